This design comes from an exercise in tuning for small area, a short achievable clock period and few clock cycles per item on the open sky130 flow, not from production work. RTL that was checked went through simulation tests only; none was proved equivalent to the original. Order is by start time. A run may have started before the one above it ended, and the first run may already hold edits. Not every run is shown, and edits may drop behaviour that the tests do not exercise. No functional check of the RTL was part of runs 2 and 8 to 11.

$ cat flow/design.v
module MCH (
    input               clk,
    input               reset,
    input               [ 7:0]  X,
    input               [ 7:0]  Y,
    output               Done,
    output reg          [16:0]  area
);
parameter READ = 4'd0, INIT0 = 4'd1, CROSS_JUDGE = 4'd2, CROSS = 4'd3, INIT1 = 4'd4, SCAN_JUDGE = 4'd5, SCAN = 4'd6, INIT2 = 4'd7, CALC_AREA = 4'd8, PREPARE_OUTPUT = 4'd9, DONE = 4'd10, CROSS_COLLINEAR = 4'd11;
reg [3:0] state, next_state;
reg [4:0] input_cnt, sort_boundary_cnt, sort_cnt, stack_cnt, area_cnt;
reg [7:0] X_buffer [0:19];
reg [7:0] Y_buffer [0:19];
reg [7:0] X_stack [0:19];
reg [7:0] Y_stack [0:19];
reg [7:0] x [0:2];
reg [7:0] y [0:2];
reg [8:0] dx1, dy1, dx2, dy2;  
reg signed  [ 8:0]  Vx, Vy, Wx, Wy;
reg signed  [17:0]  VxWy, WxVy;
reg signed  [18:0]  VxWy_WxVy;
reg signed  [21:0]  total_area;
always @(posedge clk or posedge reset) begin
    if (reset) begin
        state <= READ;
    end else begin
        state <= next_state;
    end
end
always @(*) begin
    case (state)
        READ: next_state = (input_cnt == 5'd19) ? INIT0 : READ;
        INIT0: next_state = CROSS_JUDGE;
        CROSS_JUDGE: begin
            if(sort_boundary_cnt == 5'd20) next_state = INIT1;
            else if(VxWy_WxVy == 0) next_state = CROSS_COLLINEAR; 
            else next_state = CROSS;
        end
        CROSS: next_state = CROSS_JUDGE;
        CROSS_COLLINEAR: next_state = (sort_boundary_cnt == 5'd20) ? INIT1 : CROSS;
        INIT1: next_state = SCAN_JUDGE;
        SCAN_JUDGE: next_state = (sort_boundary_cnt == 5'd20) ? INIT2 : SCAN;
        SCAN: next_state = SCAN_JUDGE;
        INIT2: next_state = CALC_AREA;
        CALC_AREA: next_state = (area_cnt == stack_cnt + 5'd1) ? PREPARE_OUTPUT : CALC_AREA;
        PREPARE_OUTPUT: next_state = DONE;
        DONE: next_state = READ;
        default: next_state = READ;
    endcase
end
integer i;
always @(posedge clk or posedge reset) begin
    if (reset) begin
        input_cnt <= 5'd0;
        sort_boundary_cnt <= 5'd2;
        sort_cnt <= 5'd2; 
        stack_cnt <= 5'd0;
        area_cnt <= 5'd1;
        total_area <= 22'd0;
        for (i = 0; i < 20; i = i + 1) begin
            X_buffer[i] <= 8'd0;
            Y_buffer[i] <= 8'd0;
            X_stack[i] <= 8'd0;
            Y_stack[i] <= 8'd0;
        end
    end else begin
        case (state)
            READ: begin                          
                input_cnt <= input_cnt + 5'd1;
                if(input_cnt == 5'd0) begin
                    X_buffer[0] <= X;
                    Y_buffer[0] <= Y;
                end 
                else if(Y < Y_buffer[0] || (Y == Y_buffer[0] && X < X_buffer[0])) begin
                    X_buffer[0] <= X;
                    Y_buffer[0] <= Y;
                    X_buffer[input_cnt] <= X_buffer[0];
                    Y_buffer[input_cnt] <= Y_buffer[0];
                end
                else begin
                    X_buffer[input_cnt] <= X;
                    Y_buffer[input_cnt] <= Y;
                end
            end
            INIT0: begin
                x[0] <= X_buffer[0];
                y[0] <= Y_buffer[0];
                x[1] <= X_buffer[1];
                y[1] <= Y_buffer[1];
                x[2] <= X_buffer[2];
                y[2] <= Y_buffer[2];
            end
            CROSS_JUDGE: begin
                if(sort_boundary_cnt != 5'd20) begin
                    if(VxWy_WxVy < 0) begin              
                        X_buffer[sort_cnt] <= X_buffer[sort_cnt - 1];
                        Y_buffer[sort_cnt] <= Y_buffer[sort_cnt - 1];
                        X_buffer[sort_cnt - 1] <= X_buffer[sort_cnt];
                        Y_buffer[sort_cnt - 1] <= Y_buffer[sort_cnt];
                        if(sort_cnt == 5'd2) begin
                            sort_boundary_cnt <= sort_boundary_cnt + 5'd1;
                            sort_cnt <= sort_boundary_cnt + 5'd1;
                        end
                        else begin
                            sort_cnt <= sort_cnt - 5'd1;
                        end
                    end
                    else if(VxWy_WxVy == 0) begin      
                        dx1 = (X_buffer[sort_cnt-1] > X_buffer[0]) ?  (X_buffer[sort_cnt-1] - X_buffer[0]) : (X_buffer[0] - X_buffer[sort_cnt-1]);
                        dy1 = (Y_buffer[sort_cnt-1] > Y_buffer[0]) ?  (Y_buffer[sort_cnt-1] - Y_buffer[0]) : (Y_buffer[0] - Y_buffer[sort_cnt-1]);
                        dx2 = (X_buffer[sort_cnt] > X_buffer[0]) ?  (X_buffer[sort_cnt] - X_buffer[0]) : (X_buffer[0] - X_buffer[sort_cnt]);
                        dy2 = (Y_buffer[sort_cnt] > Y_buffer[0]) ?  (Y_buffer[sort_cnt] - Y_buffer[0]) : (Y_buffer[0] - Y_buffer[sort_cnt]);
                    end
                    else begin                        
                        sort_boundary_cnt <= sort_boundary_cnt + 5'd1;
                        sort_cnt <= sort_boundary_cnt + 5'd1;
                    end
                end
            end
            CROSS: begin
                x[1] <= X_buffer[sort_cnt - 1];
                y[1] <= Y_buffer[sort_cnt - 1];
                x[2] <= X_buffer[sort_cnt];
                y[2] <= Y_buffer[sort_cnt];
            end
            CROSS_COLLINEAR: begin
                if(dx1 + dy1 > dx2 + dy2) begin              
                    X_buffer[sort_cnt] <= X_buffer[sort_cnt - 1];
                    Y_buffer[sort_cnt] <= Y_buffer[sort_cnt - 1];
                    X_buffer[sort_cnt - 1] <= X_buffer[sort_cnt];
                    Y_buffer[sort_cnt - 1] <= Y_buffer[sort_cnt];
                    if(sort_cnt == 5'd2) begin
                        sort_boundary_cnt <= sort_boundary_cnt + 5'd1;
                        sort_cnt <= sort_boundary_cnt + 5'd1;
                    end
                    else begin
                        sort_cnt <= sort_cnt - 5'd1;
                    end
                end
                else begin
                    sort_boundary_cnt <= sort_boundary_cnt + 5'd1;
                    sort_cnt <= sort_boundary_cnt + 5'd1; 
                end
            end
            INIT1: begin
                x[0] <=  X_buffer[0];
                y[0] <=  Y_buffer[0];
                x[1] <=  X_buffer[1];
                y[1] <=  Y_buffer[1];
                x[2] <=  X_buffer[2];
                y[2] <=  Y_buffer[2];
                X_stack[0] <= X_buffer[0];
                Y_stack[0] <= Y_buffer[0];
                X_stack[1] <= X_buffer[1];
                Y_stack[1] <= Y_buffer[1];
                stack_cnt <= 5'd1;
                sort_boundary_cnt <= 5'd2;
            end
            SCAN_JUDGE: begin
                if(sort_boundary_cnt < 5'd20) begin
                    if(VxWy_WxVy <= 19'sd0) begin             
                        if(stack_cnt == 5'd1) begin          
                            X_stack[1] <= X_buffer[sort_boundary_cnt];
                            Y_stack[1] <= Y_buffer[sort_boundary_cnt];
                            sort_boundary_cnt <= sort_boundary_cnt + 5'd1;
                        end
                        else begin
                            stack_cnt <= stack_cnt - 5'd1;
                        end    
                    end
                    else begin
                        X_stack[stack_cnt + 1] <= X_buffer[sort_boundary_cnt];
                        Y_stack[stack_cnt + 1] <= Y_buffer[sort_boundary_cnt];
                        stack_cnt <= stack_cnt + 5'd1;
                        sort_boundary_cnt <= sort_boundary_cnt + 5'd1;
                    end
                end
            end
            SCAN: begin
                x[0] <= X_stack[stack_cnt - 1];
                y[0] <= Y_stack[stack_cnt - 1];
                x[1] <= X_stack[stack_cnt];
                y[1] <= Y_stack[stack_cnt];
                x[2] <= X_buffer[sort_boundary_cnt];
                y[2] <= Y_buffer[sort_boundary_cnt];
            end
            INIT2: begin
                x[0] <= 8'd0;
                y[0] <= 8'd0;
                x[1] <= X_stack[0];
                y[1] <= Y_stack[0];
                x[2] <= X_stack[1];
                y[2] <= Y_stack[1];
                total_area <= 22'd0;       
            end
            CALC_AREA: begin
                total_area <= total_area + VxWy_WxVy;
                area_cnt <= area_cnt + 5'd1;
                x[1] <= X_stack[area_cnt];
                y[1] <= Y_stack[area_cnt];
                if(area_cnt == stack_cnt) begin
                    x[2] <= X_stack[0];
                    y[2] <= Y_stack[0];
                end
                else begin
                    x[2] <= X_stack[area_cnt + 1];
                    y[2] <= Y_stack[area_cnt + 1];
                end
            end
            DONE: begin
                input_cnt <= 5'd0;
                sort_boundary_cnt <= 5'd2;
                sort_cnt <= 5'd2; 
                stack_cnt <= 5'd0;
                area_cnt <= 5'd1;
                for (i = 0; i < 20; i = i + 1) begin
                    X_buffer[i] <= 8'd0;
                    Y_buffer[i] <= 8'd0;
                    X_stack[i] <= 8'd0;
                    Y_stack[i] <= 8'd0;
                end
            end
        endcase
    end
end
always @(*) begin
    Vx = {1'b0, x[1]} - {1'b0, x[0]};
    Vy = {1'b0, y[1]} - {1'b0, y[0]};
    Wx = {1'b0, x[2]} - {1'b0, x[0]};
    Wy = {1'b0, y[2]} - {1'b0, y[0]};
    VxWy = Vx * Wy;
    WxVy = Wx * Vy;
    VxWy_WxVy = VxWy - WxVy;
end
always @(*) begin
    if(state == DONE || state == PREPARE_OUTPUT) area = total_area[16:0];
    else area = 17'd0;
end
assign Done = (state == DONE) ? 1'b1 : 1'b0;
endmodule
$ cat flow/run.sh
#!/bin/bash
# synth_recipe.tcl (not shown) runs the flow's synth.tcl, then flattens the netlist and writes it again
# the make line also repeats each setting of config.mk as NAME=value (left out here)
make -C /OpenROAD-flow-scripts/flow DESIGN_CONFIG=/design/flow/config.mk WORK_HOME=/design/flow/orfs CLKGATE_MAP_FILE= SYNTH_SCRIPT=/design/flow/synth_recipe.tcl finish
$ cat flow/config.mk
export PLATFORM = sky130hd
export DESIGN_NAME = MCH
export DESIGN_NICKNAME = MCH
export VERILOG_FILES = /design/flow/design.v
export SDC_FILE = /design/flow/constraint.sdc
export NUM_CORES = 8
export LEC_CHECK = 0
export CAP_MARGIN = 20
export CORE_MARGIN = 2
export CORE_UTILIZATION = 25
export PLACE_DENSITY = 0.45
export SLEW_MARGIN = 20
$ cat flow/constraint.sdc
create_clock -name core_clock -period 13.0 [get_ports {clk}]
set_input_delay 2.6000 -clock core_clock [delete_from_list [all_inputs] [get_ports {clk}]]
set_output_delay 2.6000 -clock core_clock [all_outputs]
set_load 0.01 [all_outputs]
==> results.json, run 1 <==
{
  "crit_path_max_fanout": 24,
  "routabilityCongestion": 1.00,
  "tns_ps": 0,
  "hold_depth": 1,
  "r2r_start": "x[1][0]",
  "max_freq_mhz": 92.2,
  "core-area_mm2": 0.253,
  "row_count": 185,
  "grt_pass1_vias": 65800,
  "yosysMostFrequentCell": "nand2_1",
  "setup_viol": 0,
  "synth_edf_count": 84,
  "cts_setup_buffers": 0,
  "ys_top_cells_by_count": "nand2_1 (761), dfrtp_1 (683), nor2_1 (558), a22oi_1 (489), clkbuf_1 (474)",
  "cap_violations": 0,
  "seq_area_mm2": 0.0197,
  "syn_nets": 7686,
  "grt-ovfl-total": 0,
  "hold_buffers": 0,
  "r2r_slack_ps": 2150,
  "min_to": "total_area[16]",
  "wl_per_cell_um": 38.1,
  "worst_path_most_repeated_cell": "fa_1",
  "drc": 0,
  "hpwl_um": 268000,
  "area_growth_pct": 14.7,
  "r2r_end": "X_buffer[15][2]",
  "drt-total-wl_um": 402000,
  "hp-start": "total_area[16]",
  "cts_tree": "built",
  "htreeDepth": 3,
  "drt_iter0_drc": 11600,
  "via_per_inst": 6.49,
  "cp.required_ps": 13730,
  "setup.worst_path.class": "flop to flop",
  "clk_pin_slew_ps": 60,
  "synthFlopType": "dfrtp_1",
  "ys_top_cells_by_area": "dfrtp_1 (27%), fa_1 (6.1%), a22oi_1 (5.8%), ha_1 (5.1%), nand2_1 (4.5%)",
  "critPathSlowestCell": "nand4_1",
  "nFillCells": 26800,
  "finalMaxSlewViolations": 0,
  "synthArstFlopShare_pct": 89.1,
  "die_w_um": 508,
  "num_io_pins": 36,
  "grt_max_degree": 130,
  "drive_gt1_share_pct": 11.7,
  "rsz0062_at_grt": "false",
  "netlist_instances": 7214,
  "cts_sinks": 770,
  "slew-limit-headroom_pct": 14.0,
  "fin_worst_skew_ps": 75.9,
  "insertion_delay_ps": 820,
  "yosysUniqueCellTypes": 107,
  "worst_pin_slew_ps": 1280,
  "cp_data_arrival_time_ps": 11580,
  "ys_seq_area_share_pct": 31.0,
  "port_buffers": 35,
  "dr_total_vias": 68600,
  "cts_root_buffer": "clkbuf_16",
  "status": "no timing/DRC/antenna violations",
  "syn_area_per_cell_um2": 8.81,
  "ys_warn_count": 7,
  "antenna_found_initial": 23,
  "multi_input_area_mm2": 0.0411,
  "crit_path_max_incr_delay_ps": 850,
  "hold_class": "flop to flop",
  "cp-start-kind": "flop",
  "synth_largest_area_cell": "dfrtp_1",
  "globalRouteTotalUtil_pct": 30.1,
  "dr.pass1.iters": 14,
  "synth-seq-cells": 770,
  "cts_resized": 0,
  "end_kind": "flop",
  "reg2reg_depth": 34,
  "start_util_pct": 25.1,
  "post-synth-top-area-fraction_pct": 26.9,
  "dieArea_mm2": 0.258,
  "die_y_um": 508,
  "grt_pass1_wl_um": 549000,
  "clock_path_buffers": 3,
  "finalHoldViolCount": 0,
  "antenna_left": 0,
  "fin_crit_sh_pct": 83.4,
  "cts_made_buffers": 99,
  "synth_area_mm2": 0.0635,
  "period_needed_ps": 10850,
  "final_nets": 7583
}
==> per-layer routing <==
layer	up-vias	routed length, µm	global-route usage [%]
li1	27300	-	-
met2	5243	164000	42.9
met5	-	93	0
met3	1613	50900	11.6
met1	34400	156000	37.8
met4	14	32100	19.3
==> worst max path at each step <==
stage,startpoint,to,cells after the start
6_report,x[1][0],X_buffer[15][2],34
5_1_grt,y[0][1],X_buffer[13][7],30
4_1_cts,x[1][0],Y_buffer[15][4],34
3_5_place_dp,y[0][1],Y_buffer[15][4],31
3_3_place_gp,y[0][1],X_buffer[13][7],30
2_1_floorplan,reset,X_buffer[0][0],1
==> state kept, by name, indices dropped and copies added (netlist names), 9 cells and up <==
| name | cells |
|---|---|
| dx1 | 9 |
| dy1 | 9 |
| y | 24 |
| Y_stack | 160 |
| X_buffer | 160 |
| Y_buffer | 160 |
| total_area | 17 |
| x | 24 |
| dx2 | 9 |
| X_stack | 160 |
| dy2 | 9 |
==> stage by stage <==
step                worst slack [ps]  cells  util, %  area, µm²  hold WS [ps]
finish                          2150  10600     28.8      72900           507
global route                    1720  10600     28.8      72900           542
detailed placement              2290  10400     27.4      69300           498
CTS                             2280  10600     28.7      72800           510
global placement                2340  10400     27.3      69300           487
floorplan                       1020   7214        -      63500           440
==> placed cells by master (no fill, tap or decap), types with 58 or more instances in the layout <==
| cell | count |
|---|---|
| nand2_1 | 760 |
| dfrtp_1 | 680 |
| nor2_1 | 544 |
| a22oi_1 | 489 |
| buf_4 | 366 |
| a21oi_1 | 339 |
| inv_1 | 314 |
| nand3_1 | 264 |
| ha_1 | 255 |
| mux2i_1 | 249 |
| nor3_1 | 218 |
| a22o_1 | 208 |
| fa_1 | 195 |
| a221oi_1 | 184 |
| a222oi_1 | 143 |
| o21ai_0 | 140 |
| nand4_1 | 135 |
| a221o_1 | 102 |
| clkbuf_16 | 101 |
| a21o_1 | 100 |
| xnor2_1 | 91 |
| edfxtp_1 | 84 |
| o2111ai_1 | 59 |
| and3_1 | 58 |
==> kinds of logic (layout without fill, tap and decap cells) <==
logic type               Yosys count  count (layout)  synth area share (%)
AO/OA/AOI/OAI                   2302            2302                  28.1
flip-flops                       770             770                  31.0
XOR/XNOR                         133             133                  1.83
multiplexers                     298             298                  4.81
adder cells (fa/ha/maj)          454             454                  11.2
other                              0              11                     0
buffers and inverters            927             909                  5.78
AND/OR/NAND/NOR                 2330            2330                  17.2
==> critical path: cells and delay by family, from the launching register on <==
kind | cells | cell delay [ps]
adder cells (fa/ha/maj) | 10 | 4300
AO/OA/AOI/OAI | 9 | 2430
AND/OR/NAND/NOR | 7 | 2080
buffers and inverters | 7 | 1400
flip-flops | 1 | 370
XOR/XNOR | 1 | 150
==> area by class of cell <==
cell class                 count  area share [%]
tap                         3366            5.78
clock buffer                 145            4.04
multi-input combinational   5517            56.3
sequential                   770            27.0
clock inverter                41           0.755
inverter                     316            1.64
timing repair buffer         407            4.38
antenna                       11          0.0378
Testbench counts, summed over its fixed seeds: cycles 114,076, hulls 384.
Power of run 1 is not shown: default switching activity piles up to over one toggle a cycle in this logic, so the estimate is an artifact.
==> run 2, diff against run 1 <==
==> flow/design.v (replaced) <==
module MCH (
    input               clk,
    input               reset,
    input       [ 7:0]  X,
    input       [ 7:0]  Y,
    output              Done,
    output      [16:0]  area
);
localparam N = 20;
localparam S_READ = 2'd0, S_WAIT = 2'd1, S_SCAN = 2'd2, S_DONE = 2'd3;
reg  [1:0] state;
reg  [4:0] icnt;
reg  [2:0] init;      
reg        ph;        
reg        done_r;
reg  [7:0] px, py;
reg        pv;
reg  [7:0] ex [0:N-1];
reg  [7:0] ey [0:N-1];
reg  [N-1:0] val, nNE, nNW, nSE, nSW;
reg  [N-1:0] onU, onD;
wire [N-1:0] lt_x, eq_x, lt_y, eq_y;
genvar g;
generate for (g = 0; g < N; g = g + 1) begin : cmp
    assign lt_x[g] = ex[g] < px;
    assign eq_x[g] = ex[g] == px;
    assign lt_y[g] = ey[g] < py;
    assign eq_y[g] = ey[g] == py;
end endgenerate
wire [N-1:0] le_x = lt_x | eq_x;
wire [N-1:0] le_y = lt_y | eq_y;
wire [N-1:0] eq_p = eq_x & eq_y;
wire dNE_p = |(val & ~lt_x & ~lt_y);
wire dNW_p = |(val &  le_x & ~lt_y);
wire dSE_p = |(val & ~lt_x &  le_y);
wire dSW_p = |(val &  le_x &  le_y);
wire dead_p = dNE_p & dNW_p & dSE_p & dSW_p;
wire [N-1:0] kNE = le_x &  le_y & ~eq_p;
wire [N-1:0] kNW = ~lt_x & le_y & ~eq_p;
wire [N-1:0] kSE = le_x & ~lt_y & ~eq_p;
wire [N-1:0] kSW = ~lt_x & ~lt_y & ~eq_p;
wire [N-1:0] upd = {N{pv}};
wire [N-1:0] fNE = nNE & ~(kNE & upd);
wire [N-1:0] fNW = nNW & ~(kNW & upd);
wire [N-1:0] fSE = nSE & ~(kSE & upd);
wire [N-1:0] fSW = nSW & ~(kSW & upd);
wire [N-1:0] kl = val & (lt_x | (eq_x & lt_y));
wire ins = pv & ~dead_p;
wire [N-1:0] lastv = val & ~{1'b0, val[N-1:1]};
wire [N-1:0] ends  = {{(N-1){1'b0}}, 1'b1} | lastv;
wire [N-1:0] relU  = val & (nNE | nNW | ends);
wire [N-1:0] relD  = val & (nSE | nSW | ends);
reg [7:0] tx [0:1], ty [0:1];  reg [4:0] tp [0:1];    
reg [7:0] sx [0:1], sy [0:1];  reg [4:0] sp [0:1];    
reg [7:0] hx [0:1], hy [0:1];  reg [4:0] hp [0:1];    
reg [7:0] qx [0:1], qy [0:1];  reg [4:0] qp [0:1];   reg qok [0:1];   
reg [7:0] nx [0:1], ny [0:1];  reg [4:0] np [0:1];   reg nok [0:1];   
reg [4:0] sz [0:1];
reg       first [0:1];
reg       rdn [0:1];    
reg       rdh [0:1];    
function [N-1:0] lowest;  input [N-1:0] m; integer k; begin
    lowest = 0;
    for (k = N-1; k >= 0; k = k - 1) if (m[k]) begin lowest = 0; lowest[k] = 1'b1; end
end endfunction
function [N-1:0] highest; input [N-1:0] m; integer k; begin
    highest = 0;
    for (k = 0; k < N; k = k + 1) if (m[k]) begin highest = 0; highest[k] = 1'b1; end
end endfunction
function [N-1:0] above; input [4:0] a; integer k; begin
    for (k = 0; k < N; k = k + 1) above[k] = (k > a);
end endfunction
function [N-1:0] below; input [4:0] a; integer k; begin
    for (k = 0; k < N; k = k + 1) below[k] = (k < a);
end endfunction
wire [N-1:0] selU, selD;
reg  [4:0] rposU, rposD;
reg  [7:0] rxU, ryU, rxD, ryD;
wire [4:0] nfromU = (init == 3'd1) ? 5'd0 : (init == 3'd2) ? qp[0] : np[0];
wire [4:0] nfromD = (init == 3'd1) ? 5'd0 : (init == 3'd2) ? qp[1] : np[1];
assign selU = rdh[0] ? highest(onU & below(sp[0])) : lowest(relU & above(nfromU));
assign selD = rdh[1] ? highest(onD & below(sp[1])) : lowest(relD & above(nfromD));
wire okU = |selU, okD = |selD;
integer r;
always @(*) begin
    rxU = 0; ryU = 0; rposU = 0; rxD = 0; ryD = 0; rposD = 0;
    for (r = 0; r < N; r = r + 1) begin
        rxU = rxU | (ex[r] & {8{selU[r]}});
        ryU = ryU | (ey[r] & {8{selU[r]}});
        rposU = rposU | (r[4:0] & {5{selU[r]}});
        rxD = rxD | (ex[r] & {8{selD[r]}});
        ryD = ryD | (ey[r] & {8{selD[r]}});
        rposD = rposD | (r[4:0] & {5{selD[r]}});
    end
end
wire       c1 = ~ph;
wire       scan = (state == S_SCAN) && (init != 3'd1);
wire       iss = scan && qok[c1];
wire [8:0] ax = {1'b0, tx[c1]} - {1'b0, sx[c1]};    
wire [8:0] ay = {1'b0, ty[c1]} - {1'b0, sy[c1]};
wire [8:0] bx = {1'b0, qx[c1]} - {1'b0, sx[c1]};    
wire [8:0] by = {1'b0, qy[c1]} - {1'b0, sy[c1]};
wire signed [17:0] m1 = $signed({1'b0, ax[7:0]}) * $signed(by);
wire signed [17:0] m2 = $signed(ay) * $signed({1'b0, bx[7:0]});
wire [7:0] tw = qx[c1] - tx[c1];
wire [8:0] th = {1'b0, qy[c1]} + {1'b0, ty[c1]};
wire [16:0] trap = tw * th;
reg  signed [17:0] r1, r2;
reg  [16:0] rtrap;
reg         s2v, s2c, s2first, s2force;
wire signed [17:0] tv = r1 - r2;
wire popU = s2v && !s2force && (s2c == 1'b0) && !tv[17];                  
wire popD = s2v && !s2force && (s2c == 1'b1) && (tv[17] || tv == 18'd0);  
wire pop  = popU | popD;
wire push = s2v && !pop;
reg  [16:0] acc;
wire [16:0] add = (s2first ? rtrap : 17'd0) + (pop ? tv[16:0] : 17'd0);
integer i, c;
always @(posedge clk or posedge reset) begin
    if (reset) begin
        state <= S_READ;
        icnt <= 5'd0;
        pv <= 1'b0;
        done_r <= 1'b0;
        init <= 3'd0;
        ph <= 1'b0;
        s2v <= 1'b0;
    end else begin
        done_r <= 1'b0;
        pv <= (state == S_READ);
        case (state)
            S_READ: begin
                icnt <= icnt + 5'd1;
                if (icnt == 5'd19) state <= S_WAIT;
            end
            S_WAIT: begin
                state <= S_SCAN;
                init <= 3'd1;
                ph <= 1'b0;
            end
            S_SCAN: begin
                ph <= ~ph;
                if (init == 3'd1) init <= 3'd2;
                else if (init == 3'd2) init <= 3'd3;
                else init <= 3'd0;
                if (init == 3'd0 && !s2v && !qok[0] && !qok[1]) begin
                    state <= S_DONE;
                    done_r <= 1'b1;
                end
            end
            S_DONE: begin
                state <= S_READ;
                icnt <= 5'd0;
            end
        endcase
        s2v <= iss;
    end
end
always @(posedge clk) begin
    px <= X;
    py <= Y;
    if (state == S_READ && icnt == 5'd0) begin
        val <= {N{1'b0}};
    end else if (ins) begin
        for (i = 0; i < N; i = i + 1) begin
            if (kl[i]) begin
                nNE[i] <= fNE[i]; nNW[i] <= fNW[i]; nSE[i] <= fSE[i]; nSW[i] <= fSW[i];
            end else if (i == 0 || kl[i-1]) begin
                ex[i] <= px; ey[i] <= py; val[i] <= 1'b1;
                nNE[i] <= ~dNE_p; nNW[i] <= ~dNW_p; nSE[i] <= ~dSE_p; nSW[i] <= ~dSW_p;
            end else begin
                ex[i] <= ex[i-1]; ey[i] <= ey[i-1]; val[i] <= val[i-1];
                nNE[i] <= fNE[i-1]; nNW[i] <= fNW[i-1]; nSE[i] <= fSE[i-1]; nSW[i] <= fSW[i-1];
            end
        end
    end else if (pv) begin
        nNE <= fNE; nNW <= fNW; nSE <= fSE; nSW <= fSW;
    end
    r1 <= m1; r2 <= m2; rtrap <= trap;
    s2c <= c1; s2first <= first[c1]; s2force <= (sz[c1] < 5'd2);
    if (state == S_WAIT) begin
        acc <= 17'd0;
    end else if (s2v) begin
        if (s2c == 1'b0) acc <= acc + add;
        else             acc <= acc - add;
    end
    for (c = 0; c < 2; c = c + 1) begin
        rdn[c] <= 1'b0;
        rdh[c] <= 1'b0;
    end
    if (state == S_WAIT) begin
        onU <= 0; onD <= 0;
    end
    if (state == S_SCAN && init == 3'd1) begin
        onU <= {{(N-1){1'b0}}, 1'b1};
        onD <= {{(N-1){1'b0}}, 1'b1};
        for (c = 0; c < 2; c = c + 1) begin
            tx[c] <= ex[0]; ty[c] <= ey[0]; tp[c] <= 5'd0; sz[c] <= 5'd1; first[c] <= 1'b1;
        end
        qx[0] <= rxU; qy[0] <= ryU; qp[0] <= rposU; qok[0] <= okU;
        qx[1] <= rxD; qy[1] <= ryD; qp[1] <= rposD; qok[1] <= okD;
    end
    if (state == S_SCAN && init == 3'd2) begin
        nx[0] <= rxU; ny[0] <= ryU; np[0] <= rposU; nok[0] <= okU;
        nx[1] <= rxD; ny[1] <= ryD; np[1] <= rposD; nok[1] <= okD;
    end
    if (state == S_SCAN && init == 3'd0) begin
        if (rdn[0]) begin nx[0] <= rxU; ny[0] <= ryU; np[0] <= rposU; nok[0] <= okU; end
        if (rdh[0]) begin hx[0] <= rxU; hy[0] <= ryU; hp[0] <= rposU; end
        if (rdn[1]) begin nx[1] <= rxD; ny[1] <= ryD; np[1] <= rposD; nok[1] <= okD; end
        if (rdh[1]) begin hx[1] <= rxD; hy[1] <= ryD; hp[1] <= rposD; end
    end
    if (s2v) begin
        if (push) begin
            if (s2c == 1'b0) onU[qp[0]] <= 1'b1; else onD[qp[1]] <= 1'b1;
            hx[s2c] <= sx[s2c]; hy[s2c] <= sy[s2c]; hp[s2c] <= sp[s2c];
            sx[s2c] <= tx[s2c]; sy[s2c] <= ty[s2c]; sp[s2c] <= tp[s2c];
            tx[s2c] <= qx[s2c]; ty[s2c] <= qy[s2c]; tp[s2c] <= qp[s2c];
            qx[s2c] <= nx[s2c]; qy[s2c] <= ny[s2c]; qp[s2c] <= np[s2c]; qok[s2c] <= nok[s2c];
            sz[s2c] <= sz[s2c] + 5'd1;
            first[s2c] <= 1'b1;
            rdn[s2c] <= 1'b1;
        end else begin
            if (s2c == 1'b0) onU[tp[0]] <= 1'b0; else onD[tp[1]] <= 1'b0;
            tx[s2c] <= sx[s2c]; ty[s2c] <= sy[s2c]; tp[s2c] <= sp[s2c];
            sx[s2c] <= hx[s2c]; sy[s2c] <= hy[s2c]; sp[s2c] <= hp[s2c];
            sz[s2c] <= sz[s2c] - 5'd1;
            first[s2c] <= 1'b0;
            rdh[s2c] <= 1'b1;
        end
    end
end
assign Done = done_r;
assign area = acc;
endmodule
==> run 2 against run 1 <==
Fmax rose by 19%; via count down 20%; clock skew about the same; first-iteration DRC count shrank 44%; design area down 4.7%; hold slack got worse by 58 ps; critical path depth is 1 lower; wire length shrank 27%; largest cell class unchanged.
==> results.json, run 2 <==
{
  "status": "no timing/DRC/antenna violations",
  "num_io_pins": 36,
  "yosysUniqueCellTypes": 109,
  "r2r_slack_ps": 3890,
  "cts_root_buffer": "clkbuf_16",
  "cts_resized": 0,
  "ys_warn_count": 13,
  "worst_path_most_repeated_cell": "a21o_1",
  "setup.worst_path.class": "flop to flop",
  "wl_per_cell_um": 30.2,
  "area_growth_pct": 13.3,
  "fin_worst_skew_ps": 75.5,
  "cts_sinks": 788,
  "drt_iter0_drc": 6517,
  "dp.cells": 9588,
  "cp-start-kind": "flop",
  "insertion_delay_ps": 790,
  "final_common_cell": "nand2_1",
  "hpwl_um": 228000,
  "final_nets": 7227,
  "routabilityCongestion": 1.05,
  "ys_top_cells_by_area": "edfxtp_1 (28%), ha_1 (12%), dfxtp_1 (6.5%), fa_1 (5.1%), nand2_1 (4.4%)",
  "synth_largest_area_cell": "edfxtp_1",
  "synthArstFlopShare_pct": 1.65,
  "drive_gt1_share_pct": 10.5,
  "worst_pin_slew_ps": 1320,
  "reg.largest.list": "ex x160, ey x160",
  "r2r_start": "r2[10]",
  "hold_class": "flop to flop",
  "antenna_left": 0,
  "dr.pass1.iters": 11,
  "cts_made_buffers": 97,
  "critical_path.top_delay_family": "compound AO/OA/AOI/OAI gates",
  "row_count": 181,
  "cp.required_ps": 13620,
  "rsz0062_at_grt": "false",
  "ys_top_cells_by_count": "nand2_1 (721), edfxtp_1 (576), ha_1 (566), o21ai_0 (457), inv_1 (443)",
  "grt_pass1_wl_um": 412000,
  "grt_max_degree": 77,
  "hold_depth": 2,
  "synthFlopType": "edfxtp_1",
  "via_per_inst": 5.61,
  "grt_pass1_vias": 53400,
  "worst_slack_ps": 3890,
  "clock_path_buffers": 3,
  "synth-seq-cells": 788,
  "min_to": "ny[0][7]",
  "cap_violations": 0,
  "ys_seq_area_share_pct": 35.3,
  "netlist_instances": 6480,
  "crit_path_max_incr_delay_ps": 880,
  "start_util_pct": 25.2,
  "fin_crit_sh_pct": 70.1,
  "cp_data_arrival_time_ps": 9730,
  "core-area_mm2": 0.243,
  "crit_path_max_fanout": 36,
  "fin_cells": 9780,
  "globalRouteTotalUtil_pct": 22.9,
  "cts_tree": "built",
  "reg2reg_depth": 33,
  "port_buffers": 35,
  "die_w_um": 499,
  "dieArea_mm2": 0.249,
  "grt-ovfl-total": 0,
  "worst-path-buf-inv": 2,
  "syn_area_per_cell_um2": 9.45,
  "finalHoldViolCount": 0,
  "antenna_found_initial": 13,
  "max_freq_mhz": 110,
  "hold_buffers": 0,
  "dr_total_vias": 54900,
  "die_y_um": 499,
  "yosysMostFrequentCell": "nand2_1",
  "r2r_end": "acc[16]",
  "pre_cts_ws_ps": 3820,
  "tns_ps": 0,
  "hp-start": "ny[0][7]",
  "finalMaxSlewViolations": 0,
  "htreeDepth": 3,
  "syn_nets": 7219,
  "critPathSlowestCell": "o21ai_1",
  "post-synth-top-area-fraction_pct": 28.2,
  "layout_common_cells": "nand2_1 (716), edfxtp_1 (576), ha_1 (564)",
  "slew-limit-headroom_pct": 11.3,
  "period_needed_ps": 9110,
  "whs_ps": 448,
  "cts_setup_buffers": 0,
  "end_kind": "flop",
  "synth_edf_count": 576,
  "drt-total-wl_um": 295000,
  "drc": 0,
  "setup_viol": 0,
  "clk_pin_slew_ps": 60,
  "synth_area_mm2": 0.0613
}
==> run 2: kinds of logic after synthesis <==
family,count (synthesis),share of synthesized area (%)
multiplexers,350,6.15
XOR/XNOR,160,2.33
flip-flops,788,35.3
AO/OA/AOI/OAI,1795,20.0
adder cells (fa/ha/maj),721,16.6
buffers and inverters,756,4.78
AND/OR/NAND/NOR,1910,14.9
==> run 2: how the worst max path moves through the flow <==
stage	startpoint	to	slack [ps]	cells after the start
CTS	r2[10]	acc[16]	3840	33
floorplan	ph	r1[17]	5350	31
global route	r2[10]	acc[16]	3250	33
detailed placement	r2[10]	acc[16]	3820	33
finish	r2[10]	acc[16]	3890	33
global placement	r2[10]	acc[16]	3870	33
==> run 2: layout make-up <==
cell class	instances	area (µm²)
diodes	6	15.0
fillers	25600	174000
well taps	3202	4010
flip-flops and latches	788	21600
multi-input cells	4936	37100
clock inverters	55	577
clock buffers	128	2650
repair buffers	220	1780
inverters	445	1670
==> run 2: routing by layer <==
metal | up-vias | share of wire (%) | track usage [%] | wire length [µm]
met5 | - | 0.026 | 0 | 77
met2 | 2777 | 44 | 36.0 | 130000
met3 | 752 | 7.9 | 4.43 | 23400
li1 | 24100 | - | - | -
met4 | 10 | 7.6 | 15.1 | 22600
met1 | 27200 | 40 | 28.6 | 119000
==> run 2: through the flow <==
step	cell area [µm²]	utilization [%]
2_1_floorplan	61300	-
3_3_place_gp	66100	27.1
3_5_place_dp	66100	27.2
4_1_cts	69300	28.5
5_1_grt	69400	28.5
6_report	69400	28.5
==> run 2: tightest hold or removal path, cell delays in order, from the launching register on <==
cell     delay, ps
dfxtp_1        310
nand2_1         50
o21ai_1         50
Power of run 2 is left out for the same reason.
==> run 3: too many edits to list; what changed since run 2 <==
flow/design.v: 235 -> 847 lines; modules unchanged: 0
  MCH: edited, 235 -> 847 lines, shown in part
==> module MCH, changes in run 3, first 56 of 999 lines <==
@@ -10,22 +10,31 @@
 localparam S_READ = 2'd0, S_WAIT = 2'd1, S_SCAN = 2'd2, S_DONE = 2'd3;
 reg  [1:0] state;
 reg  [4:0] icnt;
-reg  [2:0] init;      
+reg  [2:0] scnt;      
 reg        ph;        
-reg        done_r;
 reg  [7:0] px, py;
 reg        pv;
 reg  [7:0] ex [0:N-1];
 reg  [7:0] ey [0:N-1];
 reg  [N-1:0] val, nNE, nNW, nSE, nSW;
-reg  [N-1:0] onU, onD;
+function [1:0] cmp8;   
+    input [7:0] a, b;
+    integer k;
+    reg l, e;
+    begin
+        l = 1'b0; e = 1'b1;
+        for (k = 7; k >= 0; k = k - 1) begin
+            l = l | (e & ~a[k] & b[k]);
+            e = e & ~(a[k] ^ b[k]);
+        end
+        cmp8 = {l, e};
+    end
+endfunction
 wire [N-1:0] lt_x, eq_x, lt_y, eq_y;
 genvar g;
 generate for (g = 0; g < N; g = g + 1) begin : cmp
-    assign lt_x[g] = ex[g] < px;
-    assign eq_x[g] = ex[g] == px;
-    assign lt_y[g] = ey[g] < py;
-    assign eq_y[g] = ey[g] == py;
+    assign {lt_x[g], eq_x[g]} = cmp8(ex[g], px);
+    assign {lt_y[g], eq_y[g]} = cmp8(ey[g], py);
 end endgenerate
 wire [N-1:0] le_x = lt_x | eq_x;
 wire [N-1:0] le_y = lt_y | eq_y;
@@ -34,100 +43,780 @@
 wire dNW_p = |(val &  le_x & ~lt_y);
 wire dSE_p = |(val & ~lt_x &  le_y);
 wire dSW_p = |(val &  le_x &  le_y);
-wire dead_p = dNE_p & dNW_p & dSE_p & dSW_p;
-wire [N-1:0] kNE = le_x &  le_y & ~eq_p;
-wire [N-1:0] kNW = ~lt_x & le_y & ~eq_p;
-wire [N-1:0] kSE = le_x & ~lt_y & ~eq_p;
-wire [N-1:0] kSW = ~lt_x & ~lt_y & ~eq_p;
-wire [N-1:0] upd = {N{pv}};
-wire [N-1:0] fNE = nNE & ~(kNE & upd);
-wire [N-1:0] fNW = nNW & ~(kNW & upd);
-wire [N-1:0] fSE = nSE & ~(kSE & upd);
-wire [N-1:0] fSW = nSW & ~(kSW & upd);
+wire [N-1:0] upd = {N{pv}} & ~eq_p;
+wire [N-1:0] fNE = nNE & ~(upd &  le_x &  le_y);
+wire [N-1:0] fNW = nNW & ~(upd & ~lt_x &  le_y);
==> run 3 against run 2 <==
Non-clock buffer count increased by 3; via count increased by 4.1%; global-route usage decreased by 0.19 points; sequential share of layout area increased by 1.0 points; sequential cell count increased by 91; utilization decreased by 0.24 points; clock-buffer cell count increased by 26; die area increased by 6.3%; design area increased by 5.6%; clock skew decreased by 8.2 ps; wire length increased by 4.8%; setup slack improved by 2800 ps; highest routed layer unchanged.
==> results.json, run 3 <==
{
  "start_util_pct": 25.1,
  "drc": 0,
  "cp_data_arrival_time_ps": 6910,
  "setup_viol": 0,
  "dieArea_mm2": 0.265,
  "startpoint": "ph",
  "layout_common_cells": "nand2_1 (821), edfxtp_1 (585), inv_1 (553)",
  "yosysUniqueCellTypes": 114,
  "grt-ovfl-total": 0,
  "crit_end": "hx0[5]",
  "fin_crit_sh_pct": 48.8,
  "grt_max_degree": 77,
  "finalHoldViolCount": 0,
  "synth-seq-cells": 879,
  "cp-start-kind": "flop",
  "wl_per_cell_um": 29.3,
  "antenna_found_initial": 32,
  "synthArstFlopShare_pct": 1.71,
  "antenna_left": 0,
  "r2r_start": "ph",
  "syn_area_per_cell_um2": 9.12,
  "die_w_um": 514,
  "ys_seq_area_share_pct": 36.1,
  "via_per_inst": 5.40,
  "cts_sinks": 879,
  "synth_largest_area_cell": "edfxtp_1",
  "multi_input_area_mm2": 0.0378,
  "reg2reg_depth": 11,
  "yosysMostFrequentCell": "nand2_1",
  "final_nets": 7544,
  "ys_top_cells_by_count": "nand2_1 (821), edfxtp_1 (585), inv_1 (555), o21ai_0 (528), nor2_1 (363)",
  "syn_nets": 7633,
  "synthFlopType": "edfxtp_1",
  "nFillCells": 27500,
  "synth_edf_count": 585,
  "slew-limit-headroom_pct": 3.18,
  "netlist_instances": 7142,
  "die_y_um": 514,
  "crit_path_max_fanout": 62,
  "hold_buffers": 0,
  "r2r_end": "hx0[5]",
  "r2r_slack_ps": 6660,
  "tns_ps": 0,
  "grt_pass1_wl_um": 432000,
  "max_freq_mhz": 158,
  "cap_violations": 0,
  "cts_root_buffer": "clkbuf_16",
  "end_kind": "flop",
  "area_growth_pct": 12.6,
  "insertion_delay_ps": 810,
  "cts_tree": "built",
  "drive_gt1_share_pct": 9.02,
  "synth_area_mm2": 0.0651,
  "htreeDepth": 3,
  "num_io_pins": 36,
  "post-synth-top-area-fraction_pct": 27.0,
  "ys_warn_count": 9,
  "cts_setup_buffers": 0,
  "rsz0062_at_grt": "false",
  "port_buffers": 35,
  "reg.largest.list": "ex x160, ey x160",
  "row_count": 187,
  "period_needed_ps": 6340,
  "cts_resized": 0,
  "cts_made_buffers": 109,
  "cp.required_ps": 13570,
  "ys_top_cells_by_area": "edfxtp_1 (27%), dfxtp_1 (8.6%), fa_1 (6.6%), ha_1 (5.0%), nand2_1 (4.7%)",
  "routabilityCongestion": 1.04,
  "core-area_mm2": 0.259,
  "dr_total_vias": 57100,
  "globalRouteTotalUtil_pct": 22.8,
  "hold_class": "flop to flop",
  "clk_pin_slew_ps": 60,
  "hpwl_um": 240000,
  "grt_pass1_vias": 55000,
  "finalMaxSlewViolations": 0,
  "fin_worst_skew_ps": 67.3,
  "drt_iter0_drc": 7550,
  "seq_area_mm2": 0.0236,
  "setup.worst_path.class": "flop to flop",
  "status": "no timing/DRC/antenna violations",
  "worst_pin_slew_ps": 1450,
  "clock_path_buffers": 3,
  "drt-total-wl_um": 310000,
  "dr.pass1.iters": 10,
  "final_common_cell": "nand2_1"
}
==> run 3: cell types whose count changed in the layout (fill, tap and decap cells not counted), moves of 89 or more <==
cell and delta:
a22oi_1 -101, ha_1 -305, inv_1 +110, maj3_1 +106
nand2_1 +105, nand2b_1 +89, nor2b_1 +141, xnor2_1 +104
==> run 3: critical path, cell delays in order, from the launching register on <==
cell      delay (ps)
dfrtp_4          610
buf_4            650
nor4_1           230
a22oi_1          760
nor4_4           280
a222oi_1        1100
nand3_1          570
a211oi_1         340
buf_2            270
nand3_1          100
nor3_1           930
o221ai_1         230
==> run 3: cells by family after synthesis <==
| logic type | count (synthesis) | synth area share (%) |
|---|---|---|
| fa+ha+maj | 579 | 13.2 |
| mux | 245 | 4.01 |
| buf+inv | 988 | 6.18 |
| flops | 879 | 36.1 |
| compound gates | 1771 | 17.6 |
| simple gates | 2339 | 18.3 |
| xor+xnor | 341 | 4.59 |
==> run 3: how the worst min path moves through the flow <==
stage,start,end,slack (ps),cells past startpoint
floorplan,d1force,s2force,310,0
global placement,d1force,s2force,310,0
detailed placement,d1force,s2force,320,0
CTS,d1force,s2force,330,0
global route,d1force,s2force,340,0
finish,d1force,s2force,330,0
==> run 3: cell type report <==
type / count / area share (%)
antenna: 20 / 0.0683
timing repair buffer: 223 / 2.48
tap: 3402 / 5.81
inverter: 565 / 2.89
clock buffer: 154 / 4.23
sequential: 879 / 32.1
clock inverter: 53 / 0.812
multi-input combinational: 5275 / 51.6
==> run 3: metal layers <==
metal	up-vias	wire length, µm	GRT usage, %
met3	599	25600	4.39
li1	25300	-	-
met5	-	66	0
met1	28500	128000	29.7
met4	10	19100	12.1
met2	2694	136000	35.5
==> run 3: stage by stage <==
stage / utilization, % / std cells / worst slack (ps) / area, µm² / hold WS, ps
after floorplan: - / 7142 / 8520 / 65100 / 310
after global placement: 26.8 / 10300 / 6180 / 69400 / 315
after detailed placement: 26.8 / 10300 / 6820 / 69500 / 320
after CTS: 28.2 / 10500 / 6770 / 73200 / 334
after global routing: 28.3 / 10600 / 6640 / 73300 / 340
final: 28.3 / 10600 / 6660 / 73300 / 331
Testbench counts for the RTL of run 3, summed over its fixed seeds: cycles 15,593, hulls 384.
Power of run 3 is left out for the same reason.
## Run 4: large edit since run 3, in outline
flow/design.v: 847 -> 1203 lines; modules unchanged: 0
  MCH: edited, 847 -> 1203 lines, shown in part
==> module MCH, changes in run 4, first 42 of 839 lines <==
@@ -105,8 +105,17 @@
 reg  [N-1:0] rem0, rem1, deep0, deep1;
 reg        rq0, rn0, rq1, rn1;                   
 wire       rdh = ph ? rdh0 : rdh1;
-wire [N-1:0] cmask = rq0 ? (relU & ~{{(N-1){1'b0}}, 1'b1}) : rq1 ? (relD & ~{{(N-1){1'b0}}, 1'b1}) : (ph ? rem0 : rem1);
-wire [N-1:0] sel = rdh ? highest(ph ? deep0 : deep1) : lowest(cmask);
+reg  [N-1:0] nsel0, nsel1, hsel0, hsel1;
+reg          wait2;
+wire [N-1:0] sel = rdh ? (ph ? hsel0 : hsel1) : (ph ? nsel0 : nsel1);
+wire [N-1:0] relU1 = relU & ~{{(N-1){1'b0}}, 1'b1};
+wire [N-1:0] relD1 = relD & ~{{(N-1){1'b0}}, 1'b1};
+always @(posedge clk) begin
+    nsel0 <= wait2 ? lowest(relU1) : lowest(rem0);
+    nsel1 <= wait2 ? lowest(relD1) : lowest(rem1);
+    hsel0 <= highest(deep0);
+    hsel1 <= highest(deep1);
+end
 reg  [7:0] rx, ry;
 reg  [4:0] rp;
 wire       rok = |sel;
@@ -515,186 +524,523 @@
     wire tu384 = (tu352 & tu353) | (tu352 & tu144) | (tu353 & tu144);
 wire [17:0] row0 = {1'b1, tu384, tu382, tu380, tu378, tu376, tu374, tu372, tu370, tu368, tu366, tu364, tu362, tu360, tu358, tu356, tu355, tu1};
 wire [17:0] row1 = {1'b0, tu354, tu383, tu381, tu379, tu377, tu375, tu373, tu371, tu369, tu367, tu365, tu363, tu361, tu359, tu357, tu82, tu73};
-wire [16:0] trap = dW * dH;
+    wire tz1 = dW[0] & dH[0];
+    wire tz2 = dW[0] & dH[1];
+    wire tz3 = dW[0] & dH[2];
+    wire tz4 = dW[0] & dH[3];
+    wire tz5 = dW[0] & dH[4];
+    wire tz6 = dW[0] & dH[5];
+    wire tz7 = dW[0] & dH[6];
+    wire tz8 = dW[0] & dH[7];
+    wire tz9 = dW[0] & dH[8];
+    wire tz10 = dW[1] & dH[0];
+    wire tz11 = dW[1] & dH[1];
+    wire tz12 = dW[1] & dH[2];
+    wire tz13 = dW[1] & dH[3];
+    wire tz14 = dW[1] & dH[4];
+    wire tz15 = dW[1] & dH[5];
+    wire tz16 = dW[1] & dH[6];
+    wire tz17 = dW[1] & dH[7];
==> run 4 against run 3 <==
Critical path depth shrank 1; first-iteration DRC count fell by 31%; still clean; via count down 5.2%; setup slack improved by 920 ps; die area increased by 0.92%; fmax up 17%; area after synthesis rose by 0.93%; wire length shrank 9.3%; non-clock buffer count decreased by 62; hold slack got worse by 2.8 ps; synthesized cell count shrank 0.81%; register-to-register slack better by 920 ps.
==> results.json, run 4 <==
{
  "setup.worst_path.class": "flop to flop",
  "antenna_left": 0,
  "die_y_um": 517,
  "dp.cells": 10300,
  "drive_gt1_share_pct": 7.35,
  "reg.largest.list": "ex x160, ey x160",
  "synthFlopType": "edfxtp_1",
  "area_growth_pct": 12.5,
  "dr_total_vias": 54100,
  "ys_top_cells_by_area": "edfxtp_1 (31%), dfxtp_1 (8.9%), fa_1 (6.9%), nand2_1 (5.9%), ha_1 (4.6%)",
  "drt_iter0_drc": 5224,
  "critical_path.top_delay_family": "simple AND/OR/NAND/NOR gates",
  "cts_resized": 0,
  "die_w_um": 517,
  "dieArea_mm2": 0.267,
  "startpoint": "py[1]",
  "drt-total-wl_um": 281000,
  "cts_root_buffer": "clkbuf_16",
  "crit_chain": "buf_4, xor2_1, nor4_1, nand2_1, o211ai_1, nor2_1, a221oi_1, and4_2, a31oi_1, a21oi_1",
  "grt_max_degree": 85,
  "place_area_mm2": 0.0698,
  "tns_ps": 0,
  "grt_pass1_wl_um": 399000,
  "hold_buffers": 0,
  "layout_common_cells": "nand2_1 (1030), edfxtp_1 (669), inv_1 (634)",
  "nFillCells": 27800,
  "final_nets": 7440,
  "setup_viol": 0,
  "dr.pass1.iters": 6,
  "fin_cells": 10600,
  "fin_worst_skew_ps": 114,
  "netlist_instances": 7084,
  "syn_nets": 7573,
  "cts_sinks": 976,
  "ys_warn_count": 9,
  "max_freq_mhz": 184,
  "cp-start-kind": "flop",
  "globalRouteTotalUtil_pct": 20.7,
  "post-synth-top-area-fraction_pct": 30.6,
  "end_kind": "flop",
  "cp.required_ps": 13610,
  "cp_data_arrival_time_ps": 6030,
  "synth-seq-cells": 976,
  "fin_crit_sh_pct": 41.7,
  "core-area_mm2": 0.262,
  "wl_per_cell_um": 26.6,
  "yosysUniqueCellTypes": 94,
  "seq_area_mm2": 0.0264,
  "finalHoldViolCount": 0,
  "slew-limit-headroom_pct": 14.5,
  "ys_top_cells_by_count": "nand2_1 (1030), edfxtp_1 (669), inv_1 (635), o21ai_0 (489), a21oi_1 (355)",
  "antenna_found_initial": 8,
  "htreeDepth": 3,
  "cap_violations": 0,
  "finalMaxSlewViolations": 0,
  "cts_setup_buffers": 0,
  "num_io_pins": 36,
  "hp-start": "d1force",
  "hpwl_um": 214000,
  "hold_class": "flop to flop",
  "worst-path-buf-inv": 1,
  "crit_path_max_incr_delay_ps": 950,
  "port_buffers": 35,
  "rsz0062_at_grt": "false",
  "yosysMostFrequentCell": "nand2_1",
  "critPathSlowestCell": "and4_2",
  "routabilityCongestion": 0.990,
  "final_common_cell": "nand2_1",
  "clock_path_buffers": 3,
  "insertion_delay_ps": 840,
  "ys_seq_area_share_pct": 40.0,
  "synth_area_mm2": 0.0657,
  "crit_path_max_fanout": 25,
  "drc": 0,
  "design_area_mm2": 0.0739,
  "row_count": 188,
  "clk_pin_slew_ps": 60,
  "cts_tree": "built",
  "via_per_inst": 5.12,
  "cts_made_buffers": 120,
  "status": "no timing/DRC/antenna violations",
  "grt_pass1_vias": 53200,
  "worst_pin_slew_ps": 1270,
  "period_needed_ps": 5420,
  "multi_input_area_mm2": 0.0354,
  "r2r_start": "py[1]",
  "synth_largest_area_cell": "edfxtp_1",
  "syn_area_per_cell_um2": 9.28,
  "start_util_pct": 25.1,
  "synth_edf_count": 669,
  "grt-ovfl-total": 0,
  "synthArstFlopShare_pct": 1.64
}
run 4: changes by cell type after synthesis, moves of 52 or more:
cell | previous run | this run
nand2_1 | 821 | 1030
edfxtp_1 | 585 | 669
mux2_2 | 126 | 44
inv_1 | 555 | 635
nor2_1 | 363 | 286
a222oi_1 | 61 | 0
o21ai_1 | 81 | 21
a211oi_1 | 93 | 38
and3_1 | 101 | 49
run 4: logic make-up after synthesis:
logic type / count (synthesis) / synth area share [%]
flip-flops: 976 / 40.0
AND/OR/NAND/NOR: 2373 / 17.5
multiplexers: 131 / 2.46
buffers and inverters: 1058 / 6.43
adder cells (fa/ha/maj): 551 / 12.8
AO/OA/AOI/OAI: 1621 / 15.8
XOR/XNOR: 374 / 4.98
run 4: worst paths after layout:
check	end	slack, ps	depth (start not counted)
worst max-delay path	nNE[18]	7580	10
worst min-delay path	s2force	330	0
worst max register to register	nNE[18]	7580	10
worst min register to register	s2force	330	0
max in group asynchronous	s2v	9970	2
min in group asynchronous	wait2	2340	2
run 4: final cells by class:
class / instances / area share [%]
tap: 3515 / 5.95
sequential: 976 / 35.6
clock inverter: 66 / 1.02
multi-input combinational: 5050 / 47.9
clock buffer: 163 / 4.51
antenna: 3 / 0.0102
inverter: 642 / 3.26
timing repair buffer: 161 / 1.75
run 4: worst reg2reg max path, delay by kind of cell, from the launching register on:
family | cells | cell delay [ps]
and+or+nand+nor | 4 | 2010
DFF | 1 | 730
xor gates and xnor gates | 1 | 170
AOI/OAI and AO/OA | 4 | 1790
buffers and inverters | 1 | 500
run 4: stage by stage:
stage / setup WS, ps / hold WS (ps) / utilization, %
final: 7580 / 328 / 28.2
after global routing: 7450 / 334 / 28.2
after floorplan: 8680 / 310 / -
after detailed placement: 7820 / 314 / 26.6
after CTS: 7770 / 328 / 28.2
after global placement: 7460 / 318 / 26.6
run 4: routing by layer:
| layer | wire (µm) | track usage [%] | vias to the layer above | part of all wire, % |
|---|---|---|---|---|
| met5 | 71 | 0 | - | 0.025 |
| met1 | 117000 | 26.2 | 26900 | 42 |
| met4 | 18700 | 11.8 | 10 | 6.7 |
| met2 | 127000 | 33.3 | 2165 | 45 |
| li1 | - | - | 24500 | - |
| met3 | 18100 | 3.31 | 565 | 6.5 |
Testbench counts for the RTL of run 4, summed over its fixed seeds: cycles 15,977, hulls 384.
Power of run 4 is left out for the same reason.
==> run 5, diff against run 4 <==
==> flow/flow/run.sh (new file) <==
#!/bin/bash
# Layout flow: the standard flow (standard synthesis, floorplan, placement,
# CTS, routing) unchanged, except that ORFS's timing repair (after CTS and after
# global routing) is asked to leave 9 ns of setup slack instead of 0, so that it
# also speeds up paths that already meet the 13 ns clock. The clock, the I/O
# constraints and everything else are the design's.
set -uo pipefail
cp standard.sh standard_sh.copy.log
export SETUP_SLACK_MARGIN=9
bash standard.sh > standard.log 2>&1
==> flow/standard.sh (new file) <==
#!/bin/bash
# synth_recipe.tcl (not shown) runs the flow's synth.tcl, then flattens the netlist and writes it again
# the make line also repeats each setting of config.mk as NAME=value (left out here)
make -C /OpenROAD-flow-scripts/flow DESIGN_CONFIG=/design/flow/config.mk WORK_HOME=/design/flow/orfs CLKGATE_MAP_FILE= SYNTH_SCRIPT=/design/flow/synth_recipe.tcl "${@:-finish}"
removed: flow/run.sh
==> run 5 against run 4 <==
Via count grew 1.3%; setup slack gained 1200 ps; global-route usage shrank 0.087 points; hold slack gained 26 ps; clock skew shrank 4.5 ps; fmax grew 30%; highest routed layer unchanged.
==> results.json, run 5 <==
{
  "crit_path_max_incr_delay_ps": 550,
  "slew-limit-headroom_pct": 9.57,
  "ys_top_cells_by_area": "edfxtp_1 (31%), dfxtp_1 (8.9%), fa_1 (6.9%), nand2_1 (5.9%), ha_1 (4.6%)",
  "drc": 0,
  "cts_tree": "built",
  "dr_total_vias": 54800,
  "insertion_delay_ps": 830,
  "drt-total-wl_um": 282000,
  "min_to": "rn1",
  "yosysUniqueCellTypes": 94,
  "tns_ps": 0,
  "post-synth-top-area-fraction_pct": 30.6,
  "ys_seq_area_share_pct": 40.0,
  "drive_gt1_share_pct": 11.3,
  "row_count": 188,
  "globalRouteTotalUtil_pct": 20.6,
  "setup.worst_path.class": "flop to flop",
  "synthFlopType": "edfxtp_1",
  "cp.required_ps": 13700,
  "r2r_start": "trr1[2]",
  "r2r_end": "acc[16]",
  "antenna_left": 0,
  "cp-start-kind": "flop",
  "end_kind": "flop",
  "rsz0062_at_grt": "true",
  "antenna_found_initial": 9,
  "routabilityCongestion": 0.959,
  "pre_cts_ws_ps": 7960,
  "max_freq_mhz": 239,
  "ys_warn_count": 9,
  "wl_per_cell_um": 26.4,
  "synth_area_mm2": 0.0657,
  "status": "no timing/DRC/antenna violations",
  "critical_path.top_delay_family": "adder cells",
  "hpwl_um": 198000,
  "synth_largest_area_cell": "edfxtp_1",
  "drt_iter0_drc": 5648,
  "finalHoldViolCount": 0,
  "cp_data_arrival_time_ps": 4880,
  "start_util_pct": 25.1,
  "final_nets": 7558,
  "cts_made_buffers": 117,
  "core-area_mm2": 0.262,
  "port_buffers": 35,
  "reg2reg_depth": 15,
  "worst_slack_ps": 8820,
  "grt-ovfl-total": 0,
  "crit_path_max_fanout": 3,
  "cts_root_buffer": "clkbuf_16",
  "crit_chain": "fa_1, inv_2, fa_1, inv_1, fa_1, ha_4, a211o_1, o211ai_1, a21oi_2, a41oi_2, a21oi_2, a31o_2, a2111oi_4, a311oi_1, a311oi_1",
  "fin_crit_sh_pct": 32.2,
  "netlist_instances": 7084,
  "fin_worst_skew_ps": 109,
  "grt_max_degree": 78,
  "via_per_inst": 5.13,
  "cts_sinks": 976,
  "setup_viol": 0,
  "hold_depth": 0,
  "syn_area_per_cell_um2": 9.28,
  "layout_common_cells": "nand2_1 (1027), edfxtp_1 (669), inv_1 (628)",
  "grt_pass1_wl_um": 398000,
  "synthArstFlopShare_pct": 1.64,
  "synth-seq-cells": 976,
  "final_common_cell": "nand2_1",
  "hold_class": "flop to flop",
  "dr.pass1.iters": 7,
  "finalMaxSlewViolations": 0,
  "num_io_pins": 36,
  "hold_buffers": 0,
  "syn_nets": 7573,
  "synth_edf_count": 669,
  "yosysMostFrequentCell": "nand2_1",
  "grt_pass1_vias": 54000,
  "cap_violations": 0,
  "die_y_um": 517,
  "area_growth_pct": 16.0,
  "htreeDepth": 3,
  "worst-path-buf-inv": 2,
  "clk_pin_slew_ps": 60,
  "ys_top_cells_by_count": "nand2_1 (1030), edfxtp_1 (669), inv_1 (635), o21ai_0 (489), a21oi_1 (355)",
  "worst_path_most_repeated_cell": "fa_1",
  "worst_pin_slew_ps": 1360,
  "hp-start": "rn0",
  "die_w_um": 517,
  "dieArea_mm2": 0.267,
  "reg.largest.list": "ex x160, ey x160",
  "period_needed_ps": 4180,
  "critPathSlowestCell": "fa_1",
  "clock_path_buffers": 3,
  "r2r_slack_ps": 8820
}
==> run 5: cell counts after synthesis <==
Identical to the previous run, type by type.
==> run 5: repair_timing <==
| action | CTS | global route |
|---|---|---|
| gates cloned | 15 | 3 |
| setup endpoints to repair | 700 | 249 |
| setup buffers | 84 | 34 |
| gates resized for setup | 291 | 115 |
| pin swaps | 51 | 54 |
==> run 5: how the worst max path moves through the flow <==
| stage | from | endpoint | cells after the start |
|---|---|---|---|
| 2_1_floorplan | q0r[12] | dH[8] | 19 |
| 3_3_place_gp | ph | qy1[1] | 11 |
| 3_5_place_dp | py[4] | nNE[2] | 11 |
| 4_1_cts | trr0[1] | acc[16] | 15 |
| 5_1_grt | acc[1] | acc[16] | 15 |
| 6_report | trr1[2] | acc[16] | 15 |
==> run 5: cell families (layout without fill, tap and decap cells) <==
kind of cell    after synthesis  count (layout)  synth area share (%)
other cells                   0               7                     0
xor+xnor                    374             374                  4.98
simple gates               2373            2374                  17.5
fa+ha+maj                   551             551                  12.8
compound gates             1621            1621                  15.8
buf+inv                    1058            1133                  6.43
flops                       976             976                  40.0
mux                         131             143                  2.46
==> run 5: per-layer routing <==
metal | GRT usage (%) | part of all wire, % | up-vias | routed length [µm]
met5 | 0 | 0.0081 | - | 23
met3 | 3.05 | 6.3 | 606 | 17900
met1 | 25.7 | 41 | 27300 | 115000
li1 | - | - | 24800 | -
met4 | 11.8 | 6.8 | 4 | 19300
met2 | 33.7 | 46 | 2173 | 131000
==> run 5: cell type report <==
cell class | instances | area [µm²]
sequential | 976 | 26500
timing repair buffer | 269 | 2560
tap | 3515 | 4400
inverter | 642 | 2420
fill | 27600 | 186000
clock inverter | 44 | 465
antenna | 7 | 17.5
clock buffer | 178 | 3460
multi-input combinational | 5063 | 36500
==> run 5: stage by stage <==
stage | hold slack, ps | instance area, µm² | instances | util (%)
2_1_floorplan | 310 | 65800 | 7084 | -
3_3_place_gp | 339 | 69700 | 10300 | 26.6
3_5_place_dp | 345 | 69700 | 10300 | 26.6
4_1_cts | 355 | 75400 | 10700 | 28.8
5_1_grt | 359 | 76200 | 10700 | 29.1
6_report | 354 | 76200 | 10700 | 29.1
==> run 5: worst register-to-register path: cells and delay by family, from the launching register on <==
kind	cells	cell delay (ps)
AO/OA/AOI/OAI	9	1830
buffers and inverters	2	100
adder cells (fa/ha/maj)	4	1840
flip-flops	1	330
Power of run 5 is left out for the same reason.
==> run 6, diff against run 5 <==
--- a/flow/config.mk
+++ b/flow/config.mk
@@ -7,6 +7,6 @@
 export LEC_CHECK = 0
 export CAP_MARGIN = 20
 export CORE_MARGIN = 2
-export CORE_UTILIZATION = 25
-export PLACE_DENSITY = 0.45
+export CORE_UTILIZATION = 45
+export PLACE_DENSITY = 0.65
 export SLEW_MARGIN = 20
==> run 6 against run 5 <==
Global-route usage is 12 points higher; area after synthesis did not move; highest routed layer unchanged; first-iteration DRC count rose by 5.7%; wire length shrank 13%; setup slack improved by 20 ps; clock-buffer cell count is 13 lower.
==> results.json, run 6 <==
{
  "status": "no timing/DRC/antenna violations",
  "cap_violations": 0,
  "routabilityCongestion": 1.05,
  "fin_crit_sh_pct": 32.0,
  "ys_seq_area_share_pct": 40.0,
  "dr_total_vias": 54700,
  "synthArstFlopShare_pct": 1.64,
  "final_common_cell": "nand2_1",
  "ys_warn_count": 9,
  "via_per_inst": 6.06,
  "period_needed_ps": 4160,
  "synth_largest_area_cell": "edfxtp_1",
  "cts_made_buffers": 110,
  "htreeDepth": 3,
  "globalRouteTotalUtil_pct": 32.1,
  "design_area_mm2": 0.0731,
  "wl_per_cell_um": 27.1,
  "antenna_left": 0,
  "die_y_um": 386,
  "hold_class": "flop to flop",
  "setup_viol": 0,
  "grt_pass1_wl_um": 352000,
  "cts_sinks": 976,
  "synth-seq-cells": 976,
  "nFillCells": 13400,
  "netlist_instances": 7084,
  "reg2reg_depth": 15,
  "final_nets": 7491,
  "port_buffers": 35,
  "syn_nets": 7573,
  "grt-ovfl-total": 0,
  "finalMaxSlewViolations": 0,
  "syn_area_per_cell_um2": 9.28,
  "layout_common_cells": "nand2_1 (1029), edfxtp_1 (669), inv_1 (627)",
  "cts_root_buffer": "clkbuf_16",
  "drc": 0,
  "cp_data_arrival_time_ps": 4790,
  "grt_pass1_vias": 52900,
  "crit_end": "acc[16]",
  "yosysUniqueCellTypes": 94,
  "yosysMostFrequentCell": "nand2_1",
  "die_w_um": 386,
  "dieArea_mm2": 0.149,
  "r2r_end": "acc[16]",
  "fin_worst_skew_ps": 56.1,
  "drt_iter0_drc": 5970,
  "drt-total-wl_um": 244000,
  "clk_pin_slew_ps": 60,
  "ys_top_cells_by_area": "edfxtp_1 (31%), dfxtp_1 (8.9%), fa_1 (6.9%), nand2_1 (5.9%), ha_1 (4.6%)",
  "drive_gt1_share_pct": 9.76,
  "hpwl_um": 178000,
  "end_kind": "flop",
  "tns_ps": 0,
  "num_io_pins": 36,
  "crit_path_max_fanout": 2,
  "area_growth_pct": 11.2,
  "clock_path_buffers": 3,
  "worst_pin_slew_ps": 1270,
  "cts_tree": "built",
  "r2r_slack_ps": 8840,
  "rsz0062_at_grt": "true",
  "max_freq_mhz": 240,
  "synthFlopType": "edfxtp_1",
  "synth_area_mm2": 0.0657,
  "startpoint": "acc[1]",
  "antenna_found_initial": 7,
  "slew-limit-headroom_pct": 15.6,
  "dr.pass1.iters": 6,
  "r2r_start": "acc[1]",
  "start_util_pct": 45.2,
  "cp.required_ps": 13630,
  "setup.worst_path.class": "flop to flop",
  "ys_top_cells_by_count": "nand2_1 (1030), edfxtp_1 (669), inv_1 (635), o21ai_0 (489), a21oi_1 (355)",
  "place_area_mm2": 0.0676,
  "row_count": 140,
  "synth_edf_count": 669,
  "post-synth-top-area-fraction_pct": 30.6,
  "reg.largest.list": "ex x160, ey x160",
  "hold_buffers": 0,
  "finalHoldViolCount": 0,
  "cp-start-kind": "flop",
  "core-area_mm2": 0.145,
  "grt_max_degree": 85,
  "insertion_delay_ps": 770
}
==> run 6: cell count changes in the layout (fill, tap and decap cells not counted), moves of 8 or more <==
cell / delta
buf_4: -39
dfxtp_1: +14
buf_12: -12
dfxtp_4: -11
a21oi_2: -9
a21oi_1: +8
clkbuf_8: -8
fa_1: +8
fa_2: -8
==> run 6: logic make-up after synthesis <==
logic type | Yosys count | synth area share, %
compound gates | 1621 | 15.8
fa+ha+maj | 551 | 12.8
xor+xnor | 374 | 4.98
simple gates | 2373 | 17.5
buf+inv | 1058 | 6.43
flops | 976 | 40.0
mux | 131 | 2.46
==> run 6: worst max-delay path, stage by stage, from the launching register on <==
cell,delay (ps)
dfxtp_4,350
fa_1,490
fa_1,500
inv_2,40
fa_1,520
inv_2,50
fa_2,350
a211o_1,260
o211ai_1,150
a21oi_2,120
a41oi_2,200
a21oi_2,120
a31o_4,250
a2111oi_4,280
a311oi_1,90
a311oi_1,260
==> run 6: cell type report <==
cell class	instances	area (µm²)	share of cell area, %
clock buffers	165	3230	4.41
flip-flops and latches	976	26400	36.1
inverters	642	2420	3.32
repair buffers	214	1950	2.67
diodes	3	7.51	0.0103
multi-input cells	5058	36200	49.6
clock inverters	44	447	0.611
well taps	1917	2400	3.28
==> run 6: metrics by stage <==
step	setup WS [ps]	instances	util, %	hold slack (ps)
2_1_floorplan	8980	7084	-	310
3_3_place_gp	7800	8721	46.5	314
3_5_place_dp	7780	8721	46.5	312
4_1_cts	8800	8987	49.8	326
5_1_grt	8700	9018	50.3	343
6_report	8840	9019	50.3	326
==> run 6: worst min-delay path by stage <==
stage | startpoint | end | slack [ps] | cells past startpoint
final | d1force | s2force | 330 | 0
after global routing | d1force | s2force | 340 | 0
after CTS | d1force | s2force | 330 | 0
after detailed placement | d1force | s2force | 310 | 0
after global placement | d1force | s2force | 310 | 0
after floorplan | d1force | s2force | 310 | 0
==> run 6: repair_timing <==
| action | in CTS | in global routing |
|---|---|---|
| buffers inserted | 49 | 26 |
| resized for setup | 199 | 117 |
| pin swaps | 34 | 39 |
| cloned | 8 | 3 |
| setup endpoints to repair | 621 | 287 |
==> run 6: metal layers <==
| metal | share of wire [%] | global-route usage (%) | vias up |
|---|---|---|---|
| li1 | - | - | 24600 |
| met1 | 38 | 39.2 | 26600 |
| met2 | 46 | 51.9 | 2781 |
| met3 | 8.5 | 5.94 | 660 |
| met4 | 8.3 | 21.3 | 2 |
| met5 | 0.0045 | 0 | - |
Power of run 6 is left out for the same reason.
==> run 7, diff against run 6 <==
--- a/flow/config.mk
+++ b/flow/config.mk
@@ -7,6 +7,6 @@
 export LEC_CHECK = 0
 export CAP_MARGIN = 20
 export CORE_MARGIN = 2
-export CORE_UTILIZATION = 45
-export PLACE_DENSITY = 0.65
+export CORE_UTILIZATION = 35
+export PLACE_DENSITY = 0.55
 export SLEW_MARGIN = 20
==> run 7 against run 6 <==
Still clean; wire length increased by 1.4%; critical path depth unchanged; via count is 0.30% lower; highest routed layer unchanged.
==> results.json, run 7 <==
{
  "hold_class": "flop to flop",
  "ys_top_cells_by_count": "nand2_1 (1030), edfxtp_1 (669), inv_1 (635), o21ai_0 (489), a21oi_1 (355)",
  "num_io_pins": 36,
  "crit_chain": "fa_1, fa_1, inv_1, fa_1, inv_2, fa_2, a211o_1, o211ai_1, a21oi_2, a41oi_2, a21oi_2, a31o_4, a2111oi_4, a311oi_1, a311oi_1",
  "synth_top_family_by_area": "simple AND/OR/NAND/NOR gates",
  "synth-seq-cells": 976,
  "setup.worst_path.class": "flop to flop",
  "critPathSlowestCell": "fa_1",
  "yosysUniqueCellTypes": 94,
  "synth_largest_area_cell": "edfxtp_1",
  "final_common_cell": "nand2_1",
  "row_count": 159,
  "fin_crit_sh_pct": 31.7,
  "worst_pin_slew_ps": 1140,
  "multi_input_area_mm2": 0.0361,
  "reg.largest.list": "ex x160, ey x160",
  "antenna_left": 0,
  "wl_per_cell_um": 25.8,
  "drt-total-wl_um": 248000,
  "crit_path_max_incr_delay_ps": 490,
  "synthXorXnorAreaFrac_pct": 4.98,
  "synth_compound_area_share_pct": 15.8,
  "cts_root_buffer": "clkbuf_16",
  "dr.pass1.iters": 7,
  "layout_common_cells": "nand2_1 (1027), edfxtp_1 (669), inv_1 (632)",
  "slew-limit-headroom_pct": 24.3,
  "routabilityCongestion": 0.995,
  "drive_gt1_share_pct": 9.64,
  "dieArea_mm2": 0.191,
  "synth_area_mm2": 0.0657,
  "cp.required_ps": 13660,
  "dr_total_vias": 54500,
  "synth_edf_count": 669,
  "area_growth_pct": 12.4,
  "core-area_mm2": 0.187,
  "yosysMostFrequentCell": "nand2_1",
  "die_y_um": 437,
  "ys_warn_count": 9,
  "grt_pass1_wl_um": 351000,
  "max_freq_mhz": 243,
  "period_needed_ps": 4120,
  "cap_violations": 0,
  "fin_worst_skew_ps": 51.3,
  "grt_max_degree": 95,
  "hpwl_um": 181000,
  "via_per_inst": 5.67,
  "setup_viol": 0,
  "clock_path_buffers": 3,
  "synthFlopType": "edfxtp_1",
  "cp_data_arrival_time_ps": 4780,
  "synthMuxAreaShare_pct": 2.46,
  "drc": 0,
  "port_buffers": 35,
  "ys_top_cells_by_area": "edfxtp_1 (31%), dfxtp_1 (8.9%), fa_1 (6.9%), nand2_1 (5.9%), ha_1 (4.6%)",
  "grt-ovfl-total": 0,
  "end_kind": "flop",
  "ys_seq_area_share_pct": 40.0,
  "start_util_pct": 35.1,
  "finalHoldViolCount": 0,
  "die_w_um": 437,
  "antenna_found_initial": 15,
  "synthAdderAreaFrac_pct": 12.8,
  "insertion_delay_ps": 790,
  "drt_iter0_drc": 6316,
  "clk_pin_slew_ps": 60,
  "post-synth-top-area-fraction_pct": 30.6,
  "syn_nets": 7573,
  "crit_path_max_fanout": 3,
  "r2r_slack_ps": 8880,
  "cts_made_buffers": 113,
  "htreeDepth": 3,
  "globalRouteTotalUtil_pct": 24.7,
  "netlist_instances": 7084,
  "grt_pass1_vias": 51600,
  "syn_area_per_cell_um2": 9.28,
  "synthArstFlopShare_pct": 1.64,
  "finalMaxSlewViolations": 0,
  "cts_sinks": 976,
  "tns_ps": 0,
  "nFillCells": 18500,
  "seq_area_mm2": 0.0264,
  "cts_tree": "built",
  "synth-simple-area-share_pct": 17.5,
  "status": "no timing/DRC/antenna violations",
  "rsz0062_at_grt": "true",
  "worst_path_most_repeated_cell": "fa_1",
  "final_nets": 7493,
  "cp-start-kind": "flop"
}
run 7: worst paths after layout:
kind,start,end,cells past startpoint
min reg2reg,d1force,s2force,0
max in group asynchronous,reset,ph,2
min in group asynchronous,reset,icnt[0],2
max reg2reg,acc[1],acc[16],15
min,d1force,s2force,0
max,acc[1],acc[16],15
run 7: logic make-up (layout without fill, tap and decap cells):
family,count (synthesis),after routing
compound gates,1621,1621
xor+xnor,374,374
other cells,0,20
mux,131,135
buf+inv,1058,1074
fa+ha+maj,551,551
flops,976,976
simple gates,2373,2374
run 7: timing repair:
action / CTS / global route
cloned: 2 / 6
gates resized for setup: 193 / 102
hold buffers: 0 / 0
setup endpoints to repair: 629 / 286
endpoints found under the hold margin: 0 / 0
buffers inserted: 46 / 34
pin swaps: 35 / 30
run 7: area by class of cell:
class | instances | area share, %
multi-input cells | 5055 | 48.9
flip-flops and latches | 976 | 35.8
clock buffers | 158 | 4.31
well taps | 2495 | 4.22
inverters | 642 | 3.29
repair buffers | 216 | 2.71
clock inverters | 58 | 0.745
diodes | 20 | 0.0677
run 7: through the flow:
step           area [µm²]  util, %  hold WS, ps  setup WS (ps)  instances
6_report            73900     39.5          327           8880       9620
5_1_grt             73900     39.5          334           8690       9616
4_1_cts             73000     39.0          328           8820       9560
3_5_place_dp        68300     36.5          316           8130       9296
3_3_place_gp        68300     36.5          316           7760       9294
2_1_floorplan       65800        -          310           8980       7084
run 7: worst max-delay path: cells and delay by family (launching register included):
family	cells	cell delay (ps)
adders and majority gates	4	1830
DFF	1	360
AOI/OAI and AO/OA	9	1730
buffers and inverters	2	100
run 7: per-layer routing:
layer / track usage, % / up-vias / share of wire [%]
li1: - / 24600 / -
met1: 32.3 / 26600 / 40
met2: 39.0 / 2630 / 45
met3: 4.06 / 621 / 8.0
met4: 13.2 / 2 / 6.6
met5: 0 / - / 0.0065
Power of run 7 is left out for the same reason.
==> run 8, diff against run 7 <==
--- a/flow/design.v
+++ b/flow/design.v
@@ -695,352 +695,149 @@
 wire [16:0] trap0 = {1'b0, tz168, tz166, tz164, tz162, tz160, tz158, tz156, tz154, tz152, tz150, tz148, tz146, tz144, tz143, tz2, tz1};
 wire [16:0] trap1 = {1'b0, tz72, tz167, tz165, tz163, tz161, tz159, tz157, tz155, tz153, tz151, tz149, tz147, tz145, tz19, tz10, 1'b0};
 reg  [17:0] q0r, q1r;
-reg  [16:0] trr0, trr1;
-reg         trneg;
+reg  [16:0] trr;
 reg         s2v, s2c, s2force;
 wire [17:0] tv = q0r + q1r;
 wire        pop  = s2v && !s2force && !tv[17];
 wire        push = s2v && !pop;
-    wire ak1 = acc[0];
-    wire ak2 = trr0[0];
-    wire ak3 = trr1[0];
-    wire ak4 = acc[1];
-    wire ak5 = trr0[1];
-    wire ak6 = trr1[1];
-    wire ak7 = acc[2];
-    wire ak8 = trr0[2];
-    wire ak9 = trr1[2];
-    wire ak10 = acc[3];
-    wire ak11 = trr0[3];
-    wire ak12 = trr1[3];
-    wire ak13 = acc[4];
-    wire ak14 = trr0[4];
-    wire ak15 = trr1[4];
-    wire ak16 = acc[5];
-    wire ak17 = trr0[5];
-    wire ak18 = trr1[5];
-    wire ak19 = acc[6];
-    wire ak20 = trr0[6];
-    wire ak21 = trr1[6];
-    wire ak22 = acc[7];
-    wire ak23 = trr0[7];
-    wire ak24 = trr1[7];
-    wire ak25 = acc[8];
-    wire ak26 = trr0[8];
-    wire ak27 = trr1[8];
-    wire ak28 = acc[9];
-    wire ak29 = trr0[9];
-    wire ak30 = trr1[9];
-    wire ak31 = acc[10];
-    wire ak32 = trr0[10];
-    wire ak33 = trr1[10];
-    wire ak34 = acc[11];
-    wire ak35 = trr0[11];
-    wire ak36 = trr1[11];
-    wire ak37 = acc[12];
-    wire ak38 = trr0[12];
-    wire ak39 = trr1[12];
-    wire ak40 = acc[13];
-    wire ak41 = trr0[13];
-    wire ak42 = trr1[13];
-    wire ak43 = acc[14];
-    wire ak44 = trr0[14];
-    wire ak45 = trr1[14];
-    wire ak46 = acc[15];
-    wire ak47 = trr0[15];
-    wire ak48 = trr1[15];
-    wire ak49 = acc[16];
-    wire ak50 = trr0[16];
-    wire ak51 = trr1[16];
-    wire ak52 = trneg;
-    wire ak53 = ak4 ^ ak5;
-    wire ak54 = ak4 & ak5;
-    wire ak55 = ak7 ^ ak8;
-    wire ak56 = ak7 & ak8;
-    wire ak57 = ak10 ^ ak11;
-    wire ak58 = ak10 & ak11;
-    wire ak59 = ak13 ^ ak14;
-    wire ak60 = ak13 & ak14;
-    wire ak61 = ak16 ^ ak17;
-    wire ak62 = ak16 & ak17;
-    wire ak63 = ak19 ^ ak20;
-    wire ak64 = ak19 & ak20;
-    wire ak65 = ak22 ^ ak23;
-    wire ak66 = ak22 & ak23;
-    wire ak67 = ak25 ^ ak26;
-    wire ak68 = ak25 & ak26;
-    wire ak69 = ak28 ^ ak29;
-    wire ak70 = ak28 & ak29;
-    wire ak71 = ak31 ^ ak32;
-    wire ak72 = ak31 & ak32;
-    wire ak73 = ak34 ^ ak35;
-    wire ak74 = ak34 & ak35;
-    wire ak75 = ak37 ^ ak38;
-    wire ak76 = ak37 & ak38;
-    wire ak77 = ak40 ^ ak41;
-    wire ak78 = ak40 & ak41;
-    wire ak79 = ak43 ^ ak44;
-    wire ak80 = ak43 & ak44;
-    wire ak81 = ak46 ^ ak47;
-    wire ak82 = ak46 & ak47;
-    wire ak83 = ak49 ^ ak50;
-    wire ak84 = ak49 & ak50;
-    wire ak85 = ak1 ^ ak2;
-    wire ak86 = ak1 & ak2;
-    wire ak87 = ak53 ^ ak6 ^ ak52;
-    wire ak88 = (ak53 & ak6) | (ak53 & ak52) | (ak6 & ak52);
-    wire ak89 = ak54 ^ ak55 ^ ak9;
-    wire ak90 = (ak54 & ak55) | (ak54 & ak9) | (ak55 & ak9);
-    wire ak91 = ak56 ^ ak57 ^ ak12;
-    wire ak92 = (ak56 & ak57) | (ak56 & ak12) | (ak57 & ak12);
-    wire ak93 = ak58 ^ ak59 ^ ak15;
-    wire ak94 = (ak58 & ak59) | (ak58 & ak15) | (ak59 & ak15);
-    wire ak95 = ak60 ^ ak61 ^ ak18;
-    wire ak96 = (ak60 & ak61) | (ak60 & ak18) | (ak61 & ak18);
-    wire ak97 = ak62 ^ ak63 ^ ak21;
-    wire ak98 = (ak62 & ak63) | (ak62 & ak21) | (ak63 & ak21);
-    wire ak99 = ak64 ^ ak65 ^ ak24;
-    wire ak100 = (ak64 & ak65) | (ak64 & ak24) | (ak65 & ak24);
-    wire ak101 = ak66 ^ ak67 ^ ak27;
-    wire ak102 = (ak66 & ak67) | (ak66 & ak27) | (ak67 & ak27);
-    wire ak103 = ak68 ^ ak69 ^ ak30;
-    wire ak104 = (ak68 & ak69) | (ak68 & ak30) | (ak69 & ak30);
-    wire ak105 = ak70 ^ ak71 ^ ak33;
-    wire ak106 = (ak70 & ak71) | (ak70 & ak33) | (ak71 & ak33);
-    wire ak107 = ak72 ^ ak73 ^ ak36;
-    wire ak108 = (ak72 & ak73) | (ak72 & ak36) | (ak73 & ak36);
-    wire ak109 = ak74 ^ ak75 ^ ak39;
-    wire ak110 = (ak74 & ak75) | (ak74 & ak39) | (ak75 & ak39);
-    wire ak111 = ak76 ^ ak77 ^ ak42;
-    wire ak112 = (ak76 & ak77) | (ak76 & ak42) | (ak77 & ak42);
-    wire ak113 = ak78 ^ ak79 ^ ak45;
-    wire ak114 = (ak78 & ak79) | (ak78 & ak45) | (ak79 & ak45);
-    wire ak115 = ak80 ^ ak81 ^ ak48;
-    wire ak116 = (ak80 & ak81) | (ak80 & ak48) | (ak81 & ak48);
-    wire ak117 = ak82 ^ ak83 ^ ak51;
-    wire ak118 = (ak82 & ak83) | (ak82 & ak51) | (ak83 & ak51);
-wire [16:0] acc_k = {ak116, ak114, ak112, ak110, ak108, ak106, ak104, ak102, ak100, ak98, ak96, ak94, ak92, ak90, ak88, ak86, ak85} + {ak117, ak115, ak113, ak111, ak109, ak107, ak105, ak103, ak101, ak99, ak97, ak95, ak93, ak91, ak89, ak87, ak3};
+wire [16:0] acc_k = acc + trr;
     wire ac1 = acc[0];
-    wire ac2 = trr0[0];
-    wire ac3 = trr1[0];
-    wire ac4 = q0r[0];
-    wire ac5 = q1r[0];
-    wire ac6 = acc[1];
-    wire ac7 = trr0[1];
-    wire ac8 = trr1[1];
-    wire ac9 = q0r[1];
-    wire ac10 = q1r[1];
-    wire ac11 = acc[2];
-    wire ac12 = trr0[2];
-    wire ac13 = trr1[2];
-    wire ac14 = q0r[2];
-    wire ac15 = q1r[2];
-    wire ac16 = acc[3];
-    wire ac17 = trr0[3];
-    wire ac18 = trr1[3];
-    wire ac19 = q0r[3];
-    wire ac20 = q1r[3];
-    wire ac21 = acc[4];
-    wire ac22 = trr0[4];
-    wire ac23 = trr1[4];
-    wire ac24 = q0r[4];
-    wire ac25 = q1r[4];
-    wire ac26 = acc[5];
-    wire ac27 = trr0[5];
-    wire ac28 = trr1[5];
-    wire ac29 = q0r[5];
-    wire ac30 = q1r[5];
-    wire ac31 = acc[6];
-    wire ac32 = trr0[6];
-    wire ac33 = trr1[6];
-    wire ac34 = q0r[6];
-    wire ac35 = q1r[6];
-    wire ac36 = acc[7];
-    wire ac37 = trr0[7];
-    wire ac38 = trr1[7];
-    wire ac39 = q0r[7];
-    wire ac40 = q1r[7];
-    wire ac41 = acc[8];
-    wire ac42 = trr0[8];
-    wire ac43 = trr1[8];
-    wire ac44 = q0r[8];
-    wire ac45 = q1r[8];
-    wire ac46 = acc[9];
-    wire ac47 = trr0[9];
-    wire ac48 = trr1[9];
-    wire ac49 = q0r[9];
-    wire ac50 = q1r[9];
-    wire ac51 = acc[10];
-    wire ac52 = trr0[10];
-    wire ac53 = trr1[10];
-    wire ac54 = q0r[10];
-    wire ac55 = q1r[10];
-    wire ac56 = acc[11];
-    wire ac57 = trr0[11];
-    wire ac58 = trr1[11];
-    wire ac59 = q0r[11];
-    wire ac60 = q1r[11];
-    wire ac61 = acc[12];
-    wire ac62 = trr0[12];
-    wire ac63 = trr1[12];
-    wire ac64 = q0r[12];
-    wire ac65 = q1r[12];
-    wire ac66 = acc[13];
-    wire ac67 = trr0[13];
-    wire ac68 = trr1[13];
-    wire ac69 = q0r[13];
-    wire ac70 = q1r[13];
-    wire ac71 = acc[14];
-    wire ac72 = trr0[14];
-    wire ac73 = trr1[14];
-    wire ac74 = q0r[14];
-    wire ac75 = q1r[14];
-    wire ac76 = acc[15];
-    wire ac77 = trr0[15];
-    wire ac78 = trr1[15];
-    wire ac79 = q0r[15];
-    wire ac80 = q1r[15];
-    wire ac81 = acc[16];
-    wire ac82 = trr0[16];
-    wire ac83 = trr1[16];
-    wire ac84 = q0r[16];
-    wire ac85 = q1r[16];
-    wire ac86 = trneg;
-    wire ac87 = ac1 ^ ac2;
-    wire ac88 = ac1 & ac2;
-    wire ac89 = ac6 ^ ac7 ^ ac8;
-    wire ac90 = (ac6 & ac7) | (ac6 & ac8) | (ac7 & ac8);
-    wire ac91 = ac9 ^ ac10;
-    wire ac92 = ac9 & ac10;
-    wire ac93 = ac11 ^ ac12 ^ ac13;
-    wire ac94 = (ac11 & ac12) | (ac11 & ac13) | (ac12 & ac13);
-    wire ac95 = ac14 ^ ac15;
-    wire ac96 = ac14 & ac15;
-    wire ac97 = ac16 ^ ac17 ^ ac18;
-    wire ac98 = (ac16 & ac17) | (ac16 & ac18) | (ac17 & ac18);
-    wire ac99 = ac19 ^ ac20;
-    wire ac100 = ac19 & ac20;
-    wire ac101 = ac21 ^ ac22 ^ ac23;
-    wire ac102 = (ac21 & ac22) | (ac21 & ac23) | (ac22 & ac23);
-    wire ac103 = ac24 ^ ac25;
-    wire ac104 = ac24 & ac25;
-    wire ac105 = ac26 ^ ac27 ^ ac28;
-    wire ac106 = (ac26 & ac27) | (ac26 & ac28) | (ac27 & ac28);
-    wire ac107 = ac29 ^ ac30;
-    wire ac108 = ac29 & ac30;
-    wire ac109 = ac31 ^ ac32 ^ ac33;
-    wire ac110 = (ac31 & ac32) | (ac31 & ac33) | (ac32 & ac33);
-    wire ac111 = ac34 ^ ac35;
-    wire ac112 = ac34 & ac35;
-    wire ac113 = ac36 ^ ac37 ^ ac38;
-    wire ac114 = (ac36 & ac37) | (ac36 & ac38) | (ac37 & ac38);
-    wire ac115 = ac39 ^ ac40;
-    wire ac116 = ac39 & ac40;
-    wire ac117 = ac41 ^ ac42 ^ ac43;
-    wire ac118 = (ac41 & ac42) | (ac41 & ac43) | (ac42 & ac43);
-    wire ac119 = ac44 ^ ac45;
-    wire ac120 = ac44 & ac45;
-    wire ac121 = ac46 ^ ac47 ^ ac48;
-    wire ac122 = (ac46 & ac47) | (ac46 & ac48) | (ac47 & ac48);
-    wire ac123 = ac49 ^ ac50;
-    wire ac124 = ac49 & ac50;
-    wire ac125 = ac51 ^ ac52 ^ ac53;
-    wire ac126 = (ac51 & ac52) | (ac51 & ac53) | (ac52 & ac53);
-    wire ac127 = ac54 ^ ac55;
-    wire ac128 = ac54 & ac55;
-    wire ac129 = ac56 ^ ac57 ^ ac58;
-    wire ac130 = (ac56 & ac57) | (ac56 & ac58) | (ac57 & ac58);
-    wire ac131 = ac59 ^ ac60;
-    wire ac132 = ac59 & ac60;
-    wire ac133 = ac61 ^ ac62 ^ ac63;
-    wire ac134 = (ac61 & ac62) | (ac61 & ac63) | (ac62 & ac63);
-    wire ac135 = ac64 ^ ac65;
-    wire ac136 = ac64 & ac65;
-    wire ac137 = ac66 ^ ac67 ^ ac68;
-    wire ac138 = (ac66 & ac67) | (ac66 & ac68) | (ac67 & ac68);
-    wire ac139 = ac69 ^ ac70;
-    wire ac140 = ac69 & ac70;
-    wire ac141 = ac71 ^ ac72 ^ ac73;
-    wire ac142 = (ac71 & ac72) | (ac71 & ac73) | (ac72 & ac73);
-    wire ac143 = ac74 ^ ac75;
-    wire ac144 = ac74 & ac75;
-    wire ac145 = ac76 ^ ac77 ^ ac78;
-    wire ac146 = (ac76 & ac77) | (ac76 & ac78) | (ac77 & ac78);
-    wire ac147 = ac79 ^ ac80;
-    wire ac148 = ac79 & ac80;
-    wire ac149 = ac81 ^ ac82 ^ ac83;
-    wire ac150 = (ac81 & ac82) | (ac81 & ac83) | (ac82 & ac83);
-    wire ac151 = ac84 ^ ac85;
-    wire ac152 = ac84 & ac85;
-    wire ac153 = ac87 ^ ac3;
-    wire ac154 = ac87 & ac3;
-    wire ac155 = ac88 ^ ac89 ^ ac91;
-    wire ac156 = (ac88 & ac89) | (ac88 & ac91) | (ac89 & ac91);
-    wire ac157 = ac90 ^ ac92 ^ ac93;
-    wire ac158 = (ac90 & ac92) | (ac90 & ac93) | (ac92 & ac93);
-    wire ac159 = ac94 ^ ac96 ^ ac97;
-    wire ac160 = (ac94 & ac96) | (ac94 & ac97) | (ac96 & ac97);
-    wire ac161 = ac98 ^ ac100 ^ ac101;
-    wire ac162 = (ac98 & ac100) | (ac98 & ac101) | (ac100 & ac101);
-    wire ac163 = ac102 ^ ac104 ^ ac105;
-    wire ac164 = (ac102 & ac104) | (ac102 & ac105) | (ac104 & ac105);
-    wire ac165 = ac106 ^ ac108 ^ ac109;
-    wire ac166 = (ac106 & ac108) | (ac106 & ac109) | (ac108 & ac109);
-    wire ac167 = ac110 ^ ac112 ^ ac113;
-    wire ac168 = (ac110 & ac112) | (ac110 & ac113) | (ac112 & ac113);
-    wire ac169 = ac114 ^ ac116 ^ ac117;
-    wire ac170 = (ac114 & ac116) | (ac114 & ac117) | (ac116 & ac117);
-    wire ac171 = ac118 ^ ac120 ^ ac121;
-    wire ac172 = (ac118 & ac120) | (ac118 & ac121) | (ac120 & ac121);
-    wire ac173 = ac122 ^ ac124 ^ ac125;
-    wire ac174 = (ac122 & ac124) | (ac122 & ac125) | (ac124 & ac125);
-    wire ac175 = ac126 ^ ac128 ^ ac129;
-    wire ac176 = (ac126 & ac128) | (ac126 & ac129) | (ac128 & ac129);
-    wire ac177 = ac130 ^ ac132 ^ ac133;
-    wire ac178 = (ac130 & ac132) | (ac130 & ac133) | (ac132 & ac133);
-    wire ac179 = ac134 ^ ac136 ^ ac137;
-    wire ac180 = (ac134 & ac136) | (ac134 & ac137) | (ac136 & ac137);
-    wire ac181 = ac138 ^ ac140 ^ ac141;
-    wire ac182 = (ac138 & ac140) | (ac138 & ac141) | (ac140 & ac141);
-    wire ac183 = ac142 ^ ac144 ^ ac145;
-    wire ac184 = (ac142 & ac144) | (ac142 & ac145) | (ac144 & ac145);
-    wire ac185 = ac146 ^ ac148 ^ ac149;
-    wire ac186 = (ac146 & ac148) | (ac146 & ac149) | (ac148 & ac149);
-    wire ac187 = ac153 ^ ac4;
-    wire ac188 = ac153 & ac4;
-    wire ac189 = ac154 ^ ac155 ^ ac86;
-    wire ac190 = (ac154 & ac155) | (ac154 & ac86) | (ac155 & ac86);
-    wire ac191 = ac156 ^ ac157 ^ ac95;
-    wire ac192 = (ac156 & ac157) | (ac156 & ac95) | (ac157 & ac95);
-    wire ac193 = ac158 ^ ac159 ^ ac99;
-    wire ac194 = (ac158 & ac159) | (ac158 & ac99) | (ac159 & ac99);
-    wire ac195 = ac160 ^ ac161 ^ ac103;
-    wire ac196 = (ac160 & ac161) | (ac160 & ac103) | (ac161 & ac103);
-    wire ac197 = ac162 ^ ac163 ^ ac107;
-    wire ac198 = (ac162 & ac163) | (ac162 & ac107) | (ac163 & ac107);
-    wire ac199 = ac164 ^ ac165 ^ ac111;
-    wire ac200 = (ac164 & ac165) | (ac164 & ac111) | (ac165 & ac111);
-    wire ac201 = ac166 ^ ac167 ^ ac115;
-    wire ac202 = (ac166 & ac167) | (ac166 & ac115) | (ac167 & ac115);
-    wire ac203 = ac168 ^ ac169 ^ ac119;
-    wire ac204 = (ac168 & ac169) | (ac168 & ac119) | (ac169 & ac119);
-    wire ac205 = ac170 ^ ac171 ^ ac123;
-    wire ac206 = (ac170 & ac171) | (ac170 & ac123) | (ac171 & ac123);
-    wire ac207 = ac172 ^ ac173 ^ ac127;
-    wire ac208 = (ac172 & ac173) | (ac172 & ac127) | (ac173 & ac127);
-    wire ac209 = ac174 ^ ac175 ^ ac131;
-    wire ac210 = (ac174 & ac175) | (ac174 & ac131) | (ac175 & ac131);
-    wire ac211 = ac176 ^ ac177 ^ ac135;
-    wire ac212 = (ac176 & ac177) | (ac176 & ac135) | (ac177 & ac135);
-    wire ac213 = ac178 ^ ac179 ^ ac139;
-    wire ac214 = (ac178 & ac179) | (ac178 & ac139) | (ac179 & ac139);
-    wire ac215 = ac180 ^ ac181 ^ ac143;
-    wire ac216 = (ac180 & ac181) | (ac180 & ac143) | (ac181 & ac143);
-    wire ac217 = ac182 ^ ac183 ^ ac147;
-    wire ac218 = (ac182 & ac183) | (ac182 & ac147) | (ac183 & ac147);
-    wire ac219 = ac184 ^ ac185 ^ ac151;
-    wire ac220 = (ac184 & ac185) | (ac184 & ac151) | (ac185 & ac151);
-wire [16:0] acc_p = {ac218, ac216, ac214, ac212, ac210, ac208, ac206, ac204, ac202, ac200, ac198, ac196, ac194, ac192, ac190, ac188, ac187} + {ac219, ac217, ac215, ac213, ac211, ac209, ac207, ac205, ac203, ac201, ac199, ac197, ac195, ac193, ac191, ac189, ac5};
+    wire ac2 = trr[0];
+    wire ac3 = q0r[0];
+    wire ac4 = q1r[0];
+    wire ac5 = acc[1];
+    wire ac6 = trr[1];
+    wire ac7 = q0r[1];
+    wire ac8 = q1r[1];
+    wire ac9 = acc[2];
+    wire ac10 = trr[2];
+    wire ac11 = q0r[2];
+    wire ac12 = q1r[2];
+    wire ac13 = acc[3];
+    wire ac14 = trr[3];
+    wire ac15 = q0r[3];
+    wire ac16 = q1r[3];
+    wire ac17 = acc[4];
+    wire ac18 = trr[4];
+    wire ac19 = q0r[4];
+    wire ac20 = q1r[4];
+    wire ac21 = acc[5];
+    wire ac22 = trr[5];
+    wire ac23 = q0r[5];
+    wire ac24 = q1r[5];
+    wire ac25 = acc[6];
+    wire ac26 = trr[6];
+    wire ac27 = q0r[6];
+    wire ac28 = q1r[6];
+    wire ac29 = acc[7];
+    wire ac30 = trr[7];
+    wire ac31 = q0r[7];
+    wire ac32 = q1r[7];
+    wire ac33 = acc[8];
+    wire ac34 = trr[8];
+    wire ac35 = q0r[8];
+    wire ac36 = q1r[8];
+    wire ac37 = acc[9];
+    wire ac38 = trr[9];
+    wire ac39 = q0r[9];
+    wire ac40 = q1r[9];
+    wire ac41 = acc[10];
+    wire ac42 = trr[10];
+    wire ac43 = q0r[10];
+    wire ac44 = q1r[10];
+    wire ac45 = acc[11];
+    wire ac46 = trr[11];
+    wire ac47 = q0r[11];
+    wire ac48 = q1r[11];
+    wire ac49 = acc[12];
+    wire ac50 = trr[12];
+    wire ac51 = q0r[12];
+    wire ac52 = q1r[12];
+    wire ac53 = acc[13];
+    wire ac54 = trr[13];
+    wire ac55 = q0r[13];
+    wire ac56 = q1r[13];
+    wire ac57 = acc[14];
+    wire ac58 = trr[14];
+    wire ac59 = q0r[14];
+    wire ac60 = q1r[14];
+    wire ac61 = acc[15];
+    wire ac62 = trr[15];
+    wire ac63 = q0r[15];
+    wire ac64 = q1r[15];
+    wire ac65 = acc[16];
+    wire ac66 = trr[16];
+    wire ac67 = q0r[16];
+    wire ac68 = q1r[16];
+    wire ac69 = ac1 ^ ac2;
+    wire ac70 = ac1 & ac2;
+    wire ac71 = ac5 ^ ac6 ^ ac7;
+    wire ac72 = (ac5 & ac6) | (ac5 & ac7) | (ac6 & ac7);
+    wire ac73 = ac9 ^ ac10 ^ ac11;
+    wire ac74 = (ac9 & ac10) | (ac9 & ac11) | (ac10 & ac11);
+    wire ac75 = ac13 ^ ac14 ^ ac15;
+    wire ac76 = (ac13 & ac14) | (ac13 & ac15) | (ac14 & ac15);
+    wire ac77 = ac17 ^ ac18 ^ ac19;
+    wire ac78 = (ac17 & ac18) | (ac17 & ac19) | (ac18 & ac19);
+    wire ac79 = ac21 ^ ac22 ^ ac23;
+    wire ac80 = (ac21 & ac22) | (ac21 & ac23) | (ac22 & ac23);
+    wire ac81 = ac25 ^ ac26 ^ ac27;
+    wire ac82 = (ac25 & ac26) | (ac25 & ac27) | (ac26 & ac27);
+    wire ac83 = ac29 ^ ac30 ^ ac31;
+    wire ac84 = (ac29 & ac30) | (ac29 & ac31) | (ac30 & ac31);
+    wire ac85 = ac33 ^ ac34 ^ ac35;
+    wire ac86 = (ac33 & ac34) | (ac33 & ac35) | (ac34 & ac35);
+    wire ac87 = ac37 ^ ac38 ^ ac39;
+    wire ac88 = (ac37 & ac38) | (ac37 & ac39) | (ac38 & ac39);
+    wire ac89 = ac41 ^ ac42 ^ ac43;
+    wire ac90 = (ac41 & ac42) | (ac41 & ac43) | (ac42 & ac43);
+    wire ac91 = ac45 ^ ac46 ^ ac47;
+    wire ac92 = (ac45 & ac46) | (ac45 & ac47) | (ac46 & ac47);
+    wire ac93 = ac49 ^ ac50 ^ ac51;
+    wire ac94 = (ac49 & ac50) | (ac49 & ac51) | (ac50 & ac51);
+    wire ac95 = ac53 ^ ac54 ^ ac55;
+    wire ac96 = (ac53 & ac54) | (ac53 & ac55) | (ac54 & ac55);
+    wire ac97 = ac57 ^ ac58 ^ ac59;
+    wire ac98 = (ac57 & ac58) | (ac57 & ac59) | (ac58 & ac59);
+    wire ac99 = ac61 ^ ac62 ^ ac63;
+    wire ac100 = (ac61 & ac62) | (ac61 & ac63) | (ac62 & ac63);
+    wire ac101 = ac65 ^ ac66 ^ ac67;
+    wire ac102 = (ac65 & ac66) | (ac65 & ac67) | (ac66 & ac67);
+    wire ac103 = ac69 ^ ac3;
+    wire ac104 = ac69 & ac3;
+    wire ac105 = ac70 ^ ac71 ^ ac8;
+    wire ac106 = (ac70 & ac71) | (ac70 & ac8) | (ac71 & ac8);
+    wire ac107 = ac72 ^ ac73 ^ ac12;
+    wire ac108 = (ac72 & ac73) | (ac72 & ac12) | (ac73 & ac12);
+    wire ac109 = ac74 ^ ac75 ^ ac16;
+    wire ac110 = (ac74 & ac75) | (ac74 & ac16) | (ac75 & ac16);
+    wire ac111 = ac76 ^ ac77 ^ ac20;
+    wire ac112 = (ac76 & ac77) | (ac76 & ac20) | (ac77 & ac20);
+    wire ac113 = ac78 ^ ac79 ^ ac24;
+    wire ac114 = (ac78 & ac79) | (ac78 & ac24) | (ac79 & ac24);
+    wire ac115 = ac80 ^ ac81 ^ ac28;
+    wire ac116 = (ac80 & ac81) | (ac80 & ac28) | (ac81 & ac28);
+    wire ac117 = ac82 ^ ac83 ^ ac32;
+    wire ac118 = (ac82 & ac83) | (ac82 & ac32) | (ac83 & ac32);
+    wire ac119 = ac84 ^ ac85 ^ ac36;
+    wire ac120 = (ac84 & ac85) | (ac84 & ac36) | (ac85 & ac36);
+    wire ac121 = ac86 ^ ac87 ^ ac40;
+    wire ac122 = (ac86 & ac87) | (ac86 & ac40) | (ac87 & ac40);
+    wire ac123 = ac88 ^ ac89 ^ ac44;
+    wire ac124 = (ac88 & ac89) | (ac88 & ac44) | (ac89 & ac44);
+    wire ac125 = ac90 ^ ac91 ^ ac48;
+    wire ac126 = (ac90 & ac91) | (ac90 & ac48) | (ac91 & ac48);
+    wire ac127 = ac92 ^ ac93 ^ ac52;
+    wire ac128 = (ac92 & ac93) | (ac92 & ac52) | (ac93 & ac52);
+    wire ac129 = ac94 ^ ac95 ^ ac56;
+    wire ac130 = (ac94 & ac95) | (ac94 & ac56) | (ac95 & ac56);
+    wire ac131 = ac96 ^ ac97 ^ ac60;
+    wire ac132 = (ac96 & ac97) | (ac96 & ac60) | (ac97 & ac60);
+    wire ac133 = ac98 ^ ac99 ^ ac64;
+    wire ac134 = (ac98 & ac99) | (ac98 & ac64) | (ac99 & ac64);
+    wire ac135 = ac100 ^ ac101 ^ ac68;
+    wire ac136 = (ac100 & ac101) | (ac100 & ac68) | (ac101 & ac68);
+wire [16:0] acc_p = {ac134, ac132, ac130, ac128, ac126, ac124, ac122, ac120, ac118, ac116, ac114, ac112, ac110, ac108, ac106, ac104, ac103} + {ac135, ac133, ac131, ac129, ac127, ac125, ac123, ac121, ac119, ac117, ac115, ac113, ac111, ac109, ac107, ac105, ac4};
 wire        dec0 = s2v && (s2c == 1'b0);
 wire        dec1 = s2v && (s2c == 1'b1);
 wire        cn = ph;                           
@@ -1074,9 +871,7 @@
 reg         done_r;
 always @(posedge clk) begin
     q0r <= row0; q1r <= row1;
-    trr0 <= d1first ? (trap0 ^ {17{d1c}}) : 17'd0;
-    trr1 <= d1first ? (trap1 ^ {17{d1c}}) : 17'd0;
-    trneg <= d1first & d1c;
+    trr <= !d1first ? 17'd0 : d1c ? ((~trap0) + (~trap1) + 17'd2) : (trap0 + trap1);
     s2c <= d1c; s2force <= d1force;
     if (state == S_WAIT) acc <= 17'd0;
     else if (s2v) acc <= pop ? acc_p : acc_k;
==> run 8 against run 7 <==
Area after synthesis about the same; hold slack better by 19 ps; fmax down 17%; clock skew up 13 ps; utilization up 0.59 points; design area up 1.5%; still clean on timing, DRC and antenna; highest routed layer unchanged; first-iteration DRC count down 7.5%; die area about the same; register-to-register slack worse by 820 ps; critical endpoint is now trr[14]; sequential share of layout area down 0.93 points.
==> results.json, run 8 <==
{
  "status": "no timing/DRC/antenna violations",
  "ys_seq_area_share_pct": 39.5,
  "clock_path_buffers": 3,
  "ys_top_cells_by_count": "nand2_1 (817), edfxtp_1 (669), inv_1 (534), o21ai_0 (393), a21oi_1 (305)",
  "drive_gt1_share_pct": 13.2,
  "whs_ps": 346,
  "worst_path_most_repeated_cell": "fa_1",
  "slew-limit-headroom_pct": 27.4,
  "design_area_mm2": 0.0750,
  "dr.pass1.iters": 7,
  "yosysUniqueCellTypes": 97,
  "place_area_mm2": 0.0688,
  "finalMaxSlewViolations": 0,
  "syn_area_per_cell_um2": 9.64,
  "synth_edf_count": 669,
  "end_kind": "flop",
  "seq_area_mm2": 0.0261,
  "clk_pin_slew_ps": 70,
  "synth_largest_area_cell": "edfxtp_1",
  "hpwl_um": 183000,
  "antenna_left": 0,
  "num_io_pins": 36,
  "drc": 0,
  "critical_path.top_delay_family": "adder cells",
  "antenna_found_initial": 11,
  "ys_top_cells_by_area": "edfxtp_1 (31%), dfxtp_1 (8.4%), fa_1 (6.1%), ha_1 (5.2%), nand2_1 (4.7%)",
  "htreeDepth": 3,
  "synthArstFlopShare_pct": 1.67,
  "dieArea_mm2": 0.191,
  "hold_class": "flop to flop",
  "finalHoldViolCount": 0,
  "cts_sinks": 960,
  "grt_pass1_vias": 52000,
  "min_to": "s2force",
  "r2r_slack_ps": 8060,
  "die_w_um": 437,
  "dr_total_vias": 54600,
  "routabilityCongestion": 0.986,
  "nFillCells": 18400,
  "insertion_delay_ps": 790,
  "final_common_cell": "nand2_1",
  "critPathSlowestCell": "fa_1",
  "layout_common_cells": "nand2_1 (812), edfxtp_1 (669), inv_1 (518)",
  "cp_data_arrival_time_ps": 5560,
  "cp-start-kind": "flop",
  "cap_violations": 0,
  "synth-seq-cells": 960,
  "globalRouteTotalUtil_pct": 25.1,
  "cts_root_buffer": "clkbuf_16",
  "worst_slack_ps": 8060,
  "hp-start": "d1force",
  "post-synth-top-area-fraction_pct": 30.6,
  "setup_viol": 0,
  "yosysMostFrequentCell": "nand2_1",
  "start_util_pct": 35.1,
  "worst_pin_slew_ps": 1090,
  "crit_chain": "and2_4, fa_1, inv_1, fa_1, fa_1, inv_1, fa_1, ha_4, ha_4, or2_4, o31ai_2, inv_1, a41oi_2, nor3_2, mux2_2, or4_1, and3_1",
  "row_count": 159,
  "ys_warn_count": 9,
  "drt-total-wl_um": 250000,
  "hold_depth": 0,
  "setup.worst_path.class": "flop to flop",
  "multi_input_area_mm2": 0.0373,
  "rsz0062_at_grt": "true",
  "cts_made_buffers": 108,
  "fin_worst_skew_ps": 64.4,
  "grt_pass1_wl_um": 357000,
  "wl_per_cell_um": 26.5,
  "via_per_inst": 5.77,
  "crit_path_max_incr_delay_ps": 530,
  "cp.required_ps": 13620,
  "grt_max_degree": 77,
  "reg2reg_depth": 17,
  "drt_iter0_drc": 5843,
  "max_freq_mhz": 202,
  "final_nets": 7347,
  "cts_tree": "built",
  "die_y_um": 437,
  "crit_path_max_fanout": 4,
  "netlist_instances": 6823,
  "port_buffers": 35,
  "synthFlopType": "edfxtp_1",
  "r2r_start": "dH[7]",
  "synth_area_mm2": 0.0658,
  "period_needed_ps": 4940,
  "area_growth_pct": 14.0,
  "r2r_end": "trr[14]",
  "worst-path-buf-inv": 3,
  "core-area_mm2": 0.187,
  "tns_ps": 0,
  "fin_crit_sh_pct": 38.0,
  "syn_nets": 7312,
  "grt-ovfl-total": 0,
  "pre_cts_ws_ps": 6920,
  "reg.largest.list": "ex x160, ey x160"
}
==> run 8: changes by cell type after synthesis, sizes merged, moves of 24 or more <==
cell / change
maj3: +29
mux2: +120
a21oi: -50
o21ai: -115
nor2: -27
inv: -106
a31oi: -24
ha: +28
nand2: -213
fa: -28
o221ai: +25
clkbuf: -24
o31ai: +53
==> run 8: metal layers <==
layer  track usage (%)  wire [µm]  vias to the layer above
li1                  -          -                    24600
met1              32.9     101000                    26900
met2              40.2     115000                     2498
met3              3.80      19600                      520
met4              12.7      14100                        4
met5             0.378        103                        -
==> run 8: worst max path at each step <==
stage / from / end / depth (start not counted)
2_1_floorplan: dH[7] / trr[14] / 17
3_3_place_gp: q0r[2] / dH[8] / 22
3_5_place_dp: q0r[2] / dH[8] / 22
4_1_cts: dH[7] / trr[14] / 17
5_1_grt: dH[7] / trr[14] / 17
6_report: dH[7] / trr[14] / 17
==> run 8: worst register-to-register path: cells and delay by family, from the launching register on <==
kind	cells	cell delay (ps)
compound gates	2	260
flops	1	460
buf+inv	3	200
mux	1	290
fa+ha+maj	6	2480
simple gates	5	1140
==> run 8: stage by stage <==
stage          std cells  util (%)
2_1_floorplan       6823         -
3_3_place_gp        9094      36.7
3_5_place_dp        9094      36.7
4_1_cts             9385      39.5
5_1_grt             9456      40.1
6_report            9457      40.1
==> run 8: logic make-up (layout without fill, tap and decap cells) <==
group	Yosys count	count (layout)	share of synthesized area, %
simple gates	2137	2137	16.2
compound gates	1612	1612	16.5
flops	960	960	39.5
buf+inv	919	1045	5.52
fa+ha+maj	580	580	12.9
xor+xnor	360	360	4.80
mux	255	259	4.57
other cells	0	9	0
==> run 8: layout make-up <==
cell class / instances / area share, %
Antenna cell: 9 / 0.0300
Clock buffer: 152 / 4.05
Clock inverter: 53 / 0.793
Inverter: 542 / 2.79
Multi-Input combinational cell: 4948 / 49.7
Sequential cell: 960 / 34.9
Tap cell: 2495 / 4.16
Timing Repair Buffer: 296 / 3.57
Timing Repair inverter: 2 / 0.0184
==> run 8: what timing repair did <==
item | CTS | global route
pin swaps | 44 | 66
cloned | 6 | 3
gates resized for setup | 255 | 124
endpoints found under the hold margin | 0 | 0
endpoints found under the setup margin | 784 | 304
setup buffers | 80 | 60
hold buffers | 0 | 0
Power of run 8 is left out for the same reason.
==> run 9, diff against run 8 <==
--- a/flow/design.v
+++ b/flow/design.v
@@ -695,149 +695,452 @@
 wire [16:0] trap0 = {1'b0, tz168, tz166, tz164, tz162, tz160, tz158, tz156, tz154, tz152, tz150, tz148, tz146, tz144, tz143, tz2, tz1};
 wire [16:0] trap1 = {1'b0, tz72, tz167, tz165, tz163, tz161, tz159, tz157, tz155, tz153, tz151, tz149, tz147, tz145, tz19, tz10, 1'b0};
 reg  [17:0] q0r, q1r;
-reg  [16:0] trr;
+reg  [16:0] trr0, trr1;
+reg         trneg;
 reg         s2v, s2c, s2force;
 wire [17:0] tv = q0r + q1r;
 wire        pop  = s2v && !s2force && !tv[17];
 wire        push = s2v && !pop;
-wire [16:0] acc_k = acc + trr;
-    wire ac1 = acc[0];
-    wire ac2 = trr[0];
-    wire ac3 = q0r[0];
-    wire ac4 = q1r[0];
-    wire ac5 = acc[1];
-    wire ac6 = trr[1];
-    wire ac7 = q0r[1];
-    wire ac8 = q1r[1];
-    wire ac9 = acc[2];
-    wire ac10 = trr[2];
-    wire ac11 = q0r[2];
-    wire ac12 = q1r[2];
-    wire ac13 = acc[3];
-    wire ac14 = trr[3];
-    wire ac15 = q0r[3];
-    wire ac16 = q1r[3];
-    wire ac17 = acc[4];
-    wire ac18 = trr[4];
-    wire ac19 = q0r[4];
-    wire ac20 = q1r[4];
-    wire ac21 = acc[5];
-    wire ac22 = trr[5];
-    wire ac23 = q0r[5];
-    wire ac24 = q1r[5];
-    wire ac25 = acc[6];
-    wire ac26 = trr[6];
-    wire ac27 = q0r[6];
-    wire ac28 = q1r[6];
-    wire ac29 = acc[7];
-    wire ac30 = trr[7];
-    wire ac31 = q0r[7];
-    wire ac32 = q1r[7];
-    wire ac33 = acc[8];
-    wire ac34 = trr[8];
-    wire ac35 = q0r[8];
-    wire ac36 = q1r[8];
-    wire ac37 = acc[9];
-    wire ac38 = trr[9];
-    wire ac39 = q0r[9];
-    wire ac40 = q1r[9];
-    wire ac41 = acc[10];
-    wire ac42 = trr[10];
-    wire ac43 = q0r[10];
-    wire ac44 = q1r[10];
-    wire ac45 = acc[11];
-    wire ac46 = trr[11];
-    wire ac47 = q0r[11];
-    wire ac48 = q1r[11];
-    wire ac49 = acc[12];
-    wire ac50 = trr[12];
-    wire ac51 = q0r[12];
-    wire ac52 = q1r[12];
-    wire ac53 = acc[13];
-    wire ac54 = trr[13];
-    wire ac55 = q0r[13];
-    wire ac56 = q1r[13];
-    wire ac57 = acc[14];
-    wire ac58 = trr[14];
-    wire ac59 = q0r[14];
-    wire ac60 = q1r[14];
-    wire ac61 = acc[15];
-    wire ac62 = trr[15];
-    wire ac63 = q0r[15];
-    wire ac64 = q1r[15];
-    wire ac65 = acc[16];
-    wire ac66 = trr[16];
-    wire ac67 = q0r[16];
-    wire ac68 = q1r[16];
-    wire ac69 = ac1 ^ ac2;
-    wire ac70 = ac1 & ac2;
-    wire ac71 = ac5 ^ ac6 ^ ac7;
-    wire ac72 = (ac5 & ac6) | (ac5 & ac7) | (ac6 & ac7);
-    wire ac73 = ac9 ^ ac10 ^ ac11;
-    wire ac74 = (ac9 & ac10) | (ac9 & ac11) | (ac10 & ac11);
-    wire ac75 = ac13 ^ ac14 ^ ac15;
-    wire ac76 = (ac13 & ac14) | (ac13 & ac15) | (ac14 & ac15);
-    wire ac77 = ac17 ^ ac18 ^ ac19;
-    wire ac78 = (ac17 & ac18) | (ac17 & ac19) | (ac18 & ac19);
-    wire ac79 = ac21 ^ ac22 ^ ac23;
-    wire ac80 = (ac21 & ac22) | (ac21 & ac23) | (ac22 & ac23);
-    wire ac81 = ac25 ^ ac26 ^ ac27;
-    wire ac82 = (ac25 & ac26) | (ac25 & ac27) | (ac26 & ac27);
-    wire ac83 = ac29 ^ ac30 ^ ac31;
-    wire ac84 = (ac29 & ac30) | (ac29 & ac31) | (ac30 & ac31);
-    wire ac85 = ac33 ^ ac34 ^ ac35;
-    wire ac86 = (ac33 & ac34) | (ac33 & ac35) | (ac34 & ac35);
-    wire ac87 = ac37 ^ ac38 ^ ac39;
-    wire ac88 = (ac37 & ac38) | (ac37 & ac39) | (ac38 & ac39);
-    wire ac89 = ac41 ^ ac42 ^ ac43;
-    wire ac90 = (ac41 & ac42) | (ac41 & ac43) | (ac42 & ac43);
-    wire ac91 = ac45 ^ ac46 ^ ac47;
-    wire ac92 = (ac45 & ac46) | (ac45 & ac47) | (ac46 & ac47);
-    wire ac93 = ac49 ^ ac50 ^ ac51;
-    wire ac94 = (ac49 & ac50) | (ac49 & ac51) | (ac50 & ac51);
-    wire ac95 = ac53 ^ ac54 ^ ac55;
-    wire ac96 = (ac53 & ac54) | (ac53 & ac55) | (ac54 & ac55);
-    wire ac97 = ac57 ^ ac58 ^ ac59;
-    wire ac98 = (ac57 & ac58) | (ac57 & ac59) | (ac58 & ac59);
-    wire ac99 = ac61 ^ ac62 ^ ac63;
-    wire ac100 = (ac61 & ac62) | (ac61 & ac63) | (ac62 & ac63);
-    wire ac101 = ac65 ^ ac66 ^ ac67;
-    wire ac102 = (ac65 & ac66) | (ac65 & ac67) | (ac66 & ac67);
-    wire ac103 = ac69 ^ ac3;
-    wire ac104 = ac69 & ac3;
-    wire ac105 = ac70 ^ ac71 ^ ac8;
-    wire ac106 = (ac70 & ac71) | (ac70 & ac8) | (ac71 & ac8);
-    wire ac107 = ac72 ^ ac73 ^ ac12;
-    wire ac108 = (ac72 & ac73) | (ac72 & ac12) | (ac73 & ac12);
-    wire ac109 = ac74 ^ ac75 ^ ac16;
-    wire ac110 = (ac74 & ac75) | (ac74 & ac16) | (ac75 & ac16);
-    wire ac111 = ac76 ^ ac77 ^ ac20;
-    wire ac112 = (ac76 & ac77) | (ac76 & ac20) | (ac77 & ac20);
-    wire ac113 = ac78 ^ ac79 ^ ac24;
-    wire ac114 = (ac78 & ac79) | (ac78 & ac24) | (ac79 & ac24);
-    wire ac115 = ac80 ^ ac81 ^ ac28;
-    wire ac116 = (ac80 & ac81) | (ac80 & ac28) | (ac81 & ac28);
-    wire ac117 = ac82 ^ ac83 ^ ac32;
-    wire ac118 = (ac82 & ac83) | (ac82 & ac32) | (ac83 & ac32);
-    wire ac119 = ac84 ^ ac85 ^ ac36;
-    wire ac120 = (ac84 & ac85) | (ac84 & ac36) | (ac85 & ac36);
-    wire ac121 = ac86 ^ ac87 ^ ac40;
-    wire ac122 = (ac86 & ac87) | (ac86 & ac40) | (ac87 & ac40);
-    wire ac123 = ac88 ^ ac89 ^ ac44;
-    wire ac124 = (ac88 & ac89) | (ac88 & ac44) | (ac89 & ac44);
-    wire ac125 = ac90 ^ ac91 ^ ac48;
-    wire ac126 = (ac90 & ac91) | (ac90 & ac48) | (ac91 & ac48);
-    wire ac127 = ac92 ^ ac93 ^ ac52;
-    wire ac128 = (ac92 & ac93) | (ac92 & ac52) | (ac93 & ac52);
-    wire ac129 = ac94 ^ ac95 ^ ac56;
-    wire ac130 = (ac94 & ac95) | (ac94 & ac56) | (ac95 & ac56);
-    wire ac131 = ac96 ^ ac97 ^ ac60;
-    wire ac132 = (ac96 & ac97) | (ac96 & ac60) | (ac97 & ac60);
-    wire ac133 = ac98 ^ ac99 ^ ac64;
-    wire ac134 = (ac98 & ac99) | (ac98 & ac64) | (ac99 & ac64);
-    wire ac135 = ac100 ^ ac101 ^ ac68;
-    wire ac136 = (ac100 & ac101) | (ac100 & ac68) | (ac101 & ac68);
-wire [16:0] acc_p = {ac134, ac132, ac130, ac128, ac126, ac124, ac122, ac120, ac118, ac116, ac114, ac112, ac110, ac108, ac106, ac104, ac103} + {ac135, ac133, ac131, ac129, ac127, ac125, ac123, ac121, ac119, ac117, ac115, ac113, ac111, ac109, ac107, ac105, ac4};
+    wire ak1 = accs[0];
+    wire ak2 = accc[0];
+    wire ak3 = trr0[0];
+    wire ak4 = trr1[0];
+    wire ak5 = accs[1];
+    wire ak6 = accc[1];
+    wire ak7 = trr0[1];
+    wire ak8 = trr1[1];
+    wire ak9 = accs[2];
+    wire ak10 = accc[2];
+    wire ak11 = trr0[2];
+    wire ak12 = trr1[2];
+    wire ak13 = accs[3];
+    wire ak14 = accc[3];
+    wire ak15 = trr0[3];
+    wire ak16 = trr1[3];
+    wire ak17 = accs[4];
+    wire ak18 = accc[4];
+    wire ak19 = trr0[4];
+    wire ak20 = trr1[4];
+    wire ak21 = accs[5];
+    wire ak22 = accc[5];
+    wire ak23 = trr0[5];
+    wire ak24 = trr1[5];
+    wire ak25 = accs[6];
+    wire ak26 = accc[6];
+    wire ak27 = trr0[6];
+    wire ak28 = trr1[6];
+    wire ak29 = accs[7];
+    wire ak30 = accc[7];
+    wire ak31 = trr0[7];
+    wire ak32 = trr1[7];
+    wire ak33 = accs[8];
+    wire ak34 = accc[8];
+    wire ak35 = trr0[8];
+    wire ak36 = trr1[8];
+    wire ak37 = accs[9];
+    wire ak38 = accc[9];
+    wire ak39 = trr0[9];
+    wire ak40 = trr1[9];
+    wire ak41 = accs[10];
+    wire ak42 = accc[10];
+    wire ak43 = trr0[10];
+    wire ak44 = trr1[10];
+    wire ak45 = accs[11];
+    wire ak46 = accc[11];
+    wire ak47 = trr0[11];
+    wire ak48 = trr1[11];
+    wire ak49 = accs[12];
+    wire ak50 = accc[12];
+    wire ak51 = trr0[12];
+    wire ak52 = trr1[12];
+    wire ak53 = accs[13];
+    wire ak54 = accc[13];
+    wire ak55 = trr0[13];
+    wire ak56 = trr1[13];
+    wire ak57 = accs[14];
+    wire ak58 = accc[14];
+    wire ak59 = trr0[14];
+    wire ak60 = trr1[14];
+    wire ak61 = accs[15];
+    wire ak62 = accc[15];
+    wire ak63 = trr0[15];
+    wire ak64 = trr1[15];
+    wire ak65 = accs[16];
+    wire ak66 = accc[16];
+    wire ak67 = trr0[16];
+    wire ak68 = trr1[16];
+    wire ak69 = trneg;
+    wire ak70 = ak5 ^ ak6;
+    wire ak71 = ak5 & ak6;
+    wire ak72 = ak9 ^ ak10;
+    wire ak73 = ak9 & ak10;
+    wire ak74 = ak13 ^ ak14;
+    wire ak75 = ak13 & ak14;
+    wire ak76 = ak17 ^ ak18;
+    wire ak77 = ak17 & ak18;
+    wire ak78 = ak21 ^ ak22;
+    wire ak79 = ak21 & ak22;
+    wire ak80 = ak25 ^ ak26;
+    wire ak81 = ak25 & ak26;
+    wire ak82 = ak29 ^ ak30;
+    wire ak83 = ak29 & ak30;
+    wire ak84 = ak33 ^ ak34;
+    wire ak85 = ak33 & ak34;
+    wire ak86 = ak37 ^ ak38;
+    wire ak87 = ak37 & ak38;
+    wire ak88 = ak41 ^ ak42;
+    wire ak89 = ak41 & ak42;
+    wire ak90 = ak45 ^ ak46;
+    wire ak91 = ak45 & ak46;
+    wire ak92 = ak49 ^ ak50;
+    wire ak93 = ak49 & ak50;
+    wire ak94 = ak53 ^ ak54;
+    wire ak95 = ak53 & ak54;
+    wire ak96 = ak57 ^ ak58;
+    wire ak97 = ak57 & ak58;
+    wire ak98 = ak61 ^ ak62;
+    wire ak99 = ak61 & ak62;
+    wire ak100 = ak65 ^ ak66;
+    wire ak101 = ak65 & ak66;
+    wire ak102 = ak1 ^ ak2;
+    wire ak103 = ak1 & ak2;
+    wire ak104 = ak70 ^ ak7 ^ ak8;
+    wire ak105 = (ak70 & ak7) | (ak70 & ak8) | (ak7 & ak8);
+    wire ak106 = ak71 ^ ak72 ^ ak11;
+    wire ak107 = (ak71 & ak72) | (ak71 & ak11) | (ak72 & ak11);
+    wire ak108 = ak73 ^ ak74 ^ ak15;
+    wire ak109 = (ak73 & ak74) | (ak73 & ak15) | (ak74 & ak15);
+    wire ak110 = ak75 ^ ak76 ^ ak19;
+    wire ak111 = (ak75 & ak76) | (ak75 & ak19) | (ak76 & ak19);
+    wire ak112 = ak77 ^ ak78 ^ ak23;
+    wire ak113 = (ak77 & ak78) | (ak77 & ak23) | (ak78 & ak23);
+    wire ak114 = ak79 ^ ak80 ^ ak27;
+    wire ak115 = (ak79 & ak80) | (ak79 & ak27) | (ak80 & ak27);
+    wire ak116 = ak81 ^ ak82 ^ ak31;
+    wire ak117 = (ak81 & ak82) | (ak81 & ak31) | (ak82 & ak31);
+    wire ak118 = ak83 ^ ak84 ^ ak35;
+    wire ak119 = (ak83 & ak84) | (ak83 & ak35) | (ak84 & ak35);
+    wire ak120 = ak85 ^ ak86 ^ ak39;
+    wire ak121 = (ak85 & ak86) | (ak85 & ak39) | (ak86 & ak39);
+    wire ak122 = ak87 ^ ak88 ^ ak43;
+    wire ak123 = (ak87 & ak88) | (ak87 & ak43) | (ak88 & ak43);
+    wire ak124 = ak89 ^ ak90 ^ ak47;
+    wire ak125 = (ak89 & ak90) | (ak89 & ak47) | (ak90 & ak47);
+    wire ak126 = ak91 ^ ak92 ^ ak51;
+    wire ak127 = (ak91 & ak92) | (ak91 & ak51) | (ak92 & ak51);
+    wire ak128 = ak93 ^ ak94 ^ ak55;
+    wire ak129 = (ak93 & ak94) | (ak93 & ak55) | (ak94 & ak55);
+    wire ak130 = ak95 ^ ak96 ^ ak59;
+    wire ak131 = (ak95 & ak96) | (ak95 & ak59) | (ak96 & ak59);
+    wire ak132 = ak97 ^ ak98 ^ ak63;
+    wire ak133 = (ak97 & ak98) | (ak97 & ak63) | (ak98 & ak63);
+    wire ak134 = ak99 ^ ak100 ^ ak67;
+    wire ak135 = (ak99 & ak100) | (ak99 & ak67) | (ak100 & ak67);
+    wire ak136 = ak102 ^ ak3;
+    wire ak137 = ak102 & ak3;
+    wire ak138 = ak103 ^ ak104 ^ ak69;
+    wire ak139 = (ak103 & ak104) | (ak103 & ak69) | (ak104 & ak69);
+    wire ak140 = ak105 ^ ak106 ^ ak12;
+    wire ak141 = (ak105 & ak106) | (ak105 & ak12) | (ak106 & ak12);
+    wire ak142 = ak107 ^ ak108 ^ ak16;
+    wire ak143 = (ak107 & ak108) | (ak107 & ak16) | (ak108 & ak16);
+    wire ak144 = ak109 ^ ak110 ^ ak20;
+    wire ak145 = (ak109 & ak110) | (ak109 & ak20) | (ak110 & ak20);
+    wire ak146 = ak111 ^ ak112 ^ ak24;
+    wire ak147 = (ak111 & ak112) | (ak111 & ak24) | (ak112 & ak24);
+    wire ak148 = ak113 ^ ak114 ^ ak28;
+    wire ak149 = (ak113 & ak114) | (ak113 & ak28) | (ak114 & ak28);
+    wire ak150 = ak115 ^ ak116 ^ ak32;
+    wire ak151 = (ak115 & ak116) | (ak115 & ak32) | (ak116 & ak32);
+    wire ak152 = ak117 ^ ak118 ^ ak36;
+    wire ak153 = (ak117 & ak118) | (ak117 & ak36) | (ak118 & ak36);
+    wire ak154 = ak119 ^ ak120 ^ ak40;
+    wire ak155 = (ak119 & ak120) | (ak119 & ak40) | (ak120 & ak40);
+    wire ak156 = ak121 ^ ak122 ^ ak44;
+    wire ak157 = (ak121 & ak122) | (ak121 & ak44) | (ak122 & ak44);
+    wire ak158 = ak123 ^ ak124 ^ ak48;
+    wire ak159 = (ak123 & ak124) | (ak123 & ak48) | (ak124 & ak48);
+    wire ak160 = ak125 ^ ak126 ^ ak52;
+    wire ak161 = (ak125 & ak126) | (ak125 & ak52) | (ak126 & ak52);
+    wire ak162 = ak127 ^ ak128 ^ ak56;
+    wire ak163 = (ak127 & ak128) | (ak127 & ak56) | (ak128 & ak56);
+    wire ak164 = ak129 ^ ak130 ^ ak60;
+    wire ak165 = (ak129 & ak130) | (ak129 & ak60) | (ak130 & ak60);
+    wire ak166 = ak131 ^ ak132 ^ ak64;
+    wire ak167 = (ak131 & ak132) | (ak131 & ak64) | (ak132 & ak64);
+    wire ak168 = ak133 ^ ak134 ^ ak68;
+    wire ak169 = (ak133 & ak134) | (ak133 & ak68) | (ak134 & ak68);
+wire [16:0] acck0 = {ak167, ak165, ak163, ak161, ak159, ak157, ak155, ak153, ak151, ak149, ak147, ak145, ak143, ak141, ak139, ak137, ak136}, acck1 = {ak168, ak166, ak164, ak162, ak160, ak158, ak156, ak154, ak152, ak150, ak148, ak146, ak144, ak142, ak140, ak138, ak4};
+    wire ac1 = accs[0];
+    wire ac2 = accc[0];
+    wire ac3 = trr0[0];
+    wire ac4 = trr1[0];
+    wire ac5 = q0r[0];
+    wire ac6 = q1r[0];
+    wire ac7 = accs[1];
+    wire ac8 = accc[1];
+    wire ac9 = trr0[1];
+    wire ac10 = trr1[1];
+    wire ac11 = q0r[1];
+    wire ac12 = q1r[1];
+    wire ac13 = accs[2];
+    wire ac14 = accc[2];
+    wire ac15 = trr0[2];
+    wire ac16 = trr1[2];
+    wire ac17 = q0r[2];
+    wire ac18 = q1r[2];
+    wire ac19 = accs[3];
+    wire ac20 = accc[3];
+    wire ac21 = trr0[3];
+    wire ac22 = trr1[3];
+    wire ac23 = q0r[3];
+    wire ac24 = q1r[3];
+    wire ac25 = accs[4];
+    wire ac26 = accc[4];
+    wire ac27 = trr0[4];
+    wire ac28 = trr1[4];
+    wire ac29 = q0r[4];
+    wire ac30 = q1r[4];
+    wire ac31 = accs[5];
+    wire ac32 = accc[5];
+    wire ac33 = trr0[5];
+    wire ac34 = trr1[5];
+    wire ac35 = q0r[5];
+    wire ac36 = q1r[5];
+    wire ac37 = accs[6];
+    wire ac38 = accc[6];
+    wire ac39 = trr0[6];
+    wire ac40 = trr1[6];
+    wire ac41 = q0r[6];
+    wire ac42 = q1r[6];
+    wire ac43 = accs[7];
+    wire ac44 = accc[7];
+    wire ac45 = trr0[7];
+    wire ac46 = trr1[7];
+    wire ac47 = q0r[7];
+    wire ac48 = q1r[7];
+    wire ac49 = accs[8];
+    wire ac50 = accc[8];
+    wire ac51 = trr0[8];
+    wire ac52 = trr1[8];
+    wire ac53 = q0r[8];
+    wire ac54 = q1r[8];
+    wire ac55 = accs[9];
+    wire ac56 = accc[9];
+    wire ac57 = trr0[9];
+    wire ac58 = trr1[9];
+    wire ac59 = q0r[9];
+    wire ac60 = q1r[9];
+    wire ac61 = accs[10];
+    wire ac62 = accc[10];
+    wire ac63 = trr0[10];
+    wire ac64 = trr1[10];
+    wire ac65 = q0r[10];
+    wire ac66 = q1r[10];
+    wire ac67 = accs[11];
+    wire ac68 = accc[11];
+    wire ac69 = trr0[11];
+    wire ac70 = trr1[11];
+    wire ac71 = q0r[11];
+    wire ac72 = q1r[11];
+    wire ac73 = accs[12];
+    wire ac74 = accc[12];
+    wire ac75 = trr0[12];
+    wire ac76 = trr1[12];
+    wire ac77 = q0r[12];
+    wire ac78 = q1r[12];
+    wire ac79 = accs[13];
+    wire ac80 = accc[13];
+    wire ac81 = trr0[13];
+    wire ac82 = trr1[13];
+    wire ac83 = q0r[13];
+    wire ac84 = q1r[13];
+    wire ac85 = accs[14];
+    wire ac86 = accc[14];
+    wire ac87 = trr0[14];
+    wire ac88 = trr1[14];
+    wire ac89 = q0r[14];
+    wire ac90 = q1r[14];
+    wire ac91 = accs[15];
+    wire ac92 = accc[15];
+    wire ac93 = trr0[15];
+    wire ac94 = trr1[15];
+    wire ac95 = q0r[15];
+    wire ac96 = q1r[15];
+    wire ac97 = accs[16];
+    wire ac98 = accc[16];
+    wire ac99 = trr0[16];
+    wire ac100 = trr1[16];
+    wire ac101 = q0r[16];
+    wire ac102 = q1r[16];
+    wire ac103 = trneg;
+    wire ac104 = ac7 ^ ac8;
+    wire ac105 = ac7 & ac8;
+    wire ac106 = ac13 ^ ac14;
+    wire ac107 = ac13 & ac14;
+    wire ac108 = ac19 ^ ac20;
+    wire ac109 = ac19 & ac20;
+    wire ac110 = ac25 ^ ac26;
+    wire ac111 = ac25 & ac26;
+    wire ac112 = ac31 ^ ac32;
+    wire ac113 = ac31 & ac32;
+    wire ac114 = ac37 ^ ac38;
+    wire ac115 = ac37 & ac38;
+    wire ac116 = ac43 ^ ac44;
+    wire ac117 = ac43 & ac44;
+    wire ac118 = ac49 ^ ac50;
+    wire ac119 = ac49 & ac50;
+    wire ac120 = ac55 ^ ac56;
+    wire ac121 = ac55 & ac56;
+    wire ac122 = ac61 ^ ac62;
+    wire ac123 = ac61 & ac62;
+    wire ac124 = ac67 ^ ac68;
+    wire ac125 = ac67 & ac68;
+    wire ac126 = ac73 ^ ac74;
+    wire ac127 = ac73 & ac74;
+    wire ac128 = ac79 ^ ac80;
+    wire ac129 = ac79 & ac80;
+    wire ac130 = ac85 ^ ac86;
+    wire ac131 = ac85 & ac86;
+    wire ac132 = ac91 ^ ac92;
+    wire ac133 = ac91 & ac92;
+    wire ac134 = ac97 ^ ac98;
+    wire ac135 = ac97 & ac98;
+    wire ac136 = ac1 ^ ac2 ^ ac3;
+    wire ac137 = (ac1 & ac2) | (ac1 & ac3) | (ac2 & ac3);
+    wire ac138 = ac104 ^ ac9 ^ ac10;
+    wire ac139 = (ac104 & ac9) | (ac104 & ac10) | (ac9 & ac10);
+    wire ac140 = ac11 ^ ac12;
+    wire ac141 = ac11 & ac12;
+    wire ac142 = ac105 ^ ac106 ^ ac15;
+    wire ac143 = (ac105 & ac106) | (ac105 & ac15) | (ac106 & ac15);
+    wire ac144 = ac16 ^ ac17 ^ ac18;
+    wire ac145 = (ac16 & ac17) | (ac16 & ac18) | (ac17 & ac18);
+    wire ac146 = ac107 ^ ac108 ^ ac21;
+    wire ac147 = (ac107 & ac108) | (ac107 & ac21) | (ac108 & ac21);
+    wire ac148 = ac22 ^ ac23 ^ ac24;
+    wire ac149 = (ac22 & ac23) | (ac22 & ac24) | (ac23 & ac24);
+    wire ac150 = ac109 ^ ac110 ^ ac27;
+    wire ac151 = (ac109 & ac110) | (ac109 & ac27) | (ac110 & ac27);
+    wire ac152 = ac28 ^ ac29 ^ ac30;
+    wire ac153 = (ac28 & ac29) | (ac28 & ac30) | (ac29 & ac30);
+    wire ac154 = ac111 ^ ac112 ^ ac33;
+    wire ac155 = (ac111 & ac112) | (ac111 & ac33) | (ac112 & ac33);
+    wire ac156 = ac34 ^ ac35 ^ ac36;
+    wire ac157 = (ac34 & ac35) | (ac34 & ac36) | (ac35 & ac36);
+    wire ac158 = ac113 ^ ac114 ^ ac39;
+    wire ac159 = (ac113 & ac114) | (ac113 & ac39) | (ac114 & ac39);
+    wire ac160 = ac40 ^ ac41 ^ ac42;
+    wire ac161 = (ac40 & ac41) | (ac40 & ac42) | (ac41 & ac42);
+    wire ac162 = ac115 ^ ac116 ^ ac45;
+    wire ac163 = (ac115 & ac116) | (ac115 & ac45) | (ac116 & ac45);
+    wire ac164 = ac46 ^ ac47 ^ ac48;
+    wire ac165 = (ac46 & ac47) | (ac46 & ac48) | (ac47 & ac48);
+    wire ac166 = ac117 ^ ac118 ^ ac51;
+    wire ac167 = (ac117 & ac118) | (ac117 & ac51) | (ac118 & ac51);
+    wire ac168 = ac52 ^ ac53 ^ ac54;
+    wire ac169 = (ac52 & ac53) | (ac52 & ac54) | (ac53 & ac54);
+    wire ac170 = ac119 ^ ac120 ^ ac57;
+    wire ac171 = (ac119 & ac120) | (ac119 & ac57) | (ac120 & ac57);
+    wire ac172 = ac58 ^ ac59 ^ ac60;
+    wire ac173 = (ac58 & ac59) | (ac58 & ac60) | (ac59 & ac60);
+    wire ac174 = ac121 ^ ac122 ^ ac63;
+    wire ac175 = (ac121 & ac122) | (ac121 & ac63) | (ac122 & ac63);
+    wire ac176 = ac64 ^ ac65 ^ ac66;
+    wire ac177 = (ac64 & ac65) | (ac64 & ac66) | (ac65 & ac66);
+    wire ac178 = ac123 ^ ac124 ^ ac69;
+    wire ac179 = (ac123 & ac124) | (ac123 & ac69) | (ac124 & ac69);
+    wire ac180 = ac70 ^ ac71 ^ ac72;
+    wire ac181 = (ac70 & ac71) | (ac70 & ac72) | (ac71 & ac72);
+    wire ac182 = ac125 ^ ac126 ^ ac75;
+    wire ac183 = (ac125 & ac126) | (ac125 & ac75) | (ac126 & ac75);
+    wire ac184 = ac76 ^ ac77 ^ ac78;
+    wire ac185 = (ac76 & ac77) | (ac76 & ac78) | (ac77 & ac78);
+    wire ac186 = ac127 ^ ac128 ^ ac81;
+    wire ac187 = (ac127 & ac128) | (ac127 & ac81) | (ac128 & ac81);
+    wire ac188 = ac82 ^ ac83 ^ ac84;
+    wire ac189 = (ac82 & ac83) | (ac82 & ac84) | (ac83 & ac84);
+    wire ac190 = ac129 ^ ac130 ^ ac87;
+    wire ac191 = (ac129 & ac130) | (ac129 & ac87) | (ac130 & ac87);
+    wire ac192 = ac88 ^ ac89 ^ ac90;
+    wire ac193 = (ac88 & ac89) | (ac88 & ac90) | (ac89 & ac90);
+    wire ac194 = ac131 ^ ac132 ^ ac93;
+    wire ac195 = (ac131 & ac132) | (ac131 & ac93) | (ac132 & ac93);
+    wire ac196 = ac94 ^ ac95 ^ ac96;
+    wire ac197 = (ac94 & ac95) | (ac94 & ac96) | (ac95 & ac96);
+    wire ac198 = ac133 ^ ac134 ^ ac99;
+    wire ac199 = (ac133 & ac134) | (ac133 & ac99) | (ac134 & ac99);
+    wire ac200 = ac100 ^ ac101 ^ ac102;
+    wire ac201 = (ac100 & ac101) | (ac100 & ac102) | (ac101 & ac102);
+    wire ac202 = ac136 ^ ac4;
+    wire ac203 = ac136 & ac4;
+    wire ac204 = ac137 ^ ac138 ^ ac140;
+    wire ac205 = (ac137 & ac138) | (ac137 & ac140) | (ac138 & ac140);
+    wire ac206 = ac139 ^ ac141 ^ ac142;
+    wire ac207 = (ac139 & ac141) | (ac139 & ac142) | (ac141 & ac142);
+    wire ac208 = ac143 ^ ac145 ^ ac146;
+    wire ac209 = (ac143 & ac145) | (ac143 & ac146) | (ac145 & ac146);
+    wire ac210 = ac147 ^ ac149 ^ ac150;
+    wire ac211 = (ac147 & ac149) | (ac147 & ac150) | (ac149 & ac150);
+    wire ac212 = ac151 ^ ac153 ^ ac154;
+    wire ac213 = (ac151 & ac153) | (ac151 & ac154) | (ac153 & ac154);
+    wire ac214 = ac155 ^ ac157 ^ ac158;
+    wire ac215 = (ac155 & ac157) | (ac155 & ac158) | (ac157 & ac158);
+    wire ac216 = ac159 ^ ac161 ^ ac162;
+    wire ac217 = (ac159 & ac161) | (ac159 & ac162) | (ac161 & ac162);
+    wire ac218 = ac163 ^ ac165 ^ ac166;
+    wire ac219 = (ac163 & ac165) | (ac163 & ac166) | (ac165 & ac166);
+    wire ac220 = ac167 ^ ac169 ^ ac170;
+    wire ac221 = (ac167 & ac169) | (ac167 & ac170) | (ac169 & ac170);
+    wire ac222 = ac171 ^ ac173 ^ ac174;
+    wire ac223 = (ac171 & ac173) | (ac171 & ac174) | (ac173 & ac174);
+    wire ac224 = ac175 ^ ac177 ^ ac178;
+    wire ac225 = (ac175 & ac177) | (ac175 & ac178) | (ac177 & ac178);
+    wire ac226 = ac179 ^ ac181 ^ ac182;
+    wire ac227 = (ac179 & ac181) | (ac179 & ac182) | (ac181 & ac182);
+    wire ac228 = ac183 ^ ac185 ^ ac186;
+    wire ac229 = (ac183 & ac185) | (ac183 & ac186) | (ac185 & ac186);
+    wire ac230 = ac187 ^ ac189 ^ ac190;
+    wire ac231 = (ac187 & ac189) | (ac187 & ac190) | (ac189 & ac190);
+    wire ac232 = ac191 ^ ac193 ^ ac194;
+    wire ac233 = (ac191 & ac193) | (ac191 & ac194) | (ac193 & ac194);
+    wire ac234 = ac195 ^ ac197 ^ ac198;
+    wire ac235 = (ac195 & ac197) | (ac195 & ac198) | (ac197 & ac198);
+    wire ac236 = ac202 ^ ac5;
+    wire ac237 = ac202 & ac5;
+    wire ac238 = ac203 ^ ac204 ^ ac103;
+    wire ac239 = (ac203 & ac204) | (ac203 & ac103) | (ac204 & ac103);
+    wire ac240 = ac205 ^ ac206 ^ ac144;
+    wire ac241 = (ac205 & ac206) | (ac205 & ac144) | (ac206 & ac144);
+    wire ac242 = ac207 ^ ac208 ^ ac148;
+    wire ac243 = (ac207 & ac208) | (ac207 & ac148) | (ac208 & ac148);
+    wire ac244 = ac209 ^ ac210 ^ ac152;
+    wire ac245 = (ac209 & ac210) | (ac209 & ac152) | (ac210 & ac152);
+    wire ac246 = ac211 ^ ac212 ^ ac156;
+    wire ac247 = (ac211 & ac212) | (ac211 & ac156) | (ac212 & ac156);
+    wire ac248 = ac213 ^ ac214 ^ ac160;
+    wire ac249 = (ac213 & ac214) | (ac213 & ac160) | (ac214 & ac160);
+    wire ac250 = ac215 ^ ac216 ^ ac164;
+    wire ac251 = (ac215 & ac216) | (ac215 & ac164) | (ac216 & ac164);
+    wire ac252 = ac217 ^ ac218 ^ ac168;
+    wire ac253 = (ac217 & ac218) | (ac217 & ac168) | (ac218 & ac168);
+    wire ac254 = ac219 ^ ac220 ^ ac172;
+    wire ac255 = (ac219 & ac220) | (ac219 & ac172) | (ac220 & ac172);
+    wire ac256 = ac221 ^ ac222 ^ ac176;
+    wire ac257 = (ac221 & ac222) | (ac221 & ac176) | (ac222 & ac176);
+    wire ac258 = ac223 ^ ac224 ^ ac180;
+    wire ac259 = (ac223 & ac224) | (ac223 & ac180) | (ac224 & ac180);
+    wire ac260 = ac225 ^ ac226 ^ ac184;
+    wire ac261 = (ac225 & ac226) | (ac225 & ac184) | (ac226 & ac184);
+    wire ac262 = ac227 ^ ac228 ^ ac188;
+    wire ac263 = (ac227 & ac228) | (ac227 & ac188) | (ac228 & ac188);
+    wire ac264 = ac229 ^ ac230 ^ ac192;
+    wire ac265 = (ac229 & ac230) | (ac229 & ac192) | (ac230 & ac192);
+    wire ac266 = ac231 ^ ac232 ^ ac196;
+    wire ac267 = (ac231 & ac232) | (ac231 & ac196) | (ac232 & ac196);
+    wire ac268 = ac233 ^ ac234 ^ ac200;
+    wire ac269 = (ac233 & ac234) | (ac233 & ac200) | (ac234 & ac200);
+wire [16:0] accp0 = {ac267, ac265, ac263, ac261, ac259, ac257, ac255, ac253, ac251, ac249, ac247, ac245, ac243, ac241, ac239, ac237, ac236}, accp1 = {ac268, ac266, ac264, ac262, ac260, ac258, ac256, ac254, ac252, ac250, ac248, ac246, ac244, ac242, ac240, ac238, ac6};
 wire        dec0 = s2v && (s2c == 1'b0);
 wire        dec1 = s2v && (s2c == 1'b1);
 wire        cn = ph;                           
@@ -867,14 +1170,22 @@
 wire useu = hasop && push;
 wire useo = hasop && pop;
 wire nv   = scan && (cn ? (scnt >= 3'd2) : (scnt >= 3'd1)) && (useu ? Nok : (useo ? 1'b1 : Qok));
-reg  [16:0] acc;
+reg  [16:0] accs, accc, area_r;
+reg         fsum;
 reg         done_r;
 always @(posedge clk) begin
     q0r <= row0; q1r <= row1;
-    trr <= !d1first ? 17'd0 : d1c ? ((~trap0) + (~trap1) + 17'd2) : (trap0 + trap1);
+    trr0 <= d1first ? (trap0 ^ {17{d1c}}) : 17'd0;
+    trr1 <= d1first ? (trap1 ^ {17{d1c}}) : 17'd0;
+    trneg <= d1first & d1c;
     s2c <= d1c; s2force <= d1force;
-    if (state == S_WAIT) acc <= 17'd0;
-    else if (s2v) acc <= pop ? acc_p : acc_k;
+    if (state == S_WAIT) begin
+        accs <= 17'd0; accc <= 17'd0;
+    end else if (s2v) begin
+        accs <= pop ? accp0 : acck0;
+        accc <= pop ? accp1 : acck1;
+    end
+    area_r <= accs + accc;
     d1c <= cn;
     if (useo) begin
         dA <= oA; dB <= oB; dC <= oC; dD <= oD;
@@ -959,6 +1270,7 @@
         s2v <= 1'b0;
         done_r <= 1'b0;
         wait2 <= 1'b0;
+        fsum <= 1'b0;
     end else begin
         pv <= (state == S_READ);
         s2v <= d1v;
@@ -983,16 +1295,20 @@
                 if (scnt != 3'd4) scnt <= scnt + 3'd1;
                 if (fin) begin
                     state <= S_DONE;
-                    done_r <= 1'b1;
+                    fsum <= 1'b1;
                 end
             end
             default: begin
-                state <= S_READ;
-                icnt <= 5'd0;
+                fsum <= 1'b0;
+                done_r <= fsum;
+                if (!fsum) begin
+                    state <= S_READ;
+                    icnt <= 5'd0;
+                end
             end
         endcase
     end
 end
 assign Done = done_r;
-assign area = acc;
+assign area = area_r;
 endmodule
==> run 9 against run 8 <==
Still clean on timing, DRC and antenna; sequential share of layout area rose by 1.3 points; utilization fell by 0.50 points; setup slack improved by 890 ps; clock skew down 6.2 ps; first-iteration DRC count is 10% higher; sequential cell count rose by 51; synthesized cell count is 1.2% higher; design area is essentially flat; hold slack worse by 16 ps.
==> results.json, run 9 <==
{
  "status": "no timing/DRC/antenna violations",
  "synthMuxAreaShare_pct": 4.55,
  "cp-start-kind": "flop",
  "rsz0062_at_grt": "true",
  "dieArea_mm2": 0.194,
  "syn_area_per_cell_um2": 9.64,
  "cts_sinks": 1011,
  "drc": 0,
  "htreeDepth": 3,
  "grt_pass1_vias": 51900,
  "die_w_um": 440,
  "antenna_left": 0,
  "port_buffers": 35,
  "hp-start": "d1force",
  "drive_gt1_share_pct": 11.5,
  "layout_common_cells": "nand2_1 (802), edfxtp_1 (669), inv_1 (580)",
  "crit_chain": "buf_6, inv_2, buf_6, a21oi_1, a21oi_1, a21oi_1, nor3b_1, nand3b_1, o311a_1, nand4_1, buf_4, o21ai_0",
  "tns_ps": 0,
  "clk_pin_slew_ps": 60,
  "max_freq_mhz": 247,
  "synthArstFlopShare_pct": 1.68,
  "synth_area_mm2": 0.0666,
  "ys_top_cells_by_count": "nand2_1 (803), edfxtp_1 (669), inv_1 (582), o21ai_0 (479), a21oi_1 (362)",
  "yosysMostFrequentCell": "nand2_1",
  "reg.largest.list": "ex x160, ey x160",
  "cts_made_buffers": 119,
  "worst_path_most_repeated_cell": "a21oi_1",
  "synthXorXnorAreaFrac_pct": 4.65,
  "synth_edf_count": 669,
  "slew-limit-headroom_pct": 17.6,
  "final_common_cell": "nand2_1",
  "syn_nets": 7391,
  "ys_top_cells_by_area": "edfxtp_1 (30%), dfxtp_1 (9.8%), fa_1 (7.6%), nand2_1 (4.5%), ha_1 (4.0%)",
  "critPathSlowestCell": "nor3b_1",
  "drt_iter0_drc": 6443,
  "clock_path_buffers": 3,
  "globalRouteTotalUtil_pct": 25.3,
  "crit_path_max_fanout": 25,
  "grt_pass1_wl_um": 360000,
  "netlist_instances": 6904,
  "synth-simple-area-share_pct": 16.4,
  "dr.pass1.iters": 7,
  "grt_max_degree": 97,
  "ys_seq_area_share_pct": 40.6,
  "cap_violations": 0,
  "setup_viol": 0,
  "die_y_um": 440,
  "crit_path_max_incr_delay_ps": 780,
  "num_io_pins": 36,
  "synthAdderAreaFrac_pct": 12.6,
  "worst_pin_slew_ps": 1220,
  "area_growth_pct": 12.6,
  "core-area_mm2": 0.190,
  "routabilityCongestion": 1.02,
  "row_count": 160,
  "synthFlopType": "edfxtp_1",
  "synth_largest_area_cell": "edfxtp_1",
  "end_kind": "flop",
  "cp_data_arrival_time_ps": 4570,
  "setup.worst_path.class": "flop to flop",
  "wl_per_cell_um": 26.8,
  "synth-seq-cells": 1011,
  "insertion_delay_ps": 810,
  "cts_root_buffer": "clkbuf_16",
  "via_per_inst": 5.71,
  "final_nets": 7343,
  "fin_worst_skew_ps": 58.1,
  "hold_buffers": 0,
  "yosysUniqueCellTypes": 97,
  "dr_total_vias": 54300,
  "startpoint": "px[4]",
  "cts_tree": "built",
  "r2r_start": "px[4]",
  "finalMaxSlewViolations": 0,
  "synth_compound_area_share_pct": 15.4,
  "antenna_found_initial": 10,
  "synth_top_family_by_area": "simple AND/OR/NAND/NOR gates",
  "drt-total-wl_um": 255000,
  "start_util_pct": 35.1,
  "post-synth-top-area-fraction_pct": 30.2,
  "hold_class": "flop to flop",
  "period_needed_ps": 4050,
  "fin_crit_sh_pct": 31.1,
  "hpwl_um": 182000,
  "finalHoldViolCount": 0,
  "ys_warn_count": 9,
  "cp.required_ps": 13530,
  "grt-ovfl-total": 0
}
run 9: cell types whose count changed after synthesis, sizes merged, moves of 26 or more:
cell and change:
a211oi +28, nor2 +47, o31ai -65, inv +49, ha -56, maj3 -49
a22oi -40, a21oi +57, o21ai +99, dfxtp +50, fa +54, and3 -26
run 9: kinds of logic after synthesis:
kind of cell,count (synthesis)
compound gates,1598
xor+xnor,353
fa+ha+maj,529
buf+inv,973
flops,1011
mux,259
simple gates,2181
run 9: final cells by class:
class                      count  area, µm²
sequential                  1011      27100
timing repair buffer         210       1930
clock buffer                 165       3350
tap                         2511       3140
clock inverter                63        739
inverter                     585       2200
fill                       18700     115000
multi-input combinational   4929      36400
antenna                       40        100
run 9: path summary, 6_finish.rpt:
kind	slack, ps	cells after the start	end
worst max-delay path	8950	12	nSE[3]
worst min-delay path	330	0	s2force
worst max register to register	8950	12	nSE[3]
worst min register to register	330	0	s2force
max in group asynchronous	10250	2	s2v
min in group asynchronous	2220	2	icnt[0]
run 9: metal layers:
metal	GRT usage, %	up-vias	part of all wire (%)
met4	15.9	2	7.5
met3	4.85	657	8.4
met1	32.6	26800	39
met5	0	-	0.0047
li1	-	24400	-
met2	39.0	2568	45
run 9: per-stage QoR:
step / setup slack [ps] / hold slack (ps) / area [µm²] / std cells / util, %
final: 8950 / 330 / 75000 / 9514 / 39.6
after global routing: 8990 / 343 / 75000 / 9510 / 39.6
after CTS: 9000 / 333 / 74400 / 9449 / 39.3
after detailed placement: 8350 / 320 / 69400 / 9175 / 36.6
after global placement: 8370 / 324 / 69400 / 9175 / 36.6
after floorplan: 9090 / 310 / 66600 / 6904 / -
run 9: repair_timing:
action,CTS,global route
cloned,8,4
setup endpoints to repair,682,392
pin swaps,20,17
gates resized for setup,139,71
buffers inserted,38,21
run 9: critical path, delay by kind of cell (launching register included):
family	cells	cell delay (ps)
AOI/OAI and AO/OA	5	890
and+or+nand+nor	3	1400
DFF	1	320
buffers and inverters	4	1090
Power of run 9 is not shown: the default activity estimate is doubtful for this run.
==> run 10: too many edits to list; what changed since run 9 <==
flow/design.v: 1314 -> 1188 lines; modules unchanged: 0
  MCH: edited, 1314 -> 1188 lines, shown in part
==> module MCH, changes in run 10, first 46 of 936 lines <==
@@ -16,7 +16,11 @@
 reg        pv;
 reg  [7:0] ex [0:N-1];
 reg  [7:0] ey [0:N-1];
-reg  [N-1:0] val, nNE, nNW, nSE, nSW;
+reg  [N-1:0] nNE, nNW, nSE, nSW;
+wire [4:0]   nins = icnt - {4'd0, pv};
+reg  [N-1:0] val;
+integer vi;
+always @(*) for (vi = 0; vi < N; vi = vi + 1) val[vi] = (vi < nins);
 function [1:0] cmp8;   
     input [7:0] a, b;
     integer k;
@@ -54,17 +58,15 @@
 always @(posedge clk) begin
     px <= X;
     py <= Y;
-    if (state == S_READ && icnt == 5'd0) begin
-        val <= {N{1'b0}};
-    end else if (ins) begin
+    if (ins) begin
         for (i = 0; i < N; i = i + 1) begin
             if (kl[i]) begin
                 nNE[i] <= fNE[i]; nNW[i] <= fNW[i]; nSE[i] <= fSE[i]; nSW[i] <= fSW[i];
             end else if (i == 0 || kl[i-1]) begin
-                ex[i] <= px; ey[i] <= py; val[i] <= 1'b1;
+                ex[i] <= px; ey[i] <= py;
                 nNE[i] <= ~dNE_p; nNW[i] <= ~dNW_p; nSE[i] <= ~dSE_p; nSW[i] <= ~dSW_p;
             end else begin
-                ex[i] <= ex[i-1]; ey[i] <= ey[i-1]; val[i] <= val[i-1];
+                ex[i] <= ex[i-1]; ey[i] <= ey[i-1];
                 nNE[i] <= fNE[i-1]; nNW[i] <= fNW[i-1]; nSE[i] <= fSE[i-1]; nSW[i] <= fSW[i-1];
             end
         end
@@ -90,10 +92,9 @@
             if (m[k]) begin highest = {N{1'b0}}; highest[k] = 1'b1; end
     end
 endfunction
-wire [N-1:0] lastv = val & ~{1'b0, val[N-1:1]};
-wire [N-1:0] ends  = {{(N-1){1'b0}}, 1'b1} | lastv;
-wire [N-1:0] relU  = val & (nNE | nNW | ends);
-wire [N-1:0] relD  = val & (nSE | nSW | ends);
+wire [N-1:0] ends  = {1'b1, {(N-2){1'b0}}, 1'b1};
+wire [N-1:0] relU  = nNE | nNW | ends;
+wire [N-1:0] relD  = nSE | nSW | ends;
 reg [7:0] tx0, ty0, sx0, sy0, hx0, hy0, qx0, qy0, nx0, ny0;
==> run 10 against run 9 <==
Still clean on timing, DRC and antenna; clock skew is 45 ps higher; sequential share of layout area is 0.67 points lower; utilization is 0.91 points higher; critical endpoint is now acc[14].
==> results.json, run 10 <==
{
  "status": "no timing/DRC/antenna violations",
  "cap_violations": 0,
  "tns_ps": 0,
  "via_per_inst": 5.68,
  "drc": 0,
  "fin_crit_sh_pct": 33.6,
  "layout_common_cells": "edfxtp_1 (652), inv_1 (602), nand2_1 (595)",
  "synth_largest_area_cell": "edfxtp_1",
  "finalHoldViolCount": 0,
  "area_growth_pct": 15.1,
  "ys_top_cells_by_area": "edfxtp_1 (31%), dfxtp_1 (9.1%), fa_1 (6.9%), inv_1 (3.6%), nand2_1 (3.5%)",
  "ys_top_cells_by_count": "edfxtp_1 (652), inv_1 (608), nand2_1 (599), o21ai_0 (422), a21oi_1 (311)",
  "grt_pass1_wl_um": 333000,
  "finalMaxSlewViolations": 0,
  "yosysUniqueCellTypes": 103,
  "num_io_pins": 36,
  "synthFlopType": "edfxtp_1",
  "setup.worst_path.class": "flop to flop",
  "max_freq_mhz": 229,
  "grt_max_degree": 118,
  "hold_class": "flop to flop",
  "synth-seq-cells": 956,
  "period_needed_ps": 4370,
  "htreeDepth": 3,
  "rsz0062_at_grt": "true",
  "drive_gt1_share_pct": 15.7,
  "row_count": 156,
  "dr.pass1.iters": 6,
  "post-synth-top-area-fraction_pct": 30.9,
  "synth_area_mm2": 0.0634,
  "reg.largest.list": "ex x160, ey x160",
  "start_util_pct": 35.2,
  "final_nets": 6878,
  "dieArea_mm2": 0.185,
  "antenna_left": 0,
  "fin_worst_skew_ps": 103,
  "routabilityCongestion": 1.02,
  "grt_pass1_vias": 49100,
  "globalRouteTotalUtil_pct": 24.3,
  "cts_root_buffer": "clkbuf_16",
  "hold_buffers": 0,
  "seq_area_mm2": 0.0259,
  "netlist_instances": 6436,
  "cp_data_arrival_time_ps": 5060,
  "drt_iter0_drc": 5492,
  "crit_path_max_fanout": 4,
  "nFillCells": 17600,
  "clk_pin_slew_ps": 60,
  "cp.required_ps": 13700,
  "setup_viol": 0,
  "drt-total-wl_um": 234000,
  "cp-start-kind": "flop",
  "ys_warn_count": 8,
  "dr_total_vias": 50700,
  "syn_nets": 6852,
  "cts_sinks": 956,
  "cts_made_buffers": 114,
  "wl_per_cell_um": 26.2,
  "antenna_found_initial": 8,
  "die_y_um": 430,
  "ys_seq_area_share_pct": 40.6,
  "worst_pin_slew_ps": 1140,
  "port_buffers": 35,
  "grt-ovfl-total": 0,
  "slew-limit-headroom_pct": 22.7,
  "syn_area_per_cell_um2": 9.85,
  "synthArstFlopShare_pct": 1.67,
  "cts_tree": "built",
  "end_kind": "flop",
  "die_w_um": 430,
  "postLayoutCoreUtil_pct": 40.5,
  "multi_input_area_mm2": 0.0352,
  "clock_path_buffers": 3,
  "insertion_delay_ps": 790,
  "synth_edf_count": 652,
  "core-area_mm2": 0.180,
  "final_common_cell": "edfxtp_1",
  "yosysMostFrequentCell": "edfxtp_1",
  "hpwl_um": 170000
}
==> run 10: cell types whose count changed in the layout (fill, tap and decap cells not counted), sizes merged, moves of 36 or more <==
| cell | before | now |
|---|---|---|
| ha | 215 | 179 |
| a21oi | 362 | 312 |
| o21ai | 494 | 427 |
| nand2 | 803 | 601 |
| buf | 174 | 248 |
| maj3 | 60 | 106 |
| xor2 | 154 | 94 |
| dfxtp | 325 | 288 |
==> run 10: critical path, stage by stage (launching register included) <==
cell and delay (ps):
dfxtp_4 370, fa_1 580, inv_1 70, fa_1 490, inv_2 40, fa_1 530
ha_4 220, a21o_1 210, a221oi_4 330, a31oi_2 150, a41o_1 310, nor4_4 270
buf_4 160, nor3_2 40, xor2_1 210, mux2i_1 100, a211oi_1 200
==> run 10: logic make-up (layout without fill, tap and decap cells) <==
family	Yosys count	in the layout	share of synthesized area, %
DFF	956	956	40.6
and+or+nand+nor	1947	1948	15.9
buffers and inverters	979	1101	6.24
muxes	319	321	6.42
xor gates and xnor gates	317	317	4.38
other	0	5	0
AOI/OAI and AO/OA	1414	1414	14.4
adders and majority gates	504	504	12.1
==> run 10: layout make-up <==
class,instances,area share (%)
antenna,5,0.0171
clock buffer,161,4.49
clock inverter,54,0.838
inverter,614,3.18
multi-input combinational,4504,48.3
sequential,956,35.5
tap,2370,4.06
timing repair buffer,272,3.64
==> run 10: timing repair <==
action                     CTS  global route
pin swaps                   54           125
setup endpoints to repair  631           276
resized for setup          272           217
buffers inserted            48            82
cloned                       7             8
==> run 10: final timing paths <==
check	depth (start not counted)	start	slack, ps	to
setup / recovery	16	acc[2]	8630	acc[14]
hold / removal	0	d1force	290	s2force
setup reg to reg	16	acc[2]	8630	acc[14]
hold reg to reg	0	d1force	290	s2force
max in group asynchronous	2	reset	10080	s2v
min in group asynchronous	2	reset	2340	icnt[0]
==> run 10: per-stage QoR <==
step	instance area (µm²)	instances	setup slack, ps	hold WS (ps)
finish	73000	8936	8630	290
global route	73000	8934	8520	296
CTS	71300	8841	8770	289
detailed placement	66000	8571	7940	339
global placement	66000	8571	7310	318
floorplan	63500	6436	9010	310
==> run 10: layer usage <==
metal	vias up	GRT usage (%)	routed length (µm)
li1	22900	-	-
met1	25300	31.2	94800
met2	2005	40.1	110000
met3	470	3.90	16500
met4	6	11.3	13000
met5	-	0	78
Power of run 10 is left out: the tool's default activity adds up to more than one toggle a clock period on the data nets, which glitch-free logic cannot reach.
==> run 11, diff against run 10 <==
--- a/flow/design.v
+++ b/flow/design.v
@@ -54,24 +54,34 @@
 wire [N-1:0] fSW = nSW & ~(upd & ~lt_x & ~lt_y);
 wire [N-1:0] kl = val & (lt_x | (eq_x & lt_y));
 wire ins = pv;
+wire [N-1:0] nNEn, nNWn, nSEn, nSWn;
+generate for (g = 0; g < N; g = g + 1) begin : nxt
+    if (g == 0) begin
+        assign nNEn[g] = kl[g] ? fNE[g] : ~dNE_p;
+        assign nNWn[g] = kl[g] ? fNW[g] : ~dNW_p;
+        assign nSEn[g] = kl[g] ? fSE[g] : ~dSE_p;
+        assign nSWn[g] = kl[g] ? fSW[g] : ~dSW_p;
+    end else begin
+        assign nNEn[g] = kl[g] ? fNE[g] : kl[g-1] ? ~dNE_p : fNE[g-1];
+        assign nNWn[g] = kl[g] ? fNW[g] : kl[g-1] ? ~dNW_p : fNW[g-1];
+        assign nSEn[g] = kl[g] ? fSE[g] : kl[g-1] ? ~dSE_p : fSE[g-1];
+        assign nSWn[g] = kl[g] ? fSW[g] : kl[g-1] ? ~dSW_p : fSW[g-1];
+    end
+end endgenerate
 integer i;
 always @(posedge clk) begin
     px <= X;
     py <= Y;
     if (ins) begin
+        nNE <= nNEn; nNW <= nNWn; nSE <= nSEn; nSW <= nSWn;
         for (i = 0; i < N; i = i + 1) begin
             if (kl[i]) begin
-                nNE[i] <= fNE[i]; nNW[i] <= fNW[i]; nSE[i] <= fSE[i]; nSW[i] <= fSW[i];
             end else if (i == 0 || kl[i-1]) begin
                 ex[i] <= px; ey[i] <= py;
-                nNE[i] <= ~dNE_p; nNW[i] <= ~dNW_p; nSE[i] <= ~dSE_p; nSW[i] <= ~dSW_p;
             end else begin
                 ex[i] <= ex[i-1]; ey[i] <= ey[i-1];
-                nNE[i] <= fNE[i-1]; nNW[i] <= fNW[i-1]; nSE[i] <= fSE[i-1]; nSW[i] <= fSW[i-1];
             end
         end
-    end else if (pv) begin
-        nNE <= fNE; nNW <= fNW; nSE <= fSE; nSW <= fSW;
     end
 end
 function [N-1:0] lowest;   
@@ -93,8 +103,8 @@
     end
 endfunction
 wire [N-1:0] ends  = {1'b1, {(N-2){1'b0}}, 1'b1};
-wire [N-1:0] relU  = nNE | nNW | ends;
-wire [N-1:0] relD  = nSE | nSW | ends;
+wire [N-1:0] relU  = nNEn | nNWn | ends;    
+wire [N-1:0] relD  = nSEn | nSWn | ends;
 reg [7:0] tx0, ty0, sx0, sy0, hx0, hy0, qx0, qy0, nx0, ny0;
 reg [7:0] tx1, ty1, sx1, sy1, hx1, hy1, qx1, qy1, nx1, ny1;
 reg [4:0] tp0, sp0, hp0, qp0, np0;
@@ -107,13 +117,12 @@
 reg        rq0, rn0, rq1, rn1;                   
 wire       rdh = ph ? rdh0 : rdh1;
 reg  [N-1:0] nsel0, nsel1, hsel0, hsel1;
-reg          wait2;
 wire [N-1:0] sel = rdh ? (ph ? hsel0 : hsel1) : (ph ? nsel0 : nsel1);
 wire [N-1:0] relU1 = relU & ~{{(N-1){1'b0}}, 1'b1};
 wire [N-1:0] relD1 = relD & ~{{(N-1){1'b0}}, 1'b1};
 always @(posedge clk) begin
-    nsel0 <= wait2 ? lowest(relU1) : lowest(rem0);
-    nsel1 <= wait2 ? lowest(relD1) : lowest(rem1);
+    nsel0 <= (state == S_WAIT) ? lowest(relU1) : lowest(rem0);
+    nsel1 <= (state == S_WAIT) ? lowest(relD1) : lowest(rem1);
     hsel0 <= highest(deep0);
     hsel1 <= highest(deep1);
 end
@@ -1083,8 +1092,8 @@
 always @(posedge clk) begin
     rdn0 <= 1'b0; rdh0 <= 1'b0;
     rdn1 <= 1'b0; rdh1 <= 1'b0;
-    rq0 <= wait2;
-    if (wait2) begin rem0 <= relU1; rem1 <= relD1; end
+    rq0 <= (state == S_WAIT);
+    if (state == S_WAIT) begin rem0 <= relU1; rem1 <= relD1; end
     rq1 <= rq0;
     rn0 <= rq1;
     rn1 <= rn0;
@@ -1148,7 +1157,6 @@
         d1v <= 1'b0;
         s2v <= 1'b0;
         done_r <= 1'b0;
-        wait2 <= 1'b0;
     end else begin
         pv <= (state == S_READ);
         s2v <= d1v;
@@ -1160,13 +1168,9 @@
                 if (icnt == 5'd19) state <= S_WAIT;
             end
             S_WAIT: begin
-                wait2 <= 1'b1;
-                if (wait2) begin
-                wait2 <= 1'b0;
                 state <= S_SCAN;
                 scnt <= 3'd0;
                 ph <= 1'b1;
-                end
             end
             S_SCAN: begin
                 ph <= ~ph;
==> run 11 against run 10 <==
Clock skew is 47 ps lower; still clean; register-to-register slack got worse by 290 ps; critical path depth is 3 higher; final cell count grew 5.6%; design area up 7.4%; critical endpoint is now acc[16]; sequential cell count down 1; utilization up 2.9 points; clock-buffer cell count shrank 15.
==> results.json, run 11 <==
{
  "syn_area_per_cell_um2": 9.54,
  "grt_pass1_wl_um": 367000,
  "ys_top_cells_by_count": "nand2_1 (717), edfxtp_1 (652), inv_1 (631), o21ai_0 (451), a21oi_1 (380)",
  "core-area_mm2": 0.181,
  "layout_common_cells": "nand2_1 (697), edfxtp_1 (652), inv_1 (616)",
  "status": "no timing/DRC/antenna violations",
  "netlist_instances": 6660,
  "area_growth_pct": 23.4,
  "cts_made_buffers": 110,
  "synthFlopType": "edfxtp_1",
  "finalHoldViolCount": 0,
  "finalMaxSlewViolations": 0,
  "cp-start-kind": "flop",
  "max_freq_mhz": 215,
  "synth-seq-cells": 955,
  "drt_iter0_drc": 6188,
  "antenna_found_initial": 4,
  "ys_seq_area_share_pct": 40.5,
  "clock_path_buffers": 3,
  "drt-total-wl_um": 257000,
  "synthArstFlopShare_pct": 1.57,
  "end_kind": "flop",
  "period_needed_ps": 4660,
  "yosysMostFrequentCell": "nand2_1",
  "grt_pass1_vias": 52900,
  "cp_data_arrival_time_ps": 5340,
  "dr.pass1.iters": 9,
  "globalRouteTotalUtil_pct": 26.9,
  "routabilityCongestion": 1.05,
  "final_nets": 7382,
  "grt-ovfl-total": 0,
  "worst_pin_slew_ps": 1060,
  "start_util_pct": 35.2,
  "rsz0062_at_grt": "true",
  "tns_ps": 0,
  "grt_max_degree": 114,
  "port_buffers": 35,
  "clk_pin_slew_ps": 60,
  "die_w_um": 430,
  "hpwl_um": 176000,
  "drive_gt1_share_pct": 21.9,
  "cap_violations": 0,
  "hold_class": "flop to flop",
  "yosysUniqueCellTypes": 109,
  "crit_path_max_fanout": 2,
  "synth_area_mm2": 0.0635,
  "slew-limit-headroom_pct": 29.7,
  "setup_viol": 0,
  "fin_crit_sh_pct": 35.8,
  "cts_root_buffer": "clkbuf_16",
  "cp.required_ps": 13680,
  "row_count": 156,
  "fin_worst_skew_ps": 56.4,
  "reg.largest.list": "ex x160, ey x160",
  "num_io_pins": 36,
  "die_y_um": 430,
  "dr_total_vias": 54400,
  "post-synth-top-area-fraction_pct": 30.8,
  "synth_largest_area_cell": "edfxtp_1",
  "wl_per_cell_um": 27.2,
  "drc": 0,
  "final_common_cell": "nand2_1",
  "ys_warn_count": 4,
  "insertion_delay_ps": 790,
  "syn_nets": 7074,
  "synth_edf_count": 652,
  "antenna_left": 0,
  "cts_tree": "built",
  "cts_sinks": 955,
  "htreeDepth": 3,
  "via_per_inst": 5.77,
  "dieArea_mm2": 0.185,
  "setup.worst_path.class": "flop to flop",
  "ys_top_cells_by_area": "edfxtp_1 (31%), dfxtp_1 (9.1%), fa_1 (6.9%), nand2_1 (4.2%), inv_1 (3.7%)"
}
[run 11: cell types whose count changed after synthesis, sizes merged, moves of 48 or more]
| cell | delta |
|---|---|
| nor2 | +65 |
| maj3 | -48 |
| a21oi | +69 |
| nand2 | +117 |
| mux2 | -48 |
| mux2i | +75 |
[run 11: repair_timing]
item | 4_1_cts | 5_1_grt
resized for setup | 738 | 335
pin swaps | 215 | 153
cloned | 35 | 4
endpoints found under the setup margin | 712 | 264
setup buffers | 266 | 118
endpoints found under the hold margin | 0 | 0
hold buffers | 0 | 0
[run 11: worst max-delay path: stages, from the launching register on]
cell,delay [ps]
dfxtp_2,330
fa_2,470
fa_1,500
inv_1,50
fa_1,490
inv_2,50
fa_2,350
a21o_1,180
a21oi_2,160
o21bai_1,100
a21oi_2,150
o21bai_1,120
a21oi_2,150
nor2b_1,80
o21a_1,210
o41ai_4,370
o21ai_2,140
a2111o_1,380
a21o_1,170
a41oi_2,120
[run 11: final timing paths]
check / start / end / slack, ps / cells after the start
max: trr0[1] / acc[16] / 8340 / 19
min: rn0 / rn1 / 350 / 0
max reg2reg: trr0[1] / acc[16] / 8340 / 19
min reg2reg: rn0 / rn1 / 350 / 0
max in group asynchronous: reset / s2v / 10070 / 2
min in group asynchronous: reset / state[0] / 2390 / 2
[run 11: cell families (layout without fill, tap and decap cells)]
group / count (synthesis) / count (layout) / share of synthesized area [%]
AOI/OAI and AO/OA: 1551 / 1552 / 15.7
xor gates and xnor gates: 337 / 337 / 4.65
adders and majority gates: 454 / 454 / 11.3
buffers and inverters: 1020 / 1417 / 6.40
DFF: 955 / 955 / 40.5
muxes: 314 / 315 / 5.61
other: 0 / 3 / 0
and+or+nand+nor: 2029 / 2032 / 15.9
[run 11: stage by stage]
step                cells  worst slack [ps]  utilization (%)  hold slack (ps)  instance area [µm²]
floorplan            6660              8530                -              310                63800
detailed placement   8803              7330             36.8              340                66400
finish               9435              8340             43.4              350                78400
global placement     8802              7130             36.8              319                66400
CTS                  9310              8250             42.1              352                76000
global route         9432              8120             43.4              360                78400
[run 11: final cells by class]
class,count,area (µm²)
Fill cell,17100,102000
Clock inverter,60,534
Antenna cell,3,7.51
Timing Repair Buffer,569,6180
Clock buffer,146,3070
Tap cell,2370,2970
Multi-Input combinational cell,4690,37300
Sequential cell,955,25900
Inverter,642,2450
[run 11: metal layers]
metal / GRT usage [%] / part of all wire (%) / vias up
met4: 15.5 / 7.1 / 6
met5: 0 / 0.015 / -
met2: 41.9 / 44 / 2709
met1: 34.2 / 39 / 26900
met3: 6.28 / 9.5 / 742
li1: - / - / 24100
Power of run 11 is left out for the same reason.
==> run 12, diff against run 11 <==
--- a/flow/design.v
+++ b/flow/design.v
@@ -16,11 +16,7 @@
 reg        pv;
 reg  [7:0] ex [0:N-1];
 reg  [7:0] ey [0:N-1];
-reg  [N-1:0] nNE, nNW, nSE, nSW;
-wire [4:0]   nins = icnt - {4'd0, pv};
-reg  [N-1:0] val;
-integer vi;
-always @(*) for (vi = 0; vi < N; vi = vi + 1) val[vi] = (vi < nins);
+reg  [N-1:0] val, nNE, nNW, nSE, nSW;
 function [1:0] cmp8;   
     input [7:0] a, b;
     integer k;
@@ -54,34 +50,26 @@
 wire [N-1:0] fSW = nSW & ~(upd & ~lt_x & ~lt_y);
 wire [N-1:0] kl = val & (lt_x | (eq_x & lt_y));
 wire ins = pv;
-wire [N-1:0] nNEn, nNWn, nSEn, nSWn;
-generate for (g = 0; g < N; g = g + 1) begin : nxt
-    if (g == 0) begin
-        assign nNEn[g] = kl[g] ? fNE[g] : ~dNE_p;
-        assign nNWn[g] = kl[g] ? fNW[g] : ~dNW_p;
-        assign nSEn[g] = kl[g] ? fSE[g] : ~dSE_p;
-        assign nSWn[g] = kl[g] ? fSW[g] : ~dSW_p;
-    end else begin
-        assign nNEn[g] = kl[g] ? fNE[g] : kl[g-1] ? ~dNE_p : fNE[g-1];
-        assign nNWn[g] = kl[g] ? fNW[g] : kl[g-1] ? ~dNW_p : fNW[g-1];
-        assign nSEn[g] = kl[g] ? fSE[g] : kl[g-1] ? ~dSE_p : fSE[g-1];
-        assign nSWn[g] = kl[g] ? fSW[g] : kl[g-1] ? ~dSW_p : fSW[g-1];
-    end
-end endgenerate
 integer i;
 always @(posedge clk) begin
     px <= X;
     py <= Y;
-    if (ins) begin
-        nNE <= nNEn; nNW <= nNWn; nSE <= nSEn; nSW <= nSWn;
+    if (state == S_READ && icnt == 5'd0) begin
+        val <= {N{1'b0}};
+    end else if (ins) begin
         for (i = 0; i < N; i = i + 1) begin
             if (kl[i]) begin
+                nNE[i] <= fNE[i]; nNW[i] <= fNW[i]; nSE[i] <= fSE[i]; nSW[i] <= fSW[i];
             end else if (i == 0 || kl[i-1]) begin
-                ex[i] <= px; ey[i] <= py;
+                ex[i] <= px; ey[i] <= py; val[i] <= 1'b1;
+                nNE[i] <= ~dNE_p; nNW[i] <= ~dNW_p; nSE[i] <= ~dSE_p; nSW[i] <= ~dSW_p;
             end else begin
-                ex[i] <= ex[i-1]; ey[i] <= ey[i-1];
+                ex[i] <= ex[i-1]; ey[i] <= ey[i-1]; val[i] <= val[i-1];
+                nNE[i] <= fNE[i-1]; nNW[i] <= fNW[i-1]; nSE[i] <= fSE[i-1]; nSW[i] <= fSW[i-1];
             end
         end
+    end else if (pv) begin
+        nNE <= fNE; nNW <= fNW; nSE <= fSE; nSW <= fSW;
     end
 end
 function [N-1:0] lowest;   
@@ -102,9 +90,10 @@
             if (m[k]) begin highest = {N{1'b0}}; highest[k] = 1'b1; end
     end
 endfunction
-wire [N-1:0] ends  = {1'b1, {(N-2){1'b0}}, 1'b1};
-wire [N-1:0] relU  = nNEn | nNWn | ends;    
-wire [N-1:0] relD  = nSEn | nSWn | ends;
+wire [N-1:0] lastv = val & ~{1'b0, val[N-1:1]};
+wire [N-1:0] ends  = {{(N-1){1'b0}}, 1'b1} | lastv;
+wire [N-1:0] relU  = val & (nNE | nNW | ends);
+wire [N-1:0] relD  = val & (nSE | nSW | ends);
 reg [7:0] tx0, ty0, sx0, sy0, hx0, hy0, qx0, qy0, nx0, ny0;
 reg [7:0] tx1, ty1, sx1, sy1, hx1, hy1, qx1, qy1, nx1, ny1;
 reg [4:0] tp0, sp0, hp0, qp0, np0;
@@ -117,12 +106,13 @@
 reg        rq0, rn0, rq1, rn1;                   
 wire       rdh = ph ? rdh0 : rdh1;
 reg  [N-1:0] nsel0, nsel1, hsel0, hsel1;
+reg          wait2;
 wire [N-1:0] sel = rdh ? (ph ? hsel0 : hsel1) : (ph ? nsel0 : nsel1);
 wire [N-1:0] relU1 = relU & ~{{(N-1){1'b0}}, 1'b1};
 wire [N-1:0] relD1 = relD & ~{{(N-1){1'b0}}, 1'b1};
 always @(posedge clk) begin
-    nsel0 <= (state == S_WAIT) ? lowest(relU1) : lowest(rem0);
-    nsel1 <= (state == S_WAIT) ? lowest(relD1) : lowest(rem1);
+    nsel0 <= wait2 ? lowest(relU1) : lowest(rem0);
+    nsel1 <= wait2 ? lowest(relD1) : lowest(rem1);
     hsel0 <= highest(deep0);
     hsel1 <= highest(deep1);
 end
@@ -1092,8 +1082,8 @@
 always @(posedge clk) begin
     rdn0 <= 1'b0; rdh0 <= 1'b0;
     rdn1 <= 1'b0; rdh1 <= 1'b0;
-    rq0 <= (state == S_WAIT);
-    if (state == S_WAIT) begin rem0 <= relU1; rem1 <= relD1; end
+    rq0 <= wait2;
+    if (wait2) begin rem0 <= relU1; rem1 <= relD1; end
     rq1 <= rq0;
     rn0 <= rq1;
     rn1 <= rn0;
@@ -1157,6 +1147,7 @@
         d1v <= 1'b0;
         s2v <= 1'b0;
         done_r <= 1'b0;
+        wait2 <= 1'b0;
     end else begin
         pv <= (state == S_READ);
         s2v <= d1v;
@@ -1168,9 +1159,13 @@
                 if (icnt == 5'd19) state <= S_WAIT;
             end
             S_WAIT: begin
+                wait2 <= 1'b1;
+                if (wait2) begin
+                wait2 <= 1'b0;
                 state <= S_SCAN;
                 scnt <= 3'd0;
                 ph <= 1'b1;
+                end
             end
             S_SCAN: begin
                 ph <= ~ph;
==> run 12 against run 11 <==
Clock skew shrank 8.9 ps; utilization down 2.8 points; fmax increased by 12%; first-iteration DRC count decreased by 3.8%; sequential share of layout area is 3.1 points higher; final cell count decreased by 3.8%; synthesized cell count fell by 1.1%; sequential cell count increased by 21; hold slack worse by 7.6 ps; die area is 0.46% lower; via count fell by 3.9%; area after synthesis is 0.47% lower; largest cell class unchanged; highest routed layer unchanged.
==> results.json, run 12 <==
{
  "layout_common_cells": "nand2_1 (849), edfxtp_1 (652), inv_1 (600)",
  "synthArstFlopShare_pct": 1.64,
  "dr.pass1.iters": 6,
  "ys_seq_area_share_pct": 41.4,
  "netlist_instances": 6590,
  "antenna_left": 0,
  "synthAdderAreaFrac_pct": 11.9,
  "drt_iter0_drc": 5952,
  "htreeDepth": 3,
  "drive_gt1_share_pct": 12.9,
  "reg2reg_depth": 20,
  "cp_data_arrival_time_ps": 4830,
  "post-synth-top-area-fraction_pct": 31.0,
  "die_y_um": 429,
  "synthFlopType": "edfxtp_1",
  "seq_area_mm2": 0.0263,
  "routabilityCongestion": 1.02,
  "worst_path_most_repeated_cell": "a21o_1",
  "synth_area_mm2": 0.0632,
  "synth_compound_area_share_pct": 14.8,
  "tns_ps": 0,
  "grt-ovfl-total": 0,
  "crit_cells": 20,
  "synthMuxAreaShare_pct": 4.61,
  "setup_viol": 0,
  "core-area_mm2": 0.179,
  "rsz0062_at_grt": "true",
  "wl_per_cell_um": 27.5,
  "drt-total-wl_um": 250000,
  "yosysMostFrequentCell": "nand2_1",
  "yosysUniqueCellTypes": 97,
  "period_needed_ps": 4160,
  "grt_max_degree": 120,
  "setup.worst_path.class": "flop to flop",
  "syn_area_per_cell_um2": 9.59,
  "clk_pin_slew_ps": 60,
  "port_buffers": 35,
  "antenna_found_initial": 23,
  "multi_input_area_mm2": 0.0345,
  "worst_pin_slew_ps": 1220,
  "hpwl_um": 173000,
  "final_common_cell": "nand2_1",
  "drc": 0,
  "cap_violations": 0,
  "hold_buffers": 0,
  "cts_made_buffers": 111,
  "dieArea_mm2": 0.184,
  "grt_pass1_wl_um": 350000,
  "syn_nets": 7003,
  "fin_worst_skew_ps": 47.5,
  "finalMaxSlewViolations": 0,
  "max_freq_mhz": 241,
  "globalRouteTotalUtil_pct": 25.8,
  "row_count": 155,
  "synth_top_family_by_area": "simple AND/OR/NAND/NOR gates",
  "via_per_inst": 5.76,
  "synth-seq-cells": 976,
  "cp.required_ps": 13670,
  "ys_top_cells_by_count": "nand2_1 (854), edfxtp_1 (652), inv_1 (605), o21ai_0 (418), dfxtp_1 (308)",
  "synth_largest_area_cell": "edfxtp_1",
  "ys_top_cells_by_area": "edfxtp_1 (31%), dfxtp_1 (9.8%), fa_1 (6.9%), nand2_1 (5.1%), inv_1 (3.6%)",
  "insertion_delay_ps": 770,
  "cts_sinks": 976,
  "crit_chain": "ha_4, a21oi_1, o21ai_1, nor4_4, o21ai_4, a21oi_4, buf_12, buf_12, mux4_2, buf_6, mux2_4, ha_4, nor2b_4, o21ai_2, nand2b_1, a21o_1, a21o_1, a21o_1, a21oi_2, xnor2_1",
  "synth_edf_count": 652,
  "dr_total_vias": 52300,
  "cts_root_buffer": "clkbuf_16",
  "grt_pass1_vias": 50100,
  "critPathSlowestCell": "mux4_2",
  "num_io_pins": 36,
  "finalHoldViolCount": 0,
  "fin_crit_sh_pct": 32.0,
  "worst-path-buf-inv": 3,
  "start_util_pct": 35.3,
  "hold_class": "flop to flop",
  "slew-limit-headroom_pct": 18.2,
  "crit_path_max_incr_delay_ps": 520,
  "die_w_um": 429,
  "area_growth_pct": 15.0,
  "synthXorXnorAreaFrac_pct": 4.59,
  "final_nets": 7020,
  "ys_warn_count": 9,
  "reg.largest.list": "ex x160, ey x160",
  "cts_tree": "built",
  "synth-simple-area-share_pct": 16.4,
  "hold_depth": 0,
  "crit_path_max_fanout": 5,
  "clock_path_buffers": 3,
  "end_kind": "flop",
  "status": "no timing/DRC/antenna violations",
  "nFillCells": 17400,
  "cp-start-kind": "flop",
  "critical_path.top_delay_family": "compound AO/OA/AOI/OAI gates"
}
[run 12: cell types whose count changed in the layout (fill, tap and decap cells not counted), sizes merged, moves of 31 or more]
cell | before | now
buf | 521 | 253
nand2 | 719 | 854
a21oi | 381 | 296
mux2 | 136 | 76
nor2b | 113 | 173
nor2 | 339 | 286
maj3 | 58 | 92
nand3 | 127 | 159
mux2i | 158 | 127
[run 12: repair_timing]
item / CTS / global route
hold endpoints to repair: 0 / 0
pin swaps: 60 / 62
cloned: 12 / 7
resized for setup: 271 / 133
setup buffers: 83 / 43
setup endpoints to repair: 753 / 237
[run 12: cell type report]
cell class | instances | area share [%]
clock buffer | 157 | 4.44
timing repair buffer | 281 | 3.65
sequential | 976 | 36.1
tap | 2355 | 4.05
antenna | 25 | 0.0861
inverter | 609 | 3.15
multi-input combinational | 4628 | 47.5
clock inverter | 49 | 0.969
[run 12: worst paths after layout]
check	from	slack, ps	to
worst max register to register	q1r[8]	8840	dB[7]
max in group asynchronous	reset	10170	ph
worst max-delay path	q1r[8]	8840	dB[7]
worst min register to register	d1force	340	s2force
min in group asynchronous	reset	2330	done_r
worst min-delay path	d1force	340	s2force
[run 12: cells by family (layout without fill, tap and decap cells)]
group           after synthesis  count (layout)
simple gates               2125            2127
compound gates             1430            1430
buf+inv                    1003            1096
flops                       976             976
fa+ha+maj                   487             487
xor+xnor                    331             331
mux                         238             253
other cells                   0              25
[run 12: metrics by stage]
step                      hold WS [ps]  worst slack, ps  cells  instance area, µm²  utilization [%]
final                              343             8840   9080               72700             40.6
after global placement             318             7750   8702               65800             36.8
after global routing               349             8670   9072               72700             40.6
after CTS                          348             8790   9005               71500             40.0
after floorplan                    310             8990   6590               63300                -
after detailed placement           333             7730   8704               65900             36.8
[run 12: per-layer routing]
layer	track usage (%)	share of wire [%]
met5	0.468	0.073
met4	17.6	8.8
met3	5.37	8.4
met2	40.7	45
met1	31.7	38
Testbench counts for the RTL of run 12, summed over its fixed seeds: cycles 15,977, hulls 384.
Power of run 12 is left out for the same reason.
==> run 13, diff against run 12 <==
--- a/flow/config.mk
+++ b/flow/config.mk
@@ -7,6 +7,6 @@
 export LEC_CHECK = 0
 export CAP_MARGIN = 20
 export CORE_MARGIN = 2
-export CORE_UTILIZATION = 35
-export PLACE_DENSITY = 0.55
+export CORE_UTILIZATION = 30
+export PLACE_DENSITY = 0.5
 export SLEW_MARGIN = 20
==> run 13 against run 12 <==
Sequential share of layout area down 0.52 points; hold slack worse by 12 ps; area after synthesis is the same; sequential cell count stayed put; register-to-register slack got worse by 50 ps.
==> results.json, run 13 <==
{
  "row_count": 168,
  "finalMaxSlewViolations": 0,
  "synth-seq-cells": 976,
  "die_y_um": 463,
  "ys_top_cells_by_area": "edfxtp_1 (31%), dfxtp_1 (9.8%), fa_1 (6.9%), nand2_1 (5.1%), inv_1 (3.6%)",
  "crit_end": "dA[7]",
  "clock_path_buffers": 3,
  "fin_crit_sh_pct": 32.3,
  "postLayoutCoreUtil_pct": 35.2,
  "via_per_inst": 5.47,
  "pre_cts_ws_ps": 7820,
  "whs_ps": 331,
  "layout_common_cells": "nand2_1 (842), edfxtp_1 (652), inv_1 (596)",
  "yosysUniqueCellTypes": 97,
  "ys_top_cells_by_count": "nand2_1 (854), edfxtp_1 (652), inv_1 (605), o21ai_0 (418), dfxtp_1 (308)",
  "cp.required_ps": 13670,
  "hold_depth": 0,
  "port_buffers": 35,
  "cts_tree": "built",
  "setup_viol": 0,
  "ys_warn_count": 9,
  "max_freq_mhz": 238,
  "drt-total-wl_um": 261000,
  "r2r_end": "dA[7]",
  "synthArstFlopShare_pct": 1.64,
  "dr_total_vias": 52300,
  "netlist_instances": 6590,
  "synth_edf_count": 652,
  "insertion_delay_ps": 780,
  "rsz0062_at_grt": "true",
  "end_kind": "flop",
  "startpoint": "q0r[2]",
  "cts_root_buffer": "clkbuf_16",
  "nFillCells": 21200,
  "cp_data_arrival_time_ps": 4870,
  "hpwl_um": 182000,
  "reg.largest.list": "ex x160, ey x160",
  "worst_slack_ps": 8800,
  "globalRouteTotalUtil_pct": 23.5,
  "post-synth-top-area-fraction_pct": 31.0,
  "fin_worst_skew_ps": 47.0,
  "core-area_mm2": 0.210,
  "r2r_start": "q0r[2]",
  "status": "no timing/DRC/antenna violations",
  "final_common_cell": "nand2_1",
  "cp-start-kind": "flop",
  "area_growth_pct": 16.8,
  "cts_made_buffers": 115,
  "tns_ps": 0,
  "start_util_pct": 30.2,
  "setup.worst_path.class": "flop to flop",
  "final_nets": 7062,
  "reg2reg_depth": 21,
  "die_w_um": 463,
  "wl_per_cell_um": 27.3,
  "worst_pin_slew_ps": 1270,
  "grt_pass1_vias": 50900,
  "period_needed_ps": 4200,
  "crit_path_max_fanout": 7,
  "routabilityCongestion": 0.994,
  "antenna_left": 0,
  "cts_sinks": 976,
  "antenna_found_initial": 13,
  "grt_pass1_wl_um": 369000,
  "syn_nets": 7003,
  "r2r_slack_ps": 8800,
  "finalHoldViolCount": 0,
  "grt-ovfl-total": 0,
  "grt_max_degree": 121,
  "drt_iter0_drc": 5559,
  "drc": 0,
  "synthFlopType": "edfxtp_1",
  "num_io_pins": 36,
  "syn_area_per_cell_um2": 9.59,
  "cap_violations": 0,
  "dieArea_mm2": 0.214,
  "htreeDepth": 3,
  "drive_gt1_share_pct": 13.9,
  "synth_largest_area_cell": "edfxtp_1",
  "clk_pin_slew_ps": 60,
  "yosysMostFrequentCell": "nand2_1",
  "hold_class": "flop to flop",
  "synth_area_mm2": 0.0632,
  "ys_seq_area_share_pct": 41.4,
  "dr.pass1.iters": 7,
  "slew-limit-headroom_pct": 14.2
}
## run 13: cell counts after synthesis
Identical to the previous run, type by type.
## run 13: per-stage QoR
step | instance area (µm²) | cells
floorplan | 63300 | 6590
global placement | 66400 | 9150
detailed placement | 66400 | 9150
CTS | 72600 | 9499
global route | 73800 | 9563
finish | 73800 | 9570
## run 13: how the worst min path moves through the flow
stage,startpoint,end,slack (ps)
finish,d1force,s2force,330
global route,d1force,s2force,340
CTS,d1force,s2force,340
detailed placement,d1force,s2force,320
global placement,d1force,s2force,320
floorplan,d1force,s2force,310
## run 13: timing repair
action,CTS,global route
gates resized for setup,296,167
endpoints found under the setup margin,734,359
buffers inserted,115,53
endpoints found under the hold margin,0,0
cloned,17,2
pin swaps,95,93
hold buffers,0,0
## run 13: cell type report
cell class / count / area, µm² / area share (%)
Antenna cell: 16 / 40.0 / 0.0542
Sequential cell: 976 / 26300 / 35.6
Timing Repair Buffer: 320 / 3080 / 4.18
Multi-Input combinational cell: 4627 / 34700 / 47.1
Clock buffer: 178 / 3430 / 4.65
Tap cell: 2805 / 3510 / 4.75
Clock inverter: 39 / 423 / 0.573
Inverter: 609 / 2300 / 3.11
## run 13: metal layers
| layer | part of all wire [%] | GRT usage, % | vias to the layer above |
|---|---|---|---|
| li1 | - | - | 23400 |
| met1 | 40 | 29.3 | 25900 |
| met2 | 45 | 37.2 | 2403 |
| met3 | 7.7 | 4.56 | 673 |
| met4 | 7.6 | 14.8 | 14 |
| met5 | 0.039 | 0 | - |
## run 13: critical path, stage by stage, from the launching register on
cell and delay (ps):
dfxtp_2 330, ha_4 290, nand4_1 190, a2111oi_4 420
nor4_2 100, o21ai_2 220, buf_6 150, a21oi_4 70
buf_12 170, buf_4 140, mux4_2 460, nand2_1 90
o21ai_0 100, ha_1 380, o21ai_2 110, a21boi_2 80
o21ai_1 120, nand2b_1 90, a21o_1 190, a21oi_2 150
xnor2_1 140, xnor2_1 140
## run 13: kinds of logic after synthesis
kind of cell / Yosys count / share of synthesized area, %
AND/OR/NAND/NOR: 2125 / 16.4
AO/OA/AOI/OAI: 1430 / 14.8
buffers and inverters: 1003 / 6.35
flip-flops: 976 / 41.4
adder cells (fa/ha/maj): 487 / 11.9
XOR/XNOR: 331 / 4.59
multiplexers: 238 / 4.61
Power of run 13 is left out for the same reason.
==> run 14, diff against run 13 <==
==> flow/flow/run.sh (replaced) <==
#!/bin/bash
# Layout flow: the standard flow (standard synthesis, floorplan, placement,
# CTS, routing) unchanged, except that ORFS's timing repair (after CTS and after
# global routing) is asked to leave 8.75 ns of setup slack instead of 0, so that it
# also speeds up paths that already meet the 13 ns clock. The clock, the I/O
# constraints and everything else are the design's.
set -uo pipefail
cp standard.sh standard_sh.copy.log
export SETUP_SLACK_MARGIN=8.75
bash standard.sh > standard.log 2>&1
--- a/flow/config.mk
+++ b/flow/config.mk
@@ -7,6 +7,6 @@
 export LEC_CHECK = 0
 export CAP_MARGIN = 20
 export CORE_MARGIN = 2
-export CORE_UTILIZATION = 30
-export PLACE_DENSITY = 0.5
+export CORE_UTILIZATION = 35
+export PLACE_DENSITY = 0.55
 export SLEW_MARGIN = 20
==> run 14 against run 13 <==
Final cell count is 6.1% lower; non-clock buffer count shrank 115; critical path type unchanged; sequential share of layout area up 1.2 points; still clean on timing, DRC and antenna.
==> results.json, run 14 <==
{
  "status": "no timing/DRC/antenna violations",
  "r2r_start": "py[7]",
  "cts_tree": "built",
  "layout_common_cells": "nand2_1 (850), edfxtp_1 (652), inv_1 (601)",
  "hp-start": "d1force",
  "post-synth-top-area-fraction_pct": 31.0,
  "synthFlopType": "edfxtp_1",
  "syn_area_per_cell_um2": 9.59,
  "finalHoldViolCount": 0,
  "core-area_mm2": 0.179,
  "num_io_pins": 36,
  "area_growth_pct": 12.7,
  "setup_viol": 0,
  "die_w_um": 429,
  "routabilityCongestion": 1.04,
  "dr_total_vias": 51100,
  "finalMaxSlewViolations": 0,
  "setup.worst_path.class": "flop to flop",
  "drive_gt1_share_pct": 10.5,
  "r2r_slack_ps": 8710,
  "slew-limit-headroom_pct": 8.20,
  "hpwl_um": 170000,
  "crit_path_max_fanout": 22,
  "nFillCells": 17500,
  "port_buffers": 35,
  "rsz0062_at_grt": "true",
  "cp-start-kind": "flop",
  "final_common_cell": "nand2_1",
  "fin_worst_skew_ps": 58.0,
  "clock_path_buffers": 3,
  "cp_data_arrival_time_ps": 4760,
  "insertion_delay_ps": 790,
  "synthArstFlopShare_pct": 1.64,
  "grt_max_degree": 65,
  "wl_met1_um": 93600,
  "cp.required_ps": 13470,
  "ys_top_cells_by_count": "nand2_1 (854), edfxtp_1 (652), inv_1 (605), o21ai_0 (418), dfxtp_1 (308)",
  "yosysUniqueCellTypes": 97,
  "wl_met3_um": 18000,
  "seq_area_mm2": 0.0262,
  "crit_end": "nSE[16]",
  "max_freq_mhz": 233,
  "synth_area_mm2": 0.0632,
  "antenna_left": 0,
  "hold_class": "flop to flop",
  "cap_violations": 0,
  "worst_pin_slew_ps": 1380,
  "reg2reg_depth": 12,
  "cts_root_buffer": "clkbuf_16",
  "synth_largest_area_cell": "edfxtp_1",
  "multi_input_area_mm2": 0.0340,
  "synth_edf_count": 652,
  "dr.pass1.iters": 7,
  "die_y_um": 429,
  "fin_crit_sh_pct": 33.0,
  "design_area_mm2": 0.0713,
  "final_nets": 6936,
  "period_needed_ps": 4290,
  "startpoint": "py[7]",
  "globalRouteTotalUtil_pct": 25.0,
  "grt-ovfl-total": 0,
  "place_area_mm2": 0.0658,
  "row_count": 155,
  "htreeDepth": 3,
  "tns_ps": 0,
  "synth-seq-cells": 976,
  "met2_length_um": 107000,
  "reg.largest.list": "ex x160, ey x160",
  "syn_nets": 7003,
  "ys_warn_count": 9,
  "pre_cts_ws_ps": 7660,
  "wl_per_cell_um": 26.2,
  "cts_sinks": 976,
  "grt_pass1_vias": 49300,
  "yosysMostFrequentCell": "nand2_1",
  "drt-total-wl_um": 236000,
  "cts_made_buffers": 112,
  "drc": 0,
  "drt_iter0_drc": 5319,
  "start_util_pct": 35.3,
  "grt_pass1_wl_um": 342000,
  "dieArea_mm2": 0.184,
  "highest_layer": "met5",
  "r2r_end": "nSE[16]",
  "clk_pin_slew_ps": 60,
  "ys_top_cells_by_area": "edfxtp_1 (31%), dfxtp_1 (9.8%), fa_1 (6.9%), nand2_1 (5.1%), inv_1 (3.6%)",
  "netlist_instances": 6590,
  "end_kind": "flop",
  "via_per_inst": 5.69,
  "antenna_found_initial": 8,
  "ys_seq_area_share_pct": 41.4,
  "worst_slack_ps": 8710
}
run 14: cell types whose count changed in the layout (fill, tap and decap cells not counted), sizes merged:
cell	before	now
buf	295	167
clkbuf	178	146
clkinv	27	53
dlygate4sd2	0	18
bufinv	5	14
mux4	49	41
diode	16	9
clkdlybuf4s15	6	0
inv	610	605
clkinvlp	6	7
nor2	286	285
run 14: layer usage:
metal | global-route usage (%) | vias up
li1 | - | 23100
met4 | 15.9 | 4
met5 | 0 | -
met3 | 4.42 | 597
met2 | 39.6 | 2283
met1 | 31.4 | 25200
run 14: per-stage QoR:
stage | util, % | std cells | hold slack, ps
after global routing | 39.8 | 8984 | 353
after detailed placement | 36.8 | 8698 | 329
after global placement | 36.7 | 8697 | 318
after CTS | 39.4 | 8956 | 342
final | 39.8 | 8987 | 346
after floorplan | - | 6590 | 310
run 14: layout make-up:
class / instances / share of cell area (%)
Multi-Input combinational cell: 4618 / 47.7
Clock buffer: 145 / 4.34
Tap cell: 2355 / 4.14
Timing Repair inverter: 1 / 0.00702
Clock inverter: 69 / 1.12
Inverter: 609 / 3.21
Sequential cell: 976 / 36.8
Antenna cell: 9 / 0.0316
Timing Repair Buffer: 205 / 2.71
run 14: worst max-delay path: stages (launching register included):
cell and delay (ps):
dfxtp_2 310, buf_4 290, buf_4 370, ha_1 210, and3_1 210, nand4_1 490
o211ai_1 420, nor3b_1 670, a22o_1 340, nor4_2 70, buf_4 250, a41oi_1 280
a21oi_1 90
run 14: worst min path at each step:
stage                    to  slack (ps)  cells after the start
CTS                 s2force         340                      0
finish              s2force         350                      0
global placement    s2force         320                      0
detailed placement  s2force         330                      0
global route        s2force         350                      0
floorplan           s2force         310                      0
run 14: kinds of logic (layout without fill, tap and decap cells):
logic type / after synthesis / in the layout / share of synthesized area [%]
buffers and inverters: 1003 / 1029 / 6.35
AO/OA/AOI/OAI: 1430 / 1430 / 14.8
AND/OR/NAND/NOR: 2125 / 2126 / 16.4
XOR/XNOR: 331 / 331 / 4.59
other: 0 / 9 / 0
flip-flops: 976 / 976 / 41.4
multiplexers: 238 / 244 / 4.61
adder cells (fa/ha/maj): 487 / 487 / 11.9
run 14: timing repair:
action | in CTS | in global routing
hold buffers | 0 | 0
setup buffers | 33 | 21
pin swaps | 15 | 49
endpoints found under the setup margin | 492 | 172
gates cloned | 11 | 1
resized for setup | 117 | 100
Power of run 14 is left out for the same reason.
==> run 15, diff against run 14 <==
==> flow/flow/run.sh (replaced) <==
#!/bin/bash
# Layout flow: the standard flow (standard synthesis, floorplan, placement,
# CTS, routing) unchanged, except that ORFS's timing repair (after CTS and after
# global routing) is asked to leave 9.25 ns of setup slack instead of 0, so that it
# also speeds up paths that already meet the 13 ns clock. The clock, the I/O
# constraints and everything else are the design's.
set -uo pipefail
cp standard.sh standard_sh.copy.log
export SETUP_SLACK_MARGIN=9.25
bash standard.sh > standard.log 2>&1
==> run 15 against run 14 <==
Critical path type unchanged; sequential cell count unchanged; design area increased by 4.8%; clock skew fell by 15 ps; global-route usage grew 0.33 points; still clean on timing, DRC and antenna; setup slack better by 47 ps; final cell count grew 2.0%.
==> results.json, run 15 <==
{
  "dr_total_vias": 52700,
  "clock_path_buffers": 3,
  "finalMaxSlewViolations": 0,
  "globalRouteTotalUtil_pct": 25.3,
  "fin_worst_skew_ps": 43.0,
  "ys_warn_count": 9,
  "nFillCells": 17200,
  "die_y_um": 429,
  "htreeDepth": 3,
  "drc": 0,
  "drt_iter0_drc": 5873,
  "synthFlopType": "edfxtp_1",
  "hold_buffers": 0,
  "antenna_found_initial": 6,
  "num_io_pins": 36,
  "design_area_mm2": 0.0747,
  "crit_path_max_fanout": 5,
  "cts_tree": "built",
  "synth_edf_count": 652,
  "synthArstFlopShare_pct": 1.64,
  "final_nets": 7127,
  "port_buffers": 35,
  "finalHoldViolCount": 0,
  "final_common_cell": "nand2_1",
  "drt-total-wl_um": 248000,
  "place_area_mm2": 0.0659,
  "dr.pass1.iters": 6,
  "cts_made_buffers": 113,
  "grt-ovfl-total": 0,
  "hpwl_um": 172000,
  "min_to": "rn1",
  "hold_class": "flop to flop",
  "clk_pin_slew_ps": 60,
  "cp.required_ps": 13630,
  "post-synth-top-area-fraction_pct": 31.0,
  "synth_area_mm2": 0.0632,
  "whs_ps": 356,
  "netlist_instances": 6590,
  "worst_pin_slew_ps": 1290,
  "r2r_start": "q0r[10]",
  "grt_pass1_vias": 50500,
  "reg2reg_depth": 21,
  "ys_top_cells_by_area": "edfxtp_1 (31%), dfxtp_1 (9.8%), fa_1 (6.9%), nand2_1 (5.1%), inv_1 (3.6%)",
  "ys_top_cells_by_count": "nand2_1 (854), edfxtp_1 (652), inv_1 (605), o21ai_0 (418), dfxtp_1 (308)",
  "ys_seq_area_share_pct": 41.4,
  "dieArea_mm2": 0.184,
  "die_w_um": 429,
  "worst-path-buf-inv": 4,
  "insertion_delay_ps": 770,
  "rsz0062_at_grt": "true",
  "cap_violations": 0,
  "setup_viol": 0,
  "critPathSlowestCell": "mux4_2",
  "tns_ps": 0,
  "reg.largest.list": "ex x160, ey x160",
  "status": "no timing/DRC/antenna violations",
  "syn_nets": 7003,
  "core-area_mm2": 0.179,
  "r2r_end": "dW[7]",
  "cp-start-kind": "flop",
  "area_growth_pct": 18.1,
  "grt_pass1_wl_um": 346000,
  "period_needed_ps": 4240,
  "drive_gt1_share_pct": 16.2,
  "routabilityCongestion": 0.992,
  "grt_max_degree": 71,
  "syn_area_per_cell_um2": 9.59,
  "fin_crit_sh_pct": 32.6,
  "start_util_pct": 35.3,
  "synth_largest_area_cell": "edfxtp_1",
  "setup.worst_path.class": "flop to flop",
  "wl_per_cell_um": 27.0,
  "max_freq_mhz": 236,
  "row_count": 155,
  "crit_path_max_incr_delay_ps": 560,
  "crit_chain": "ha_4, a21oi_4, o221ai_4, nor4_4, o21ai_4, buf_6, a21oi_4, buf_12, mux4_2, buf_4, buf_6, ha_4, nor2b_4, o21ai_2, a21boi_2, o21a_1, o21ai_1, nand2b_1, a21oi_2, xor2_1, xnor2_1",
  "antenna_left": 0,
  "via_per_inst": 5.75,
  "hp-start": "rn0",
  "slew-limit-headroom_pct": 13.5,
  "yosysMostFrequentCell": "nand2_1",
  "critical_path.top_delay_family": "compound AO/OA/AOI/OAI gates",
  "r2r_slack_ps": 8760,
  "cts_root_buffer": "clkbuf_16",
  "end_kind": "flop",
  "cp_data_arrival_time_ps": 4880,
  "yosysUniqueCellTypes": 97,
  "layout_common_cells": "nand2_1 (840), edfxtp_1 (652), inv_1 (592)",
  "cts_sinks": 976,
  "hold_depth": 0,
  "synth-seq-cells": 976
}
-- run 15: area by class of cell --
class | count | area (µm²) | area share [%]
Inverter | 609 | 2300 | 3.08
Clock buffer | 138 | 3020 | 4.05
Timing Repair Buffer | 391 | 4000 | 5.36
Antenna cell | 3 | 7.51 | 0.0101
Sequential cell | 976 | 26300 | 35.2
Clock inverter | 74 | 898 | 1.20
Multi-Input combinational cell | 4623 | 35200 | 47.1
Tap cell | 2355 | 2950 | 3.95
-- run 15: worst max path at each step --
stage	startpoint	to	slack (ps)	cells past startpoint
3_3_place_gp	q0r[6]	dC[8]	7640	18
2_1_floorplan	q1r[10]	dD[7]	9130	20
3_5_place_dp	q0r[7]	dC[8]	7650	18
5_1_grt	q0r[10]	dW[7]	8550	21
4_1_cts	q1r[6]	dB[7]	8790	19
6_report	q0r[10]	dW[7]	8760	21
-- run 15: per-stage QoR --
stage / setup slack [ps] / instances / utilization (%)
after floorplan: 9130 / 6590 / -
after detailed placement: 7650 / 8698 / 36.8
after CTS: 8790 / 9049 / 40.6
after global placement: 7640 / 8698 / 36.8
final: 8760 / 9169 / 41.7
after global routing: 8550 / 9167 / 41.7
-- run 15: routing by layer --
layer	wire length [µm]	share of wire [%]	vias up	GRT usage, %
li1	-	-	23400	-
met1	96500	39	25900	31.7
met2	111000	45	2688	40.3
met3	21200	8.6	705	5.10
met4	19400	7.8	4	15.2
met5	29	0.012	-	0
-- run 15: kinds of logic after synthesis --
logic type | synth area share, %
DFF | 41.4
adders and majority gates | 11.9
xor gates and xnor gates | 4.59
muxes | 4.61
and+or+nand+nor | 16.4
AOI/OAI and AO/OA | 14.8
buffers and inverters | 6.35
-- run 15: what timing repair did --
action | CTS | global route
pin swaps | 122 | 103
gates cloned | 10 | 13
endpoints found under the setup margin | 980 | 402
gates resized for setup | 432 | 188
buffers inserted | 129 | 104
Power of run 15 is left out for the same reason.
==> run 16, diff against run 15 <==
==> flow/flow/run.sh (replaced) <==
#!/bin/bash
# Layout flow: the standard flow (standard synthesis, floorplan, placement,
# CTS, routing) unchanged, except that ORFS's timing repair (after CTS and after
# global routing) is asked to leave 9 ns of setup slack instead of 0, so that it
# also speeds up paths that already meet the 13 ns clock. The clock, the I/O
# constraints and everything else are the design's.
set -uo pipefail
cp standard.sh standard_sh.copy.log
export SETUP_SLACK_MARGIN=9
bash standard.sh > standard.log 2>&1
--- a/flow/config.mk
+++ b/flow/config.mk
@@ -8,5 +8,6 @@
 export CAP_MARGIN = 20
 export CORE_MARGIN = 2
 export CORE_UTILIZATION = 35
+export CTS_BUF_LIST = sky130_fd_sc_hd__clkbuf_4 sky130_fd_sc_hd__clkbuf_8
 export PLACE_DENSITY = 0.55
 export SLEW_MARGIN = 20
==> run 16 against run 15 <==
Hold slack worse by 12 ps; utilization down 0.93 points; first-iteration DRC count up 4.4%; fmax up 2.8%; sequential share of layout area up 0.78 points; wire length up 2.6%; clock-buffer cell count up 121; clock skew up 18 ps; final cell count up 0.37%; via count up 0.70%; die area unchanged; critical path type unchanged; critical endpoint is now dD[7]; largest cell class unchanged.
==> results.json, run 16 <==
{
  "status": "no timing/DRC/antenna violations",
  "dr.pass1.iters": 6,
  "via_per_inst": 5.77,
  "rsz0062_at_grt": "true",
  "ys_top_cells_by_area": "edfxtp_1 (31%), dfxtp_1 (9.8%), fa_1 (6.9%), nand2_1 (5.1%), inv_1 (3.6%)",
  "layout_common_cells": "nand2_1 (848), edfxtp_1 (652), inv_1 (596)",
  "syn_nets": 7003,
  "critPathSlowestCell": "mux4_2",
  "final_nets": 7111,
  "dr_total_vias": 53100,
  "syn_area_per_cell_um2": 9.59,
  "area_growth_pct": 15.5,
  "clk_pin_slew_ps": 70,
  "multi_input_area_mm2": 0.0346,
  "start_util_pct": 35.3,
  "ys_top_cells_by_count": "nand2_1 (854), edfxtp_1 (652), inv_1 (605), o21ai_0 (418), dfxtp_1 (308)",
  "tns_ps": 0,
  "slew-limit-headroom_pct": 17.1,
  "ys_warn_count": 9,
  "end_kind": "flop",
  "nFillCells": 17500,
  "num_io_pins": 36,
  "crit_path_max_fanout": 7,
  "hold_buffers": 0,
  "fin_worst_skew_ps": 61.3,
  "final_common_cell": "nand2_1",
  "synthArstFlopShare_pct": 1.64,
  "wl_per_cell_um": 27.6,
  "grt_use_met1_pct": 32.3,
  "reg.largest.list": "ex x160, ey x160",
  "crit_path_max_incr_delay_ps": 580,
  "cts_tree": "built",
  "synth_largest_area_cell": "edfxtp_1",
  "clock_path_buffers": 3,
  "drt_iter0_drc": 6132,
  "grt-ovfl-total": 0,
  "core-area_mm2": 0.179,
  "grtUsageMet3_pct": 6.60,
  "synth_edf_count": 652,
  "yosysUniqueCellTypes": 97,
  "grt_pass1_vias": 51300,
  "cts_root_buffer": "clkbuf_8",
  "cts_sinks": 976,
  "hold_depth": 0,
  "drive_gt1_share_pct": 15.1,
  "synth-seq-cells": 976,
  "port_buffers": 35,
  "yosysMostFrequentCell": "nand2_1",
  "seq_area_mm2": 0.0263,
  "drt-total-wl_um": 254000,
  "ys_seq_area_share_pct": 41.4,
  "cp-start-kind": "flop",
  "synthFlopType": "edfxtp_1",
  "finalHoldViolCount": 0,
  "finalMaxSlewViolations": 0,
  "cap_violations": 0,
  "globalRouteTotalUtil_pct": 26.9,
  "cts_made_buffers": 178,
  "grt_max_degree": 120,
  "routabilityCongestion": 1.02,
  "die_y_um": 429,
  "drc": 0,
  "setup_viol": 0,
  "hpwl_um": 173000,
  "grt.busiest_layer": "met2",
  "die_w_um": 429,
  "htreeDepth": 4,
  "grt_pass1_wl_um": 363000,
  "cp.required_ps": 13750,
  "cp_data_arrival_time_ps": 4880,
  "antenna_found_initial": 14,
  "row_count": 155,
  "reg2reg_depth": 20,
  "setup.worst_path.class": "flop to flop",
  "fin_crit_sh_pct": 31.7,
  "dieArea_mm2": 0.184,
  "post-synth-top-area-fraction_pct": 31.0,
  "netlist_instances": 6590,
  "period_needed_ps": 4130,
  "grt_use_met2_pct": 41.6,
  "synth_area_mm2": 0.0632,
  "max_freq_mhz": 242,
  "worst_pin_slew_ps": 1240,
  "crit_chain": "ha_1, a21oi_1, o21bai_1, a21oi_1, o21ai_4, a21oi_4, buf_12, mux4_2, nand2_2, o21ai_2, ha_1, nor2b_1, o21ai_2, a21boi_1, o21ai_1, nand2b_1, a21o_1, a21oi_2, xnor2_2, xnor2_1",
  "insertion_delay_ps": 950,
  "hold_class": "flop to flop",
  "antenna_left": 0
}
[run 16: kinds of logic after synthesis]
kind of cell               share of synthesized area, %
AOI/OAI and AO/OA                                  14.8
xor gates and xnor gates                           4.59
adders and majority gates                          11.9
buffers and inverters                              6.35
DFF                                                41.4
muxes                                              4.61
and+or+nand+nor                                    16.4
[run 16: final timing paths]
path	start	endpoint	slack, ps
max	q0r[14]	dD[7]	8870
min	d1force	s2force	340
max reg2reg	q0r[14]	dD[7]	8870
min reg2reg	d1force	s2force	340
max in group asynchronous	reset	s2v	10390
min in group asynchronous	reset	done_r	2120
[run 16: metal layers]
metal | vias to the layer above | wire length, µm
met1 | 26000 | 95900
met5 | - | 145
met2 | 2799 | 113000
met4 | 6 | 23100
li1 | 23500 | -
met3 | 843 | 22300
[run 16: per-stage QoR]
stage / util, % / setup slack (ps) / cells / cell area (µm²) / hold WS [ps]
detailed placement: 36.8 / 7730 / 8704 / 65900 / 333
floorplan: - / 8990 / 6590 / 63300 / 310
global route: 40.8 / 8660 / 9197 / 73000 / 352
CTS: 40.1 / 8830 / 9136 / 71800 / 352
global placement: 36.8 / 7750 / 8702 / 65800 / 318
finish: 40.8 / 8870 / 9203 / 73000 / 344
[run 16: critical path: cells and delay by family, from the launching register on]
| family | cells | cell delay (ps) |
|---|---|---|
| buffers and inverters | 1 | 170 |
| DFF | 1 | 300 |
| adders and majority gates | 2 | 610 |
| AOI/OAI and AO/OA | 11 | 1720 |
| xor gates and xnor gates | 2 | 230 |
| muxes | 1 | 580 |
| and+or+nand+nor | 3 | 350 |
[run 16: cell type report]
type / count / share of cell area [%]
Multi-Input combinational cell: 4629 / 47.5
Sequential cell: 976 / 36.0
Clock buffer: 259 / 4.41
Timing Repair Buffer: 304 / 4.13
Tap cell: 2355 / 4.04
Inverter: 609 / 3.14
Clock inverter: 63 / 0.771
Antenna cell: 8 / 0.0274
[run 16: repair_timing]
action | in CTS | in global routing
buffers inserted | 92 | 55
hold endpoints to repair | 0 | 0
resized for setup | 317 | 149
endpoints found under the setup margin | 718 | 286
pin swaps | 64 | 75
gates cloned | 18 | 2
Power of run 16 is left out for the same reason.
==> run 17, diff against run 16 <==
--- a/flow/config.mk
+++ b/flow/config.mk
@@ -8,6 +8,7 @@
 export CAP_MARGIN = 20
 export CORE_MARGIN = 2
 export CORE_UTILIZATION = 35
-export CTS_BUF_LIST = sky130_fd_sc_hd__clkbuf_4 sky130_fd_sc_hd__clkbuf_8
+export CTS_CLUSTER_DIAMETER = 60
+export CTS_CLUSTER_SIZE = 30
 export PLACE_DENSITY = 0.55
 export SLEW_MARGIN = 20
==> run 17 against run 16 <==
Critical path depth shrank 10; die area is the same; clock skew grew 9.5 ps; synthesized cell count is the same; wire length shrank 1.4%; sequential cell count is the same; fmax shrank 1.7%; global-route usage shrank 0.32 points; first-iteration DRC count grew 0.41%; critical endpoint is now ex[3][5]; sequential share of layout area is essentially flat; largest cell class unchanged.
==> results.json, run 17 <==
{
  "status": "no timing/DRC/antenna violations",
  "multi_input_area_mm2": 0.0346,
  "htreeDepth": 3,
  "cp.required_ps": 13420,
  "core-area_mm2": 0.179,
  "setup_viol": 0,
  "syn_nets": 7003,
  "clock_path_buffers": 3,
  "grt.busiest_layer": "met2",
  "wl_per_cell_um": 27.6,
  "port_buffers": 35,
  "ys_seq_area_share_pct": 41.4,
  "crit_path_max_fanout": 45,
  "fin_worst_skew_ps": 70.8,
  "design_area_mm2": 0.0729,
  "finalMaxSlewViolations": 0,
  "cts_tree": "built",
  "layout_common_cells": "nand2_1 (848), edfxtp_1 (652), inv_1 (600)",
  "cts_made_buffers": 109,
  "drc": 0,
  "reg2reg_depth": 10,
  "place_area_mm2": 0.0659,
  "r2r_end": "ex[3][5]",
  "synth_area_mm2": 0.0632,
  "period_needed_ps": 4200,
  "hold_class": "flop to flop",
  "drive_gt1_share_pct": 13.5,
  "cts_sinks": 976,
  "yosysUniqueCellTypes": 97,
  "grt_pass1_vias": 50400,
  "routabilityCongestion": 1.02,
  "slew-limit-headroom_pct": 22.0,
  "synthFlopType": "edfxtp_1",
  "die_y_um": 429,
  "synthArstFlopShare_pct": 1.64,
  "area_growth_pct": 15.3,
  "dr_total_vias": 52500,
  "synth-seq-cells": 976,
  "die_w_um": 429,
  "row_count": 155,
  "grt-ovfl-total": 0,
  "r2r_start": "py[3]",
  "antenna_left": 0,
  "synth_edf_count": 652,
  "post-synth-top-area-fraction_pct": 31.0,
  "nFillCells": 17400,
  "finalHoldViolCount": 0,
  "rsz0062_at_grt": "true",
  "antenna_found_initial": 18,
  "drt_iter0_drc": 6157,
  "r2r_slack_ps": 8800,
  "tns_ps": 0,
  "grt_use_met1_pct": 32.5,
  "grt_use_met2_pct": 41.5,
  "fin_crit_sh_pct": 32.3,
  "ys_top_cells_by_area": "edfxtp_1 (31%), dfxtp_1 (9.8%), fa_1 (6.9%), nand2_1 (5.1%), inv_1 (3.6%)",
  "setup.worst_path.class": "flop to flop",
  "start_util_pct": 35.3,
  "cp-start-kind": "flop",
  "cp_data_arrival_time_ps": 4620,
  "crit_end": "ex[3][5]",
  "ys_warn_count": 9,
  "max_freq_mhz": 238,
  "dieArea_mm2": 0.184,
  "worst_pin_slew_ps": 1160,
  "final_common_cell": "nand2_1",
  "num_io_pins": 36,
  "grt_max_degree": 120,
  "synth_largest_area_cell": "edfxtp_1",
  "globalRouteTotalUtil_pct": 26.6,
  "cts_root_buffer": "clkbuf_16",
  "dr.pass1.iters": 8,
  "insertion_delay_ps": 810,
  "hpwl_um": 173000,
  "cap_violations": 0,
  "reg.largest.list": "ex x160, ey x160",
  "grt_pass1_wl_um": 359000,
  "clk_pin_slew_ps": 60,
  "seq_area_mm2": 0.0263,
  "final_nets": 7019,
  "netlist_instances": 6590,
  "drt-total-wl_um": 251000,
  "grtUsageMet3_pct": 5.63,
  "yosysMostFrequentCell": "nand2_1",
  "via_per_inst": 5.78,
  "syn_area_per_cell_um2": 9.59,
  "startpoint": "py[3]",
  "end_kind": "flop",
  "ys_top_cells_by_count": "nand2_1 (854), edfxtp_1 (652), inv_1 (605), o21ai_0 (418), dfxtp_1 (308)"
}
-- run 17: cell counts after synthesis --
Identical to the previous run, type by type.
-- run 17: kinds of logic after synthesis --
logic type	Yosys count	synth area share (%)
multiplexers	238	4.61
adder cells (fa/ha/maj)	487	11.9
AND/OR/NAND/NOR	2125	16.4
flip-flops	976	41.4
XOR/XNOR	331	4.59
AO/OA/AOI/OAI	1430	14.8
buffers and inverters	1003	6.35
-- run 17: critical path, cell delays in order, from the launching register on --
cell      delay, ps
dfxtp_2         310
clkbuf_8        270
inv_1           360
a221oi_1        150
a211oi_1        640
o211a_1         620
nand2_1         350
and2_1          380
buf_4           260
nor2_1          120
buf_4           300
-- run 17: worst min-delay path by stage --
stage,startpoint,to,cells past startpoint
floorplan,d1force,s2force,0
global placement,d1force,s2force,0
detailed placement,d1force,s2force,0
CTS,d1force,s2force,0
global route,d1force,s2force,0
finish,d1force,s2force,0
-- run 17: cell type report --
cell class              count  share of cell area (%)
multi-input cells        4628                    47.4
flip-flops and latches    976                    36.0
clock buffers             123                    4.03
diodes                     23                  0.0790
clock inverters            84                    1.54
well taps                2355                    4.04
repair buffers            282                    3.68
inverters                 609                    3.15
-- run 17: repair_timing --
item,4_1_cts,5_1_grt
cloned,18,1
resized for setup,304,123
setup endpoints to repair,697,244
buffers inserted,94,32
pin swaps,61,59
hold buffers,0,0
-- run 17: per-stage QoR --
| step | worst slack, ps | utilization [%] | hold WS, ps | instances |
|---|---|---|---|---|
| after floorplan | 8990 | - | 310 | 6590 |
| after global placement | 7750 | 36.8 | 318 | 8702 |
| after detailed placement | 7730 | 36.8 | 333 | 8704 |
| after CTS | 8830 | 40.2 | 348 | 9023 |
| after global routing | 8620 | 40.7 | 348 | 9070 |
| final | 8800 | 40.7 | 345 | 9080 |
-- run 17: routing by layer --
layer | vias up | wire length (µm)
met1 | 25700 | 95600
met2 | 2628 | 111000
met3 | 791 | 21000
met5 | - | 88
met4 | 12 | 22600
li1 | 23300 | -
Power of run 17 is left out for the same reason.
==> run 18, diff against run 17 <==
--- a/flow/config.mk
+++ b/flow/config.mk
@@ -8,7 +8,7 @@
 export CAP_MARGIN = 20
 export CORE_MARGIN = 2
 export CORE_UTILIZATION = 35
-export CTS_CLUSTER_DIAMETER = 60
-export CTS_CLUSTER_SIZE = 30
+export CTS_CLUSTER_DIAMETER = 80
+export CTS_CLUSTER_SIZE = 25
 export PLACE_DENSITY = 0.55
 export SLEW_MARGIN = 20
==> run 18 against run 17 <==
Clock skew down 5.5 ps; via count is 0.46% lower; clock-buffer cell count is 41 lower; critical path depth increased by 10; hold slack gained 1.4 ps; non-clock buffer count up 7; setup slack improved by 81 ps; fmax grew 2.0%; utilization is 0.59 points lower; wire length fell by 0.25%.
==> results.json, run 18 <==
{
  "status": "no timing/DRC/antenna violations",
  "dieArea_mm2": 0.184,
  "drt_iter0_drc": 6113,
  "ys_top_cells_by_area": "edfxtp_1 (31%), dfxtp_1 (9.8%), fa_1 (6.9%), nand2_1 (5.1%), inv_1 (3.6%)",
  "antenna_left": 0,
  "grt-ovfl-total": 0,
  "period_needed_ps": 4120,
  "dr_total_vias": 52300,
  "num_io_pins": 36,
  "hold_depth": 0,
  "final_nets": 6992,
  "post-synth-top-area-fraction_pct": 31.0,
  "clk_pin_slew_ps": 90,
  "insertion_delay_ps": 760,
  "yosysMostFrequentCell": "nand2_1",
  "syn_area_per_cell_um2": 9.59,
  "whs_ps": 346,
  "hold_class": "flop to flop",
  "max_freq_mhz": 243,
  "cp-start-kind": "flop",
  "cts_root_buffer": "clkbuf_16",
  "worst_pin_slew_ps": 1210,
  "grt_pass1_wl_um": 357000,
  "area_growth_pct": 13.7,
  "grt_max_degree": 120,
  "htreeDepth": 3,
  "end_kind": "flop",
  "hpwl_um": 173000,
  "rsz0062_at_grt": "true",
  "layout_common_cells": "nand2_1 (847), edfxtp_1 (652), inv_1 (598)",
  "synthFlopType": "edfxtp_1",
  "finalHoldViolCount": 0,
  "drc": 0,
  "cp.required_ps": 13580,
  "reg.largest.list": "ex x160, ey x160",
  "synth_edf_count": 652,
  "finalMaxSlewViolations": 0,
  "core-area_mm2": 0.179,
  "ys_seq_area_share_pct": 41.4,
  "routabilityCongestion": 1.02,
  "die_y_um": 429,
  "clock_path_buffers": 3,
  "drt-total-wl_um": 250000,
  "yosysUniqueCellTypes": 97,
  "fin_crit_sh_pct": 31.7,
  "setup.worst_path.class": "flop to flop",
  "start_util_pct": 35.3,
  "grt_pass1_vias": 49900,
  "die_w_um": 429,
  "final_common_cell": "nand2_1",
  "synth-seq-cells": 976,
  "setup_viol": 0,
  "synthArstFlopShare_pct": 1.64,
  "cts_sinks": 976,
  "port_buffers": 35,
  "via_per_inst": 5.79,
  "crit_path_max_fanout": 7,
  "drive_gt1_share_pct": 12.7,
  "tns_ps": 0,
  "ys_top_cells_by_count": "nand2_1 (854), edfxtp_1 (652), inv_1 (605), o21ai_0 (418), dfxtp_1 (308)",
  "cap_violations": 0,
  "reg2reg_depth": 20,
  "antenna_found_initial": 21,
  "globalRouteTotalUtil_pct": 26.5,
  "cts_made_buffers": 76,
  "syn_nets": 7003,
  "cp_data_arrival_time_ps": 4700,
  "cts_tree": "built",
  "slew-limit-headroom_pct": 18.7,
  "ys_warn_count": 9,
  "synth_largest_area_cell": "edfxtp_1",
  "netlist_instances": 6590,
  "wl_per_cell_um": 27.7,
  "row_count": 155,
  "dr.pass1.iters": 7,
  "synth_area_mm2": 0.0632,
  "fin_worst_skew_ps": 65.3
}
-- run 18: cell counts after synthesis --
Identical to the previous run, type by type.
-- run 18: metrics by stage --
stage | utilization [%] | instance area, µm² | setup slack (ps) | instances
after floorplan | - | 63300 | 8990 | 6590
after global placement | 36.8 | 65800 | 7750 | 8702
after detailed placement | 36.8 | 65900 | 7730 | 8704
after CTS | 39.4 | 70600 | 8870 | 8933
after global routing | 40.1 | 71800 | 8640 | 9001
final | 40.1 | 71800 | 8880 | 9022
-- run 18: worst paths after layout --
kind | startpoint | end | slack (ps)
worst max-delay path | q0r[2] | dD[7] | 8880
worst min-delay path | d1force | s2force | 350
worst max register to register | q0r[2] | dD[7] | 8880
worst min register to register | d1force | s2force | 350
max in group asynchronous | reset | ph | 10180
min in group asynchronous | reset | scnt[0] | 2320
-- run 18: critical path, stage by stage (launching register included) --
cell       delay [ps]
dfxtp_1           330
ha_4              300
nand4_1           170
a2111oi_4         480
nor4_4            110
o21ai_4           220
a21oi_4            90
buf_12            160
mux4_2            500
nand2_2            90
o21ai_2            70
ha_1              290
nor2b_4           130
o21ai_2           150
a21boi_2           80
o21ai_1           130
nand2b_1           90
a21o_1            190
a21oi_2           160
xnor2_2            80
xnor2_1           150
-- run 18: cell type report --
class	instances	area, µm²
Fill cell	17500	107000
Multi-Input combinational cell	4627	34600
Sequential cell	976	26300
Tap cell	2355	2950
Timing Repair Buffer	289	2820
Inverter	609	2290
Clock buffer	82	1990
Clock inverter	60	875
Antenna cell	24	60.1
-- run 18: logic make-up after synthesis --
group	Yosys count	share of synthesized area (%)
flip-flops	976	41.4
AO/OA/AOI/OAI	1430	14.8
AND/OR/NAND/NOR	2125	16.4
adder cells (fa/ha/maj)	487	11.9
multiplexers	238	4.61
XOR/XNOR	331	4.59
buffers and inverters	1003	6.35
-- run 18: layer usage --
| layer | part of all wire (%) | track usage [%] | up-vias |
|---|---|---|---|
| met2 | 45 | 41.5 | 2633 |
| met5 | 0.032 | 0 | - |
| met1 | 38 | 32.1 | 25600 |
| met4 | 8.6 | 18.9 | 12 |
| li1 | - | - | 23200 |
| met3 | 8.5 | 6.05 | 764 |
-- run 18: what timing repair did --
| action | CTS | global route |
|---|---|---|
| resized for setup | 251 | 160 |
| hold buffers | 0 | 0 |
| pin swaps | 63 | 68 |
| buffers inserted | 70 | 62 |
| cloned | 17 | 1 |
| endpoints found under the setup margin | 724 | 319 |
Power of run 18 is left out for the same reason.
==> run 19, diff against run 18 <==
--- a/flow/config.mk
+++ b/flow/config.mk
@@ -8,7 +8,7 @@
 export CAP_MARGIN = 20
 export CORE_MARGIN = 2
 export CORE_UTILIZATION = 35
-export CTS_CLUSTER_DIAMETER = 80
-export CTS_CLUSTER_SIZE = 25
+export CTS_CLUSTER_DIAMETER = 100
+export CTS_CLUSTER_SIZE = 20
 export PLACE_DENSITY = 0.55
 export SLEW_MARGIN = 20
==> run 19 against run 18 <==
Still clean; area after synthesis is the same; final cell count fell by 0.67%; design area fell by 1.6%; critical endpoint is now dB[7].
==> results.json, run 19 <==
{
  "row_count": 155,
  "reg.largest.list": "ex x160, ey x160",
  "area_growth_pct": 11.9,
  "grt_max_degree": 120,
  "fin_crit_sh_pct": 31.2,
  "dr.pass1.iters": 9,
  "clock_path_buffers": 3,
  "antenna_found_initial": 13,
  "synthFlopType": "edfxtp_1",
  "drt_iter0_drc": 6127,
  "finalMaxSlewViolations": 0,
  "grt-ovfl-total": 0,
  "die_w_um": 429,
  "setup.worst_path.class": "flop to flop",
  "port_buffers": 35,
  "synth_largest_area_cell": "edfxtp_1",
  "worst_path_most_repeated_cell": "a21o_1",
  "clk_pin_slew_ps": 80,
  "antenna_left": 0,
  "hold_buffers": 0,
  "cap_violations": 0,
  "layout_common_cells": "nand2_1 (847), edfxtp_1 (652), inv_1 (598)",
  "num_io_pins": 36,
  "grt_pass1_wl_um": 348000,
  "period_needed_ps": 4060,
  "crit_path_max_incr_delay_ps": 470,
  "hold_depth": 0,
  "cts_made_buffers": 60,
  "crit_path_max_fanout": 7,
  "cp-start-kind": "flop",
  "final_nets": 6967,
  "drc": 0,
  "globalRouteTotalUtil_pct": 25.5,
  "synthArstFlopShare_pct": 1.64,
  "core-area_mm2": 0.179,
  "cts_tree": "built",
  "netlist_instances": 6590,
  "hold_class": "flop to flop",
  "cp.required_ps": 13650,
  "hpwl_um": 173000,
  "syn_nets": 7003,
  "ys_seq_area_share_pct": 41.4,
  "ys_top_cells_by_area": "edfxtp_1 (31%), dfxtp_1 (9.8%), fa_1 (6.9%), nand2_1 (5.1%), inv_1 (3.6%)",
  "routabilityCongestion": 1.02,
  "setup_viol": 0,
  "dieArea_mm2": 0.184,
  "final_common_cell": "nand2_1",
  "rsz0062_at_grt": "true",
  "end_kind": "flop",
  "status": "no timing/DRC/antenna violations",
  "synth_area_mm2": 0.0632,
  "wl_per_cell_um": 27.6,
  "max_freq_mhz": 246,
  "critPathSlowestCell": "mux4_2",
  "worst_pin_slew_ps": 1220,
  "fin_worst_skew_ps": 72.3,
  "grt_pass1_vias": 49500,
  "start_util_pct": 35.3,
  "crit_chain": "ha_4, nand4_1, a2111oi_4, nor4_4, o21ai_4, a21oi_4, buf_12, mux4_2, buf_6, mux2_4, ha_4, nor2b_4, o21ai_2, nand2b_1, a21o_1, a21o_1, a21o_1, a21oi_2, xnor2_1",
  "syn_area_per_cell_um2": 9.59,
  "yosysUniqueCellTypes": 97,
  "via_per_inst": 5.78,
  "yosysMostFrequentCell": "nand2_1",
  "post-synth-top-area-fraction_pct": 31.0,
  "drt-total-wl_um": 248000,
  "dr_total_vias": 51800,
  "drive_gt1_share_pct": 11.8,
  "htreeDepth": 2,
  "cp_data_arrival_time_ps": 4710,
  "finalHoldViolCount": 0,
  "synth-seq-cells": 976,
  "die_y_um": 429,
  "cts_sinks": 976,
  "cts_root_buffer": "clkbuf_16",
  "ys_top_cells_by_count": "nand2_1 (854), edfxtp_1 (652), inv_1 (605), o21ai_0 (418), dfxtp_1 (308)",
  "tns_ps": 0,
  "insertion_delay_ps": 760,
  "synth_edf_count": 652,
  "ys_warn_count": 9,
  "reg2reg_depth": 19,
  "slew-limit-headroom_pct": 18.8
}
==> run 19: cells by family after synthesis <==
kind of cell | after synthesis | synth area share [%]
simple gates | 2125 | 16.4
compound gates | 1430 | 14.8
buf+inv | 1003 | 6.35
flops | 976 | 41.4
fa+ha+maj | 487 | 11.9
xor+xnor | 331 | 4.59
mux | 238 | 4.61
==> run 19: critical path, delay by kind of cell, from the launching register on <==
| kind | cells | cell delay [ps] |
|---|---|---|
| AO/OA/AOI/OAI | 8 | 1490 |
| multiplexers | 2 | 760 |
| adder cells (fa/ha/maj) | 2 | 520 |
| AND/OR/NAND/NOR | 4 | 460 |
| flip-flops | 1 | 330 |
| buffers and inverters | 2 | 300 |
| XOR/XNOR | 1 | 120 |
==> run 19: path summary, 6_finish.rpt <==
kind | endpoint | startpoint | slack (ps)
max | dB[7] | q0r[2] | 8940
max in group asynchronous | ph | reset | 10190
max reg2reg | dB[7] | q0r[2] | 8940
min | s2force | d1force | 350
min in group asynchronous | icnt[0] | reset | 2330
min reg2reg | s2force | d1force | 350
==> run 19: timing repair <==
item	4_1_cts	5_1_grt
endpoints found under the setup margin	744	258
gates resized for setup	267	156
cloned	11	7
setup buffers	73	51
pin swaps	60	66
==> run 19: per-stage QoR <==
step / cells / hold slack [ps] / instance area, µm² / worst slack (ps) / util, %
floorplan: 6590 / 310 / 63300 / 8990 / -
global placement: 8702 / 318 / 65800 / 7750 / 36.8
detailed placement: 8704 / 333 / 65900 / 7730 / 36.8
CTS: 8897 / 350 / 69500 / 8820 / 38.8
global route: 8957 / 351 / 70700 / 8760 / 39.5
finish: 8962 / 345 / 70700 / 8940 / 39.5
==> run 19: layout make-up <==
type,instances,area (µm²)
Fill cell,17600,108000
Multi-Input combinational cell,4627,34600
Sequential cell,976,26300
Tap cell,2355,2950
Timing Repair Buffer,280,2690
Inverter,609,2300
Clock buffer,93,1660
Clock inverter,16,195
Antenna cell,6,15.0
==> run 19: layer usage <==
| layer | wire [µm] | global-route usage (%) |
|---|---|---|
| met2 | 112000 | 40.8 |
| met5 | 160 | 0.468 |
| met4 | 21300 | 16.5 |
| met1 | 94000 | 31.7 |
| met3 | 20700 | 4.58 |
Power of run 19 is left out for the same reason.
==> run 20, diff against run 19 <==
--- a/flow/config.mk
+++ b/flow/config.mk
@@ -9,6 +9,6 @@
 export CORE_MARGIN = 2
 export CORE_UTILIZATION = 35
 export CTS_CLUSTER_DIAMETER = 100
-export CTS_CLUSTER_SIZE = 20
+export CTS_CLUSTER_SIZE = 15
 export PLACE_DENSITY = 0.55
 export SLEW_MARGIN = 20
==> run 20 against run 19 <==
Clock-buffer cell count up 32; sequential cell count stayed put; fmax shrank 1.7%; sequential share of layout area shrank 0.45 points; register-to-register slack worse by 70 ps; design area grew 1.3%; hold slack got worse by 3.2 ps; global-route usage rose by 1.0 points.
==> results.json, run 20 <==
{
  "fin_worst_skew_ps": 69.2,
  "rsz0062_at_grt": "true",
  "ys_top_cells_by_area": "edfxtp_1 (31%), dfxtp_1 (9.8%), fa_1 (6.9%), nand2_1 (5.1%), inv_1 (3.6%)",
  "slew-limit-headroom_pct": 18.5,
  "core-area_mm2": 0.179,
  "via_per_inst": 5.80,
  "cts_root_buffer": "clkbuf_16",
  "final_nets": 7009,
  "clock_path_buffers": 3,
  "finalHoldViolCount": 0,
  "r2r_slack_ps": 8870,
  "synth_largest_area_cell": "edfxtp_1",
  "clk_pin_slew_ps": 70,
  "ys_warn_count": 9,
  "setup_viol": 0,
  "drive_gt1_share_pct": 12.3,
  "cap_violations": 0,
  "globalRouteTotalUtil_pct": 26.5,
  "dr_total_vias": 52400,
  "netlist_instances": 6590,
  "cts_tree": "built",
  "finalMaxSlewViolations": 0,
  "r2r_start": "q1r[10]",
  "area_growth_pct": 13.3,
  "grt_pass1_vias": 49900,
  "crit_path_max_fanout": 7,
  "critPathSlowestCell": "mux4_2",
  "reg.largest.list": "ex x160, ey x160",
  "final_common_cell": "nand2_1",
  "hold_buffers": 0,
  "cts_sinks": 976,
  "die_y_um": 429,
  "fin_crit_sh_pct": 31.7,
  "drt_iter0_drc": 6132,
  "dieArea_mm2": 0.184,
  "setup.worst_path.class": "flop to flop",
  "post-synth-top-area-fraction_pct": 31.0,
  "insertion_delay_ps": 760,
  "crit_chain": "ha_4, a21oi_2, o221ai_4, nor4_4, o21ai_4, a21oi_4, buf_12, mux4_2, buf_6, mux2_4, ha_4, nor2b_4, o21ai_2, nand2b_1, a21o_1, a21o_1, a21o_1, a21oi_2, xnor2_1",
  "dr.pass1.iters": 7,
  "routabilityCongestion": 1.02,
  "end_kind": "flop",
  "hp-start": "d1force",
  "hpwl_um": 173000,
  "wl_per_cell_um": 27.7,
  "die_w_um": 429,
  "r2r_end": "dB[7]",
  "synth_edf_count": 652,
  "worst_pin_slew_ps": 1220,
  "worst_path_most_repeated_cell": "a21o_1",
  "antenna_left": 0,
  "cp-start-kind": "flop",
  "syn_area_per_cell_um2": 9.59,
  "yosysUniqueCellTypes": 97,
  "yosysMostFrequentCell": "nand2_1",
  "row_count": 155,
  "multi_input_area_mm2": 0.0346,
  "hold_depth": 0,
  "period_needed_ps": 4130,
  "start_util_pct": 35.3,
  "port_buffers": 35,
  "synthArstFlopShare_pct": 1.64,
  "ys_top_cells_by_count": "nand2_1 (854), edfxtp_1 (652), inv_1 (605), o21ai_0 (418), dfxtp_1 (308)",
  "hold_class": "flop to flop",
  "synth-seq-cells": 976,
  "place_area_mm2": 0.0659,
  "nFillCells": 17600,
  "status": "no timing/DRC/antenna violations",
  "num_io_pins": 36,
  "drt-total-wl_um": 251000,
  "cts_made_buffers": 77,
  "whs_ps": 342,
  "htreeDepth": 3,
  "antenna_found_initial": 17,
  "cp_data_arrival_time_ps": 4780,
  "min_to": "s2force",
  "crit_path_max_incr_delay_ps": 550,
  "design_area_mm2": 0.0716,
  "synthFlopType": "edfxtp_1",
  "grt_pass1_wl_um": 358000,
  "seq_area_mm2": 0.0263,
  "layout_common_cells": "nand2_1 (846), edfxtp_1 (652), inv_1 (596)",
  "tns_ps": 0,
  "reg2reg_depth": 19,
  "syn_nets": 7003,
  "grt-ovfl-total": 0,
  "synth_area_mm2": 0.0632,
  "cp.required_ps": 13660,
  "drc": 0,
  "max_freq_mhz": 242,
  "grt_max_degree": 120,
  "ys_seq_area_share_pct": 41.4
}
run 20: changes by cell type in the layout (fill, tap and decap cells not counted), moves of 3 or more:
cell and delta:
buf_4 +17, diode_2 +17, clkbuf_1 +16, clkbuf_16 +16
buf_12 +8, buf_8 -5, clkinv_2 -4, a21oi_2 -3
buf_16 +3, ha_2 -3, inv_2 +3
run 20: final cells by class:
class / count / share of cell area [%]
inverters: 609 / 3.20
multi-input cells: 4627 / 48.4
flip-flops and latches: 976 / 36.7
clock inverters: 13 / 0.313
repair buffers: 305 / 4.26
clock buffers: 125 / 2.96
diodes: 23 / 0.0804
well taps: 2355 / 4.11
run 20: cells by family after synthesis:
logic type                 share of synthesized area (%)
AOI/OAI and AO/OA                                   14.8
adders and majority gates                           11.9
buffers and inverters                               6.35
xor gates and xnor gates                            4.59
and+or+nand+nor                                     16.4
muxes                                               4.61
DFF                                                 41.4
run 20: critical path: cells and delay by family, from the launching register on:
family,cells,cell delay [ps]
AOI/OAI and AO/OA,9,1490
muxes,2,830
and+or+nand+nor,3,530
adders and majority gates,2,480
DFF,1,330
buffers and inverters,2,310
xor gates and xnor gates,1,120
run 20: worst max-delay path by stage:
stage	end	startpoint	slack [ps]
2_1_floorplan	dD[7]	q0r[8]	8990
3_3_place_gp	dD[7]	q0r[8]	7750
3_5_place_dp	dD[7]	q0r[8]	7730
4_1_cts	dD[7]	q0r[2]	8830
5_1_grt	dD[7]	q0r[10]	8640
6_report	dB[7]	q1r[10]	8870
run 20: metrics by stage:
step           std cells  util [%]  worst slack [ps]
2_1_floorplan       6590         -              8990
3_3_place_gp        8702      36.8              7750
3_5_place_dp        8704      36.8              7730
4_1_cts             8942      39.3              8830
5_1_grt             9022      40.0              8640
6_report            9033      40.0              8870
run 20: timing repair:
| item | in CTS | in global routing |
|---|---|---|
| setup buffers | 81 | 65 |
| setup endpoints to repair | 747 | 271 |
| resized for setup | 266 | 162 |
| pin swaps | 65 | 72 |
| gates cloned | 19 | 1 |
run 20: per-layer routing:
metal / track usage [%] / up-vias / routed length (µm)
li1: - / 23200 / -
met1: 32.4 / 25700 / 95300
met2: 41.6 / 2666 / 113000
met3: 5.75 / 738 / 21400
met4: 18.8 / 10 / 21000
met5: 0.468 / - / 172
Power of run 20 is left out for the same reason.
==> run 21, diff against run 20 <==
--- a/flow/config.mk
+++ b/flow/config.mk
@@ -8,7 +8,7 @@
 export CAP_MARGIN = 20
 export CORE_MARGIN = 2
 export CORE_UTILIZATION = 35
-export CTS_CLUSTER_DIAMETER = 100
-export CTS_CLUSTER_SIZE = 15
+export CTS_CLUSTER_DIAMETER = 150
+export CTS_CLUSTER_SIZE = 20
 export PLACE_DENSITY = 0.55
 export SLEW_MARGIN = 20
==> run 21 against run 20 <==
Utilization down 0.59 points; first-iteration DRC count grew 0.62%; global-route usage decreased by 0.97 points; fmax down 1.6%; sequential share of layout area is 0.52 points higher; highest routed layer unchanged; critical path type unchanged.
==> results.json, run 21 <==
{
  "cp_data_arrival_time_ps": 4850,
  "clk_pin_slew_ps": 100,
  "tns_ps": 0,
  "reg.largest.list": "ex x160, ey x160",
  "drt-total-wl_um": 250000,
  "nFillCells": 17700,
  "synth_largest_area_cell": "edfxtp_1",
  "design_area_mm2": 0.0706,
  "synth-seq-cells": 976,
  "cp-start-kind": "flop",
  "grt_pass1_vias": 49400,
  "dr_total_vias": 52000,
  "place_area_mm2": 0.0659,
  "htreeDepth": 2,
  "grt_pass1_wl_um": 348000,
  "grt-ovfl-total": 0,
  "cts_made_buffers": 54,
  "post-synth-top-area-fraction_pct": 31.0,
  "synthArstFlopShare_pct": 1.64,
  "final_nets": 6971,
  "ys_warn_count": 9,
  "insertion_delay_ps": 740,
  "ys_top_cells_by_area": "edfxtp_1 (31%), dfxtp_1 (9.8%), fa_1 (6.9%), nand2_1 (5.1%), inv_1 (3.6%)",
  "drive_gt1_share_pct": 11.3,
  "port_buffers": 35,
  "cts_tree": "built",
  "cp.required_ps": 13650,
  "core-area_mm2": 0.179,
  "slew-limit-headroom_pct": 21.3,
  "finalHoldViolCount": 0,
  "cts_root_buffer": "clkbuf_16",
  "setup.worst_path.class": "flop to flop",
  "synth_edf_count": 652,
  "crit_path_max_fanout": 5,
  "cap_violations": 0,
  "synthFlopType": "edfxtp_1",
  "antenna_found_initial": 15,
  "num_io_pins": 36,
  "hold_class": "flop to flop",
  "fin_worst_skew_ps": 77.6,
  "dr.pass1.iters": 6,
  "row_count": 155,
  "hold_buffers": 0,
  "layout_common_cells": "nand2_1 (848), edfxtp_1 (652), inv_1 (596)",
  "ys_seq_area_share_pct": 41.4,
  "drt_iter0_drc": 6170,
  "via_per_inst": 5.80,
  "start_util_pct": 35.3,
  "multi_input_area_mm2": 0.0345,
  "setup_viol": 0,
  "status": "no timing/DRC/antenna violations",
  "clock_path_buffers": 3,
  "wl_per_cell_um": 27.8,
  "globalRouteTotalUtil_pct": 25.6,
  "whs_ps": 354,
  "fin_crit_sh_pct": 32.3,
  "netlist_instances": 6590,
  "seq_area_mm2": 0.0263,
  "pre_cts_ws_ps": 7730,
  "yosysMostFrequentCell": "nand2_1",
  "max_freq_mhz": 238,
  "hpwl_um": 173000,
  "die_w_um": 429,
  "drc": 0,
  "rsz0062_at_grt": "true",
  "synth_area_mm2": 0.0632,
  "dieArea_mm2": 0.184,
  "period_needed_ps": 4190,
  "finalMaxSlewViolations": 0,
  "end_kind": "flop",
  "worst_pin_slew_ps": 1180,
  "syn_area_per_cell_um2": 9.59,
  "routabilityCongestion": 1.02,
  "syn_nets": 7003,
  "antenna_left": 0,
  "final_common_cell": "nand2_1",
  "cts_sinks": 976,
  "yosysUniqueCellTypes": 97,
  "ys_top_cells_by_count": "nand2_1 (854), edfxtp_1 (652), inv_1 (605), o21ai_0 (418), dfxtp_1 (308)",
  "die_y_um": 429,
  "area_growth_pct": 11.6,
  "grt_max_degree": 120,
  "worst_slack_ps": 8810
}
run 21: what timing repair did:
item,CTS,global route
pin swaps,58,68
setup endpoints to repair,746,225
setup buffers,76,55
gates cloned,11,9
gates resized for setup,264,128
run 21: kinds of logic after synthesis:
kind of cell / count (synthesis) / synth area share (%)
AOI/OAI and AO/OA: 1430 / 14.8
xor gates and xnor gates: 331 / 4.59
adders and majority gates: 487 / 11.9
buffers and inverters: 1003 / 6.35
DFF: 976 / 41.4
muxes: 238 / 4.61
and+or+nand+nor: 2125 / 16.4
run 21: through the flow:
stage / util (%) / std cells
floorplan: - / 6590
global placement: 36.8 / 8702
detailed placement: 36.8 / 8704
CTS: 38.7 / 8887
global route: 39.4 / 8956
finish: 39.4 / 8966
run 21: worst max-delay path, cell delays in order (launching register included):
cell and delay [ps]:
dfxtp_1 310, ha_1 320, nand4_1 210, nor2_2 80, nor4_4 350, o21ai_4 120
a21oi_4 190, buf_12 150, buf_12 110, mux4_2 520, buf_6 130, mux2_4 290
ha_4 220, nor2b_4 120, o21ai_2 100, nand2b_1 80, a21o_1 190, a21o_1 200
a21o_1 170, a21oi_2 150, xnor2_1 120
run 21: routing by layer:
metal,vias to the layer above,global-route usage (%),share of wire (%)
met2,2612,40.7,45
met5,-,0,0.059
met1,25600,31.8,38
met3,748,4.43,8.2
met4,8,16.9,8.9
li1,23100,-,-
run 21: cell type report:
type                    count  area share [%]
flip-flops and latches    976            37.2
clock inverters             2          0.0372
diodes                     13          0.0461
multi-input cells        4627            48.9
well taps                2355            4.18
clock buffers              94            2.17
inverters                 609            3.26
repair buffers            290            4.14
run 21: worst paths after layout:
check / slack, ps / start / endpoint / cells after the start
worst max register to register: 8810 / q1r[7] / dB[7] / 20
worst max-delay path: 8810 / q1r[7] / dB[7] / 20
worst min register to register: 350 / d1force / s2force / 0
max in group asynchronous: 10160 / reset / ph / 2
worst min-delay path: 350 / d1force / s2force / 0
min in group asynchronous: 2360 / reset / icnt[0] / 2
Power of run 21 is left out for the same reason.
==> run 22, diff against run 21 <==
--- a/flow/config.mk
+++ b/flow/config.mk
@@ -8,7 +8,7 @@
 export CAP_MARGIN = 20
 export CORE_MARGIN = 2
 export CORE_UTILIZATION = 35
-export CTS_CLUSTER_DIAMETER = 150
+export CTS_CLUSTER_DIAMETER = 100
 export CTS_CLUSTER_SIZE = 20
-export PLACE_DENSITY = 0.55
+export PLACE_DENSITY = 0.68
 export SLEW_MARGIN = 20
==> run 22 against run 21 <==
Fmax rose by 2.1%; register-to-register slack improved by 80 ps; synthesized cell count unchanged; largest cell class unchanged; final cell count down 0.35%; hold slack better by 1.7 ps; still clean; critical path type unchanged; area after synthesis unchanged.
==> results.json, run 22 <==
{
  "status": "no timing/DRC/antenna violations",
  "netlist_instances": 6590,
  "die_w_um": 429,
  "port_buffers": 35,
  "cp.required_ps": 13560,
  "tns_ps": 0,
  "r2r_slack_ps": 8890,
  "nFillCells": 17400,
  "reg.largest.list": "ex x160, ey x160",
  "final_nets": 6944,
  "syn_area_per_cell_um2": 9.59,
  "slew-limit-headroom_pct": 19.9,
  "grt_pass1_vias": 50000,
  "syn_nets": 7003,
  "routabilityCongestion": 1.03,
  "reg2reg_depth": 11,
  "drt_iter0_drc": 6869,
  "antenna_left": 0,
  "cp_data_arrival_time_ps": 4670,
  "hpwl_um": 162000,
  "yosysUniqueCellTypes": 97,
  "layout_common_cells": "nand2_1 (844), edfxtp_1 (652), inv_1 (600)",
  "synthFlopType": "edfxtp_1",
  "yosysMostFrequentCell": "nand2_1",
  "setup.worst_path.class": "flop to flop",
  "period_needed_ps": 4110,
  "min_to": "rn1",
  "setup_viol": 0,
  "globalRouteTotalUtil_pct": 23.8,
  "hold_depth": 0,
  "post-synth-top-area-fraction_pct": 31.0,
  "fin_crit_sh_pct": 31.6,
  "core-area_mm2": 0.179,
  "end_kind": "flop",
  "cts_sinks": 976,
  "finalMaxSlewViolations": 0,
  "start_util_pct": 35.3,
  "final_common_cell": "nand2_1",
  "synth_area_mm2": 0.0632,
  "hp-start": "rn0",
  "synth_edf_count": 652,
  "cts_tree": "built",
  "cp-start-kind": "flop",
  "ys_warn_count": 9,
  "cap_violations": 0,
  "grt_max_degree": 121,
  "dr.pass1.iters": 12,
  "area_growth_pct": 11.4,
  "antenna_found_initial": 6,
  "via_per_inst": 5.85,
  "ys_top_cells_by_area": "edfxtp_1 (31%), dfxtp_1 (9.8%), fa_1 (6.9%), nand2_1 (5.1%), inv_1 (3.6%)",
  "finalHoldViolCount": 0,
  "crit_path_max_fanout": 60,
  "drc": 0,
  "r2r_start": "px[3]",
  "cts_made_buffers": 57,
  "grt-ovfl-total": 0,
  "grt_pass1_wl_um": 331000,
  "fin_worst_skew_ps": 104,
  "clock_path_buffers": 3,
  "num_io_pins": 36,
  "row_count": 155,
  "die_y_um": 429,
  "synthArstFlopShare_pct": 1.64,
  "ys_seq_area_share_pct": 41.4,
  "htreeDepth": 2,
  "rsz0062_at_grt": "true",
  "drive_gt1_share_pct": 11.3,
  "r2r_end": "nNE[8]",
  "drt-total-wl_um": 233000,
  "cts_root_buffer": "clkbuf_16",
  "hold_class": "flop to flop",
  "wl_per_cell_um": 26.1,
  "max_freq_mhz": 243,
  "clk_pin_slew_ps": 90,
  "synth_largest_area_cell": "edfxtp_1",
  "worst_pin_slew_ps": 1200,
  "dieArea_mm2": 0.184,
  "synth-seq-cells": 976,
  "ys_top_cells_by_count": "nand2_1 (854), edfxtp_1 (652), inv_1 (605), o21ai_0 (418), dfxtp_1 (308)",
  "dr_total_vias": 52300,
  "insertion_delay_ps": 770
}
==> run 22: cell counts after synthesis <==
Identical to the previous run, type by type.
==> run 22: worst max-delay path by stage <==
| stage | from | to | slack, ps | cells after the start |
|---|---|---|---|---|
| floorplan | q0r[8] | dD[7] | 8990 | 21 |
| global placement | q0r[8] | dB[7] | 7810 | 19 |
| detailed placement | q0r[8] | dB[7] | 7880 | 19 |
| CTS | q1r[2] | dB[7] | 8820 | 18 |
| global route | q0r[6] | dD[7] | 8740 | 21 |
| finish | px[3] | nNE[8] | 8890 | 11 |
==> run 22: layout make-up <==
type	instances	area, µm²	area share, %
tap	2355	2950	4.18
inverter	609	2290	3.25
clock inverter	9	115	0.163
antenna	3	7.51	0.0107
sequential	976	26300	37.3
multi-input combinational	4625	34600	49.1
clock buffer	96	1600	2.28
timing repair buffer	262	2600	3.69
==> run 22: worst max-delay path: stages, from the launching register on <==
cell	delay [ps]
dfxtp_2	340
buf_8	390
nand2b_1	120
maj3_1	350
a21boi_0	170
o211ai_1	610
nor2_1	270
a22oi_1	270
nand4_1	260
or4_4	710
buf_4	210
o31ai_2	180
==> run 22: kinds of logic after synthesis <==
logic type	synth area share [%]
AND/OR/NAND/NOR	16.4
multiplexers	4.61
adder cells (fa/ha/maj)	11.9
AO/OA/AOI/OAI	14.8
buffers and inverters	6.35
XOR/XNOR	4.59
flip-flops	41.4
==> run 22: metal layers <==
| layer | global-route usage [%] | vias to the layer above | part of all wire, % |
|---|---|---|---|
| li1 | - | 23100 | - |
| met1 | 29.9 | 25300 | 37 |
| met2 | 37.4 | 3105 | 44 |
| met3 | 4.42 | 778 | 9.7 |
| met4 | 16.0 | 4 | 8.5 |
| met5 | 0 | - | 0.029 |
==> run 22: timing repair <==
| action | 4_1_cts | 5_1_grt |
|---|---|---|
| cloned | 11 | 8 |
| gates resized for setup | 217 | 187 |
| pin swaps | 60 | 89 |
| buffers inserted | 64 | 61 |
| endpoints found under the setup margin | 694 | 324 |
| hold buffers | 0 | 0 |
==> run 22: through the flow <==
stage          instance area (µm²)  worst slack [ps]  hold slack (ps)  utilization (%)  std cells
6_report                     70400              8890              356             39.3       8935
5_1_grt                      70400              8740              368             39.3       8932
4_1_cts                      69000              8820              354             38.5       8863
3_5_place_dp                 65700              7880              322             36.7       8683
3_3_place_gp                 65700              7810              323             36.7       8683
2_1_floorplan                63300              8990              310                -       6590
Power of run 22 is left out for the same reason.
==> run 23, diff against run 22 <==
--- a/flow/config.mk
+++ b/flow/config.mk
@@ -10,5 +10,5 @@
 export CORE_UTILIZATION = 35
 export CTS_CLUSTER_DIAMETER = 100
 export CTS_CLUSTER_SIZE = 20
-export PLACE_DENSITY = 0.68
+export PLACE_DENSITY = 0.45
 export SLEW_MARGIN = 20
==> run 23 against run 22 <==
Critical path depth increased by 10; wire length up 11%; final cell count grew 0.49%; sequential cell count unchanged; still clean; highest routed layer unchanged; utilization up 0.25 points; global-route usage up 3.4 points; critical endpoint is now dB[7]; setup slack got worse by 220 ps.
==> results.json, run 23 <==
{
  "fin_crit_sh_pct": 33.3,
  "grt_pass1_wl_um": 365000,
  "r2r_end": "dB[7]",
  "finalHoldViolCount": 0,
  "synth_edf_count": 652,
  "cp_data_arrival_time_ps": 4980,
  "reg2reg_depth": 21,
  "dr_total_vias": 50900,
  "grt.busiest_layer": "met2",
  "critPathSlowestCell": "a2111oi_4",
  "period_needed_ps": 4330,
  "grtUsageMet3_pct": 3.65,
  "synth-seq-cells": 976,
  "grt_use_met2_pct": 45.1,
  "crit_path_max_fanout": 6,
  "globalRouteTotalUtil_pct": 27.2,
  "clock_path_buffers": 3,
  "htreeDepth": 2,
  "syn_nets": 7003,
  "drt-total-wl_um": 258000,
  "cp.required_ps": 13650,
  "max_freq_mhz": 231,
  "ys_top_cells_by_count": "nand2_1 (854), edfxtp_1 (652), inv_1 (605), o21ai_0 (418), dfxtp_1 (308)",
  "drc": 0,
  "crit_chain": "ha_4, nand4_1, a2111oi_4, nor4_2, o21ai_2, buf_4, a21oi_4, buf_12, buf_12, buf_6, mux4_2, mux2_4, ha_4, nor2b_4, o21ai_2, nand2b_1, a21o_1, a21o_1, a21o_1, a21oi_2, xnor2_1",
  "hold_class": "flop to flop",
  "r2r_start": "q0r[2]",
  "drt_iter0_drc": 5445,
  "synthFlopType": "edfxtp_1",
  "routabilityCongestion": 1.03,
  "yosysMostFrequentCell": "nand2_1",
  "synth_largest_area_cell": "edfxtp_1",
  "worst_pin_slew_ps": 1240,
  "antenna_found_initial": 3,
  "area_growth_pct": 12.1,
  "layout_common_cells": "nand2_1 (845), edfxtp_1 (652), inv_1 (595)",
  "cap_violations": 0,
  "dr.pass1.iters": 6,
  "reg.largest.list": "ex x160, ey x160",
  "critical_path.top_delay_family": "compound AO/OA/AOI/OAI gates",
  "final_common_cell": "nand2_1",
  "hold_depth": 0,
  "setup.worst_path.class": "flop to flop",
  "cts_root_buffer": "clkbuf_16",
  "hold_buffers": 0,
  "num_io_pins": 36,
  "tns_ps": 0,
  "fin_worst_skew_ps": 52.7,
  "cts_sinks": 976,
  "hpwl_um": 185000,
  "min_to": "rn1",
  "cts_made_buffers": 59,
  "row_count": 155,
  "die_y_um": 429,
  "worst-path-buf-inv": 4,
  "core-area_mm2": 0.179,
  "status": "no timing/DRC/antenna violations",
  "final_nets": 6986,
  "antenna_left": 0,
  "grt_max_degree": 122,
  "worst_path_most_repeated_cell": "a21o_1",
  "start_util_pct": 35.3,
  "hp-start": "rn0",
  "ys_top_cells_by_area": "edfxtp_1 (31%), dfxtp_1 (9.8%), fa_1 (6.9%), nand2_1 (5.1%), inv_1 (3.6%)",
  "rsz0062_at_grt": "true",
  "crit_path_max_incr_delay_ps": 430,
  "synthArstFlopShare_pct": 1.64,
  "post-synth-top-area-fraction_pct": 31.0,
  "grt_pass1_vias": 49600,
  "yosysUniqueCellTypes": 97,
  "via_per_inst": 5.67,
  "ys_warn_count": 9,
  "slew-limit-headroom_pct": 16.7,
  "cp-start-kind": "flop",
  "grt-ovfl-total": 0,
  "syn_area_per_cell_um2": 9.59,
  "grt_use_met1_pct": 34.3,
  "insertion_delay_ps": 740,
  "netlist_instances": 6590,
  "setup_viol": 0,
  "end_kind": "flop",
  "finalMaxSlewViolations": 0,
  "cts_tree": "built",
  "dieArea_mm2": 0.184,
  "port_buffers": 35,
  "clk_pin_slew_ps": 100,
  "die_w_um": 429,
  "nFillCells": 17800,
  "drive_gt1_share_pct": 12.7,
  "ys_seq_area_share_pct": 41.4,
  "r2r_slack_ps": 8670,
  "wl_per_cell_um": 28.7,
  "synth_area_mm2": 0.0632
}
==> run 23: cell counts after synthesis <==
Identical to the previous run, type by type.
==> run 23: repair_timing <==
action | 4_1_cts | 5_1_grt
cloned | 12 | 1
setup endpoints to repair | 767 | 304
pin swaps | 110 | 84
resized for setup | 338 | 147
hold endpoints to repair | 0 | 0
setup buffers | 111 | 37
==> run 23: per-stage QoR <==
stage / hold slack, ps / worst slack (ps) / utilization [%] / instances / instance area, µm²
global route: 375 / 8490 / 39.6 / 8977 / 70900
finish: 366 / 8670 / 39.6 / 8979 / 70900
detailed placement: 342 / 7450 / 36.8 / 8706 / 65900
global placement: 339 / 7650 / 36.8 / 8706 / 65900
CTS: 365 / 8620 / 39.0 / 8939 / 69900
floorplan: 310 / 8990 / - / 6590 / 63300
==> run 23: worst max path at each step <==
stage / startpoint / endpoint / slack [ps] / cells past startpoint
detailed placement: q0r[8] / dD[7] / 7450 / 20
finish: q0r[2] / dB[7] / 8670 / 21
CTS: q1r[10] / dD[7] / 8620 / 21
global placement: q0r[8] / dA[7] / 7650 / 20
floorplan: q0r[8] / dD[7] / 8990 / 21
global route: q0r[2] / dB[7] / 8490 / 21
==> run 23: metal layers <==
metal / part of all wire [%] / vias to the layer above / wire (µm)
li1: - / 23100 / -
met1: 40 / 25400 / 104000
met2: 47 / 1867 / 121000
met3: 5.9 / 470 / 15300
met4: 6.6 / 4 / 17000
met5: 0.0093 / - / 24
==> run 23: cells by family after synthesis <==
logic type | synth area share (%)
AO/OA/AOI/OAI | 14.8
XOR/XNOR | 4.59
adder cells (fa/ha/maj) | 11.9
buffers and inverters | 6.35
flip-flops | 41.4
multiplexers | 4.61
AND/OR/NAND/NOR | 16.4
==> run 23: layout make-up <==
cell class              count  area, µm²  area share (%)
clock inverters            14        150           0.212
repair buffers            304       2810            3.96
clock buffers              96       1690            2.38
well taps                2355       2950            4.16
inverters                 609       2290            3.23
multi-input cells        4623      34700            48.9
diodes                      2       5.00         0.00706
flip-flops and latches    976      26300            37.1
Power of run 23 is left out for the same reason.
==> run 24, diff against run 23 <==
==> flow/run.sh (new file) <==
#!/bin/bash
# synth_recipe.tcl (not shown) runs the flow's synth.tcl, then flattens the netlist and writes it again
# the make line also repeats each setting of config.mk as NAME=value (left out here)
make -C /OpenROAD-flow-scripts/flow DESIGN_CONFIG=/design/flow/config.mk WORK_HOME=/design/flow/orfs CLKGATE_MAP_FILE= SYNTH_SCRIPT=/design/flow/synth_recipe.tcl finish
--- a/flow/config.mk
+++ b/flow/config.mk
@@ -7,7 +7,7 @@
 export LEC_CHECK = 0
 export CAP_MARGIN = 20
 export CORE_MARGIN = 2
-export CORE_UTILIZATION = 35
+export CORE_UTILIZATION = 25
 export CTS_CLUSTER_DIAMETER = 100
 export CTS_CLUSTER_SIZE = 20
 export PLACE_DENSITY = 0.45
removed: flow/flow/run.sh
removed: flow/standard.sh
==> run 24 against run 23 <==
Still clean; synthesized cell count did not move; final cell count rose by 9.2%; die area rose by 40%; hold slack lost 24 ps; setup slack got worse by 1300 ps; sequential share of layout area grew 0.93 points; global-route usage is 9.2 points lower; clock-buffer cell count shrank 1; design area decreased by 2.8%; via count shrank 3.3%; non-clock buffer count down 157; first-iteration DRC count is 12% lower.
==> results.json, run 24 <==
{
  "drive_gt1_share_pct": 6.73,
  "final_common_cell": "nand2_1",
  "fin_crit_sh_pct": 42.9,
  "globalRouteTotalUtil_pct": 18.0,
  "clock_path_buffers": 3,
  "cts_tree": "built",
  "drt_iter0_drc": 4807,
  "worst_pin_slew_ps": 1200,
  "antenna_left": 0,
  "startpoint": "q0r[8]",
  "setup.worst_path.class": "flop to flop",
  "routabilityCongestion": 0.935,
  "critPathSlowestCell": "o21ai_0",
  "cp.required_ps": 13630,
  "core-area_mm2": 0.251,
  "hp-start": "d1force",
  "fin_worst_skew_ps": 97.8,
  "hold_buffers": 0,
  "netlist_instances": 6590,
  "worst_path_most_repeated_cell": "o21ai_0",
  "finalMaxSlewViolations": 0,
  "rsz0062_at_grt": "false",
  "via_per_inst": 5.02,
  "synth_largest_area_cell": "edfxtp_1",
  "layout_common_cells": "nand2_1 (854), edfxtp_1 (652), inv_1 (604)",
  "cts_sinks": 976,
  "grt_pass1_vias": 48700,
  "start_util_pct": 25.1,
  "fin_cells": 9802,
  "syn_area_per_cell_um2": 9.59,
  "ys_top_cells_by_count": "nand2_1 (854), edfxtp_1 (652), inv_1 (605), o21ai_0 (418), dfxtp_1 (308)",
  "critical_path.top_delay_family": "compound AO/OA/AOI/OAI gates",
  "grt-ovfl-total": 0,
  "crit_chain": "ha_1, nand4_1, a2111oi_0, nor4_1, o21ai_0, nand3_4, buf_4, nor2_1, a31oi_1, o21ai_0, ha_1, nor2b_1, o21ai_0, a21boi_0, o21ai_0, nand2b_1, a21o_1, a21oi_1, xnor2_1, xnor2_1",
  "ys_seq_area_share_pct": 41.4,
  "final_nets": 6817,
  "drc": 0,
  "clk_pin_slew_ps": 90,
  "grt_max_degree": 116,
  "area_growth_pct": 8.95,
  "ys_warn_count": 9,
  "antenna_found_initial": 5,
  "max_freq_mhz": 179,
  "hpwl_um": 179000,
  "end_kind": "flop",
  "synth_edf_count": 652,
  "cts_root_buffer": "clkbuf_16",
  "cts_made_buffers": 59,
  "insertion_delay_ps": 790,
  "setup_viol": 0,
  "finalHoldViolCount": 0,
  "status": "no timing/DRC/antenna violations",
  "cap_violations": 0,
  "syn_nets": 7003,
  "drt-total-wl_um": 237000,
  "row_count": 184,
  "cts_resized": 0,
  "dieArea_mm2": 0.257,
  "slew-limit-headroom_pct": 19.0,
  "yosysMostFrequentCell": "nand2_1",
  "r2r_start": "q0r[8]",
  "cp-start-kind": "flop",
  "whs_ps": 341,
  "cts_setup_buffers": 0,
  "dr.pass1.iters": 6,
  "crit_path_max_incr_delay_ps": 600,
  "dp.cells": 9691,
  "synthArstFlopShare_pct": 1.64,
  "postLayoutCoreUtil_pct": 27.4,
  "dr_total_vias": 49200,
  "htreeDepth": 2,
  "reg.largest.list": "ex x160, ey x160",
  "yosysUniqueCellTypes": 97,
  "tns_ps": 0,
  "grt_pass1_wl_um": 344000,
  "port_buffers": 35,
  "ys_top_cells_by_area": "edfxtp_1 (31%), dfxtp_1 (9.8%), fa_1 (6.9%), nand2_1 (5.1%), inv_1 (3.6%)",
  "cp_data_arrival_time_ps": 6200,
  "die_y_um": 507,
  "worst-path-buf-inv": 1,
  "die_w_um": 507,
  "synth-seq-cells": 976,
  "crit_path_max_fanout": 61,
  "num_io_pins": 36,
  "period_needed_ps": 5580,
  "hold_class": "flop to flop",
  "wl_per_cell_um": 24.2,
  "post-synth-top-area-fraction_pct": 31.0,
  "synthFlopType": "edfxtp_1",
  "synth_area_mm2": 0.0632
}
==> run 24: changes by cell type in the layout (fill, tap and decap cells not counted), sizes merged <==
cell,previous run,this run
buf,282,112
bufbuf,1,0
clkbuf,97,95
clkdlybuf4s15,3,0
clkdlybuf4s50,17,35
clkinv,9,8
clkinvlp,3,0
diode,2,1
inv,610,615
mux4,44,35
nand3,160,158
nor2,286,285
==> run 24: worst paths after layout <==
check                          end  slack [ps]  cells after the start
setup reg to reg             dD[7]        7420                     20
hold / removal             s2force         340                      0
min in group asynchronous  icnt[0]        2420                      2
max in group asynchronous       ph       10040                      2
hold reg to reg            s2force         340                      0
setup / recovery             dD[7]        7420                     20
==> run 24: through the flow <==
step,instance area [µm²],setup slack (ps)
floorplan,63200,8320
global placement,67000,7400
detailed placement,67000,7310
CTS,68900,7250
global route,68900,6680
finish,68900,7420
==> run 24: per-layer routing <==
layer / up-vias / part of all wire, % / global-route usage (%)
met5: - / 0 / 0
met4: 0 / 5.5 / 8.59
met3: 375 / 6.2 / 2.59
met2: 1706 / 46 / 29.2
met1: 24400 / 43 / 23.5
li1: 22700 / - / -
==> run 24: worst register-to-register path: stages (launching register included) <==
cell,delay (ps)
dfxtp_1,310
ha_1,350
nand4_1,130
a2111oi_0,550
nor4_1,160
o21ai_0,600
nand3_4,460
buf_4,490
nor2_1,220
a31oi_1,100
o21ai_0,430
ha_1,300
nor2b_1,120
o21ai_0,210
a21boi_0,150
o21ai_0,180
nand2b_1,110
a21o_1,180
a21oi_1,180
xnor2_1,150
xnor2_1,140
==> run 24: logic make-up (layout without fill, tap and decap cells) <==
group,count (synthesis),after routing,synth area share [%]
buf+inv,1003,866,6.35
flops,976,976,41.4
simple gates,2125,2125,16.4
other cells,0,1,0
fa+ha+maj,487,487,11.9
compound gates,1430,1430,14.8
xor+xnor,331,331,4.59
mux,238,238,4.61
==> run 24: cell type report <==
class / count / area [µm²]
flip-flops and latches: 976 / 26200
inverters: 609 / 2290
clock inverters: 15 / 179
fillers: 26600 / 183000
repair buffers: 147 / 1200
well taps: 3348 / 4190
clock buffers: 95 / 1630
diodes: 1 / 2.50
multi-input cells: 4611 / 33200
Power of run 24 is left out for the same reason.
==> run 25, diff against run 24 <==
--- a/flow/config.mk
+++ b/flow/config.mk
@@ -7,8 +7,8 @@
 export LEC_CHECK = 0
 export CAP_MARGIN = 20
 export CORE_MARGIN = 2
-export CORE_UTILIZATION = 25
+export CORE_UTILIZATION = 35
 export CTS_CLUSTER_DIAMETER = 100
 export CTS_CLUSTER_SIZE = 20
-export PLACE_DENSITY = 0.45
+export PLACE_DENSITY = 0.55
 export SLEW_MARGIN = 20
==> run 25 against run 24 <==
Still clean on timing, DRC and antenna; sequential share of layout area rose by 0.74 points; hold slack better by 0.89 ps; first-iteration DRC count rose by 11%; final cell count is 10% lower; non-clock buffer count decreased by 1; die area decreased by 28%; wire length fell by 3.6%; critical path depth is 1 lower; global-route usage rose by 6.3 points; critical path type unchanged.
==> results.json, run 25 <==
{
  "setup.worst_path.class": "flop to flop",
  "setup_viol": 0,
  "cp-start-kind": "flop",
  "cts_setup_buffers": 0,
  "ys_top_cells_by_area": "edfxtp_1 (31%), dfxtp_1 (9.8%), fa_1 (6.9%), nand2_1 (5.1%), inv_1 (3.6%)",
  "cts_made_buffers": 58,
  "drive_gt1_share_pct": 6.56,
  "core-area_mm2": 0.179,
  "dieArea_mm2": 0.184,
  "fin_worst_skew_ps": 68.6,
  "final_nets": 6815,
  "period_needed_ps": 5550,
  "routabilityCongestion": 1.02,
  "clk_pin_slew_ps": 90,
  "die_y_um": 429,
  "worst_pin_slew_ps": 1160,
  "status": "no timing/DRC/antenna violations",
  "cts_root_buffer": "clkbuf_16",
  "hold_buffers": 0,
  "place_area_mm2": 0.0658,
  "yosysMostFrequentCell": "nand2_1",
  "max_freq_mhz": 180,
  "area_growth_pct": 6.88,
  "synth_area_mm2": 0.0632,
  "design_area_mm2": 0.0676,
  "finalHoldViolCount": 0,
  "synth_largest_area_cell": "edfxtp_1",
  "syn_area_per_cell_um2": 9.59,
  "drc": 0,
  "row_count": 155,
  "start_util_pct": 35.3,
  "globalRouteTotalUtil_pct": 24.3,
  "die_w_um": 429,
  "ys_top_cells_by_count": "nand2_1 (854), edfxtp_1 (652), inv_1 (605), o21ai_0 (418), dfxtp_1 (308)",
  "cts_tree": "built",
  "synth_edf_count": 652,
  "ys_warn_count": 9,
  "ys_seq_area_share_pct": 41.4,
  "num_io_pins": 36,
  "finalMaxSlewViolations": 0,
  "worst_slack_ps": 7450,
  "grt_pass1_wl_um": 334000,
  "layout_common_cells": "nand2_1 (854), edfxtp_1 (652), inv_1 (604)",
  "end_kind": "flop",
  "crit_path_max_fanout": 47,
  "post-synth-top-area-fraction_pct": 31.0,
  "cp.required_ps": 13640,
  "cts_sinks": 976,
  "insertion_delay_ps": 750,
  "yosysUniqueCellTypes": 97,
  "drt_iter0_drc": 5327,
  "grt-ovfl-total": 0,
  "antenna_left": 0,
  "synth-seq-cells": 976,
  "rsz0062_at_grt": "false",
  "htreeDepth": 2,
  "antenna_found_initial": 5,
  "hold_class": "flop to flop",
  "reg.largest.list": "ex x160, ey x160",
  "final_common_cell": "nand2_1",
  "hpwl_um": 173000,
  "grt_pass1_vias": 48700,
  "slew-limit-headroom_pct": 21.5,
  "synthArstFlopShare_pct": 1.64,
  "cts_resized": 0,
  "fin_crit_sh_pct": 42.7,
  "wl_per_cell_um": 26.0,
  "pre_cts_ws_ps": 7470,
  "clock_path_buffers": 3,
  "drt-total-wl_um": 229000,
  "via_per_inst": 5.67,
  "dr.pass1.iters": 6,
  "dr_total_vias": 49900,
  "cp_data_arrival_time_ps": 6190,
  "tns_ps": 0,
  "cap_violations": 0,
  "synthFlopType": "edfxtp_1",
  "netlist_instances": 6590,
  "grt_max_degree": 119,
  "nFillCells": 17800,
  "syn_nets": 7003,
  "port_buffers": 35
}
-- run 25: cell types whose count changed in the layout (fill, tap and decap cells not counted), sizes merged --
cell,previous run,this run
buf,112,111
clkinvlp,0,1
inv,615,613
clkbuf,95,97
clkinv,8,5
-- run 25: path summary, 6_finish.rpt --
check | startpoint | to | slack, ps | cells after the start
setup / recovery | q0r[8] | dB[7] | 7450 | 19
hold / removal | d1force | s2force | 340 | 0
hold reg to reg | d1force | s2force | 340 | 0
min in group asynchronous | reset | icnt[4] | 2330 | 2
setup reg to reg | q0r[8] | dB[7] | 7450 | 19
max in group asynchronous | reset | ph | 10180 | 2
-- run 25: layout make-up --
class | count | area (µm²) | share of cell area (%)
inverter | 609 | 2290 | 3.38
clock inverter | 11 | 125 | 0.185
timing repair buffer | 146 | 1200 | 1.77
clock buffer | 97 | 1630 | 2.41
tap | 2355 | 2950 | 4.36
sequential | 976 | 26200 | 38.8
multi-input combinational | 4611 | 33200 | 49.1
antenna | 1 | 2.50 | 0.00370
-- run 25: per-stage QoR --
stage	util, %	instances	hold WS [ps]
2_1_floorplan	-	6590	310
3_3_place_gp	36.7	8697	318
3_5_place_dp	36.8	8697	327
4_1_cts	37.7	8805	348
5_1_grt	37.7	8805	356
6_report	37.7	8806	342
-- run 25: logic make-up after synthesis --
kind of cell | Yosys count | share of synthesized area (%)
buf+inv | 1003 | 6.35
compound gates | 1430 | 14.8
xor+xnor | 331 | 4.59
simple gates | 2125 | 16.4
fa+ha+maj | 487 | 11.9
mux | 238 | 4.61
flops | 976 | 41.4
-- run 25: layer usage --
| layer | global-route usage, % | part of all wire, % | wire length (µm) |
|---|---|---|---|
| met3 | 3.22 | 7.0 | 15900 |
| met1 | 31.3 | 41 | 93900 |
| met2 | 39.8 | 46 | 105000 |
| met5 | 0 | 0.027 | 61 |
| met4 | 12.7 | 6.0 | 13700 |
-- run 25: critical path, stage by stage, from the launching register on --
cell	delay (ps)
dfxtp_1	310
ha_1	350
nand4_1	120
a2111oi_0	530
nor4_1	150
o21ai_0	540
nand3_4	560
buf_4	510
o211ai_1	160
o21ai_0	230
mux2_2	370
ha_1	290
nor2b_1	120
o21ai_0	190
nand2b_1	120
a21o_1	190
a21o_1	190
a21o_1	180
a21oi_1	170
xnor2_1	140
Power of run 25 is left out for the same reason.
==> run 26, diff against run 25 <==
==> flow/flow/run.sh (new file) <==
#!/bin/bash
# Layout flow: the standard flow (standard synthesis, floorplan, placement,
# CTS, routing) unchanged, except that ORFS's timing repair (after CTS and after
# global routing) is asked to leave 8.7 ns of setup slack instead of 0, so that it
# also speeds up paths that already meet the 13 ns clock. The clock, the I/O
# constraints and everything else are the design's.
set -uo pipefail
cp standard.sh standard_sh.copy.log
export SETUP_SLACK_MARGIN=8.7
bash standard.sh > standard.log 2>&1
==> flow/standard.sh (new file) <==
#!/bin/bash
# synth_recipe.tcl (not shown) runs the flow's synth.tcl, then flattens the netlist and writes it again
# the make line also repeats each setting of config.mk as NAME=value (left out here)
make -C /OpenROAD-flow-scripts/flow DESIGN_CONFIG=/design/flow/config.mk WORK_HOME=/design/flow/orfs CLKGATE_MAP_FILE= SYNTH_SCRIPT=/design/flow/synth_recipe.tcl "${@:-finish}"
removed: flow/run.sh
==> run 26 against run 25 <==
Clock skew fell by 2.7 ps; clock-buffer cell count did not move; critical path depth fell by 8; non-clock buffer count rose by 62; critical endpoint is now nSW[3]; wire length rose by 7.8%; highest routed layer unchanged; critical path type unchanged; global-route usage rose by 1.1 points; hold slack got worse by 8.3 ps.
==> results.json, run 26 <==
{
  "cts_tree": "built",
  "grt_pass1_wl_um": 346000,
  "reg2reg_depth": 11,
  "slew-limit-headroom_pct": 13.6,
  "syn_nets": 7003,
  "dr.pass1.iters": 7,
  "yosysMostFrequentCell": "nand2_1",
  "cp-start-kind": "flop",
  "nFillCells": 17700,
  "rsz0062_at_grt": "true",
  "core-area_mm2": 0.179,
  "htreeDepth": 2,
  "insertion_delay_ps": 760,
  "drive_gt1_share_pct": 9.09,
  "ys_top_cells_by_area": "edfxtp_1 (31%), dfxtp_1 (9.8%), fa_1 (6.9%), nand2_1 (5.1%), inv_1 (3.6%)",
  "grt-ovfl-total": 0,
  "antenna_found_initial": 15,
  "row_count": 155,
  "cts_sinks": 976,
  "cp.required_ps": 13470,
  "clk_pin_slew_ps": 100,
  "final_nets": 6892,
  "dr_total_vias": 51300,
  "synth-simple-area-share_pct": 16.4,
  "synthAdderAreaFrac_pct": 11.9,
  "port_buffers": 35,
  "crit_path_max_incr_delay_ps": 930,
  "syn_area_per_cell_um2": 9.59,
  "synth_area_mm2": 0.0632,
  "reg.largest.list": "ex x160, ey x160",
  "ys_top_cells_by_count": "nand2_1 (854), edfxtp_1 (652), inv_1 (605), o21ai_0 (418), dfxtp_1 (308)",
  "crit_cells": 11,
  "max_freq_mhz": 230,
  "r2r_slack_ps": 8660,
  "worst_pin_slew_ps": 1300,
  "fin_cells": 8889,
  "area_growth_pct": 9.90,
  "ys_seq_area_share_pct": 41.4,
  "netlist_instances": 6590,
  "clock_path_buffers": 3,
  "hold_depth": 0,
  "cts_made_buffers": 59,
  "cap_violations": 0,
  "final_common_cell": "nand2_1",
  "synth_compound_area_share_pct": 14.8,
  "drc": 0,
  "synthFlopType": "edfxtp_1",
  "end_kind": "flop",
  "synthArstFlopShare_pct": 1.64,
  "ys_warn_count": 9,
  "synth_largest_area_cell": "edfxtp_1",
  "cts_root_buffer": "clkbuf_16",
  "hold_class": "flop to flop",
  "synthXorXnorAreaFrac_pct": 4.59,
  "fin_worst_skew_ps": 65.9,
  "drt-total-wl_um": 247000,
  "hpwl_um": 175000,
  "drt_iter0_drc": 5887,
  "crit_path_max_fanout": 29,
  "synth-seq-cells": 976,
  "finalMaxSlewViolations": 0,
  "setup.worst_path.class": "flop to flop",
  "wl_per_cell_um": 27.7,
  "critical_path.top_delay_family": "compound AO/OA/AOI/OAI gates",
  "critPathSlowestCell": "o211ai_1",
  "finalHoldViolCount": 0,
  "num_io_pins": 36,
  "worst_path_most_repeated_cell": "o211ai_1",
  "cp_data_arrival_time_ps": 4820,
  "die_w_um": 429,
  "post-synth-top-area-fraction_pct": 31.0,
  "routabilityCongestion": 1.03,
  "setup_viol": 0,
  "layout_common_cells": "nand2_1 (851), edfxtp_1 (652), inv_1 (604)",
  "crit_chain": "buf_6, xor2_1, nor3_1, nand4_1, o211ai_1, inv_1, o211ai_1, nor2_1, buf_4, a311oi_1, a21oi_1",
  "yosysUniqueCellTypes": 97,
  "status": "no timing/DRC/antenna violations",
  "grt_pass1_vias": 49100,
  "die_y_um": 429,
  "dieArea_mm2": 0.184,
  "synth_edf_count": 652,
  "synth_top_family_by_area": "simple AND/OR/NAND/NOR gates",
  "grt_max_degree": 119,
  "synthMuxAreaShare_pct": 4.61,
  "period_needed_ps": 4340,
  "worst-path-buf-inv": 3,
  "antenna_left": 0,
  "tns_ps": 0,
  "globalRouteTotalUtil_pct": 25.4,
  "via_per_inst": 5.77,
  "fin_crit_sh_pct": 33.4,
  "start_util_pct": 35.3,
  "dp.cells": 8697
}
==> run 26: cell types whose count changed in the layout (fill, tap and decap cells not counted), sizes merged <==
cell	before	now
dlymetal6s2s	0	11
buf	111	166
nand3	158	159
bufinv	1	0
dlygate4sd2	0	6
clkinv	5	9
clkbuf	97	103
diode	1	9
bufbuf	0	1
clkdlybuf4s50	35	18
inv	613	609
mux4	35	48
==> run 26: path summary, 6_finish.rpt <==
check                           endpoint  startpoint
worst max-delay path              nSW[3]       py[4]
worst min-delay path             s2force     d1force
worst max register to register    nSW[3]       py[4]
worst min register to register   s2force     d1force
max in group asynchronous             ph       reset
min in group asynchronous       state[1]       reset
==> run 26: timing repair <==
action,4_1_cts,5_1_grt
gates resized for setup,114,102
pin swaps,7,23
buffers inserted,22,33
hold buffers,0,0
endpoints found under the setup margin,497,223
cloned,9,9
==> run 26: worst register-to-register path: cells and delay by family (launching register included) <==
family,cells,cell delay (ps)
AO/OA/AOI/OAI,4,1760
XOR/XNOR,1,160
buffers and inverters,3,890
flip-flops,1,610
AND/OR/NAND/NOR,3,680
==> run 26: cell type report <==
cell class	count	area, µm²	share of cell area [%]
clock buffers	97	1690	2.43
multi-input cells	4625	34100	49.1
well taps	2355	2950	4.24
flip-flops and latches	976	26200	37.8
clock inverters	10	123	0.177
repair buffers	208	2080	3.00
diodes	9	22.5	0.0324
inverters	609	2290	3.29
==> run 26: routing by layer <==
layer	GRT usage, %	up-vias	wire (µm)
li1	-	22900	-
met1	32.1	25300	96400
met2	41.2	2422	113000
met3	3.96	644	19000
met4	14.9	8	18600
met5	0	-	58
==> run 26: per-stage QoR <==
stage / instance area, µm² / hold slack [ps] / util [%] / setup WS, ps
6_report: 69500 / 334 / 38.8 / 8660
5_1_grt: 69500 / 342 / 38.8 / 8540
4_1_cts: 68500 / 342 / 38.2 / 8620
3_5_place_dp: 65800 / 327 / 36.8 / 7450
3_3_place_gp: 65800 / 329 / 36.7 / 7460
2_1_floorplan: 63200 / 310 / - / 8730
==> run 26: cell families after synthesis <==
logic type / count (synthesis)
adders and majority gates: 487
xor gates and xnor gates: 331
buffers and inverters: 1003
DFF: 976
and+or+nand+nor: 2125
AOI/OAI and AO/OA: 1430
muxes: 238
Power of run 26 is left out for the same reason.
==> run 27, diff against run 26 <==
==> flow/flow/run.sh (replaced) <==
#!/bin/bash
# Layout flow: the standard flow (standard synthesis, floorplan, placement,
# CTS, routing) unchanged, except that ORFS's timing repair (after CTS and after
# global routing) is asked to leave 9.3 ns of setup slack instead of 0, so that it
# also speeds up paths that already meet the 13 ns clock. The clock, the I/O
# constraints and everything else are the design's.
set -uo pipefail
cp standard.sh standard_sh.copy.log
export SETUP_SLACK_MARGIN=9.3
bash standard.sh > standard.log 2>&1
==> run 27 against run 26 <==
Still clean on timing, DRC and antenna; critical path depth is 7 higher; fmax is 4.0% higher; die area stayed put; sequential share of layout area is 2.1 points lower.
==> results.json, run 27 <==
{
  "status": "no timing/DRC/antenna violations",
  "start_util_pct": 35.3,
  "slew-limit-headroom_pct": 26.0,
  "grt_max_degree": 119,
  "synthXorXnorAreaFrac_pct": 4.59,
  "end_kind": "flop",
  "wl_per_cell_um": 28.4,
  "cts_tree": "built",
  "max_freq_mhz": 240,
  "fin_crit_sh_pct": 32.1,
  "cp.required_ps": 13670,
  "synth_compound_area_share_pct": 14.8,
  "synth-simple-area-share_pct": 16.4,
  "drt_iter0_drc": 5969,
  "post-synth-top-area-fraction_pct": 31.0,
  "hpwl_um": 173000,
  "cp-start-kind": "flop",
  "finalMaxSlewViolations": 0,
  "place_area_mm2": 0.0659,
  "synthFlopType": "edfxtp_1",
  "antenna_left": 0,
  "r2r_start": "q0r[2]",
  "hold_class": "flop to flop",
  "cts_root_buffer": "clkbuf_16",
  "clk_pin_slew_ps": 90,
  "crit_path_max_fanout": 5,
  "antenna_found_initial": 13,
  "synth_edf_count": 652,
  "syn_nets": 7003,
  "syn_area_per_cell_um2": 9.59,
  "num_io_pins": 36,
  "ys_seq_area_share_pct": 41.4,
  "crit_chain": "ha_4, nand4_1, a2111oi_4, nor4_2, o21ai_2, a21oi_4, buf_12, buf_4, mux4_2, mux2i_2, ha_1, a21oi_1, o21ai_2, a21o_1, a21o_1, a21o_1, a21oi_2, xnor2_1",
  "startpoint": "q0r[2]",
  "routabilityCongestion": 1.00,
  "area_growth_pct": 16.8,
  "yosysUniqueCellTypes": 97,
  "dieArea_mm2": 0.184,
  "tns_ps": 0,
  "ys_top_cells_by_count": "nand2_1 (854), edfxtp_1 (652), inv_1 (605), o21ai_0 (418), dfxtp_1 (308)",
  "synth-seq-cells": 976,
  "finalHoldViolCount": 0,
  "dp.cells": 8693,
  "hold_buffers": 0,
  "synthArstFlopShare_pct": 1.64,
  "worst_pin_slew_ps": 1110,
  "insertion_delay_ps": 790,
  "final_common_cell": "nand2_1",
  "clock_path_buffers": 3,
  "reg2reg_depth": 18,
  "grt_pass1_vias": 50700,
  "crit_end": "dC[7]",
  "rsz0062_at_grt": "true",
  "dr.pass1.iters": 11,
  "netlist_instances": 6590,
  "worst_path_most_repeated_cell": "a21o_1",
  "synth_largest_area_cell": "edfxtp_1",
  "drt-total-wl_um": 260000,
  "htreeDepth": 2,
  "via_per_inst": 5.86,
  "port_buffers": 35,
  "globalRouteTotalUtil_pct": 26.6,
  "crit_path_max_incr_delay_ps": 480,
  "setup.worst_path.class": "flop to flop",
  "ys_warn_count": 9,
  "reg.largest.list": "ex x160, ey x160",
  "synth_area_mm2": 0.0632,
  "design_area_mm2": 0.0738,
  "cap_violations": 0,
  "grt_pass1_wl_um": 360000,
  "layout_common_cells": "nand2_1 (839), edfxtp_1 (652), inv_1 (595)",
  "fin_worst_skew_ps": 92.7,
  "whs_ps": 336,
  "setup_viol": 0,
  "dr_total_vias": 53500,
  "grt-ovfl-total": 0,
  "drive_gt1_share_pct": 16.0,
  "yosysMostFrequentCell": "nand2_1",
  "fin_cells": 9137,
  "synthAdderAreaFrac_pct": 11.9,
  "row_count": 155,
  "synthMuxAreaShare_pct": 4.61,
  "die_y_um": 429,
  "cp_data_arrival_time_ps": 4850,
  "core-area_mm2": 0.179,
  "cts_made_buffers": 59,
  "period_needed_ps": 4180,
  "drc": 0,
  "die_w_um": 429,
  "r2r_slack_ps": 8820,
  "synth_top_family_by_area": "simple AND/OR/NAND/NOR gates",
  "r2r_end": "dC[7]",
  "ys_top_cells_by_area": "edfxtp_1 (31%), dfxtp_1 (9.8%), fa_1 (6.9%), nand2_1 (5.1%), inv_1 (3.6%)",
  "final_nets": 7127,
  "critPathSlowestCell": "mux4_2",
  "cts_sinks": 976
}
[run 27: cell counts after synthesis]
Identical to the previous run, type by type.
[run 27: how the worst min path moves through the flow]
stage               startpoint  endpoint  slack, ps  cells after the start
floorplan              d1force   s2force        310                      0
finish                 d1force   s2force        340                      0
global placement       d1force   s2force        330                      0
CTS                    d1force   s2force        340                      0
global route           d1force   s2force        350                      0
detailed placement     d1force   s2force        330                      0
[run 27: routing by layer]
metal / up-vias / routed length (µm) / track usage [%]
met5: - / 82 / 0
met4: 12 / 22900 / 19.4
met3: 808 / 23800 / 4.88
met2: 2940 / 115000 / 42.2
met1: 26300 / 98100 / 32.6
li1: 23500 / - / -
[run 27: area by class of cell]
type,count,area (µm²)
Multi-Input combinational cell,4626,35600
Antenna cell,19,47.5
Clock inverter,13,160
Inverter,609,2290
Clock buffer,97,1640
Tap cell,2355,2950
Timing Repair Buffer,442,4830
Fill cell,17400,105000
Sequential cell,976,26300
[run 27: cell families after synthesis]
group	Yosys count
buffers and inverters	1003
AO/OA/AOI/OAI	1430
XOR/XNOR	331
AND/OR/NAND/NOR	2125
flip-flops	976
multiplexers	238
adder cells (fa/ha/maj)	487
[run 27: critical path, delay by kind of cell, from the launching register on]
kind / cells / cell delay (ps)
fa+ha+maj: 2 / 580
flops: 1 / 340
buf+inv: 2 / 310
simple gates: 2 / 290
xor+xnor: 1 / 140
mux: 2 / 680
compound gates: 9 / 1760
[run 27: timing repair]
item	4_1_cts	5_1_grt
pin swaps	119	127
gates resized for setup	417	264
setup buffers	134	132
gates cloned	26	23
endpoints found under the setup margin	908	419
[run 27: through the flow]
stage	setup slack [ps]	utilization, %
floorplan	9130	-
global placement	7990	36.8
detailed placement	7950	36.8
finish	8820	41.2
CTS	8900	39.6
global route	8630	41.2
Power of run 27 is left out for the same reason.
==> run 28, diff against run 27 <==
==> flow/design.v: back to that of run 4 <==
==> flow/flow/run.sh (replaced) <==
#!/bin/bash
# Layout flow: the standard flow (standard synthesis, floorplan, placement,
# CTS, routing) unchanged, except that ORFS's timing repair (after CTS and after
# global routing) is asked to leave 9 ns of setup slack instead of 0, so that it
# also speeds up paths that already meet the 13 ns clock. The clock, the I/O
# constraints and everything else are the design's.
set -uo pipefail
cp standard.sh standard_sh.copy.log
export SETUP_SLACK_MARGIN=9
bash standard.sh > standard.log 2>&1
==> run 28 against run 27 <==
Clock-buffer cell count is the same; highest routed layer is now met4; largest cell class unchanged; non-clock buffer count is 231 lower; critical path depth fell by 3; still clean on timing, DRC and antenna; critical path type unchanged; register-to-register slack better by 20 ps.
==> results.json, run 28 <==
{
  "status": "no timing/DRC/antenna violations",
  "die_w_um": 437,
  "cts_sinks": 976,
  "synth_largest_area_cell": "edfxtp_1",
  "synthMuxAreaShare_pct": 2.46,
  "tns_ps": 0,
  "clock_path_buffers": 3,
  "ys_top_cells_by_count": "nand2_1 (1030), edfxtp_1 (669), inv_1 (635), o21ai_0 (489), a21oi_1 (355)",
  "reg.largest.list": "ex x160, ey x160",
  "place_area_mm2": 0.0683,
  "drt_iter0_drc": 5883,
  "fin_worst_skew_ps": 65.8,
  "grt_pass1_vias": 51100,
  "cap_violations": 0,
  "antenna_left": 0,
  "row_count": 159,
  "yosysMostFrequentCell": "nand2_1",
  "drc": 0,
  "crit_path_max_fanout": 4,
  "synth_edf_count": 669,
  "grt_max_degree": 95,
  "grt_pass1_wl_um": 348000,
  "port_buffers": 35,
  "hold_depth": 0,
  "dr.pass1.iters": 6,
  "setup.worst_path.class": "flop to flop",
  "setup_viol": 0,
  "cp_data_arrival_time_ps": 4760,
  "synth_top_family_by_area": "simple AND/OR/NAND/NOR gates",
  "antenna_found_initial": 13,
  "synthArstFlopShare_pct": 1.64,
  "num_io_pins": 36,
  "reg2reg_depth": 15,
  "wl_per_cell_um": 25.8,
  "finalHoldViolCount": 0,
  "synthAdderAreaFrac_pct": 12.8,
  "hold_class": "flop to flop",
  "yosysUniqueCellTypes": 94,
  "via_per_inst": 5.65,
  "layout_common_cells": "nand2_1 (1028), edfxtp_1 (669), inv_1 (632)",
  "ys_seq_area_share_pct": 40.0,
  "rsz0062_at_grt": "true",
  "syn_area_per_cell_um2": 9.28,
  "ys_top_cells_by_area": "edfxtp_1 (31%), dfxtp_1 (8.9%), fa_1 (6.9%), nand2_1 (5.9%), ha_1 (4.6%)",
  "max_freq_mhz": 241,
  "cp-start-kind": "flop",
  "fin_crit_sh_pct": 32.0,
  "cts_root_buffer": "clkbuf_16",
  "worst_pin_slew_ps": 1160,
  "design_area_mm2": 0.0719,
  "synthFlopType": "edfxtp_1",
  "die_y_um": 437,
  "globalRouteTotalUtil_pct": 24.4,
  "cts_tree": "built",
  "cts_made_buffers": 58,
  "synth_compound_area_share_pct": 15.8,
  "dieArea_mm2": 0.191,
  "hpwl_um": 181000,
  "hold_buffers": 0,
  "netlist_instances": 7084,
  "synth-simple-area-share_pct": 17.5,
  "postLayoutCoreUtil_pct": 38.4,
  "final_common_cell": "nand2_1",
  "synth-seq-cells": 976,
  "core-area_mm2": 0.187,
  "dr_total_vias": 53700,
  "routabilityCongestion": 0.995,
  "start_util_pct": 35.1,
  "cp.required_ps": 13600,
  "drive_gt1_share_pct": 8.18,
  "synthXorXnorAreaFrac_pct": 4.98,
  "insertion_delay_ps": 760,
  "final_nets": 7432,
  "drt-total-wl_um": 245000,
  "post-synth-top-area-fraction_pct": 30.6,
  "syn_nets": 7573,
  "finalMaxSlewViolations": 0,
  "grt-ovfl-total": 0,
  "end_kind": "flop",
  "ys_warn_count": 9,
  "synth_area_mm2": 0.0657,
  "clk_pin_slew_ps": 90,
  "htreeDepth": 2,
  "period_needed_ps": 4160,
  "area_growth_pct": 9.32,
  "slew-limit-headroom_pct": 22.7
}
-- run 28: final cells by class --
cell class	count	area, µm²
clock inverters	10	96.3
clock buffers	97	1690
inverters	642	2430
repair buffers	211	1970
diodes	24	60.1
flip-flops and latches	976	26400
multi-input cells	5054	36100
fillers	18600	115000
well taps	2495	3120
-- run 28: per-stage QoR --
stage               hold slack (ps)  setup WS, ps  cells
floorplan                       310          8980   7084
global placement                316          7760   9294
detailed placement              316          8130   9296
CTS                             337          8830   9447
global route                    342          8670   9508
finish                          333          8840   9509
-- run 28: kinds of logic after synthesis --
family	Yosys count
AO/OA/AOI/OAI	1621
XOR/XNOR	374
adder cells (fa/ha/maj)	551
buffers and inverters	1058
flip-flops	976
multiplexers	131
AND/OR/NAND/NOR	2373
-- run 28: final timing paths --
check,start,to,slack (ps)
max in group asynchronous,reset,ph,10160
hold reg to reg,d1force,s2force,330
hold / removal,d1force,s2force,330
min in group asynchronous,reset,done_r,2320
setup / recovery,acc[2],acc[16],8840
setup reg to reg,acc[2],acc[16],8840
-- run 28: layer usage --
layer | vias to the layer above | routed length (µm) | track usage [%]
li1 | 24400 | - | -
met1 | 26200 | 98600 | 31.8
met2 | 2479 | 111000 | 38.8
met3 | 538 | 19400 | 3.86
met4 | 0 | 16400 | 13.0
met5 | - | 0 | 0
-- run 28: worst max-delay path: stages (launching register included) --
cell	delay (ps)
dfxtp_4	370
fa_1	560
inv_2	40
fa_1	470
inv_1	50
fa_1	530
ha_4	210
a211o_1	290
o211ai_1	150
a21oi_2	130
a41oi_2	210
a21oi_2	110
a31o_4	250
a2111oi_4	350
a311oi_1	80
a311oi_1	250
-- run 28: repair_timing --
| item | in CTS | in global routing |
|---|---|---|
| setup endpoints to repair | 628 | 275 |
| pin swaps | 36 | 49 |
| setup buffers | 42 | 33 |
| cloned | 2 | 5 |
| resized for setup | 167 | 90 |
Testbench counts for the RTL of run 28, summed over its fixed seeds: cycles 15,977, hulls 384.
Power of run 28 is left out for the same reason.
==> run 29, diff against run 28 <==
==> flow/design.v: back to that of run 12 <==
--- a/flow/config.mk
+++ b/flow/config.mk
@@ -5,6 +5,7 @@
 export SDC_FILE = /design/flow/constraint.sdc
 export NUM_CORES = 8
 export LEC_CHECK = 0
+export ABC_AREA = 1
 export CAP_MARGIN = 20
 export CORE_MARGIN = 2
 export CORE_UTILIZATION = 35
==> run 29 against run 28 <==
Utilization about the same; hold slack worse by 1.6 ps; clock skew is 7.6 ps higher.
==> results.json, run 29 <==
{
  "cts_sinks": 976,
  "drive_gt1_share_pct": 6.43,
  "hold_buffers": 0,
  "rsz0062_at_grt": "true",
  "r2r_slack_ps": 9040,
  "ys_top_cells_by_area": "edfxtp_1 (30%), nand2_1 (11%), dfxtp_1 (9.5%), inv_1 (7.1%), fa_1 (6.8%)",
  "synth_area_mm2": 0.0648,
  "cp-start-kind": "flop",
  "yosysMostFrequentCell": "nand2_1",
  "row_count": 157,
  "final_nets": 8720,
  "finalHoldViolCount": 0,
  "ys_warn_count": 9,
  "hold_class": "flop to flop",
  "synth-seq-cells": 976,
  "syn_area_per_cell_um2": 7.67,
  "cp.required_ps": 13610,
  "wl_per_cell_um": 23.4,
  "synthFlopType": "edfxtp_1",
  "reg.largest.list": "ex x160, ey x160",
  "dieArea_mm2": 0.189,
  "routabilityCongestion": 0.976,
  "globalRouteTotalUtil_pct": 26.2,
  "area_growth_pct": 8.86,
  "antenna_found_initial": 3,
  "postLayoutCoreUtil_pct": 38.4,
  "layout_common_cells": "nand2_1 (1926), inv_1 (1208), nor2_1 (892)",
  "core-area_mm2": 0.184,
  "max_freq_mhz": 252,
  "insertion_delay_ps": 790,
  "critPathSlowestCell": "nor2_1",
  "nFillCells": 19100,
  "slew-limit-headroom_pct": 19.1,
  "ys_seq_area_share_pct": 40.3,
  "synthArstFlopShare_pct": 1.64,
  "num_io_pins": 36,
  "tns_ps": 0,
  "die_y_um": 434,
  "grt_pass1_wl_um": 367000,
  "diodes": 0,
  "worst_pin_slew_ps": 1200,
  "fin_worst_skew_ps": 73.4,
  "cts_made_buffers": 59,
  "status": "no timing/DRC/antenna violations",
  "die_w_um": 434,
  "crit_path_max_fanout": 23,
  "grt-ovfl-total": 0,
  "finalMaxSlewViolations": 0,
  "ys_top_cells_by_count": "nand2_1 (1939), inv_1 (1221), nor2_1 (917), o21ai_0 (849), edfxtp_1 (652)",
  "fin_crit_sh_pct": 30.5,
  "antenna_left": 0,
  "setup.worst_path.class": "flop to flop",
  "start_util_pct": 35.3,
  "yosysUniqueCellTypes": 63,
  "period_needed_ps": 3960,
  "setup_viol": 0,
  "hpwl_um": 192000,
  "seq_area_mm2": 0.0263,
  "syn_nets": 8867,
  "cap_violations": 0,
  "post-synth-top-area-fraction_pct": 30.2,
  "multi_input_area_mm2": 0.0325,
  "cts_root_buffer": "clkbuf_16",
  "worst_path_most_repeated_cell": "nand2_1",
  "cts_tree": "built",
  "crit_path_max_incr_delay_ps": 420,
  "drt_iter0_drc": 6069,
  "synth_largest_area_cell": "edfxtp_1",
  "via_per_inst": 5.41,
  "dr_total_vias": 58600,
  "grt_pass1_vias": 55200,
  "port_buffers": 35,
  "cp_data_arrival_time_ps": 4580,
  "crit_chain": "buf_6, ha_1, a31o_2, nor2_1, nand2_1, nor2_1, nand2_1, nor2_1, nand2_1, nand3_1, nand2_1, nor2_1, nand3_4, o21ai_0, nand2_1, nand2_1",
  "drt-total-wl_um": 253000,
  "grt_max_degree": 89,
  "clock_path_buffers": 3,
  "dr.pass1.iters": 6,
  "final_common_cell": "nand2_1",
  "htreeDepth": 2,
  "netlist_instances": 8454,
  "end_kind": "flop",
  "clk_pin_slew_ps": 90,
  "synth_edf_count": 652,
  "drc": 0
}
run 29: cell count changes after synthesis, moves of 69 or more:
cell      previous run  this run
nor2_1             286       917
and2_1             204        10
nand2b_1           148         0
nand2_1           1030      1939
nor2b_1            184         1
a21oi_1            355       243
o21ai_0            489       849
xor2_1             146        67
maj3_1              69         0
nand4_1             50       123
nand3_1            137       529
inv_1              635      1221
xnor2_1            228        94
run 29: final cells by class:
cell class	instances	area share [%]
Clock buffer	93	2.29
Sequential cell	976	37.2
Tap cell	2464	4.37
Timing Repair Buffer	239	2.97
Multi-Input combinational cell	5780	46.1
Inverter	1251	6.75
Clock inverter	16	0.305
run 29: metal layers:
layer	wire, µm	GRT usage [%]	part of all wire (%)
met4	15700	14.0	6.2
met5	13	0	0.0051
met3	17100	2.77	6.8
met2	117000	43.3	46
met1	103000	33.8	41
run 29: cell families (layout without fill, tap and decap cells):
family          count (synthesis)  count (layout)  share of synthesized area, %
simple gates                 3724            3724                          23.8
buf+inv                      1698            1599                          10.3
compound gates               1491            1491                          13.1
flops                         976             976                          40.3
fa+ha+maj                     395             395                          10.2
xor+xnor                      161             161                          2.17
mux                             9               9                         0.139
run 29: final timing paths:
check | from | to | depth (start not counted)
max | px[7] | nNW[3] | 16
max reg2reg | px[7] | nNW[3] | 16
max in group asynchronous | reset | ph | 2
min reg2reg | d1force | s2force | 0
min in group asynchronous | reset | ph | 2
min | d1force | s2force | 0
run 29: what timing repair did:
action	in CTS	in global routing
gates cloned	1	2
setup buffers	29	45
endpoints found under the setup margin	467	320
gates resized for setup	213	137
pin swaps	8	21
run 29: critical path, delay by kind of cell, from the launching register on:
kind,cells,cell delay [ps]
adders and majority gates,1,310
AOI/OAI and AO/OA,2,610
and+or+nand+nor,12,2230
DFF,1,330
buffers and inverters,1,290
run 29: metrics by stage:
stage	hold WS [ps]	cells	setup slack (ps)	cell area (µm²)
final	331	10800	9040	70600
after floorplan	310	8454	9190	64800
after global placement	315	10600	7370	67300
after detailed placement	317	10600	7240	67300
after global routing	338	10800	8870	70600
after CTS	335	10800	8940	69700
Testbench counts for the RTL of run 29, summed over its fixed seeds: cycles 15,977, hulls 384.
Power of run 29 is left out for the same reason.
==> run 30, diff against run 29 <==
==> flow/flow/run.sh (replaced) <==
#!/bin/bash
# Layout flow: the standard flow (standard synthesis, floorplan, placement,
# CTS, routing) unchanged, except that ORFS's timing repair (after CTS and after
# global routing) is asked to leave 8.8 ns of setup slack instead of 0, so that it
# also speeds up paths that already meet the 13 ns clock. The clock, the I/O
# constraints and everything else are the design's.
set -uo pipefail
cp standard.sh standard_sh.copy.log
export SETUP_SLACK_MARGIN=8.8
bash standard.sh > standard.log 2>&1
==> run 30 against run 29 <==
Fmax fell by 4.3%; clock skew down 2.7 ps; clock-buffer cell count did not move; wire length fell by 0.41%; setup slack got worse by 180 ps; first-iteration DRC count is 0.48% lower; utilization shrank 0.32 points; via count down 0.61%; highest routed layer is now met4.
==> results.json, run 30 <==
{
  "period_needed_ps": 4140,
  "wl_per_cell_um": 23.4,
  "finalHoldViolCount": 0,
  "fin_crit_sh_pct": 31.9,
  "cp.required_ps": 10400,
  "post-synth-top-area-fraction_pct": 30.2,
  "crit_chain": "clkdlybuf4s15_2",
  "cts_sinks": 976,
  "max_freq_mhz": 241,
  "clock_path_buffers": 3,
  "grt_pass1_wl_um": 366000,
  "drc": 0,
  "ys_warn_count": 9,
  "drt_iter0_drc": 6040,
  "synth-seq-cells": 976,
  "setup_viol": 0,
  "synthFlopType": "edfxtp_1",
  "num_io_pins": 36,
  "routabilityCongestion": 0.976,
  "yosysMostFrequentCell": "nand2_1",
  "die_y_um": 434,
  "syn_nets": 8867,
  "start_util_pct": 35.3,
  "hold_buffers": 0,
  "grt_max_degree": 89,
  "cap_violations": 0,
  "hold_class": "flop to flop",
  "area_growth_pct": 7.96,
  "cp_data_arrival_time_ps": 1540,
  "drt-total-wl_um": 252000,
  "dr_total_vias": 58200,
  "synth_area_mm2": 0.0648,
  "critical_path.top_delay_family": "flip-flops",
  "insertion_delay_ps": 780,
  "grt-ovfl-total": 0,
  "hpwl_um": 192000,
  "final_common_cell": "nand2_1",
  "tns_ps": 0,
  "final_nets": 8675,
  "antenna_found_initial": 3,
  "setup.worst_path.class": "flop to primary output",
  "synth_edf_count": 652,
  "ys_top_cells_by_count": "nand2_1 (1939), inv_1 (1221), nor2_1 (917), o21ai_0 (849), edfxtp_1 (652)",
  "cts_made_buffers": 59,
  "dieArea_mm2": 0.189,
  "via_per_inst": 5.40,
  "port_buffers": 35,
  "htreeDepth": 2,
  "cp-start-kind": "flop",
  "crit_path_max_fanout": 4,
  "clk_pin_slew_ps": 90,
  "cts_root_buffer": "clkbuf_16",
  "dr.pass1.iters": 8,
  "ys_top_cells_by_area": "edfxtp_1 (30%), nand2_1 (11%), dfxtp_1 (9.5%), inv_1 (7.1%), fa_1 (6.8%)",
  "globalRouteTotalUtil_pct": 26.2,
  "yosysUniqueCellTypes": 63,
  "drive_gt1_share_pct": 5.09,
  "crit_path_max_incr_delay_ps": 480,
  "synth_largest_area_cell": "edfxtp_1",
  "fin_worst_skew_ps": 70.7,
  "worst_pin_slew_ps": 1240,
  "worst-path-buf-inv": 1,
  "core-area_mm2": 0.184,
  "reg.largest.list": "ex x160, ey x160",
  "layout_common_cells": "nand2_1 (1929), inv_1 (1217), nor2_1 (902)",
  "syn_area_per_cell_um2": 7.67,
  "slew-limit-headroom_pct": 16.3,
  "ys_seq_area_share_pct": 40.3,
  "grt_pass1_vias": 55100,
  "rsz0062_at_grt": "true",
  "cts_tree": "built",
  "finalMaxSlewViolations": 0,
  "critPathSlowestCell": "dfxtp_1",
  "die_w_um": 434,
  "end_kind": "primary output",
  "antenna_left": 0,
  "synthArstFlopShare_pct": 1.64,
  "status": "no timing/DRC/antenna violations",
  "row_count": 157,
  "netlist_instances": 8454
}
-- run 30: what timing repair did --
action / in CTS / in global routing
pin swaps: 7 / 9
gates cloned: 1 / 2
gates resized for setup: 110 / 81
setup buffers: 12 / 17
setup endpoints to repair: 346 / 327
-- run 30: area by class of cell --
class | count | area [µm²]
tap | 2464 | 3080
fill | 19100 | 114000
antenna | 3 | 7.51
sequential | 976 | 26200
inverter | 1251 | 4740
clock buffer | 93 | 1610
timing repair buffer | 194 | 1750
multi-input combinational | 5780 | 32400
clock inverter | 16 | 215
-- run 30: cells by family (layout without fill, tap and decap cells) --
family,Yosys count,in the layout,share of synthesized area [%]
buf+inv,1698,1554,10.3
other cells,0,3,0
flops,976,976,40.3
xor+xnor,161,161,2.17
mux,9,9,0.139
fa+ha+maj,395,395,10.2
compound gates,1491,1491,13.1
simple gates,3724,3724,23.8
-- run 30: worst paths after layout --
check / startpoint / end / slack (ps) / cells after the start
min: d1force / s2force / 330 / 0
max reg2reg: px[7] / nSW[3] / 8880 / 16
min reg2reg: d1force / s2force / 330 / 0
min in group asynchronous: reset / ph / 2320 / 2
max: acc[8] / area[8] / 8860 / 1
max in group asynchronous: reset / ph / 10110 / 2
-- run 30: routing by layer --
layer	share of wire, %	wire length (µm)	global-route usage [%]
met1	41	103000	33.7
met2	46	117000	43.4
met3	6.6	16500	2.84
met4	6.1	15300	13.9
met5	0	0	0
-- run 30: per-stage QoR --
step / hold slack (ps) / area, µm² / util, % / setup slack, ps / cells
after floorplan: 310 / 64800 / - / 9190 / 8454
after global placement: 315 / 67300 / 36.6 / 7370 / 10600
after detailed placement: 317 / 67300 / 36.6 / 7240 / 10600
after CTS: 335 / 69500 / 37.9 / 8810 / 10800
after global routing: 338 / 70000 / 38.1 / 8780 / 10800
final: 331 / 70000 / 38.1 / 8860 / 10800
Power of run 30 is left out for the same reason.
==> run 31, diff against run 30 <==
==> flow/flow/run.sh (replaced) <==
#!/bin/bash
# Layout flow: the standard flow (standard synthesis, floorplan, placement,
# CTS, routing) unchanged, except that ORFS's timing repair (after CTS and after
# global routing) is asked to leave 9.6 ns of setup slack instead of 0, so that it
# also speeds up paths that already meet the 13 ns clock. The clock, the I/O
# constraints and everything else are the design's.
set -uo pipefail
cp standard.sh standard_sh.copy.log
export SETUP_SLACK_MARGIN=9.6
bash standard.sh > standard.log 2>&1
==> run 31 against run 30 <==
Clock skew down 25 ps; global-route usage up 1.3 points; first-iteration DRC count up 7.2%; critical path type unchanged; largest cell class unchanged.
==> results.json, run 31 <==
{
  "ys_top_cells_by_count": "nand2_1 (1939), inv_1 (1221), nor2_1 (917), o21ai_0 (849), edfxtp_1 (652)",
  "diodes": 0,
  "min_to": "rn1",
  "synth_edf_count": 652,
  "worst_pin_slew_ps": 1200,
  "status": "no timing/DRC/antenna violations",
  "setup.worst_path.class": "flop to primary output",
  "synth_largest_area_cell": "edfxtp_1",
  "clk_pin_slew_ps": 90,
  "r2r_end": "dD[7]",
  "die_y_um": 434,
  "syn_nets": 8867,
  "crit_path_max_incr_delay_ps": 420,
  "critPathSlowestCell": "dfxtp_4",
  "wl_per_cell_um": 24.2,
  "reg.largest.list": "ex x160, ey x160",
  "ys_top_cells_by_area": "edfxtp_1 (30%), nand2_1 (11%), dfxtp_1 (9.5%), inv_1 (7.1%), fa_1 (6.8%)",
  "antenna_left": 0,
  "crit_chain": "buf_6",
  "cp.required_ps": 10400,
  "yosysUniqueCellTypes": 63,
  "cts_sinks": 976,
  "max_freq_mhz": 261,
  "grt-ovfl-total": 0,
  "dp.cells": 10600,
  "routabilityCongestion": 1.00,
  "fin_crit_sh_pct": 29.5,
  "netlist_instances": 8454,
  "period_needed_ps": 3830,
  "grt_pass1_vias": 57700,
  "hold_depth": 0,
  "finalHoldViolCount": 0,
  "cap_violations": 0,
  "cp-start-kind": "flop",
  "grt_pass1_wl_um": 382000,
  "ys_warn_count": 9,
  "worst-path-buf-inv": 1,
  "yosysMostFrequentCell": "nand2_1",
  "cts_tree": "built",
  "drive_gt1_share_pct": 14.4,
  "crit_path_max_fanout": 3,
  "dr_total_vias": 60600,
  "wl_met1_um": 105000,
  "r2r_slack_ps": 9180,
  "hp-start": "rn0",
  "critical_path.top_delay_family": "flip-flops",
  "end_kind": "primary output",
  "synthFlopType": "edfxtp_1",
  "cts_made_buffers": 66,
  "whs_ps": 360,
  "met2_length_um": 126000,
  "grt_max_degree": 109,
  "die_w_um": 434,
  "rsz0062_at_grt": "true",
  "drt_iter0_drc": 6472,
  "cts_root_buffer": "clkbuf_16",
  "dr.pass1.iters": 5,
  "post-synth-top-area-fraction_pct": 30.2,
  "r2r_start": "q1r[16]",
  "fin_cells": 11100,
  "setup_viol": 0,
  "insertion_delay_ps": 740,
  "antenna_found_initial": 3,
  "core-area_mm2": 0.184,
  "fin_worst_skew_ps": 45.5,
  "globalRouteTotalUtil_pct": 27.4,
  "clock_path_buffers": 3,
  "wl_met3_um": 20000,
  "syn_area_per_cell_um2": 7.67,
  "area_growth_pct": 17.8,
  "layout_common_cells": "nand2_1 (1864), inv_1 (1136), nor2_1 (806)",
  "drc": 0,
  "highest_layer": "met5",
  "hpwl_um": 193000,
  "slew-limit-headroom_pct": 19.5,
  "hold_class": "flop to flop",
  "start_util_pct": 35.3,
  "nFillCells": 18300,
  "tns_ps": 0,
  "reg2reg_depth": 26,
  "dieArea_mm2": 0.189,
  "htreeDepth": 3,
  "port_buffers": 35,
  "synth-seq-cells": 976,
  "final_common_cell": "nand2_1",
  "synth_area_mm2": 0.0648,
  "ys_seq_area_share_pct": 40.3,
  "via_per_inst": 5.48,
  "drt-total-wl_um": 268000,
  "synthArstFlopShare_pct": 1.64,
  "final_nets": 8964,
  "row_count": 157,
  "cp_data_arrival_time_ps": 1230,
  "num_io_pins": 36,
  "finalMaxSlewViolations": 0
}
## run 31: cell counts after synthesis
Identical to the previous run, type by type.
## run 31: layout make-up
cell class | count | area, µm² | area share, %
Timing Repair inverter | 2 | 16.3 | 0.0213
Multi-Input combinational cell | 5789 | 35100 | 45.9
Clock buffer | 92 | 1780 | 2.33
Tap cell | 2464 | 3080 | 4.03
Inverter | 1251 | 4890 | 6.40
Timing Repair Buffer | 465 | 4970 | 6.50
Sequential cell | 976 | 26300 | 34.4
Clock inverter | 26 | 272 | 0.355
## run 31: repair_timing
action,in CTS,in global routing
pin swaps,193,157
hold buffers,0,0
gates resized for setup,714,378
endpoints found under the setup margin,1047,673
hold endpoints to repair,0,0
buffers inserted,221,95
gates cloned,9,11
## run 31: cell families (layout without fill, tap and decap cells)
| kind of cell | count (synthesis) | in the layout | share of synthesized area, % |
|---|---|---|---|
| AO/OA/AOI/OAI | 1491 | 1491 | 13.1 |
| XOR/XNOR | 161 | 161 | 2.17 |
| adder cells (fa/ha/maj) | 395 | 395 | 10.2 |
| buffers and inverters | 1698 | 1836 | 10.3 |
| flip-flops | 976 | 976 | 40.3 |
| multiplexers | 9 | 9 | 0.139 |
| AND/OR/NAND/NOR | 3724 | 3733 | 23.8 |
## run 31: worst max-delay path by stage
stage / start / end / depth (start not counted)
floorplan: dB[5] / q1r[9] / 13
global placement: ph / qok1 / 14
detailed placement: ph / hy1[1] / 14
CTS: done_r / Done / 1
global route: q1r[16] / dD[7] / 26
finish: acc[11] / area[11] / 1
## run 31: stage by stage
stage | utilization [%] | worst slack, ps | instance area [µm²]
after detailed placement | 36.7 | 7170 | 67400
final | 41.6 | 9170 | 76400
after global placement | 36.7 | 7230 | 67400
after floorplan | - | 9450 | 65300
after CTS | 40.3 | 9130 | 74100
after global routing | 41.6 | 8940 | 76400
## run 31: layer usage
| metal | vias to the layer above | GRT usage [%] |
|---|---|---|
| met1 | 29300 | 34.2 |
| li1 | 27800 | - |
| met2 | 2860 | 46.2 |
| met4 | 4 | 14.8 |
| met5 | - | 0 |
| met3 | 625 | 3.46 |
Power of run 31 is left out for the same reason.
==> run 32, diff against run 31 <==
==> flow/flow/run.sh (replaced) <==
#!/bin/bash
# Layout flow: the standard flow (standard synthesis, floorplan, placement,
# CTS, routing) unchanged, except that ORFS's timing repair (after CTS and after
# global routing) is asked to leave 9.3 ns of setup slack instead of 0, so that it
# also speeds up paths that already meet the 13 ns clock. The clock, the I/O
# constraints and everything else are the design's.
set -uo pipefail
cp standard.sh standard_sh.copy.log
export SETUP_SLACK_MARGIN=9.3
bash standard.sh > standard.log 2>&1
==> run 32 against run 31 <==
Still clean on timing, DRC and antenna; design area decreased by 4.8%; die area unchanged; non-clock buffer count is 140 lower; first-iteration DRC count shrank 6.5%; final cell count is 1.4% lower; sequential cell count stayed put; utilization shrank 2.0 points; fmax decreased by 0.12%; via count down 2.5%; hold slack worse by 7.5 ps.
==> results.json, run 32 <==
{
  "cp_data_arrival_time_ps": 1240,
  "grt_pass1_wl_um": 369000,
  "pre_cts_ws_ps": 7180,
  "die_y_um": 434,
  "hold_depth": 0,
  "syn_area_per_cell_um2": 7.67,
  "synth_largest_area_cell": "edfxtp_1",
  "tns_ps": 0,
  "drive_gt1_share_pct": 9.66,
  "dr_total_vias": 59100,
  "yosysUniqueCellTypes": 63,
  "num_io_pins": 36,
  "hpwl_um": 189000,
  "row_count": 157,
  "crit_cells": 1,
  "htreeDepth": 2,
  "reg.largest.list": "ex x160, ey x160",
  "routabilityCongestion": 0.969,
  "setup.worst_path.class": "flop to primary output",
  "dieArea_mm2": 0.189,
  "synth_edf_count": 652,
  "fin_worst_skew_ps": 60.7,
  "synth_area_mm2": 0.0648,
  "start_util_pct": 35.3,
  "dr.pass1.iters": 8,
  "cts_root_buffer": "clkbuf_16",
  "hold_buffers": 0,
  "rsz0062_at_grt": "true",
  "drt_iter0_drc": 6049,
  "antenna_left": 0,
  "status": "no timing/DRC/antenna violations",
  "wl_per_cell_um": 23.3,
  "fin_crit_sh_pct": 29.5,
  "yosysMostFrequentCell": "nand2_1",
  "multi_input_area_mm2": 0.0335,
  "drc": 0,
  "reg2reg_depth": 17,
  "synth-seq-cells": 976,
  "finalHoldViolCount": 0,
  "end_kind": "primary output",
  "post-synth-top-area-fraction_pct": 30.2,
  "synthArstFlopShare_pct": 1.64,
  "critPathSlowestCell": "dfxtp_4",
  "seq_area_mm2": 0.0263,
  "grt_max_degree": 94,
  "hold_class": "flop to flop",
  "layout_common_cells": "nand2_1 (1906), inv_1 (1167), nor2_1 (878)",
  "drt-total-wl_um": 254000,
  "cts_tree": "built",
  "critical_path.top_delay_family": "flip-flops",
  "final_nets": 8810,
  "grt_pass1_vias": 56000,
  "setup_viol": 0,
  "netlist_instances": 8454,
  "core-area_mm2": 0.184,
  "crit_chain": "buf_6",
  "port_buffers": 35,
  "synthFlopType": "edfxtp_1",
  "clock_path_buffers": 3,
  "nFillCells": 18700,
  "cp-start-kind": "flop",
  "cts_sinks": 976,
  "ys_warn_count": 9,
  "slew-limit-headroom_pct": 15.8,
  "max_freq_mhz": 261,
  "crit_path_max_fanout": 3,
  "final_common_cell": "nand2_1",
  "cts_made_buffers": 60,
  "cap_violations": 0,
  "worst-path-buf-inv": 1,
  "worst_pin_slew_ps": 1260,
  "cp.required_ps": 10400,
  "syn_nets": 8867,
  "worst_slack_ps": 9160,
  "antenna_found_initial": 3,
  "insertion_delay_ps": 750,
  "ys_top_cells_by_area": "edfxtp_1 (30%), nand2_1 (11%), dfxtp_1 (9.5%), inv_1 (7.1%), fa_1 (6.8%)",
  "via_per_inst": 5.42,
  "period_needed_ps": 3840,
  "clk_pin_slew_ps": 90,
  "die_w_um": 434,
  "finalMaxSlewViolations": 0,
  "ys_seq_area_share_pct": 40.3,
  "area_growth_pct": 12.1,
  "globalRouteTotalUtil_pct": 26.3,
  "grt-ovfl-total": 0,
  "ys_top_cells_by_count": "nand2_1 (1939), inv_1 (1221), nor2_1 (917), o21ai_0 (849), edfxtp_1 (652)",
  "crit_path_max_incr_delay_ps": 400
}
## run 32: cell types whose count changed in the layout (fill, tap and decap cells not counted), moves of 28 or more
cell	previous run	this run
nor2_2	70	39
buf_4	282	219
nor2_1	806	878
nand2_2	48	20
nand2_1	1864	1906
nor2_4	60	19
inv_1	1136	1167
buf_12	65	22
## run 32: per-layer routing
metal / wire [µm] / track usage (%) / up-vias
li1: - / - / 27500
met1: 103000 / 33.7 / 28800
met2: 120000 / 44.4 / 2388
met3: 16700 / 2.68 / 465
met4: 14300 / 12.7 / 0
met5: 0 / 0 / -
## run 32: worst paths after layout
kind                              start      end  slack (ps)
min in group asynchronous         reset   done_r        2330
max in group asynchronous         reset       ph       10140
worst min-delay path            d1force  s2force         350
worst max-delay path             acc[2]  area[2]        9160
worst min register to register  d1force  s2force         350
worst max register to register   acc[2]   acc[9]        9240
## run 32: cell families after synthesis
logic type                 after synthesis  synth area share [%]
and+or+nand+nor                       3724                  23.8
xor gates and xnor gates               161                  2.17
buffers and inverters                 1698                  10.3
adders and majority gates              395                  10.2
DFF                                    976                  40.3
muxes                                    9                 0.139
AOI/OAI and AO/OA                     1491                  13.1
## run 32: per-stage QoR
stage / instance area [µm²] / std cells / hold WS, ps / util (%)
detailed placement: 67200 / 10600 / 313 / 36.6
floorplan: 64900 / 8454 / 310 / -
CTS: 71000 / 10800 / 352 / 38.7
finish: 72700 / 10900 / 353 / 39.6
global placement: 67200 / 10600 / 314 / 36.6
global route: 72700 / 10900 / 369 / 39.6
## run 32: repair_timing
item / 4_1_cts / 5_1_grt
pin swaps: 73 / 149
buffers inserted: 92 / 77
gates cloned: 4 / 2
gates resized for setup: 412 / 262
setup endpoints to repair: 885 / 406
## run 32: area by class of cell
cell class	instances	share of cell area [%]
Antenna cell	2	0.00688
Clock buffer	95	2.29
Clock inverter	14	0.241
Sequential cell	976	36.1
Timing Repair inverter	1	0.00688
Inverter	1251	6.65
Timing Repair Buffer	325	4.36
Tap cell	2464	4.24
Multi-Input combinational cell	5782	46.1
Power of run 32 is left out for the same reason.
==> run 33, diff against run 32 <==
==> flow/flow/run.sh (replaced) <==
#!/bin/bash
# Layout flow: the standard flow (standard synthesis, floorplan, placement,
# CTS, routing) unchanged, except that ORFS's timing repair (after CTS and after
# global routing) is asked to leave 9.2 ns of setup slack instead of 0, so that it
# also speeds up paths that already meet the 13 ns clock. The clock, the I/O
# constraints and everything else are the design's.
set -uo pipefail
cp standard.sh standard_sh.copy.log
export SETUP_SLACK_MARGIN=9.2
bash standard.sh > standard.log 2>&1
==> run 33 against run 32 <==
Still clean; register-to-register slack got worse by 60 ps; first-iteration DRC count increased by 8.6%; critical path type unchanged; die area did not move.
==> results.json, run 33 <==
{
  "status": "no timing/DRC/antenna violations",
  "cts_tree": "built",
  "synth_area_mm2": 0.0648,
  "nFillCells": 18900,
  "setup_viol": 0,
  "fin_crit_sh_pct": 29.5,
  "r2r_slack_ps": 9180,
  "cts_sinks": 976,
  "post-synth-top-area-fraction_pct": 30.2,
  "drc": 0,
  "cap_violations": 0,
  "routabilityCongestion": 0.993,
  "worst-path-buf-inv": 1,
  "crit_path_max_fanout": 4,
  "critical_path.top_delay_family": "flip-flops",
  "period_needed_ps": 3840,
  "cp-start-kind": "flop",
  "slew-limit-headroom_pct": 18.7,
  "cp_data_arrival_time_ps": 1240,
  "postLayoutCoreUtil_pct": 39.1,
  "area_growth_pct": 10.7,
  "max_freq_mhz": 261,
  "synth-seq-cells": 976,
  "dr_total_vias": 58800,
  "reg.largest.list": "ex x160, ey x160",
  "clock_path_buffers": 3,
  "hold_class": "flop to flop",
  "ys_top_cells_by_count": "nand2_1 (1939), inv_1 (1221), nor2_1 (917), o21ai_0 (849), edfxtp_1 (652)",
  "netlist_instances": 8454,
  "synthFlopType": "edfxtp_1",
  "start_util_pct": 35.3,
  "drive_gt1_share_pct": 7.98,
  "setup.worst_path.class": "flop to primary output",
  "grt_pass1_wl_um": 369000,
  "synthArstFlopShare_pct": 1.64,
  "wl_per_cell_um": 23.4,
  "dr.pass1.iters": 6,
  "crit_chain": "buf_6",
  "ys_seq_area_share_pct": 40.3,
  "rsz0062_at_grt": "true",
  "hpwl_um": 191000,
  "fin_worst_skew_ps": 69.0,
  "ys_top_cells_by_area": "edfxtp_1 (30%), nand2_1 (11%), dfxtp_1 (9.5%), inv_1 (7.1%), fa_1 (6.8%)",
  "finalHoldViolCount": 0,
  "die_w_um": 434,
  "syn_area_per_cell_um2": 7.67,
  "drt_iter0_drc": 6569,
  "drt-total-wl_um": 254000,
  "port_buffers": 35,
  "tns_ps": 0,
  "crit_path_max_incr_delay_ps": 400,
  "grt-ovfl-total": 0,
  "final_common_cell": "nand2_1",
  "synth_largest_area_cell": "edfxtp_1",
  "antenna_left": 0,
  "clk_pin_slew_ps": 90,
  "antenna_found_initial": 6,
  "final_nets": 8767,
  "cp.required_ps": 10400,
  "synth_edf_count": 652,
  "finalMaxSlewViolations": 0,
  "syn_nets": 8867,
  "grt_pass1_vias": 56000,
  "core-area_mm2": 0.184,
  "worst_pin_slew_ps": 1220,
  "die_y_um": 434,
  "cts_made_buffers": 59,
  "num_io_pins": 36,
  "layout_common_cells": "nand2_1 (1918), inv_1 (1201), nor2_1 (879)",
  "cts_root_buffer": "clkbuf_16",
  "insertion_delay_ps": 760,
  "end_kind": "primary output",
  "critPathSlowestCell": "dfxtp_4",
  "via_per_inst": 5.41,
  "grt_max_degree": 95,
  "dieArea_mm2": 0.189,
  "ys_warn_count": 9,
  "row_count": 157,
  "yosysUniqueCellTypes": 63,
  "globalRouteTotalUtil_pct": 26.2,
  "yosysMostFrequentCell": "nand2_1",
  "htreeDepth": 2
}
==> run 33: cell types whose count changed in the layout (fill, tap and decap cells not counted), sizes merged, moves of 2 or more <==
cell / before / now
clkinvlp: 15 / 9
bufbuf: 3 / 1
inv: 1236 / 1240
clkbuf: 96 / 101
buf: 304 / 261
==> run 33: final cells by class <==
type	instances	area, µm²	share of cell area (%)
multi-input combinational	5781	33100	46.1
clock inverter	11	134	0.187
clock buffer	96	1650	2.30
timing repair inverter	1	11.3	0.0157
sequential	976	26300	36.6
antenna	1	2.50	0.00349
inverter	1251	4790	6.68
tap	2464	3080	4.30
timing repair buffer	284	2720	3.80
==> run 33: what timing repair did <==
item                                    CTS  global route
setup buffers                            56            56
hold endpoints to repair                  0             0
pin swaps                                33            85
gates resized for setup                 323           200
endpoints found under the setup margin  760           344
cloned                                    1             6
hold buffers                              0             0
==> run 33: cell families after synthesis <==
logic type | Yosys count | share of synthesized area, %
fa+ha+maj | 395 | 10.2
flops | 976 | 40.3
xor+xnor | 161 | 2.17
compound gates | 1491 | 13.1
mux | 9 | 0.139
simple gates | 3724 | 23.8
buf+inv | 1698 | 10.3
==> run 33: through the flow <==
stage / instance area [µm²] / hold slack, ps / std cells / worst slack, ps
2_1_floorplan: 64800 / 310 / 8454 / 9220
3_3_place_gp: 67300 / 322 / 10600 / 6750
3_5_place_dp: 67300 / 338 / 10600 / 6540
4_1_cts: 70400 / 356 / 10800 / 9120
5_1_grt: 71800 / 358 / 10900 / 9070
6_report: 71800 / 356 / 10900 / 9160
==> run 33: final timing paths <==
| kind | start | to | cells after the start |
|---|---|---|---|
| max | acc[1] | area[1] | 1 |
| min | rn0 | rn1 | 0 |
| max reg2reg | dA[4] | q1r[10] | 13 |
| min reg2reg | rn0 | rn1 | 0 |
| max in group asynchronous | reset | ph | 2 |
| min in group asynchronous | reset | icnt[3] | 2 |
==> run 33: metal layers <==
| metal | routed length (µm) | global-route usage (%) | vias up |
|---|---|---|---|
| met2 | 118000 | 43.7 | 2548 |
| met1 | 103000 | 33.7 | 28400 |
| met3 | 19100 | 3.05 | 496 |
| li1 | - | - | 27400 |
| met4 | 14800 | 13.0 | 2 |
| met5 | 13 | 0 | - |
Power of run 33 is left out for the same reason.
==> run 34, diff against run 33 <==
==> flow/flow/run.sh (replaced) <==
#!/bin/bash
# Layout flow: the standard flow (standard synthesis, floorplan, placement,
# CTS, routing) unchanged, except that ORFS's timing repair (after CTS and after
# global routing) is asked to leave 9.4 ns of setup slack instead of 0, so that it
# also speeds up paths that already meet the 13 ns clock. The clock, the I/O
# constraints and everything else are the design's.
set -uo pipefail
cp standard.sh standard_sh.copy.log
export SETUP_SLACK_MARGIN=9.4
bash standard.sh > standard.log 2>&1
==> run 34 against run 33 <==
Register-to-register slack improved by 90 ps; sequential cell count did not move; first-iteration DRC count fell by 3.4%; final cell count grew 0.98%; via count grew 1.2%; die area stayed put; clock-buffer cell count is 1 lower; still clean; non-clock buffer count is 103 higher; hold slack got worse by 21 ps; critical endpoint is now area[14]; synthesized cell count unchanged; critical path depth did not move; sequential share of layout area decreased by 1.0 points.
==> results.json, run 34 <==
{
  "routabilityCongestion": 0.992,
  "wl_per_cell_um": 23.7,
  "synth_largest_area_cell": "edfxtp_1",
  "antenna_found_initial": 4,
  "ys_top_cells_by_area": "edfxtp_1 (30%), nand2_1 (11%), dfxtp_1 (9.5%), inv_1 (7.1%), fa_1 (6.8%)",
  "antenna_left": 0,
  "core-area_mm2": 0.184,
  "setup.worst_path.class": "flop to primary output",
  "cts_tree": "built",
  "fin_crit_sh_pct": 29.9,
  "fin_worst_skew_ps": 55.5,
  "final_common_cell": "nand2_1",
  "hold_buffers": 0,
  "min_to": "s2force",
  "slew-limit-headroom_pct": 22.3,
  "crit_path_max_incr_delay_ps": 420,
  "die_y_um": 434,
  "drive_gt1_share_pct": 11.7,
  "tns_ps": 0,
  "critPathSlowestCell": "dfxtp_4",
  "critical_path.top_delay_family": "flip-flops",
  "synth-seq-cells": 976,
  "cts_root_buffer": "clkbuf_16",
  "clock_path_buffers": 3,
  "hold_class": "flop to flop",
  "r2r_start": "q0r[6]",
  "end_kind": "primary output",
  "die_w_um": 434,
  "r2r_end": "dD[7]",
  "ys_warn_count": 9,
  "syn_area_per_cell_um2": 7.67,
  "clk_pin_slew_ps": 100,
  "dieArea_mm2": 0.189,
  "post-synth-top-area-fraction_pct": 30.2,
  "layout_common_cells": "nand2_1 (1879), inv_1 (1155), nor2_1 (856)",
  "hold_depth": 0,
  "drt-total-wl_um": 260000,
  "synthFlopType": "edfxtp_1",
  "yosysMostFrequentCell": "nand2_1",
  "cp_data_arrival_time_ps": 1290,
  "final_nets": 8871,
  "drc": 0,
  "grt_pass1_vias": 56300,
  "cts_made_buffers": 58,
  "dr_total_vias": 59500,
  "insertion_delay_ps": 780,
  "cts_sinks": 976,
  "synth_edf_count": 652,
  "netlist_instances": 8454,
  "ys_top_cells_by_count": "nand2_1 (1939), inv_1 (1221), nor2_1 (917), o21ai_0 (849), edfxtp_1 (652)",
  "synth_area_mm2": 0.0648,
  "finalHoldViolCount": 0,
  "start_util_pct": 35.3,
  "worst_pin_slew_ps": 1160,
  "cp-start-kind": "flop",
  "area_growth_pct": 14.0,
  "globalRouteTotalUtil_pct": 26.7,
  "startpoint": "acc[14]",
  "cap_violations": 0,
  "status": "no timing/DRC/antenna violations",
  "reg2reg_depth": 26,
  "worst-path-buf-inv": 1,
  "r2r_slack_ps": 9270,
  "dr.pass1.iters": 7,
  "hp-start": "d1force",
  "syn_nets": 8867,
  "yosysUniqueCellTypes": 63,
  "reg.largest.list": "ex x160, ey x160",
  "grt_pass1_wl_um": 374000,
  "ys_seq_area_share_pct": 40.3,
  "crit_chain": "buf_6",
  "port_buffers": 35,
  "finalMaxSlewViolations": 0,
  "max_freq_mhz": 257,
  "htreeDepth": 2,
  "grt-ovfl-total": 0,
  "setup_viol": 0,
  "via_per_inst": 5.43,
  "period_needed_ps": 3890,
  "drt_iter0_drc": 6346,
  "grt_max_degree": 98,
  "crit_path_max_fanout": 2,
  "cp.required_ps": 10400,
  "rsz0062_at_grt": "true",
  "hpwl_um": 192000,
  "num_io_pins": 36,
  "row_count": 157,
  "synthArstFlopShare_pct": 1.64
}
-- run 34: cell counts after synthesis --
Identical to the previous run, type by type.
-- run 34: layout make-up --
class,instances,area [µm²]
fillers,18600,110000
repair buffers,387,3760
repair inverters,1,8.76
inverters,1251,4840
multi-input cells,5783,34100
diodes,2,5.00
well taps,2464,3080
clock inverters,13,195
clock buffers,95,1610
flip-flops and latches,976,26300
-- run 34: timing repair --
| item | CTS | global route |
|---|---|---|
| buffers inserted | 139 | 87 |
| endpoints found under the hold margin | 0 | 0 |
| pin swaps | 122 | 191 |
| gates resized for setup | 536 | 346 |
| cloned | 6 | 6 |
| setup endpoints to repair | 771 | 420 |
-- run 34: how the worst max path moves through the flow --
stage,end,slack (ps),cells after the start
3_5_place_dp,hy0[6],6760,14
4_1_cts,area[8],9060,1
6_report,area[14],9110,1
3_3_place_gp,hy1[6],6870,14
5_1_grt,area[14],9050,1
2_1_floorplan,ex[6][0],9270,8
-- run 34: metrics by stage --
stage               hold WS (ps)  util, %  area [µm²]  setup WS [ps]  std cells
global placement             314     36.6       67200           6870      10600
global route                 342     40.2       73900           9050      11000
finish                       335     40.2       73900           9110      11000
CTS                          336     39.1       71800           9060      10900
detailed placement           314     36.6       67200           6760      10600
floorplan                    310        -       64900           9270       8454
-- run 34: cells by family after synthesis --
kind of cell	after synthesis	share of synthesized area, %
xor+xnor	161	2.17
fa+ha+maj	395	10.2
flops	976	40.3
compound gates	1491	13.1
simple gates	3724	23.8
buf+inv	1698	10.3
mux	9	0.139
-- run 34: layer usage --
layer | track usage, % | part of all wire [%] | up-vias
met3 | 3.53 | 7.5 | 535
met5 | 0 | 0.011 | -
met2 | 44.2 | 47 | 2619
met4 | 14.0 | 6.0 | 4
met1 | 34.0 | 40 | 28700
li1 | - | - | 27700
Power of run 34 is left out for the same reason.
==> run 35, diff against run 34 <==
==> flow/flow/run.sh (replaced) <==
#!/bin/bash
# Layout flow: the standard flow (standard synthesis, floorplan, placement,
# CTS, routing) unchanged, except that ORFS's timing repair (after CTS and after
# global routing) is asked to leave 9.3 ns of setup slack instead of 0, so that it
# also speeds up paths that already meet the 13 ns clock. The clock, the I/O
# constraints and everything else are the design's.
set -uo pipefail
cp standard.sh standard_sh.copy.log
export SETUP_SLACK_MARGIN=9.3
bash standard.sh > standard.log 2>&1
--- a/flow/config.mk
+++ b/flow/config.mk
@@ -8,8 +8,8 @@
 export ABC_AREA = 1
 export CAP_MARGIN = 20
 export CORE_MARGIN = 2
-export CORE_UTILIZATION = 35
+export CORE_UTILIZATION = 45
 export CTS_CLUSTER_DIAMETER = 100
 export CTS_CLUSTER_SIZE = 20
-export PLACE_DENSITY = 0.55
+export PLACE_DENSITY = 0.65
 export SLEW_MARGIN = 20
==> run 35 against run 34 <==
Design area decreased by 1.8%; non-clock buffer count down 28; highest routed layer unchanged; via count is 2.2% higher; synthesized cell count stayed put; critical path depth unchanged; final cell count decreased by 5.4%; wire length is 0.80% lower; hold slack gained 25 ps; area after synthesis did not move; global-route usage increased by 7.1 points; die area decreased by 22%; clock skew up 3.3 ps.
==> results.json, run 35 <==
{
  "cp.required_ps": 10400,
  "setup.worst_path.class": "flop to primary output",
  "fin_cells": 10400,
  "reg.largest.list": "ex x160, ey x160",
  "nFillCells": 13600,
  "r2r_start": "dA[4]",
  "netlist_instances": 8454,
  "dp.cells": 10100,
  "finalMaxSlewViolations": 0,
  "max_freq_mhz": 261,
  "row_count": 139,
  "htreeDepth": 2,
  "via_per_inst": 5.86,
  "end_kind": "primary output",
  "dr.pass1.iters": 9,
  "hold_buffers": 0,
  "die_w_um": 384,
  "cap_violations": 0,
  "yosysMostFrequentCell": "nand2_1",
  "finalHoldViolCount": 0,
  "die_y_um": 384,
  "post-synth-top-area-fraction_pct": 30.2,
  "startpoint": "acc[15]",
  "crit_chain": "buf_6",
  "synthArstFlopShare_pct": 1.64,
  "critPathSlowestCell": "dfxtp_4",
  "antenna_found_initial": 8,
  "worst_pin_slew_ps": 1210,
  "ys_seq_area_share_pct": 40.3,
  "drt_iter0_drc": 7786,
  "final_common_cell": "nand2_1",
  "insertion_delay_ps": 760,
  "globalRouteTotalUtil_pct": 33.8,
  "fin_worst_skew_ps": 58.8,
  "dieArea_mm2": 0.147,
  "slew-limit-headroom_pct": 18.4,
  "fin_crit_sh_pct": 29.5,
  "synth_edf_count": 652,
  "grt_pass1_wl_um": 372000,
  "worst_slack_ps": 9170,
  "port_buffers": 35,
  "hp-start": "rn0",
  "cp_data_arrival_time_ps": 1230,
  "clk_pin_slew_ps": 90,
  "synth_largest_area_cell": "edfxtp_1",
  "multi_input_area_mm2": 0.0339,
  "final_nets": 8841,
  "drive_gt1_share_pct": 10.4,
  "cp-start-kind": "flop",
  "tns_ps": 0,
  "start_util_pct": 45.2,
  "synth-seq-cells": 976,
  "area_growth_pct": 11.9,
  "cts_root_buffer": "clkbuf_16",
  "core-area_mm2": 0.143,
  "wl_per_cell_um": 24.8,
  "ys_warn_count": 9,
  "worst-path-buf-inv": 1,
  "syn_nets": 8867,
  "synth_area_mm2": 0.0648,
  "grt_max_degree": 82,
  "grt-ovfl-total": 0,
  "ys_top_cells_by_area": "edfxtp_1 (30%), nand2_1 (11%), dfxtp_1 (9.5%), inv_1 (7.1%), fa_1 (6.8%)",
  "grt_pass1_vias": 57200,
  "drt-total-wl_um": 258000,
  "cts_made_buffers": 57,
  "crit_path_max_incr_delay_ps": 390,
  "hpwl_um": 186000,
  "rsz0062_at_grt": "true",
  "routabilityCongestion": 1.07,
  "drc": 0,
  "critical_path.top_delay_family": "flip-flops",
  "period_needed_ps": 3830,
  "ys_top_cells_by_count": "nand2_1 (1939), inv_1 (1221), nor2_1 (917), o21ai_0 (849), edfxtp_1 (652)",
  "syn_area_per_cell_um2": 7.67,
  "layout_common_cells": "nand2_1 (1884), inv_1 (1174), nor2_1 (873)",
  "pre_cts_ws_ps": 7610,
  "hold_class": "flop to flop",
  "clock_path_buffers": 3,
  "yosysUniqueCellTypes": 63,
  "status": "no timing/DRC/antenna violations",
  "dr_total_vias": 60800,
  "num_io_pins": 36,
  "seq_area_mm2": 0.0263,
  "synthFlopType": "edfxtp_1",
  "antenna_left": 0,
  "setup_viol": 0,
  "cts_tree": "built",
  "crit_path_max_fanout": 3,
  "cts_sinks": 976
}
[run 35: cell counts after synthesis]
No cell type changed its count.
[run 35: cell type report]
class,count,share of cell area (%)
Antenna cell,4,0.0138
Clock buffer,94,2.22
Clock inverter,10,0.150
Inverter,1251,6.66
Multi-Input combinational cell,5783,46.6
Sequential cell,976,36.2
Tap cell,1903,3.28
Timing Repair Buffer,359,4.81
[run 35: layer usage]
layer	GRT usage, %	part of all wire, %	vias up
met3	5.69	10	769
met5	0	0.052	-
met1	43.2	38	29000
met4	21.8	7.7	6
met2	53.2	44	3487
li1	-	-	27600
[run 35: repair_timing]
item | CTS | global route
gates cloned | 4 | 7
setup endpoints to repair | 664 | 467
gates resized for setup | 451 | 324
pin swaps | 87 | 144
setup buffers | 94 | 102
[run 35: per-stage QoR]
stage | hold WS, ps | utilization, % | cell area, µm²
final | 359 | 50.6 | 72600
after global placement | 339 | 46.5 | 66600
after CTS | 357 | 49.1 | 70300
after detailed placement | 338 | 46.5 | 66600
after global routing | 358 | 50.6 | 72600
after floorplan | 310 | - | 64900
[run 35: cells by family (layout without fill, tap and decap cells)]
family | Yosys count | in the layout | share of synthesized area [%]
flops | 976 | 976 | 40.3
fa+ha+maj | 395 | 395 | 10.2
xor+xnor | 161 | 161 | 2.17
compound gates | 1491 | 1491 | 13.1
simple gates | 3724 | 3727 | 23.8
buf+inv | 1698 | 1714 | 10.3
other cells | 0 | 4 | 0
mux | 9 | 9 | 0.139
[run 35: worst paths after layout]
kind	cells past startpoint	end	slack [ps]
hold / removal	0	rn1	360
setup / recovery	1	area[15]	9170
setup reg to reg	12	q1r[10]	9170
hold reg to reg	0	rn1	360
max in group asynchronous	2	ph	10250
min in group asynchronous	2	scnt[0]	2280
[run 35: worst reg2reg max path, stage by stage, from the launching register on]
cell	delay (ps)
dfxtp_4	400
nand2_2	90
inv_2	40
fa_1	540
inv_2	40
fa_1	540
inv_2	50
fa_2	330
inv_2	60
fa_1	460
fa_2	560
inv_2	40
fa_2	600
Power of run 35 is left out for the same reason.
==> run 36, diff against run 35 <==
==> flow/design.v: back to that of run 4 <==
--- a/flow/config.mk
+++ b/flow/config.mk
@@ -8,8 +8,8 @@
 export ABC_AREA = 1
 export CAP_MARGIN = 20
 export CORE_MARGIN = 2
-export CORE_UTILIZATION = 45
+export CORE_UTILIZATION = 35
 export CTS_CLUSTER_DIAMETER = 100
 export CTS_CLUSTER_SIZE = 20
-export PLACE_DENSITY = 0.65
+export PLACE_DENSITY = 0.55
 export SLEW_MARGIN = 20
==> run 36 against run 35 <==
Design area up 3.4%; critical endpoint is now Done; via count rose by 1.9%; synthesized cell count grew 4.5%; die area increased by 33%; critical path type unchanged; global-route usage is 5.8 points lower; fmax increased by 0.29%; utilization decreased by 11 points; clock skew decreased by 11 ps; final cell count is 9.3% higher.
==> results.json, run 36 <==
{
  "status": "no timing/DRC/antenna violations",
  "core-area_mm2": 0.191,
  "grt_pass1_vias": 59100,
  "ys_top_cells_by_area": "edfxtp_1 (30%), nand2_1 (11%), dfxtp_1 (8.7%), inv_1 (7.4%), fa_1 (6.8%)",
  "r2r_end": "q1r[9]",
  "finalMaxSlewViolations": 0,
  "crit_path_max_incr_delay_ps": 390,
  "worst_pin_slew_ps": 1140,
  "cap_violations": 0,
  "antenna_found_initial": 4,
  "grt_pass1_wl_um": 405000,
  "reg2reg_depth": 9,
  "synth_area_mm2": 0.0673,
  "synthFlopType": "edfxtp_1",
  "drive_gt1_share_pct": 8.25,
  "reg.largest.list": "ex x160, ey x160",
  "port_buffers": 35,
  "htreeDepth": 3,
  "antenna_left": 0,
  "worst-path-buf-inv": 1,
  "routabilityCongestion": 1.01,
  "max_freq_mhz": 262,
  "final_common_cell": "nand2_1",
  "synth_largest_area_cell": "edfxtp_1",
  "syn_nets": 9327,
  "grt-ovfl-total": 0,
  "cp_data_arrival_time_ps": 1220,
  "place_area_mm2": 0.0700,
  "area_growth_pct": 11.4,
  "tns_ps": 0,
  "die_y_um": 443,
  "hold_class": "flop to flop",
  "period_needed_ps": 3820,
  "via_per_inst": 5.46,
  "hpwl_um": 213000,
  "drt_iter0_drc": 6573,
  "ys_seq_area_share_pct": 39.1,
  "diodes": 0,
  "dr.pass1.iters": 8,
  "dieArea_mm2": 0.196,
  "final_nets": 9271,
  "setup.worst_path.class": "flop to primary output",
  "dr_total_vias": 62000,
  "design_area_mm2": 0.0750,
  "hold_buffers": 0,
  "row_count": 160,
  "fin_crit_sh_pct": 29.4,
  "num_io_pins": 36,
  "critical_path.top_delay_family": "flip-flops",
  "post-synth-top-area-fraction_pct": 29.8,
  "drc": 0,
  "grt_max_degree": 98,
  "startpoint": "done_r",
  "insertion_delay_ps": 740,
  "critPathSlowestCell": "dfrtp_1",
  "finalHoldViolCount": 0,
  "wl_per_cell_um": 24.9,
  "rsz0062_at_grt": "true",
  "globalRouteTotalUtil_pct": 28.0,
  "drt-total-wl_um": 282000,
  "synth_edf_count": 669,
  "crit_path_max_fanout": 1,
  "yosysUniqueCellTypes": 61,
  "layout_common_cells": "nand2_1 (2018), inv_1 (1297), nor2_1 (978)",
  "clk_pin_slew_ps": 90,
  "fin_worst_skew_ps": 48.2,
  "setup_viol": 0,
  "die_w_um": 443,
  "ys_warn_count": 9,
  "cts_tree": "built",
  "cts_made_buffers": 66,
  "nFillCells": 19600,
  "r2r_start": "dD[6]",
  "clock_path_buffers": 3,
  "synth-seq-cells": 976,
  "end_kind": "primary output",
  "yosysMostFrequentCell": "nand2_1",
  "cp-start-kind": "flop",
  "crit_chain": "buf_6",
  "crit_cells": 1,
  "syn_area_per_cell_um2": 7.62,
  "cts_root_buffer": "clkbuf_16",
  "r2r_slack_ps": 9330,
  "netlist_instances": 8838,
  "ys_top_cells_by_count": "nand2_1 (2043), inv_1 (1335), nor2_1 (1007), o21ai_0 (726), edfxtp_1 (669)",
  "synthArstFlopShare_pct": 1.64,
  "start_util_pct": 35.3,
  "slew-limit-headroom_pct": 23.1,
  "crit_end": "Done",
  "cts_sinks": 976,
  "cp.required_ps": 10400
}
[run 36: cell types whose count changed after synthesis, sizes merged, moves of 23 or more]
cell	delta
ha	+67
inv	+113
nor2	+93
nand2	+102
nand3	+30
o21ai	-115
a21oi	+75
clkbuf	-23
[run 36: logic make-up (layout without fill, tap and decap cells)]
kind of cell	count (synthesis)	in the layout	share of synthesized area [%]
XOR/XNOR	181	181	2.36
AO/OA/AOI/OAI	1459	1459	12.4
multiplexers	4	4	0.0595
flip-flops	976	976	39.1
AND/OR/NAND/NOR	3960	3961	24.4
buffers and inverters	1787	1782	10.4
adder cells (fa/ha/maj)	471	471	11.3
[run 36: final cells by class]
cell class / instances / area [µm²] / share of cell area [%]
Sequential cell: 976 / 26500 / 35.3
Tap cell: 2511 / 3140 / 4.19
Timing Repair Buffer: 296 / 2990 / 3.98
Clock buffer: 94 / 1800 / 2.40
Timing Repair inverter: 1 / 5.00 / 0.00667
Multi-Input combinational cell: 6076 / 35100 / 46.8
Clock inverter: 26 / 300 / 0.400
Inverter: 1365 / 5220 / 6.96
[run 36: timing repair]
item                       CTS  global route
gates resized for setup    359           177
buffers inserted            68            48
setup endpoints to repair  769           418
pin swaps                   63           103
gates cloned                 8             3
[run 36: worst min-delay path by stage]
stage / start / endpoint / slack, ps / cells past startpoint
2_1_floorplan: d1force / s2force / 310 / 0
3_3_place_gp: rn0 / rn1 / 340 / 0
3_5_place_dp: rn0 / rn1 / 340 / 0
4_1_cts: rn0 / rn1 / 340 / 0
5_1_grt: rn0 / rn1 / 350 / 0
6_report: rn0 / rn1 / 340 / 0
[run 36: through the flow]
stage	worst slack, ps	utilization [%]	hold WS, ps	cells
floorplan	9280	-	310	8838
detailed placement	7440	36.7	337	11100
global placement	7530	36.7	335	11100
CTS	9110	38.7	339	11300
global route	9110	39.4	351	11300
finish	9180	39.4	344	11300
[run 36: routing by layer]
layer / global-route usage, % / vias to the layer above / wire length (µm)
met5: 0 / - / 27
met1: 35.7 / 30000 / 113000
met2: 45.5 / 2776 / 129000
met4: 15.7 / 4 / 19000
met3: 4.11 / 584 / 21300
li1: - / 28600 / -
Testbench counts for the RTL of run 36, summed over its fixed seeds: cycles 15,977, hulls 384.
Power of run 36 is left out for the same reason.
==> run 37, diff against run 36 <==
==> flow/design.v: back to that of run 12 <==
--- a/flow/config.mk
+++ b/flow/config.mk
@@ -11,5 +11,6 @@
 export CORE_UTILIZATION = 35
 export CTS_CLUSTER_DIAMETER = 100
 export CTS_CLUSTER_SIZE = 20
+export GPL_TIMING_DRIVEN = 0
 export PLACE_DENSITY = 0.55
 export SLEW_MARGIN = 20
==> run 37 against run 36 <==
Die area down 3.6%; final cell count down 0.38%; utilization up 1.7 points; clock skew up 43 ps; fmax down 3.1%; critical path depth up 1; clock-buffer cell count up 2; synthesized cell count down 4.3%; design area up 0.61%; sequential cell count unchanged; global-route usage up 1.4 points; register-to-register slack worse by 200 ps; critical endpoint is now area[1].
==> results.json, run 37 <==
{
  "insertion_delay_ps": 790,
  "yosysMostFrequentCell": "nand2_1",
  "area_growth_pct": 16.4,
  "via_per_inst": 5.48,
  "ys_warn_count": 9,
  "dieArea_mm2": 0.189,
  "grt_pass1_vias": 59200,
  "antenna_found_initial": 3,
  "synth_edf_count": 652,
  "die_w_um": 434,
  "cts_tree": "built",
  "ys_seq_area_share_pct": 40.3,
  "wl_per_cell_um": 25.2,
  "crit_chain": "buf_6, buf_6",
  "cts_made_buffers": 58,
  "cp_data_arrival_time_ps": 1340,
  "die_y_um": 434,
  "tns_ps": 0,
  "setup_viol": 0,
  "setup.worst_path.class": "flop to primary output",
  "num_io_pins": 36,
  "port_buffers": 35,
  "period_needed_ps": 3940,
  "grt-ovfl-total": 0,
  "fin_worst_skew_ps": 91.2,
  "globalRouteTotalUtil_pct": 29.4,
  "worst_path_most_repeated_cell": "buf_6",
  "place_area_mm2": 0.0688,
  "rsz0062_at_grt": "true",
  "core-area_mm2": 0.184,
  "met2_length_um": 133000,
  "ys_top_cells_by_area": "edfxtp_1 (30%), nand2_1 (11%), dfxtp_1 (9.5%), inv_1 (7.1%), fa_1 (6.8%)",
  "grt_max_degree": 27,
  "hold_class": "flop to flop",
  "final_nets": 9199,
  "clk_pin_slew_ps": 90,
  "crit_path_max_fanout": 3,
  "critPathSlowestCell": "dfxtp_4",
  "max_freq_mhz": 254,
  "highest_layer": "met4",
  "htreeDepth": 2,
  "cts_root_buffer": "clkbuf_16",
  "ys_top_cells_by_count": "nand2_1 (1939), inv_1 (1221), nor2_1 (917), o21ai_0 (849), edfxtp_1 (652)",
  "netlist_instances": 8454,
  "worst_slack_ps": 9060,
  "clock_path_buffers": 3,
  "cap_violations": 0,
  "drive_gt1_share_pct": 12.8,
  "syn_area_per_cell_um2": 7.67,
  "reg.largest.list": "ex x160, ey x160",
  "cp-start-kind": "flop",
  "slew-limit-headroom_pct": 24.8,
  "worst_pin_slew_ps": 1130,
  "start_util_pct": 35.3,
  "synth_area_mm2": 0.0648,
  "wl_met3_um": 22000,
  "pre_cts_ws_ps": 7380,
  "synthArstFlopShare_pct": 1.64,
  "dr.pass1.iters": 8,
  "yosysUniqueCellTypes": 63,
  "final_common_cell": "nand2_1",
  "design_area_mm2": 0.0755,
  "cp.required_ps": 10400,
  "fin_cells": 11300,
  "synthFlopType": "edfxtp_1",
  "drt-total-wl_um": 284000,
  "finalHoldViolCount": 0,
  "antenna_left": 0,
  "r2r_slack_ps": 9130,
  "crit_path_max_incr_delay_ps": 390,
  "status": "no timing/DRC/antenna violations",
  "cts_sinks": 976,
  "dr_total_vias": 61900,
  "wl_met1_um": 106000,
  "drc": 0,
  "synth-seq-cells": 976,
  "row_count": 157,
  "layout_common_cells": "nand2_1 (1882), inv_1 (1169), nor2_1 (842)",
  "grt_pass1_wl_um": 401000,
  "drt_iter0_drc": 7091,
  "finalMaxSlewViolations": 0,
  "hold_buffers": 0,
  "syn_nets": 8867,
  "end_kind": "primary output",
  "fin_crit_sh_pct": 30.3,
  "synth_largest_area_cell": "edfxtp_1",
  "hpwl_um": 227000,
  "post-synth-top-area-fraction_pct": 30.2,
  "routabilityCongestion": 1.03,
  "dp.cells": 11000
}
run 37: critical path: cells and delay by family (launching register included):
family | cells | cell delay [ps]
flip-flops | 1 | 390
buffers and inverters | 2 | 230
run 37: kinds of logic after synthesis:
kind of cell             synth area share, %
multiplexers                           0.139
AO/OA/AOI/OAI                           13.1
adder cells (fa/ha/maj)                 10.2
AND/OR/NAND/NOR                         23.8
flip-flops                              40.3
XOR/XNOR                                2.17
buffers and inverters                   10.3
run 37: metrics by stage:
stage / utilization [%] / hold WS [ps]
after detailed placement: 37.5 / 329
after CTS: 40.2 / 351
after global placement: 37.2 / 311
final: 41.1 / 348
after global routing: 41.1 / 351
after floorplan: - / 310
run 37: final timing paths:
kind,startpoint,end,cells after the start
worst min-delay path,d1force,s2force,0
worst max-delay path,acc[1],area[1],2
worst min register to register,d1force,s2force,0
worst max register to register,q1r[16],dH[8],23
max in group asynchronous,reset,scnt[2],2
min in group asynchronous,reset,done_r,2
run 37: repair_timing:
action / 4_1_cts / 5_1_grt
cloned: 2 / 0
pin swaps: 113 / 171
buffers inserted: 141 / 67
resized for setup: 680 / 338
setup endpoints to repair: 951 / 555
endpoints found under the hold margin: 0 / 0
run 37: area by class of cell:
class / count / area [µm²]
diodes: 5 / 12.5
plain buffers: 447 / 2730
clock buffers: 96 / 1710
clock inverters: 11 / 111
fillers: 18900 / 108000
inverters: 1251 / 4770
multi-input cells: 5781 / 34300
flip-flops and latches: 976 / 26200
well taps: 2464 / 3080
repair buffers: 271 / 2550
run 37: metal layers:
layer / vias to the layer above / global-route usage [%]
li1: 28300 / -
met1: 29900 / 34.6
met2: 2975 / 49.5
met3: 726 / 4.61
met4: 0 / 19.8
met5: - / 0
Testbench counts for the RTL of run 37, summed over its fixed seeds: cycles 15,977, hulls 384.
Power of run 37 is left out for the same reason.
==> run 38, diff against run 37 <==
--- a/flow/config.mk
+++ b/flow/config.mk
@@ -11,6 +11,6 @@
 export CORE_UTILIZATION = 35
 export CTS_CLUSTER_DIAMETER = 100
 export CTS_CLUSTER_SIZE = 20
-export GPL_TIMING_DRIVEN = 0
 export PLACE_DENSITY = 0.55
 export SLEW_MARGIN = 20
+export TNS_END_PERCENT = 20
==> run 38 against run 37 <==
Still clean; hold slack improved by 10 ps; sequential share of layout area up 1.7 points; die area did not move; register-to-register slack gained 30 ps; via count shrank 4.5%; critical path depth decreased by 1; final cell count fell by 3.9%; setup slack better by 55 ps; critical path type unchanged; highest routed layer is now met5.
==> results.json, run 38 <==
{
  "worst_slack_ps": 9110,
  "hold_class": "flop to flop",
  "synthFlopType": "edfxtp_1",
  "row_count": 157,
  "synthArstFlopShare_pct": 1.64,
  "drc": 0,
  "die_w_um": 434,
  "dieArea_mm2": 0.189,
  "clock_path_buffers": 3,
  "htreeDepth": 2,
  "drt_iter0_drc": 6249,
  "core-area_mm2": 0.184,
  "wl_per_cell_um": 24.4,
  "ys_warn_count": 9,
  "finalMaxSlewViolations": 0,
  "setup_viol": 0,
  "cap_violations": 0,
  "cp.required_ps": 10400,
  "final_nets": 8757,
  "cts_sinks": 976,
  "cp_data_arrival_time_ps": 1290,
  "period_needed_ps": 3890,
  "die_y_um": 434,
  "finalHoldViolCount": 0,
  "reg2reg_depth": 9,
  "setup.worst_path.class": "flop to primary output",
  "globalRouteTotalUtil_pct": 27.3,
  "ys_top_cells_by_area": "edfxtp_1 (30%), nand2_1 (11%), dfxtp_1 (9.5%), inv_1 (7.1%), fa_1 (6.8%)",
  "layout_common_cells": "nand2_1 (1909), inv_1 (1195), nor2_1 (862)",
  "synth_edf_count": 652,
  "grt-ovfl-total": 0,
  "drive_gt1_share_pct": 8.30,
  "synth-seq-cells": 976,
  "post-synth-top-area-fraction_pct": 30.2,
  "antenna_found_initial": 5,
  "rsz0062_at_grt": "true",
  "crit_chain": "buf_2",
  "ys_top_cells_by_count": "nand2_1 (1939), inv_1 (1221), nor2_1 (917), o21ai_0 (849), edfxtp_1 (652)",
  "max_freq_mhz": 257,
  "hpwl_um": 198000,
  "crit_path_max_fanout": 2,
  "crit_path_max_incr_delay_ps": 400,
  "via_per_inst": 5.45,
  "grt_pass1_vias": 56000,
  "fin_crit_sh_pct": 29.9,
  "synth_area_mm2": 0.0648,
  "start_util_pct": 35.3,
  "critical_path.top_delay_family": "flip-flops",
  "pre_cts_ws_ps": 7160,
  "grt_pass1_wl_um": 380000,
  "area_growth_pct": 10.9,
  "grt_max_degree": 174,
  "clk_pin_slew_ps": 90,
  "tns_ps": 0,
  "cts_tree": "built",
  "syn_area_per_cell_um2": 7.67,
  "num_io_pins": 36,
  "slew-limit-headroom_pct": 24.6,
  "fin_worst_skew_ps": 91.0,
  "cts_made_buffers": 59,
  "end_kind": "primary output",
  "yosysUniqueCellTypes": 63,
  "hold_depth": 0,
  "critPathSlowestCell": "dfxtp_4",
  "port_buffers": 35,
  "dr_total_vias": 59100,
  "routabilityCongestion": 0.994,
  "reg.largest.list": "ex x160, ey x160",
  "antenna_left": 0,
  "status": "no timing/DRC/antenna violations",
  "insertion_delay_ps": 790,
  "syn_nets": 8867,
  "worst-path-buf-inv": 1,
  "cts_root_buffer": "clkbuf_16",
  "ys_seq_area_share_pct": 40.3,
  "worst_pin_slew_ps": 1130,
  "synth_largest_area_cell": "edfxtp_1",
  "final_common_cell": "nand2_1",
  "dr.pass1.iters": 6,
  "cp-start-kind": "flop",
  "drt-total-wl_um": 265000,
  "crit_cells": 1,
  "netlist_instances": 8454,
  "yosysMostFrequentCell": "nand2_1"
}
run 38: layer usage:
metal	vias up	wire length [µm]	GRT usage [%]
met5	-	23	0
met1	28600	107000	35.2
li1	27400	-	-
met3	472	19300	3.09
met4	4	13500	12.2
met2	2635	125000	45.8
run 38: stage by stage:
step	utilization, %	instances	area, µm²	hold WS, ps
3_3_place_gp	36.7	10600	67300	344
3_5_place_dp	36.7	10600	67300	341
4_1_cts	38.2	10800	70200	357
2_1_floorplan	-	8454	64900	310
6_report	39.1	10900	71900	358
5_1_grt	39.1	10900	71900	372
run 38: path summary, 6_finish.rpt:
path,from,endpoint,slack [ps]
worst max-delay path,acc[14],area[14],9110
worst min-delay path,rn0,rn1,360
worst max register to register,dD[6],q1r[11],9160
worst min register to register,rn0,rn1,360
max in group asynchronous,reset,s2v,10190
min in group asynchronous,reset,ph,2300
run 38: kinds of logic (layout without fill, tap and decap cells):
group / after synthesis / count (layout) / share of synthesized area, %
AOI/OAI and AO/OA: 1491 / 1491 / 13.1
adders and majority gates: 395 / 395 / 10.2
other: 0 / 2 / 0
buffers and inverters: 1698 / 1637 / 10.3
DFF: 976 / 976 / 40.3
muxes: 9 / 9 / 0.139
and+or+nand+nor: 3724 / 3725 / 23.8
xor gates and xnor gates: 161 / 161 / 2.17
run 38: cell type report:
| type | count | area (µm²) |
|---|---|---|
| clock buffers | 95 | 1650 |
| clock inverters | 16 | 248 |
| diodes | 2 | 5.00 |
| well taps | 2464 | 3080 |
| inverters | 1251 | 4790 |
| multi-input cells | 5781 | 33200 |
| flip-flops and latches | 976 | 26300 |
| fillers | 19000 | 112000 |
| repair buffers | 275 | 2620 |
run 38: timing repair:
item,CTS,global route
gates cloned,2,4
setup buffers,49,54
setup endpoints to repair,604,499
hold buffers,0,0
gates resized for setup,261,302
pin swaps,13,88
Power of run 38 is left out for the same reason.
==> run 39, diff against run 38 <==
--- a/flow/config.mk
+++ b/flow/config.mk
@@ -13,4 +13,4 @@
 export CTS_CLUSTER_SIZE = 20
 export PLACE_DENSITY = 0.55
 export SLEW_MARGIN = 20
-export TNS_END_PERCENT = 20
+export TNS_END_PERCENT = 50
==> run 39 against run 38 <==
Critical path depth unchanged; clock-buffer cell count unchanged; still clean; first-iteration DRC count grew 0.61%; wire length grew 0.16%.
==> results.json, run 39 <==
{
  "status": "no timing/DRC/antenna violations",
  "finalHoldViolCount": 0,
  "grt_pass1_wl_um": 381000,
  "die_w_um": 434,
  "r2r_slack_ps": 9250,
  "critical_path.top_delay_family": "flip-flops",
  "reg2reg_depth": 18,
  "drc": 0,
  "cp_data_arrival_time_ps": 1270,
  "dr.pass1.iters": 6,
  "crit_chain": "buf_6",
  "slew-limit-headroom_pct": 20.2,
  "tns_ps": 0,
  "post-synth-top-area-fraction_pct": 30.2,
  "htreeDepth": 2,
  "hpwl_um": 198000,
  "insertion_delay_ps": 780,
  "synthArstFlopShare_pct": 1.64,
  "synth-seq-cells": 976,
  "row_count": 157,
  "ys_seq_area_share_pct": 40.3,
  "max_freq_mhz": 258,
  "cap_violations": 0,
  "end_kind": "primary output",
  "yosysMostFrequentCell": "nand2_1",
  "fin_crit_sh_pct": 29.8,
  "grt_max_degree": 174,
  "crit_path_max_fanout": 4,
  "hp-start": "rn0",
  "ys_top_cells_by_count": "nand2_1 (1939), inv_1 (1221), nor2_1 (917), o21ai_0 (849), edfxtp_1 (652)",
  "final_common_cell": "nand2_1",
  "whs_ps": 357,
  "globalRouteTotalUtil_pct": 27.4,
  "crit_path_max_incr_delay_ps": 410,
  "grt-ovfl-total": 0,
  "antenna_found_initial": 6,
  "core-area_mm2": 0.184,
  "final_nets": 8790,
  "num_io_pins": 36,
  "drt_iter0_drc": 6287,
  "drive_gt1_share_pct": 9.22,
  "postLayoutCoreUtil_pct": 39.5,
  "syn_nets": 8867,
  "synthFlopType": "edfxtp_1",
  "port_buffers": 35,
  "yosysUniqueCellTypes": 63,
  "reg.largest.list": "ex x160, ey x160",
  "worst_pin_slew_ps": 1190,
  "clock_path_buffers": 3,
  "routabilityCongestion": 0.994,
  "r2r_end": "acc[15]",
  "wl_per_cell_um": 24.4,
  "finalMaxSlewViolations": 0,
  "cp.required_ps": 10400,
  "setup.worst_path.class": "flop to primary output",
  "cp-start-kind": "flop",
  "hold_depth": 0,
  "critPathSlowestCell": "dfxtp_4",
  "area_growth_pct": 11.8,
  "min_to": "rn1",
  "hold_class": "flop to flop",
  "ys_top_cells_by_area": "edfxtp_1 (30%), nand2_1 (11%), dfxtp_1 (9.5%), inv_1 (7.1%), fa_1 (6.8%)",
  "cts_tree": "built",
  "clk_pin_slew_ps": 90,
  "period_needed_ps": 3870,
  "synth_edf_count": 652,
  "syn_area_per_cell_um2": 7.67,
  "synth_largest_area_cell": "edfxtp_1",
  "die_y_um": 434,
  "layout_common_cells": "nand2_1 (1905), inv_1 (1182), nor2_1 (866)",
  "worst_slack_ps": 9130,
  "r2r_start": "acc[2]",
  "grt_pass1_vias": 56300,
  "worst-path-buf-inv": 1,
  "pre_cts_ws_ps": 7160,
  "ys_warn_count": 9,
  "rsz0062_at_grt": "true",
  "cts_root_buffer": "clkbuf_16",
  "synth_area_mm2": 0.0648,
  "cts_made_buffers": 59,
  "setup_viol": 0,
  "via_per_inst": 5.44,
  "dieArea_mm2": 0.189,
  "fin_worst_skew_ps": 83.9,
  "antenna_left": 0,
  "dr_total_vias": 59300,
  "cts_sinks": 976,
  "hold_buffers": 0,
  "drt-total-wl_um": 265000,
  "netlist_instances": 8454,
  "start_util_pct": 35.3
}
## run 39: cell count changes in the layout (fill, tap and decap cells not counted), sizes merged
cell | previous run | this run
buf | 248 | 279
bufbuf | 2 | 4
clkbuf | 103 | 102
clkinvlp | 9 | 10
diode | 2 | 1
## run 39: kinds of logic after synthesis
logic type	Yosys count	share of synthesized area (%)
simple gates	3724	23.8
buf+inv	1698	10.3
compound gates	1491	13.1
flops	976	40.3
fa+ha+maj	395	10.2
xor+xnor	161	2.17
mux	9	0.139
## run 39: cell type report
class	instances	area, µm²
clock inverter	16	248
inverter	1251	4800
timing repair inverter	1	11.3
antenna	1	2.50
fill	18900	111000
multi-input combinational	5781	33400
timing repair buffer	307	2980
tap	2464	3080
sequential	976	26300
clock buffer	95	1650
## run 39: stage by stage
stage / cell area, µm² / std cells
2_1_floorplan: 64900 / 8454
3_3_place_gp: 67300 / 10600
3_5_place_dp: 67300 / 10600
4_1_cts: 71000 / 10800
5_1_grt: 72500 / 10900
6_report: 72500 / 10900
## run 39: worst max path at each step
stage	startpoint	slack, ps	to	cells after the start
CTS	acc[10]	9060	area[10]	1
floorplan	dA[4]	9270	q1r[11]	11
finish	acc[1]	9130	area[1]	1
detailed placement	ph	7160	qok0	13
global route	q1r[7]	9020	dB[7]	22
global placement	ph	7210	qok0	13
## run 39: metal layers
metal	part of all wire (%)	GRT usage, %	up-vias
met1	41	35.4	28800
met3	6.6	3.02	493
met2	47	46.0	2455
met5	0.013	0	-
li1	-	-	27500
met4	5.4	12.4	6
## run 39: repair_timing
action | in CTS | in global routing
endpoints found under the setup margin | 604 | 357
resized for setup | 381 | 274
pin swaps | 52 | 127
gates cloned | 4 | 3
buffers inserted | 77 | 58
## run 39: worst register-to-register path: cells and delay by family, from the launching register on
family / cells / cell delay, ps
flip-flops: 1 / 370
AND/OR/NAND/NOR: 3 / 230
adder cells (fa/ha/maj): 4 / 1780
buffers and inverters: 4 / 360
AO/OA/AOI/OAI: 7 / 880
Power of run 39 is left out for the same reason.
==> run 40, diff against run 39 <==
--- a/flow/config.mk
+++ b/flow/config.mk
@@ -11,6 +11,6 @@
 export CORE_UTILIZATION = 35
 export CTS_CLUSTER_DIAMETER = 100
 export CTS_CLUSTER_SIZE = 20
+export GPL_ROUTABILITY_DRIVEN = 0
 export PLACE_DENSITY = 0.55
 export SLEW_MARGIN = 20
-export TNS_END_PERCENT = 50
==> run 40 against run 39 <==
Synthesized cell count unchanged; design area rose by 0.32%; wire length decreased by 5.5%; critical path type unchanged; first-iteration DRC count rose by 12%; critical path depth did not move; highest routed layer is now met4.
==> results.json, run 40 <==
{
  "clk_pin_slew_ps": 90,
  "dr_total_vias": 59900,
  "globalRouteTotalUtil_pct": 25.8,
  "via_per_inst": 5.49,
  "ys_seq_area_share_pct": 40.3,
  "insertion_delay_ps": 760,
  "row_count": 157,
  "setup.worst_path.class": "flop to primary output",
  "clock_path_buffers": 3,
  "crit_end": "area[2]",
  "layout_common_cells": "nand2_1 (1905), inv_1 (1174), nor2_1 (882)",
  "max_freq_mhz": 256,
  "crit_cells": 1,
  "grtUsageMet3_pct": 5.12,
  "startpoint": "acc[2]",
  "antenna_found_initial": 2,
  "grt.busiest_layer": "met2",
  "grt_pass1_wl_um": 365000,
  "syn_nets": 8867,
  "critPathSlowestCell": "dfxtp_4",
  "final_nets": 8814,
  "cts_sinks": 976,
  "period_needed_ps": 3900,
  "netlist_instances": 8454,
  "wl_per_cell_um": 23.0,
  "cp_data_arrival_time_ps": 1300,
  "drt_iter0_drc": 7017,
  "reg2reg_depth": 18,
  "r2r_slack_ps": 9230,
  "r2r_end": "acc[12]",
  "num_io_pins": 36,
  "seq_area_mm2": 0.0263,
  "antenna_left": 0,
  "cts_tree": "built",
  "nFillCells": 18800,
  "crit_chain": "buf_6",
  "grt_max_degree": 96,
  "htreeDepth": 2,
  "drc": 0,
  "hold_depth": 0,
  "dr.pass1.iters": 7,
  "die_w_um": 434,
  "fin_worst_skew_ps": 81.1,
  "synthFlopType": "edfxtp_1",
  "crit_path_max_fanout": 3,
  "reg.largest.list": "ex x160, ey x160",
  "slew-limit-headroom_pct": 20.3,
  "ys_top_cells_by_area": "edfxtp_1 (30%), nand2_1 (11%), dfxtp_1 (9.5%), inv_1 (7.1%), fa_1 (6.8%)",
  "worst_pin_slew_ps": 1190,
  "worst-path-buf-inv": 1,
  "rsz0062_at_grt": "true",
  "synth_largest_area_cell": "edfxtp_1",
  "worst_slack_ps": 9100,
  "multi_input_area_mm2": 0.0335,
  "grt_use_met2_pct": 42.7,
  "synth_edf_count": 652,
  "fin_crit_sh_pct": 30.0,
  "yosysUniqueCellTypes": 63,
  "ys_top_cells_by_count": "nand2_1 (1939), inv_1 (1221), nor2_1 (917), o21ai_0 (849), edfxtp_1 (652)",
  "crit_path_max_incr_delay_ps": 400,
  "drt-total-wl_um": 251000,
  "grt-ovfl-total": 0,
  "r2r_start": "acc[3]",
  "pre_cts_ws_ps": 7030,
  "syn_area_per_cell_um2": 7.67,
  "cp.required_ps": 10400,
  "core-area_mm2": 0.184,
  "grt_pass1_vias": 56900,
  "synth_area_mm2": 0.0648,
  "finalHoldViolCount": 0,
  "hpwl_um": 185000,
  "cts_made_buffers": 60,
  "post-synth-top-area-fraction_pct": 30.2,
  "yosysMostFrequentCell": "nand2_1",
  "hold_buffers": 0,
  "synth-seq-cells": 976,
  "critical_path.top_delay_family": "flip-flops",
  "cap_violations": 0,
  "cp-start-kind": "flop",
  "finalMaxSlewViolations": 0,
  "final_common_cell": "nand2_1",
  "hold_class": "flop to flop",
  "area_growth_pct": 12.1,
  "status": "no timing/DRC/antenna violations",
  "die_y_um": 434,
  "grt_use_met1_pct": 31.9,
  "cts_root_buffer": "clkbuf_16",
  "tns_ps": 0,
  "port_buffers": 35,
  "start_util_pct": 35.3,
  "synthArstFlopShare_pct": 1.64,
  "ys_warn_count": 9,
  "end_kind": "primary output",
  "drive_gt1_share_pct": 9.51,
  "dieArea_mm2": 0.189,
  "setup_viol": 0
}
## run 40: cell counts after synthesis
No cell type changed its count.
## run 40: layout make-up
class	count	share of cell area (%)
inverter	1251	6.60
antenna	1	0.00344
clock buffer	87	2.23
timing repair inverter	1	0.0155
clock inverter	20	0.401
tap	2464	4.24
timing repair buffer	330	4.36
multi-input combinational	5781	46.0
sequential	976	36.1
## run 40: metal layers
| metal | vias up | wire (µm) | part of all wire (%) |
|---|---|---|---|
| li1 | 27500 | - | - |
| met1 | 28700 | 95800 | 38 |
| met2 | 3014 | 115000 | 46 |
| met3 | 710 | 23900 | 9.5 |
| met4 | 0 | 15900 | 6.3 |
| met5 | - | 0 | 0 |
## run 40: worst min-delay path by stage
stage	from	end	slack [ps]
2_1_floorplan	d1force	s2force	310
3_3_place_gp	d1force	s2force	310
3_5_place_dp	d1force	s2force	320
4_1_cts	d1force	s2force	340
5_1_grt	d1force	s2force	340
6_report	d1force	s2force	340
## run 40: repair_timing
| action | in CTS | in global routing |
|---|---|---|
| setup endpoints to repair | 587 | 363 |
| gates cloned | 3 | 3 |
| gates resized for setup | 360 | 274 |
| buffers inserted | 90 | 80 |
| pin swaps | 66 | 157 |
## run 40: per-stage QoR
step	hold slack (ps)	std cells	area, µm²	utilization [%]
2_1_floorplan	310	8454	64900	-
3_3_place_gp	315	10600	67200	36.6
3_5_place_dp	316	10600	67300	36.6
4_1_cts	336	10800	71000	38.7
5_1_grt	341	10900	72700	39.6
6_report	338	10900	72700	39.6
## run 40: logic make-up (layout without fill, tap and decap cells)
logic type / Yosys count / in the layout / synth area share, %
adders and majority gates: 395 / 395 / 10.2
AOI/OAI and AO/OA: 1491 / 1491 / 13.1
and+or+nand+nor: 3724 / 3725 / 23.8
other: 0 / 1 / 0
DFF: 976 / 976 / 40.3
xor gates and xnor gates: 161 / 161 / 2.17
buffers and inverters: 1698 / 1689 / 10.3
muxes: 9 / 9 / 0.139
## run 40: worst register-to-register path: cells and delay by family (launching register included)
kind / cells / cell delay (ps)
AO/OA/AOI/OAI: 6 / 820
flip-flops: 1 / 380
buffers and inverters: 4 / 260
AND/OR/NAND/NOR: 4 / 360
adder cells (fa/ha/maj): 4 / 1880
Power of run 40 is left out for the same reason.
==> run 41, diff against run 40 <==
==> flow/flow/run.sh (replaced) <==
#!/bin/bash
# Layout flow: the standard flow (standard synthesis, floorplan, placement,
# CTS, routing) unchanged, except that ORFS's timing repair (after CTS and after
# global routing) is asked to leave 9.25 ns of setup slack instead of 0, so that it
# also speeds up paths that already meet the 13 ns clock. The clock, the I/O
# constraints and everything else are the design's.
set -uo pipefail
cp standard.sh standard_sh.copy.log
export SETUP_SLACK_MARGIN=9.25
bash standard.sh > standard.log 2>&1
--- a/flow/config.mk
+++ b/flow/config.mk
@@ -11,6 +11,5 @@
 export CORE_UTILIZATION = 35
 export CTS_CLUSTER_DIAMETER = 100
 export CTS_CLUSTER_SIZE = 20
-export GPL_ROUTABILITY_DRIVEN = 0
 export PLACE_DENSITY = 0.55
 export SLEW_MARGIN = 20
==> run 41 against run 40 <==
First-iteration DRC count shrank 6.7%; fmax up 1.7%; hold slack worse by 3.3 ps; wire length is 2.1% higher; critical endpoint is now area[14]; non-clock buffer count down 31; utilization decreased by 0.14 points; via count shrank 1.2%; sequential share of layout area up 0.13 points.
==> results.json, run 41 <==
{
  "status": "no timing/DRC/antenna violations",
  "ys_top_cells_by_count": "nand2_1 (1939), inv_1 (1221), nor2_1 (917), o21ai_0 (849), edfxtp_1 (652)",
  "ys_seq_area_share_pct": 40.3,
  "netlist_instances": 8454,
  "crit_path_max_incr_delay_ps": 400,
  "area_growth_pct": 11.8,
  "cp.required_ps": 10400,
  "cts_tree": "built",
  "reg.largest.list": "ex x160, ey x160",
  "drc": 0,
  "yosysMostFrequentCell": "nand2_1",
  "routabilityCongestion": 1.01,
  "insertion_delay_ps": 750,
  "die_y_um": 434,
  "grt-ovfl-total": 0,
  "grt_max_degree": 174,
  "worst_pin_slew_ps": 1250,
  "max_freq_mhz": 261,
  "slew-limit-headroom_pct": 16.2,
  "clk_pin_slew_ps": 90,
  "finalMaxSlewViolations": 0,
  "syn_area_per_cell_um2": 7.67,
  "syn_nets": 8867,
  "dieArea_mm2": 0.189,
  "setup.worst_path.class": "flop to primary output",
  "wl_per_cell_um": 23.5,
  "final_nets": 8790,
  "ys_warn_count": 9,
  "num_io_pins": 36,
  "port_buffers": 35,
  "start_util_pct": 35.3,
  "diodes": 0,
  "globalRouteTotalUtil_pct": 26.6,
  "drive_gt1_share_pct": 9.15,
  "tns_ps": 0,
  "worst-path-buf-inv": 1,
  "critPathSlowestCell": "dfxtp_4",
  "dr.pass1.iters": 8,
  "antenna_found_initial": 6,
  "rsz0062_at_grt": "true",
  "final_common_cell": "nand2_1",
  "setup_viol": 0,
  "cap_violations": 0,
  "critical_path.top_delay_family": "flip-flops",
  "synthFlopType": "edfxtp_1",
  "postLayoutCoreUtil_pct": 39.5,
  "synth_largest_area_cell": "edfxtp_1",
  "grt_pass1_wl_um": 374000,
  "synth_edf_count": 652,
  "core-area_mm2": 0.184,
  "crit_path_max_fanout": 2,
  "drt-total-wl_um": 256000,
  "synth_area_mm2": 0.0648,
  "fin_worst_skew_ps": 58.0,
  "dr_total_vias": 59200,
  "ys_top_cells_by_area": "edfxtp_1 (30%), nand2_1 (11%), dfxtp_1 (9.5%), inv_1 (7.1%), fa_1 (6.8%)",
  "clock_path_buffers": 3,
  "cts_sinks": 976,
  "finalHoldViolCount": 0,
  "synthArstFlopShare_pct": 1.64,
  "drt_iter0_drc": 6550,
  "cp_data_arrival_time_ps": 1240,
  "cts_root_buffer": "clkbuf_16",
  "yosysUniqueCellTypes": 63,
  "post-synth-top-area-fraction_pct": 30.2,
  "htreeDepth": 3,
  "via_per_inst": 5.44,
  "crit_chain": "buf_6",
  "end_kind": "primary output",
  "cts_made_buffers": 66,
  "cp-start-kind": "flop",
  "fin_crit_sh_pct": 29.5,
  "synth-seq-cells": 976,
  "hold_class": "flop to flop",
  "period_needed_ps": 3840,
  "antenna_left": 0,
  "layout_common_cells": "nand2_1 (1908), inv_1 (1180), nor2_1 (873)",
  "hpwl_um": 191000,
  "grt_pass1_vias": 56300,
  "row_count": 157,
  "die_w_um": 434
}
-- run 41: cells by family (layout without fill, tap and decap cells) --
family	count (synthesis)	count (layout)	synth area share (%)
mux	9	9	0.139
flops	976	976	40.3
buf+inv	1698	1670	10.3
compound gates	1491	1491	13.1
fa+ha+maj	395	395	10.2
xor+xnor	161	161	2.17
simple gates	3724	3727	23.8
-- run 41: what timing repair did --
action	in CTS	in global routing
setup buffers	86	49
setup endpoints to repair	623	394
pin swaps	68	133
hold buffers	0	0
gates resized for setup	364	254
gates cloned	4	4
-- run 41: path summary, 6_finish.rpt --
| check | startpoint | end | slack (ps) | depth (start not counted) |
|---|---|---|---|---|
| hold / removal | d1force | s2force | 330 | 0 |
| setup reg to reg | acc[9] | acc[14] | 9270 | 16 |
| max in group asynchronous | reset | ph | 10130 | 2 |
| hold reg to reg | d1force | s2force | 330 | 0 |
| setup / recovery | acc[14] | area[14] | 9160 | 1 |
| min in group asynchronous | reset | ph | 2320 | 2 |
-- run 41: through the flow --
step / instance area (µm²) / std cells / hold WS (ps) / setup slack (ps)
floorplan: 64900 / 8454 / 310 / 9250
global placement: 67300 / 10600 / 322 / 7280
detailed placement: 67300 / 10600 / 316 / 7120
CTS: 71100 / 10800 / 334 / 9110
global route: 72500 / 10900 / 340 / 9060
finish: 72500 / 10900 / 334 / 9160
-- run 41: per-layer routing --
metal  up-vias  share of wire [%]  GRT usage (%)  wire length (µm)
li1      27500                  -              -                 -
met1     28600                 40           33.9            103000
met2      2598                 47           44.8            120000
met3       507                7.2           3.70             18600
met4         8                5.4           12.1             13900
met5         -              0.021              0                54
-- run 41: cell type report --
class	instances	area [µm²]
fillers	18800	111000
multi-input cells	5783	33400
flip-flops and latches	976	26300
inverters	1251	4790
well taps	2464	3080
repair buffers	299	2780
clock buffers	98	1860
clock inverters	22	264
Power of run 41 is left out for the same reason.
==> run 42, diff against run 41 <==
==> flow/flow/run.sh (replaced) <==
#!/bin/bash
# Layout flow: the standard flow (standard synthesis, floorplan, placement,
# CTS, routing) unchanged, except that ORFS's timing repair (after CTS and after
# global routing) is asked to leave 9.35 ns of setup slack instead of 0, so that it
# also speeds up paths that already meet the 13 ns clock. The clock, the I/O
# constraints and everything else are the design's.
set -uo pipefail
cp standard.sh standard_sh.copy.log
export SETUP_SLACK_MARGIN=9.35
bash standard.sh > standard.log 2>&1
==> run 42 against run 41 <==
Register-to-register slack lost 20 ps; sequential cell count is the same; die area did not move; area after synthesis is the same; via count is 0.30% higher; largest cell class unchanged; highest routed layer is now met4.
==> results.json, run 42 <==
{
  "cts_tree": "built",
  "clk_pin_slew_ps": 90,
  "drt_iter0_drc": 6411,
  "yosysUniqueCellTypes": 63,
  "drt-total-wl_um": 257000,
  "post-synth-top-area-fraction_pct": 30.2,
  "crit_path_max_fanout": 2,
  "crit_path_max_incr_delay_ps": 410,
  "cp-start-kind": "flop",
  "cp.required_ps": 10400,
  "seq_area_mm2": 0.0263,
  "hold_class": "flop to flop",
  "synth-seq-cells": 976,
  "syn_area_per_cell_um2": 7.67,
  "hold_buffers": 0,
  "core-area_mm2": 0.184,
  "wl_met1_um": 101000,
  "synth_area_mm2": 0.0648,
  "port_buffers": 35,
  "crit_cells": 1,
  "globalRouteTotalUtil_pct": 26.5,
  "ys_warn_count": 9,
  "max_freq_mhz": 258,
  "finalMaxSlewViolations": 0,
  "insertion_delay_ps": 780,
  "ys_top_cells_by_area": "edfxtp_1 (30%), nand2_1 (11%), dfxtp_1 (9.5%), inv_1 (7.1%), fa_1 (6.8%)",
  "drc": 0,
  "synthFlopType": "edfxtp_1",
  "setup.worst_path.class": "flop to primary output",
  "cap_violations": 0,
  "fin_worst_skew_ps": 89.0,
  "antenna_found_initial": 2,
  "area_growth_pct": 12.8,
  "finalHoldViolCount": 0,
  "hold_depth": 0,
  "netlist_instances": 8454,
  "critical_path.top_delay_family": "flip-flops",
  "grt_max_degree": 87,
  "critPathSlowestCell": "dfxtp_4",
  "drive_gt1_share_pct": 10.4,
  "grt_pass1_vias": 56500,
  "postLayoutCoreUtil_pct": 39.8,
  "reg2reg_depth": 11,
  "met2_length_um": 119000,
  "synthArstFlopShare_pct": 1.64,
  "worst-path-buf-inv": 1,
  "crit_chain": "buf_6",
  "routabilityCongestion": 1.02,
  "antenna_left": 0,
  "num_io_pins": 36,
  "highest_layer": "met4",
  "die_y_um": 434,
  "end_kind": "primary output",
  "synth_largest_area_cell": "edfxtp_1",
  "row_count": 157,
  "final_common_cell": "nand2_1",
  "cp_data_arrival_time_ps": 1270,
  "grt-ovfl-total": 0,
  "dr_total_vias": 59400,
  "clock_path_buffers": 3,
  "wl_met3_um": 19400,
  "period_needed_ps": 3870,
  "synth_edf_count": 652,
  "fin_crit_sh_pct": 29.8,
  "nFillCells": 18700,
  "setup_viol": 0,
  "rsz0062_at_grt": "true",
  "reg.largest.list": "ex x160, ey x160",
  "grt_pass1_wl_um": 371000,
  "multi_input_area_mm2": 0.0338,
  "start_util_pct": 35.3,
  "ys_seq_area_share_pct": 40.3,
  "htreeDepth": 2,
  "ys_top_cells_by_count": "nand2_1 (1939), inv_1 (1221), nor2_1 (917), o21ai_0 (849), edfxtp_1 (652)",
  "dr.pass1.iters": 6,
  "slew-limit-headroom_pct": 20.8,
  "cts_made_buffers": 58,
  "die_w_um": 434,
  "dieArea_mm2": 0.189,
  "layout_common_cells": "nand2_1 (1894), inv_1 (1165), nor2_1 (867)",
  "final_nets": 8825,
  "via_per_inst": 5.44,
  "hpwl_um": 190000,
  "worst_pin_slew_ps": 1190,
  "wl_per_cell_um": 23.5,
  "cts_sinks": 976,
  "tns_ps": 0,
  "syn_nets": 8867,
  "status": "no timing/DRC/antenna violations",
  "cts_root_buffer": "clkbuf_16",
  "yosysMostFrequentCell": "nand2_1"
}
-- run 42: timing repair --
action / 4_1_cts / 5_1_grt
setup buffers: 105 / 73
gates cloned: 4 / 5
pin swaps: 91 / 144
setup endpoints to repair: 678 / 391
resized for setup: 433 / 329
-- run 42: final timing paths --
kind                       endpoint  slack [ps]  startpoint
hold reg to reg             s2force         340     d1force
max in group asynchronous        ph       10230       reset
hold / removal              s2force         340     d1force
setup reg to reg            q1r[11]        9250       dA[3]
setup / recovery           area[12]        9130     acc[12]
min in group asynchronous    done_r        2300       reset
-- run 42: layout make-up --
type / count / area share [%]
antenna: 2 / 0.00684
clock buffer: 94 / 2.23
clock inverter: 13 / 0.212
timing repair buffer: 344 / 4.63
inverter: 1251 / 6.60
tap: 2464 / 4.21
sequential: 976 / 35.9
multi-input combinational: 5781 / 46.2
-- run 42: cell families after synthesis --
kind of cell	after synthesis	share of synthesized area, %
simple gates	3724	23.8
buf+inv	1698	10.3
compound gates	1491	13.1
flops	976	40.3
fa+ha+maj	395	10.2
xor+xnor	161	2.17
mux	9	0.139
-- run 42: metal layers --
metal  vias to the layer above  GRT usage (%)
met5                         -              0
met4                         0           14.8
met3                       604           3.29
met2                      2570           44.2
met1                     28700           33.2
li1                      27500              -
-- run 42: per-stage QoR --
stage | cell area [µm²] | std cells | worst slack [ps] | hold slack (ps)
final | 73100 | 10900 | 9130 | 337
after global routing | 73100 | 10900 | 9050 | 351
after CTS | 71200 | 10800 | 9090 | 339
after detailed placement | 67200 | 10600 | 7080 | 317
after global placement | 67200 | 10600 | 7310 | 316
after floorplan | 64900 | 8454 | 9270 | 310
Power of run 42 is left out for the same reason.
==> run 43, diff against run 42 <==
==> flow/flow/run.sh (replaced) <==
#!/bin/bash
# Layout flow: the standard flow (standard synthesis, floorplan, placement,
# CTS, routing) unchanged, except that ORFS's timing repair (after CTS and after
# global routing) is asked to leave 9.3 ns of setup slack instead of 0, so that it
# also speeds up paths that already meet the 13 ns clock. The clock, the I/O
# constraints and everything else are the design's.
set -uo pipefail
cp standard.sh standard_sh.copy.log
export SETUP_SLACK_MARGIN=9.3
bash standard.sh > standard.log 2>&1
--- a/flow/config.mk
+++ b/flow/config.mk
@@ -12,4 +12,5 @@
 export CTS_CLUSTER_DIAMETER = 100
 export CTS_CLUSTER_SIZE = 20
 export PLACE_DENSITY = 0.55
+export PLACE_DENSITY_LB_ADDON = 0.05
 export SLEW_MARGIN = 20
==> run 43 against run 42 <==
Still clean on timing, DRC and antenna; critical path depth stayed put; register-to-register slack is essentially flat; final cell count is 0.26% lower; global-route usage increased by 1.4 points; sequential share of layout area increased by 0.24 points; area after synthesis is the same.
==> results.json, run 43 <==
{
  "synth_area_mm2": 0.0648,
  "final_common_cell": "nand2_1",
  "cts_tree": "built",
  "die_y_um": 434,
  "crit_cells": 1,
  "dieArea_mm2": 0.189,
  "ys_top_cells_by_area": "edfxtp_1 (30%), nand2_1 (11%), dfxtp_1 (9.5%), inv_1 (7.1%), fa_1 (6.8%)",
  "grt_use_met1_pct": 34.8,
  "synth_edf_count": 652,
  "wl_per_cell_um": 24.5,
  "crit_chain": "buf_6",
  "start_util_pct": 35.3,
  "row_count": 157,
  "synthMuxAreaShare_pct": 0.139,
  "dr_total_vias": 58100,
  "grt_use_met2_pct": 48.3,
  "port_buffers": 35,
  "syn_nets": 8867,
  "cts_root_buffer": "clkbuf_16",
  "place_area_mm2": 0.0672,
  "clock_path_buffers": 3,
  "rsz0062_at_grt": "true",
  "reg.largest.list": "ex x160, ey x160",
  "tns_ps": 0,
  "synth_compound_area_share_pct": 13.1,
  "synthArstFlopShare_pct": 1.64,
  "finalMaxSlewViolations": 0,
  "final_nets": 8795,
  "critPathSlowestCell": "dfxtp_4",
  "hold_class": "flop to flop",
  "layout_common_cells": "nand2_1 (1902), inv_1 (1171), nor2_1 (868)",
  "htreeDepth": 2,
  "cp_data_arrival_time_ps": 1260,
  "design_area_mm2": 0.0727,
  "post-synth-top-area-fraction_pct": 30.2,
  "clk_pin_slew_ps": 80,
  "grt_max_degree": 80,
  "crit_path_max_incr_delay_ps": 410,
  "end_kind": "primary output",
  "worst_slack_ps": 9140,
  "grt_pass1_vias": 56300,
  "area_growth_pct": 12.1,
  "yosysUniqueCellTypes": 63,
  "netlist_instances": 8454,
  "hold_depth": 0,
  "ys_seq_area_share_pct": 40.3,
  "slew-limit-headroom_pct": 25.7,
  "setup.worst_path.class": "flop to primary output",
  "die_w_um": 434,
  "cts_sinks": 976,
  "status": "no timing/DRC/antenna violations",
  "worst-path-buf-inv": 1,
  "antenna_found_initial": 0,
  "fin_crit_sh_pct": 29.7,
  "num_io_pins": 36,
  "cap_violations": 0,
  "synth_largest_area_cell": "edfxtp_1",
  "setup_viol": 0,
  "cp.required_ps": 10400,
  "synth_top_family_by_area": "simple AND/OR/NAND/NOR gates",
  "cp-start-kind": "flop",
  "synth-simple-area-share_pct": 23.8,
  "synthAdderAreaFrac_pct": 10.2,
  "grt_pass1_wl_um": 386000,
  "crit_path_max_fanout": 4,
  "synth-seq-cells": 976,
  "max_freq_mhz": 259,
  "synthFlopType": "edfxtp_1",
  "drive_gt1_share_pct": 9.65,
  "pre_cts_ws_ps": 7130,
  "period_needed_ps": 3860,
  "globalRouteTotalUtil_pct": 27.9,
  "critical_path.top_delay_family": "flip-flops",
  "drt-total-wl_um": 267000,
  "hold_buffers": 0,
  "whs_ps": 334,
  "core-area_mm2": 0.184,
  "antenna_left": 0,
  "worst_pin_slew_ps": 1100,
  "grt.busiest_layer": "met2",
  "syn_area_per_cell_um2": 7.67,
  "reg2reg_depth": 12,
  "grt-ovfl-total": 0,
  "yosysMostFrequentCell": "nand2_1",
  "synthXorXnorAreaFrac_pct": 2.17,
  "ys_warn_count": 9,
  "ys_top_cells_by_count": "nand2_1 (1939), inv_1 (1221), nor2_1 (917), o21ai_0 (849), edfxtp_1 (652)",
  "grtUsageMet3_pct": 2.57,
  "r2r_slack_ps": 9250,
  "routabilityCongestion": 0.936,
  "fin_worst_skew_ps": 48.5,
  "insertion_delay_ps": 780,
  "cts_made_buffers": 61,
  "drc": 0,
  "drt_iter0_drc": 5275,
  "dr.pass1.iters": 6,
  "finalHoldViolCount": 0,
  "via_per_inst": 5.33,
  "hpwl_um": 200000
}
run 43: cell count changes in the layout (fill, tap and decap cells not counted), sizes merged:
cell	change
nand2	+1
clkinvlp	+4
inv	+3
buf	-35
clkbuf	-3
clkinv	+2
run 43: cell type report:
type,instances,area (µm²)
Antenna cell,2,5.00
Clock buffer,90,1700
Clock inverter,22,188
Fill cell,19000,111000
Inverter,1251,4810
Multi-Input combinational cell,5782,33500
Sequential cell,976,26300
Tap cell,2464,3080
Timing Repair Buffer,310,3150
run 43: routing by layer:
metal / share of wire, % / routed length [µm] / up-vias
li1: - / - / 27500
met1: 41 / 110000 / 28300
met2: 48 / 129000 / 1838
met3: 4.9 / 13100 / 418
met4: 5.7 / 15300 / 0
met5: 0 / 0 / -
run 43: path summary, 6_finish.rpt:
| path | endpoint | from |
|---|---|---|
| worst max-delay path | area[4] | acc[4] |
| worst min-delay path | s2force | d1force |
| worst max register to register | q1r[9] | dA[5] |
| worst min register to register | s2force | d1force |
| max in group asynchronous | ph | reset |
| min in group asynchronous | icnt[3] | reset |
run 43: metrics by stage:
| step | util (%) | std cells |
|---|---|---|
| after floorplan | - | 8454 |
| after global placement | 36.6 | 10600 |
| after detailed placement | 36.6 | 10600 |
| after CTS | 38.8 | 10800 |
| after global routing | 39.6 | 10900 |
| final | 39.6 | 10900 |
run 43: timing repair:
action / in CTS / in global routing
cloned: 4 / 4
resized for setup: 441 / 235
pin swaps: 86 / 99
buffers inserted: 110 / 49
setup endpoints to repair: 643 / 438
run 43: cell families (layout without fill, tap and decap cells):
family          Yosys count  in the layout
fa+ha+maj               395            395
simple gates           3724           3726
buf+inv                1698           1673
compound gates         1491           1491
flops                   976            976
mux                       9              9
other cells               0              2
xor+xnor                161            161
Power of run 43 is left out for the same reason.
==> run 44, diff against run 43 <==
--- a/flow/config.mk
+++ b/flow/config.mk
@@ -6,11 +6,10 @@
 export NUM_CORES = 8
 export LEC_CHECK = 0
 export ABC_AREA = 1
-export CAP_MARGIN = 20
+export CAP_MARGIN = 10
 export CORE_MARGIN = 2
 export CORE_UTILIZATION = 35
 export CTS_CLUSTER_DIAMETER = 100
 export CTS_CLUSTER_SIZE = 20
 export PLACE_DENSITY = 0.55
-export PLACE_DENSITY_LB_ADDON = 0.05
-export SLEW_MARGIN = 20
+export SLEW_MARGIN = 10
==> run 44 against run 43 <==
Global-route usage decreased by 1.6 points; area after synthesis unchanged; wire length decreased by 4.7%; final cell count about the same; register-to-register slack got worse by 20 ps; design area about the same; critical path type unchanged.
==> results.json, run 44 <==
{
  "status": "no timing/DRC/antenna violations",
  "syn_nets": 8867,
  "fin_crit_sh_pct": 29.5,
  "critical_path.top_delay_family": "flip-flops",
  "yosysUniqueCellTypes": 63,
  "ys_warn_count": 9,
  "yosysMostFrequentCell": "nand2_1",
  "htreeDepth": 2,
  "die_y_um": 434,
  "core-area_mm2": 0.184,
  "start_util_pct": 35.3,
  "grt_pass1_vias": 56000,
  "cp_data_arrival_time_ps": 1240,
  "diodes": 0,
  "post-synth-top-area-fraction_pct": 30.2,
  "grt_pass1_wl_um": 369000,
  "synth_top_family_by_area": "simple AND/OR/NAND/NOR gates",
  "finalMaxSlewViolations": 0,
  "crit_path_max_fanout": 3,
  "period_needed_ps": 3840,
  "rsz0062_at_grt": "true",
  "port_buffers": 35,
  "cp.required_ps": 10400,
  "synthArstFlopShare_pct": 1.64,
  "antenna_left": 0,
  "drt-total-wl_um": 254000,
  "r2r_slack_ps": 9230,
  "ys_seq_area_share_pct": 40.3,
  "row_count": 157,
  "synth_edf_count": 652,
  "crit_end": "area[2]",
  "routabilityCongestion": 0.969,
  "finalHoldViolCount": 0,
  "synth_compound_area_share_pct": 13.1,
  "synthAdderAreaFrac_pct": 10.2,
  "max_freq_mhz": 261,
  "setup_viol": 0,
  "clk_pin_slew_ps": 90,
  "num_io_pins": 36,
  "cp-start-kind": "flop",
  "hold_depth": 0,
  "synthMuxAreaShare_pct": 0.139,
  "syn_area_per_cell_um2": 7.67,
  "cts_sinks": 976,
  "worst-path-buf-inv": 1,
  "hp-start": "d1force",
  "crit_chain": "buf_6",
  "tns_ps": 0,
  "reg.largest.list": "ex x160, ey x160",
  "setup.worst_path.class": "flop to primary output",
  "via_per_inst": 5.41,
  "dieArea_mm2": 0.189,
  "clock_path_buffers": 3,
  "worst_pin_slew_ps": 1200,
  "die_w_um": 434,
  "design_area_mm2": 0.0727,
  "synth_area_mm2": 0.0648,
  "r2r_start": "acc[2]",
  "synthXorXnorAreaFrac_pct": 2.17,
  "synth-seq-cells": 976,
  "critPathSlowestCell": "dfxtp_4",
  "dr_total_vias": 59000,
  "fin_worst_skew_ps": 58.6,
  "drive_gt1_share_pct": 9.64,
  "insertion_delay_ps": 750,
  "grt-ovfl-total": 0,
  "area_growth_pct": 12.1,
  "ys_top_cells_by_count": "nand2_1 (1939), inv_1 (1221), nor2_1 (917), o21ai_0 (849), edfxtp_1 (652)",
  "drt_iter0_drc": 5988,
  "drc": 0,
  "end_kind": "primary output",
  "synth_largest_area_cell": "edfxtp_1",
  "reg2reg_depth": 17,
  "ys_top_cells_by_area": "edfxtp_1 (30%), nand2_1 (11%), dfxtp_1 (9.5%), inv_1 (7.1%), fa_1 (6.8%)",
  "crit_path_max_incr_delay_ps": 400,
  "cts_tree": "built",
  "hpwl_um": 189000,
  "slew-limit-headroom_pct": 20.0,
  "dp.cells": 10600,
  "place_area_mm2": 0.0672,
  "layout_common_cells": "nand2_1 (1906), inv_1 (1168), nor2_1 (878)",
  "cap_violations": 0,
  "startpoint": "acc[2]",
  "netlist_instances": 8454,
  "cts_made_buffers": 60,
  "antenna_found_initial": 3,
  "dr.pass1.iters": 6,
  "nFillCells": 18700,
  "synthFlopType": "edfxtp_1",
  "crit_cells": 1,
  "grt_max_degree": 94,
  "wl_per_cell_um": 23.3,
  "final_nets": 8808,
  "r2r_end": "acc[9]",
  "hold_class": "flop to flop",
  "whs_ps": 354,
  "globalRouteTotalUtil_pct": 26.3,
  "fin_cells": 10900,
  "cts_root_buffer": "clkbuf_16",
  "final_common_cell": "nand2_1",
  "synth-simple-area-share_pct": 23.8
}
[run 44: cell counts after synthesis]
Identical to the previous run, type by type.
[run 44: metal layers]
metal  up-vias  GRT usage, %  wire (µm)
li1      27500             -          -
met1     28600          33.7     103000
met2      2455          44.4     120000
met3       476          2.68      17600
met4         2          12.7      14300
met5         -             0         11
[run 44: through the flow]
step | util (%) | setup WS [ps]
6_report | 39.6 | 9160
5_1_grt | 39.6 | 9090
4_1_cts | 38.7 | 9100
3_5_place_dp | 36.6 | 7180
3_3_place_gp | 36.6 | 7290
2_1_floorplan | - | 9270
[run 44: cells by family (layout without fill, tap and decap cells)]
group	count (synthesis)	in the layout
compound gates	1491	1491
simple gates	3724	3726
xor+xnor	161	161
buf+inv	1698	1684
flops	976	976
mux	9	9
fa+ha+maj	395	395
[run 44: how the worst min path moves through the flow]
stage	to	slack (ps)
2_1_floorplan	s2force	310
4_1_cts	s2force	350
3_5_place_dp	s2force	310
5_1_grt	s2force	370
3_3_place_gp	s2force	310
6_report	s2force	350
[run 44: cell type report]
type | instances | area (µm²) | area share (%)
multi-input cells | 5782 | 33500 | 46.1
clock inverters | 14 | 175 | 0.241
repair inverters | 1 | 5.00 | 0.00689
clock buffers | 95 | 1660 | 2.29
inverters | 1251 | 4830 | 6.65
repair buffers | 323 | 3110 | 4.28
flip-flops and latches | 976 | 26300 | 36.2
well taps | 2464 | 3080 | 4.24
[run 44: timing repair]
item	in CTS	in global routing
gates cloned	4	2
setup endpoints to repair	885	424
pin swaps	73	149
hold buffers	0	0
buffers inserted	92	77
resized for setup	412	262
Power of run 44 is left out for the same reason.

static timing again, ports no longer ideal:
How much do the figures lean on ideal ports? The routed layouts below were timed once more, with nothing changed but the port constraints. Step 1 (the two cells are an assumption about what drives the block):
set clk [get_ports {clk}]
set_driving_cell -lib_cell sky130_fd_sc_hd__clkbuf_16 $clk
set_driving_cell -lib_cell sky130_fd_sc_hd__buf_2 [delete_from_list [all_inputs] $clk]
Step 2 moves the port delays by t, midway between the first and last clock arrival at a register: inputs arrive t later, outputs are due t later. That takes back most of the time a late clock gives input paths. a / b / c = no drivers / after step 1 / after step 2; a / b = the first two.
| run | t, ns | slack for setup (ns) | pins driven straight from the clock port |
|---|---|---|---|
| run 1 | 0.870 | 2.153 / 2.153 / 2.153 | 1 |
| run 2 | 0.851 | 3.889 / 3.889 / 3.889 | 1 |
| run 3 | 0.870 | 6.660 / 6.660 / 6.660 | 1 |
| run 4 | 0.879 | 7.578 / 7.578 / 7.578 | 1 |
| run 5 | 0.868 | 8.818 / 8.802 / 8.818 | 1 |
| run 6 | 0.824 | 8.838 / 8.838 / 8.838 | 1 |
| run 7 | 0.847 | 8.883 / 8.883 / 8.883 | 1 |
| run 8 | 0.838 | 8.061 / 8.061 / 8.061 | 1 |
| run 9 | 0.876 | 8.952 / 8.952 / 8.952 | 1 |
| run 10 | 0.826 | 8.634 / 8.634 / 8.634 | 1 |
| run 11 | 0.846 | 8.340 / 8.340 / 8.340 | 1 |
| run 12 | 0.833 | 8.842 / 8.842 / 8.842 | 1 |
| run 13 | 0.846 | 8.796 / 8.796 / 8.796 | 1 |
| run 14 | 0.841 | 8.710 / 8.710 / 8.710 | 1 |
| run 15 | 0.826 | 8.758 / 8.758 / 8.758 | 1 |
| run 16 | 0.992 | 8.873 / 8.873 / 8.873 | 1 |
| run 17 | 0.857 | 8.801 / 8.801 / 8.801 | 1 |
| run 18 | 0.801 | 8.882 / 8.882 / 8.882 | 1 |
| run 19 | 0.805 | 8.943 / 8.943 / 8.943 | 1 |
| run 20 | 0.806 | 8.873 / 8.873 / 8.873 | 1 |
| run 21 | 0.787 | 8.806 / 8.806 / 8.806 | 1 |
| run 22 | 0.803 | 8.890 / 8.890 / 8.890 | 1 |
| run 23 | 0.812 | 8.674 / 8.674 / 8.674 | 1 |
| run 24 | 0.818 | 7.422 / 7.422 / 7.422 | 1 |
| run 25 | 0.799 | 7.449 / 7.449 / 7.449 | 1 |
| run 26 | 0.819 | 8.657 / 8.657 / 8.657 | 1 |
| run 27 | 0.830 | 8.825 / 8.825 / 8.825 | 1 |
| run 28 | 0.812 | 8.842 / 8.842 / 8.842 | 1 |
| run 29 | 0.840 | 9.035 / 8.949 / 9.035 | 1 |
| run 30 | 0.835 | 8.856 / 8.768 / 8.879 | 1 |
| run 31 | 0.800 | 9.166 / 9.077 / 9.176 | 1 |
| run 32 | 0.812 | 9.162 / 9.067 / 9.242 | 1 |
| run 33 | 0.814 | 9.164 / 9.075 / 9.180 | 1 |
| run 34 | 0.839 | 9.110 / 9.015 / 9.267 | 1 |
| run 35 | 0.815 | 9.168 / 9.085 / 9.174 | 1 |
| run 36 | 0.807 | 9.179 / 9.091 / 9.325 | 1 |
| run 37 | 0.835 | 9.055 / 8.965 / 9.128 | 1 |
| run 38 | 0.828 | 9.111 / 9.023 / 9.163 | 1 |
| run 39 | 0.829 | 9.125 / 9.037 / 9.249 | 1 |
| run 40 | 0.809 | 9.097 / 9.011 / 9.230 | 1 |
| run 41 | 0.811 | 9.162 / 9.071 / 9.270 | 1 |
| run 42 | 0.834 | 9.126 / 9.032 / 9.253 | 1 |
| run 43 | 0.846 | 9.136 / 9.047 / 9.246 | 1 |
| run 44 | 0.811 | 9.164 / 9.071 / 9.225 | 1 |
After both steps every run listed still meets setup and hold.
